Background: an optimization exercise with open tools, aiming at small area. Do not read the settings as production practice. Where RTL was checked, it was by simulation tests only, not by an equivalence proof against the original. Runs are listed by start time; runs that overlapped did not see each other's results, and the first one shown may already differ from the original design. The series may have gaps, and a smaller design here may also do less where the tests do not look. Only the layout flow was run in run 1; the RTL was not checked for function there.

`design/flow/constraint.sdc`:
```
create_clock -name core_clock -period 16.0 [get_ports {clk}]
set_input_delay 3.2000 -clock core_clock [delete_from_list [all_inputs] [get_ports {clk}]]
set_output_delay 3.2000 -clock core_clock [all_outputs]
set_load 0.01 [all_outputs]
```
`design/flow/run.sh`:
```
#!/bin/bash
# synth_recipe.tcl (not shown) runs the flow's synth.tcl, then flattens the netlist and writes it again
# the make line also repeats each setting of config.mk as NAME=value (left out here)
make -C /OpenROAD-flow-scripts/flow DESIGN_CONFIG=/design/flow/config.mk WORK_HOME=/design/flow/orfs CLKGATE_MAP_FILE= SYNTH_SCRIPT=/design/flow/synth_recipe.tcl finish
```
`design/flow/design.v`:
```
module hold_detect #(
    parameter [15:0]  SAMPLE_DELAY = 16'd100
) (
    input  wire  rstn,
    input  wire  clk,
    input  wire  in,
    output reg   out
);
reg        latch1, latch2;
reg [15:0] cnt;
always @ (posedge clk or negedge rstn)
    if(~rstn)
        {latch1, latch2} <= '1;
    else
        {latch1, latch2} <= {in, latch1};
always @ (posedge clk or negedge rstn)
    if(~rstn) begin
        out <= 1'b0;
        cnt <= 16'd0;
    end else begin
        out <= 1'b0;
        if(latch1) begin
            if(latch2) begin
                if( cnt != 16'd0 )
                    cnt <= cnt - 16'd1;
                out <= cnt == 16'd1;
            end else begin
                cnt <= SAMPLE_DELAY;
            end
        end else begin
            cnt <= 16'd0;
        end
    end
endmodule
module sincos(
    input  wire               rstn,
    input  wire               clk,
    input  wire               i_en,
    input  wire        [11:0] i_theta,       
    output reg                o_en,
    output reg  signed [15:0] o_sin, o_cos   
);
enum logic [2:0] {IDLE, S1, S2, S3, S4, S5} stat;
reg [11:0] theta_a, theta_b;
reg        cos_z, cos_s, sin_z, sin_s;
reg [ 9:0] rom_x;
reg [14:0] rom_y;
reg signed [15:0] cos_tmp;
always @ (posedge clk or negedge rstn)
    if(~rstn) begin
        stat <= IDLE;
        {theta_a, theta_b} <= '0;
        {cos_z, cos_s, sin_z, sin_s} <= '0;
        rom_x <= '0;
        cos_tmp <= '0;
        {o_en, o_sin, o_cos} <= '0;
    end else begin
        o_en <= 1'b0;
        case(stat)
            IDLE: if(i_en) begin
                stat <= S1;
                theta_a <= i_theta - 12'd1024;
                if(i_theta>12'd2048)
                    theta_b <= 12'd0 - i_theta;
                else
                    theta_b <= i_theta;
            end
            S1: begin
                stat <= S2;
                if(theta_a>12'd2048)
                    theta_b <= 12'd0 - theta_a;
                else
                    theta_b <= theta_a;
                if(theta_b>12'd1024) begin
                    rom_x <= 10'd0 - theta_b[9:0];
                    cos_z <= 1'b0;
                    cos_s <= 1'b1;
                end else begin
                    rom_x <= theta_b[9:0];
                    cos_z <= theta_b==12'd1024;
                    cos_s <= 1'b0;
                end
            end
            S2: begin
                stat <= S3;
                if(theta_b>12'd1024) begin
                    rom_x <= 10'd0 - theta_b[9:0];
                    sin_z <= 1'b0;
                    sin_s <= 1'b1;
                end else begin
                    rom_x <= theta_b[9:0];
                    sin_z <= theta_b==12'd1024;
                    sin_s <= 1'b0;
                end
            end
            S3: begin
                stat <= S4;
                if(cos_z)
                    cos_tmp <= '0;
                else if(cos_s)
                    cos_tmp <= -$signed({1'b0,rom_y});
                else
                    cos_tmp <=  $signed({1'b0,rom_y});
            end
            S4: begin
                stat <= S5;
                o_en <= 1'b1;
                o_cos <= cos_tmp;
                if(sin_z)
                    o_sin <= '0;
                else if(sin_s)
                    o_sin <= -$signed({1'b0,rom_y});
                else
                    o_sin <= $signed({1'b0,rom_y});
            end
            S5: stat <= IDLE;
        endcase
    end
always @ (posedge clk)
case(rom_x)
10'd0:rom_y<=15'd16384;
10'd1:rom_y<=15'd16384;
10'd2:rom_y<=15'd16384;
10'd3:rom_y<=15'd16384;
10'd4:rom_y<=15'd16384;
10'd5:rom_y<=15'd16384;
10'd6:rom_y<=15'd16383;
10'd7:rom_y<=15'd16383;
10'd8:rom_y<=15'd16383;
10'd9:rom_y<=15'd16382;
10'd10:rom_y<=15'd16382;
10'd11:rom_y<=15'd16382;
10'd12:rom_y<=15'd16381;
10'd13:rom_y<=15'd16381;
10'd14:rom_y<=15'd16380;
10'd15:rom_y<=15'd16380;
10'd16:rom_y<=15'd16379;
10'd17:rom_y<=15'd16378;
10'd18:rom_y<=15'd16378;
10'd19:rom_y<=15'd16377;
10'd20:rom_y<=15'd16376;
10'd21:rom_y<=15'd16375;
10'd22:rom_y<=15'd16375;
10'd23:rom_y<=15'd16374;
10'd24:rom_y<=15'd16373;
10'd25:rom_y<=15'd16372;
10'd26:rom_y<=15'd16371;
10'd27:rom_y<=15'd16370;
10'd28:rom_y<=15'd16369;
10'd29:rom_y<=15'd16368;
10'd30:rom_y<=15'd16367;
10'd31:rom_y<=15'd16365;
10'd32:rom_y<=15'd16364;
10'd33:rom_y<=15'd16363;
10'd34:rom_y<=15'd16362;
10'd35:rom_y<=15'd16360;
10'd36:rom_y<=15'd16359;
10'd37:rom_y<=15'd16358;
10'd38:rom_y<=15'd16356;
10'd39:rom_y<=15'd16355;
10'd40:rom_y<=15'd16353;
10'd41:rom_y<=15'd16352;
10'd42:rom_y<=15'd16350;
10'd43:rom_y<=15'd16348;
10'd44:rom_y<=15'd16347;
10'd45:rom_y<=15'd16345;
10'd46:rom_y<=15'd16343;
10'd47:rom_y<=15'd16341;
10'd48:rom_y<=15'd16340;
10'd49:rom_y<=15'd16338;
10'd50:rom_y<=15'd16336;
10'd51:rom_y<=15'd16334;
10'd52:rom_y<=15'd16332;
10'd53:rom_y<=15'd16330;
10'd54:rom_y<=15'd16328;
10'd55:rom_y<=15'd16326;
10'd56:rom_y<=15'd16324;
10'd57:rom_y<=15'd16321;
10'd58:rom_y<=15'd16319;
10'd59:rom_y<=15'd16317;
10'd60:rom_y<=15'd16315;
10'd61:rom_y<=15'd16312;
10'd62:rom_y<=15'd16310;
10'd63:rom_y<=15'd16308;
10'd64:rom_y<=15'd16305;
10'd65:rom_y<=15'd16303;
10'd66:rom_y<=15'd16300;
10'd67:rom_y<=15'd16298;
10'd68:rom_y<=15'd16295;
10'd69:rom_y<=15'd16292;
10'd70:rom_y<=15'd16290;
10'd71:rom_y<=15'd16287;
10'd72:rom_y<=15'd16284;
10'd73:rom_y<=15'd16281;
10'd74:rom_y<=15'd16279;
10'd75:rom_y<=15'd16276;
10'd76:rom_y<=15'd16273;
10'd77:rom_y<=15'd16270;
10'd78:rom_y<=15'd16267;
10'd79:rom_y<=15'd16264;
10'd80:rom_y<=15'd16261;
10'd81:rom_y<=15'd16258;
10'd82:rom_y<=15'd16255;
10'd83:rom_y<=15'd16251;
10'd84:rom_y<=15'd16248;
10'd85:rom_y<=15'd16245;
10'd86:rom_y<=15'd16242;
10'd87:rom_y<=15'd16238;
10'd88:rom_y<=15'd16235;
10'd89:rom_y<=15'd16232;
10'd90:rom_y<=15'd16228;
10'd91:rom_y<=15'd16225;
10'd92:rom_y<=15'd16221;
10'd93:rom_y<=15'd16218;
10'd94:rom_y<=15'd16214;
10'd95:rom_y<=15'd16210;
10'd96:rom_y<=15'd16207;
10'd97:rom_y<=15'd16203;
10'd98:rom_y<=15'd16199;
10'd99:rom_y<=15'd16195;
10'd100:rom_y<=15'd16192;
10'd101:rom_y<=15'd16188;
10'd102:rom_y<=15'd16184;
10'd103:rom_y<=15'd16180;
10'd104:rom_y<=15'd16176;
10'd105:rom_y<=15'd16172;
10'd106:rom_y<=15'd16168;
10'd107:rom_y<=15'd16164;
10'd108:rom_y<=15'd16160;
10'd109:rom_y<=15'd16156;
10'd110:rom_y<=15'd16151;
10'd111:rom_y<=15'd16147;
10'd112:rom_y<=15'd16143;
10'd113:rom_y<=15'd16138;
10'd114:rom_y<=15'd16134;
10'd115:rom_y<=15'd16130;
10'd116:rom_y<=15'd16125;
10'd117:rom_y<=15'd16121;
10'd118:rom_y<=15'd16116;
10'd119:rom_y<=15'd16112;
10'd120:rom_y<=15'd16107;
10'd121:rom_y<=15'd16103;
10'd122:rom_y<=15'd16098;
10'd123:rom_y<=15'd16093;
10'd124:rom_y<=15'd16088;
10'd125:rom_y<=15'd16084;
10'd126:rom_y<=15'd16079;
10'd127:rom_y<=15'd16074;
10'd128:rom_y<=15'd16069;
10'd129:rom_y<=15'd16064;
10'd130:rom_y<=15'd16059;
10'd131:rom_y<=15'd16054;
10'd132:rom_y<=15'd16049;
10'd133:rom_y<=15'd16044;
10'd134:rom_y<=15'd16039;
10'd135:rom_y<=15'd16034;
10'd136:rom_y<=15'd16029;
10'd137:rom_y<=15'd16024;
10'd138:rom_y<=15'd16018;
10'd139:rom_y<=15'd16013;
10'd140:rom_y<=15'd16008;
10'd141:rom_y<=15'd16002;
10'd142:rom_y<=15'd15997;
10'd143:rom_y<=15'd15991;
10'd144:rom_y<=15'd15986;
10'd145:rom_y<=15'd15980;
10'd146:rom_y<=15'd15975;
10'd147:rom_y<=15'd15969;
10'd148:rom_y<=15'd15964;
10'd149:rom_y<=15'd15958;
10'd150:rom_y<=15'd15952;
10'd151:rom_y<=15'd15946;
10'd152:rom_y<=15'd15941;
10'd153:rom_y<=15'd15935;
10'd154:rom_y<=15'd15929;
10'd155:rom_y<=15'd15923;
10'd156:rom_y<=15'd15917;
10'd157:rom_y<=15'd15911;
10'd158:rom_y<=15'd15905;
10'd159:rom_y<=15'd15899;
10'd160:rom_y<=15'd15893;
10'd161:rom_y<=15'd15887;
10'd162:rom_y<=15'd15881;
10'd163:rom_y<=15'd15875;
10'd164:rom_y<=15'd15868;
10'd165:rom_y<=15'd15862;
10'd166:rom_y<=15'd15856;
10'd167:rom_y<=15'd15849;
10'd168:rom_y<=15'd15843;
10'd169:rom_y<=15'd15837;
10'd170:rom_y<=15'd15830;
10'd171:rom_y<=15'd15824;
10'd172:rom_y<=15'd15817;
10'd173:rom_y<=15'd15810;
10'd174:rom_y<=15'd15804;
10'd175:rom_y<=15'd15797;
10'd176:rom_y<=15'd15791;
10'd177:rom_y<=15'd15784;
10'd178:rom_y<=15'd15777;
10'd179:rom_y<=15'd15770;
10'd180:rom_y<=15'd15763;
10'd181:rom_y<=15'd15757;
10'd182:rom_y<=15'd15750;
10'd183:rom_y<=15'd15743;
10'd184:rom_y<=15'd15736;
10'd185:rom_y<=15'd15729;
10'd186:rom_y<=15'd15722;
10'd187:rom_y<=15'd15715;
10'd188:rom_y<=15'd15707;
10'd189:rom_y<=15'd15700;
10'd190:rom_y<=15'd15693;
10'd191:rom_y<=15'd15686;
10'd192:rom_y<=15'd15679;
10'd193:rom_y<=15'd15671;
10'd194:rom_y<=15'd15664;
10'd195:rom_y<=15'd15656;
10'd196:rom_y<=15'd15649;
10'd197:rom_y<=15'd15642;
10'd198:rom_y<=15'd15634;
10'd199:rom_y<=15'd15627;
10'd200:rom_y<=15'd15619;
10'd201:rom_y<=15'd15611;
10'd202:rom_y<=15'd15604;
10'd203:rom_y<=15'd15596;
10'd204:rom_y<=15'd15588;
10'd205:rom_y<=15'd15581;
10'd206:rom_y<=15'd15573;
10'd207:rom_y<=15'd15565;
10'd208:rom_y<=15'd15557;
10'd209:rom_y<=15'd15549;
10'd210:rom_y<=15'd15541;
10'd211:rom_y<=15'd15533;
10'd212:rom_y<=15'd15525;
10'd213:rom_y<=15'd15517;
10'd214:rom_y<=15'd15509;
10'd215:rom_y<=15'd15501;
10'd216:rom_y<=15'd15493;
10'd217:rom_y<=15'd15485;
10'd218:rom_y<=15'd15476;
10'd219:rom_y<=15'd15468;
10'd220:rom_y<=15'd15460;
10'd221:rom_y<=15'd15451;
10'd222:rom_y<=15'd15443;
10'd223:rom_y<=15'd15435;
10'd224:rom_y<=15'd15426;
10'd225:rom_y<=15'd15418;
10'd226:rom_y<=15'd15409;
10'd227:rom_y<=15'd15401;
10'd228:rom_y<=15'd15392;
10'd229:rom_y<=15'd15383;
10'd230:rom_y<=15'd15375;
10'd231:rom_y<=15'd15366;
10'd232:rom_y<=15'd15357;
10'd233:rom_y<=15'd15349;
10'd234:rom_y<=15'd15340;
10'd235:rom_y<=15'd15331;
10'd236:rom_y<=15'd15322;
10'd237:rom_y<=15'd15313;
10'd238:rom_y<=15'd15304;
10'd239:rom_y<=15'd15295;
10'd240:rom_y<=15'd15286;
10'd241:rom_y<=15'd15277;
10'd242:rom_y<=15'd15268;
10'd243:rom_y<=15'd15259;
10'd244:rom_y<=15'd15250;
10'd245:rom_y<=15'd15240;
10'd246:rom_y<=15'd15231;
10'd247:rom_y<=15'd15222;
10'd248:rom_y<=15'd15213;
10'd249:rom_y<=15'd15203;
10'd250:rom_y<=15'd15194;
10'd251:rom_y<=15'd15184;
10'd252:rom_y<=15'd15175;
10'd253:rom_y<=15'd15166;
10'd254:rom_y<=15'd15156;
10'd255:rom_y<=15'd15146;
10'd256:rom_y<=15'd15137;
10'd257:rom_y<=15'd15127;
10'd258:rom_y<=15'd15118;
10'd259:rom_y<=15'd15108;
10'd260:rom_y<=15'd15098;
10'd261:rom_y<=15'd15088;
10'd262:rom_y<=15'd15078;
10'd263:rom_y<=15'd15069;
10'd264:rom_y<=15'd15059;
10'd265:rom_y<=15'd15049;
10'd266:rom_y<=15'd15039;
10'd267:rom_y<=15'd15029;
10'd268:rom_y<=15'd15019;
10'd269:rom_y<=15'd15009;
10'd270:rom_y<=15'd14999;
10'd271:rom_y<=15'd14989;
10'd272:rom_y<=15'd14978;
10'd273:rom_y<=15'd14968;
10'd274:rom_y<=15'd14958;
10'd275:rom_y<=15'd14948;
10'd276:rom_y<=15'd14937;
10'd277:rom_y<=15'd14927;
10'd278:rom_y<=15'd14917;
10'd279:rom_y<=15'd14906;
10'd280:rom_y<=15'd14896;
10'd281:rom_y<=15'd14885;
10'd282:rom_y<=15'd14875;
10'd283:rom_y<=15'd14864;
10'd284:rom_y<=15'd14854;
10'd285:rom_y<=15'd14843;
10'd286:rom_y<=15'd14832;
10'd287:rom_y<=15'd14822;
10'd288:rom_y<=15'd14811;
10'd289:rom_y<=15'd14800;
10'd290:rom_y<=15'd14789;
10'd291:rom_y<=15'd14779;
10'd292:rom_y<=15'd14768;
10'd293:rom_y<=15'd14757;
10'd294:rom_y<=15'd14746;
10'd295:rom_y<=15'd14735;
10'd296:rom_y<=15'd14724;
10'd297:rom_y<=15'd14713;
10'd298:rom_y<=15'd14702;
10'd299:rom_y<=15'd14691;
10'd300:rom_y<=15'd14680;
10'd301:rom_y<=15'd14668;
10'd302:rom_y<=15'd14657;
10'd303:rom_y<=15'd14646;
10'd304:rom_y<=15'd14635;
10'd305:rom_y<=15'd14623;
10'd306:rom_y<=15'd14612;
10'd307:rom_y<=15'd14601;
10'd308:rom_y<=15'd14589;
10'd309:rom_y<=15'd14578;
10'd310:rom_y<=15'd14566;
10'd311:rom_y<=15'd14555;
10'd312:rom_y<=15'd14543;
10'd313:rom_y<=15'd14531;
10'd314:rom_y<=15'd14520;
10'd315:rom_y<=15'd14508;
10'd316:rom_y<=15'd14497;
10'd317:rom_y<=15'd14485;
10'd318:rom_y<=15'd14473;
10'd319:rom_y<=15'd14461;
10'd320:rom_y<=15'd14449;
10'd321:rom_y<=15'd14438;
10'd322:rom_y<=15'd14426;
10'd323:rom_y<=15'd14414;
10'd324:rom_y<=15'd14402;
10'd325:rom_y<=15'd14390;
10'd326:rom_y<=15'd14378;
10'd327:rom_y<=15'd14366;
10'd328:rom_y<=15'd14354;
10'd329:rom_y<=15'd14341;
10'd330:rom_y<=15'd14329;
10'd331:rom_y<=15'd14317;
10'd332:rom_y<=15'd14305;
10'd333:rom_y<=15'd14293;
10'd334:rom_y<=15'd14280;
10'd335:rom_y<=15'd14268;
10'd336:rom_y<=15'd14256;
10'd337:rom_y<=15'd14243;
10'd338:rom_y<=15'd14231;
10'd339:rom_y<=15'd14218;
10'd340:rom_y<=15'd14206;
10'd341:rom_y<=15'd14193;
10'd342:rom_y<=15'd14181;
10'd343:rom_y<=15'd14168;
10'd344:rom_y<=15'd14155;
10'd345:rom_y<=15'd14143;
10'd346:rom_y<=15'd14130;
10'd347:rom_y<=15'd14117;
10'd348:rom_y<=15'd14104;
10'd349:rom_y<=15'd14092;
10'd350:rom_y<=15'd14079;
10'd351:rom_y<=15'd14066;
10'd352:rom_y<=15'd14053;
10'd353:rom_y<=15'd14040;
10'd354:rom_y<=15'd14027;
10'd355:rom_y<=15'd14014;
10'd356:rom_y<=15'd14001;
10'd357:rom_y<=15'd13988;
10'd358:rom_y<=15'd13975;
10'd359:rom_y<=15'd13962;
10'd360:rom_y<=15'd13949;
10'd361:rom_y<=15'd13935;
10'd362:rom_y<=15'd13922;
10'd363:rom_y<=15'd13909;
10'd364:rom_y<=15'd13896;
10'd365:rom_y<=15'd13882;
10'd366:rom_y<=15'd13869;
10'd367:rom_y<=15'd13856;
10'd368:rom_y<=15'd13842;
10'd369:rom_y<=15'd13829;
10'd370:rom_y<=15'd13815;
10'd371:rom_y<=15'd13802;
10'd372:rom_y<=15'd13788;
10'd373:rom_y<=15'd13774;
10'd374:rom_y<=15'd13761;
10'd375:rom_y<=15'd13747;
10'd376:rom_y<=15'd13733;
10'd377:rom_y<=15'd13720;
10'd378:rom_y<=15'd13706;
10'd379:rom_y<=15'd13692;
10'd380:rom_y<=15'd13678;
10'd381:rom_y<=15'd13665;
10'd382:rom_y<=15'd13651;
10'd383:rom_y<=15'd13637;
10'd384:rom_y<=15'd13623;
10'd385:rom_y<=15'd13609;
10'd386:rom_y<=15'd13595;
10'd387:rom_y<=15'd13581;
10'd388:rom_y<=15'd13567;
10'd389:rom_y<=15'd13553;
10'd390:rom_y<=15'd13538;
10'd391:rom_y<=15'd13524;
10'd392:rom_y<=15'd13510;
10'd393:rom_y<=15'd13496;
10'd394:rom_y<=15'd13482;
10'd395:rom_y<=15'd13467;
10'd396:rom_y<=15'd13453;
10'd397:rom_y<=15'd13439;
10'd398:rom_y<=15'd13424;
10'd399:rom_y<=15'd13410;
10'd400:rom_y<=15'd13395;
10'd401:rom_y<=15'd13381;
10'd402:rom_y<=15'd13366;
10'd403:rom_y<=15'd13352;
10'd404:rom_y<=15'd13337;
10'd405:rom_y<=15'd13323;
10'd406:rom_y<=15'd13308;
10'd407:rom_y<=15'd13293;
10'd408:rom_y<=15'd13279;
10'd409:rom_y<=15'd13264;
10'd410:rom_y<=15'd13249;
10'd411:rom_y<=15'd13234;
10'd412:rom_y<=15'd13219;
10'd413:rom_y<=15'd13205;
10'd414:rom_y<=15'd13190;
10'd415:rom_y<=15'd13175;
10'd416:rom_y<=15'd13160;
10'd417:rom_y<=15'd13145;
10'd418:rom_y<=15'd13130;
10'd419:rom_y<=15'd13115;
10'd420:rom_y<=15'd13100;
10'd421:rom_y<=15'd13085;
10'd422:rom_y<=15'd13069;
10'd423:rom_y<=15'd13054;
10'd424:rom_y<=15'd13039;
10'd425:rom_y<=15'd13024;
10'd426:rom_y<=15'd13008;
10'd427:rom_y<=15'd12993;
10'd428:rom_y<=15'd12978;
10'd429:rom_y<=15'd12963;
10'd430:rom_y<=15'd12947;
10'd431:rom_y<=15'd12932;
10'd432:rom_y<=15'd12916;
10'd433:rom_y<=15'd12901;
10'd434:rom_y<=15'd12885;
10'd435:rom_y<=15'd12870;
10'd436:rom_y<=15'd12854;
10'd437:rom_y<=15'd12839;
10'd438:rom_y<=15'd12823;
10'd439:rom_y<=15'd12807;
10'd440:rom_y<=15'd12792;
10'd441:rom_y<=15'd12776;
10'd442:rom_y<=15'd12760;
10'd443:rom_y<=15'd12744;
10'd444:rom_y<=15'd12729;
10'd445:rom_y<=15'd12713;
10'd446:rom_y<=15'd12697;
10'd447:rom_y<=15'd12681;
10'd448:rom_y<=15'd12665;
10'd449:rom_y<=15'd12649;
10'd450:rom_y<=15'd12633;
10'd451:rom_y<=15'd12617;
10'd452:rom_y<=15'd12601;
10'd453:rom_y<=15'd12585;
10'd454:rom_y<=15'd12569;
10'd455:rom_y<=15'd12553;
10'd456:rom_y<=15'd12537;
10'd457:rom_y<=15'd12520;
10'd458:rom_y<=15'd12504;
10'd459:rom_y<=15'd12488;
10'd460:rom_y<=15'd12472;
10'd461:rom_y<=15'd12455;
10'd462:rom_y<=15'd12439;
10'd463:rom_y<=15'd12423;
10'd464:rom_y<=15'd12406;
10'd465:rom_y<=15'd12390;
10'd466:rom_y<=15'd12373;
10'd467:rom_y<=15'd12357;
10'd468:rom_y<=15'd12340;
10'd469:rom_y<=15'd12324;
10'd470:rom_y<=15'd12307;
10'd471:rom_y<=15'd12290;
10'd472:rom_y<=15'd12274;
10'd473:rom_y<=15'd12257;
10'd474:rom_y<=15'd12240;
10'd475:rom_y<=15'd12224;
10'd476:rom_y<=15'd12207;
10'd477:rom_y<=15'd12190;
10'd478:rom_y<=15'd12173;
10'd479:rom_y<=15'd12157;
10'd480:rom_y<=15'd12140;
10'd481:rom_y<=15'd12123;
10'd482:rom_y<=15'd12106;
10'd483:rom_y<=15'd12089;
10'd484:rom_y<=15'd12072;
10'd485:rom_y<=15'd12055;
10'd486:rom_y<=15'd12038;
10'd487:rom_y<=15'd12021;
10'd488:rom_y<=15'd12004;
10'd489:rom_y<=15'd11987;
10'd490:rom_y<=15'd11970;
10'd491:rom_y<=15'd11952;
10'd492:rom_y<=15'd11935;
10'd493:rom_y<=15'd11918;
10'd494:rom_y<=15'd11901;
10'd495:rom_y<=15'd11883;
10'd496:rom_y<=15'd11866;
10'd497:rom_y<=15'd11849;
10'd498:rom_y<=15'd11831;
10'd499:rom_y<=15'd11814;
10'd500:rom_y<=15'd11797;
10'd501:rom_y<=15'd11779;
10'd502:rom_y<=15'd11762;
10'd503:rom_y<=15'd11744;
10'd504:rom_y<=15'd11727;
10'd505:rom_y<=15'd11709;
10'd506:rom_y<=15'd11691;
10'd507:rom_y<=15'd11674;
10'd508:rom_y<=15'd11656;
10'd509:rom_y<=15'd11638;
10'd510:rom_y<=15'd11621;
10'd511:rom_y<=15'd11603;
10'd512:rom_y<=15'd11585;
10'd513:rom_y<=15'd11567;
10'd514:rom_y<=15'd11550;
10'd515:rom_y<=15'd11532;
10'd516:rom_y<=15'd11514;
10'd517:rom_y<=15'd11496;
10'd518:rom_y<=15'd11478;
10'd519:rom_y<=15'd11460;
10'd520:rom_y<=15'd11442;
10'd521:rom_y<=15'd11424;
10'd522:rom_y<=15'd11406;
10'd523:rom_y<=15'd11388;
10'd524:rom_y<=15'd11370;
10'd525:rom_y<=15'd11352;
10'd526:rom_y<=15'd11334;
10'd527:rom_y<=15'd11316;
10'd528:rom_y<=15'd11297;
10'd529:rom_y<=15'd11279;
10'd530:rom_y<=15'd11261;
10'd531:rom_y<=15'd11243;
10'd532:rom_y<=15'd11224;
10'd533:rom_y<=15'd11206;
10'd534:rom_y<=15'd11188;
10'd535:rom_y<=15'd11169;
10'd536:rom_y<=15'd11151;
10'd537:rom_y<=15'd11133;
10'd538:rom_y<=15'd11114;
10'd539:rom_y<=15'd11096;
10'd540:rom_y<=15'd11077;
10'd541:rom_y<=15'd11059;
10'd542:rom_y<=15'd11040;
10'd543:rom_y<=15'd11021;
10'd544:rom_y<=15'd11003;
10'd545:rom_y<=15'd10984;
10'd546:rom_y<=15'd10966;
10'd547:rom_y<=15'd10947;
10'd548:rom_y<=15'd10928;
10'd549:rom_y<=15'd10909;
10'd550:rom_y<=15'd10891;
10'd551:rom_y<=15'd10872;
10'd552:rom_y<=15'd10853;
10'd553:rom_y<=15'd10834;
10'd554:rom_y<=15'd10815;
10'd555:rom_y<=15'd10796;
10'd556:rom_y<=15'd10778;
10'd557:rom_y<=15'd10759;
10'd558:rom_y<=15'd10740;
10'd559:rom_y<=15'd10721;
10'd560:rom_y<=15'd10702;
10'd561:rom_y<=15'd10683;
10'd562:rom_y<=15'd10663;
10'd563:rom_y<=15'd10644;
10'd564:rom_y<=15'd10625;
10'd565:rom_y<=15'd10606;
10'd566:rom_y<=15'd10587;
10'd567:rom_y<=15'd10568;
10'd568:rom_y<=15'd10549;
10'd569:rom_y<=15'd10529;
10'd570:rom_y<=15'd10510;
10'd571:rom_y<=15'd10491;
10'd572:rom_y<=15'd10471;
10'd573:rom_y<=15'd10452;
10'd574:rom_y<=15'd10433;
10'd575:rom_y<=15'd10413;
10'd576:rom_y<=15'd10394;
10'd577:rom_y<=15'd10374;
10'd578:rom_y<=15'd10355;
10'd579:rom_y<=15'd10336;
10'd580:rom_y<=15'd10316;
10'd581:rom_y<=15'd10296;
10'd582:rom_y<=15'd10277;
10'd583:rom_y<=15'd10257;
10'd584:rom_y<=15'd10238;
10'd585:rom_y<=15'd10218;
10'd586:rom_y<=15'd10198;
10'd587:rom_y<=15'd10179;
10'd588:rom_y<=15'd10159;
10'd589:rom_y<=15'd10139;
10'd590:rom_y<=15'd10120;
10'd591:rom_y<=15'd10100;
10'd592:rom_y<=15'd10080;
10'd593:rom_y<=15'd10060;
10'd594:rom_y<=15'd10040;
10'd595:rom_y<=15'd10020;
10'd596:rom_y<=15'd10001;
10'd597:rom_y<=15'd9981;
10'd598:rom_y<=15'd9961;
10'd599:rom_y<=15'd9941;
10'd600:rom_y<=15'd9921;
10'd601:rom_y<=15'd9901;
10'd602:rom_y<=15'd9881;
10'd603:rom_y<=15'd9861;
10'd604:rom_y<=15'd9841;
10'd605:rom_y<=15'd9820;
10'd606:rom_y<=15'd9800;
10'd607:rom_y<=15'd9780;
10'd608:rom_y<=15'd9760;
10'd609:rom_y<=15'd9740;
10'd610:rom_y<=15'd9720;
10'd611:rom_y<=15'd9699;
10'd612:rom_y<=15'd9679;
10'd613:rom_y<=15'd9659;
10'd614:rom_y<=15'd9638;
10'd615:rom_y<=15'd9618;
10'd616:rom_y<=15'd9598;
10'd617:rom_y<=15'd9577;
10'd618:rom_y<=15'd9557;
10'd619:rom_y<=15'd9537;
10'd620:rom_y<=15'd9516;
10'd621:rom_y<=15'd9496;
10'd622:rom_y<=15'd9475;
10'd623:rom_y<=15'd9455;
10'd624:rom_y<=15'd9434;
10'd625:rom_y<=15'd9413;
10'd626:rom_y<=15'd9393;
10'd627:rom_y<=15'd9372;
10'd628:rom_y<=15'd9352;
10'd629:rom_y<=15'd9331;
10'd630:rom_y<=15'd9310;
10'd631:rom_y<=15'd9290;
10'd632:rom_y<=15'd9269;
10'd633:rom_y<=15'd9248;
10'd634:rom_y<=15'd9227;
10'd635:rom_y<=15'd9207;
10'd636:rom_y<=15'd9186;
10'd637:rom_y<=15'd9165;
10'd638:rom_y<=15'd9144;
10'd639:rom_y<=15'd9123;
10'd640:rom_y<=15'd9102;
10'd641:rom_y<=15'd9082;
10'd642:rom_y<=15'd9061;
10'd643:rom_y<=15'd9040;
10'd644:rom_y<=15'd9019;
10'd645:rom_y<=15'd8998;
10'd646:rom_y<=15'd8977;
10'd647:rom_y<=15'd8956;
10'd648:rom_y<=15'd8935;
10'd649:rom_y<=15'd8914;
10'd650:rom_y<=15'd8892;
10'd651:rom_y<=15'd8871;
10'd652:rom_y<=15'd8850;
10'd653:rom_y<=15'd8829;
10'd654:rom_y<=15'd8808;
10'd655:rom_y<=15'd8787;
10'd656:rom_y<=15'd8765;
10'd657:rom_y<=15'd8744;
10'd658:rom_y<=15'd8723;
10'd659:rom_y<=15'd8702;
10'd660:rom_y<=15'd8680;
10'd661:rom_y<=15'd8659;
10'd662:rom_y<=15'd8638;
10'd663:rom_y<=15'd8616;
10'd664:rom_y<=15'd8595;
10'd665:rom_y<=15'd8573;
10'd666:rom_y<=15'd8552;
10'd667:rom_y<=15'd8531;
10'd668:rom_y<=15'd8509;
10'd669:rom_y<=15'd8488;
10'd670:rom_y<=15'd8466;
10'd671:rom_y<=15'd8445;
10'd672:rom_y<=15'd8423;
10'd673:rom_y<=15'd8401;
10'd674:rom_y<=15'd8380;
10'd675:rom_y<=15'd8358;
10'd676:rom_y<=15'd8337;
10'd677:rom_y<=15'd8315;
10'd678:rom_y<=15'd8293;
10'd679:rom_y<=15'd8272;
10'd680:rom_y<=15'd8250;
10'd681:rom_y<=15'd8228;
10'd682:rom_y<=15'd8207;
10'd683:rom_y<=15'd8185;
10'd684:rom_y<=15'd8163;
10'd685:rom_y<=15'd8141;
10'd686:rom_y<=15'd8119;
10'd687:rom_y<=15'd8098;
10'd688:rom_y<=15'd8076;
10'd689:rom_y<=15'd8054;
10'd690:rom_y<=15'd8032;
10'd691:rom_y<=15'd8010;
10'd692:rom_y<=15'd7988;
10'd693:rom_y<=15'd7966;
10'd694:rom_y<=15'd7944;
10'd695:rom_y<=15'd7922;
10'd696:rom_y<=15'd7900;
10'd697:rom_y<=15'd7878;
10'd698:rom_y<=15'd7856;
10'd699:rom_y<=15'd7834;
10'd700:rom_y<=15'd7812;
10'd701:rom_y<=15'd7790;
10'd702:rom_y<=15'd7768;
10'd703:rom_y<=15'd7746;
10'd704:rom_y<=15'd7723;
10'd705:rom_y<=15'd7701;
10'd706:rom_y<=15'd7679;
10'd707:rom_y<=15'd7657;
10'd708:rom_y<=15'd7635;
10'd709:rom_y<=15'd7612;
10'd710:rom_y<=15'd7590;
10'd711:rom_y<=15'd7568;
10'd712:rom_y<=15'd7545;
10'd713:rom_y<=15'd7523;
10'd714:rom_y<=15'd7501;
10'd715:rom_y<=15'd7478;
10'd716:rom_y<=15'd7456;
10'd717:rom_y<=15'd7434;
10'd718:rom_y<=15'd7411;
10'd719:rom_y<=15'd7389;
10'd720:rom_y<=15'd7366;
10'd721:rom_y<=15'd7344;
10'd722:rom_y<=15'd7321;
10'd723:rom_y<=15'd7299;
10'd724:rom_y<=15'd7276;
10'd725:rom_y<=15'd7254;
10'd726:rom_y<=15'd7231;
10'd727:rom_y<=15'd7209;
10'd728:rom_y<=15'd7186;
10'd729:rom_y<=15'd7164;
10'd730:rom_y<=15'd7141;
10'd731:rom_y<=15'd7118;
10'd732:rom_y<=15'd7096;
10'd733:rom_y<=15'd7073;
10'd734:rom_y<=15'd7050;
10'd735:rom_y<=15'd7028;
10'd736:rom_y<=15'd7005;
10'd737:rom_y<=15'd6982;
10'd738:rom_y<=15'd6960;
10'd739:rom_y<=15'd6937;
10'd740:rom_y<=15'd6914;
10'd741:rom_y<=15'd6891;
10'd742:rom_y<=15'd6868;
10'd743:rom_y<=15'd6846;
10'd744:rom_y<=15'd6823;
10'd745:rom_y<=15'd6800;
10'd746:rom_y<=15'd6777;
10'd747:rom_y<=15'd6754;
10'd748:rom_y<=15'd6731;
10'd749:rom_y<=15'd6708;
10'd750:rom_y<=15'd6685;
10'd751:rom_y<=15'd6662;
10'd752:rom_y<=15'd6639;
10'd753:rom_y<=15'd6616;
10'd754:rom_y<=15'd6593;
10'd755:rom_y<=15'd6570;
10'd756:rom_y<=15'd6547;
10'd757:rom_y<=15'd6524;
10'd758:rom_y<=15'd6501;
10'd759:rom_y<=15'd6478;
10'd760:rom_y<=15'd6455;
10'd761:rom_y<=15'd6432;
10'd762:rom_y<=15'd6409;
10'd763:rom_y<=15'd6386;
10'd764:rom_y<=15'd6363;
10'd765:rom_y<=15'd6339;
10'd766:rom_y<=15'd6316;
10'd767:rom_y<=15'd6293;
10'd768:rom_y<=15'd6270;
10'd769:rom_y<=15'd6247;
10'd770:rom_y<=15'd6223;
10'd771:rom_y<=15'd6200;
10'd772:rom_y<=15'd6177;
10'd773:rom_y<=15'd6154;
10'd774:rom_y<=15'd6130;
10'd775:rom_y<=15'd6107;
10'd776:rom_y<=15'd6084;
10'd777:rom_y<=15'd6060;
10'd778:rom_y<=15'd6037;
10'd779:rom_y<=15'd6014;
10'd780:rom_y<=15'd5990;
10'd781:rom_y<=15'd5967;
10'd782:rom_y<=15'd5943;
10'd783:rom_y<=15'd5920;
10'd784:rom_y<=15'd5897;
10'd785:rom_y<=15'd5873;
10'd786:rom_y<=15'd5850;
10'd787:rom_y<=15'd5826;
10'd788:rom_y<=15'd5803;
10'd789:rom_y<=15'd5779;
10'd790:rom_y<=15'd5756;
10'd791:rom_y<=15'd5732;
10'd792:rom_y<=15'd5708;
10'd793:rom_y<=15'd5685;
10'd794:rom_y<=15'd5661;
10'd795:rom_y<=15'd5638;
10'd796:rom_y<=15'd5614;
10'd797:rom_y<=15'd5591;
10'd798:rom_y<=15'd5567;
10'd799:rom_y<=15'd5543;
10'd800:rom_y<=15'd5520;
10'd801:rom_y<=15'd5496;
10'd802:rom_y<=15'd5472;
10'd803:rom_y<=15'd5449;
10'd804:rom_y<=15'd5425;
10'd805:rom_y<=15'd5401;
10'd806:rom_y<=15'd5377;
10'd807:rom_y<=15'd5354;
10'd808:rom_y<=15'd5330;
10'd809:rom_y<=15'd5306;
10'd810:rom_y<=15'd5282;
10'd811:rom_y<=15'd5259;
10'd812:rom_y<=15'd5235;
10'd813:rom_y<=15'd5211;
10'd814:rom_y<=15'd5187;
10'd815:rom_y<=15'd5163;
10'd816:rom_y<=15'd5139;
10'd817:rom_y<=15'd5115;
10'd818:rom_y<=15'd5092;
10'd819:rom_y<=15'd5068;
10'd820:rom_y<=15'd5044;
10'd821:rom_y<=15'd5020;
10'd822:rom_y<=15'd4996;
10'd823:rom_y<=15'd4972;
10'd824:rom_y<=15'd4948;
10'd825:rom_y<=15'd4924;
10'd826:rom_y<=15'd4900;
10'd827:rom_y<=15'd4876;
10'd828:rom_y<=15'd4852;
10'd829:rom_y<=15'd4828;
10'd830:rom_y<=15'd4804;
10'd831:rom_y<=15'd4780;
10'd832:rom_y<=15'd4756;
10'd833:rom_y<=15'd4732;
10'd834:rom_y<=15'd4708;
10'd835:rom_y<=15'd4684;
10'd836:rom_y<=15'd4660;
10'd837:rom_y<=15'd4636;
10'd838:rom_y<=15'd4612;
10'd839:rom_y<=15'd4587;
10'd840:rom_y<=15'd4563;
10'd841:rom_y<=15'd4539;
10'd842:rom_y<=15'd4515;
10'd843:rom_y<=15'd4491;
10'd844:rom_y<=15'd4467;
10'd845:rom_y<=15'd4442;
10'd846:rom_y<=15'd4418;
10'd847:rom_y<=15'd4394;
10'd848:rom_y<=15'd4370;
10'd849:rom_y<=15'd4346;
10'd850:rom_y<=15'd4321;
10'd851:rom_y<=15'd4297;
10'd852:rom_y<=15'd4273;
10'd853:rom_y<=15'd4249;
10'd854:rom_y<=15'd4224;
10'd855:rom_y<=15'd4200;
10'd856:rom_y<=15'd4176;
10'd857:rom_y<=15'd4151;
10'd858:rom_y<=15'd4127;
10'd859:rom_y<=15'd4103;
10'd860:rom_y<=15'd4078;
10'd861:rom_y<=15'd4054;
10'd862:rom_y<=15'd4030;
10'd863:rom_y<=15'd4005;
10'd864:rom_y<=15'd3981;
10'd865:rom_y<=15'd3957;
10'd866:rom_y<=15'd3932;
10'd867:rom_y<=15'd3908;
10'd868:rom_y<=15'd3883;
10'd869:rom_y<=15'd3859;
10'd870:rom_y<=15'd3835;
10'd871:rom_y<=15'd3810;
10'd872:rom_y<=15'd3786;
10'd873:rom_y<=15'd3761;
10'd874:rom_y<=15'd3737;
10'd875:rom_y<=15'd3712;
10'd876:rom_y<=15'd3688;
10'd877:rom_y<=15'd3663;
10'd878:rom_y<=15'd3639;
10'd879:rom_y<=15'd3614;
10'd880:rom_y<=15'd3590;
10'd881:rom_y<=15'd3565;
10'd882:rom_y<=15'd3541;
10'd883:rom_y<=15'd3516;
10'd884:rom_y<=15'd3492;
10'd885:rom_y<=15'd3467;
10'd886:rom_y<=15'd3442;
10'd887:rom_y<=15'd3418;
10'd888:rom_y<=15'd3393;
10'd889:rom_y<=15'd3369;
10'd890:rom_y<=15'd3344;
10'd891:rom_y<=15'd3320;
10'd892:rom_y<=15'd3295;
10'd893:rom_y<=15'd3270;
10'd894:rom_y<=15'd3246;
10'd895:rom_y<=15'd3221;
10'd896:rom_y<=15'd3196;
10'd897:rom_y<=15'd3172;
10'd898:rom_y<=15'd3147;
10'd899:rom_y<=15'd3122;
10'd900:rom_y<=15'd3098;
10'd901:rom_y<=15'd3073;
10'd902:rom_y<=15'd3048;
10'd903:rom_y<=15'd3024;
10'd904:rom_y<=15'd2999;
10'd905:rom_y<=15'd2974;
10'd906:rom_y<=15'd2949;
10'd907:rom_y<=15'd2925;
10'd908:rom_y<=15'd2900;
10'd909:rom_y<=15'd2875;
10'd910:rom_y<=15'd2851;
10'd911:rom_y<=15'd2826;
10'd912:rom_y<=15'd2801;
10'd913:rom_y<=15'd2776;
10'd914:rom_y<=15'd2752;
10'd915:rom_y<=15'd2727;
10'd916:rom_y<=15'd2702;
10'd917:rom_y<=15'd2677;
10'd918:rom_y<=15'd2652;
10'd919:rom_y<=15'd2628;
10'd920:rom_y<=15'd2603;
10'd921:rom_y<=15'd2578;
10'd922:rom_y<=15'd2553;
10'd923:rom_y<=15'd2528;
10'd924:rom_y<=15'd2503;
10'd925:rom_y<=15'd2479;
10'd926:rom_y<=15'd2454;
10'd927:rom_y<=15'd2429;
10'd928:rom_y<=15'd2404;
10'd929:rom_y<=15'd2379;
10'd930:rom_y<=15'd2354;
10'd931:rom_y<=15'd2329;
10'd932:rom_y<=15'd2305;
10'd933:rom_y<=15'd2280;
10'd934:rom_y<=15'd2255;
10'd935:rom_y<=15'd2230;
10'd936:rom_y<=15'd2205;
10'd937:rom_y<=15'd2180;
10'd938:rom_y<=15'd2155;
10'd939:rom_y<=15'd2130;
10'd940:rom_y<=15'd2105;
10'd941:rom_y<=15'd2080;
10'd942:rom_y<=15'd2055;
10'd943:rom_y<=15'd2031;
10'd944:rom_y<=15'd2006;
10'd945:rom_y<=15'd1981;
10'd946:rom_y<=15'd1956;
10'd947:rom_y<=15'd1931;
10'd948:rom_y<=15'd1906;
10'd949:rom_y<=15'd1881;
10'd950:rom_y<=15'd1856;
10'd951:rom_y<=15'd1831;
10'd952:rom_y<=15'd1806;
10'd953:rom_y<=15'd1781;
10'd954:rom_y<=15'd1756;
10'd955:rom_y<=15'd1731;
10'd956:rom_y<=15'd1706;
10'd957:rom_y<=15'd1681;
10'd958:rom_y<=15'd1656;
10'd959:rom_y<=15'd1631;
10'd960:rom_y<=15'd1606;
10'd961:rom_y<=15'd1581;
10'd962:rom_y<=15'd1556;
10'd963:rom_y<=15'd1531;
10'd964:rom_y<=15'd1506;
10'd965:rom_y<=15'd1481;
10'd966:rom_y<=15'd1456;
10'd967:rom_y<=15'd1431;
10'd968:rom_y<=15'd1406;
10'd969:rom_y<=15'd1381;
10'd970:rom_y<=15'd1356;
10'd971:rom_y<=15'd1331;
10'd972:rom_y<=15'd1306;
10'd973:rom_y<=15'd1280;
10'd974:rom_y<=15'd1255;
10'd975:rom_y<=15'd1230;
10'd976:rom_y<=15'd1205;
10'd977:rom_y<=15'd1180;
10'd978:rom_y<=15'd1155;
10'd979:rom_y<=15'd1130;
10'd980:rom_y<=15'd1105;
10'd981:rom_y<=15'd1080;
10'd982:rom_y<=15'd1055;
10'd983:rom_y<=15'd1030;
10'd984:rom_y<=15'd1005;
10'd985:rom_y<=15'd980;
10'd986:rom_y<=15'd955;
10'd987:rom_y<=15'd929;
10'd988:rom_y<=15'd904;
10'd989:rom_y<=15'd879;
10'd990:rom_y<=15'd854;
10'd991:rom_y<=15'd829;
10'd992:rom_y<=15'd804;
10'd993:rom_y<=15'd779;
10'd994:rom_y<=15'd754;
10'd995:rom_y<=15'd729;
10'd996:rom_y<=15'd704;
10'd997:rom_y<=15'd678;
10'd998:rom_y<=15'd653;
10'd999:rom_y<=15'd628;
10'd1000:rom_y<=15'd603;
10'd1001:rom_y<=15'd578;
10'd1002:rom_y<=15'd553;
10'd1003:rom_y<=15'd528;
10'd1004:rom_y<=15'd503;
10'd1005:rom_y<=15'd477;
10'd1006:rom_y<=15'd452;
10'd1007:rom_y<=15'd427;
10'd1008:rom_y<=15'd402;
10'd1009:rom_y<=15'd377;
10'd1010:rom_y<=15'd352;
10'd1011:rom_y<=15'd327;
10'd1012:rom_y<=15'd302;
10'd1013:rom_y<=15'd276;
10'd1014:rom_y<=15'd251;
10'd1015:rom_y<=15'd226;
10'd1016:rom_y<=15'd201;
10'd1017:rom_y<=15'd176;
10'd1018:rom_y<=15'd151;
10'd1019:rom_y<=15'd126;
10'd1020:rom_y<=15'd101;
10'd1021:rom_y<=15'd75;
10'd1022:rom_y<=15'd50;
10'd1023:rom_y<=15'd25;
endcase
endmodule
module clark_tr(
    input  wire               rstn,
    input  wire               clk,
    input  wire               i_en,
    input  wire signed [15:0] i_ia, i_ib, i_ic,    
    output reg                o_en,
    output reg  signed [15:0] o_ialpha, o_ibeta
);
reg               en_s1;
reg signed [15:0] ax2_s1, bmc_s1, bpc_s1;
reg               en_s2;
reg signed [15:0] ialpha_s2, i_beta1_s2, i_beta2_s2, i_beta3_s2;
always @ (posedge clk or negedge rstn)
    if(~rstn) begin
        {en_s1, ax2_s1, bmc_s1, bpc_s1} <= '0;
    end else begin
        en_s1 <= i_en;
        ax2_s1 <= i_ia << 1;
        bmc_s1 <= i_ib - i_ic;
        bpc_s1 <= i_ib + i_ic;
    end
always @ (posedge clk or negedge rstn)
    if(~rstn) begin
        {en_s2, ialpha_s2, i_beta1_s2, i_beta2_s2, i_beta3_s2} <= '0;
    end else begin
        en_s2 <= en_s1;
        ialpha_s2 <= ax2_s1 - bpc_s1;
        i_beta1_s2 <= bmc_s1                                     +
                      $signed({{ 1{bmc_s1[15]}}, bmc_s1[15: 1]}) +
                      $signed({{ 3{bmc_s1[15]}}, bmc_s1[15: 3]});
        i_beta2_s2 <= $signed({{ 4{bmc_s1[15]}}, bmc_s1[15: 4]}) +
                      $signed({{ 5{bmc_s1[15]}}, bmc_s1[15: 5]}) +
                      $signed({{ 7{bmc_s1[15]}}, bmc_s1[15: 7]});
        i_beta3_s2 <= $signed({{ 8{bmc_s1[15]}}, bmc_s1[15: 8]}) +
                      $signed({{10{bmc_s1[15]}}, bmc_s1[15:10]}) +
                      $signed({{11{bmc_s1[15]}}, bmc_s1[15:11]});
    end
always @ (posedge clk or negedge rstn)
    if(~rstn) begin
        {o_en, o_ialpha, o_ibeta} <= 1'b0;
    end else begin
        o_en <= en_s2;
        if(en_s2) begin
            o_ialpha <= ialpha_s2;
            o_ibeta <= i_beta1_s2 + i_beta2_s2 + i_beta3_s2;
        end
    end
endmodule
module park_tr(
    input  wire               rstn,
    input  wire               clk,
    input  wire        [11:0] psi,
    input  wire               i_en,
    input  wire signed [15:0] i_ialpha, i_ibeta,
    output reg                o_en,
    output signed [15:0] o_id, o_iq
);
reg  signed [15:0] o_id_now, o_iq_now;
reg  signed [15:0] o_id_last, o_iq_last;
wire  signed [27:0] o_id_low, o_iq_low;
reg signed [15:0] sin_psi, cos_psi;   
reg               en_s1;
reg signed [31:0] alpha_cos, alpha_sin, beta_cos, beta_sin;
wire signed[31:0] ide = alpha_cos + beta_sin;
wire signed[31:0] iqe = beta_cos  - alpha_sin;
sincos sincos_i(
    .rstn        ( rstn       ),
    .clk         ( clk        ),
    .i_en        ( 1'b1       ),
    .i_theta     ( psi        ),
    .o_en        (            ),
    .o_sin       ( sin_psi    ),
    .o_cos       ( cos_psi    )
);
always @ (posedge clk or negedge rstn)
    if(~rstn) begin
        {en_s1, alpha_cos, alpha_sin, beta_cos, beta_sin} <= '0;
    end else begin
        en_s1 <= i_en;
        alpha_cos <= i_ialpha * cos_psi;
        alpha_sin <= i_ialpha * sin_psi;
        beta_cos  <= i_ibeta  * cos_psi;
        beta_sin  <= i_ibeta  * sin_psi;
    end
always @ (posedge clk or negedge rstn)
    if(~rstn) begin
        {o_en, o_id_now, o_iq_now, o_id_last, o_iq_last} <= '0;
    end else begin
        o_en <= en_s1;
        if(en_s1) begin
            o_id_now <= ide[31:16];
            o_iq_now <= iqe[31:16];
			o_id_last <= o_id;
			o_iq_last <= o_iq;	
        end
    end
assign o_id_low = (26 * o_id_now)+ (4070 * o_id_last);
assign o_iq_low = (26 * o_iq_now)+ (4070 * o_iq_last);
assign o_id = o_id_low[27:12];
assign o_iq = o_iq_low[27:12];
endmodule
module pi_controller #(
    parameter logic [23:0] Kp = 24'd25169,
    parameter logic [23:0] Ki = 24'd2
) (
    input  wire               rstn,
    input  wire               clk,
    input  wire               i_en,
    input  wire signed [15:0] i_aim,
    input  wire signed [15:0] i_real,
    output reg                o_en,
    output wire signed [15:0] o_value
);
parameter [23:0] Kp1 = 24'd243250;
parameter [23:0] Ki1 = 24'd1;
reg               en1, en2, en3, en4;
reg signed [31:0] pdelta, idelta, kpdelta1, kpdelta, kidelta, kpidelta, value;
assign o_value = value[31:16];
always @(posedge clk or negedge rstn)	begin
	if (!rstn) begin
		pdelta <= 'd0;
		idelta <= 'd0;
		value <= 'd0;
	end
	else begin
		pdelta <= i_aim - i_real;
		idelta <= idelta +  pdelta; 
		value <= $signed((Kp1 * pdelta) + (Ki1 * idelta));
	end
end
endmodule
module cartesian2polar #(
    parameter ATTENUAION = 0
) (
    input  wire               rstn,
    input  wire               clk,
    input  wire               i_en,
    input  wire signed [15:0] i_x, i_y,
    output reg                o_en,
    output reg         [11:0] o_rho,
    output reg         [11:0] o_theta
);
reg [ 4:0] cnt;
reg        signx, signy, signxy;
reg [15:0] absx, absy;   
reg [27:0] smtb, smta;
reg [27:0] accb;
reg [15:0] acca;
reg [8:0] rom_a, rom_theta;
reg [8:0] a;
reg [11:0] theta;
reg [15:0] amp;
wire [23:0] mul = {15'd0,a} * {8'd0,absx};
wire [15:0] amp_w = {2'b0,mul[23:10]} + absx;
wire [15:0] ampatt_w = amp_w >> ATTENUAION;
always @ (posedge clk or negedge rstn)
    if(~rstn) begin
        cnt <= '0;
        {signx, signy, signxy, absx, absy, smtb, smta, accb, acca} <= '0;
        {a, theta, amp} <= '0;
        {o_en, o_rho, o_theta} <= '0;
    end else begin
        o_en <= 1'b0;
        if(cnt==5'd0) begin
            accb <= '0;
            acca <= '0;
            signx <= i_x<$signed(16'd0);
            signy <= i_y<$signed(16'd0);
            absx  <= i_x<$signed(16'd0) ? -i_x : i_x;
            absy  <= i_y<$signed(16'd0) ? -i_y : i_y;
            if(i_en)
                cnt <= 5'd30;
        end else begin
            cnt <= cnt - 5'd1;
            if(cnt>=5'd30) begin
                signxy <= absx < absy;
                if(absx < absy) begin
                    absx <= absy;
                    smtb <= {absy, 12'h0};
                    smta <= {absx, 12'h0};
                end else begin
                    smtb <= {absx, 12'h0};
                    smta <= {absy, 12'h0};
                end
            end else if(cnt>5'd4) begin
                if( accb + smtb <= 28'h8000 ) begin
                    accb <= accb + smtb;
                    acca <= acca + smta[15:0];
                end
                smtb <= smtb >> 1;
                smta <= smta >> 1;
            end else if(cnt==5'd4) begin
                a <= acca[15] ? 9'd424 : rom_a;
                theta <= (acca[15:3]>=13'd4090) ? 12'd512 : {3'b0,rom_theta};
            end else if(cnt==5'd3) begin
                if(signxy) begin
                    theta <= 12'd1024 - theta;
                end
            end else if(cnt==5'd2) begin
                amp <= ampatt_w;
                if(signx)
                    theta <= 12'd2048 - theta;
            end else if(cnt==5'd1) begin
                o_en <= 1'b1;
                o_rho <= amp>16'd4095 ? 12'd4095 : amp[11:0];
                o_theta <= signy ? 12'd0-theta : theta;
            end
        end
    end
always @ (posedge clk)
case(acca[14:3])
12'd0:{rom_a,rom_theta}<={9'd0,9'd0};
12'd1:{rom_a,rom_theta}<={9'd0,9'd0};
12'd2:{rom_a,rom_theta}<={9'd0,9'd0};
12'd3:{rom_a,rom_theta}<={9'd0,9'd0};
12'd4:{rom_a,rom_theta}<={9'd0,9'd1};
12'd5:{rom_a,rom_theta}<={9'd0,9'd1};
12'd6:{rom_a,rom_theta}<={9'd0,9'd1};
12'd7:{rom_a,rom_theta}<={9'd0,9'd1};
12'd8:{rom_a,rom_theta}<={9'd0,9'd1};
12'd9:{rom_a,rom_theta}<={9'd0,9'd1};
12'd10:{rom_a,rom_theta}<={9'd0,9'd2};
12'd11:{rom_a,rom_theta}<={9'd0,9'd2};
12'd12:{rom_a,rom_theta}<={9'd0,9'd2};
12'd13:{rom_a,rom_theta}<={9'd0,9'd2};
12'd14:{rom_a,rom_theta}<={9'd0,9'd2};
12'd15:{rom_a,rom_theta}<={9'd0,9'd2};
12'd16:{rom_a,rom_theta}<={9'd0,9'd3};
12'd17:{rom_a,rom_theta}<={9'd0,9'd3};
12'd18:{rom_a,rom_theta}<={9'd0,9'd3};
12'd19:{rom_a,rom_theta}<={9'd0,9'd3};
12'd20:{rom_a,rom_theta}<={9'd0,9'd3};
12'd21:{rom_a,rom_theta}<={9'd0,9'd3};
12'd22:{rom_a,rom_theta}<={9'd0,9'd4};
12'd23:{rom_a,rom_theta}<={9'd0,9'd4};
12'd24:{rom_a,rom_theta}<={9'd0,9'd4};
12'd25:{rom_a,rom_theta}<={9'd0,9'd4};
12'd26:{rom_a,rom_theta}<={9'd0,9'd4};
12'd27:{rom_a,rom_theta}<={9'd0,9'd4};
12'd28:{rom_a,rom_theta}<={9'd0,9'd4};
12'd29:{rom_a,rom_theta}<={9'd0,9'd5};
12'd30:{rom_a,rom_theta}<={9'd0,9'd5};
12'd31:{rom_a,rom_theta}<={9'd0,9'd5};
12'd32:{rom_a,rom_theta}<={9'd0,9'd5};
12'd33:{rom_a,rom_theta}<={9'd0,9'd5};
12'd34:{rom_a,rom_theta}<={9'd0,9'd5};
12'd35:{rom_a,rom_theta}<={9'd0,9'd6};
12'd36:{rom_a,rom_theta}<={9'd0,9'd6};
12'd37:{rom_a,rom_theta}<={9'd0,9'd6};
12'd38:{rom_a,rom_theta}<={9'd0,9'd6};
12'd39:{rom_a,rom_theta}<={9'd0,9'd6};
12'd40:{rom_a,rom_theta}<={9'd0,9'd6};
12'd41:{rom_a,rom_theta}<={9'd0,9'd7};
12'd42:{rom_a,rom_theta}<={9'd0,9'd7};
12'd43:{rom_a,rom_theta}<={9'd0,9'd7};
12'd44:{rom_a,rom_theta}<={9'd0,9'd7};
12'd45:{rom_a,rom_theta}<={9'd0,9'd7};
12'd46:{rom_a,rom_theta}<={9'd0,9'd7};
12'd47:{rom_a,rom_theta}<={9'd0,9'd7};
12'd48:{rom_a,rom_theta}<={9'd0,9'd8};
12'd49:{rom_a,rom_theta}<={9'd0,9'd8};
12'd50:{rom_a,rom_theta}<={9'd0,9'd8};
12'd51:{rom_a,rom_theta}<={9'd0,9'd8};
12'd52:{rom_a,rom_theta}<={9'd0,9'd8};
12'd53:{rom_a,rom_theta}<={9'd0,9'd8};
12'd54:{rom_a,rom_theta}<={9'd0,9'd9};
12'd55:{rom_a,rom_theta}<={9'd0,9'd9};
12'd56:{rom_a,rom_theta}<={9'd0,9'd9};
12'd57:{rom_a,rom_theta}<={9'd0,9'd9};
12'd58:{rom_a,rom_theta}<={9'd0,9'd9};
12'd59:{rom_a,rom_theta}<={9'd0,9'd9};
12'd60:{rom_a,rom_theta}<={9'd0,9'd10};
12'd61:{rom_a,rom_theta}<={9'd0,9'd10};
12'd62:{rom_a,rom_theta}<={9'd0,9'd10};
12'd63:{rom_a,rom_theta}<={9'd0,9'd10};
12'd64:{rom_a,rom_theta}<={9'd0,9'd10};
12'd65:{rom_a,rom_theta}<={9'd0,9'd10};
12'd66:{rom_a,rom_theta}<={9'd0,9'd11};
12'd67:{rom_a,rom_theta}<={9'd0,9'd11};
12'd68:{rom_a,rom_theta}<={9'd0,9'd11};
12'd69:{rom_a,rom_theta}<={9'd0,9'd11};
12'd70:{rom_a,rom_theta}<={9'd0,9'd11};
12'd71:{rom_a,rom_theta}<={9'd0,9'd11};
12'd72:{rom_a,rom_theta}<={9'd0,9'd11};
12'd73:{rom_a,rom_theta}<={9'd0,9'd12};
12'd74:{rom_a,rom_theta}<={9'd0,9'd12};
12'd75:{rom_a,rom_theta}<={9'd0,9'd12};
12'd76:{rom_a,rom_theta}<={9'd0,9'd12};
12'd77:{rom_a,rom_theta}<={9'd0,9'd12};
12'd78:{rom_a,rom_theta}<={9'd0,9'd12};
12'd79:{rom_a,rom_theta}<={9'd0,9'd13};
12'd80:{rom_a,rom_theta}<={9'd0,9'd13};
12'd81:{rom_a,rom_theta}<={9'd0,9'd13};
12'd82:{rom_a,rom_theta}<={9'd0,9'd13};
12'd83:{rom_a,rom_theta}<={9'd0,9'd13};
12'd84:{rom_a,rom_theta}<={9'd0,9'd13};
12'd85:{rom_a,rom_theta}<={9'd0,9'd14};
12'd86:{rom_a,rom_theta}<={9'd0,9'd14};
12'd87:{rom_a,rom_theta}<={9'd0,9'd14};
12'd88:{rom_a,rom_theta}<={9'd0,9'd14};
12'd89:{rom_a,rom_theta}<={9'd0,9'd14};
12'd90:{rom_a,rom_theta}<={9'd0,9'd14};
12'd91:{rom_a,rom_theta}<={9'd0,9'd14};
12'd92:{rom_a,rom_theta}<={9'd0,9'd15};
12'd93:{rom_a,rom_theta}<={9'd0,9'd15};
12'd94:{rom_a,rom_theta}<={9'd0,9'd15};
12'd95:{rom_a,rom_theta}<={9'd0,9'd15};
12'd96:{rom_a,rom_theta}<={9'd0,9'd15};
12'd97:{rom_a,rom_theta}<={9'd0,9'd15};
12'd98:{rom_a,rom_theta}<={9'd0,9'd16};
12'd99:{rom_a,rom_theta}<={9'd0,9'd16};
12'd100:{rom_a,rom_theta}<={9'd0,9'd16};
12'd101:{rom_a,rom_theta}<={9'd0,9'd16};
12'd102:{rom_a,rom_theta}<={9'd0,9'd16};
12'd103:{rom_a,rom_theta}<={9'd0,9'd16};
12'd104:{rom_a,rom_theta}<={9'd0,9'd17};
12'd105:{rom_a,rom_theta}<={9'd0,9'd17};
12'd106:{rom_a,rom_theta}<={9'd0,9'd17};
12'd107:{rom_a,rom_theta}<={9'd0,9'd17};
12'd108:{rom_a,rom_theta}<={9'd0,9'd17};
12'd109:{rom_a,rom_theta}<={9'd0,9'd17};
12'd110:{rom_a,rom_theta}<={9'd0,9'd18};
12'd111:{rom_a,rom_theta}<={9'd0,9'd18};
12'd112:{rom_a,rom_theta}<={9'd0,9'd18};
12'd113:{rom_a,rom_theta}<={9'd0,9'd18};
12'd114:{rom_a,rom_theta}<={9'd0,9'd18};
12'd115:{rom_a,rom_theta}<={9'd0,9'd18};
12'd116:{rom_a,rom_theta}<={9'd0,9'd18};
12'd117:{rom_a,rom_theta}<={9'd0,9'd19};
12'd118:{rom_a,rom_theta}<={9'd0,9'd19};
12'd119:{rom_a,rom_theta}<={9'd0,9'd19};
12'd120:{rom_a,rom_theta}<={9'd0,9'd19};
12'd121:{rom_a,rom_theta}<={9'd0,9'd19};
12'd122:{rom_a,rom_theta}<={9'd0,9'd19};
12'd123:{rom_a,rom_theta}<={9'd0,9'd20};
12'd124:{rom_a,rom_theta}<={9'd0,9'd20};
12'd125:{rom_a,rom_theta}<={9'd0,9'd20};
12'd126:{rom_a,rom_theta}<={9'd0,9'd20};
12'd127:{rom_a,rom_theta}<={9'd0,9'd20};
12'd128:{rom_a,rom_theta}<={9'd0,9'd20};
12'd129:{rom_a,rom_theta}<={9'd1,9'd21};
12'd130:{rom_a,rom_theta}<={9'd1,9'd21};
12'd131:{rom_a,rom_theta}<={9'd1,9'd21};
12'd132:{rom_a,rom_theta}<={9'd1,9'd21};
12'd133:{rom_a,rom_theta}<={9'd1,9'd21};
12'd134:{rom_a,rom_theta}<={9'd1,9'd21};
12'd135:{rom_a,rom_theta}<={9'd1,9'd21};
12'd136:{rom_a,rom_theta}<={9'd1,9'd22};
12'd137:{rom_a,rom_theta}<={9'd1,9'd22};
12'd138:{rom_a,rom_theta}<={9'd1,9'd22};
12'd139:{rom_a,rom_theta}<={9'd1,9'd22};
12'd140:{rom_a,rom_theta}<={9'd1,9'd22};
12'd141:{rom_a,rom_theta}<={9'd1,9'd22};
12'd142:{rom_a,rom_theta}<={9'd1,9'd23};
12'd143:{rom_a,rom_theta}<={9'd1,9'd23};
12'd144:{rom_a,rom_theta}<={9'd1,9'd23};
12'd145:{rom_a,rom_theta}<={9'd1,9'd23};
12'd146:{rom_a,rom_theta}<={9'd1,9'd23};
12'd147:{rom_a,rom_theta}<={9'd1,9'd23};
12'd148:{rom_a,rom_theta}<={9'd1,9'd24};
12'd149:{rom_a,rom_theta}<={9'd1,9'd24};
12'd150:{rom_a,rom_theta}<={9'd1,9'd24};
12'd151:{rom_a,rom_theta}<={9'd1,9'd24};
12'd152:{rom_a,rom_theta}<={9'd1,9'd24};
12'd153:{rom_a,rom_theta}<={9'd1,9'd24};
12'd154:{rom_a,rom_theta}<={9'd1,9'd24};
12'd155:{rom_a,rom_theta}<={9'd1,9'd25};
12'd156:{rom_a,rom_theta}<={9'd1,9'd25};
12'd157:{rom_a,rom_theta}<={9'd1,9'd25};
12'd158:{rom_a,rom_theta}<={9'd1,9'd25};
12'd159:{rom_a,rom_theta}<={9'd1,9'd25};
12'd160:{rom_a,rom_theta}<={9'd1,9'd25};
12'd161:{rom_a,rom_theta}<={9'd1,9'd26};
12'd162:{rom_a,rom_theta}<={9'd1,9'd26};
12'd163:{rom_a,rom_theta}<={9'd1,9'd26};
12'd164:{rom_a,rom_theta}<={9'd1,9'd26};
12'd165:{rom_a,rom_theta}<={9'd1,9'd26};
12'd166:{rom_a,rom_theta}<={9'd1,9'd26};
12'd167:{rom_a,rom_theta}<={9'd1,9'd27};
12'd168:{rom_a,rom_theta}<={9'd1,9'd27};
12'd169:{rom_a,rom_theta}<={9'd1,9'd27};
12'd170:{rom_a,rom_theta}<={9'd1,9'd27};
12'd171:{rom_a,rom_theta}<={9'd1,9'd27};
12'd172:{rom_a,rom_theta}<={9'd1,9'd27};
12'd173:{rom_a,rom_theta}<={9'd1,9'd28};
12'd174:{rom_a,rom_theta}<={9'd1,9'd28};
12'd175:{rom_a,rom_theta}<={9'd1,9'd28};
12'd176:{rom_a,rom_theta}<={9'd1,9'd28};
12'd177:{rom_a,rom_theta}<={9'd1,9'd28};
12'd178:{rom_a,rom_theta}<={9'd1,9'd28};
12'd179:{rom_a,rom_theta}<={9'd1,9'd28};
12'd180:{rom_a,rom_theta}<={9'd1,9'd29};
12'd181:{rom_a,rom_theta}<={9'd1,9'd29};
12'd182:{rom_a,rom_theta}<={9'd1,9'd29};
12'd183:{rom_a,rom_theta}<={9'd1,9'd29};
12'd184:{rom_a,rom_theta}<={9'd1,9'd29};
12'd185:{rom_a,rom_theta}<={9'd1,9'd29};
12'd186:{rom_a,rom_theta}<={9'd1,9'd30};
12'd187:{rom_a,rom_theta}<={9'd1,9'd30};
12'd188:{rom_a,rom_theta}<={9'd1,9'd30};
12'd189:{rom_a,rom_theta}<={9'd1,9'd30};
12'd190:{rom_a,rom_theta}<={9'd1,9'd30};
12'd191:{rom_a,rom_theta}<={9'd1,9'd30};
12'd192:{rom_a,rom_theta}<={9'd1,9'd31};
12'd193:{rom_a,rom_theta}<={9'd1,9'd31};
12'd194:{rom_a,rom_theta}<={9'd1,9'd31};
12'd195:{rom_a,rom_theta}<={9'd1,9'd31};
12'd196:{rom_a,rom_theta}<={9'd1,9'd31};
12'd197:{rom_a,rom_theta}<={9'd1,9'd31};
12'd198:{rom_a,rom_theta}<={9'd1,9'd31};
12'd199:{rom_a,rom_theta}<={9'd1,9'd32};
12'd200:{rom_a,rom_theta}<={9'd1,9'd32};
12'd201:{rom_a,rom_theta}<={9'd1,9'd32};
12'd202:{rom_a,rom_theta}<={9'd1,9'd32};
12'd203:{rom_a,rom_theta}<={9'd1,9'd32};
12'd204:{rom_a,rom_theta}<={9'd1,9'd32};
12'd205:{rom_a,rom_theta}<={9'd1,9'd33};
12'd206:{rom_a,rom_theta}<={9'd1,9'd33};
12'd207:{rom_a,rom_theta}<={9'd1,9'd33};
12'd208:{rom_a,rom_theta}<={9'd1,9'd33};
12'd209:{rom_a,rom_theta}<={9'd1,9'd33};
12'd210:{rom_a,rom_theta}<={9'd1,9'd33};
12'd211:{rom_a,rom_theta}<={9'd1,9'd34};
12'd212:{rom_a,rom_theta}<={9'd1,9'd34};
12'd213:{rom_a,rom_theta}<={9'd1,9'd34};
12'd214:{rom_a,rom_theta}<={9'd1,9'd34};
12'd215:{rom_a,rom_theta}<={9'd1,9'd34};
12'd216:{rom_a,rom_theta}<={9'd1,9'd34};
12'd217:{rom_a,rom_theta}<={9'd1,9'd35};
12'd218:{rom_a,rom_theta}<={9'd1,9'd35};
12'd219:{rom_a,rom_theta}<={9'd1,9'd35};
12'd220:{rom_a,rom_theta}<={9'd1,9'd35};
12'd221:{rom_a,rom_theta}<={9'd1,9'd35};
12'd222:{rom_a,rom_theta}<={9'd2,9'd35};
12'd223:{rom_a,rom_theta}<={9'd2,9'd35};
12'd224:{rom_a,rom_theta}<={9'd2,9'd36};
12'd225:{rom_a,rom_theta}<={9'd2,9'd36};
12'd226:{rom_a,rom_theta}<={9'd2,9'd36};
12'd227:{rom_a,rom_theta}<={9'd2,9'd36};
12'd228:{rom_a,rom_theta}<={9'd2,9'd36};
12'd229:{rom_a,rom_theta}<={9'd2,9'd36};
12'd230:{rom_a,rom_theta}<={9'd2,9'd37};
12'd231:{rom_a,rom_theta}<={9'd2,9'd37};
12'd232:{rom_a,rom_theta}<={9'd2,9'd37};
12'd233:{rom_a,rom_theta}<={9'd2,9'd37};
12'd234:{rom_a,rom_theta}<={9'd2,9'd37};
12'd235:{rom_a,rom_theta}<={9'd2,9'd37};
12'd236:{rom_a,rom_theta}<={9'd2,9'd38};
12'd237:{rom_a,rom_theta}<={9'd2,9'd38};
12'd238:{rom_a,rom_theta}<={9'd2,9'd38};
12'd239:{rom_a,rom_theta}<={9'd2,9'd38};
12'd240:{rom_a,rom_theta}<={9'd2,9'd38};
12'd241:{rom_a,rom_theta}<={9'd2,9'd38};
12'd242:{rom_a,rom_theta}<={9'd2,9'd38};
12'd243:{rom_a,rom_theta}<={9'd2,9'd39};
12'd244:{rom_a,rom_theta}<={9'd2,9'd39};
12'd245:{rom_a,rom_theta}<={9'd2,9'd39};
12'd246:{rom_a,rom_theta}<={9'd2,9'd39};
12'd247:{rom_a,rom_theta}<={9'd2,9'd39};
12'd248:{rom_a,rom_theta}<={9'd2,9'd39};
12'd249:{rom_a,rom_theta}<={9'd2,9'd40};
12'd250:{rom_a,rom_theta}<={9'd2,9'd40};
12'd251:{rom_a,rom_theta}<={9'd2,9'd40};
12'd252:{rom_a,rom_theta}<={9'd2,9'd40};
12'd253:{rom_a,rom_theta}<={9'd2,9'd40};
12'd254:{rom_a,rom_theta}<={9'd2,9'd40};
12'd255:{rom_a,rom_theta}<={9'd2,9'd41};
12'd256:{rom_a,rom_theta}<={9'd2,9'd41};
12'd257:{rom_a,rom_theta}<={9'd2,9'd41};
12'd258:{rom_a,rom_theta}<={9'd2,9'd41};
12'd259:{rom_a,rom_theta}<={9'd2,9'd41};
12'd260:{rom_a,rom_theta}<={9'd2,9'd41};
12'd261:{rom_a,rom_theta}<={9'd2,9'd41};
12'd262:{rom_a,rom_theta}<={9'd2,9'd42};
12'd263:{rom_a,rom_theta}<={9'd2,9'd42};
12'd264:{rom_a,rom_theta}<={9'd2,9'd42};
12'd265:{rom_a,rom_theta}<={9'd2,9'd42};
12'd266:{rom_a,rom_theta}<={9'd2,9'd42};
12'd267:{rom_a,rom_theta}<={9'd2,9'd42};
12'd268:{rom_a,rom_theta}<={9'd2,9'd43};
12'd269:{rom_a,rom_theta}<={9'd2,9'd43};
12'd270:{rom_a,rom_theta}<={9'd2,9'd43};
12'd271:{rom_a,rom_theta}<={9'd2,9'd43};
12'd272:{rom_a,rom_theta}<={9'd2,9'd43};
12'd273:{rom_a,rom_theta}<={9'd2,9'd43};
12'd274:{rom_a,rom_theta}<={9'd2,9'd44};
12'd275:{rom_a,rom_theta}<={9'd2,9'd44};
12'd276:{rom_a,rom_theta}<={9'd2,9'd44};
12'd277:{rom_a,rom_theta}<={9'd2,9'd44};
12'd278:{rom_a,rom_theta}<={9'd2,9'd44};
12'd279:{rom_a,rom_theta}<={9'd2,9'd44};
12'd280:{rom_a,rom_theta}<={9'd2,9'd44};
12'd281:{rom_a,rom_theta}<={9'd2,9'd45};
12'd282:{rom_a,rom_theta}<={9'd2,9'd45};
12'd283:{rom_a,rom_theta}<={9'd2,9'd45};
12'd284:{rom_a,rom_theta}<={9'd2,9'd45};
12'd285:{rom_a,rom_theta}<={9'd2,9'd45};
12'd286:{rom_a,rom_theta}<={9'd2,9'd45};
12'd287:{rom_a,rom_theta}<={9'd3,9'd46};
12'd288:{rom_a,rom_theta}<={9'd3,9'd46};
12'd289:{rom_a,rom_theta}<={9'd3,9'd46};
12'd290:{rom_a,rom_theta}<={9'd3,9'd46};
12'd291:{rom_a,rom_theta}<={9'd3,9'd46};
12'd292:{rom_a,rom_theta}<={9'd3,9'd46};
12'd293:{rom_a,rom_theta}<={9'd3,9'd47};
12'd294:{rom_a,rom_theta}<={9'd3,9'd47};
12'd295:{rom_a,rom_theta}<={9'd3,9'd47};
12'd296:{rom_a,rom_theta}<={9'd3,9'd47};
12'd297:{rom_a,rom_theta}<={9'd3,9'd47};
12'd298:{rom_a,rom_theta}<={9'd3,9'd47};
12'd299:{rom_a,rom_theta}<={9'd3,9'd48};
12'd300:{rom_a,rom_theta}<={9'd3,9'd48};
12'd301:{rom_a,rom_theta}<={9'd3,9'd48};
12'd302:{rom_a,rom_theta}<={9'd3,9'd48};
12'd303:{rom_a,rom_theta}<={9'd3,9'd48};
12'd304:{rom_a,rom_theta}<={9'd3,9'd48};
12'd305:{rom_a,rom_theta}<={9'd3,9'd48};
12'd306:{rom_a,rom_theta}<={9'd3,9'd49};
12'd307:{rom_a,rom_theta}<={9'd3,9'd49};
12'd308:{rom_a,rom_theta}<={9'd3,9'd49};
12'd309:{rom_a,rom_theta}<={9'd3,9'd49};
12'd310:{rom_a,rom_theta}<={9'd3,9'd49};
12'd311:{rom_a,rom_theta}<={9'd3,9'd49};
12'd312:{rom_a,rom_theta}<={9'd3,9'd50};
12'd313:{rom_a,rom_theta}<={9'd3,9'd50};
12'd314:{rom_a,rom_theta}<={9'd3,9'd50};
12'd315:{rom_a,rom_theta}<={9'd3,9'd50};
12'd316:{rom_a,rom_theta}<={9'd3,9'd50};
12'd317:{rom_a,rom_theta}<={9'd3,9'd50};
12'd318:{rom_a,rom_theta}<={9'd3,9'd51};
12'd319:{rom_a,rom_theta}<={9'd3,9'd51};
12'd320:{rom_a,rom_theta}<={9'd3,9'd51};
12'd321:{rom_a,rom_theta}<={9'd3,9'd51};
12'd322:{rom_a,rom_theta}<={9'd3,9'd51};
12'd323:{rom_a,rom_theta}<={9'd3,9'd51};
12'd324:{rom_a,rom_theta}<={9'd3,9'd51};
12'd325:{rom_a,rom_theta}<={9'd3,9'd52};
12'd326:{rom_a,rom_theta}<={9'd3,9'd52};
12'd327:{rom_a,rom_theta}<={9'd3,9'd52};
12'd328:{rom_a,rom_theta}<={9'd3,9'd52};
12'd329:{rom_a,rom_theta}<={9'd3,9'd52};
12'd330:{rom_a,rom_theta}<={9'd3,9'd52};
12'd331:{rom_a,rom_theta}<={9'd3,9'd53};
12'd332:{rom_a,rom_theta}<={9'd3,9'd53};
12'd333:{rom_a,rom_theta}<={9'd3,9'd53};
12'd334:{rom_a,rom_theta}<={9'd3,9'd53};
12'd335:{rom_a,rom_theta}<={9'd3,9'd53};
12'd336:{rom_a,rom_theta}<={9'd3,9'd53};
12'd337:{rom_a,rom_theta}<={9'd3,9'd54};
12'd338:{rom_a,rom_theta}<={9'd3,9'd54};
12'd339:{rom_a,rom_theta}<={9'd4,9'd54};
12'd340:{rom_a,rom_theta}<={9'd4,9'd54};
12'd341:{rom_a,rom_theta}<={9'd4,9'd54};
12'd342:{rom_a,rom_theta}<={9'd4,9'd54};
12'd343:{rom_a,rom_theta}<={9'd4,9'd54};
12'd344:{rom_a,rom_theta}<={9'd4,9'd55};
12'd345:{rom_a,rom_theta}<={9'd4,9'd55};
12'd346:{rom_a,rom_theta}<={9'd4,9'd55};
12'd347:{rom_a,rom_theta}<={9'd4,9'd55};
12'd348:{rom_a,rom_theta}<={9'd4,9'd55};
12'd349:{rom_a,rom_theta}<={9'd4,9'd55};
12'd350:{rom_a,rom_theta}<={9'd4,9'd56};
12'd351:{rom_a,rom_theta}<={9'd4,9'd56};
12'd352:{rom_a,rom_theta}<={9'd4,9'd56};
12'd353:{rom_a,rom_theta}<={9'd4,9'd56};
12'd354:{rom_a,rom_theta}<={9'd4,9'd56};
12'd355:{rom_a,rom_theta}<={9'd4,9'd56};
12'd356:{rom_a,rom_theta}<={9'd4,9'd57};
12'd357:{rom_a,rom_theta}<={9'd4,9'd57};
12'd358:{rom_a,rom_theta}<={9'd4,9'd57};
12'd359:{rom_a,rom_theta}<={9'd4,9'd57};
12'd360:{rom_a,rom_theta}<={9'd4,9'd57};
12'd361:{rom_a,rom_theta}<={9'd4,9'd57};
12'd362:{rom_a,rom_theta}<={9'd4,9'd57};
12'd363:{rom_a,rom_theta}<={9'd4,9'd58};
12'd364:{rom_a,rom_theta}<={9'd4,9'd58};
12'd365:{rom_a,rom_theta}<={9'd4,9'd58};
12'd366:{rom_a,rom_theta}<={9'd4,9'd58};
12'd367:{rom_a,rom_theta}<={9'd4,9'd58};
12'd368:{rom_a,rom_theta}<={9'd4,9'd58};
12'd369:{rom_a,rom_theta}<={9'd4,9'd59};
12'd370:{rom_a,rom_theta}<={9'd4,9'd59};
12'd371:{rom_a,rom_theta}<={9'd4,9'd59};
12'd372:{rom_a,rom_theta}<={9'd4,9'd59};
12'd373:{rom_a,rom_theta}<={9'd4,9'd59};
12'd374:{rom_a,rom_theta}<={9'd4,9'd59};
12'd375:{rom_a,rom_theta}<={9'd4,9'd60};
12'd376:{rom_a,rom_theta}<={9'd4,9'd60};
12'd377:{rom_a,rom_theta}<={9'd4,9'd60};
12'd378:{rom_a,rom_theta}<={9'd4,9'd60};
12'd379:{rom_a,rom_theta}<={9'd4,9'd60};
12'd380:{rom_a,rom_theta}<={9'd4,9'd60};
12'd381:{rom_a,rom_theta}<={9'd4,9'd60};
12'd382:{rom_a,rom_theta}<={9'd4,9'd61};
12'd383:{rom_a,rom_theta}<={9'd4,9'd61};
12'd384:{rom_a,rom_theta}<={9'd4,9'd61};
12'd385:{rom_a,rom_theta}<={9'd5,9'd61};
12'd386:{rom_a,rom_theta}<={9'd5,9'd61};
12'd387:{rom_a,rom_theta}<={9'd5,9'd61};
12'd388:{rom_a,rom_theta}<={9'd5,9'd62};
12'd389:{rom_a,rom_theta}<={9'd5,9'd62};
12'd390:{rom_a,rom_theta}<={9'd5,9'd62};
12'd391:{rom_a,rom_theta}<={9'd5,9'd62};
12'd392:{rom_a,rom_theta}<={9'd5,9'd62};
12'd393:{rom_a,rom_theta}<={9'd5,9'd62};
12'd394:{rom_a,rom_theta}<={9'd5,9'd63};
12'd395:{rom_a,rom_theta}<={9'd5,9'd63};
12'd396:{rom_a,rom_theta}<={9'd5,9'd63};
12'd397:{rom_a,rom_theta}<={9'd5,9'd63};
12'd398:{rom_a,rom_theta}<={9'd5,9'd63};
12'd399:{rom_a,rom_theta}<={9'd5,9'd63};
12'd400:{rom_a,rom_theta}<={9'd5,9'd63};
12'd401:{rom_a,rom_theta}<={9'd5,9'd64};
12'd402:{rom_a,rom_theta}<={9'd5,9'd64};
12'd403:{rom_a,rom_theta}<={9'd5,9'd64};
12'd404:{rom_a,rom_theta}<={9'd5,9'd64};
12'd405:{rom_a,rom_theta}<={9'd5,9'd64};
12'd406:{rom_a,rom_theta}<={9'd5,9'd64};
12'd407:{rom_a,rom_theta}<={9'd5,9'd65};
12'd408:{rom_a,rom_theta}<={9'd5,9'd65};
12'd409:{rom_a,rom_theta}<={9'd5,9'd65};
12'd410:{rom_a,rom_theta}<={9'd5,9'd65};
12'd411:{rom_a,rom_theta}<={9'd5,9'd65};
12'd412:{rom_a,rom_theta}<={9'd5,9'd65};
12'd413:{rom_a,rom_theta}<={9'd5,9'd66};
12'd414:{rom_a,rom_theta}<={9'd5,9'd66};
12'd415:{rom_a,rom_theta}<={9'd5,9'd66};
12'd416:{rom_a,rom_theta}<={9'd5,9'd66};
12'd417:{rom_a,rom_theta}<={9'd5,9'd66};
12'd418:{rom_a,rom_theta}<={9'd5,9'd66};
12'd419:{rom_a,rom_theta}<={9'd5,9'd66};
12'd420:{rom_a,rom_theta}<={9'd5,9'd67};
12'd421:{rom_a,rom_theta}<={9'd5,9'd67};
12'd422:{rom_a,rom_theta}<={9'd5,9'd67};
12'd423:{rom_a,rom_theta}<={9'd5,9'd67};
12'd424:{rom_a,rom_theta}<={9'd5,9'd67};
12'd425:{rom_a,rom_theta}<={9'd5,9'd67};
12'd426:{rom_a,rom_theta}<={9'd6,9'd68};
12'd427:{rom_a,rom_theta}<={9'd6,9'd68};
12'd428:{rom_a,rom_theta}<={9'd6,9'd68};
12'd429:{rom_a,rom_theta}<={9'd6,9'd68};
12'd430:{rom_a,rom_theta}<={9'd6,9'd68};
12'd431:{rom_a,rom_theta}<={9'd6,9'd68};
12'd432:{rom_a,rom_theta}<={9'd6,9'd69};
12'd433:{rom_a,rom_theta}<={9'd6,9'd69};
12'd434:{rom_a,rom_theta}<={9'd6,9'd69};
12'd435:{rom_a,rom_theta}<={9'd6,9'd69};
12'd436:{rom_a,rom_theta}<={9'd6,9'd69};
12'd437:{rom_a,rom_theta}<={9'd6,9'd69};
12'd438:{rom_a,rom_theta}<={9'd6,9'd69};
12'd439:{rom_a,rom_theta}<={9'd6,9'd70};
12'd440:{rom_a,rom_theta}<={9'd6,9'd70};
12'd441:{rom_a,rom_theta}<={9'd6,9'd70};
12'd442:{rom_a,rom_theta}<={9'd6,9'd70};
12'd443:{rom_a,rom_theta}<={9'd6,9'd70};
12'd444:{rom_a,rom_theta}<={9'd6,9'd70};
12'd445:{rom_a,rom_theta}<={9'd6,9'd71};
12'd446:{rom_a,rom_theta}<={9'd6,9'd71};
12'd447:{rom_a,rom_theta}<={9'd6,9'd71};
12'd448:{rom_a,rom_theta}<={9'd6,9'd71};
12'd449:{rom_a,rom_theta}<={9'd6,9'd71};
12'd450:{rom_a,rom_theta}<={9'd6,9'd71};
12'd451:{rom_a,rom_theta}<={9'd6,9'd71};
12'd452:{rom_a,rom_theta}<={9'd6,9'd72};
12'd453:{rom_a,rom_theta}<={9'd6,9'd72};
12'd454:{rom_a,rom_theta}<={9'd6,9'd72};
12'd455:{rom_a,rom_theta}<={9'd6,9'd72};
12'd456:{rom_a,rom_theta}<={9'd6,9'd72};
12'd457:{rom_a,rom_theta}<={9'd6,9'd72};
12'd458:{rom_a,rom_theta}<={9'd6,9'd73};
12'd459:{rom_a,rom_theta}<={9'd6,9'd73};
12'd460:{rom_a,rom_theta}<={9'd6,9'd73};
12'd461:{rom_a,rom_theta}<={9'd6,9'd73};
12'd462:{rom_a,rom_theta}<={9'd6,9'd73};
12'd463:{rom_a,rom_theta}<={9'd7,9'd73};
12'd464:{rom_a,rom_theta}<={9'd7,9'd74};
12'd465:{rom_a,rom_theta}<={9'd7,9'd74};
12'd466:{rom_a,rom_theta}<={9'd7,9'd74};
12'd467:{rom_a,rom_theta}<={9'd7,9'd74};
12'd468:{rom_a,rom_theta}<={9'd7,9'd74};
12'd469:{rom_a,rom_theta}<={9'd7,9'd74};
12'd470:{rom_a,rom_theta}<={9'd7,9'd74};
12'd471:{rom_a,rom_theta}<={9'd7,9'd75};
12'd472:{rom_a,rom_theta}<={9'd7,9'd75};
12'd473:{rom_a,rom_theta}<={9'd7,9'd75};
12'd474:{rom_a,rom_theta}<={9'd7,9'd75};
12'd475:{rom_a,rom_theta}<={9'd7,9'd75};
12'd476:{rom_a,rom_theta}<={9'd7,9'd75};
12'd477:{rom_a,rom_theta}<={9'd7,9'd76};
12'd478:{rom_a,rom_theta}<={9'd7,9'd76};
12'd479:{rom_a,rom_theta}<={9'd7,9'd76};
12'd480:{rom_a,rom_theta}<={9'd7,9'd76};
12'd481:{rom_a,rom_theta}<={9'd7,9'd76};
12'd482:{rom_a,rom_theta}<={9'd7,9'd76};
12'd483:{rom_a,rom_theta}<={9'd7,9'd77};
12'd484:{rom_a,rom_theta}<={9'd7,9'd77};
12'd485:{rom_a,rom_theta}<={9'd7,9'd77};
12'd486:{rom_a,rom_theta}<={9'd7,9'd77};
12'd487:{rom_a,rom_theta}<={9'd7,9'd77};
12'd488:{rom_a,rom_theta}<={9'd7,9'd77};
12'd489:{rom_a,rom_theta}<={9'd7,9'd77};
12'd490:{rom_a,rom_theta}<={9'd7,9'd78};
12'd491:{rom_a,rom_theta}<={9'd7,9'd78};
12'd492:{rom_a,rom_theta}<={9'd7,9'd78};
12'd493:{rom_a,rom_theta}<={9'd7,9'd78};
12'd494:{rom_a,rom_theta}<={9'd7,9'd78};
12'd495:{rom_a,rom_theta}<={9'd7,9'd78};
12'd496:{rom_a,rom_theta}<={9'd7,9'd79};
12'd497:{rom_a,rom_theta}<={9'd8,9'd79};
12'd498:{rom_a,rom_theta}<={9'd8,9'd79};
12'd499:{rom_a,rom_theta}<={9'd8,9'd79};
12'd500:{rom_a,rom_theta}<={9'd8,9'd79};
12'd501:{rom_a,rom_theta}<={9'd8,9'd79};
12'd502:{rom_a,rom_theta}<={9'd8,9'd79};
12'd503:{rom_a,rom_theta}<={9'd8,9'd80};
12'd504:{rom_a,rom_theta}<={9'd8,9'd80};
12'd505:{rom_a,rom_theta}<={9'd8,9'd80};
12'd506:{rom_a,rom_theta}<={9'd8,9'd80};
12'd507:{rom_a,rom_theta}<={9'd8,9'd80};
12'd508:{rom_a,rom_theta}<={9'd8,9'd80};
12'd509:{rom_a,rom_theta}<={9'd8,9'd81};
12'd510:{rom_a,rom_theta}<={9'd8,9'd81};
12'd511:{rom_a,rom_theta}<={9'd8,9'd81};
12'd512:{rom_a,rom_theta}<={9'd8,9'd81};
12'd513:{rom_a,rom_theta}<={9'd8,9'd81};
12'd514:{rom_a,rom_theta}<={9'd8,9'd81};
12'd515:{rom_a,rom_theta}<={9'd8,9'd82};
12'd516:{rom_a,rom_theta}<={9'd8,9'd82};
12'd517:{rom_a,rom_theta}<={9'd8,9'd82};
12'd518:{rom_a,rom_theta}<={9'd8,9'd82};
12'd519:{rom_a,rom_theta}<={9'd8,9'd82};
12'd520:{rom_a,rom_theta}<={9'd8,9'd82};
12'd521:{rom_a,rom_theta}<={9'd8,9'd82};
12'd522:{rom_a,rom_theta}<={9'd8,9'd83};
12'd523:{rom_a,rom_theta}<={9'd8,9'd83};
12'd524:{rom_a,rom_theta}<={9'd8,9'd83};
12'd525:{rom_a,rom_theta}<={9'd8,9'd83};
12'd526:{rom_a,rom_theta}<={9'd8,9'd83};
12'd527:{rom_a,rom_theta}<={9'd8,9'd83};
12'd528:{rom_a,rom_theta}<={9'd8,9'd84};
12'd529:{rom_a,rom_theta}<={9'd9,9'd84};
12'd530:{rom_a,rom_theta}<={9'd9,9'd84};
12'd531:{rom_a,rom_theta}<={9'd9,9'd84};
12'd532:{rom_a,rom_theta}<={9'd9,9'd84};
12'd533:{rom_a,rom_theta}<={9'd9,9'd84};
12'd534:{rom_a,rom_theta}<={9'd9,9'd85};
12'd535:{rom_a,rom_theta}<={9'd9,9'd85};
12'd536:{rom_a,rom_theta}<={9'd9,9'd85};
12'd537:{rom_a,rom_theta}<={9'd9,9'd85};
12'd538:{rom_a,rom_theta}<={9'd9,9'd85};
12'd539:{rom_a,rom_theta}<={9'd9,9'd85};
12'd540:{rom_a,rom_theta}<={9'd9,9'd85};
12'd541:{rom_a,rom_theta}<={9'd9,9'd86};
12'd542:{rom_a,rom_theta}<={9'd9,9'd86};
12'd543:{rom_a,rom_theta}<={9'd9,9'd86};
12'd544:{rom_a,rom_theta}<={9'd9,9'd86};
12'd545:{rom_a,rom_theta}<={9'd9,9'd86};
12'd546:{rom_a,rom_theta}<={9'd9,9'd86};
12'd547:{rom_a,rom_theta}<={9'd9,9'd87};
12'd548:{rom_a,rom_theta}<={9'd9,9'd87};
12'd549:{rom_a,rom_theta}<={9'd9,9'd87};
12'd550:{rom_a,rom_theta}<={9'd9,9'd87};
12'd551:{rom_a,rom_theta}<={9'd9,9'd87};
12'd552:{rom_a,rom_theta}<={9'd9,9'd87};
12'd553:{rom_a,rom_theta}<={9'd9,9'd87};
12'd554:{rom_a,rom_theta}<={9'd9,9'd88};
12'd555:{rom_a,rom_theta}<={9'd9,9'd88};
12'd556:{rom_a,rom_theta}<={9'd9,9'd88};
12'd557:{rom_a,rom_theta}<={9'd9,9'd88};
12'd558:{rom_a,rom_theta}<={9'd9,9'd88};
12'd559:{rom_a,rom_theta}<={9'd9,9'd88};
12'd560:{rom_a,rom_theta}<={9'd10,9'd89};
12'd561:{rom_a,rom_theta}<={9'd10,9'd89};
12'd562:{rom_a,rom_theta}<={9'd10,9'd89};
12'd563:{rom_a,rom_theta}<={9'd10,9'd89};
12'd564:{rom_a,rom_theta}<={9'd10,9'd89};
12'd565:{rom_a,rom_theta}<={9'd10,9'd89};
12'd566:{rom_a,rom_theta}<={9'd10,9'd90};
12'd567:{rom_a,rom_theta}<={9'd10,9'd90};
12'd568:{rom_a,rom_theta}<={9'd10,9'd90};
12'd569:{rom_a,rom_theta}<={9'd10,9'd90};
12'd570:{rom_a,rom_theta}<={9'd10,9'd90};
12'd571:{rom_a,rom_theta}<={9'd10,9'd90};
12'd572:{rom_a,rom_theta}<={9'd10,9'd90};
12'd573:{rom_a,rom_theta}<={9'd10,9'd91};
12'd574:{rom_a,rom_theta}<={9'd10,9'd91};
12'd575:{rom_a,rom_theta}<={9'd10,9'd91};
12'd576:{rom_a,rom_theta}<={9'd10,9'd91};
12'd577:{rom_a,rom_theta}<={9'd10,9'd91};
12'd578:{rom_a,rom_theta}<={9'd10,9'd91};
12'd579:{rom_a,rom_theta}<={9'd10,9'd92};
12'd580:{rom_a,rom_theta}<={9'd10,9'd92};
12'd581:{rom_a,rom_theta}<={9'd10,9'd92};
12'd582:{rom_a,rom_theta}<={9'd10,9'd92};
12'd583:{rom_a,rom_theta}<={9'd10,9'd92};
12'd584:{rom_a,rom_theta}<={9'd10,9'd92};
12'd585:{rom_a,rom_theta}<={9'd10,9'd92};
12'd586:{rom_a,rom_theta}<={9'd10,9'd93};
12'd587:{rom_a,rom_theta}<={9'd10,9'd93};
12'd588:{rom_a,rom_theta}<={9'd10,9'd93};
12'd589:{rom_a,rom_theta}<={9'd11,9'd93};
12'd590:{rom_a,rom_theta}<={9'd11,9'd93};
12'd591:{rom_a,rom_theta}<={9'd11,9'd93};
12'd592:{rom_a,rom_theta}<={9'd11,9'd94};
12'd593:{rom_a,rom_theta}<={9'd11,9'd94};
12'd594:{rom_a,rom_theta}<={9'd11,9'd94};
12'd595:{rom_a,rom_theta}<={9'd11,9'd94};
12'd596:{rom_a,rom_theta}<={9'd11,9'd94};
12'd597:{rom_a,rom_theta}<={9'd11,9'd94};
12'd598:{rom_a,rom_theta}<={9'd11,9'd95};
12'd599:{rom_a,rom_theta}<={9'd11,9'd95};
12'd600:{rom_a,rom_theta}<={9'd11,9'd95};
12'd601:{rom_a,rom_theta}<={9'd11,9'd95};
12'd602:{rom_a,rom_theta}<={9'd11,9'd95};
12'd603:{rom_a,rom_theta}<={9'd11,9'd95};
12'd604:{rom_a,rom_theta}<={9'd11,9'd95};
12'd605:{rom_a,rom_theta}<={9'd11,9'd96};
12'd606:{rom_a,rom_theta}<={9'd11,9'd96};
12'd607:{rom_a,rom_theta}<={9'd11,9'd96};
12'd608:{rom_a,rom_theta}<={9'd11,9'd96};
12'd609:{rom_a,rom_theta}<={9'd11,9'd96};
12'd610:{rom_a,rom_theta}<={9'd11,9'd96};
12'd611:{rom_a,rom_theta}<={9'd11,9'd97};
12'd612:{rom_a,rom_theta}<={9'd11,9'd97};
12'd613:{rom_a,rom_theta}<={9'd11,9'd97};
12'd614:{rom_a,rom_theta}<={9'd11,9'd97};
12'd615:{rom_a,rom_theta}<={9'd11,9'd97};
12'd616:{rom_a,rom_theta}<={9'd12,9'd97};
12'd617:{rom_a,rom_theta}<={9'd12,9'd97};
12'd618:{rom_a,rom_theta}<={9'd12,9'd98};
12'd619:{rom_a,rom_theta}<={9'd12,9'd98};
12'd620:{rom_a,rom_theta}<={9'd12,9'd98};
12'd621:{rom_a,rom_theta}<={9'd12,9'd98};
12'd622:{rom_a,rom_theta}<={9'd12,9'd98};
12'd623:{rom_a,rom_theta}<={9'd12,9'd98};
12'd624:{rom_a,rom_theta}<={9'd12,9'd99};
12'd625:{rom_a,rom_theta}<={9'd12,9'd99};
12'd626:{rom_a,rom_theta}<={9'd12,9'd99};
12'd627:{rom_a,rom_theta}<={9'd12,9'd99};
12'd628:{rom_a,rom_theta}<={9'd12,9'd99};
12'd629:{rom_a,rom_theta}<={9'd12,9'd99};
12'd630:{rom_a,rom_theta}<={9'd12,9'd99};
12'd631:{rom_a,rom_theta}<={9'd12,9'd100};
12'd632:{rom_a,rom_theta}<={9'd12,9'd100};
12'd633:{rom_a,rom_theta}<={9'd12,9'd100};
12'd634:{rom_a,rom_theta}<={9'd12,9'd100};
12'd635:{rom_a,rom_theta}<={9'd12,9'd100};
12'd636:{rom_a,rom_theta}<={9'd12,9'd100};
12'd637:{rom_a,rom_theta}<={9'd12,9'd101};
12'd638:{rom_a,rom_theta}<={9'd12,9'd101};
12'd639:{rom_a,rom_theta}<={9'd12,9'd101};
12'd640:{rom_a,rom_theta}<={9'd12,9'd101};
12'd641:{rom_a,rom_theta}<={9'd12,9'd101};
12'd642:{rom_a,rom_theta}<={9'd13,9'd101};
12'd643:{rom_a,rom_theta}<={9'd13,9'd102};
12'd644:{rom_a,rom_theta}<={9'd13,9'd102};
12'd645:{rom_a,rom_theta}<={9'd13,9'd102};
12'd646:{rom_a,rom_theta}<={9'd13,9'd102};
12'd647:{rom_a,rom_theta}<={9'd13,9'd102};
12'd648:{rom_a,rom_theta}<={9'd13,9'd102};
12'd649:{rom_a,rom_theta}<={9'd13,9'd102};
12'd650:{rom_a,rom_theta}<={9'd13,9'd103};
12'd651:{rom_a,rom_theta}<={9'd13,9'd103};
12'd652:{rom_a,rom_theta}<={9'd13,9'd103};
12'd653:{rom_a,rom_theta}<={9'd13,9'd103};
12'd654:{rom_a,rom_theta}<={9'd13,9'd103};
12'd655:{rom_a,rom_theta}<={9'd13,9'd103};
12'd656:{rom_a,rom_theta}<={9'd13,9'd104};
12'd657:{rom_a,rom_theta}<={9'd13,9'd104};
12'd658:{rom_a,rom_theta}<={9'd13,9'd104};
12'd659:{rom_a,rom_theta}<={9'd13,9'd104};
12'd660:{rom_a,rom_theta}<={9'd13,9'd104};
12'd661:{rom_a,rom_theta}<={9'd13,9'd104};
12'd662:{rom_a,rom_theta}<={9'd13,9'd104};
12'd663:{rom_a,rom_theta}<={9'd13,9'd105};
12'd664:{rom_a,rom_theta}<={9'd13,9'd105};
12'd665:{rom_a,rom_theta}<={9'd13,9'd105};
12'd666:{rom_a,rom_theta}<={9'd13,9'd105};
12'd667:{rom_a,rom_theta}<={9'd13,9'd105};
12'd668:{rom_a,rom_theta}<={9'd14,9'd105};
12'd669:{rom_a,rom_theta}<={9'd14,9'd106};
12'd670:{rom_a,rom_theta}<={9'd14,9'd106};
12'd671:{rom_a,rom_theta}<={9'd14,9'd106};
12'd672:{rom_a,rom_theta}<={9'd14,9'd106};
12'd673:{rom_a,rom_theta}<={9'd14,9'd106};
12'd674:{rom_a,rom_theta}<={9'd14,9'd106};
12'd675:{rom_a,rom_theta}<={9'd14,9'd106};
12'd676:{rom_a,rom_theta}<={9'd14,9'd107};
12'd677:{rom_a,rom_theta}<={9'd14,9'd107};
12'd678:{rom_a,rom_theta}<={9'd14,9'd107};
12'd679:{rom_a,rom_theta}<={9'd14,9'd107};
12'd680:{rom_a,rom_theta}<={9'd14,9'd107};
12'd681:{rom_a,rom_theta}<={9'd14,9'd107};
12'd682:{rom_a,rom_theta}<={9'd14,9'd108};
12'd683:{rom_a,rom_theta}<={9'd14,9'd108};
12'd684:{rom_a,rom_theta}<={9'd14,9'd108};
12'd685:{rom_a,rom_theta}<={9'd14,9'd108};
12'd686:{rom_a,rom_theta}<={9'd14,9'd108};
12'd687:{rom_a,rom_theta}<={9'd14,9'd108};
12'd688:{rom_a,rom_theta}<={9'd14,9'd108};
12'd689:{rom_a,rom_theta}<={9'd14,9'd109};
12'd690:{rom_a,rom_theta}<={9'd14,9'd109};
12'd691:{rom_a,rom_theta}<={9'd14,9'd109};
12'd692:{rom_a,rom_theta}<={9'd15,9'd109};
12'd693:{rom_a,rom_theta}<={9'd15,9'd109};
12'd694:{rom_a,rom_theta}<={9'd15,9'd109};
12'd695:{rom_a,rom_theta}<={9'd15,9'd110};
12'd696:{rom_a,rom_theta}<={9'd15,9'd110};
12'd697:{rom_a,rom_theta}<={9'd15,9'd110};
12'd698:{rom_a,rom_theta}<={9'd15,9'd110};
12'd699:{rom_a,rom_theta}<={9'd15,9'd110};
12'd700:{rom_a,rom_theta}<={9'd15,9'd110};
12'd701:{rom_a,rom_theta}<={9'd15,9'd110};
12'd702:{rom_a,rom_theta}<={9'd15,9'd111};
12'd703:{rom_a,rom_theta}<={9'd15,9'd111};
12'd704:{rom_a,rom_theta}<={9'd15,9'd111};
12'd705:{rom_a,rom_theta}<={9'd15,9'd111};
12'd706:{rom_a,rom_theta}<={9'd15,9'd111};
12'd707:{rom_a,rom_theta}<={9'd15,9'd111};
12'd708:{rom_a,rom_theta}<={9'd15,9'd112};
12'd709:{rom_a,rom_theta}<={9'd15,9'd112};
12'd710:{rom_a,rom_theta}<={9'd15,9'd112};
12'd711:{rom_a,rom_theta}<={9'd15,9'd112};
12'd712:{rom_a,rom_theta}<={9'd15,9'd112};
12'd713:{rom_a,rom_theta}<={9'd15,9'd112};
12'd714:{rom_a,rom_theta}<={9'd15,9'd113};
12'd715:{rom_a,rom_theta}<={9'd15,9'd113};
12'd716:{rom_a,rom_theta}<={9'd16,9'd113};
12'd717:{rom_a,rom_theta}<={9'd16,9'd113};
12'd718:{rom_a,rom_theta}<={9'd16,9'd113};
12'd719:{rom_a,rom_theta}<={9'd16,9'd113};
12'd720:{rom_a,rom_theta}<={9'd16,9'd113};
12'd721:{rom_a,rom_theta}<={9'd16,9'd114};
12'd722:{rom_a,rom_theta}<={9'd16,9'd114};
12'd723:{rom_a,rom_theta}<={9'd16,9'd114};
12'd724:{rom_a,rom_theta}<={9'd16,9'd114};
12'd725:{rom_a,rom_theta}<={9'd16,9'd114};
12'd726:{rom_a,rom_theta}<={9'd16,9'd114};
12'd727:{rom_a,rom_theta}<={9'd16,9'd115};
12'd728:{rom_a,rom_theta}<={9'd16,9'd115};
12'd729:{rom_a,rom_theta}<={9'd16,9'd115};
12'd730:{rom_a,rom_theta}<={9'd16,9'd115};
12'd731:{rom_a,rom_theta}<={9'd16,9'd115};
12'd732:{rom_a,rom_theta}<={9'd16,9'd115};
12'd733:{rom_a,rom_theta}<={9'd16,9'd115};
12'd734:{rom_a,rom_theta}<={9'd16,9'd116};
12'd735:{rom_a,rom_theta}<={9'd16,9'd116};
12'd736:{rom_a,rom_theta}<={9'd16,9'd116};
12'd737:{rom_a,rom_theta}<={9'd16,9'd116};
12'd738:{rom_a,rom_theta}<={9'd16,9'd116};
12'd739:{rom_a,rom_theta}<={9'd17,9'd116};
12'd740:{rom_a,rom_theta}<={9'd17,9'd117};
12'd741:{rom_a,rom_theta}<={9'd17,9'd117};
12'd742:{rom_a,rom_theta}<={9'd17,9'd117};
12'd743:{rom_a,rom_theta}<={9'd17,9'd117};
12'd744:{rom_a,rom_theta}<={9'd17,9'd117};
12'd745:{rom_a,rom_theta}<={9'd17,9'd117};
12'd746:{rom_a,rom_theta}<={9'd17,9'd117};
12'd747:{rom_a,rom_theta}<={9'd17,9'd118};
12'd748:{rom_a,rom_theta}<={9'd17,9'd118};
12'd749:{rom_a,rom_theta}<={9'd17,9'd118};
12'd750:{rom_a,rom_theta}<={9'd17,9'd118};
12'd751:{rom_a,rom_theta}<={9'd17,9'd118};
12'd752:{rom_a,rom_theta}<={9'd17,9'd118};
12'd753:{rom_a,rom_theta}<={9'd17,9'd119};
12'd754:{rom_a,rom_theta}<={9'd17,9'd119};
12'd755:{rom_a,rom_theta}<={9'd17,9'd119};
12'd756:{rom_a,rom_theta}<={9'd17,9'd119};
12'd757:{rom_a,rom_theta}<={9'd17,9'd119};
12'd758:{rom_a,rom_theta}<={9'd17,9'd119};
12'd759:{rom_a,rom_theta}<={9'd17,9'd119};
12'd760:{rom_a,rom_theta}<={9'd17,9'd120};
12'd761:{rom_a,rom_theta}<={9'd18,9'd120};
12'd762:{rom_a,rom_theta}<={9'd18,9'd120};
12'd763:{rom_a,rom_theta}<={9'd18,9'd120};
12'd764:{rom_a,rom_theta}<={9'd18,9'd120};
12'd765:{rom_a,rom_theta}<={9'd18,9'd120};
12'd766:{rom_a,rom_theta}<={9'd18,9'd121};
12'd767:{rom_a,rom_theta}<={9'd18,9'd121};
12'd768:{rom_a,rom_theta}<={9'd18,9'd121};
12'd769:{rom_a,rom_theta}<={9'd18,9'd121};
12'd770:{rom_a,rom_theta}<={9'd18,9'd121};
12'd771:{rom_a,rom_theta}<={9'd18,9'd121};
12'd772:{rom_a,rom_theta}<={9'd18,9'd121};
12'd773:{rom_a,rom_theta}<={9'd18,9'd122};
12'd774:{rom_a,rom_theta}<={9'd18,9'd122};
12'd775:{rom_a,rom_theta}<={9'd18,9'd122};
12'd776:{rom_a,rom_theta}<={9'd18,9'd122};
12'd777:{rom_a,rom_theta}<={9'd18,9'd122};
12'd778:{rom_a,rom_theta}<={9'd18,9'd122};
12'd779:{rom_a,rom_theta}<={9'd18,9'd123};
12'd780:{rom_a,rom_theta}<={9'd18,9'd123};
12'd781:{rom_a,rom_theta}<={9'd18,9'd123};
12'd782:{rom_a,rom_theta}<={9'd18,9'd123};
12'd783:{rom_a,rom_theta}<={9'd19,9'd123};
12'd784:{rom_a,rom_theta}<={9'd19,9'd123};
12'd785:{rom_a,rom_theta}<={9'd19,9'd123};
12'd786:{rom_a,rom_theta}<={9'd19,9'd124};
12'd787:{rom_a,rom_theta}<={9'd19,9'd124};
12'd788:{rom_a,rom_theta}<={9'd19,9'd124};
12'd789:{rom_a,rom_theta}<={9'd19,9'd124};
12'd790:{rom_a,rom_theta}<={9'd19,9'd124};
12'd791:{rom_a,rom_theta}<={9'd19,9'd124};
12'd792:{rom_a,rom_theta}<={9'd19,9'd125};
12'd793:{rom_a,rom_theta}<={9'd19,9'd125};
12'd794:{rom_a,rom_theta}<={9'd19,9'd125};
12'd795:{rom_a,rom_theta}<={9'd19,9'd125};
12'd796:{rom_a,rom_theta}<={9'd19,9'd125};
12'd797:{rom_a,rom_theta}<={9'd19,9'd125};
12'd798:{rom_a,rom_theta}<={9'd19,9'd125};
12'd799:{rom_a,rom_theta}<={9'd19,9'd126};
12'd800:{rom_a,rom_theta}<={9'd19,9'd126};
12'd801:{rom_a,rom_theta}<={9'd19,9'd126};
12'd802:{rom_a,rom_theta}<={9'd19,9'd126};
12'd803:{rom_a,rom_theta}<={9'd19,9'd126};
12'd804:{rom_a,rom_theta}<={9'd20,9'd126};
12'd805:{rom_a,rom_theta}<={9'd20,9'd127};
12'd806:{rom_a,rom_theta}<={9'd20,9'd127};
12'd807:{rom_a,rom_theta}<={9'd20,9'd127};
12'd808:{rom_a,rom_theta}<={9'd20,9'd127};
12'd809:{rom_a,rom_theta}<={9'd20,9'd127};
12'd810:{rom_a,rom_theta}<={9'd20,9'd127};
12'd811:{rom_a,rom_theta}<={9'd20,9'd127};
12'd812:{rom_a,rom_theta}<={9'd20,9'd128};
12'd813:{rom_a,rom_theta}<={9'd20,9'd128};
12'd814:{rom_a,rom_theta}<={9'd20,9'd128};
12'd815:{rom_a,rom_theta}<={9'd20,9'd128};
12'd816:{rom_a,rom_theta}<={9'd20,9'd128};
12'd817:{rom_a,rom_theta}<={9'd20,9'd128};
12'd818:{rom_a,rom_theta}<={9'd20,9'd128};
12'd819:{rom_a,rom_theta}<={9'd20,9'd129};
12'd820:{rom_a,rom_theta}<={9'd20,9'd129};
12'd821:{rom_a,rom_theta}<={9'd20,9'd129};
12'd822:{rom_a,rom_theta}<={9'd20,9'd129};
12'd823:{rom_a,rom_theta}<={9'd20,9'd129};
12'd824:{rom_a,rom_theta}<={9'd21,9'd129};
12'd825:{rom_a,rom_theta}<={9'd21,9'd130};
12'd826:{rom_a,rom_theta}<={9'd21,9'd130};
12'd827:{rom_a,rom_theta}<={9'd21,9'd130};
12'd828:{rom_a,rom_theta}<={9'd21,9'd130};
12'd829:{rom_a,rom_theta}<={9'd21,9'd130};
12'd830:{rom_a,rom_theta}<={9'd21,9'd130};
12'd831:{rom_a,rom_theta}<={9'd21,9'd130};
12'd832:{rom_a,rom_theta}<={9'd21,9'd131};
12'd833:{rom_a,rom_theta}<={9'd21,9'd131};
12'd834:{rom_a,rom_theta}<={9'd21,9'd131};
12'd835:{rom_a,rom_theta}<={9'd21,9'd131};
12'd836:{rom_a,rom_theta}<={9'd21,9'd131};
12'd837:{rom_a,rom_theta}<={9'd21,9'd131};
12'd838:{rom_a,rom_theta}<={9'd21,9'd132};
12'd839:{rom_a,rom_theta}<={9'd21,9'd132};
12'd840:{rom_a,rom_theta}<={9'd21,9'd132};
12'd841:{rom_a,rom_theta}<={9'd21,9'd132};
12'd842:{rom_a,rom_theta}<={9'd21,9'd132};
12'd843:{rom_a,rom_theta}<={9'd21,9'd132};
12'd844:{rom_a,rom_theta}<={9'd22,9'd132};
12'd845:{rom_a,rom_theta}<={9'd22,9'd133};
12'd846:{rom_a,rom_theta}<={9'd22,9'd133};
12'd847:{rom_a,rom_theta}<={9'd22,9'd133};
12'd848:{rom_a,rom_theta}<={9'd22,9'd133};
12'd849:{rom_a,rom_theta}<={9'd22,9'd133};
12'd850:{rom_a,rom_theta}<={9'd22,9'd133};
12'd851:{rom_a,rom_theta}<={9'd22,9'd134};
12'd852:{rom_a,rom_theta}<={9'd22,9'd134};
12'd853:{rom_a,rom_theta}<={9'd22,9'd134};
12'd854:{rom_a,rom_theta}<={9'd22,9'd134};
12'd855:{rom_a,rom_theta}<={9'd22,9'd134};
12'd856:{rom_a,rom_theta}<={9'd22,9'd134};
12'd857:{rom_a,rom_theta}<={9'd22,9'd134};
12'd858:{rom_a,rom_theta}<={9'd22,9'd135};
12'd859:{rom_a,rom_theta}<={9'd22,9'd135};
12'd860:{rom_a,rom_theta}<={9'd22,9'd135};
12'd861:{rom_a,rom_theta}<={9'd22,9'd135};
12'd862:{rom_a,rom_theta}<={9'd22,9'd135};
12'd863:{rom_a,rom_theta}<={9'd22,9'd135};
12'd864:{rom_a,rom_theta}<={9'd23,9'd136};
12'd865:{rom_a,rom_theta}<={9'd23,9'd136};
12'd866:{rom_a,rom_theta}<={9'd23,9'd136};
12'd867:{rom_a,rom_theta}<={9'd23,9'd136};
12'd868:{rom_a,rom_theta}<={9'd23,9'd136};
12'd869:{rom_a,rom_theta}<={9'd23,9'd136};
12'd870:{rom_a,rom_theta}<={9'd23,9'd136};
12'd871:{rom_a,rom_theta}<={9'd23,9'd137};
12'd872:{rom_a,rom_theta}<={9'd23,9'd137};
12'd873:{rom_a,rom_theta}<={9'd23,9'd137};
12'd874:{rom_a,rom_theta}<={9'd23,9'd137};
12'd875:{rom_a,rom_theta}<={9'd23,9'd137};
12'd876:{rom_a,rom_theta}<={9'd23,9'd137};
12'd877:{rom_a,rom_theta}<={9'd23,9'd138};
12'd878:{rom_a,rom_theta}<={9'd23,9'd138};
12'd879:{rom_a,rom_theta}<={9'd23,9'd138};
12'd880:{rom_a,rom_theta}<={9'd23,9'd138};
12'd881:{rom_a,rom_theta}<={9'd23,9'd138};
12'd882:{rom_a,rom_theta}<={9'd23,9'd138};
12'd883:{rom_a,rom_theta}<={9'd24,9'd138};
12'd884:{rom_a,rom_theta}<={9'd24,9'd139};
12'd885:{rom_a,rom_theta}<={9'd24,9'd139};
12'd886:{rom_a,rom_theta}<={9'd24,9'd139};
12'd887:{rom_a,rom_theta}<={9'd24,9'd139};
12'd888:{rom_a,rom_theta}<={9'd24,9'd139};
12'd889:{rom_a,rom_theta}<={9'd24,9'd139};
12'd890:{rom_a,rom_theta}<={9'd24,9'd139};
12'd891:{rom_a,rom_theta}<={9'd24,9'd140};
12'd892:{rom_a,rom_theta}<={9'd24,9'd140};
12'd893:{rom_a,rom_theta}<={9'd24,9'd140};
12'd894:{rom_a,rom_theta}<={9'd24,9'd140};
12'd895:{rom_a,rom_theta}<={9'd24,9'd140};
12'd896:{rom_a,rom_theta}<={9'd24,9'd140};
12'd897:{rom_a,rom_theta}<={9'd24,9'd141};
12'd898:{rom_a,rom_theta}<={9'd24,9'd141};
12'd899:{rom_a,rom_theta}<={9'd24,9'd141};
12'd900:{rom_a,rom_theta}<={9'd24,9'd141};
12'd901:{rom_a,rom_theta}<={9'd24,9'd141};
12'd902:{rom_a,rom_theta}<={9'd25,9'd141};
12'd903:{rom_a,rom_theta}<={9'd25,9'd141};
12'd904:{rom_a,rom_theta}<={9'd25,9'd142};
12'd905:{rom_a,rom_theta}<={9'd25,9'd142};
12'd906:{rom_a,rom_theta}<={9'd25,9'd142};
12'd907:{rom_a,rom_theta}<={9'd25,9'd142};
12'd908:{rom_a,rom_theta}<={9'd25,9'd142};
12'd909:{rom_a,rom_theta}<={9'd25,9'd142};
12'd910:{rom_a,rom_theta}<={9'd25,9'd143};
12'd911:{rom_a,rom_theta}<={9'd25,9'd143};
12'd912:{rom_a,rom_theta}<={9'd25,9'd143};
12'd913:{rom_a,rom_theta}<={9'd25,9'd143};
12'd914:{rom_a,rom_theta}<={9'd25,9'd143};
12'd915:{rom_a,rom_theta}<={9'd25,9'd143};
12'd916:{rom_a,rom_theta}<={9'd25,9'd143};
12'd917:{rom_a,rom_theta}<={9'd25,9'd144};
12'd918:{rom_a,rom_theta}<={9'd25,9'd144};
12'd919:{rom_a,rom_theta}<={9'd25,9'd144};
12'd920:{rom_a,rom_theta}<={9'd26,9'd144};
12'd921:{rom_a,rom_theta}<={9'd26,9'd144};
12'd922:{rom_a,rom_theta}<={9'd26,9'd144};
12'd923:{rom_a,rom_theta}<={9'd26,9'd144};
12'd924:{rom_a,rom_theta}<={9'd26,9'd145};
12'd925:{rom_a,rom_theta}<={9'd26,9'd145};
12'd926:{rom_a,rom_theta}<={9'd26,9'd145};
12'd927:{rom_a,rom_theta}<={9'd26,9'd145};
12'd928:{rom_a,rom_theta}<={9'd26,9'd145};
12'd929:{rom_a,rom_theta}<={9'd26,9'd145};
12'd930:{rom_a,rom_theta}<={9'd26,9'd146};
12'd931:{rom_a,rom_theta}<={9'd26,9'd146};
12'd932:{rom_a,rom_theta}<={9'd26,9'd146};
12'd933:{rom_a,rom_theta}<={9'd26,9'd146};
12'd934:{rom_a,rom_theta}<={9'd26,9'd146};
12'd935:{rom_a,rom_theta}<={9'd26,9'd146};
12'd936:{rom_a,rom_theta}<={9'd26,9'd146};
12'd937:{rom_a,rom_theta}<={9'd26,9'd147};
12'd938:{rom_a,rom_theta}<={9'd27,9'd147};
12'd939:{rom_a,rom_theta}<={9'd27,9'd147};
12'd940:{rom_a,rom_theta}<={9'd27,9'd147};
12'd941:{rom_a,rom_theta}<={9'd27,9'd147};
12'd942:{rom_a,rom_theta}<={9'd27,9'd147};
12'd943:{rom_a,rom_theta}<={9'd27,9'd148};
12'd944:{rom_a,rom_theta}<={9'd27,9'd148};
12'd945:{rom_a,rom_theta}<={9'd27,9'd148};
12'd946:{rom_a,rom_theta}<={9'd27,9'd148};
12'd947:{rom_a,rom_theta}<={9'd27,9'd148};
12'd948:{rom_a,rom_theta}<={9'd27,9'd148};
12'd949:{rom_a,rom_theta}<={9'd27,9'd148};
12'd950:{rom_a,rom_theta}<={9'd27,9'd149};
12'd951:{rom_a,rom_theta}<={9'd27,9'd149};
12'd952:{rom_a,rom_theta}<={9'd27,9'd149};
12'd953:{rom_a,rom_theta}<={9'd27,9'd149};
12'd954:{rom_a,rom_theta}<={9'd27,9'd149};
12'd955:{rom_a,rom_theta}<={9'd27,9'd149};
12'd956:{rom_a,rom_theta}<={9'd28,9'd149};
12'd957:{rom_a,rom_theta}<={9'd28,9'd150};
12'd958:{rom_a,rom_theta}<={9'd28,9'd150};
12'd959:{rom_a,rom_theta}<={9'd28,9'd150};
12'd960:{rom_a,rom_theta}<={9'd28,9'd150};
12'd961:{rom_a,rom_theta}<={9'd28,9'd150};
12'd962:{rom_a,rom_theta}<={9'd28,9'd150};
12'd963:{rom_a,rom_theta}<={9'd28,9'd151};
12'd964:{rom_a,rom_theta}<={9'd28,9'd151};
12'd965:{rom_a,rom_theta}<={9'd28,9'd151};
12'd966:{rom_a,rom_theta}<={9'd28,9'd151};
12'd967:{rom_a,rom_theta}<={9'd28,9'd151};
12'd968:{rom_a,rom_theta}<={9'd28,9'd151};
12'd969:{rom_a,rom_theta}<={9'd28,9'd151};
12'd970:{rom_a,rom_theta}<={9'd28,9'd152};
12'd971:{rom_a,rom_theta}<={9'd28,9'd152};
12'd972:{rom_a,rom_theta}<={9'd28,9'd152};
12'd973:{rom_a,rom_theta}<={9'd28,9'd152};
12'd974:{rom_a,rom_theta}<={9'd29,9'd152};
12'd975:{rom_a,rom_theta}<={9'd29,9'd152};
12'd976:{rom_a,rom_theta}<={9'd29,9'd152};
12'd977:{rom_a,rom_theta}<={9'd29,9'd153};
12'd978:{rom_a,rom_theta}<={9'd29,9'd153};
12'd979:{rom_a,rom_theta}<={9'd29,9'd153};
12'd980:{rom_a,rom_theta}<={9'd29,9'd153};
12'd981:{rom_a,rom_theta}<={9'd29,9'd153};
12'd982:{rom_a,rom_theta}<={9'd29,9'd153};
12'd983:{rom_a,rom_theta}<={9'd29,9'd154};
12'd984:{rom_a,rom_theta}<={9'd29,9'd154};
12'd985:{rom_a,rom_theta}<={9'd29,9'd154};
12'd986:{rom_a,rom_theta}<={9'd29,9'd154};
12'd987:{rom_a,rom_theta}<={9'd29,9'd154};
12'd988:{rom_a,rom_theta}<={9'd29,9'd154};
12'd989:{rom_a,rom_theta}<={9'd29,9'd154};
12'd990:{rom_a,rom_theta}<={9'd29,9'd155};
12'd991:{rom_a,rom_theta}<={9'd30,9'd155};
12'd992:{rom_a,rom_theta}<={9'd30,9'd155};
12'd993:{rom_a,rom_theta}<={9'd30,9'd155};
12'd994:{rom_a,rom_theta}<={9'd30,9'd155};
12'd995:{rom_a,rom_theta}<={9'd30,9'd155};
12'd996:{rom_a,rom_theta}<={9'd30,9'd156};
12'd997:{rom_a,rom_theta}<={9'd30,9'd156};
12'd998:{rom_a,rom_theta}<={9'd30,9'd156};
12'd999:{rom_a,rom_theta}<={9'd30,9'd156};
12'd1000:{rom_a,rom_theta}<={9'd30,9'd156};
12'd1001:{rom_a,rom_theta}<={9'd30,9'd156};
12'd1002:{rom_a,rom_theta}<={9'd30,9'd156};
12'd1003:{rom_a,rom_theta}<={9'd30,9'd157};
12'd1004:{rom_a,rom_theta}<={9'd30,9'd157};
12'd1005:{rom_a,rom_theta}<={9'd30,9'd157};
12'd1006:{rom_a,rom_theta}<={9'd30,9'd157};
12'd1007:{rom_a,rom_theta}<={9'd30,9'd157};
12'd1008:{rom_a,rom_theta}<={9'd31,9'd157};
12'd1009:{rom_a,rom_theta}<={9'd31,9'd157};
12'd1010:{rom_a,rom_theta}<={9'd31,9'd158};
12'd1011:{rom_a,rom_theta}<={9'd31,9'd158};
12'd1012:{rom_a,rom_theta}<={9'd31,9'd158};
12'd1013:{rom_a,rom_theta}<={9'd31,9'd158};
12'd1014:{rom_a,rom_theta}<={9'd31,9'd158};
12'd1015:{rom_a,rom_theta}<={9'd31,9'd158};
12'd1016:{rom_a,rom_theta}<={9'd31,9'd159};
12'd1017:{rom_a,rom_theta}<={9'd31,9'd159};
12'd1018:{rom_a,rom_theta}<={9'd31,9'd159};
12'd1019:{rom_a,rom_theta}<={9'd31,9'd159};
12'd1020:{rom_a,rom_theta}<={9'd31,9'd159};
12'd1021:{rom_a,rom_theta}<={9'd31,9'd159};
12'd1022:{rom_a,rom_theta}<={9'd31,9'd159};
12'd1023:{rom_a,rom_theta}<={9'd31,9'd160};
12'd1024:{rom_a,rom_theta}<={9'd32,9'd160};
12'd1025:{rom_a,rom_theta}<={9'd32,9'd160};
12'd1026:{rom_a,rom_theta}<={9'd32,9'd160};
12'd1027:{rom_a,rom_theta}<={9'd32,9'd160};
12'd1028:{rom_a,rom_theta}<={9'd32,9'd160};
12'd1029:{rom_a,rom_theta}<={9'd32,9'd160};
12'd1030:{rom_a,rom_theta}<={9'd32,9'd161};
12'd1031:{rom_a,rom_theta}<={9'd32,9'd161};
12'd1032:{rom_a,rom_theta}<={9'd32,9'd161};
12'd1033:{rom_a,rom_theta}<={9'd32,9'd161};
12'd1034:{rom_a,rom_theta}<={9'd32,9'd161};
12'd1035:{rom_a,rom_theta}<={9'd32,9'd161};
12'd1036:{rom_a,rom_theta}<={9'd32,9'd161};
12'd1037:{rom_a,rom_theta}<={9'd32,9'd162};
12'd1038:{rom_a,rom_theta}<={9'd32,9'd162};
12'd1039:{rom_a,rom_theta}<={9'd32,9'd162};
12'd1040:{rom_a,rom_theta}<={9'd32,9'd162};
12'd1041:{rom_a,rom_theta}<={9'd33,9'd162};
12'd1042:{rom_a,rom_theta}<={9'd33,9'd162};
12'd1043:{rom_a,rom_theta}<={9'd33,9'd163};
12'd1044:{rom_a,rom_theta}<={9'd33,9'd163};
12'd1045:{rom_a,rom_theta}<={9'd33,9'd163};
12'd1046:{rom_a,rom_theta}<={9'd33,9'd163};
12'd1047:{rom_a,rom_theta}<={9'd33,9'd163};
12'd1048:{rom_a,rom_theta}<={9'd33,9'd163};
12'd1049:{rom_a,rom_theta}<={9'd33,9'd163};
12'd1050:{rom_a,rom_theta}<={9'd33,9'd164};
12'd1051:{rom_a,rom_theta}<={9'd33,9'd164};
12'd1052:{rom_a,rom_theta}<={9'd33,9'd164};
12'd1053:{rom_a,rom_theta}<={9'd33,9'd164};
12'd1054:{rom_a,rom_theta}<={9'd33,9'd164};
12'd1055:{rom_a,rom_theta}<={9'd33,9'd164};
12'd1056:{rom_a,rom_theta}<={9'd33,9'd164};
12'd1057:{rom_a,rom_theta}<={9'd34,9'd165};
12'd1058:{rom_a,rom_theta}<={9'd34,9'd165};
12'd1059:{rom_a,rom_theta}<={9'd34,9'd165};
12'd1060:{rom_a,rom_theta}<={9'd34,9'd165};
12'd1061:{rom_a,rom_theta}<={9'd34,9'd165};
12'd1062:{rom_a,rom_theta}<={9'd34,9'd165};
12'd1063:{rom_a,rom_theta}<={9'd34,9'd166};
12'd1064:{rom_a,rom_theta}<={9'd34,9'd166};
12'd1065:{rom_a,rom_theta}<={9'd34,9'd166};
12'd1066:{rom_a,rom_theta}<={9'd34,9'd166};
12'd1067:{rom_a,rom_theta}<={9'd34,9'd166};
12'd1068:{rom_a,rom_theta}<={9'd34,9'd166};
12'd1069:{rom_a,rom_theta}<={9'd34,9'd166};
12'd1070:{rom_a,rom_theta}<={9'd34,9'd167};
12'd1071:{rom_a,rom_theta}<={9'd34,9'd167};
12'd1072:{rom_a,rom_theta}<={9'd34,9'd167};
12'd1073:{rom_a,rom_theta}<={9'd35,9'd167};
12'd1074:{rom_a,rom_theta}<={9'd35,9'd167};
12'd1075:{rom_a,rom_theta}<={9'd35,9'd167};
12'd1076:{rom_a,rom_theta}<={9'd35,9'd167};
12'd1077:{rom_a,rom_theta}<={9'd35,9'd168};
12'd1078:{rom_a,rom_theta}<={9'd35,9'd168};
12'd1079:{rom_a,rom_theta}<={9'd35,9'd168};
12'd1080:{rom_a,rom_theta}<={9'd35,9'd168};
12'd1081:{rom_a,rom_theta}<={9'd35,9'd168};
12'd1082:{rom_a,rom_theta}<={9'd35,9'd168};
12'd1083:{rom_a,rom_theta}<={9'd35,9'd169};
12'd1084:{rom_a,rom_theta}<={9'd35,9'd169};
12'd1085:{rom_a,rom_theta}<={9'd35,9'd169};
12'd1086:{rom_a,rom_theta}<={9'd35,9'd169};
12'd1087:{rom_a,rom_theta}<={9'd35,9'd169};
12'd1088:{rom_a,rom_theta}<={9'd36,9'd169};
12'd1089:{rom_a,rom_theta}<={9'd36,9'd169};
12'd1090:{rom_a,rom_theta}<={9'd36,9'd170};
12'd1091:{rom_a,rom_theta}<={9'd36,9'd170};
12'd1092:{rom_a,rom_theta}<={9'd36,9'd170};
12'd1093:{rom_a,rom_theta}<={9'd36,9'd170};
12'd1094:{rom_a,rom_theta}<={9'd36,9'd170};
12'd1095:{rom_a,rom_theta}<={9'd36,9'd170};
12'd1096:{rom_a,rom_theta}<={9'd36,9'd170};
12'd1097:{rom_a,rom_theta}<={9'd36,9'd171};
12'd1098:{rom_a,rom_theta}<={9'd36,9'd171};
12'd1099:{rom_a,rom_theta}<={9'd36,9'd171};
12'd1100:{rom_a,rom_theta}<={9'd36,9'd171};
12'd1101:{rom_a,rom_theta}<={9'd36,9'd171};
12'd1102:{rom_a,rom_theta}<={9'd36,9'd171};
12'd1103:{rom_a,rom_theta}<={9'd36,9'd171};
12'd1104:{rom_a,rom_theta}<={9'd37,9'd172};
12'd1105:{rom_a,rom_theta}<={9'd37,9'd172};
12'd1106:{rom_a,rom_theta}<={9'd37,9'd172};
12'd1107:{rom_a,rom_theta}<={9'd37,9'd172};
12'd1108:{rom_a,rom_theta}<={9'd37,9'd172};
12'd1109:{rom_a,rom_theta}<={9'd37,9'd172};
12'd1110:{rom_a,rom_theta}<={9'd37,9'd173};
12'd1111:{rom_a,rom_theta}<={9'd37,9'd173};
12'd1112:{rom_a,rom_theta}<={9'd37,9'd173};
12'd1113:{rom_a,rom_theta}<={9'd37,9'd173};
12'd1114:{rom_a,rom_theta}<={9'd37,9'd173};
12'd1115:{rom_a,rom_theta}<={9'd37,9'd173};
12'd1116:{rom_a,rom_theta}<={9'd37,9'd173};
12'd1117:{rom_a,rom_theta}<={9'd37,9'd174};
12'd1118:{rom_a,rom_theta}<={9'd37,9'd174};
12'd1119:{rom_a,rom_theta}<={9'd38,9'd174};
12'd1120:{rom_a,rom_theta}<={9'd38,9'd174};
12'd1121:{rom_a,rom_theta}<={9'd38,9'd174};
12'd1122:{rom_a,rom_theta}<={9'd38,9'd174};
12'd1123:{rom_a,rom_theta}<={9'd38,9'd174};
12'd1124:{rom_a,rom_theta}<={9'd38,9'd175};
12'd1125:{rom_a,rom_theta}<={9'd38,9'd175};
12'd1126:{rom_a,rom_theta}<={9'd38,9'd175};
12'd1127:{rom_a,rom_theta}<={9'd38,9'd175};
12'd1128:{rom_a,rom_theta}<={9'd38,9'd175};
12'd1129:{rom_a,rom_theta}<={9'd38,9'd175};
12'd1130:{rom_a,rom_theta}<={9'd38,9'd175};
12'd1131:{rom_a,rom_theta}<={9'd38,9'd176};
12'd1132:{rom_a,rom_theta}<={9'd38,9'd176};
12'd1133:{rom_a,rom_theta}<={9'd38,9'd176};
12'd1134:{rom_a,rom_theta}<={9'd39,9'd176};
12'd1135:{rom_a,rom_theta}<={9'd39,9'd176};
12'd1136:{rom_a,rom_theta}<={9'd39,9'd176};
12'd1137:{rom_a,rom_theta}<={9'd39,9'd177};
12'd1138:{rom_a,rom_theta}<={9'd39,9'd177};
12'd1139:{rom_a,rom_theta}<={9'd39,9'd177};
12'd1140:{rom_a,rom_theta}<={9'd39,9'd177};
12'd1141:{rom_a,rom_theta}<={9'd39,9'd177};
12'd1142:{rom_a,rom_theta}<={9'd39,9'd177};
12'd1143:{rom_a,rom_theta}<={9'd39,9'd177};
12'd1144:{rom_a,rom_theta}<={9'd39,9'd178};
12'd1145:{rom_a,rom_theta}<={9'd39,9'd178};
12'd1146:{rom_a,rom_theta}<={9'd39,9'd178};
12'd1147:{rom_a,rom_theta}<={9'd39,9'd178};
12'd1148:{rom_a,rom_theta}<={9'd39,9'd178};
12'd1149:{rom_a,rom_theta}<={9'd40,9'd178};
12'd1150:{rom_a,rom_theta}<={9'd40,9'd178};
12'd1151:{rom_a,rom_theta}<={9'd40,9'd179};
12'd1152:{rom_a,rom_theta}<={9'd40,9'd179};
12'd1153:{rom_a,rom_theta}<={9'd40,9'd179};
12'd1154:{rom_a,rom_theta}<={9'd40,9'd179};
12'd1155:{rom_a,rom_theta}<={9'd40,9'd179};
12'd1156:{rom_a,rom_theta}<={9'd40,9'd179};
12'd1157:{rom_a,rom_theta}<={9'd40,9'd179};
12'd1158:{rom_a,rom_theta}<={9'd40,9'd180};
12'd1159:{rom_a,rom_theta}<={9'd40,9'd180};
12'd1160:{rom_a,rom_theta}<={9'd40,9'd180};
12'd1161:{rom_a,rom_theta}<={9'd40,9'd180};
12'd1162:{rom_a,rom_theta}<={9'd40,9'd180};
12'd1163:{rom_a,rom_theta}<={9'd40,9'd180};
12'd1164:{rom_a,rom_theta}<={9'd41,9'd180};
12'd1165:{rom_a,rom_theta}<={9'd41,9'd181};
12'd1166:{rom_a,rom_theta}<={9'd41,9'd181};
12'd1167:{rom_a,rom_theta}<={9'd41,9'd181};
12'd1168:{rom_a,rom_theta}<={9'd41,9'd181};
12'd1169:{rom_a,rom_theta}<={9'd41,9'd181};
12'd1170:{rom_a,rom_theta}<={9'd41,9'd181};
12'd1171:{rom_a,rom_theta}<={9'd41,9'd182};
12'd1172:{rom_a,rom_theta}<={9'd41,9'd182};
12'd1173:{rom_a,rom_theta}<={9'd41,9'd182};
12'd1174:{rom_a,rom_theta}<={9'd41,9'd182};
12'd1175:{rom_a,rom_theta}<={9'd41,9'd182};
12'd1176:{rom_a,rom_theta}<={9'd41,9'd182};
12'd1177:{rom_a,rom_theta}<={9'd41,9'd182};
12'd1178:{rom_a,rom_theta}<={9'd42,9'd183};
12'd1179:{rom_a,rom_theta}<={9'd42,9'd183};
12'd1180:{rom_a,rom_theta}<={9'd42,9'd183};
12'd1181:{rom_a,rom_theta}<={9'd42,9'd183};
12'd1182:{rom_a,rom_theta}<={9'd42,9'd183};
12'd1183:{rom_a,rom_theta}<={9'd42,9'd183};
12'd1184:{rom_a,rom_theta}<={9'd42,9'd183};
12'd1185:{rom_a,rom_theta}<={9'd42,9'd184};
12'd1186:{rom_a,rom_theta}<={9'd42,9'd184};
12'd1187:{rom_a,rom_theta}<={9'd42,9'd184};
12'd1188:{rom_a,rom_theta}<={9'd42,9'd184};
12'd1189:{rom_a,rom_theta}<={9'd42,9'd184};
12'd1190:{rom_a,rom_theta}<={9'd42,9'd184};
12'd1191:{rom_a,rom_theta}<={9'd42,9'd184};
12'd1192:{rom_a,rom_theta}<={9'd42,9'd185};
12'd1193:{rom_a,rom_theta}<={9'd43,9'd185};
12'd1194:{rom_a,rom_theta}<={9'd43,9'd185};
12'd1195:{rom_a,rom_theta}<={9'd43,9'd185};
12'd1196:{rom_a,rom_theta}<={9'd43,9'd185};
12'd1197:{rom_a,rom_theta}<={9'd43,9'd185};
12'd1198:{rom_a,rom_theta}<={9'd43,9'd185};
12'd1199:{rom_a,rom_theta}<={9'd43,9'd186};
12'd1200:{rom_a,rom_theta}<={9'd43,9'd186};
12'd1201:{rom_a,rom_theta}<={9'd43,9'd186};
12'd1202:{rom_a,rom_theta}<={9'd43,9'd186};
12'd1203:{rom_a,rom_theta}<={9'd43,9'd186};
12'd1204:{rom_a,rom_theta}<={9'd43,9'd186};
12'd1205:{rom_a,rom_theta}<={9'd43,9'd187};
12'd1206:{rom_a,rom_theta}<={9'd43,9'd187};
12'd1207:{rom_a,rom_theta}<={9'd44,9'd187};
12'd1208:{rom_a,rom_theta}<={9'd44,9'd187};
12'd1209:{rom_a,rom_theta}<={9'd44,9'd187};
12'd1210:{rom_a,rom_theta}<={9'd44,9'd187};
12'd1211:{rom_a,rom_theta}<={9'd44,9'd187};
12'd1212:{rom_a,rom_theta}<={9'd44,9'd188};
12'd1213:{rom_a,rom_theta}<={9'd44,9'd188};
12'd1214:{rom_a,rom_theta}<={9'd44,9'd188};
12'd1215:{rom_a,rom_theta}<={9'd44,9'd188};
12'd1216:{rom_a,rom_theta}<={9'd44,9'd188};
12'd1217:{rom_a,rom_theta}<={9'd44,9'd188};
12'd1218:{rom_a,rom_theta}<={9'd44,9'd188};
12'd1219:{rom_a,rom_theta}<={9'd44,9'd189};
12'd1220:{rom_a,rom_theta}<={9'd44,9'd189};
12'd1221:{rom_a,rom_theta}<={9'd45,9'd189};
12'd1222:{rom_a,rom_theta}<={9'd45,9'd189};
12'd1223:{rom_a,rom_theta}<={9'd45,9'd189};
12'd1224:{rom_a,rom_theta}<={9'd45,9'd189};
12'd1225:{rom_a,rom_theta}<={9'd45,9'd189};
12'd1226:{rom_a,rom_theta}<={9'd45,9'd190};
12'd1227:{rom_a,rom_theta}<={9'd45,9'd190};
12'd1228:{rom_a,rom_theta}<={9'd45,9'd190};
12'd1229:{rom_a,rom_theta}<={9'd45,9'd190};
12'd1230:{rom_a,rom_theta}<={9'd45,9'd190};
12'd1231:{rom_a,rom_theta}<={9'd45,9'd190};
12'd1232:{rom_a,rom_theta}<={9'd45,9'd190};
12'd1233:{rom_a,rom_theta}<={9'd45,9'd191};
12'd1234:{rom_a,rom_theta}<={9'd45,9'd191};
12'd1235:{rom_a,rom_theta}<={9'd46,9'd191};
12'd1236:{rom_a,rom_theta}<={9'd46,9'd191};
12'd1237:{rom_a,rom_theta}<={9'd46,9'd191};
12'd1238:{rom_a,rom_theta}<={9'd46,9'd191};
12'd1239:{rom_a,rom_theta}<={9'd46,9'd191};
12'd1240:{rom_a,rom_theta}<={9'd46,9'd192};
12'd1241:{rom_a,rom_theta}<={9'd46,9'd192};
12'd1242:{rom_a,rom_theta}<={9'd46,9'd192};
12'd1243:{rom_a,rom_theta}<={9'd46,9'd192};
12'd1244:{rom_a,rom_theta}<={9'd46,9'd192};
12'd1245:{rom_a,rom_theta}<={9'd46,9'd192};
12'd1246:{rom_a,rom_theta}<={9'd46,9'd193};
12'd1247:{rom_a,rom_theta}<={9'd46,9'd193};
12'd1248:{rom_a,rom_theta}<={9'd46,9'd193};
12'd1249:{rom_a,rom_theta}<={9'd47,9'd193};
12'd1250:{rom_a,rom_theta}<={9'd47,9'd193};
12'd1251:{rom_a,rom_theta}<={9'd47,9'd193};
12'd1252:{rom_a,rom_theta}<={9'd47,9'd193};
12'd1253:{rom_a,rom_theta}<={9'd47,9'd194};
12'd1254:{rom_a,rom_theta}<={9'd47,9'd194};
12'd1255:{rom_a,rom_theta}<={9'd47,9'd194};
12'd1256:{rom_a,rom_theta}<={9'd47,9'd194};
12'd1257:{rom_a,rom_theta}<={9'd47,9'd194};
12'd1258:{rom_a,rom_theta}<={9'd47,9'd194};
12'd1259:{rom_a,rom_theta}<={9'd47,9'd194};
12'd1260:{rom_a,rom_theta}<={9'd47,9'd195};
12'd1261:{rom_a,rom_theta}<={9'd47,9'd195};
12'd1262:{rom_a,rom_theta}<={9'd48,9'd195};
12'd1263:{rom_a,rom_theta}<={9'd48,9'd195};
12'd1264:{rom_a,rom_theta}<={9'd48,9'd195};
12'd1265:{rom_a,rom_theta}<={9'd48,9'd195};
12'd1266:{rom_a,rom_theta}<={9'd48,9'd195};
12'd1267:{rom_a,rom_theta}<={9'd48,9'd196};
12'd1268:{rom_a,rom_theta}<={9'd48,9'd196};
12'd1269:{rom_a,rom_theta}<={9'd48,9'd196};
12'd1270:{rom_a,rom_theta}<={9'd48,9'd196};
12'd1271:{rom_a,rom_theta}<={9'd48,9'd196};
12'd1272:{rom_a,rom_theta}<={9'd48,9'd196};
12'd1273:{rom_a,rom_theta}<={9'd48,9'd196};
12'd1274:{rom_a,rom_theta}<={9'd48,9'd197};
12'd1275:{rom_a,rom_theta}<={9'd48,9'd197};
12'd1276:{rom_a,rom_theta}<={9'd49,9'd197};
12'd1277:{rom_a,rom_theta}<={9'd49,9'd197};
12'd1278:{rom_a,rom_theta}<={9'd49,9'd197};
12'd1279:{rom_a,rom_theta}<={9'd49,9'd197};
12'd1280:{rom_a,rom_theta}<={9'd49,9'd197};
12'd1281:{rom_a,rom_theta}<={9'd49,9'd198};
12'd1282:{rom_a,rom_theta}<={9'd49,9'd198};
12'd1283:{rom_a,rom_theta}<={9'd49,9'd198};
12'd1284:{rom_a,rom_theta}<={9'd49,9'd198};
12'd1285:{rom_a,rom_theta}<={9'd49,9'd198};
12'd1286:{rom_a,rom_theta}<={9'd49,9'd198};
12'd1287:{rom_a,rom_theta}<={9'd49,9'd198};
12'd1288:{rom_a,rom_theta}<={9'd49,9'd199};
12'd1289:{rom_a,rom_theta}<={9'd50,9'd199};
12'd1290:{rom_a,rom_theta}<={9'd50,9'd199};
12'd1291:{rom_a,rom_theta}<={9'd50,9'd199};
12'd1292:{rom_a,rom_theta}<={9'd50,9'd199};
12'd1293:{rom_a,rom_theta}<={9'd50,9'd199};
12'd1294:{rom_a,rom_theta}<={9'd50,9'd199};
12'd1295:{rom_a,rom_theta}<={9'd50,9'd200};
12'd1296:{rom_a,rom_theta}<={9'd50,9'd200};
12'd1297:{rom_a,rom_theta}<={9'd50,9'd200};
12'd1298:{rom_a,rom_theta}<={9'd50,9'd200};
12'd1299:{rom_a,rom_theta}<={9'd50,9'd200};
12'd1300:{rom_a,rom_theta}<={9'd50,9'd200};
12'd1301:{rom_a,rom_theta}<={9'd50,9'd200};
12'd1302:{rom_a,rom_theta}<={9'd50,9'd201};
12'd1303:{rom_a,rom_theta}<={9'd51,9'd201};
12'd1304:{rom_a,rom_theta}<={9'd51,9'd201};
12'd1305:{rom_a,rom_theta}<={9'd51,9'd201};
12'd1306:{rom_a,rom_theta}<={9'd51,9'd201};
12'd1307:{rom_a,rom_theta}<={9'd51,9'd201};
12'd1308:{rom_a,rom_theta}<={9'd51,9'd202};
12'd1309:{rom_a,rom_theta}<={9'd51,9'd202};
12'd1310:{rom_a,rom_theta}<={9'd51,9'd202};
12'd1311:{rom_a,rom_theta}<={9'd51,9'd202};
12'd1312:{rom_a,rom_theta}<={9'd51,9'd202};
12'd1313:{rom_a,rom_theta}<={9'd51,9'd202};
12'd1314:{rom_a,rom_theta}<={9'd51,9'd202};
12'd1315:{rom_a,rom_theta}<={9'd51,9'd203};
12'd1316:{rom_a,rom_theta}<={9'd52,9'd203};
12'd1317:{rom_a,rom_theta}<={9'd52,9'd203};
12'd1318:{rom_a,rom_theta}<={9'd52,9'd203};
12'd1319:{rom_a,rom_theta}<={9'd52,9'd203};
12'd1320:{rom_a,rom_theta}<={9'd52,9'd203};
12'd1321:{rom_a,rom_theta}<={9'd52,9'd203};
12'd1322:{rom_a,rom_theta}<={9'd52,9'd204};
12'd1323:{rom_a,rom_theta}<={9'd52,9'd204};
12'd1324:{rom_a,rom_theta}<={9'd52,9'd204};
12'd1325:{rom_a,rom_theta}<={9'd52,9'd204};
12'd1326:{rom_a,rom_theta}<={9'd52,9'd204};
12'd1327:{rom_a,rom_theta}<={9'd52,9'd204};
12'd1328:{rom_a,rom_theta}<={9'd52,9'd204};
12'd1329:{rom_a,rom_theta}<={9'd53,9'd205};
12'd1330:{rom_a,rom_theta}<={9'd53,9'd205};
12'd1331:{rom_a,rom_theta}<={9'd53,9'd205};
12'd1332:{rom_a,rom_theta}<={9'd53,9'd205};
12'd1333:{rom_a,rom_theta}<={9'd53,9'd205};
12'd1334:{rom_a,rom_theta}<={9'd53,9'd205};
12'd1335:{rom_a,rom_theta}<={9'd53,9'd205};
12'd1336:{rom_a,rom_theta}<={9'd53,9'd206};
12'd1337:{rom_a,rom_theta}<={9'd53,9'd206};
12'd1338:{rom_a,rom_theta}<={9'd53,9'd206};
12'd1339:{rom_a,rom_theta}<={9'd53,9'd206};
12'd1340:{rom_a,rom_theta}<={9'd53,9'd206};
12'd1341:{rom_a,rom_theta}<={9'd53,9'd206};
12'd1342:{rom_a,rom_theta}<={9'd54,9'd206};
12'd1343:{rom_a,rom_theta}<={9'd54,9'd207};
12'd1344:{rom_a,rom_theta}<={9'd54,9'd207};
12'd1345:{rom_a,rom_theta}<={9'd54,9'd207};
12'd1346:{rom_a,rom_theta}<={9'd54,9'd207};
12'd1347:{rom_a,rom_theta}<={9'd54,9'd207};
12'd1348:{rom_a,rom_theta}<={9'd54,9'd207};
12'd1349:{rom_a,rom_theta}<={9'd54,9'd207};
12'd1350:{rom_a,rom_theta}<={9'd54,9'd208};
12'd1351:{rom_a,rom_theta}<={9'd54,9'd208};
12'd1352:{rom_a,rom_theta}<={9'd54,9'd208};
12'd1353:{rom_a,rom_theta}<={9'd54,9'd208};
12'd1354:{rom_a,rom_theta}<={9'd54,9'd208};
12'd1355:{rom_a,rom_theta}<={9'd55,9'd208};
12'd1356:{rom_a,rom_theta}<={9'd55,9'd208};
12'd1357:{rom_a,rom_theta}<={9'd55,9'd209};
12'd1358:{rom_a,rom_theta}<={9'd55,9'd209};
12'd1359:{rom_a,rom_theta}<={9'd55,9'd209};
12'd1360:{rom_a,rom_theta}<={9'd55,9'd209};
12'd1361:{rom_a,rom_theta}<={9'd55,9'd209};
12'd1362:{rom_a,rom_theta}<={9'd55,9'd209};
12'd1363:{rom_a,rom_theta}<={9'd55,9'd209};
12'd1364:{rom_a,rom_theta}<={9'd55,9'd210};
12'd1365:{rom_a,rom_theta}<={9'd55,9'd210};
12'd1366:{rom_a,rom_theta}<={9'd55,9'd210};
12'd1367:{rom_a,rom_theta}<={9'd56,9'd210};
12'd1368:{rom_a,rom_theta}<={9'd56,9'd210};
12'd1369:{rom_a,rom_theta}<={9'd56,9'd210};
12'd1370:{rom_a,rom_theta}<={9'd56,9'd210};
12'd1371:{rom_a,rom_theta}<={9'd56,9'd211};
12'd1372:{rom_a,rom_theta}<={9'd56,9'd211};
12'd1373:{rom_a,rom_theta}<={9'd56,9'd211};
12'd1374:{rom_a,rom_theta}<={9'd56,9'd211};
12'd1375:{rom_a,rom_theta}<={9'd56,9'd211};
12'd1376:{rom_a,rom_theta}<={9'd56,9'd211};
12'd1377:{rom_a,rom_theta}<={9'd56,9'd211};
12'd1378:{rom_a,rom_theta}<={9'd56,9'd212};
12'd1379:{rom_a,rom_theta}<={9'd56,9'd212};
12'd1380:{rom_a,rom_theta}<={9'd57,9'd212};
12'd1381:{rom_a,rom_theta}<={9'd57,9'd212};
12'd1382:{rom_a,rom_theta}<={9'd57,9'd212};
12'd1383:{rom_a,rom_theta}<={9'd57,9'd212};
12'd1384:{rom_a,rom_theta}<={9'd57,9'd212};
12'd1385:{rom_a,rom_theta}<={9'd57,9'd213};
12'd1386:{rom_a,rom_theta}<={9'd57,9'd213};
12'd1387:{rom_a,rom_theta}<={9'd57,9'd213};
12'd1388:{rom_a,rom_theta}<={9'd57,9'd213};
12'd1389:{rom_a,rom_theta}<={9'd57,9'd213};
12'd1390:{rom_a,rom_theta}<={9'd57,9'd213};
12'd1391:{rom_a,rom_theta}<={9'd57,9'd213};
12'd1392:{rom_a,rom_theta}<={9'd58,9'd214};
12'd1393:{rom_a,rom_theta}<={9'd58,9'd214};
12'd1394:{rom_a,rom_theta}<={9'd58,9'd214};
12'd1395:{rom_a,rom_theta}<={9'd58,9'd214};
12'd1396:{rom_a,rom_theta}<={9'd58,9'd214};
12'd1397:{rom_a,rom_theta}<={9'd58,9'd214};
12'd1398:{rom_a,rom_theta}<={9'd58,9'd214};
12'd1399:{rom_a,rom_theta}<={9'd58,9'd215};
12'd1400:{rom_a,rom_theta}<={9'd58,9'd215};
12'd1401:{rom_a,rom_theta}<={9'd58,9'd215};
12'd1402:{rom_a,rom_theta}<={9'd58,9'd215};
12'd1403:{rom_a,rom_theta}<={9'd58,9'd215};
12'd1404:{rom_a,rom_theta}<={9'd58,9'd215};
12'd1405:{rom_a,rom_theta}<={9'd59,9'd215};
12'd1406:{rom_a,rom_theta}<={9'd59,9'd216};
12'd1407:{rom_a,rom_theta}<={9'd59,9'd216};
12'd1408:{rom_a,rom_theta}<={9'd59,9'd216};
12'd1409:{rom_a,rom_theta}<={9'd59,9'd216};
12'd1410:{rom_a,rom_theta}<={9'd59,9'd216};
12'd1411:{rom_a,rom_theta}<={9'd59,9'd216};
12'd1412:{rom_a,rom_theta}<={9'd59,9'd216};
12'd1413:{rom_a,rom_theta}<={9'd59,9'd217};
12'd1414:{rom_a,rom_theta}<={9'd59,9'd217};
12'd1415:{rom_a,rom_theta}<={9'd59,9'd217};
12'd1416:{rom_a,rom_theta}<={9'd59,9'd217};
12'd1417:{rom_a,rom_theta}<={9'd60,9'd217};
12'd1418:{rom_a,rom_theta}<={9'd60,9'd217};
12'd1419:{rom_a,rom_theta}<={9'd60,9'd217};
12'd1420:{rom_a,rom_theta}<={9'd60,9'd218};
12'd1421:{rom_a,rom_theta}<={9'd60,9'd218};
12'd1422:{rom_a,rom_theta}<={9'd60,9'd218};
12'd1423:{rom_a,rom_theta}<={9'd60,9'd218};
12'd1424:{rom_a,rom_theta}<={9'd60,9'd218};
12'd1425:{rom_a,rom_theta}<={9'd60,9'd218};
12'd1426:{rom_a,rom_theta}<={9'd60,9'd218};
12'd1427:{rom_a,rom_theta}<={9'd60,9'd219};
12'd1428:{rom_a,rom_theta}<={9'd60,9'd219};
12'd1429:{rom_a,rom_theta}<={9'd61,9'd219};
12'd1430:{rom_a,rom_theta}<={9'd61,9'd219};
12'd1431:{rom_a,rom_theta}<={9'd61,9'd219};
12'd1432:{rom_a,rom_theta}<={9'd61,9'd219};
12'd1433:{rom_a,rom_theta}<={9'd61,9'd219};
12'd1434:{rom_a,rom_theta}<={9'd61,9'd220};
12'd1435:{rom_a,rom_theta}<={9'd61,9'd220};
12'd1436:{rom_a,rom_theta}<={9'd61,9'd220};
12'd1437:{rom_a,rom_theta}<={9'd61,9'd220};
12'd1438:{rom_a,rom_theta}<={9'd61,9'd220};
12'd1439:{rom_a,rom_theta}<={9'd61,9'd220};
12'd1440:{rom_a,rom_theta}<={9'd61,9'd220};
12'd1441:{rom_a,rom_theta}<={9'd62,9'd221};
12'd1442:{rom_a,rom_theta}<={9'd62,9'd221};
12'd1443:{rom_a,rom_theta}<={9'd62,9'd221};
12'd1444:{rom_a,rom_theta}<={9'd62,9'd221};
12'd1445:{rom_a,rom_theta}<={9'd62,9'd221};
12'd1446:{rom_a,rom_theta}<={9'd62,9'd221};
12'd1447:{rom_a,rom_theta}<={9'd62,9'd221};
12'd1448:{rom_a,rom_theta}<={9'd62,9'd222};
12'd1449:{rom_a,rom_theta}<={9'd62,9'd222};
12'd1450:{rom_a,rom_theta}<={9'd62,9'd222};
12'd1451:{rom_a,rom_theta}<={9'd62,9'd222};
12'd1452:{rom_a,rom_theta}<={9'd62,9'd222};
12'd1453:{rom_a,rom_theta}<={9'd63,9'd222};
12'd1454:{rom_a,rom_theta}<={9'd63,9'd222};
12'd1455:{rom_a,rom_theta}<={9'd63,9'd223};
12'd1456:{rom_a,rom_theta}<={9'd63,9'd223};
12'd1457:{rom_a,rom_theta}<={9'd63,9'd223};
12'd1458:{rom_a,rom_theta}<={9'd63,9'd223};
12'd1459:{rom_a,rom_theta}<={9'd63,9'd223};
12'd1460:{rom_a,rom_theta}<={9'd63,9'd223};
12'd1461:{rom_a,rom_theta}<={9'd63,9'd223};
12'd1462:{rom_a,rom_theta}<={9'd63,9'd223};
12'd1463:{rom_a,rom_theta}<={9'd63,9'd224};
12'd1464:{rom_a,rom_theta}<={9'd63,9'd224};
12'd1465:{rom_a,rom_theta}<={9'd64,9'd224};
12'd1466:{rom_a,rom_theta}<={9'd64,9'd224};
12'd1467:{rom_a,rom_theta}<={9'd64,9'd224};
12'd1468:{rom_a,rom_theta}<={9'd64,9'd224};
12'd1469:{rom_a,rom_theta}<={9'd64,9'd224};
12'd1470:{rom_a,rom_theta}<={9'd64,9'd225};
12'd1471:{rom_a,rom_theta}<={9'd64,9'd225};
12'd1472:{rom_a,rom_theta}<={9'd64,9'd225};
12'd1473:{rom_a,rom_theta}<={9'd64,9'd225};
12'd1474:{rom_a,rom_theta}<={9'd64,9'd225};
12'd1475:{rom_a,rom_theta}<={9'd64,9'd225};
12'd1476:{rom_a,rom_theta}<={9'd64,9'd225};
12'd1477:{rom_a,rom_theta}<={9'd65,9'd226};
12'd1478:{rom_a,rom_theta}<={9'd65,9'd226};
12'd1479:{rom_a,rom_theta}<={9'd65,9'd226};
12'd1480:{rom_a,rom_theta}<={9'd65,9'd226};
12'd1481:{rom_a,rom_theta}<={9'd65,9'd226};
12'd1482:{rom_a,rom_theta}<={9'd65,9'd226};
12'd1483:{rom_a,rom_theta}<={9'd65,9'd226};
12'd1484:{rom_a,rom_theta}<={9'd65,9'd227};
12'd1485:{rom_a,rom_theta}<={9'd65,9'd227};
12'd1486:{rom_a,rom_theta}<={9'd65,9'd227};
12'd1487:{rom_a,rom_theta}<={9'd65,9'd227};
12'd1488:{rom_a,rom_theta}<={9'd65,9'd227};
12'd1489:{rom_a,rom_theta}<={9'd66,9'd227};
12'd1490:{rom_a,rom_theta}<={9'd66,9'd227};
12'd1491:{rom_a,rom_theta}<={9'd66,9'd228};
12'd1492:{rom_a,rom_theta}<={9'd66,9'd228};
12'd1493:{rom_a,rom_theta}<={9'd66,9'd228};
12'd1494:{rom_a,rom_theta}<={9'd66,9'd228};
12'd1495:{rom_a,rom_theta}<={9'd66,9'd228};
12'd1496:{rom_a,rom_theta}<={9'd66,9'd228};
12'd1497:{rom_a,rom_theta}<={9'd66,9'd228};
12'd1498:{rom_a,rom_theta}<={9'd66,9'd229};
12'd1499:{rom_a,rom_theta}<={9'd66,9'd229};
12'd1500:{rom_a,rom_theta}<={9'd67,9'd229};
12'd1501:{rom_a,rom_theta}<={9'd67,9'd229};
12'd1502:{rom_a,rom_theta}<={9'd67,9'd229};
12'd1503:{rom_a,rom_theta}<={9'd67,9'd229};
12'd1504:{rom_a,rom_theta}<={9'd67,9'd229};
12'd1505:{rom_a,rom_theta}<={9'd67,9'd230};
12'd1506:{rom_a,rom_theta}<={9'd67,9'd230};
12'd1507:{rom_a,rom_theta}<={9'd67,9'd230};
12'd1508:{rom_a,rom_theta}<={9'd67,9'd230};
12'd1509:{rom_a,rom_theta}<={9'd67,9'd230};
12'd1510:{rom_a,rom_theta}<={9'd67,9'd230};
12'd1511:{rom_a,rom_theta}<={9'd67,9'd230};
12'd1512:{rom_a,rom_theta}<={9'd68,9'd231};
12'd1513:{rom_a,rom_theta}<={9'd68,9'd231};
12'd1514:{rom_a,rom_theta}<={9'd68,9'd231};
12'd1515:{rom_a,rom_theta}<={9'd68,9'd231};
12'd1516:{rom_a,rom_theta}<={9'd68,9'd231};
12'd1517:{rom_a,rom_theta}<={9'd68,9'd231};
12'd1518:{rom_a,rom_theta}<={9'd68,9'd231};
12'd1519:{rom_a,rom_theta}<={9'd68,9'd232};
12'd1520:{rom_a,rom_theta}<={9'd68,9'd232};
12'd1521:{rom_a,rom_theta}<={9'd68,9'd232};
12'd1522:{rom_a,rom_theta}<={9'd68,9'd232};
12'd1523:{rom_a,rom_theta}<={9'd68,9'd232};
12'd1524:{rom_a,rom_theta}<={9'd69,9'd232};
12'd1525:{rom_a,rom_theta}<={9'd69,9'd232};
12'd1526:{rom_a,rom_theta}<={9'd69,9'd232};
12'd1527:{rom_a,rom_theta}<={9'd69,9'd233};
12'd1528:{rom_a,rom_theta}<={9'd69,9'd233};
12'd1529:{rom_a,rom_theta}<={9'd69,9'd233};
12'd1530:{rom_a,rom_theta}<={9'd69,9'd233};
12'd1531:{rom_a,rom_theta}<={9'd69,9'd233};
12'd1532:{rom_a,rom_theta}<={9'd69,9'd233};
12'd1533:{rom_a,rom_theta}<={9'd69,9'd233};
12'd1534:{rom_a,rom_theta}<={9'd69,9'd234};
12'd1535:{rom_a,rom_theta}<={9'd70,9'd234};
12'd1536:{rom_a,rom_theta}<={9'd70,9'd234};
12'd1537:{rom_a,rom_theta}<={9'd70,9'd234};
12'd1538:{rom_a,rom_theta}<={9'd70,9'd234};
12'd1539:{rom_a,rom_theta}<={9'd70,9'd234};
12'd1540:{rom_a,rom_theta}<={9'd70,9'd234};
12'd1541:{rom_a,rom_theta}<={9'd70,9'd235};
12'd1542:{rom_a,rom_theta}<={9'd70,9'd235};
12'd1543:{rom_a,rom_theta}<={9'd70,9'd235};
12'd1544:{rom_a,rom_theta}<={9'd70,9'd235};
12'd1545:{rom_a,rom_theta}<={9'd70,9'd235};
12'd1546:{rom_a,rom_theta}<={9'd71,9'd235};
12'd1547:{rom_a,rom_theta}<={9'd71,9'd235};
12'd1548:{rom_a,rom_theta}<={9'd71,9'd236};
12'd1549:{rom_a,rom_theta}<={9'd71,9'd236};
12'd1550:{rom_a,rom_theta}<={9'd71,9'd236};
12'd1551:{rom_a,rom_theta}<={9'd71,9'd236};
12'd1552:{rom_a,rom_theta}<={9'd71,9'd236};
12'd1553:{rom_a,rom_theta}<={9'd71,9'd236};
12'd1554:{rom_a,rom_theta}<={9'd71,9'd236};
12'd1555:{rom_a,rom_theta}<={9'd71,9'd237};
12'd1556:{rom_a,rom_theta}<={9'd71,9'd237};
12'd1557:{rom_a,rom_theta}<={9'd71,9'd237};
12'd1558:{rom_a,rom_theta}<={9'd72,9'd237};
12'd1559:{rom_a,rom_theta}<={9'd72,9'd237};
12'd1560:{rom_a,rom_theta}<={9'd72,9'd237};
12'd1561:{rom_a,rom_theta}<={9'd72,9'd237};
12'd1562:{rom_a,rom_theta}<={9'd72,9'd238};
12'd1563:{rom_a,rom_theta}<={9'd72,9'd238};
12'd1564:{rom_a,rom_theta}<={9'd72,9'd238};
12'd1565:{rom_a,rom_theta}<={9'd72,9'd238};
12'd1566:{rom_a,rom_theta}<={9'd72,9'd238};
12'd1567:{rom_a,rom_theta}<={9'd72,9'd238};
12'd1568:{rom_a,rom_theta}<={9'd72,9'd238};
12'd1569:{rom_a,rom_theta}<={9'd73,9'd238};
12'd1570:{rom_a,rom_theta}<={9'd73,9'd239};
12'd1571:{rom_a,rom_theta}<={9'd73,9'd239};
12'd1572:{rom_a,rom_theta}<={9'd73,9'd239};
12'd1573:{rom_a,rom_theta}<={9'd73,9'd239};
12'd1574:{rom_a,rom_theta}<={9'd73,9'd239};
12'd1575:{rom_a,rom_theta}<={9'd73,9'd239};
12'd1576:{rom_a,rom_theta}<={9'd73,9'd239};
12'd1577:{rom_a,rom_theta}<={9'd73,9'd240};
12'd1578:{rom_a,rom_theta}<={9'd73,9'd240};
12'd1579:{rom_a,rom_theta}<={9'd73,9'd240};
12'd1580:{rom_a,rom_theta}<={9'd74,9'd240};
12'd1581:{rom_a,rom_theta}<={9'd74,9'd240};
12'd1582:{rom_a,rom_theta}<={9'd74,9'd240};
12'd1583:{rom_a,rom_theta}<={9'd74,9'd240};
12'd1584:{rom_a,rom_theta}<={9'd74,9'd241};
12'd1585:{rom_a,rom_theta}<={9'd74,9'd241};
12'd1586:{rom_a,rom_theta}<={9'd74,9'd241};
12'd1587:{rom_a,rom_theta}<={9'd74,9'd241};
12'd1588:{rom_a,rom_theta}<={9'd74,9'd241};
12'd1589:{rom_a,rom_theta}<={9'd74,9'd241};
12'd1590:{rom_a,rom_theta}<={9'd74,9'd241};
12'd1591:{rom_a,rom_theta}<={9'd75,9'd242};
12'd1592:{rom_a,rom_theta}<={9'd75,9'd242};
12'd1593:{rom_a,rom_theta}<={9'd75,9'd242};
12'd1594:{rom_a,rom_theta}<={9'd75,9'd242};
12'd1595:{rom_a,rom_theta}<={9'd75,9'd242};
12'd1596:{rom_a,rom_theta}<={9'd75,9'd242};
12'd1597:{rom_a,rom_theta}<={9'd75,9'd242};
12'd1598:{rom_a,rom_theta}<={9'd75,9'd242};
12'd1599:{rom_a,rom_theta}<={9'd75,9'd243};
12'd1600:{rom_a,rom_theta}<={9'd75,9'd243};
12'd1601:{rom_a,rom_theta}<={9'd75,9'd243};
12'd1602:{rom_a,rom_theta}<={9'd76,9'd243};
12'd1603:{rom_a,rom_theta}<={9'd76,9'd243};
12'd1604:{rom_a,rom_theta}<={9'd76,9'd243};
12'd1605:{rom_a,rom_theta}<={9'd76,9'd243};
12'd1606:{rom_a,rom_theta}<={9'd76,9'd244};
12'd1607:{rom_a,rom_theta}<={9'd76,9'd244};
12'd1608:{rom_a,rom_theta}<={9'd76,9'd244};
12'd1609:{rom_a,rom_theta}<={9'd76,9'd244};
12'd1610:{rom_a,rom_theta}<={9'd76,9'd244};
12'd1611:{rom_a,rom_theta}<={9'd76,9'd244};
12'd1612:{rom_a,rom_theta}<={9'd76,9'd244};
12'd1613:{rom_a,rom_theta}<={9'd77,9'd245};
12'd1614:{rom_a,rom_theta}<={9'd77,9'd245};
12'd1615:{rom_a,rom_theta}<={9'd77,9'd245};
12'd1616:{rom_a,rom_theta}<={9'd77,9'd245};
12'd1617:{rom_a,rom_theta}<={9'd77,9'd245};
12'd1618:{rom_a,rom_theta}<={9'd77,9'd245};
12'd1619:{rom_a,rom_theta}<={9'd77,9'd245};
12'd1620:{rom_a,rom_theta}<={9'd77,9'd246};
12'd1621:{rom_a,rom_theta}<={9'd77,9'd246};
12'd1622:{rom_a,rom_theta}<={9'd77,9'd246};
12'd1623:{rom_a,rom_theta}<={9'd77,9'd246};
12'd1624:{rom_a,rom_theta}<={9'd78,9'd246};
12'd1625:{rom_a,rom_theta}<={9'd78,9'd246};
12'd1626:{rom_a,rom_theta}<={9'd78,9'd246};
12'd1627:{rom_a,rom_theta}<={9'd78,9'd246};
12'd1628:{rom_a,rom_theta}<={9'd78,9'd247};
12'd1629:{rom_a,rom_theta}<={9'd78,9'd247};
12'd1630:{rom_a,rom_theta}<={9'd78,9'd247};
12'd1631:{rom_a,rom_theta}<={9'd78,9'd247};
12'd1632:{rom_a,rom_theta}<={9'd78,9'd247};
12'd1633:{rom_a,rom_theta}<={9'd78,9'd247};
12'd1634:{rom_a,rom_theta}<={9'd78,9'd247};
12'd1635:{rom_a,rom_theta}<={9'd79,9'd248};
12'd1636:{rom_a,rom_theta}<={9'd79,9'd248};
12'd1637:{rom_a,rom_theta}<={9'd79,9'd248};
12'd1638:{rom_a,rom_theta}<={9'd79,9'd248};
12'd1639:{rom_a,rom_theta}<={9'd79,9'd248};
12'd1640:{rom_a,rom_theta}<={9'd79,9'd248};
12'd1641:{rom_a,rom_theta}<={9'd79,9'd248};
12'd1642:{rom_a,rom_theta}<={9'd79,9'd249};
12'd1643:{rom_a,rom_theta}<={9'd79,9'd249};
12'd1644:{rom_a,rom_theta}<={9'd79,9'd249};
12'd1645:{rom_a,rom_theta}<={9'd79,9'd249};
12'd1646:{rom_a,rom_theta}<={9'd80,9'd249};
12'd1647:{rom_a,rom_theta}<={9'd80,9'd249};
12'd1648:{rom_a,rom_theta}<={9'd80,9'd249};
12'd1649:{rom_a,rom_theta}<={9'd80,9'd250};
12'd1650:{rom_a,rom_theta}<={9'd80,9'd250};
12'd1651:{rom_a,rom_theta}<={9'd80,9'd250};
12'd1652:{rom_a,rom_theta}<={9'd80,9'd250};
12'd1653:{rom_a,rom_theta}<={9'd80,9'd250};
12'd1654:{rom_a,rom_theta}<={9'd80,9'd250};
12'd1655:{rom_a,rom_theta}<={9'd80,9'd250};
12'd1656:{rom_a,rom_theta}<={9'd81,9'd250};
12'd1657:{rom_a,rom_theta}<={9'd81,9'd251};
12'd1658:{rom_a,rom_theta}<={9'd81,9'd251};
12'd1659:{rom_a,rom_theta}<={9'd81,9'd251};
12'd1660:{rom_a,rom_theta}<={9'd81,9'd251};
12'd1661:{rom_a,rom_theta}<={9'd81,9'd251};
12'd1662:{rom_a,rom_theta}<={9'd81,9'd251};
12'd1663:{rom_a,rom_theta}<={9'd81,9'd251};
12'd1664:{rom_a,rom_theta}<={9'd81,9'd252};
12'd1665:{rom_a,rom_theta}<={9'd81,9'd252};
12'd1666:{rom_a,rom_theta}<={9'd81,9'd252};
12'd1667:{rom_a,rom_theta}<={9'd82,9'd252};
12'd1668:{rom_a,rom_theta}<={9'd82,9'd252};
12'd1669:{rom_a,rom_theta}<={9'd82,9'd252};
12'd1670:{rom_a,rom_theta}<={9'd82,9'd252};
12'd1671:{rom_a,rom_theta}<={9'd82,9'd253};
12'd1672:{rom_a,rom_theta}<={9'd82,9'd253};
12'd1673:{rom_a,rom_theta}<={9'd82,9'd253};
12'd1674:{rom_a,rom_theta}<={9'd82,9'd253};
12'd1675:{rom_a,rom_theta}<={9'd82,9'd253};
12'd1676:{rom_a,rom_theta}<={9'd82,9'd253};
12'd1677:{rom_a,rom_theta}<={9'd83,9'd253};
12'd1678:{rom_a,rom_theta}<={9'd83,9'd253};
12'd1679:{rom_a,rom_theta}<={9'd83,9'd254};
12'd1680:{rom_a,rom_theta}<={9'd83,9'd254};
12'd1681:{rom_a,rom_theta}<={9'd83,9'd254};
12'd1682:{rom_a,rom_theta}<={9'd83,9'd254};
12'd1683:{rom_a,rom_theta}<={9'd83,9'd254};
12'd1684:{rom_a,rom_theta}<={9'd83,9'd254};
12'd1685:{rom_a,rom_theta}<={9'd83,9'd254};
12'd1686:{rom_a,rom_theta}<={9'd83,9'd255};
12'd1687:{rom_a,rom_theta}<={9'd83,9'd255};
12'd1688:{rom_a,rom_theta}<={9'd84,9'd255};
12'd1689:{rom_a,rom_theta}<={9'd84,9'd255};
12'd1690:{rom_a,rom_theta}<={9'd84,9'd255};
12'd1691:{rom_a,rom_theta}<={9'd84,9'd255};
12'd1692:{rom_a,rom_theta}<={9'd84,9'd255};
12'd1693:{rom_a,rom_theta}<={9'd84,9'd256};
12'd1694:{rom_a,rom_theta}<={9'd84,9'd256};
12'd1695:{rom_a,rom_theta}<={9'd84,9'd256};
12'd1696:{rom_a,rom_theta}<={9'd84,9'd256};
12'd1697:{rom_a,rom_theta}<={9'd84,9'd256};
12'd1698:{rom_a,rom_theta}<={9'd85,9'd256};
12'd1699:{rom_a,rom_theta}<={9'd85,9'd256};
12'd1700:{rom_a,rom_theta}<={9'd85,9'd256};
12'd1701:{rom_a,rom_theta}<={9'd85,9'd257};
12'd1702:{rom_a,rom_theta}<={9'd85,9'd257};
12'd1703:{rom_a,rom_theta}<={9'd85,9'd257};
12'd1704:{rom_a,rom_theta}<={9'd85,9'd257};
12'd1705:{rom_a,rom_theta}<={9'd85,9'd257};
12'd1706:{rom_a,rom_theta}<={9'd85,9'd257};
12'd1707:{rom_a,rom_theta}<={9'd85,9'd257};
12'd1708:{rom_a,rom_theta}<={9'd85,9'd258};
12'd1709:{rom_a,rom_theta}<={9'd86,9'd258};
12'd1710:{rom_a,rom_theta}<={9'd86,9'd258};
12'd1711:{rom_a,rom_theta}<={9'd86,9'd258};
12'd1712:{rom_a,rom_theta}<={9'd86,9'd258};
12'd1713:{rom_a,rom_theta}<={9'd86,9'd258};
12'd1714:{rom_a,rom_theta}<={9'd86,9'd258};
12'd1715:{rom_a,rom_theta}<={9'd86,9'd258};
12'd1716:{rom_a,rom_theta}<={9'd86,9'd259};
12'd1717:{rom_a,rom_theta}<={9'd86,9'd259};
12'd1718:{rom_a,rom_theta}<={9'd86,9'd259};
12'd1719:{rom_a,rom_theta}<={9'd87,9'd259};
12'd1720:{rom_a,rom_theta}<={9'd87,9'd259};
12'd1721:{rom_a,rom_theta}<={9'd87,9'd259};
12'd1722:{rom_a,rom_theta}<={9'd87,9'd259};
12'd1723:{rom_a,rom_theta}<={9'd87,9'd260};
12'd1724:{rom_a,rom_theta}<={9'd87,9'd260};
12'd1725:{rom_a,rom_theta}<={9'd87,9'd260};
12'd1726:{rom_a,rom_theta}<={9'd87,9'd260};
12'd1727:{rom_a,rom_theta}<={9'd87,9'd260};
12'd1728:{rom_a,rom_theta}<={9'd87,9'd260};
12'd1729:{rom_a,rom_theta}<={9'd87,9'd260};
12'd1730:{rom_a,rom_theta}<={9'd88,9'd261};
12'd1731:{rom_a,rom_theta}<={9'd88,9'd261};
12'd1732:{rom_a,rom_theta}<={9'd88,9'd261};
12'd1733:{rom_a,rom_theta}<={9'd88,9'd261};
12'd1734:{rom_a,rom_theta}<={9'd88,9'd261};
12'd1735:{rom_a,rom_theta}<={9'd88,9'd261};
12'd1736:{rom_a,rom_theta}<={9'd88,9'd261};
12'd1737:{rom_a,rom_theta}<={9'd88,9'd261};
12'd1738:{rom_a,rom_theta}<={9'd88,9'd262};
12'd1739:{rom_a,rom_theta}<={9'd88,9'd262};
12'd1740:{rom_a,rom_theta}<={9'd89,9'd262};
12'd1741:{rom_a,rom_theta}<={9'd89,9'd262};
12'd1742:{rom_a,rom_theta}<={9'd89,9'd262};
12'd1743:{rom_a,rom_theta}<={9'd89,9'd262};
12'd1744:{rom_a,rom_theta}<={9'd89,9'd262};
12'd1745:{rom_a,rom_theta}<={9'd89,9'd263};
12'd1746:{rom_a,rom_theta}<={9'd89,9'd263};
12'd1747:{rom_a,rom_theta}<={9'd89,9'd263};
12'd1748:{rom_a,rom_theta}<={9'd89,9'd263};
12'd1749:{rom_a,rom_theta}<={9'd89,9'd263};
12'd1750:{rom_a,rom_theta}<={9'd90,9'd263};
12'd1751:{rom_a,rom_theta}<={9'd90,9'd263};
12'd1752:{rom_a,rom_theta}<={9'd90,9'd263};
12'd1753:{rom_a,rom_theta}<={9'd90,9'd264};
12'd1754:{rom_a,rom_theta}<={9'd90,9'd264};
12'd1755:{rom_a,rom_theta}<={9'd90,9'd264};
12'd1756:{rom_a,rom_theta}<={9'd90,9'd264};
12'd1757:{rom_a,rom_theta}<={9'd90,9'd264};
12'd1758:{rom_a,rom_theta}<={9'd90,9'd264};
12'd1759:{rom_a,rom_theta}<={9'd90,9'd264};
12'd1760:{rom_a,rom_theta}<={9'd91,9'd265};
12'd1761:{rom_a,rom_theta}<={9'd91,9'd265};
12'd1762:{rom_a,rom_theta}<={9'd91,9'd265};
12'd1763:{rom_a,rom_theta}<={9'd91,9'd265};
12'd1764:{rom_a,rom_theta}<={9'd91,9'd265};
12'd1765:{rom_a,rom_theta}<={9'd91,9'd265};
12'd1766:{rom_a,rom_theta}<={9'd91,9'd265};
12'd1767:{rom_a,rom_theta}<={9'd91,9'd266};
12'd1768:{rom_a,rom_theta}<={9'd91,9'd266};
12'd1769:{rom_a,rom_theta}<={9'd91,9'd266};
12'd1770:{rom_a,rom_theta}<={9'd92,9'd266};
12'd1771:{rom_a,rom_theta}<={9'd92,9'd266};
12'd1772:{rom_a,rom_theta}<={9'd92,9'd266};
12'd1773:{rom_a,rom_theta}<={9'd92,9'd266};
12'd1774:{rom_a,rom_theta}<={9'd92,9'd266};
12'd1775:{rom_a,rom_theta}<={9'd92,9'd267};
12'd1776:{rom_a,rom_theta}<={9'd92,9'd267};
12'd1777:{rom_a,rom_theta}<={9'd92,9'd267};
12'd1778:{rom_a,rom_theta}<={9'd92,9'd267};
12'd1779:{rom_a,rom_theta}<={9'd92,9'd267};
12'd1780:{rom_a,rom_theta}<={9'd93,9'd267};
12'd1781:{rom_a,rom_theta}<={9'd93,9'd267};
12'd1782:{rom_a,rom_theta}<={9'd93,9'd268};
12'd1783:{rom_a,rom_theta}<={9'd93,9'd268};
12'd1784:{rom_a,rom_theta}<={9'd93,9'd268};
12'd1785:{rom_a,rom_theta}<={9'd93,9'd268};
12'd1786:{rom_a,rom_theta}<={9'd93,9'd268};
12'd1787:{rom_a,rom_theta}<={9'd93,9'd268};
12'd1788:{rom_a,rom_theta}<={9'd93,9'd268};
12'd1789:{rom_a,rom_theta}<={9'd93,9'd268};
12'd1790:{rom_a,rom_theta}<={9'd94,9'd269};
12'd1791:{rom_a,rom_theta}<={9'd94,9'd269};
12'd1792:{rom_a,rom_theta}<={9'd94,9'd269};
12'd1793:{rom_a,rom_theta}<={9'd94,9'd269};
12'd1794:{rom_a,rom_theta}<={9'd94,9'd269};
12'd1795:{rom_a,rom_theta}<={9'd94,9'd269};
12'd1796:{rom_a,rom_theta}<={9'd94,9'd269};
12'd1797:{rom_a,rom_theta}<={9'd94,9'd270};
12'd1798:{rom_a,rom_theta}<={9'd94,9'd270};
12'd1799:{rom_a,rom_theta}<={9'd94,9'd270};
12'd1800:{rom_a,rom_theta}<={9'd95,9'd270};
12'd1801:{rom_a,rom_theta}<={9'd95,9'd270};
12'd1802:{rom_a,rom_theta}<={9'd95,9'd270};
12'd1803:{rom_a,rom_theta}<={9'd95,9'd270};
12'd1804:{rom_a,rom_theta}<={9'd95,9'd270};
12'd1805:{rom_a,rom_theta}<={9'd95,9'd271};
12'd1806:{rom_a,rom_theta}<={9'd95,9'd271};
12'd1807:{rom_a,rom_theta}<={9'd95,9'd271};
12'd1808:{rom_a,rom_theta}<={9'd95,9'd271};
12'd1809:{rom_a,rom_theta}<={9'd95,9'd271};
12'd1810:{rom_a,rom_theta}<={9'd96,9'd271};
12'd1811:{rom_a,rom_theta}<={9'd96,9'd271};
12'd1812:{rom_a,rom_theta}<={9'd96,9'd272};
12'd1813:{rom_a,rom_theta}<={9'd96,9'd272};
12'd1814:{rom_a,rom_theta}<={9'd96,9'd272};
12'd1815:{rom_a,rom_theta}<={9'd96,9'd272};
12'd1816:{rom_a,rom_theta}<={9'd96,9'd272};
12'd1817:{rom_a,rom_theta}<={9'd96,9'd272};
12'd1818:{rom_a,rom_theta}<={9'd96,9'd272};
12'd1819:{rom_a,rom_theta}<={9'd96,9'd272};
12'd1820:{rom_a,rom_theta}<={9'd97,9'd273};
12'd1821:{rom_a,rom_theta}<={9'd97,9'd273};
12'd1822:{rom_a,rom_theta}<={9'd97,9'd273};
12'd1823:{rom_a,rom_theta}<={9'd97,9'd273};
12'd1824:{rom_a,rom_theta}<={9'd97,9'd273};
12'd1825:{rom_a,rom_theta}<={9'd97,9'd273};
12'd1826:{rom_a,rom_theta}<={9'd97,9'd273};
12'd1827:{rom_a,rom_theta}<={9'd97,9'd274};
12'd1828:{rom_a,rom_theta}<={9'd97,9'd274};
12'd1829:{rom_a,rom_theta}<={9'd97,9'd274};
12'd1830:{rom_a,rom_theta}<={9'd98,9'd274};
12'd1831:{rom_a,rom_theta}<={9'd98,9'd274};
12'd1832:{rom_a,rom_theta}<={9'd98,9'd274};
12'd1833:{rom_a,rom_theta}<={9'd98,9'd274};
12'd1834:{rom_a,rom_theta}<={9'd98,9'd274};
12'd1835:{rom_a,rom_theta}<={9'd98,9'd275};
12'd1836:{rom_a,rom_theta}<={9'd98,9'd275};
12'd1837:{rom_a,rom_theta}<={9'd98,9'd275};
12'd1838:{rom_a,rom_theta}<={9'd98,9'd275};
12'd1839:{rom_a,rom_theta}<={9'd98,9'd275};
12'd1840:{rom_a,rom_theta}<={9'd99,9'd275};
12'd1841:{rom_a,rom_theta}<={9'd99,9'd275};
12'd1842:{rom_a,rom_theta}<={9'd99,9'd275};
12'd1843:{rom_a,rom_theta}<={9'd99,9'd276};
12'd1844:{rom_a,rom_theta}<={9'd99,9'd276};
12'd1845:{rom_a,rom_theta}<={9'd99,9'd276};
12'd1846:{rom_a,rom_theta}<={9'd99,9'd276};
12'd1847:{rom_a,rom_theta}<={9'd99,9'd276};
12'd1848:{rom_a,rom_theta}<={9'd99,9'd276};
12'd1849:{rom_a,rom_theta}<={9'd99,9'd276};
12'd1850:{rom_a,rom_theta}<={9'd100,9'd277};
12'd1851:{rom_a,rom_theta}<={9'd100,9'd277};
12'd1852:{rom_a,rom_theta}<={9'd100,9'd277};
12'd1853:{rom_a,rom_theta}<={9'd100,9'd277};
12'd1854:{rom_a,rom_theta}<={9'd100,9'd277};
12'd1855:{rom_a,rom_theta}<={9'd100,9'd277};
12'd1856:{rom_a,rom_theta}<={9'd100,9'd277};
12'd1857:{rom_a,rom_theta}<={9'd100,9'd277};
12'd1858:{rom_a,rom_theta}<={9'd100,9'd278};
12'd1859:{rom_a,rom_theta}<={9'd101,9'd278};
12'd1860:{rom_a,rom_theta}<={9'd101,9'd278};
12'd1861:{rom_a,rom_theta}<={9'd101,9'd278};
12'd1862:{rom_a,rom_theta}<={9'd101,9'd278};
12'd1863:{rom_a,rom_theta}<={9'd101,9'd278};
12'd1864:{rom_a,rom_theta}<={9'd101,9'd278};
12'd1865:{rom_a,rom_theta}<={9'd101,9'd279};
12'd1866:{rom_a,rom_theta}<={9'd101,9'd279};
12'd1867:{rom_a,rom_theta}<={9'd101,9'd279};
12'd1868:{rom_a,rom_theta}<={9'd101,9'd279};
12'd1869:{rom_a,rom_theta}<={9'd102,9'd279};
12'd1870:{rom_a,rom_theta}<={9'd102,9'd279};
12'd1871:{rom_a,rom_theta}<={9'd102,9'd279};
12'd1872:{rom_a,rom_theta}<={9'd102,9'd279};
12'd1873:{rom_a,rom_theta}<={9'd102,9'd280};
12'd1874:{rom_a,rom_theta}<={9'd102,9'd280};
12'd1875:{rom_a,rom_theta}<={9'd102,9'd280};
12'd1876:{rom_a,rom_theta}<={9'd102,9'd280};
12'd1877:{rom_a,rom_theta}<={9'd102,9'd280};
12'd1878:{rom_a,rom_theta}<={9'd103,9'd280};
12'd1879:{rom_a,rom_theta}<={9'd103,9'd280};
12'd1880:{rom_a,rom_theta}<={9'd103,9'd281};
12'd1881:{rom_a,rom_theta}<={9'd103,9'd281};
12'd1882:{rom_a,rom_theta}<={9'd103,9'd281};
12'd1883:{rom_a,rom_theta}<={9'd103,9'd281};
12'd1884:{rom_a,rom_theta}<={9'd103,9'd281};
12'd1885:{rom_a,rom_theta}<={9'd103,9'd281};
12'd1886:{rom_a,rom_theta}<={9'd103,9'd281};
12'd1887:{rom_a,rom_theta}<={9'd103,9'd281};
12'd1888:{rom_a,rom_theta}<={9'd104,9'd282};
12'd1889:{rom_a,rom_theta}<={9'd104,9'd282};
12'd1890:{rom_a,rom_theta}<={9'd104,9'd282};
12'd1891:{rom_a,rom_theta}<={9'd104,9'd282};
12'd1892:{rom_a,rom_theta}<={9'd104,9'd282};
12'd1893:{rom_a,rom_theta}<={9'd104,9'd282};
12'd1894:{rom_a,rom_theta}<={9'd104,9'd282};
12'd1895:{rom_a,rom_theta}<={9'd104,9'd282};
12'd1896:{rom_a,rom_theta}<={9'd104,9'd283};
12'd1897:{rom_a,rom_theta}<={9'd104,9'd283};
12'd1898:{rom_a,rom_theta}<={9'd105,9'd283};
12'd1899:{rom_a,rom_theta}<={9'd105,9'd283};
12'd1900:{rom_a,rom_theta}<={9'd105,9'd283};
12'd1901:{rom_a,rom_theta}<={9'd105,9'd283};
12'd1902:{rom_a,rom_theta}<={9'd105,9'd283};
12'd1903:{rom_a,rom_theta}<={9'd105,9'd284};
12'd1904:{rom_a,rom_theta}<={9'd105,9'd284};
12'd1905:{rom_a,rom_theta}<={9'd105,9'd284};
12'd1906:{rom_a,rom_theta}<={9'd105,9'd284};
12'd1907:{rom_a,rom_theta}<={9'd106,9'd284};
12'd1908:{rom_a,rom_theta}<={9'd106,9'd284};
12'd1909:{rom_a,rom_theta}<={9'd106,9'd284};
12'd1910:{rom_a,rom_theta}<={9'd106,9'd284};
12'd1911:{rom_a,rom_theta}<={9'd106,9'd285};
12'd1912:{rom_a,rom_theta}<={9'd106,9'd285};
12'd1913:{rom_a,rom_theta}<={9'd106,9'd285};
12'd1914:{rom_a,rom_theta}<={9'd106,9'd285};
12'd1915:{rom_a,rom_theta}<={9'd106,9'd285};
12'd1916:{rom_a,rom_theta}<={9'd106,9'd285};
12'd1917:{rom_a,rom_theta}<={9'd107,9'd285};
12'd1918:{rom_a,rom_theta}<={9'd107,9'd285};
12'd1919:{rom_a,rom_theta}<={9'd107,9'd286};
12'd1920:{rom_a,rom_theta}<={9'd107,9'd286};
12'd1921:{rom_a,rom_theta}<={9'd107,9'd286};
12'd1922:{rom_a,rom_theta}<={9'd107,9'd286};
12'd1923:{rom_a,rom_theta}<={9'd107,9'd286};
12'd1924:{rom_a,rom_theta}<={9'd107,9'd286};
12'd1925:{rom_a,rom_theta}<={9'd107,9'd286};
12'd1926:{rom_a,rom_theta}<={9'd108,9'd287};
12'd1927:{rom_a,rom_theta}<={9'd108,9'd287};
12'd1928:{rom_a,rom_theta}<={9'd108,9'd287};
12'd1929:{rom_a,rom_theta}<={9'd108,9'd287};
12'd1930:{rom_a,rom_theta}<={9'd108,9'd287};
12'd1931:{rom_a,rom_theta}<={9'd108,9'd287};
12'd1932:{rom_a,rom_theta}<={9'd108,9'd287};
12'd1933:{rom_a,rom_theta}<={9'd108,9'd287};
12'd1934:{rom_a,rom_theta}<={9'd108,9'd288};
12'd1935:{rom_a,rom_theta}<={9'd109,9'd288};
12'd1936:{rom_a,rom_theta}<={9'd109,9'd288};
12'd1937:{rom_a,rom_theta}<={9'd109,9'd288};
12'd1938:{rom_a,rom_theta}<={9'd109,9'd288};
12'd1939:{rom_a,rom_theta}<={9'd109,9'd288};
12'd1940:{rom_a,rom_theta}<={9'd109,9'd288};
12'd1941:{rom_a,rom_theta}<={9'd109,9'd288};
12'd1942:{rom_a,rom_theta}<={9'd109,9'd289};
12'd1943:{rom_a,rom_theta}<={9'd109,9'd289};
12'd1944:{rom_a,rom_theta}<={9'd109,9'd289};
12'd1945:{rom_a,rom_theta}<={9'd110,9'd289};
12'd1946:{rom_a,rom_theta}<={9'd110,9'd289};
12'd1947:{rom_a,rom_theta}<={9'd110,9'd289};
12'd1948:{rom_a,rom_theta}<={9'd110,9'd289};
12'd1949:{rom_a,rom_theta}<={9'd110,9'd290};
12'd1950:{rom_a,rom_theta}<={9'd110,9'd290};
12'd1951:{rom_a,rom_theta}<={9'd110,9'd290};
12'd1952:{rom_a,rom_theta}<={9'd110,9'd290};
12'd1953:{rom_a,rom_theta}<={9'd110,9'd290};
12'd1954:{rom_a,rom_theta}<={9'd111,9'd290};
12'd1955:{rom_a,rom_theta}<={9'd111,9'd290};
12'd1956:{rom_a,rom_theta}<={9'd111,9'd290};
12'd1957:{rom_a,rom_theta}<={9'd111,9'd291};
12'd1958:{rom_a,rom_theta}<={9'd111,9'd291};
12'd1959:{rom_a,rom_theta}<={9'd111,9'd291};
12'd1960:{rom_a,rom_theta}<={9'd111,9'd291};
12'd1961:{rom_a,rom_theta}<={9'd111,9'd291};
12'd1962:{rom_a,rom_theta}<={9'd111,9'd291};
12'd1963:{rom_a,rom_theta}<={9'd112,9'd291};
12'd1964:{rom_a,rom_theta}<={9'd112,9'd291};
12'd1965:{rom_a,rom_theta}<={9'd112,9'd292};
12'd1966:{rom_a,rom_theta}<={9'd112,9'd292};
12'd1967:{rom_a,rom_theta}<={9'd112,9'd292};
12'd1968:{rom_a,rom_theta}<={9'd112,9'd292};
12'd1969:{rom_a,rom_theta}<={9'd112,9'd292};
12'd1970:{rom_a,rom_theta}<={9'd112,9'd292};
12'd1971:{rom_a,rom_theta}<={9'd112,9'd292};
12'd1972:{rom_a,rom_theta}<={9'd112,9'd293};
12'd1973:{rom_a,rom_theta}<={9'd113,9'd293};
12'd1974:{rom_a,rom_theta}<={9'd113,9'd293};
12'd1975:{rom_a,rom_theta}<={9'd113,9'd293};
12'd1976:{rom_a,rom_theta}<={9'd113,9'd293};
12'd1977:{rom_a,rom_theta}<={9'd113,9'd293};
12'd1978:{rom_a,rom_theta}<={9'd113,9'd293};
12'd1979:{rom_a,rom_theta}<={9'd113,9'd293};
12'd1980:{rom_a,rom_theta}<={9'd113,9'd294};
12'd1981:{rom_a,rom_theta}<={9'd113,9'd294};
12'd1982:{rom_a,rom_theta}<={9'd114,9'd294};
12'd1983:{rom_a,rom_theta}<={9'd114,9'd294};
12'd1984:{rom_a,rom_theta}<={9'd114,9'd294};
12'd1985:{rom_a,rom_theta}<={9'd114,9'd294};
12'd1986:{rom_a,rom_theta}<={9'd114,9'd294};
12'd1987:{rom_a,rom_theta}<={9'd114,9'd294};
12'd1988:{rom_a,rom_theta}<={9'd114,9'd295};
12'd1989:{rom_a,rom_theta}<={9'd114,9'd295};
12'd1990:{rom_a,rom_theta}<={9'd114,9'd295};
12'd1991:{rom_a,rom_theta}<={9'd115,9'd295};
12'd1992:{rom_a,rom_theta}<={9'd115,9'd295};
12'd1993:{rom_a,rom_theta}<={9'd115,9'd295};
12'd1994:{rom_a,rom_theta}<={9'd115,9'd295};
12'd1995:{rom_a,rom_theta}<={9'd115,9'd295};
12'd1996:{rom_a,rom_theta}<={9'd115,9'd296};
12'd1997:{rom_a,rom_theta}<={9'd115,9'd296};
12'd1998:{rom_a,rom_theta}<={9'd115,9'd296};
12'd1999:{rom_a,rom_theta}<={9'd115,9'd296};
12'd2000:{rom_a,rom_theta}<={9'd116,9'd296};
12'd2001:{rom_a,rom_theta}<={9'd116,9'd296};
12'd2002:{rom_a,rom_theta}<={9'd116,9'd296};
12'd2003:{rom_a,rom_theta}<={9'd116,9'd296};
12'd2004:{rom_a,rom_theta}<={9'd116,9'd297};
12'd2005:{rom_a,rom_theta}<={9'd116,9'd297};
12'd2006:{rom_a,rom_theta}<={9'd116,9'd297};
12'd2007:{rom_a,rom_theta}<={9'd116,9'd297};
12'd2008:{rom_a,rom_theta}<={9'd116,9'd297};
12'd2009:{rom_a,rom_theta}<={9'd117,9'd297};
12'd2010:{rom_a,rom_theta}<={9'd117,9'd297};
12'd2011:{rom_a,rom_theta}<={9'd117,9'd298};
12'd2012:{rom_a,rom_theta}<={9'd117,9'd298};
12'd2013:{rom_a,rom_theta}<={9'd117,9'd298};
12'd2014:{rom_a,rom_theta}<={9'd117,9'd298};
12'd2015:{rom_a,rom_theta}<={9'd117,9'd298};
12'd2016:{rom_a,rom_theta}<={9'd117,9'd298};
12'd2017:{rom_a,rom_theta}<={9'd117,9'd298};
12'd2018:{rom_a,rom_theta}<={9'd118,9'd298};
12'd2019:{rom_a,rom_theta}<={9'd118,9'd299};
12'd2020:{rom_a,rom_theta}<={9'd118,9'd299};
12'd2021:{rom_a,rom_theta}<={9'd118,9'd299};
12'd2022:{rom_a,rom_theta}<={9'd118,9'd299};
12'd2023:{rom_a,rom_theta}<={9'd118,9'd299};
12'd2024:{rom_a,rom_theta}<={9'd118,9'd299};
12'd2025:{rom_a,rom_theta}<={9'd118,9'd299};
12'd2026:{rom_a,rom_theta}<={9'd118,9'd299};
12'd2027:{rom_a,rom_theta}<={9'd119,9'd300};
12'd2028:{rom_a,rom_theta}<={9'd119,9'd300};
12'd2029:{rom_a,rom_theta}<={9'd119,9'd300};
12'd2030:{rom_a,rom_theta}<={9'd119,9'd300};
12'd2031:{rom_a,rom_theta}<={9'd119,9'd300};
12'd2032:{rom_a,rom_theta}<={9'd119,9'd300};
12'd2033:{rom_a,rom_theta}<={9'd119,9'd300};
12'd2034:{rom_a,rom_theta}<={9'd119,9'd300};
12'd2035:{rom_a,rom_theta}<={9'd119,9'd301};
12'd2036:{rom_a,rom_theta}<={9'd120,9'd301};
12'd2037:{rom_a,rom_theta}<={9'd120,9'd301};
12'd2038:{rom_a,rom_theta}<={9'd120,9'd301};
12'd2039:{rom_a,rom_theta}<={9'd120,9'd301};
12'd2040:{rom_a,rom_theta}<={9'd120,9'd301};
12'd2041:{rom_a,rom_theta}<={9'd120,9'd301};
12'd2042:{rom_a,rom_theta}<={9'd120,9'd301};
12'd2043:{rom_a,rom_theta}<={9'd120,9'd302};
12'd2044:{rom_a,rom_theta}<={9'd120,9'd302};
12'd2045:{rom_a,rom_theta}<={9'd121,9'd302};
12'd2046:{rom_a,rom_theta}<={9'd121,9'd302};
12'd2047:{rom_a,rom_theta}<={9'd121,9'd302};
12'd2048:{rom_a,rom_theta}<={9'd121,9'd302};
12'd2049:{rom_a,rom_theta}<={9'd121,9'd302};
12'd2050:{rom_a,rom_theta}<={9'd121,9'd303};
12'd2051:{rom_a,rom_theta}<={9'd121,9'd303};
12'd2052:{rom_a,rom_theta}<={9'd121,9'd303};
12'd2053:{rom_a,rom_theta}<={9'd121,9'd303};
12'd2054:{rom_a,rom_theta}<={9'd122,9'd303};
12'd2055:{rom_a,rom_theta}<={9'd122,9'd303};
12'd2056:{rom_a,rom_theta}<={9'd122,9'd303};
12'd2057:{rom_a,rom_theta}<={9'd122,9'd303};
12'd2058:{rom_a,rom_theta}<={9'd122,9'd304};
12'd2059:{rom_a,rom_theta}<={9'd122,9'd304};
12'd2060:{rom_a,rom_theta}<={9'd122,9'd304};
12'd2061:{rom_a,rom_theta}<={9'd122,9'd304};
12'd2062:{rom_a,rom_theta}<={9'd122,9'd304};
12'd2063:{rom_a,rom_theta}<={9'd123,9'd304};
12'd2064:{rom_a,rom_theta}<={9'd123,9'd304};
12'd2065:{rom_a,rom_theta}<={9'd123,9'd304};
12'd2066:{rom_a,rom_theta}<={9'd123,9'd305};
12'd2067:{rom_a,rom_theta}<={9'd123,9'd305};
12'd2068:{rom_a,rom_theta}<={9'd123,9'd305};
12'd2069:{rom_a,rom_theta}<={9'd123,9'd305};
12'd2070:{rom_a,rom_theta}<={9'd123,9'd305};
12'd2071:{rom_a,rom_theta}<={9'd123,9'd305};
12'd2072:{rom_a,rom_theta}<={9'd124,9'd305};
12'd2073:{rom_a,rom_theta}<={9'd124,9'd305};
12'd2074:{rom_a,rom_theta}<={9'd124,9'd306};
12'd2075:{rom_a,rom_theta}<={9'd124,9'd306};
12'd2076:{rom_a,rom_theta}<={9'd124,9'd306};
12'd2077:{rom_a,rom_theta}<={9'd124,9'd306};
12'd2078:{rom_a,rom_theta}<={9'd124,9'd306};
12'd2079:{rom_a,rom_theta}<={9'd124,9'd306};
12'd2080:{rom_a,rom_theta}<={9'd124,9'd306};
12'd2081:{rom_a,rom_theta}<={9'd125,9'd306};
12'd2082:{rom_a,rom_theta}<={9'd125,9'd307};
12'd2083:{rom_a,rom_theta}<={9'd125,9'd307};
12'd2084:{rom_a,rom_theta}<={9'd125,9'd307};
12'd2085:{rom_a,rom_theta}<={9'd125,9'd307};
12'd2086:{rom_a,rom_theta}<={9'd125,9'd307};
12'd2087:{rom_a,rom_theta}<={9'd125,9'd307};
12'd2088:{rom_a,rom_theta}<={9'd125,9'd307};
12'd2089:{rom_a,rom_theta}<={9'd125,9'd307};
12'd2090:{rom_a,rom_theta}<={9'd126,9'd308};
12'd2091:{rom_a,rom_theta}<={9'd126,9'd308};
12'd2092:{rom_a,rom_theta}<={9'd126,9'd308};
12'd2093:{rom_a,rom_theta}<={9'd126,9'd308};
12'd2094:{rom_a,rom_theta}<={9'd126,9'd308};
12'd2095:{rom_a,rom_theta}<={9'd126,9'd308};
12'd2096:{rom_a,rom_theta}<={9'd126,9'd308};
12'd2097:{rom_a,rom_theta}<={9'd126,9'd308};
12'd2098:{rom_a,rom_theta}<={9'd127,9'd309};
12'd2099:{rom_a,rom_theta}<={9'd127,9'd309};
12'd2100:{rom_a,rom_theta}<={9'd127,9'd309};
12'd2101:{rom_a,rom_theta}<={9'd127,9'd309};
12'd2102:{rom_a,rom_theta}<={9'd127,9'd309};
12'd2103:{rom_a,rom_theta}<={9'd127,9'd309};
12'd2104:{rom_a,rom_theta}<={9'd127,9'd309};
12'd2105:{rom_a,rom_theta}<={9'd127,9'd309};
12'd2106:{rom_a,rom_theta}<={9'd127,9'd310};
12'd2107:{rom_a,rom_theta}<={9'd128,9'd310};
12'd2108:{rom_a,rom_theta}<={9'd128,9'd310};
12'd2109:{rom_a,rom_theta}<={9'd128,9'd310};
12'd2110:{rom_a,rom_theta}<={9'd128,9'd310};
12'd2111:{rom_a,rom_theta}<={9'd128,9'd310};
12'd2112:{rom_a,rom_theta}<={9'd128,9'd310};
12'd2113:{rom_a,rom_theta}<={9'd128,9'd310};
12'd2114:{rom_a,rom_theta}<={9'd128,9'd311};
12'd2115:{rom_a,rom_theta}<={9'd128,9'd311};
12'd2116:{rom_a,rom_theta}<={9'd129,9'd311};
12'd2117:{rom_a,rom_theta}<={9'd129,9'd311};
12'd2118:{rom_a,rom_theta}<={9'd129,9'd311};
12'd2119:{rom_a,rom_theta}<={9'd129,9'd311};
12'd2120:{rom_a,rom_theta}<={9'd129,9'd311};
12'd2121:{rom_a,rom_theta}<={9'd129,9'd311};
12'd2122:{rom_a,rom_theta}<={9'd129,9'd312};
12'd2123:{rom_a,rom_theta}<={9'd129,9'd312};
12'd2124:{rom_a,rom_theta}<={9'd129,9'd312};
12'd2125:{rom_a,rom_theta}<={9'd130,9'd312};
12'd2126:{rom_a,rom_theta}<={9'd130,9'd312};
12'd2127:{rom_a,rom_theta}<={9'd130,9'd312};
12'd2128:{rom_a,rom_theta}<={9'd130,9'd312};
12'd2129:{rom_a,rom_theta}<={9'd130,9'd312};
12'd2130:{rom_a,rom_theta}<={9'd130,9'd313};
12'd2131:{rom_a,rom_theta}<={9'd130,9'd313};
12'd2132:{rom_a,rom_theta}<={9'd130,9'd313};
12'd2133:{rom_a,rom_theta}<={9'd131,9'd313};
12'd2134:{rom_a,rom_theta}<={9'd131,9'd313};
12'd2135:{rom_a,rom_theta}<={9'd131,9'd313};
12'd2136:{rom_a,rom_theta}<={9'd131,9'd313};
12'd2137:{rom_a,rom_theta}<={9'd131,9'd313};
12'd2138:{rom_a,rom_theta}<={9'd131,9'd314};
12'd2139:{rom_a,rom_theta}<={9'd131,9'd314};
12'd2140:{rom_a,rom_theta}<={9'd131,9'd314};
12'd2141:{rom_a,rom_theta}<={9'd131,9'd314};
12'd2142:{rom_a,rom_theta}<={9'd132,9'd314};
12'd2143:{rom_a,rom_theta}<={9'd132,9'd314};
12'd2144:{rom_a,rom_theta}<={9'd132,9'd314};
12'd2145:{rom_a,rom_theta}<={9'd132,9'd314};
12'd2146:{rom_a,rom_theta}<={9'd132,9'd315};
12'd2147:{rom_a,rom_theta}<={9'd132,9'd315};
12'd2148:{rom_a,rom_theta}<={9'd132,9'd315};
12'd2149:{rom_a,rom_theta}<={9'd132,9'd315};
12'd2150:{rom_a,rom_theta}<={9'd132,9'd315};
12'd2151:{rom_a,rom_theta}<={9'd133,9'd315};
12'd2152:{rom_a,rom_theta}<={9'd133,9'd315};
12'd2153:{rom_a,rom_theta}<={9'd133,9'd315};
12'd2154:{rom_a,rom_theta}<={9'd133,9'd316};
12'd2155:{rom_a,rom_theta}<={9'd133,9'd316};
12'd2156:{rom_a,rom_theta}<={9'd133,9'd316};
12'd2157:{rom_a,rom_theta}<={9'd133,9'd316};
12'd2158:{rom_a,rom_theta}<={9'd133,9'd316};
12'd2159:{rom_a,rom_theta}<={9'd134,9'd316};
12'd2160:{rom_a,rom_theta}<={9'd134,9'd316};
12'd2161:{rom_a,rom_theta}<={9'd134,9'd316};
12'd2162:{rom_a,rom_theta}<={9'd134,9'd317};
12'd2163:{rom_a,rom_theta}<={9'd134,9'd317};
12'd2164:{rom_a,rom_theta}<={9'd134,9'd317};
12'd2165:{rom_a,rom_theta}<={9'd134,9'd317};
12'd2166:{rom_a,rom_theta}<={9'd134,9'd317};
12'd2167:{rom_a,rom_theta}<={9'd134,9'd317};
12'd2168:{rom_a,rom_theta}<={9'd135,9'd317};
12'd2169:{rom_a,rom_theta}<={9'd135,9'd317};
12'd2170:{rom_a,rom_theta}<={9'd135,9'd318};
12'd2171:{rom_a,rom_theta}<={9'd135,9'd318};
12'd2172:{rom_a,rom_theta}<={9'd135,9'd318};
12'd2173:{rom_a,rom_theta}<={9'd135,9'd318};
12'd2174:{rom_a,rom_theta}<={9'd135,9'd318};
12'd2175:{rom_a,rom_theta}<={9'd135,9'd318};
12'd2176:{rom_a,rom_theta}<={9'd136,9'd318};
12'd2177:{rom_a,rom_theta}<={9'd136,9'd318};
12'd2178:{rom_a,rom_theta}<={9'd136,9'd319};
12'd2179:{rom_a,rom_theta}<={9'd136,9'd319};
12'd2180:{rom_a,rom_theta}<={9'd136,9'd319};
12'd2181:{rom_a,rom_theta}<={9'd136,9'd319};
12'd2182:{rom_a,rom_theta}<={9'd136,9'd319};
12'd2183:{rom_a,rom_theta}<={9'd136,9'd319};
12'd2184:{rom_a,rom_theta}<={9'd136,9'd319};
12'd2185:{rom_a,rom_theta}<={9'd137,9'd319};
12'd2186:{rom_a,rom_theta}<={9'd137,9'd320};
12'd2187:{rom_a,rom_theta}<={9'd137,9'd320};
12'd2188:{rom_a,rom_theta}<={9'd137,9'd320};
12'd2189:{rom_a,rom_theta}<={9'd137,9'd320};
12'd2190:{rom_a,rom_theta}<={9'd137,9'd320};
12'd2191:{rom_a,rom_theta}<={9'd137,9'd320};
12'd2192:{rom_a,rom_theta}<={9'd137,9'd320};
12'd2193:{rom_a,rom_theta}<={9'd138,9'd320};
12'd2194:{rom_a,rom_theta}<={9'd138,9'd321};
12'd2195:{rom_a,rom_theta}<={9'd138,9'd321};
12'd2196:{rom_a,rom_theta}<={9'd138,9'd321};
12'd2197:{rom_a,rom_theta}<={9'd138,9'd321};
12'd2198:{rom_a,rom_theta}<={9'd138,9'd321};
12'd2199:{rom_a,rom_theta}<={9'd138,9'd321};
12'd2200:{rom_a,rom_theta}<={9'd138,9'd321};
12'd2201:{rom_a,rom_theta}<={9'd138,9'd321};
12'd2202:{rom_a,rom_theta}<={9'd139,9'd322};
12'd2203:{rom_a,rom_theta}<={9'd139,9'd322};
12'd2204:{rom_a,rom_theta}<={9'd139,9'd322};
12'd2205:{rom_a,rom_theta}<={9'd139,9'd322};
12'd2206:{rom_a,rom_theta}<={9'd139,9'd322};
12'd2207:{rom_a,rom_theta}<={9'd139,9'd322};
12'd2208:{rom_a,rom_theta}<={9'd139,9'd322};
12'd2209:{rom_a,rom_theta}<={9'd139,9'd322};
12'd2210:{rom_a,rom_theta}<={9'd140,9'd323};
12'd2211:{rom_a,rom_theta}<={9'd140,9'd323};
12'd2212:{rom_a,rom_theta}<={9'd140,9'd323};
12'd2213:{rom_a,rom_theta}<={9'd140,9'd323};
12'd2214:{rom_a,rom_theta}<={9'd140,9'd323};
12'd2215:{rom_a,rom_theta}<={9'd140,9'd323};
12'd2216:{rom_a,rom_theta}<={9'd140,9'd323};
12'd2217:{rom_a,rom_theta}<={9'd140,9'd323};
12'd2218:{rom_a,rom_theta}<={9'd140,9'd324};
12'd2219:{rom_a,rom_theta}<={9'd141,9'd324};
12'd2220:{rom_a,rom_theta}<={9'd141,9'd324};
12'd2221:{rom_a,rom_theta}<={9'd141,9'd324};
12'd2222:{rom_a,rom_theta}<={9'd141,9'd324};
12'd2223:{rom_a,rom_theta}<={9'd141,9'd324};
12'd2224:{rom_a,rom_theta}<={9'd141,9'd324};
12'd2225:{rom_a,rom_theta}<={9'd141,9'd324};
12'd2226:{rom_a,rom_theta}<={9'd141,9'd325};
12'd2227:{rom_a,rom_theta}<={9'd142,9'd325};
12'd2228:{rom_a,rom_theta}<={9'd142,9'd325};
12'd2229:{rom_a,rom_theta}<={9'd142,9'd325};
12'd2230:{rom_a,rom_theta}<={9'd142,9'd325};
12'd2231:{rom_a,rom_theta}<={9'd142,9'd325};
12'd2232:{rom_a,rom_theta}<={9'd142,9'd325};
12'd2233:{rom_a,rom_theta}<={9'd142,9'd325};
12'd2234:{rom_a,rom_theta}<={9'd142,9'd326};
12'd2235:{rom_a,rom_theta}<={9'd143,9'd326};
12'd2236:{rom_a,rom_theta}<={9'd143,9'd326};
12'd2237:{rom_a,rom_theta}<={9'd143,9'd326};
12'd2238:{rom_a,rom_theta}<={9'd143,9'd326};
12'd2239:{rom_a,rom_theta}<={9'd143,9'd326};
12'd2240:{rom_a,rom_theta}<={9'd143,9'd326};
12'd2241:{rom_a,rom_theta}<={9'd143,9'd326};
12'd2242:{rom_a,rom_theta}<={9'd143,9'd326};
12'd2243:{rom_a,rom_theta}<={9'd143,9'd327};
12'd2244:{rom_a,rom_theta}<={9'd144,9'd327};
12'd2245:{rom_a,rom_theta}<={9'd144,9'd327};
12'd2246:{rom_a,rom_theta}<={9'd144,9'd327};
12'd2247:{rom_a,rom_theta}<={9'd144,9'd327};
12'd2248:{rom_a,rom_theta}<={9'd144,9'd327};
12'd2249:{rom_a,rom_theta}<={9'd144,9'd327};
12'd2250:{rom_a,rom_theta}<={9'd144,9'd327};
12'd2251:{rom_a,rom_theta}<={9'd144,9'd328};
12'd2252:{rom_a,rom_theta}<={9'd145,9'd328};
12'd2253:{rom_a,rom_theta}<={9'd145,9'd328};
12'd2254:{rom_a,rom_theta}<={9'd145,9'd328};
12'd2255:{rom_a,rom_theta}<={9'd145,9'd328};
12'd2256:{rom_a,rom_theta}<={9'd145,9'd328};
12'd2257:{rom_a,rom_theta}<={9'd145,9'd328};
12'd2258:{rom_a,rom_theta}<={9'd145,9'd328};
12'd2259:{rom_a,rom_theta}<={9'd145,9'd329};
12'd2260:{rom_a,rom_theta}<={9'd146,9'd329};
12'd2261:{rom_a,rom_theta}<={9'd146,9'd329};
12'd2262:{rom_a,rom_theta}<={9'd146,9'd329};
12'd2263:{rom_a,rom_theta}<={9'd146,9'd329};
12'd2264:{rom_a,rom_theta}<={9'd146,9'd329};
12'd2265:{rom_a,rom_theta}<={9'd146,9'd329};
12'd2266:{rom_a,rom_theta}<={9'd146,9'd329};
12'd2267:{rom_a,rom_theta}<={9'd146,9'd330};
12'd2268:{rom_a,rom_theta}<={9'd146,9'd330};
12'd2269:{rom_a,rom_theta}<={9'd147,9'd330};
12'd2270:{rom_a,rom_theta}<={9'd147,9'd330};
12'd2271:{rom_a,rom_theta}<={9'd147,9'd330};
12'd2272:{rom_a,rom_theta}<={9'd147,9'd330};
12'd2273:{rom_a,rom_theta}<={9'd147,9'd330};
12'd2274:{rom_a,rom_theta}<={9'd147,9'd330};
12'd2275:{rom_a,rom_theta}<={9'd147,9'd331};
12'd2276:{rom_a,rom_theta}<={9'd147,9'd331};
12'd2277:{rom_a,rom_theta}<={9'd148,9'd331};
12'd2278:{rom_a,rom_theta}<={9'd148,9'd331};
12'd2279:{rom_a,rom_theta}<={9'd148,9'd331};
12'd2280:{rom_a,rom_theta}<={9'd148,9'd331};
12'd2281:{rom_a,rom_theta}<={9'd148,9'd331};
12'd2282:{rom_a,rom_theta}<={9'd148,9'd331};
12'd2283:{rom_a,rom_theta}<={9'd148,9'd331};
12'd2284:{rom_a,rom_theta}<={9'd148,9'd332};
12'd2285:{rom_a,rom_theta}<={9'd149,9'd332};
12'd2286:{rom_a,rom_theta}<={9'd149,9'd332};
12'd2287:{rom_a,rom_theta}<={9'd149,9'd332};
12'd2288:{rom_a,rom_theta}<={9'd149,9'd332};
12'd2289:{rom_a,rom_theta}<={9'd149,9'd332};
12'd2290:{rom_a,rom_theta}<={9'd149,9'd332};
12'd2291:{rom_a,rom_theta}<={9'd149,9'd332};
12'd2292:{rom_a,rom_theta}<={9'd149,9'd333};
12'd2293:{rom_a,rom_theta}<={9'd150,9'd333};
12'd2294:{rom_a,rom_theta}<={9'd150,9'd333};
12'd2295:{rom_a,rom_theta}<={9'd150,9'd333};
12'd2296:{rom_a,rom_theta}<={9'd150,9'd333};
12'd2297:{rom_a,rom_theta}<={9'd150,9'd333};
12'd2298:{rom_a,rom_theta}<={9'd150,9'd333};
12'd2299:{rom_a,rom_theta}<={9'd150,9'd333};
12'd2300:{rom_a,rom_theta}<={9'd150,9'd334};
12'd2301:{rom_a,rom_theta}<={9'd151,9'd334};
12'd2302:{rom_a,rom_theta}<={9'd151,9'd334};
12'd2303:{rom_a,rom_theta}<={9'd151,9'd334};
12'd2304:{rom_a,rom_theta}<={9'd151,9'd334};
12'd2305:{rom_a,rom_theta}<={9'd151,9'd334};
12'd2306:{rom_a,rom_theta}<={9'd151,9'd334};
12'd2307:{rom_a,rom_theta}<={9'd151,9'd334};
12'd2308:{rom_a,rom_theta}<={9'd151,9'd335};
12'd2309:{rom_a,rom_theta}<={9'd151,9'd335};
12'd2310:{rom_a,rom_theta}<={9'd152,9'd335};
12'd2311:{rom_a,rom_theta}<={9'd152,9'd335};
12'd2312:{rom_a,rom_theta}<={9'd152,9'd335};
12'd2313:{rom_a,rom_theta}<={9'd152,9'd335};
12'd2314:{rom_a,rom_theta}<={9'd152,9'd335};
12'd2315:{rom_a,rom_theta}<={9'd152,9'd335};
12'd2316:{rom_a,rom_theta}<={9'd152,9'd335};
12'd2317:{rom_a,rom_theta}<={9'd152,9'd336};
12'd2318:{rom_a,rom_theta}<={9'd153,9'd336};
12'd2319:{rom_a,rom_theta}<={9'd153,9'd336};
12'd2320:{rom_a,rom_theta}<={9'd153,9'd336};
12'd2321:{rom_a,rom_theta}<={9'd153,9'd336};
12'd2322:{rom_a,rom_theta}<={9'd153,9'd336};
12'd2323:{rom_a,rom_theta}<={9'd153,9'd336};
12'd2324:{rom_a,rom_theta}<={9'd153,9'd336};
12'd2325:{rom_a,rom_theta}<={9'd153,9'd337};
12'd2326:{rom_a,rom_theta}<={9'd154,9'd337};
12'd2327:{rom_a,rom_theta}<={9'd154,9'd337};
12'd2328:{rom_a,rom_theta}<={9'd154,9'd337};
12'd2329:{rom_a,rom_theta}<={9'd154,9'd337};
12'd2330:{rom_a,rom_theta}<={9'd154,9'd337};
12'd2331:{rom_a,rom_theta}<={9'd154,9'd337};
12'd2332:{rom_a,rom_theta}<={9'd154,9'd337};
12'd2333:{rom_a,rom_theta}<={9'd154,9'd338};
12'd2334:{rom_a,rom_theta}<={9'd155,9'd338};
12'd2335:{rom_a,rom_theta}<={9'd155,9'd338};
12'd2336:{rom_a,rom_theta}<={9'd155,9'd338};
12'd2337:{rom_a,rom_theta}<={9'd155,9'd338};
12'd2338:{rom_a,rom_theta}<={9'd155,9'd338};
12'd2339:{rom_a,rom_theta}<={9'd155,9'd338};
12'd2340:{rom_a,rom_theta}<={9'd155,9'd338};
12'd2341:{rom_a,rom_theta}<={9'd155,9'd338};
12'd2342:{rom_a,rom_theta}<={9'd156,9'd339};
12'd2343:{rom_a,rom_theta}<={9'd156,9'd339};
12'd2344:{rom_a,rom_theta}<={9'd156,9'd339};
12'd2345:{rom_a,rom_theta}<={9'd156,9'd339};
12'd2346:{rom_a,rom_theta}<={9'd156,9'd339};
12'd2347:{rom_a,rom_theta}<={9'd156,9'd339};
12'd2348:{rom_a,rom_theta}<={9'd156,9'd339};
12'd2349:{rom_a,rom_theta}<={9'd156,9'd339};
12'd2350:{rom_a,rom_theta}<={9'd157,9'd340};
12'd2351:{rom_a,rom_theta}<={9'd157,9'd340};
12'd2352:{rom_a,rom_theta}<={9'd157,9'd340};
12'd2353:{rom_a,rom_theta}<={9'd157,9'd340};
12'd2354:{rom_a,rom_theta}<={9'd157,9'd340};
12'd2355:{rom_a,rom_theta}<={9'd157,9'd340};
12'd2356:{rom_a,rom_theta}<={9'd157,9'd340};
12'd2357:{rom_a,rom_theta}<={9'd157,9'd340};
12'd2358:{rom_a,rom_theta}<={9'd158,9'd341};
12'd2359:{rom_a,rom_theta}<={9'd158,9'd341};
12'd2360:{rom_a,rom_theta}<={9'd158,9'd341};
12'd2361:{rom_a,rom_theta}<={9'd158,9'd341};
12'd2362:{rom_a,rom_theta}<={9'd158,9'd341};
12'd2363:{rom_a,rom_theta}<={9'd158,9'd341};
12'd2364:{rom_a,rom_theta}<={9'd158,9'd341};
12'd2365:{rom_a,rom_theta}<={9'd158,9'd341};
12'd2366:{rom_a,rom_theta}<={9'd159,9'd341};
12'd2367:{rom_a,rom_theta}<={9'd159,9'd342};
12'd2368:{rom_a,rom_theta}<={9'd159,9'd342};
12'd2369:{rom_a,rom_theta}<={9'd159,9'd342};
12'd2370:{rom_a,rom_theta}<={9'd159,9'd342};
12'd2371:{rom_a,rom_theta}<={9'd159,9'd342};
12'd2372:{rom_a,rom_theta}<={9'd159,9'd342};
12'd2373:{rom_a,rom_theta}<={9'd159,9'd342};
12'd2374:{rom_a,rom_theta}<={9'd160,9'd342};
12'd2375:{rom_a,rom_theta}<={9'd160,9'd343};
12'd2376:{rom_a,rom_theta}<={9'd160,9'd343};
12'd2377:{rom_a,rom_theta}<={9'd160,9'd343};
12'd2378:{rom_a,rom_theta}<={9'd160,9'd343};
12'd2379:{rom_a,rom_theta}<={9'd160,9'd343};
12'd2380:{rom_a,rom_theta}<={9'd160,9'd343};
12'd2381:{rom_a,rom_theta}<={9'd160,9'd343};
12'd2382:{rom_a,rom_theta}<={9'd161,9'd343};
12'd2383:{rom_a,rom_theta}<={9'd161,9'd343};
12'd2384:{rom_a,rom_theta}<={9'd161,9'd344};
12'd2385:{rom_a,rom_theta}<={9'd161,9'd344};
12'd2386:{rom_a,rom_theta}<={9'd161,9'd344};
12'd2387:{rom_a,rom_theta}<={9'd161,9'd344};
12'd2388:{rom_a,rom_theta}<={9'd161,9'd344};
12'd2389:{rom_a,rom_theta}<={9'd161,9'd344};
12'd2390:{rom_a,rom_theta}<={9'd162,9'd344};
12'd2391:{rom_a,rom_theta}<={9'd162,9'd344};
12'd2392:{rom_a,rom_theta}<={9'd162,9'd345};
12'd2393:{rom_a,rom_theta}<={9'd162,9'd345};
12'd2394:{rom_a,rom_theta}<={9'd162,9'd345};
12'd2395:{rom_a,rom_theta}<={9'd162,9'd345};
12'd2396:{rom_a,rom_theta}<={9'd162,9'd345};
12'd2397:{rom_a,rom_theta}<={9'd162,9'd345};
12'd2398:{rom_a,rom_theta}<={9'd163,9'd345};
12'd2399:{rom_a,rom_theta}<={9'd163,9'd345};
12'd2400:{rom_a,rom_theta}<={9'd163,9'd346};
12'd2401:{rom_a,rom_theta}<={9'd163,9'd346};
12'd2402:{rom_a,rom_theta}<={9'd163,9'd346};
12'd2403:{rom_a,rom_theta}<={9'd163,9'd346};
12'd2404:{rom_a,rom_theta}<={9'd163,9'd346};
12'd2405:{rom_a,rom_theta}<={9'd163,9'd346};
12'd2406:{rom_a,rom_theta}<={9'd164,9'd346};
12'd2407:{rom_a,rom_theta}<={9'd164,9'd346};
12'd2408:{rom_a,rom_theta}<={9'd164,9'd346};
12'd2409:{rom_a,rom_theta}<={9'd164,9'd347};
12'd2410:{rom_a,rom_theta}<={9'd164,9'd347};
12'd2411:{rom_a,rom_theta}<={9'd164,9'd347};
12'd2412:{rom_a,rom_theta}<={9'd164,9'd347};
12'd2413:{rom_a,rom_theta}<={9'd164,9'd347};
12'd2414:{rom_a,rom_theta}<={9'd165,9'd347};
12'd2415:{rom_a,rom_theta}<={9'd165,9'd347};
12'd2416:{rom_a,rom_theta}<={9'd165,9'd347};
12'd2417:{rom_a,rom_theta}<={9'd165,9'd348};
12'd2418:{rom_a,rom_theta}<={9'd165,9'd348};
12'd2419:{rom_a,rom_theta}<={9'd165,9'd348};
12'd2420:{rom_a,rom_theta}<={9'd165,9'd348};
12'd2421:{rom_a,rom_theta}<={9'd165,9'd348};
12'd2422:{rom_a,rom_theta}<={9'd166,9'd348};
12'd2423:{rom_a,rom_theta}<={9'd166,9'd348};
12'd2424:{rom_a,rom_theta}<={9'd166,9'd348};
12'd2425:{rom_a,rom_theta}<={9'd166,9'd348};
12'd2426:{rom_a,rom_theta}<={9'd166,9'd349};
12'd2427:{rom_a,rom_theta}<={9'd166,9'd349};
12'd2428:{rom_a,rom_theta}<={9'd166,9'd349};
12'd2429:{rom_a,rom_theta}<={9'd167,9'd349};
12'd2430:{rom_a,rom_theta}<={9'd167,9'd349};
12'd2431:{rom_a,rom_theta}<={9'd167,9'd349};
12'd2432:{rom_a,rom_theta}<={9'd167,9'd349};
12'd2433:{rom_a,rom_theta}<={9'd167,9'd349};
12'd2434:{rom_a,rom_theta}<={9'd167,9'd350};
12'd2435:{rom_a,rom_theta}<={9'd167,9'd350};
12'd2436:{rom_a,rom_theta}<={9'd167,9'd350};
12'd2437:{rom_a,rom_theta}<={9'd168,9'd350};
12'd2438:{rom_a,rom_theta}<={9'd168,9'd350};
12'd2439:{rom_a,rom_theta}<={9'd168,9'd350};
12'd2440:{rom_a,rom_theta}<={9'd168,9'd350};
12'd2441:{rom_a,rom_theta}<={9'd168,9'd350};
12'd2442:{rom_a,rom_theta}<={9'd168,9'd350};
12'd2443:{rom_a,rom_theta}<={9'd168,9'd351};
12'd2444:{rom_a,rom_theta}<={9'd168,9'd351};
12'd2445:{rom_a,rom_theta}<={9'd169,9'd351};
12'd2446:{rom_a,rom_theta}<={9'd169,9'd351};
12'd2447:{rom_a,rom_theta}<={9'd169,9'd351};
12'd2448:{rom_a,rom_theta}<={9'd169,9'd351};
12'd2449:{rom_a,rom_theta}<={9'd169,9'd351};
12'd2450:{rom_a,rom_theta}<={9'd169,9'd351};
12'd2451:{rom_a,rom_theta}<={9'd169,9'd352};
12'd2452:{rom_a,rom_theta}<={9'd169,9'd352};
12'd2453:{rom_a,rom_theta}<={9'd170,9'd352};
12'd2454:{rom_a,rom_theta}<={9'd170,9'd352};
12'd2455:{rom_a,rom_theta}<={9'd170,9'd352};
12'd2456:{rom_a,rom_theta}<={9'd170,9'd352};
12'd2457:{rom_a,rom_theta}<={9'd170,9'd352};
12'd2458:{rom_a,rom_theta}<={9'd170,9'd352};
12'd2459:{rom_a,rom_theta}<={9'd170,9'd352};
12'd2460:{rom_a,rom_theta}<={9'd170,9'd353};
12'd2461:{rom_a,rom_theta}<={9'd171,9'd353};
12'd2462:{rom_a,rom_theta}<={9'd171,9'd353};
12'd2463:{rom_a,rom_theta}<={9'd171,9'd353};
12'd2464:{rom_a,rom_theta}<={9'd171,9'd353};
12'd2465:{rom_a,rom_theta}<={9'd171,9'd353};
12'd2466:{rom_a,rom_theta}<={9'd171,9'd353};
12'd2467:{rom_a,rom_theta}<={9'd171,9'd353};
12'd2468:{rom_a,rom_theta}<={9'd172,9'd354};
12'd2469:{rom_a,rom_theta}<={9'd172,9'd354};
12'd2470:{rom_a,rom_theta}<={9'd172,9'd354};
12'd2471:{rom_a,rom_theta}<={9'd172,9'd354};
12'd2472:{rom_a,rom_theta}<={9'd172,9'd354};
12'd2473:{rom_a,rom_theta}<={9'd172,9'd354};
12'd2474:{rom_a,rom_theta}<={9'd172,9'd354};
12'd2475:{rom_a,rom_theta}<={9'd172,9'd354};
12'd2476:{rom_a,rom_theta}<={9'd173,9'd354};
12'd2477:{rom_a,rom_theta}<={9'd173,9'd355};
12'd2478:{rom_a,rom_theta}<={9'd173,9'd355};
12'd2479:{rom_a,rom_theta}<={9'd173,9'd355};
12'd2480:{rom_a,rom_theta}<={9'd173,9'd355};
12'd2481:{rom_a,rom_theta}<={9'd173,9'd355};
12'd2482:{rom_a,rom_theta}<={9'd173,9'd355};
12'd2483:{rom_a,rom_theta}<={9'd173,9'd355};
12'd2484:{rom_a,rom_theta}<={9'd174,9'd355};
12'd2485:{rom_a,rom_theta}<={9'd174,9'd355};
12'd2486:{rom_a,rom_theta}<={9'd174,9'd356};
12'd2487:{rom_a,rom_theta}<={9'd174,9'd356};
12'd2488:{rom_a,rom_theta}<={9'd174,9'd356};
12'd2489:{rom_a,rom_theta}<={9'd174,9'd356};
12'd2490:{rom_a,rom_theta}<={9'd174,9'd356};
12'd2491:{rom_a,rom_theta}<={9'd174,9'd356};
12'd2492:{rom_a,rom_theta}<={9'd175,9'd356};
12'd2493:{rom_a,rom_theta}<={9'd175,9'd356};
12'd2494:{rom_a,rom_theta}<={9'd175,9'd357};
12'd2495:{rom_a,rom_theta}<={9'd175,9'd357};
12'd2496:{rom_a,rom_theta}<={9'd175,9'd357};
12'd2497:{rom_a,rom_theta}<={9'd175,9'd357};
12'd2498:{rom_a,rom_theta}<={9'd175,9'd357};
12'd2499:{rom_a,rom_theta}<={9'd176,9'd357};
12'd2500:{rom_a,rom_theta}<={9'd176,9'd357};
12'd2501:{rom_a,rom_theta}<={9'd176,9'd357};
12'd2502:{rom_a,rom_theta}<={9'd176,9'd357};
12'd2503:{rom_a,rom_theta}<={9'd176,9'd358};
12'd2504:{rom_a,rom_theta}<={9'd176,9'd358};
12'd2505:{rom_a,rom_theta}<={9'd176,9'd358};
12'd2506:{rom_a,rom_theta}<={9'd176,9'd358};
12'd2507:{rom_a,rom_theta}<={9'd177,9'd358};
12'd2508:{rom_a,rom_theta}<={9'd177,9'd358};
12'd2509:{rom_a,rom_theta}<={9'd177,9'd358};
12'd2510:{rom_a,rom_theta}<={9'd177,9'd358};
12'd2511:{rom_a,rom_theta}<={9'd177,9'd359};
12'd2512:{rom_a,rom_theta}<={9'd177,9'd359};
12'd2513:{rom_a,rom_theta}<={9'd177,9'd359};
12'd2514:{rom_a,rom_theta}<={9'd177,9'd359};
12'd2515:{rom_a,rom_theta}<={9'd178,9'd359};
12'd2516:{rom_a,rom_theta}<={9'd178,9'd359};
12'd2517:{rom_a,rom_theta}<={9'd178,9'd359};
12'd2518:{rom_a,rom_theta}<={9'd178,9'd359};
12'd2519:{rom_a,rom_theta}<={9'd178,9'd359};
12'd2520:{rom_a,rom_theta}<={9'd178,9'd360};
12'd2521:{rom_a,rom_theta}<={9'd178,9'd360};
12'd2522:{rom_a,rom_theta}<={9'd179,9'd360};
12'd2523:{rom_a,rom_theta}<={9'd179,9'd360};
12'd2524:{rom_a,rom_theta}<={9'd179,9'd360};
12'd2525:{rom_a,rom_theta}<={9'd179,9'd360};
12'd2526:{rom_a,rom_theta}<={9'd179,9'd360};
12'd2527:{rom_a,rom_theta}<={9'd179,9'd360};
12'd2528:{rom_a,rom_theta}<={9'd179,9'd360};
12'd2529:{rom_a,rom_theta}<={9'd179,9'd361};
12'd2530:{rom_a,rom_theta}<={9'd180,9'd361};
12'd2531:{rom_a,rom_theta}<={9'd180,9'd361};
12'd2532:{rom_a,rom_theta}<={9'd180,9'd361};
12'd2533:{rom_a,rom_theta}<={9'd180,9'd361};
12'd2534:{rom_a,rom_theta}<={9'd180,9'd361};
12'd2535:{rom_a,rom_theta}<={9'd180,9'd361};
12'd2536:{rom_a,rom_theta}<={9'd180,9'd361};
12'd2537:{rom_a,rom_theta}<={9'd181,9'd362};
12'd2538:{rom_a,rom_theta}<={9'd181,9'd362};
12'd2539:{rom_a,rom_theta}<={9'd181,9'd362};
12'd2540:{rom_a,rom_theta}<={9'd181,9'd362};
12'd2541:{rom_a,rom_theta}<={9'd181,9'd362};
12'd2542:{rom_a,rom_theta}<={9'd181,9'd362};
12'd2543:{rom_a,rom_theta}<={9'd181,9'd362};
12'd2544:{rom_a,rom_theta}<={9'd181,9'd362};
12'd2545:{rom_a,rom_theta}<={9'd182,9'd362};
12'd2546:{rom_a,rom_theta}<={9'd182,9'd363};
12'd2547:{rom_a,rom_theta}<={9'd182,9'd363};
12'd2548:{rom_a,rom_theta}<={9'd182,9'd363};
12'd2549:{rom_a,rom_theta}<={9'd182,9'd363};
12'd2550:{rom_a,rom_theta}<={9'd182,9'd363};
12'd2551:{rom_a,rom_theta}<={9'd182,9'd363};
12'd2552:{rom_a,rom_theta}<={9'd182,9'd363};
12'd2553:{rom_a,rom_theta}<={9'd183,9'd363};
12'd2554:{rom_a,rom_theta}<={9'd183,9'd363};
12'd2555:{rom_a,rom_theta}<={9'd183,9'd364};
12'd2556:{rom_a,rom_theta}<={9'd183,9'd364};
12'd2557:{rom_a,rom_theta}<={9'd183,9'd364};
12'd2558:{rom_a,rom_theta}<={9'd183,9'd364};
12'd2559:{rom_a,rom_theta}<={9'd183,9'd364};
12'd2560:{rom_a,rom_theta}<={9'd184,9'd364};
12'd2561:{rom_a,rom_theta}<={9'd184,9'd364};
12'd2562:{rom_a,rom_theta}<={9'd184,9'd364};
12'd2563:{rom_a,rom_theta}<={9'd184,9'd364};
12'd2564:{rom_a,rom_theta}<={9'd184,9'd365};
12'd2565:{rom_a,rom_theta}<={9'd184,9'd365};
12'd2566:{rom_a,rom_theta}<={9'd184,9'd365};
12'd2567:{rom_a,rom_theta}<={9'd184,9'd365};
12'd2568:{rom_a,rom_theta}<={9'd185,9'd365};
12'd2569:{rom_a,rom_theta}<={9'd185,9'd365};
12'd2570:{rom_a,rom_theta}<={9'd185,9'd365};
12'd2571:{rom_a,rom_theta}<={9'd185,9'd365};
12'd2572:{rom_a,rom_theta}<={9'd185,9'd366};
12'd2573:{rom_a,rom_theta}<={9'd185,9'd366};
12'd2574:{rom_a,rom_theta}<={9'd185,9'd366};
12'd2575:{rom_a,rom_theta}<={9'd186,9'd366};
12'd2576:{rom_a,rom_theta}<={9'd186,9'd366};
12'd2577:{rom_a,rom_theta}<={9'd186,9'd366};
12'd2578:{rom_a,rom_theta}<={9'd186,9'd366};
12'd2579:{rom_a,rom_theta}<={9'd186,9'd366};
12'd2580:{rom_a,rom_theta}<={9'd186,9'd366};
12'd2581:{rom_a,rom_theta}<={9'd186,9'd367};
12'd2582:{rom_a,rom_theta}<={9'd186,9'd367};
12'd2583:{rom_a,rom_theta}<={9'd187,9'd367};
12'd2584:{rom_a,rom_theta}<={9'd187,9'd367};
12'd2585:{rom_a,rom_theta}<={9'd187,9'd367};
12'd2586:{rom_a,rom_theta}<={9'd187,9'd367};
12'd2587:{rom_a,rom_theta}<={9'd187,9'd367};
12'd2588:{rom_a,rom_theta}<={9'd187,9'd367};
12'd2589:{rom_a,rom_theta}<={9'd187,9'd367};
12'd2590:{rom_a,rom_theta}<={9'd188,9'd368};
12'd2591:{rom_a,rom_theta}<={9'd188,9'd368};
12'd2592:{rom_a,rom_theta}<={9'd188,9'd368};
12'd2593:{rom_a,rom_theta}<={9'd188,9'd368};
12'd2594:{rom_a,rom_theta}<={9'd188,9'd368};
12'd2595:{rom_a,rom_theta}<={9'd188,9'd368};
12'd2596:{rom_a,rom_theta}<={9'd188,9'd368};
12'd2597:{rom_a,rom_theta}<={9'd188,9'd368};
12'd2598:{rom_a,rom_theta}<={9'd189,9'd368};
12'd2599:{rom_a,rom_theta}<={9'd189,9'd369};
12'd2600:{rom_a,rom_theta}<={9'd189,9'd369};
12'd2601:{rom_a,rom_theta}<={9'd189,9'd369};
12'd2602:{rom_a,rom_theta}<={9'd189,9'd369};
12'd2603:{rom_a,rom_theta}<={9'd189,9'd369};
12'd2604:{rom_a,rom_theta}<={9'd189,9'd369};
12'd2605:{rom_a,rom_theta}<={9'd190,9'd369};
12'd2606:{rom_a,rom_theta}<={9'd190,9'd369};
12'd2607:{rom_a,rom_theta}<={9'd190,9'd370};
12'd2608:{rom_a,rom_theta}<={9'd190,9'd370};
12'd2609:{rom_a,rom_theta}<={9'd190,9'd370};
12'd2610:{rom_a,rom_theta}<={9'd190,9'd370};
12'd2611:{rom_a,rom_theta}<={9'd190,9'd370};
12'd2612:{rom_a,rom_theta}<={9'd190,9'd370};
12'd2613:{rom_a,rom_theta}<={9'd191,9'd370};
12'd2614:{rom_a,rom_theta}<={9'd191,9'd370};
12'd2615:{rom_a,rom_theta}<={9'd191,9'd370};
12'd2616:{rom_a,rom_theta}<={9'd191,9'd371};
12'd2617:{rom_a,rom_theta}<={9'd191,9'd371};
12'd2618:{rom_a,rom_theta}<={9'd191,9'd371};
12'd2619:{rom_a,rom_theta}<={9'd191,9'd371};
12'd2620:{rom_a,rom_theta}<={9'd192,9'd371};
12'd2621:{rom_a,rom_theta}<={9'd192,9'd371};
12'd2622:{rom_a,rom_theta}<={9'd192,9'd371};
12'd2623:{rom_a,rom_theta}<={9'd192,9'd371};
12'd2624:{rom_a,rom_theta}<={9'd192,9'd371};
12'd2625:{rom_a,rom_theta}<={9'd192,9'd372};
12'd2626:{rom_a,rom_theta}<={9'd192,9'd372};
12'd2627:{rom_a,rom_theta}<={9'd193,9'd372};
12'd2628:{rom_a,rom_theta}<={9'd193,9'd372};
12'd2629:{rom_a,rom_theta}<={9'd193,9'd372};
12'd2630:{rom_a,rom_theta}<={9'd193,9'd372};
12'd2631:{rom_a,rom_theta}<={9'd193,9'd372};
12'd2632:{rom_a,rom_theta}<={9'd193,9'd372};
12'd2633:{rom_a,rom_theta}<={9'd193,9'd372};
12'd2634:{rom_a,rom_theta}<={9'd193,9'd373};
12'd2635:{rom_a,rom_theta}<={9'd194,9'd373};
12'd2636:{rom_a,rom_theta}<={9'd194,9'd373};
12'd2637:{rom_a,rom_theta}<={9'd194,9'd373};
12'd2638:{rom_a,rom_theta}<={9'd194,9'd373};
12'd2639:{rom_a,rom_theta}<={9'd194,9'd373};
12'd2640:{rom_a,rom_theta}<={9'd194,9'd373};
12'd2641:{rom_a,rom_theta}<={9'd194,9'd373};
12'd2642:{rom_a,rom_theta}<={9'd195,9'd373};
12'd2643:{rom_a,rom_theta}<={9'd195,9'd374};
12'd2644:{rom_a,rom_theta}<={9'd195,9'd374};
12'd2645:{rom_a,rom_theta}<={9'd195,9'd374};
12'd2646:{rom_a,rom_theta}<={9'd195,9'd374};
12'd2647:{rom_a,rom_theta}<={9'd195,9'd374};
12'd2648:{rom_a,rom_theta}<={9'd195,9'd374};
12'd2649:{rom_a,rom_theta}<={9'd195,9'd374};
12'd2650:{rom_a,rom_theta}<={9'd196,9'd374};
12'd2651:{rom_a,rom_theta}<={9'd196,9'd374};
12'd2652:{rom_a,rom_theta}<={9'd196,9'd375};
12'd2653:{rom_a,rom_theta}<={9'd196,9'd375};
12'd2654:{rom_a,rom_theta}<={9'd196,9'd375};
12'd2655:{rom_a,rom_theta}<={9'd196,9'd375};
12'd2656:{rom_a,rom_theta}<={9'd196,9'd375};
12'd2657:{rom_a,rom_theta}<={9'd197,9'd375};
12'd2658:{rom_a,rom_theta}<={9'd197,9'd375};
12'd2659:{rom_a,rom_theta}<={9'd197,9'd375};
12'd2660:{rom_a,rom_theta}<={9'd197,9'd375};
12'd2661:{rom_a,rom_theta}<={9'd197,9'd376};
12'd2662:{rom_a,rom_theta}<={9'd197,9'd376};
12'd2663:{rom_a,rom_theta}<={9'd197,9'd376};
12'd2664:{rom_a,rom_theta}<={9'd198,9'd376};
12'd2665:{rom_a,rom_theta}<={9'd198,9'd376};
12'd2666:{rom_a,rom_theta}<={9'd198,9'd376};
12'd2667:{rom_a,rom_theta}<={9'd198,9'd376};
12'd2668:{rom_a,rom_theta}<={9'd198,9'd376};
12'd2669:{rom_a,rom_theta}<={9'd198,9'd376};
12'd2670:{rom_a,rom_theta}<={9'd198,9'd377};
12'd2671:{rom_a,rom_theta}<={9'd198,9'd377};
12'd2672:{rom_a,rom_theta}<={9'd199,9'd377};
12'd2673:{rom_a,rom_theta}<={9'd199,9'd377};
12'd2674:{rom_a,rom_theta}<={9'd199,9'd377};
12'd2675:{rom_a,rom_theta}<={9'd199,9'd377};
12'd2676:{rom_a,rom_theta}<={9'd199,9'd377};
12'd2677:{rom_a,rom_theta}<={9'd199,9'd377};
12'd2678:{rom_a,rom_theta}<={9'd199,9'd377};
12'd2679:{rom_a,rom_theta}<={9'd200,9'd378};
12'd2680:{rom_a,rom_theta}<={9'd200,9'd378};
12'd2681:{rom_a,rom_theta}<={9'd200,9'd378};
12'd2682:{rom_a,rom_theta}<={9'd200,9'd378};
12'd2683:{rom_a,rom_theta}<={9'd200,9'd378};
12'd2684:{rom_a,rom_theta}<={9'd200,9'd378};
12'd2685:{rom_a,rom_theta}<={9'd200,9'd378};
12'd2686:{rom_a,rom_theta}<={9'd201,9'd378};
12'd2687:{rom_a,rom_theta}<={9'd201,9'd378};
12'd2688:{rom_a,rom_theta}<={9'd201,9'd379};
12'd2689:{rom_a,rom_theta}<={9'd201,9'd379};
12'd2690:{rom_a,rom_theta}<={9'd201,9'd379};
12'd2691:{rom_a,rom_theta}<={9'd201,9'd379};
12'd2692:{rom_a,rom_theta}<={9'd201,9'd379};
12'd2693:{rom_a,rom_theta}<={9'd201,9'd379};
12'd2694:{rom_a,rom_theta}<={9'd202,9'd379};
12'd2695:{rom_a,rom_theta}<={9'd202,9'd379};
12'd2696:{rom_a,rom_theta}<={9'd202,9'd379};
12'd2697:{rom_a,rom_theta}<={9'd202,9'd380};
12'd2698:{rom_a,rom_theta}<={9'd202,9'd380};
12'd2699:{rom_a,rom_theta}<={9'd202,9'd380};
12'd2700:{rom_a,rom_theta}<={9'd202,9'd380};
12'd2701:{rom_a,rom_theta}<={9'd203,9'd380};
12'd2702:{rom_a,rom_theta}<={9'd203,9'd380};
12'd2703:{rom_a,rom_theta}<={9'd203,9'd380};
12'd2704:{rom_a,rom_theta}<={9'd203,9'd380};
12'd2705:{rom_a,rom_theta}<={9'd203,9'd380};
12'd2706:{rom_a,rom_theta}<={9'd203,9'd381};
12'd2707:{rom_a,rom_theta}<={9'd203,9'd381};
12'd2708:{rom_a,rom_theta}<={9'd204,9'd381};
12'd2709:{rom_a,rom_theta}<={9'd204,9'd381};
12'd2710:{rom_a,rom_theta}<={9'd204,9'd381};
12'd2711:{rom_a,rom_theta}<={9'd204,9'd381};
12'd2712:{rom_a,rom_theta}<={9'd204,9'd381};
12'd2713:{rom_a,rom_theta}<={9'd204,9'd381};
12'd2714:{rom_a,rom_theta}<={9'd204,9'd381};
12'd2715:{rom_a,rom_theta}<={9'd205,9'd382};
12'd2716:{rom_a,rom_theta}<={9'd205,9'd382};
12'd2717:{rom_a,rom_theta}<={9'd205,9'd382};
12'd2718:{rom_a,rom_theta}<={9'd205,9'd382};
12'd2719:{rom_a,rom_theta}<={9'd205,9'd382};
12'd2720:{rom_a,rom_theta}<={9'd205,9'd382};
12'd2721:{rom_a,rom_theta}<={9'd205,9'd382};
12'd2722:{rom_a,rom_theta}<={9'd205,9'd382};
12'd2723:{rom_a,rom_theta}<={9'd206,9'd382};
12'd2724:{rom_a,rom_theta}<={9'd206,9'd383};
12'd2725:{rom_a,rom_theta}<={9'd206,9'd383};
12'd2726:{rom_a,rom_theta}<={9'd206,9'd383};
12'd2727:{rom_a,rom_theta}<={9'd206,9'd383};
12'd2728:{rom_a,rom_theta}<={9'd206,9'd383};
12'd2729:{rom_a,rom_theta}<={9'd206,9'd383};
12'd2730:{rom_a,rom_theta}<={9'd207,9'd383};
12'd2731:{rom_a,rom_theta}<={9'd207,9'd383};
12'd2732:{rom_a,rom_theta}<={9'd207,9'd383};
12'd2733:{rom_a,rom_theta}<={9'd207,9'd384};
12'd2734:{rom_a,rom_theta}<={9'd207,9'd384};
12'd2735:{rom_a,rom_theta}<={9'd207,9'd384};
12'd2736:{rom_a,rom_theta}<={9'd207,9'd384};
12'd2737:{rom_a,rom_theta}<={9'd208,9'd384};
12'd2738:{rom_a,rom_theta}<={9'd208,9'd384};
12'd2739:{rom_a,rom_theta}<={9'd208,9'd384};
12'd2740:{rom_a,rom_theta}<={9'd208,9'd384};
12'd2741:{rom_a,rom_theta}<={9'd208,9'd384};
12'd2742:{rom_a,rom_theta}<={9'd208,9'd385};
12'd2743:{rom_a,rom_theta}<={9'd208,9'd385};
12'd2744:{rom_a,rom_theta}<={9'd209,9'd385};
12'd2745:{rom_a,rom_theta}<={9'd209,9'd385};
12'd2746:{rom_a,rom_theta}<={9'd209,9'd385};
12'd2747:{rom_a,rom_theta}<={9'd209,9'd385};
12'd2748:{rom_a,rom_theta}<={9'd209,9'd385};
12'd2749:{rom_a,rom_theta}<={9'd209,9'd385};
12'd2750:{rom_a,rom_theta}<={9'd209,9'd385};
12'd2751:{rom_a,rom_theta}<={9'd210,9'd386};
12'd2752:{rom_a,rom_theta}<={9'd210,9'd386};
12'd2753:{rom_a,rom_theta}<={9'd210,9'd386};
12'd2754:{rom_a,rom_theta}<={9'd210,9'd386};
12'd2755:{rom_a,rom_theta}<={9'd210,9'd386};
12'd2756:{rom_a,rom_theta}<={9'd210,9'd386};
12'd2757:{rom_a,rom_theta}<={9'd210,9'd386};
12'd2758:{rom_a,rom_theta}<={9'd210,9'd386};
12'd2759:{rom_a,rom_theta}<={9'd211,9'd386};
12'd2760:{rom_a,rom_theta}<={9'd211,9'd387};
12'd2761:{rom_a,rom_theta}<={9'd211,9'd387};
12'd2762:{rom_a,rom_theta}<={9'd211,9'd387};
12'd2763:{rom_a,rom_theta}<={9'd211,9'd387};
12'd2764:{rom_a,rom_theta}<={9'd211,9'd387};
12'd2765:{rom_a,rom_theta}<={9'd211,9'd387};
12'd2766:{rom_a,rom_theta}<={9'd212,9'd387};
12'd2767:{rom_a,rom_theta}<={9'd212,9'd387};
12'd2768:{rom_a,rom_theta}<={9'd212,9'd387};
12'd2769:{rom_a,rom_theta}<={9'd212,9'd388};
12'd2770:{rom_a,rom_theta}<={9'd212,9'd388};
12'd2771:{rom_a,rom_theta}<={9'd212,9'd388};
12'd2772:{rom_a,rom_theta}<={9'd212,9'd388};
12'd2773:{rom_a,rom_theta}<={9'd213,9'd388};
12'd2774:{rom_a,rom_theta}<={9'd213,9'd388};
12'd2775:{rom_a,rom_theta}<={9'd213,9'd388};
12'd2776:{rom_a,rom_theta}<={9'd213,9'd388};
12'd2777:{rom_a,rom_theta}<={9'd213,9'd388};
12'd2778:{rom_a,rom_theta}<={9'd213,9'd389};
12'd2779:{rom_a,rom_theta}<={9'd213,9'd389};
12'd2780:{rom_a,rom_theta}<={9'd214,9'd389};
12'd2781:{rom_a,rom_theta}<={9'd214,9'd389};
12'd2782:{rom_a,rom_theta}<={9'd214,9'd389};
12'd2783:{rom_a,rom_theta}<={9'd214,9'd389};
12'd2784:{rom_a,rom_theta}<={9'd214,9'd389};
12'd2785:{rom_a,rom_theta}<={9'd214,9'd389};
12'd2786:{rom_a,rom_theta}<={9'd214,9'd389};
12'd2787:{rom_a,rom_theta}<={9'd215,9'd389};
12'd2788:{rom_a,rom_theta}<={9'd215,9'd390};
12'd2789:{rom_a,rom_theta}<={9'd215,9'd390};
12'd2790:{rom_a,rom_theta}<={9'd215,9'd390};
12'd2791:{rom_a,rom_theta}<={9'd215,9'd390};
12'd2792:{rom_a,rom_theta}<={9'd215,9'd390};
12'd2793:{rom_a,rom_theta}<={9'd215,9'd390};
12'd2794:{rom_a,rom_theta}<={9'd216,9'd390};
12'd2795:{rom_a,rom_theta}<={9'd216,9'd390};
12'd2796:{rom_a,rom_theta}<={9'd216,9'd390};
12'd2797:{rom_a,rom_theta}<={9'd216,9'd391};
12'd2798:{rom_a,rom_theta}<={9'd216,9'd391};
12'd2799:{rom_a,rom_theta}<={9'd216,9'd391};
12'd2800:{rom_a,rom_theta}<={9'd216,9'd391};
12'd2801:{rom_a,rom_theta}<={9'd217,9'd391};
12'd2802:{rom_a,rom_theta}<={9'd217,9'd391};
12'd2803:{rom_a,rom_theta}<={9'd217,9'd391};
12'd2804:{rom_a,rom_theta}<={9'd217,9'd391};
12'd2805:{rom_a,rom_theta}<={9'd217,9'd391};
12'd2806:{rom_a,rom_theta}<={9'd217,9'd392};
12'd2807:{rom_a,rom_theta}<={9'd217,9'd392};
12'd2808:{rom_a,rom_theta}<={9'd218,9'd392};
12'd2809:{rom_a,rom_theta}<={9'd218,9'd392};
12'd2810:{rom_a,rom_theta}<={9'd218,9'd392};
12'd2811:{rom_a,rom_theta}<={9'd218,9'd392};
12'd2812:{rom_a,rom_theta}<={9'd218,9'd392};
12'd2813:{rom_a,rom_theta}<={9'd218,9'd392};
12'd2814:{rom_a,rom_theta}<={9'd218,9'd392};
12'd2815:{rom_a,rom_theta}<={9'd219,9'd393};
12'd2816:{rom_a,rom_theta}<={9'd219,9'd393};
12'd2817:{rom_a,rom_theta}<={9'd219,9'd393};
12'd2818:{rom_a,rom_theta}<={9'd219,9'd393};
12'd2819:{rom_a,rom_theta}<={9'd219,9'd393};
12'd2820:{rom_a,rom_theta}<={9'd219,9'd393};
12'd2821:{rom_a,rom_theta}<={9'd219,9'd393};
12'd2822:{rom_a,rom_theta}<={9'd220,9'd393};
12'd2823:{rom_a,rom_theta}<={9'd220,9'd393};
12'd2824:{rom_a,rom_theta}<={9'd220,9'd393};
12'd2825:{rom_a,rom_theta}<={9'd220,9'd394};
12'd2826:{rom_a,rom_theta}<={9'd220,9'd394};
12'd2827:{rom_a,rom_theta}<={9'd220,9'd394};
12'd2828:{rom_a,rom_theta}<={9'd220,9'd394};
12'd2829:{rom_a,rom_theta}<={9'd220,9'd394};
12'd2830:{rom_a,rom_theta}<={9'd221,9'd394};
12'd2831:{rom_a,rom_theta}<={9'd221,9'd394};
12'd2832:{rom_a,rom_theta}<={9'd221,9'd394};
12'd2833:{rom_a,rom_theta}<={9'd221,9'd394};
12'd2834:{rom_a,rom_theta}<={9'd221,9'd395};
12'd2835:{rom_a,rom_theta}<={9'd221,9'd395};
12'd2836:{rom_a,rom_theta}<={9'd221,9'd395};
12'd2837:{rom_a,rom_theta}<={9'd222,9'd395};
12'd2838:{rom_a,rom_theta}<={9'd222,9'd395};
12'd2839:{rom_a,rom_theta}<={9'd222,9'd395};
12'd2840:{rom_a,rom_theta}<={9'd222,9'd395};
12'd2841:{rom_a,rom_theta}<={9'd222,9'd395};
12'd2842:{rom_a,rom_theta}<={9'd222,9'd395};
12'd2843:{rom_a,rom_theta}<={9'd222,9'd396};
12'd2844:{rom_a,rom_theta}<={9'd223,9'd396};
12'd2845:{rom_a,rom_theta}<={9'd223,9'd396};
12'd2846:{rom_a,rom_theta}<={9'd223,9'd396};
12'd2847:{rom_a,rom_theta}<={9'd223,9'd396};
12'd2848:{rom_a,rom_theta}<={9'd223,9'd396};
12'd2849:{rom_a,rom_theta}<={9'd223,9'd396};
12'd2850:{rom_a,rom_theta}<={9'd223,9'd396};
12'd2851:{rom_a,rom_theta}<={9'd224,9'd396};
12'd2852:{rom_a,rom_theta}<={9'd224,9'd397};
12'd2853:{rom_a,rom_theta}<={9'd224,9'd397};
12'd2854:{rom_a,rom_theta}<={9'd224,9'd397};
12'd2855:{rom_a,rom_theta}<={9'd224,9'd397};
12'd2856:{rom_a,rom_theta}<={9'd224,9'd397};
12'd2857:{rom_a,rom_theta}<={9'd224,9'd397};
12'd2858:{rom_a,rom_theta}<={9'd225,9'd397};
12'd2859:{rom_a,rom_theta}<={9'd225,9'd397};
12'd2860:{rom_a,rom_theta}<={9'd225,9'd397};
12'd2861:{rom_a,rom_theta}<={9'd225,9'd397};
12'd2862:{rom_a,rom_theta}<={9'd225,9'd398};
12'd2863:{rom_a,rom_theta}<={9'd225,9'd398};
12'd2864:{rom_a,rom_theta}<={9'd225,9'd398};
12'd2865:{rom_a,rom_theta}<={9'd226,9'd398};
12'd2866:{rom_a,rom_theta}<={9'd226,9'd398};
12'd2867:{rom_a,rom_theta}<={9'd226,9'd398};
12'd2868:{rom_a,rom_theta}<={9'd226,9'd398};
12'd2869:{rom_a,rom_theta}<={9'd226,9'd398};
12'd2870:{rom_a,rom_theta}<={9'd226,9'd398};
12'd2871:{rom_a,rom_theta}<={9'd226,9'd399};
12'd2872:{rom_a,rom_theta}<={9'd227,9'd399};
12'd2873:{rom_a,rom_theta}<={9'd227,9'd399};
12'd2874:{rom_a,rom_theta}<={9'd227,9'd399};
12'd2875:{rom_a,rom_theta}<={9'd227,9'd399};
12'd2876:{rom_a,rom_theta}<={9'd227,9'd399};
12'd2877:{rom_a,rom_theta}<={9'd227,9'd399};
12'd2878:{rom_a,rom_theta}<={9'd228,9'd399};
12'd2879:{rom_a,rom_theta}<={9'd228,9'd399};
12'd2880:{rom_a,rom_theta}<={9'd228,9'd399};
12'd2881:{rom_a,rom_theta}<={9'd228,9'd400};
12'd2882:{rom_a,rom_theta}<={9'd228,9'd400};
12'd2883:{rom_a,rom_theta}<={9'd228,9'd400};
12'd2884:{rom_a,rom_theta}<={9'd228,9'd400};
12'd2885:{rom_a,rom_theta}<={9'd229,9'd400};
12'd2886:{rom_a,rom_theta}<={9'd229,9'd400};
12'd2887:{rom_a,rom_theta}<={9'd229,9'd400};
12'd2888:{rom_a,rom_theta}<={9'd229,9'd400};
12'd2889:{rom_a,rom_theta}<={9'd229,9'd400};
12'd2890:{rom_a,rom_theta}<={9'd229,9'd401};
12'd2891:{rom_a,rom_theta}<={9'd229,9'd401};
12'd2892:{rom_a,rom_theta}<={9'd230,9'd401};
12'd2893:{rom_a,rom_theta}<={9'd230,9'd401};
12'd2894:{rom_a,rom_theta}<={9'd230,9'd401};
12'd2895:{rom_a,rom_theta}<={9'd230,9'd401};
12'd2896:{rom_a,rom_theta}<={9'd230,9'd401};
12'd2897:{rom_a,rom_theta}<={9'd230,9'd401};
12'd2898:{rom_a,rom_theta}<={9'd230,9'd401};
12'd2899:{rom_a,rom_theta}<={9'd231,9'd402};
12'd2900:{rom_a,rom_theta}<={9'd231,9'd402};
12'd2901:{rom_a,rom_theta}<={9'd231,9'd402};
12'd2902:{rom_a,rom_theta}<={9'd231,9'd402};
12'd2903:{rom_a,rom_theta}<={9'd231,9'd402};
12'd2904:{rom_a,rom_theta}<={9'd231,9'd402};
12'd2905:{rom_a,rom_theta}<={9'd231,9'd402};
12'd2906:{rom_a,rom_theta}<={9'd232,9'd402};
12'd2907:{rom_a,rom_theta}<={9'd232,9'd402};
12'd2908:{rom_a,rom_theta}<={9'd232,9'd402};
12'd2909:{rom_a,rom_theta}<={9'd232,9'd403};
12'd2910:{rom_a,rom_theta}<={9'd232,9'd403};
12'd2911:{rom_a,rom_theta}<={9'd232,9'd403};
12'd2912:{rom_a,rom_theta}<={9'd232,9'd403};
12'd2913:{rom_a,rom_theta}<={9'd233,9'd403};
12'd2914:{rom_a,rom_theta}<={9'd233,9'd403};
12'd2915:{rom_a,rom_theta}<={9'd233,9'd403};
12'd2916:{rom_a,rom_theta}<={9'd233,9'd403};
12'd2917:{rom_a,rom_theta}<={9'd233,9'd403};
12'd2918:{rom_a,rom_theta}<={9'd233,9'd404};
12'd2919:{rom_a,rom_theta}<={9'd233,9'd404};
12'd2920:{rom_a,rom_theta}<={9'd234,9'd404};
12'd2921:{rom_a,rom_theta}<={9'd234,9'd404};
12'd2922:{rom_a,rom_theta}<={9'd234,9'd404};
12'd2923:{rom_a,rom_theta}<={9'd234,9'd404};
12'd2924:{rom_a,rom_theta}<={9'd234,9'd404};
12'd2925:{rom_a,rom_theta}<={9'd234,9'd404};
12'd2926:{rom_a,rom_theta}<={9'd234,9'd404};
12'd2927:{rom_a,rom_theta}<={9'd235,9'd404};
12'd2928:{rom_a,rom_theta}<={9'd235,9'd405};
12'd2929:{rom_a,rom_theta}<={9'd235,9'd405};
12'd2930:{rom_a,rom_theta}<={9'd235,9'd405};
12'd2931:{rom_a,rom_theta}<={9'd235,9'd405};
12'd2932:{rom_a,rom_theta}<={9'd235,9'd405};
12'd2933:{rom_a,rom_theta}<={9'd235,9'd405};
12'd2934:{rom_a,rom_theta}<={9'd236,9'd405};
12'd2935:{rom_a,rom_theta}<={9'd236,9'd405};
12'd2936:{rom_a,rom_theta}<={9'd236,9'd405};
12'd2937:{rom_a,rom_theta}<={9'd236,9'd406};
12'd2938:{rom_a,rom_theta}<={9'd236,9'd406};
12'd2939:{rom_a,rom_theta}<={9'd236,9'd406};
12'd2940:{rom_a,rom_theta}<={9'd236,9'd406};
12'd2941:{rom_a,rom_theta}<={9'd237,9'd406};
12'd2942:{rom_a,rom_theta}<={9'd237,9'd406};
12'd2943:{rom_a,rom_theta}<={9'd237,9'd406};
12'd2944:{rom_a,rom_theta}<={9'd237,9'd406};
12'd2945:{rom_a,rom_theta}<={9'd237,9'd406};
12'd2946:{rom_a,rom_theta}<={9'd237,9'd406};
12'd2947:{rom_a,rom_theta}<={9'd237,9'd407};
12'd2948:{rom_a,rom_theta}<={9'd238,9'd407};
12'd2949:{rom_a,rom_theta}<={9'd238,9'd407};
12'd2950:{rom_a,rom_theta}<={9'd238,9'd407};
12'd2951:{rom_a,rom_theta}<={9'd238,9'd407};
12'd2952:{rom_a,rom_theta}<={9'd238,9'd407};
12'd2953:{rom_a,rom_theta}<={9'd238,9'd407};
12'd2954:{rom_a,rom_theta}<={9'd239,9'd407};
12'd2955:{rom_a,rom_theta}<={9'd239,9'd407};
12'd2956:{rom_a,rom_theta}<={9'd239,9'd408};
12'd2957:{rom_a,rom_theta}<={9'd239,9'd408};
12'd2958:{rom_a,rom_theta}<={9'd239,9'd408};
12'd2959:{rom_a,rom_theta}<={9'd239,9'd408};
12'd2960:{rom_a,rom_theta}<={9'd239,9'd408};
12'd2961:{rom_a,rom_theta}<={9'd240,9'd408};
12'd2962:{rom_a,rom_theta}<={9'd240,9'd408};
12'd2963:{rom_a,rom_theta}<={9'd240,9'd408};
12'd2964:{rom_a,rom_theta}<={9'd240,9'd408};
12'd2965:{rom_a,rom_theta}<={9'd240,9'd408};
12'd2966:{rom_a,rom_theta}<={9'd240,9'd409};
12'd2967:{rom_a,rom_theta}<={9'd240,9'd409};
12'd2968:{rom_a,rom_theta}<={9'd241,9'd409};
12'd2969:{rom_a,rom_theta}<={9'd241,9'd409};
12'd2970:{rom_a,rom_theta}<={9'd241,9'd409};
12'd2971:{rom_a,rom_theta}<={9'd241,9'd409};
12'd2972:{rom_a,rom_theta}<={9'd241,9'd409};
12'd2973:{rom_a,rom_theta}<={9'd241,9'd409};
12'd2974:{rom_a,rom_theta}<={9'd241,9'd409};
12'd2975:{rom_a,rom_theta}<={9'd242,9'd410};
12'd2976:{rom_a,rom_theta}<={9'd242,9'd410};
12'd2977:{rom_a,rom_theta}<={9'd242,9'd410};
12'd2978:{rom_a,rom_theta}<={9'd242,9'd410};
12'd2979:{rom_a,rom_theta}<={9'd242,9'd410};
12'd2980:{rom_a,rom_theta}<={9'd242,9'd410};
12'd2981:{rom_a,rom_theta}<={9'd242,9'd410};
12'd2982:{rom_a,rom_theta}<={9'd243,9'd410};
12'd2983:{rom_a,rom_theta}<={9'd243,9'd410};
12'd2984:{rom_a,rom_theta}<={9'd243,9'd410};
12'd2985:{rom_a,rom_theta}<={9'd243,9'd411};
12'd2986:{rom_a,rom_theta}<={9'd243,9'd411};
12'd2987:{rom_a,rom_theta}<={9'd243,9'd411};
12'd2988:{rom_a,rom_theta}<={9'd244,9'd411};
12'd2989:{rom_a,rom_theta}<={9'd244,9'd411};
12'd2990:{rom_a,rom_theta}<={9'd244,9'd411};
12'd2991:{rom_a,rom_theta}<={9'd244,9'd411};
12'd2992:{rom_a,rom_theta}<={9'd244,9'd411};
12'd2993:{rom_a,rom_theta}<={9'd244,9'd411};
12'd2994:{rom_a,rom_theta}<={9'd244,9'd411};
12'd2995:{rom_a,rom_theta}<={9'd245,9'd412};
12'd2996:{rom_a,rom_theta}<={9'd245,9'd412};
12'd2997:{rom_a,rom_theta}<={9'd245,9'd412};
12'd2998:{rom_a,rom_theta}<={9'd245,9'd412};
12'd2999:{rom_a,rom_theta}<={9'd245,9'd412};
12'd3000:{rom_a,rom_theta}<={9'd245,9'd412};
12'd3001:{rom_a,rom_theta}<={9'd245,9'd412};
12'd3002:{rom_a,rom_theta}<={9'd246,9'd412};
12'd3003:{rom_a,rom_theta}<={9'd246,9'd412};
12'd3004:{rom_a,rom_theta}<={9'd246,9'd413};
12'd3005:{rom_a,rom_theta}<={9'd246,9'd413};
12'd3006:{rom_a,rom_theta}<={9'd246,9'd413};
12'd3007:{rom_a,rom_theta}<={9'd246,9'd413};
12'd3008:{rom_a,rom_theta}<={9'd246,9'd413};
12'd3009:{rom_a,rom_theta}<={9'd247,9'd413};
12'd3010:{rom_a,rom_theta}<={9'd247,9'd413};
12'd3011:{rom_a,rom_theta}<={9'd247,9'd413};
12'd3012:{rom_a,rom_theta}<={9'd247,9'd413};
12'd3013:{rom_a,rom_theta}<={9'd247,9'd413};
12'd3014:{rom_a,rom_theta}<={9'd247,9'd414};
12'd3015:{rom_a,rom_theta}<={9'd248,9'd414};
12'd3016:{rom_a,rom_theta}<={9'd248,9'd414};
12'd3017:{rom_a,rom_theta}<={9'd248,9'd414};
12'd3018:{rom_a,rom_theta}<={9'd248,9'd414};
12'd3019:{rom_a,rom_theta}<={9'd248,9'd414};
12'd3020:{rom_a,rom_theta}<={9'd248,9'd414};
12'd3021:{rom_a,rom_theta}<={9'd248,9'd414};
12'd3022:{rom_a,rom_theta}<={9'd249,9'd414};
12'd3023:{rom_a,rom_theta}<={9'd249,9'd414};
12'd3024:{rom_a,rom_theta}<={9'd249,9'd415};
12'd3025:{rom_a,rom_theta}<={9'd249,9'd415};
12'd3026:{rom_a,rom_theta}<={9'd249,9'd415};
12'd3027:{rom_a,rom_theta}<={9'd249,9'd415};
12'd3028:{rom_a,rom_theta}<={9'd249,9'd415};
12'd3029:{rom_a,rom_theta}<={9'd250,9'd415};
12'd3030:{rom_a,rom_theta}<={9'd250,9'd415};
12'd3031:{rom_a,rom_theta}<={9'd250,9'd415};
12'd3032:{rom_a,rom_theta}<={9'd250,9'd415};
12'd3033:{rom_a,rom_theta}<={9'd250,9'd416};
12'd3034:{rom_a,rom_theta}<={9'd250,9'd416};
12'd3035:{rom_a,rom_theta}<={9'd250,9'd416};
12'd3036:{rom_a,rom_theta}<={9'd251,9'd416};
12'd3037:{rom_a,rom_theta}<={9'd251,9'd416};
12'd3038:{rom_a,rom_theta}<={9'd251,9'd416};
12'd3039:{rom_a,rom_theta}<={9'd251,9'd416};
12'd3040:{rom_a,rom_theta}<={9'd251,9'd416};
12'd3041:{rom_a,rom_theta}<={9'd251,9'd416};
12'd3042:{rom_a,rom_theta}<={9'd252,9'd416};
12'd3043:{rom_a,rom_theta}<={9'd252,9'd417};
12'd3044:{rom_a,rom_theta}<={9'd252,9'd417};
12'd3045:{rom_a,rom_theta}<={9'd252,9'd417};
12'd3046:{rom_a,rom_theta}<={9'd252,9'd417};
12'd3047:{rom_a,rom_theta}<={9'd252,9'd417};
12'd3048:{rom_a,rom_theta}<={9'd252,9'd417};
12'd3049:{rom_a,rom_theta}<={9'd253,9'd417};
12'd3050:{rom_a,rom_theta}<={9'd253,9'd417};
12'd3051:{rom_a,rom_theta}<={9'd253,9'd417};
12'd3052:{rom_a,rom_theta}<={9'd253,9'd417};
12'd3053:{rom_a,rom_theta}<={9'd253,9'd418};
12'd3054:{rom_a,rom_theta}<={9'd253,9'd418};
12'd3055:{rom_a,rom_theta}<={9'd253,9'd418};
12'd3056:{rom_a,rom_theta}<={9'd254,9'd418};
12'd3057:{rom_a,rom_theta}<={9'd254,9'd418};
12'd3058:{rom_a,rom_theta}<={9'd254,9'd418};
12'd3059:{rom_a,rom_theta}<={9'd254,9'd418};
12'd3060:{rom_a,rom_theta}<={9'd254,9'd418};
12'd3061:{rom_a,rom_theta}<={9'd254,9'd418};
12'd3062:{rom_a,rom_theta}<={9'd255,9'd418};
12'd3063:{rom_a,rom_theta}<={9'd255,9'd419};
12'd3064:{rom_a,rom_theta}<={9'd255,9'd419};
12'd3065:{rom_a,rom_theta}<={9'd255,9'd419};
12'd3066:{rom_a,rom_theta}<={9'd255,9'd419};
12'd3067:{rom_a,rom_theta}<={9'd255,9'd419};
12'd3068:{rom_a,rom_theta}<={9'd255,9'd419};
12'd3069:{rom_a,rom_theta}<={9'd256,9'd419};
12'd3070:{rom_a,rom_theta}<={9'd256,9'd419};
12'd3071:{rom_a,rom_theta}<={9'd256,9'd419};
12'd3072:{rom_a,rom_theta}<={9'd256,9'd419};
12'd3073:{rom_a,rom_theta}<={9'd256,9'd420};
12'd3074:{rom_a,rom_theta}<={9'd256,9'd420};
12'd3075:{rom_a,rom_theta}<={9'd256,9'd420};
12'd3076:{rom_a,rom_theta}<={9'd257,9'd420};
12'd3077:{rom_a,rom_theta}<={9'd257,9'd420};
12'd3078:{rom_a,rom_theta}<={9'd257,9'd420};
12'd3079:{rom_a,rom_theta}<={9'd257,9'd420};
12'd3080:{rom_a,rom_theta}<={9'd257,9'd420};
12'd3081:{rom_a,rom_theta}<={9'd257,9'd420};
12'd3082:{rom_a,rom_theta}<={9'd258,9'd421};
12'd3083:{rom_a,rom_theta}<={9'd258,9'd421};
12'd3084:{rom_a,rom_theta}<={9'd258,9'd421};
12'd3085:{rom_a,rom_theta}<={9'd258,9'd421};
12'd3086:{rom_a,rom_theta}<={9'd258,9'd421};
12'd3087:{rom_a,rom_theta}<={9'd258,9'd421};
12'd3088:{rom_a,rom_theta}<={9'd258,9'd421};
12'd3089:{rom_a,rom_theta}<={9'd259,9'd421};
12'd3090:{rom_a,rom_theta}<={9'd259,9'd421};
12'd3091:{rom_a,rom_theta}<={9'd259,9'd421};
12'd3092:{rom_a,rom_theta}<={9'd259,9'd422};
12'd3093:{rom_a,rom_theta}<={9'd259,9'd422};
12'd3094:{rom_a,rom_theta}<={9'd259,9'd422};
12'd3095:{rom_a,rom_theta}<={9'd259,9'd422};
12'd3096:{rom_a,rom_theta}<={9'd260,9'd422};
12'd3097:{rom_a,rom_theta}<={9'd260,9'd422};
12'd3098:{rom_a,rom_theta}<={9'd260,9'd422};
12'd3099:{rom_a,rom_theta}<={9'd260,9'd422};
12'd3100:{rom_a,rom_theta}<={9'd260,9'd422};
12'd3101:{rom_a,rom_theta}<={9'd260,9'd422};
12'd3102:{rom_a,rom_theta}<={9'd261,9'd423};
12'd3103:{rom_a,rom_theta}<={9'd261,9'd423};
12'd3104:{rom_a,rom_theta}<={9'd261,9'd423};
12'd3105:{rom_a,rom_theta}<={9'd261,9'd423};
12'd3106:{rom_a,rom_theta}<={9'd261,9'd423};
12'd3107:{rom_a,rom_theta}<={9'd261,9'd423};
12'd3108:{rom_a,rom_theta}<={9'd261,9'd423};
12'd3109:{rom_a,rom_theta}<={9'd262,9'd423};
12'd3110:{rom_a,rom_theta}<={9'd262,9'd423};
12'd3111:{rom_a,rom_theta}<={9'd262,9'd423};
12'd3112:{rom_a,rom_theta}<={9'd262,9'd424};
12'd3113:{rom_a,rom_theta}<={9'd262,9'd424};
12'd3114:{rom_a,rom_theta}<={9'd262,9'd424};
12'd3115:{rom_a,rom_theta}<={9'd262,9'd424};
12'd3116:{rom_a,rom_theta}<={9'd263,9'd424};
12'd3117:{rom_a,rom_theta}<={9'd263,9'd424};
12'd3118:{rom_a,rom_theta}<={9'd263,9'd424};
12'd3119:{rom_a,rom_theta}<={9'd263,9'd424};
12'd3120:{rom_a,rom_theta}<={9'd263,9'd424};
12'd3121:{rom_a,rom_theta}<={9'd263,9'd424};
12'd3122:{rom_a,rom_theta}<={9'd264,9'd425};
12'd3123:{rom_a,rom_theta}<={9'd264,9'd425};
12'd3124:{rom_a,rom_theta}<={9'd264,9'd425};
12'd3125:{rom_a,rom_theta}<={9'd264,9'd425};
12'd3126:{rom_a,rom_theta}<={9'd264,9'd425};
12'd3127:{rom_a,rom_theta}<={9'd264,9'd425};
12'd3128:{rom_a,rom_theta}<={9'd264,9'd425};
12'd3129:{rom_a,rom_theta}<={9'd265,9'd425};
12'd3130:{rom_a,rom_theta}<={9'd265,9'd425};
12'd3131:{rom_a,rom_theta}<={9'd265,9'd425};
12'd3132:{rom_a,rom_theta}<={9'd265,9'd426};
12'd3133:{rom_a,rom_theta}<={9'd265,9'd426};
12'd3134:{rom_a,rom_theta}<={9'd265,9'd426};
12'd3135:{rom_a,rom_theta}<={9'd266,9'd426};
12'd3136:{rom_a,rom_theta}<={9'd266,9'd426};
12'd3137:{rom_a,rom_theta}<={9'd266,9'd426};
12'd3138:{rom_a,rom_theta}<={9'd266,9'd426};
12'd3139:{rom_a,rom_theta}<={9'd266,9'd426};
12'd3140:{rom_a,rom_theta}<={9'd266,9'd426};
12'd3141:{rom_a,rom_theta}<={9'd266,9'd426};
12'd3142:{rom_a,rom_theta}<={9'd267,9'd427};
12'd3143:{rom_a,rom_theta}<={9'd267,9'd427};
12'd3144:{rom_a,rom_theta}<={9'd267,9'd427};
12'd3145:{rom_a,rom_theta}<={9'd267,9'd427};
12'd3146:{rom_a,rom_theta}<={9'd267,9'd427};
12'd3147:{rom_a,rom_theta}<={9'd267,9'd427};
12'd3148:{rom_a,rom_theta}<={9'd267,9'd427};
12'd3149:{rom_a,rom_theta}<={9'd268,9'd427};
12'd3150:{rom_a,rom_theta}<={9'd268,9'd427};
12'd3151:{rom_a,rom_theta}<={9'd268,9'd427};
12'd3152:{rom_a,rom_theta}<={9'd268,9'd428};
12'd3153:{rom_a,rom_theta}<={9'd268,9'd428};
12'd3154:{rom_a,rom_theta}<={9'd268,9'd428};
12'd3155:{rom_a,rom_theta}<={9'd269,9'd428};
12'd3156:{rom_a,rom_theta}<={9'd269,9'd428};
12'd3157:{rom_a,rom_theta}<={9'd269,9'd428};
12'd3158:{rom_a,rom_theta}<={9'd269,9'd428};
12'd3159:{rom_a,rom_theta}<={9'd269,9'd428};
12'd3160:{rom_a,rom_theta}<={9'd269,9'd428};
12'd3161:{rom_a,rom_theta}<={9'd269,9'd428};
12'd3162:{rom_a,rom_theta}<={9'd270,9'd429};
12'd3163:{rom_a,rom_theta}<={9'd270,9'd429};
12'd3164:{rom_a,rom_theta}<={9'd270,9'd429};
12'd3165:{rom_a,rom_theta}<={9'd270,9'd429};
12'd3166:{rom_a,rom_theta}<={9'd270,9'd429};
12'd3167:{rom_a,rom_theta}<={9'd270,9'd429};
12'd3168:{rom_a,rom_theta}<={9'd271,9'd429};
12'd3169:{rom_a,rom_theta}<={9'd271,9'd429};
12'd3170:{rom_a,rom_theta}<={9'd271,9'd429};
12'd3171:{rom_a,rom_theta}<={9'd271,9'd429};
12'd3172:{rom_a,rom_theta}<={9'd271,9'd430};
12'd3173:{rom_a,rom_theta}<={9'd271,9'd430};
12'd3174:{rom_a,rom_theta}<={9'd271,9'd430};
12'd3175:{rom_a,rom_theta}<={9'd272,9'd430};
12'd3176:{rom_a,rom_theta}<={9'd272,9'd430};
12'd3177:{rom_a,rom_theta}<={9'd272,9'd430};
12'd3178:{rom_a,rom_theta}<={9'd272,9'd430};
12'd3179:{rom_a,rom_theta}<={9'd272,9'd430};
12'd3180:{rom_a,rom_theta}<={9'd272,9'd430};
12'd3181:{rom_a,rom_theta}<={9'd273,9'd430};
12'd3182:{rom_a,rom_theta}<={9'd273,9'd431};
12'd3183:{rom_a,rom_theta}<={9'd273,9'd431};
12'd3184:{rom_a,rom_theta}<={9'd273,9'd431};
12'd3185:{rom_a,rom_theta}<={9'd273,9'd431};
12'd3186:{rom_a,rom_theta}<={9'd273,9'd431};
12'd3187:{rom_a,rom_theta}<={9'd273,9'd431};
12'd3188:{rom_a,rom_theta}<={9'd274,9'd431};
12'd3189:{rom_a,rom_theta}<={9'd274,9'd431};
12'd3190:{rom_a,rom_theta}<={9'd274,9'd431};
12'd3191:{rom_a,rom_theta}<={9'd274,9'd431};
12'd3192:{rom_a,rom_theta}<={9'd274,9'd432};
12'd3193:{rom_a,rom_theta}<={9'd274,9'd432};
12'd3194:{rom_a,rom_theta}<={9'd275,9'd432};
12'd3195:{rom_a,rom_theta}<={9'd275,9'd432};
12'd3196:{rom_a,rom_theta}<={9'd275,9'd432};
12'd3197:{rom_a,rom_theta}<={9'd275,9'd432};
12'd3198:{rom_a,rom_theta}<={9'd275,9'd432};
12'd3199:{rom_a,rom_theta}<={9'd275,9'd432};
12'd3200:{rom_a,rom_theta}<={9'd275,9'd432};
12'd3201:{rom_a,rom_theta}<={9'd276,9'd432};
12'd3202:{rom_a,rom_theta}<={9'd276,9'd433};
12'd3203:{rom_a,rom_theta}<={9'd276,9'd433};
12'd3204:{rom_a,rom_theta}<={9'd276,9'd433};
12'd3205:{rom_a,rom_theta}<={9'd276,9'd433};
12'd3206:{rom_a,rom_theta}<={9'd276,9'd433};
12'd3207:{rom_a,rom_theta}<={9'd277,9'd433};
12'd3208:{rom_a,rom_theta}<={9'd277,9'd433};
12'd3209:{rom_a,rom_theta}<={9'd277,9'd433};
12'd3210:{rom_a,rom_theta}<={9'd277,9'd433};
12'd3211:{rom_a,rom_theta}<={9'd277,9'd433};
12'd3212:{rom_a,rom_theta}<={9'd277,9'd434};
12'd3213:{rom_a,rom_theta}<={9'd277,9'd434};
12'd3214:{rom_a,rom_theta}<={9'd278,9'd434};
12'd3215:{rom_a,rom_theta}<={9'd278,9'd434};
12'd3216:{rom_a,rom_theta}<={9'd278,9'd434};
12'd3217:{rom_a,rom_theta}<={9'd278,9'd434};
12'd3218:{rom_a,rom_theta}<={9'd278,9'd434};
12'd3219:{rom_a,rom_theta}<={9'd278,9'd434};
12'd3220:{rom_a,rom_theta}<={9'd279,9'd434};
12'd3221:{rom_a,rom_theta}<={9'd279,9'd434};
12'd3222:{rom_a,rom_theta}<={9'd279,9'd435};
12'd3223:{rom_a,rom_theta}<={9'd279,9'd435};
12'd3224:{rom_a,rom_theta}<={9'd279,9'd435};
12'd3225:{rom_a,rom_theta}<={9'd279,9'd435};
12'd3226:{rom_a,rom_theta}<={9'd279,9'd435};
12'd3227:{rom_a,rom_theta}<={9'd280,9'd435};
12'd3228:{rom_a,rom_theta}<={9'd280,9'd435};
12'd3229:{rom_a,rom_theta}<={9'd280,9'd435};
12'd3230:{rom_a,rom_theta}<={9'd280,9'd435};
12'd3231:{rom_a,rom_theta}<={9'd280,9'd435};
12'd3232:{rom_a,rom_theta}<={9'd280,9'd435};
12'd3233:{rom_a,rom_theta}<={9'd281,9'd436};
12'd3234:{rom_a,rom_theta}<={9'd281,9'd436};
12'd3235:{rom_a,rom_theta}<={9'd281,9'd436};
12'd3236:{rom_a,rom_theta}<={9'd281,9'd436};
12'd3237:{rom_a,rom_theta}<={9'd281,9'd436};
12'd3238:{rom_a,rom_theta}<={9'd281,9'd436};
12'd3239:{rom_a,rom_theta}<={9'd281,9'd436};
12'd3240:{rom_a,rom_theta}<={9'd282,9'd436};
12'd3241:{rom_a,rom_theta}<={9'd282,9'd436};
12'd3242:{rom_a,rom_theta}<={9'd282,9'd436};
12'd3243:{rom_a,rom_theta}<={9'd282,9'd437};
12'd3244:{rom_a,rom_theta}<={9'd282,9'd437};
12'd3245:{rom_a,rom_theta}<={9'd282,9'd437};
12'd3246:{rom_a,rom_theta}<={9'd283,9'd437};
12'd3247:{rom_a,rom_theta}<={9'd283,9'd437};
12'd3248:{rom_a,rom_theta}<={9'd283,9'd437};
12'd3249:{rom_a,rom_theta}<={9'd283,9'd437};
12'd3250:{rom_a,rom_theta}<={9'd283,9'd437};
12'd3251:{rom_a,rom_theta}<={9'd283,9'd437};
12'd3252:{rom_a,rom_theta}<={9'd283,9'd437};
12'd3253:{rom_a,rom_theta}<={9'd284,9'd438};
12'd3254:{rom_a,rom_theta}<={9'd284,9'd438};
12'd3255:{rom_a,rom_theta}<={9'd284,9'd438};
12'd3256:{rom_a,rom_theta}<={9'd284,9'd438};
12'd3257:{rom_a,rom_theta}<={9'd284,9'd438};
12'd3258:{rom_a,rom_theta}<={9'd284,9'd438};
12'd3259:{rom_a,rom_theta}<={9'd285,9'd438};
12'd3260:{rom_a,rom_theta}<={9'd285,9'd438};
12'd3261:{rom_a,rom_theta}<={9'd285,9'd438};
12'd3262:{rom_a,rom_theta}<={9'd285,9'd438};
12'd3263:{rom_a,rom_theta}<={9'd285,9'd439};
12'd3264:{rom_a,rom_theta}<={9'd285,9'd439};
12'd3265:{rom_a,rom_theta}<={9'd286,9'd439};
12'd3266:{rom_a,rom_theta}<={9'd286,9'd439};
12'd3267:{rom_a,rom_theta}<={9'd286,9'd439};
12'd3268:{rom_a,rom_theta}<={9'd286,9'd439};
12'd3269:{rom_a,rom_theta}<={9'd286,9'd439};
12'd3270:{rom_a,rom_theta}<={9'd286,9'd439};
12'd3271:{rom_a,rom_theta}<={9'd286,9'd439};
12'd3272:{rom_a,rom_theta}<={9'd287,9'd439};
12'd3273:{rom_a,rom_theta}<={9'd287,9'd439};
12'd3274:{rom_a,rom_theta}<={9'd287,9'd440};
12'd3275:{rom_a,rom_theta}<={9'd287,9'd440};
12'd3276:{rom_a,rom_theta}<={9'd287,9'd440};
12'd3277:{rom_a,rom_theta}<={9'd287,9'd440};
12'd3278:{rom_a,rom_theta}<={9'd288,9'd440};
12'd3279:{rom_a,rom_theta}<={9'd288,9'd440};
12'd3280:{rom_a,rom_theta}<={9'd288,9'd440};
12'd3281:{rom_a,rom_theta}<={9'd288,9'd440};
12'd3282:{rom_a,rom_theta}<={9'd288,9'd440};
12'd3283:{rom_a,rom_theta}<={9'd288,9'd440};
12'd3284:{rom_a,rom_theta}<={9'd288,9'd441};
12'd3285:{rom_a,rom_theta}<={9'd289,9'd441};
12'd3286:{rom_a,rom_theta}<={9'd289,9'd441};
12'd3287:{rom_a,rom_theta}<={9'd289,9'd441};
12'd3288:{rom_a,rom_theta}<={9'd289,9'd441};
12'd3289:{rom_a,rom_theta}<={9'd289,9'd441};
12'd3290:{rom_a,rom_theta}<={9'd289,9'd441};
12'd3291:{rom_a,rom_theta}<={9'd290,9'd441};
12'd3292:{rom_a,rom_theta}<={9'd290,9'd441};
12'd3293:{rom_a,rom_theta}<={9'd290,9'd441};
12'd3294:{rom_a,rom_theta}<={9'd290,9'd442};
12'd3295:{rom_a,rom_theta}<={9'd290,9'd442};
12'd3296:{rom_a,rom_theta}<={9'd290,9'd442};
12'd3297:{rom_a,rom_theta}<={9'd291,9'd442};
12'd3298:{rom_a,rom_theta}<={9'd291,9'd442};
12'd3299:{rom_a,rom_theta}<={9'd291,9'd442};
12'd3300:{rom_a,rom_theta}<={9'd291,9'd442};
12'd3301:{rom_a,rom_theta}<={9'd291,9'd442};
12'd3302:{rom_a,rom_theta}<={9'd291,9'd442};
12'd3303:{rom_a,rom_theta}<={9'd291,9'd442};
12'd3304:{rom_a,rom_theta}<={9'd292,9'd442};
12'd3305:{rom_a,rom_theta}<={9'd292,9'd443};
12'd3306:{rom_a,rom_theta}<={9'd292,9'd443};
12'd3307:{rom_a,rom_theta}<={9'd292,9'd443};
12'd3308:{rom_a,rom_theta}<={9'd292,9'd443};
12'd3309:{rom_a,rom_theta}<={9'd292,9'd443};
12'd3310:{rom_a,rom_theta}<={9'd293,9'd443};
12'd3311:{rom_a,rom_theta}<={9'd293,9'd443};
12'd3312:{rom_a,rom_theta}<={9'd293,9'd443};
12'd3313:{rom_a,rom_theta}<={9'd293,9'd443};
12'd3314:{rom_a,rom_theta}<={9'd293,9'd443};
12'd3315:{rom_a,rom_theta}<={9'd293,9'd444};
12'd3316:{rom_a,rom_theta}<={9'd294,9'd444};
12'd3317:{rom_a,rom_theta}<={9'd294,9'd444};
12'd3318:{rom_a,rom_theta}<={9'd294,9'd444};
12'd3319:{rom_a,rom_theta}<={9'd294,9'd444};
12'd3320:{rom_a,rom_theta}<={9'd294,9'd444};
12'd3321:{rom_a,rom_theta}<={9'd294,9'd444};
12'd3322:{rom_a,rom_theta}<={9'd294,9'd444};
12'd3323:{rom_a,rom_theta}<={9'd295,9'd444};
12'd3324:{rom_a,rom_theta}<={9'd295,9'd444};
12'd3325:{rom_a,rom_theta}<={9'd295,9'd445};
12'd3326:{rom_a,rom_theta}<={9'd295,9'd445};
12'd3327:{rom_a,rom_theta}<={9'd295,9'd445};
12'd3328:{rom_a,rom_theta}<={9'd295,9'd445};
12'd3329:{rom_a,rom_theta}<={9'd296,9'd445};
12'd3330:{rom_a,rom_theta}<={9'd296,9'd445};
12'd3331:{rom_a,rom_theta}<={9'd296,9'd445};
12'd3332:{rom_a,rom_theta}<={9'd296,9'd445};
12'd3333:{rom_a,rom_theta}<={9'd296,9'd445};
12'd3334:{rom_a,rom_theta}<={9'd296,9'd445};
12'd3335:{rom_a,rom_theta}<={9'd296,9'd445};
12'd3336:{rom_a,rom_theta}<={9'd297,9'd446};
12'd3337:{rom_a,rom_theta}<={9'd297,9'd446};
12'd3338:{rom_a,rom_theta}<={9'd297,9'd446};
12'd3339:{rom_a,rom_theta}<={9'd297,9'd446};
12'd3340:{rom_a,rom_theta}<={9'd297,9'd446};
12'd3341:{rom_a,rom_theta}<={9'd297,9'd446};
12'd3342:{rom_a,rom_theta}<={9'd298,9'd446};
12'd3343:{rom_a,rom_theta}<={9'd298,9'd446};
12'd3344:{rom_a,rom_theta}<={9'd298,9'd446};
12'd3345:{rom_a,rom_theta}<={9'd298,9'd446};
12'd3346:{rom_a,rom_theta}<={9'd298,9'd447};
12'd3347:{rom_a,rom_theta}<={9'd298,9'd447};
12'd3348:{rom_a,rom_theta}<={9'd299,9'd447};
12'd3349:{rom_a,rom_theta}<={9'd299,9'd447};
12'd3350:{rom_a,rom_theta}<={9'd299,9'd447};
12'd3351:{rom_a,rom_theta}<={9'd299,9'd447};
12'd3352:{rom_a,rom_theta}<={9'd299,9'd447};
12'd3353:{rom_a,rom_theta}<={9'd299,9'd447};
12'd3354:{rom_a,rom_theta}<={9'd300,9'd447};
12'd3355:{rom_a,rom_theta}<={9'd300,9'd447};
12'd3356:{rom_a,rom_theta}<={9'd300,9'd447};
12'd3357:{rom_a,rom_theta}<={9'd300,9'd448};
12'd3358:{rom_a,rom_theta}<={9'd300,9'd448};
12'd3359:{rom_a,rom_theta}<={9'd300,9'd448};
12'd3360:{rom_a,rom_theta}<={9'd300,9'd448};
12'd3361:{rom_a,rom_theta}<={9'd301,9'd448};
12'd3362:{rom_a,rom_theta}<={9'd301,9'd448};
12'd3363:{rom_a,rom_theta}<={9'd301,9'd448};
12'd3364:{rom_a,rom_theta}<={9'd301,9'd448};
12'd3365:{rom_a,rom_theta}<={9'd301,9'd448};
12'd3366:{rom_a,rom_theta}<={9'd301,9'd448};
12'd3367:{rom_a,rom_theta}<={9'd302,9'd449};
12'd3368:{rom_a,rom_theta}<={9'd302,9'd449};
12'd3369:{rom_a,rom_theta}<={9'd302,9'd449};
12'd3370:{rom_a,rom_theta}<={9'd302,9'd449};
12'd3371:{rom_a,rom_theta}<={9'd302,9'd449};
12'd3372:{rom_a,rom_theta}<={9'd302,9'd449};
12'd3373:{rom_a,rom_theta}<={9'd303,9'd449};
12'd3374:{rom_a,rom_theta}<={9'd303,9'd449};
12'd3375:{rom_a,rom_theta}<={9'd303,9'd449};
12'd3376:{rom_a,rom_theta}<={9'd303,9'd449};
12'd3377:{rom_a,rom_theta}<={9'd303,9'd449};
12'd3378:{rom_a,rom_theta}<={9'd303,9'd450};
12'd3379:{rom_a,rom_theta}<={9'd303,9'd450};
12'd3380:{rom_a,rom_theta}<={9'd304,9'd450};
12'd3381:{rom_a,rom_theta}<={9'd304,9'd450};
12'd3382:{rom_a,rom_theta}<={9'd304,9'd450};
12'd3383:{rom_a,rom_theta}<={9'd304,9'd450};
12'd3384:{rom_a,rom_theta}<={9'd304,9'd450};
12'd3385:{rom_a,rom_theta}<={9'd304,9'd450};
12'd3386:{rom_a,rom_theta}<={9'd305,9'd450};
12'd3387:{rom_a,rom_theta}<={9'd305,9'd450};
12'd3388:{rom_a,rom_theta}<={9'd305,9'd451};
12'd3389:{rom_a,rom_theta}<={9'd305,9'd451};
12'd3390:{rom_a,rom_theta}<={9'd305,9'd451};
12'd3391:{rom_a,rom_theta}<={9'd305,9'd451};
12'd3392:{rom_a,rom_theta}<={9'd306,9'd451};
12'd3393:{rom_a,rom_theta}<={9'd306,9'd451};
12'd3394:{rom_a,rom_theta}<={9'd306,9'd451};
12'd3395:{rom_a,rom_theta}<={9'd306,9'd451};
12'd3396:{rom_a,rom_theta}<={9'd306,9'd451};
12'd3397:{rom_a,rom_theta}<={9'd306,9'd451};
12'd3398:{rom_a,rom_theta}<={9'd306,9'd451};
12'd3399:{rom_a,rom_theta}<={9'd307,9'd452};
12'd3400:{rom_a,rom_theta}<={9'd307,9'd452};
12'd3401:{rom_a,rom_theta}<={9'd307,9'd452};
12'd3402:{rom_a,rom_theta}<={9'd307,9'd452};
12'd3403:{rom_a,rom_theta}<={9'd307,9'd452};
12'd3404:{rom_a,rom_theta}<={9'd307,9'd452};
12'd3405:{rom_a,rom_theta}<={9'd308,9'd452};
12'd3406:{rom_a,rom_theta}<={9'd308,9'd452};
12'd3407:{rom_a,rom_theta}<={9'd308,9'd452};
12'd3408:{rom_a,rom_theta}<={9'd308,9'd452};
12'd3409:{rom_a,rom_theta}<={9'd308,9'd452};
12'd3410:{rom_a,rom_theta}<={9'd308,9'd453};
12'd3411:{rom_a,rom_theta}<={9'd309,9'd453};
12'd3412:{rom_a,rom_theta}<={9'd309,9'd453};
12'd3413:{rom_a,rom_theta}<={9'd309,9'd453};
12'd3414:{rom_a,rom_theta}<={9'd309,9'd453};
12'd3415:{rom_a,rom_theta}<={9'd309,9'd453};
12'd3416:{rom_a,rom_theta}<={9'd309,9'd453};
12'd3417:{rom_a,rom_theta}<={9'd310,9'd453};
12'd3418:{rom_a,rom_theta}<={9'd310,9'd453};
12'd3419:{rom_a,rom_theta}<={9'd310,9'd453};
12'd3420:{rom_a,rom_theta}<={9'd310,9'd454};
12'd3421:{rom_a,rom_theta}<={9'd310,9'd454};
12'd3422:{rom_a,rom_theta}<={9'd310,9'd454};
12'd3423:{rom_a,rom_theta}<={9'd310,9'd454};
12'd3424:{rom_a,rom_theta}<={9'd311,9'd454};
12'd3425:{rom_a,rom_theta}<={9'd311,9'd454};
12'd3426:{rom_a,rom_theta}<={9'd311,9'd454};
12'd3427:{rom_a,rom_theta}<={9'd311,9'd454};
12'd3428:{rom_a,rom_theta}<={9'd311,9'd454};
12'd3429:{rom_a,rom_theta}<={9'd311,9'd454};
12'd3430:{rom_a,rom_theta}<={9'd312,9'd454};
12'd3431:{rom_a,rom_theta}<={9'd312,9'd455};
12'd3432:{rom_a,rom_theta}<={9'd312,9'd455};
12'd3433:{rom_a,rom_theta}<={9'd312,9'd455};
12'd3434:{rom_a,rom_theta}<={9'd312,9'd455};
12'd3435:{rom_a,rom_theta}<={9'd312,9'd455};
12'd3436:{rom_a,rom_theta}<={9'd313,9'd455};
12'd3437:{rom_a,rom_theta}<={9'd313,9'd455};
12'd3438:{rom_a,rom_theta}<={9'd313,9'd455};
12'd3439:{rom_a,rom_theta}<={9'd313,9'd455};
12'd3440:{rom_a,rom_theta}<={9'd313,9'd455};
12'd3441:{rom_a,rom_theta}<={9'd313,9'd455};
12'd3442:{rom_a,rom_theta}<={9'd314,9'd456};
12'd3443:{rom_a,rom_theta}<={9'd314,9'd456};
12'd3444:{rom_a,rom_theta}<={9'd314,9'd456};
12'd3445:{rom_a,rom_theta}<={9'd314,9'd456};
12'd3446:{rom_a,rom_theta}<={9'd314,9'd456};
12'd3447:{rom_a,rom_theta}<={9'd314,9'd456};
12'd3448:{rom_a,rom_theta}<={9'd315,9'd456};
12'd3449:{rom_a,rom_theta}<={9'd315,9'd456};
12'd3450:{rom_a,rom_theta}<={9'd315,9'd456};
12'd3451:{rom_a,rom_theta}<={9'd315,9'd456};
12'd3452:{rom_a,rom_theta}<={9'd315,9'd457};
12'd3453:{rom_a,rom_theta}<={9'd315,9'd457};
12'd3454:{rom_a,rom_theta}<={9'd315,9'd457};
12'd3455:{rom_a,rom_theta}<={9'd316,9'd457};
12'd3456:{rom_a,rom_theta}<={9'd316,9'd457};
12'd3457:{rom_a,rom_theta}<={9'd316,9'd457};
12'd3458:{rom_a,rom_theta}<={9'd316,9'd457};
12'd3459:{rom_a,rom_theta}<={9'd316,9'd457};
12'd3460:{rom_a,rom_theta}<={9'd316,9'd457};
12'd3461:{rom_a,rom_theta}<={9'd317,9'd457};
12'd3462:{rom_a,rom_theta}<={9'd317,9'd457};
12'd3463:{rom_a,rom_theta}<={9'd317,9'd458};
12'd3464:{rom_a,rom_theta}<={9'd317,9'd458};
12'd3465:{rom_a,rom_theta}<={9'd317,9'd458};
12'd3466:{rom_a,rom_theta}<={9'd317,9'd458};
12'd3467:{rom_a,rom_theta}<={9'd318,9'd458};
12'd3468:{rom_a,rom_theta}<={9'd318,9'd458};
12'd3469:{rom_a,rom_theta}<={9'd318,9'd458};
12'd3470:{rom_a,rom_theta}<={9'd318,9'd458};
12'd3471:{rom_a,rom_theta}<={9'd318,9'd458};
12'd3472:{rom_a,rom_theta}<={9'd318,9'd458};
12'd3473:{rom_a,rom_theta}<={9'd319,9'd458};
12'd3474:{rom_a,rom_theta}<={9'd319,9'd459};
12'd3475:{rom_a,rom_theta}<={9'd319,9'd459};
12'd3476:{rom_a,rom_theta}<={9'd319,9'd459};
12'd3477:{rom_a,rom_theta}<={9'd319,9'd459};
12'd3478:{rom_a,rom_theta}<={9'd319,9'd459};
12'd3479:{rom_a,rom_theta}<={9'd320,9'd459};
12'd3480:{rom_a,rom_theta}<={9'd320,9'd459};
12'd3481:{rom_a,rom_theta}<={9'd320,9'd459};
12'd3482:{rom_a,rom_theta}<={9'd320,9'd459};
12'd3483:{rom_a,rom_theta}<={9'd320,9'd459};
12'd3484:{rom_a,rom_theta}<={9'd320,9'd459};
12'd3485:{rom_a,rom_theta}<={9'd320,9'd460};
12'd3486:{rom_a,rom_theta}<={9'd321,9'd460};
12'd3487:{rom_a,rom_theta}<={9'd321,9'd460};
12'd3488:{rom_a,rom_theta}<={9'd321,9'd460};
12'd3489:{rom_a,rom_theta}<={9'd321,9'd460};
12'd3490:{rom_a,rom_theta}<={9'd321,9'd460};
12'd3491:{rom_a,rom_theta}<={9'd321,9'd460};
12'd3492:{rom_a,rom_theta}<={9'd322,9'd460};
12'd3493:{rom_a,rom_theta}<={9'd322,9'd460};
12'd3494:{rom_a,rom_theta}<={9'd322,9'd460};
12'd3495:{rom_a,rom_theta}<={9'd322,9'd460};
12'd3496:{rom_a,rom_theta}<={9'd322,9'd461};
12'd3497:{rom_a,rom_theta}<={9'd322,9'd461};
12'd3498:{rom_a,rom_theta}<={9'd323,9'd461};
12'd3499:{rom_a,rom_theta}<={9'd323,9'd461};
12'd3500:{rom_a,rom_theta}<={9'd323,9'd461};
12'd3501:{rom_a,rom_theta}<={9'd323,9'd461};
12'd3502:{rom_a,rom_theta}<={9'd323,9'd461};
12'd3503:{rom_a,rom_theta}<={9'd323,9'd461};
12'd3504:{rom_a,rom_theta}<={9'd324,9'd461};
12'd3505:{rom_a,rom_theta}<={9'd324,9'd461};
12'd3506:{rom_a,rom_theta}<={9'd324,9'd462};
12'd3507:{rom_a,rom_theta}<={9'd324,9'd462};
12'd3508:{rom_a,rom_theta}<={9'd324,9'd462};
12'd3509:{rom_a,rom_theta}<={9'd324,9'd462};
12'd3510:{rom_a,rom_theta}<={9'd325,9'd462};
12'd3511:{rom_a,rom_theta}<={9'd325,9'd462};
12'd3512:{rom_a,rom_theta}<={9'd325,9'd462};
12'd3513:{rom_a,rom_theta}<={9'd325,9'd462};
12'd3514:{rom_a,rom_theta}<={9'd325,9'd462};
12'd3515:{rom_a,rom_theta}<={9'd325,9'd462};
12'd3516:{rom_a,rom_theta}<={9'd326,9'd462};
12'd3517:{rom_a,rom_theta}<={9'd326,9'd463};
12'd3518:{rom_a,rom_theta}<={9'd326,9'd463};
12'd3519:{rom_a,rom_theta}<={9'd326,9'd463};
12'd3520:{rom_a,rom_theta}<={9'd326,9'd463};
12'd3521:{rom_a,rom_theta}<={9'd326,9'd463};
12'd3522:{rom_a,rom_theta}<={9'd327,9'd463};
12'd3523:{rom_a,rom_theta}<={9'd327,9'd463};
12'd3524:{rom_a,rom_theta}<={9'd327,9'd463};
12'd3525:{rom_a,rom_theta}<={9'd327,9'd463};
12'd3526:{rom_a,rom_theta}<={9'd327,9'd463};
12'd3527:{rom_a,rom_theta}<={9'd327,9'd463};
12'd3528:{rom_a,rom_theta}<={9'd327,9'd464};
12'd3529:{rom_a,rom_theta}<={9'd328,9'd464};
12'd3530:{rom_a,rom_theta}<={9'd328,9'd464};
12'd3531:{rom_a,rom_theta}<={9'd328,9'd464};
12'd3532:{rom_a,rom_theta}<={9'd328,9'd464};
12'd3533:{rom_a,rom_theta}<={9'd328,9'd464};
12'd3534:{rom_a,rom_theta}<={9'd328,9'd464};
12'd3535:{rom_a,rom_theta}<={9'd329,9'd464};
12'd3536:{rom_a,rom_theta}<={9'd329,9'd464};
12'd3537:{rom_a,rom_theta}<={9'd329,9'd464};
12'd3538:{rom_a,rom_theta}<={9'd329,9'd464};
12'd3539:{rom_a,rom_theta}<={9'd329,9'd465};
12'd3540:{rom_a,rom_theta}<={9'd329,9'd465};
12'd3541:{rom_a,rom_theta}<={9'd330,9'd465};
12'd3542:{rom_a,rom_theta}<={9'd330,9'd465};
12'd3543:{rom_a,rom_theta}<={9'd330,9'd465};
12'd3544:{rom_a,rom_theta}<={9'd330,9'd465};
12'd3545:{rom_a,rom_theta}<={9'd330,9'd465};
12'd3546:{rom_a,rom_theta}<={9'd330,9'd465};
12'd3547:{rom_a,rom_theta}<={9'd331,9'd465};
12'd3548:{rom_a,rom_theta}<={9'd331,9'd465};
12'd3549:{rom_a,rom_theta}<={9'd331,9'd465};
12'd3550:{rom_a,rom_theta}<={9'd331,9'd466};
12'd3551:{rom_a,rom_theta}<={9'd331,9'd466};
12'd3552:{rom_a,rom_theta}<={9'd331,9'd466};
12'd3553:{rom_a,rom_theta}<={9'd332,9'd466};
12'd3554:{rom_a,rom_theta}<={9'd332,9'd466};
12'd3555:{rom_a,rom_theta}<={9'd332,9'd466};
12'd3556:{rom_a,rom_theta}<={9'd332,9'd466};
12'd3557:{rom_a,rom_theta}<={9'd332,9'd466};
12'd3558:{rom_a,rom_theta}<={9'd332,9'd466};
12'd3559:{rom_a,rom_theta}<={9'd333,9'd466};
12'd3560:{rom_a,rom_theta}<={9'd333,9'd466};
12'd3561:{rom_a,rom_theta}<={9'd333,9'd467};
12'd3562:{rom_a,rom_theta}<={9'd333,9'd467};
12'd3563:{rom_a,rom_theta}<={9'd333,9'd467};
12'd3564:{rom_a,rom_theta}<={9'd333,9'd467};
12'd3565:{rom_a,rom_theta}<={9'd334,9'd467};
12'd3566:{rom_a,rom_theta}<={9'd334,9'd467};
12'd3567:{rom_a,rom_theta}<={9'd334,9'd467};
12'd3568:{rom_a,rom_theta}<={9'd334,9'd467};
12'd3569:{rom_a,rom_theta}<={9'd334,9'd467};
12'd3570:{rom_a,rom_theta}<={9'd334,9'd467};
12'd3571:{rom_a,rom_theta}<={9'd335,9'd467};
12'd3572:{rom_a,rom_theta}<={9'd335,9'd468};
12'd3573:{rom_a,rom_theta}<={9'd335,9'd468};
12'd3574:{rom_a,rom_theta}<={9'd335,9'd468};
12'd3575:{rom_a,rom_theta}<={9'd335,9'd468};
12'd3576:{rom_a,rom_theta}<={9'd335,9'd468};
12'd3577:{rom_a,rom_theta}<={9'd336,9'd468};
12'd3578:{rom_a,rom_theta}<={9'd336,9'd468};
12'd3579:{rom_a,rom_theta}<={9'd336,9'd468};
12'd3580:{rom_a,rom_theta}<={9'd336,9'd468};
12'd3581:{rom_a,rom_theta}<={9'd336,9'd468};
12'd3582:{rom_a,rom_theta}<={9'd336,9'd468};
12'd3583:{rom_a,rom_theta}<={9'd336,9'd469};
12'd3584:{rom_a,rom_theta}<={9'd337,9'd469};
12'd3585:{rom_a,rom_theta}<={9'd337,9'd469};
12'd3586:{rom_a,rom_theta}<={9'd337,9'd469};
12'd3587:{rom_a,rom_theta}<={9'd337,9'd469};
12'd3588:{rom_a,rom_theta}<={9'd337,9'd469};
12'd3589:{rom_a,rom_theta}<={9'd337,9'd469};
12'd3590:{rom_a,rom_theta}<={9'd338,9'd469};
12'd3591:{rom_a,rom_theta}<={9'd338,9'd469};
12'd3592:{rom_a,rom_theta}<={9'd338,9'd469};
12'd3593:{rom_a,rom_theta}<={9'd338,9'd469};
12'd3594:{rom_a,rom_theta}<={9'd338,9'd470};
12'd3595:{rom_a,rom_theta}<={9'd338,9'd470};
12'd3596:{rom_a,rom_theta}<={9'd339,9'd470};
12'd3597:{rom_a,rom_theta}<={9'd339,9'd470};
12'd3598:{rom_a,rom_theta}<={9'd339,9'd470};
12'd3599:{rom_a,rom_theta}<={9'd339,9'd470};
12'd3600:{rom_a,rom_theta}<={9'd339,9'd470};
12'd3601:{rom_a,rom_theta}<={9'd339,9'd470};
12'd3602:{rom_a,rom_theta}<={9'd340,9'd470};
12'd3603:{rom_a,rom_theta}<={9'd340,9'd470};
12'd3604:{rom_a,rom_theta}<={9'd340,9'd470};
12'd3605:{rom_a,rom_theta}<={9'd340,9'd470};
12'd3606:{rom_a,rom_theta}<={9'd340,9'd471};
12'd3607:{rom_a,rom_theta}<={9'd340,9'd471};
12'd3608:{rom_a,rom_theta}<={9'd341,9'd471};
12'd3609:{rom_a,rom_theta}<={9'd341,9'd471};
12'd3610:{rom_a,rom_theta}<={9'd341,9'd471};
12'd3611:{rom_a,rom_theta}<={9'd341,9'd471};
12'd3612:{rom_a,rom_theta}<={9'd341,9'd471};
12'd3613:{rom_a,rom_theta}<={9'd341,9'd471};
12'd3614:{rom_a,rom_theta}<={9'd342,9'd471};
12'd3615:{rom_a,rom_theta}<={9'd342,9'd471};
12'd3616:{rom_a,rom_theta}<={9'd342,9'd471};
12'd3617:{rom_a,rom_theta}<={9'd342,9'd472};
12'd3618:{rom_a,rom_theta}<={9'd342,9'd472};
12'd3619:{rom_a,rom_theta}<={9'd342,9'd472};
12'd3620:{rom_a,rom_theta}<={9'd343,9'd472};
12'd3621:{rom_a,rom_theta}<={9'd343,9'd472};
12'd3622:{rom_a,rom_theta}<={9'd343,9'd472};
12'd3623:{rom_a,rom_theta}<={9'd343,9'd472};
12'd3624:{rom_a,rom_theta}<={9'd343,9'd472};
12'd3625:{rom_a,rom_theta}<={9'd343,9'd472};
12'd3626:{rom_a,rom_theta}<={9'd344,9'd472};
12'd3627:{rom_a,rom_theta}<={9'd344,9'd472};
12'd3628:{rom_a,rom_theta}<={9'd344,9'd473};
12'd3629:{rom_a,rom_theta}<={9'd344,9'd473};
12'd3630:{rom_a,rom_theta}<={9'd344,9'd473};
12'd3631:{rom_a,rom_theta}<={9'd344,9'd473};
12'd3632:{rom_a,rom_theta}<={9'd345,9'd473};
12'd3633:{rom_a,rom_theta}<={9'd345,9'd473};
12'd3634:{rom_a,rom_theta}<={9'd345,9'd473};
12'd3635:{rom_a,rom_theta}<={9'd345,9'd473};
12'd3636:{rom_a,rom_theta}<={9'd345,9'd473};
12'd3637:{rom_a,rom_theta}<={9'd345,9'd473};
12'd3638:{rom_a,rom_theta}<={9'd346,9'd473};
12'd3639:{rom_a,rom_theta}<={9'd346,9'd474};
12'd3640:{rom_a,rom_theta}<={9'd346,9'd474};
12'd3641:{rom_a,rom_theta}<={9'd346,9'd474};
12'd3642:{rom_a,rom_theta}<={9'd346,9'd474};
12'd3643:{rom_a,rom_theta}<={9'd346,9'd474};
12'd3644:{rom_a,rom_theta}<={9'd347,9'd474};
12'd3645:{rom_a,rom_theta}<={9'd347,9'd474};
12'd3646:{rom_a,rom_theta}<={9'd347,9'd474};
12'd3647:{rom_a,rom_theta}<={9'd347,9'd474};
12'd3648:{rom_a,rom_theta}<={9'd347,9'd474};
12'd3649:{rom_a,rom_theta}<={9'd347,9'd474};
12'd3650:{rom_a,rom_theta}<={9'd348,9'd475};
12'd3651:{rom_a,rom_theta}<={9'd348,9'd475};
12'd3652:{rom_a,rom_theta}<={9'd348,9'd475};
12'd3653:{rom_a,rom_theta}<={9'd348,9'd475};
12'd3654:{rom_a,rom_theta}<={9'd348,9'd475};
12'd3655:{rom_a,rom_theta}<={9'd348,9'd475};
12'd3656:{rom_a,rom_theta}<={9'd349,9'd475};
12'd3657:{rom_a,rom_theta}<={9'd349,9'd475};
12'd3658:{rom_a,rom_theta}<={9'd349,9'd475};
12'd3659:{rom_a,rom_theta}<={9'd349,9'd475};
12'd3660:{rom_a,rom_theta}<={9'd349,9'd475};
12'd3661:{rom_a,rom_theta}<={9'd349,9'd475};
12'd3662:{rom_a,rom_theta}<={9'd350,9'd476};
12'd3663:{rom_a,rom_theta}<={9'd350,9'd476};
12'd3664:{rom_a,rom_theta}<={9'd350,9'd476};
12'd3665:{rom_a,rom_theta}<={9'd350,9'd476};
12'd3666:{rom_a,rom_theta}<={9'd350,9'd476};
12'd3667:{rom_a,rom_theta}<={9'd350,9'd476};
12'd3668:{rom_a,rom_theta}<={9'd351,9'd476};
12'd3669:{rom_a,rom_theta}<={9'd351,9'd476};
12'd3670:{rom_a,rom_theta}<={9'd351,9'd476};
12'd3671:{rom_a,rom_theta}<={9'd351,9'd476};
12'd3672:{rom_a,rom_theta}<={9'd351,9'd476};
12'd3673:{rom_a,rom_theta}<={9'd351,9'd477};
12'd3674:{rom_a,rom_theta}<={9'd352,9'd477};
12'd3675:{rom_a,rom_theta}<={9'd352,9'd477};
12'd3676:{rom_a,rom_theta}<={9'd352,9'd477};
12'd3677:{rom_a,rom_theta}<={9'd352,9'd477};
12'd3678:{rom_a,rom_theta}<={9'd352,9'd477};
12'd3679:{rom_a,rom_theta}<={9'd352,9'd477};
12'd3680:{rom_a,rom_theta}<={9'd353,9'd477};
12'd3681:{rom_a,rom_theta}<={9'd353,9'd477};
12'd3682:{rom_a,rom_theta}<={9'd353,9'd477};
12'd3683:{rom_a,rom_theta}<={9'd353,9'd477};
12'd3684:{rom_a,rom_theta}<={9'd353,9'd478};
12'd3685:{rom_a,rom_theta}<={9'd353,9'd478};
12'd3686:{rom_a,rom_theta}<={9'd354,9'd478};
12'd3687:{rom_a,rom_theta}<={9'd354,9'd478};
12'd3688:{rom_a,rom_theta}<={9'd354,9'd478};
12'd3689:{rom_a,rom_theta}<={9'd354,9'd478};
12'd3690:{rom_a,rom_theta}<={9'd354,9'd478};
12'd3691:{rom_a,rom_theta}<={9'd354,9'd478};
12'd3692:{rom_a,rom_theta}<={9'd355,9'd478};
12'd3693:{rom_a,rom_theta}<={9'd355,9'd478};
12'd3694:{rom_a,rom_theta}<={9'd355,9'd478};
12'd3695:{rom_a,rom_theta}<={9'd355,9'd478};
12'd3696:{rom_a,rom_theta}<={9'd355,9'd479};
12'd3697:{rom_a,rom_theta}<={9'd355,9'd479};
12'd3698:{rom_a,rom_theta}<={9'd356,9'd479};
12'd3699:{rom_a,rom_theta}<={9'd356,9'd479};
12'd3700:{rom_a,rom_theta}<={9'd356,9'd479};
12'd3701:{rom_a,rom_theta}<={9'd356,9'd479};
12'd3702:{rom_a,rom_theta}<={9'd356,9'd479};
12'd3703:{rom_a,rom_theta}<={9'd356,9'd479};
12'd3704:{rom_a,rom_theta}<={9'd357,9'd479};
12'd3705:{rom_a,rom_theta}<={9'd357,9'd479};
12'd3706:{rom_a,rom_theta}<={9'd357,9'd479};
12'd3707:{rom_a,rom_theta}<={9'd357,9'd480};
12'd3708:{rom_a,rom_theta}<={9'd357,9'd480};
12'd3709:{rom_a,rom_theta}<={9'd357,9'd480};
12'd3710:{rom_a,rom_theta}<={9'd358,9'd480};
12'd3711:{rom_a,rom_theta}<={9'd358,9'd480};
12'd3712:{rom_a,rom_theta}<={9'd358,9'd480};
12'd3713:{rom_a,rom_theta}<={9'd358,9'd480};
12'd3714:{rom_a,rom_theta}<={9'd358,9'd480};
12'd3715:{rom_a,rom_theta}<={9'd358,9'd480};
12'd3716:{rom_a,rom_theta}<={9'd359,9'd480};
12'd3717:{rom_a,rom_theta}<={9'd359,9'd480};
12'd3718:{rom_a,rom_theta}<={9'd359,9'd480};
12'd3719:{rom_a,rom_theta}<={9'd359,9'd481};
12'd3720:{rom_a,rom_theta}<={9'd359,9'd481};
12'd3721:{rom_a,rom_theta}<={9'd359,9'd481};
12'd3722:{rom_a,rom_theta}<={9'd360,9'd481};
12'd3723:{rom_a,rom_theta}<={9'd360,9'd481};
12'd3724:{rom_a,rom_theta}<={9'd360,9'd481};
12'd3725:{rom_a,rom_theta}<={9'd360,9'd481};
12'd3726:{rom_a,rom_theta}<={9'd360,9'd481};
12'd3727:{rom_a,rom_theta}<={9'd360,9'd481};
12'd3728:{rom_a,rom_theta}<={9'd361,9'd481};
12'd3729:{rom_a,rom_theta}<={9'd361,9'd481};
12'd3730:{rom_a,rom_theta}<={9'd361,9'd482};
12'd3731:{rom_a,rom_theta}<={9'd361,9'd482};
12'd3732:{rom_a,rom_theta}<={9'd361,9'd482};
12'd3733:{rom_a,rom_theta}<={9'd361,9'd482};
12'd3734:{rom_a,rom_theta}<={9'd362,9'd482};
12'd3735:{rom_a,rom_theta}<={9'd362,9'd482};
12'd3736:{rom_a,rom_theta}<={9'd362,9'd482};
12'd3737:{rom_a,rom_theta}<={9'd362,9'd482};
12'd3738:{rom_a,rom_theta}<={9'd362,9'd482};
12'd3739:{rom_a,rom_theta}<={9'd362,9'd482};
12'd3740:{rom_a,rom_theta}<={9'd363,9'd482};
12'd3741:{rom_a,rom_theta}<={9'd363,9'd482};
12'd3742:{rom_a,rom_theta}<={9'd363,9'd483};
12'd3743:{rom_a,rom_theta}<={9'd363,9'd483};
12'd3744:{rom_a,rom_theta}<={9'd363,9'd483};
12'd3745:{rom_a,rom_theta}<={9'd363,9'd483};
12'd3746:{rom_a,rom_theta}<={9'd364,9'd483};
12'd3747:{rom_a,rom_theta}<={9'd364,9'd483};
12'd3748:{rom_a,rom_theta}<={9'd364,9'd483};
12'd3749:{rom_a,rom_theta}<={9'd364,9'd483};
12'd3750:{rom_a,rom_theta}<={9'd364,9'd483};
12'd3751:{rom_a,rom_theta}<={9'd365,9'd483};
12'd3752:{rom_a,rom_theta}<={9'd365,9'd483};
12'd3753:{rom_a,rom_theta}<={9'd365,9'd484};
12'd3754:{rom_a,rom_theta}<={9'd365,9'd484};
12'd3755:{rom_a,rom_theta}<={9'd365,9'd484};
12'd3756:{rom_a,rom_theta}<={9'd365,9'd484};
12'd3757:{rom_a,rom_theta}<={9'd366,9'd484};
12'd3758:{rom_a,rom_theta}<={9'd366,9'd484};
12'd3759:{rom_a,rom_theta}<={9'd366,9'd484};
12'd3760:{rom_a,rom_theta}<={9'd366,9'd484};
12'd3761:{rom_a,rom_theta}<={9'd366,9'd484};
12'd3762:{rom_a,rom_theta}<={9'd366,9'd484};
12'd3763:{rom_a,rom_theta}<={9'd367,9'd484};
12'd3764:{rom_a,rom_theta}<={9'd367,9'd484};
12'd3765:{rom_a,rom_theta}<={9'd367,9'd485};
12'd3766:{rom_a,rom_theta}<={9'd367,9'd485};
12'd3767:{rom_a,rom_theta}<={9'd367,9'd485};
12'd3768:{rom_a,rom_theta}<={9'd367,9'd485};
12'd3769:{rom_a,rom_theta}<={9'd368,9'd485};
12'd3770:{rom_a,rom_theta}<={9'd368,9'd485};
12'd3771:{rom_a,rom_theta}<={9'd368,9'd485};
12'd3772:{rom_a,rom_theta}<={9'd368,9'd485};
12'd3773:{rom_a,rom_theta}<={9'd368,9'd485};
12'd3774:{rom_a,rom_theta}<={9'd368,9'd485};
12'd3775:{rom_a,rom_theta}<={9'd369,9'd485};
12'd3776:{rom_a,rom_theta}<={9'd369,9'd486};
12'd3777:{rom_a,rom_theta}<={9'd369,9'd486};
12'd3778:{rom_a,rom_theta}<={9'd369,9'd486};
12'd3779:{rom_a,rom_theta}<={9'd369,9'd486};
12'd3780:{rom_a,rom_theta}<={9'd369,9'd486};
12'd3781:{rom_a,rom_theta}<={9'd370,9'd486};
12'd3782:{rom_a,rom_theta}<={9'd370,9'd486};
12'd3783:{rom_a,rom_theta}<={9'd370,9'd486};
12'd3784:{rom_a,rom_theta}<={9'd370,9'd486};
12'd3785:{rom_a,rom_theta}<={9'd370,9'd486};
12'd3786:{rom_a,rom_theta}<={9'd370,9'd486};
12'd3787:{rom_a,rom_theta}<={9'd371,9'd486};
12'd3788:{rom_a,rom_theta}<={9'd371,9'd487};
12'd3789:{rom_a,rom_theta}<={9'd371,9'd487};
12'd3790:{rom_a,rom_theta}<={9'd371,9'd487};
12'd3791:{rom_a,rom_theta}<={9'd371,9'd487};
12'd3792:{rom_a,rom_theta}<={9'd371,9'd487};
12'd3793:{rom_a,rom_theta}<={9'd372,9'd487};
12'd3794:{rom_a,rom_theta}<={9'd372,9'd487};
12'd3795:{rom_a,rom_theta}<={9'd372,9'd487};
12'd3796:{rom_a,rom_theta}<={9'd372,9'd487};
12'd3797:{rom_a,rom_theta}<={9'd372,9'd487};
12'd3798:{rom_a,rom_theta}<={9'd372,9'd487};
12'd3799:{rom_a,rom_theta}<={9'd373,9'd487};
12'd3800:{rom_a,rom_theta}<={9'd373,9'd488};
12'd3801:{rom_a,rom_theta}<={9'd373,9'd488};
12'd3802:{rom_a,rom_theta}<={9'd373,9'd488};
12'd3803:{rom_a,rom_theta}<={9'd373,9'd488};
12'd3804:{rom_a,rom_theta}<={9'd373,9'd488};
12'd3805:{rom_a,rom_theta}<={9'd374,9'd488};
12'd3806:{rom_a,rom_theta}<={9'd374,9'd488};
12'd3807:{rom_a,rom_theta}<={9'd374,9'd488};
12'd3808:{rom_a,rom_theta}<={9'd374,9'd488};
12'd3809:{rom_a,rom_theta}<={9'd374,9'd488};
12'd3810:{rom_a,rom_theta}<={9'd375,9'd488};
12'd3811:{rom_a,rom_theta}<={9'd375,9'd489};
12'd3812:{rom_a,rom_theta}<={9'd375,9'd489};
12'd3813:{rom_a,rom_theta}<={9'd375,9'd489};
12'd3814:{rom_a,rom_theta}<={9'd375,9'd489};
12'd3815:{rom_a,rom_theta}<={9'd375,9'd489};
12'd3816:{rom_a,rom_theta}<={9'd376,9'd489};
12'd3817:{rom_a,rom_theta}<={9'd376,9'd489};
12'd3818:{rom_a,rom_theta}<={9'd376,9'd489};
12'd3819:{rom_a,rom_theta}<={9'd376,9'd489};
12'd3820:{rom_a,rom_theta}<={9'd376,9'd489};
12'd3821:{rom_a,rom_theta}<={9'd376,9'd489};
12'd3822:{rom_a,rom_theta}<={9'd377,9'd489};
12'd3823:{rom_a,rom_theta}<={9'd377,9'd490};
12'd3824:{rom_a,rom_theta}<={9'd377,9'd490};
12'd3825:{rom_a,rom_theta}<={9'd377,9'd490};
12'd3826:{rom_a,rom_theta}<={9'd377,9'd490};
12'd3827:{rom_a,rom_theta}<={9'd377,9'd490};
12'd3828:{rom_a,rom_theta}<={9'd378,9'd490};
12'd3829:{rom_a,rom_theta}<={9'd378,9'd490};
12'd3830:{rom_a,rom_theta}<={9'd378,9'd490};
12'd3831:{rom_a,rom_theta}<={9'd378,9'd490};
12'd3832:{rom_a,rom_theta}<={9'd378,9'd490};
12'd3833:{rom_a,rom_theta}<={9'd378,9'd490};
12'd3834:{rom_a,rom_theta}<={9'd379,9'd490};
12'd3835:{rom_a,rom_theta}<={9'd379,9'd491};
12'd3836:{rom_a,rom_theta}<={9'd379,9'd491};
12'd3837:{rom_a,rom_theta}<={9'd379,9'd491};
12'd3838:{rom_a,rom_theta}<={9'd379,9'd491};
12'd3839:{rom_a,rom_theta}<={9'd379,9'd491};
12'd3840:{rom_a,rom_theta}<={9'd380,9'd491};
12'd3841:{rom_a,rom_theta}<={9'd380,9'd491};
12'd3842:{rom_a,rom_theta}<={9'd380,9'd491};
12'd3843:{rom_a,rom_theta}<={9'd380,9'd491};
12'd3844:{rom_a,rom_theta}<={9'd380,9'd491};
12'd3845:{rom_a,rom_theta}<={9'd380,9'd491};
12'd3846:{rom_a,rom_theta}<={9'd381,9'd491};
12'd3847:{rom_a,rom_theta}<={9'd381,9'd492};
12'd3848:{rom_a,rom_theta}<={9'd381,9'd492};
12'd3849:{rom_a,rom_theta}<={9'd381,9'd492};
12'd3850:{rom_a,rom_theta}<={9'd381,9'd492};
12'd3851:{rom_a,rom_theta}<={9'd382,9'd492};
12'd3852:{rom_a,rom_theta}<={9'd382,9'd492};
12'd3853:{rom_a,rom_theta}<={9'd382,9'd492};
12'd3854:{rom_a,rom_theta}<={9'd382,9'd492};
12'd3855:{rom_a,rom_theta}<={9'd382,9'd492};
12'd3856:{rom_a,rom_theta}<={9'd382,9'd492};
12'd3857:{rom_a,rom_theta}<={9'd383,9'd492};
12'd3858:{rom_a,rom_theta}<={9'd383,9'd492};
12'd3859:{rom_a,rom_theta}<={9'd383,9'd493};
12'd3860:{rom_a,rom_theta}<={9'd383,9'd493};
12'd3861:{rom_a,rom_theta}<={9'd383,9'd493};
12'd3862:{rom_a,rom_theta}<={9'd383,9'd493};
12'd3863:{rom_a,rom_theta}<={9'd384,9'd493};
12'd3864:{rom_a,rom_theta}<={9'd384,9'd493};
12'd3865:{rom_a,rom_theta}<={9'd384,9'd493};
12'd3866:{rom_a,rom_theta}<={9'd384,9'd493};
12'd3867:{rom_a,rom_theta}<={9'd384,9'd493};
12'd3868:{rom_a,rom_theta}<={9'd384,9'd493};
12'd3869:{rom_a,rom_theta}<={9'd385,9'd493};
12'd3870:{rom_a,rom_theta}<={9'd385,9'd494};
12'd3871:{rom_a,rom_theta}<={9'd385,9'd494};
12'd3872:{rom_a,rom_theta}<={9'd385,9'd494};
12'd3873:{rom_a,rom_theta}<={9'd385,9'd494};
12'd3874:{rom_a,rom_theta}<={9'd385,9'd494};
12'd3875:{rom_a,rom_theta}<={9'd386,9'd494};
12'd3876:{rom_a,rom_theta}<={9'd386,9'd494};
12'd3877:{rom_a,rom_theta}<={9'd386,9'd494};
12'd3878:{rom_a,rom_theta}<={9'd386,9'd494};
12'd3879:{rom_a,rom_theta}<={9'd386,9'd494};
12'd3880:{rom_a,rom_theta}<={9'd386,9'd494};
12'd3881:{rom_a,rom_theta}<={9'd387,9'd494};
12'd3882:{rom_a,rom_theta}<={9'd387,9'd495};
12'd3883:{rom_a,rom_theta}<={9'd387,9'd495};
12'd3884:{rom_a,rom_theta}<={9'd387,9'd495};
12'd3885:{rom_a,rom_theta}<={9'd387,9'd495};
12'd3886:{rom_a,rom_theta}<={9'd388,9'd495};
12'd3887:{rom_a,rom_theta}<={9'd388,9'd495};
12'd3888:{rom_a,rom_theta}<={9'd388,9'd495};
12'd3889:{rom_a,rom_theta}<={9'd388,9'd495};
12'd3890:{rom_a,rom_theta}<={9'd388,9'd495};
12'd3891:{rom_a,rom_theta}<={9'd388,9'd495};
12'd3892:{rom_a,rom_theta}<={9'd389,9'd495};
12'd3893:{rom_a,rom_theta}<={9'd389,9'd495};
12'd3894:{rom_a,rom_theta}<={9'd389,9'd496};
12'd3895:{rom_a,rom_theta}<={9'd389,9'd496};
12'd3896:{rom_a,rom_theta}<={9'd389,9'd496};
12'd3897:{rom_a,rom_theta}<={9'd389,9'd496};
12'd3898:{rom_a,rom_theta}<={9'd390,9'd496};
12'd3899:{rom_a,rom_theta}<={9'd390,9'd496};
12'd3900:{rom_a,rom_theta}<={9'd390,9'd496};
12'd3901:{rom_a,rom_theta}<={9'd390,9'd496};
12'd3902:{rom_a,rom_theta}<={9'd390,9'd496};
12'd3903:{rom_a,rom_theta}<={9'd390,9'd496};
12'd3904:{rom_a,rom_theta}<={9'd391,9'd496};
12'd3905:{rom_a,rom_theta}<={9'd391,9'd496};
12'd3906:{rom_a,rom_theta}<={9'd391,9'd497};
12'd3907:{rom_a,rom_theta}<={9'd391,9'd497};
12'd3908:{rom_a,rom_theta}<={9'd391,9'd497};
12'd3909:{rom_a,rom_theta}<={9'd391,9'd497};
12'd3910:{rom_a,rom_theta}<={9'd392,9'd497};
12'd3911:{rom_a,rom_theta}<={9'd392,9'd497};
12'd3912:{rom_a,rom_theta}<={9'd392,9'd497};
12'd3913:{rom_a,rom_theta}<={9'd392,9'd497};
12'd3914:{rom_a,rom_theta}<={9'd392,9'd497};
12'd3915:{rom_a,rom_theta}<={9'd393,9'd497};
12'd3916:{rom_a,rom_theta}<={9'd393,9'd497};
12'd3917:{rom_a,rom_theta}<={9'd393,9'd497};
12'd3918:{rom_a,rom_theta}<={9'd393,9'd498};
12'd3919:{rom_a,rom_theta}<={9'd393,9'd498};
12'd3920:{rom_a,rom_theta}<={9'd393,9'd498};
12'd3921:{rom_a,rom_theta}<={9'd394,9'd498};
12'd3922:{rom_a,rom_theta}<={9'd394,9'd498};
12'd3923:{rom_a,rom_theta}<={9'd394,9'd498};
12'd3924:{rom_a,rom_theta}<={9'd394,9'd498};
12'd3925:{rom_a,rom_theta}<={9'd394,9'd498};
12'd3926:{rom_a,rom_theta}<={9'd394,9'd498};
12'd3927:{rom_a,rom_theta}<={9'd395,9'd498};
12'd3928:{rom_a,rom_theta}<={9'd395,9'd498};
12'd3929:{rom_a,rom_theta}<={9'd395,9'd498};
12'd3930:{rom_a,rom_theta}<={9'd395,9'd499};
12'd3931:{rom_a,rom_theta}<={9'd395,9'd499};
12'd3932:{rom_a,rom_theta}<={9'd395,9'd499};
12'd3933:{rom_a,rom_theta}<={9'd396,9'd499};
12'd3934:{rom_a,rom_theta}<={9'd396,9'd499};
12'd3935:{rom_a,rom_theta}<={9'd396,9'd499};
12'd3936:{rom_a,rom_theta}<={9'd396,9'd499};
12'd3937:{rom_a,rom_theta}<={9'd396,9'd499};
12'd3938:{rom_a,rom_theta}<={9'd396,9'd499};
12'd3939:{rom_a,rom_theta}<={9'd397,9'd499};
12'd3940:{rom_a,rom_theta}<={9'd397,9'd499};
12'd3941:{rom_a,rom_theta}<={9'd397,9'd499};
12'd3942:{rom_a,rom_theta}<={9'd397,9'd500};
12'd3943:{rom_a,rom_theta}<={9'd397,9'd500};
12'd3944:{rom_a,rom_theta}<={9'd398,9'd500};
12'd3945:{rom_a,rom_theta}<={9'd398,9'd500};
12'd3946:{rom_a,rom_theta}<={9'd398,9'd500};
12'd3947:{rom_a,rom_theta}<={9'd398,9'd500};
12'd3948:{rom_a,rom_theta}<={9'd398,9'd500};
12'd3949:{rom_a,rom_theta}<={9'd398,9'd500};
12'd3950:{rom_a,rom_theta}<={9'd399,9'd500};
12'd3951:{rom_a,rom_theta}<={9'd399,9'd500};
12'd3952:{rom_a,rom_theta}<={9'd399,9'd500};
12'd3953:{rom_a,rom_theta}<={9'd399,9'd500};
12'd3954:{rom_a,rom_theta}<={9'd399,9'd501};
12'd3955:{rom_a,rom_theta}<={9'd399,9'd501};
12'd3956:{rom_a,rom_theta}<={9'd400,9'd501};
12'd3957:{rom_a,rom_theta}<={9'd400,9'd501};
12'd3958:{rom_a,rom_theta}<={9'd400,9'd501};
12'd3959:{rom_a,rom_theta}<={9'd400,9'd501};
12'd3960:{rom_a,rom_theta}<={9'd400,9'd501};
12'd3961:{rom_a,rom_theta}<={9'd400,9'd501};
12'd3962:{rom_a,rom_theta}<={9'd401,9'd501};
12'd3963:{rom_a,rom_theta}<={9'd401,9'd501};
12'd3964:{rom_a,rom_theta}<={9'd401,9'd501};
12'd3965:{rom_a,rom_theta}<={9'd401,9'd501};
12'd3966:{rom_a,rom_theta}<={9'd401,9'd501};
12'd3967:{rom_a,rom_theta}<={9'd402,9'd502};
12'd3968:{rom_a,rom_theta}<={9'd402,9'd502};
12'd3969:{rom_a,rom_theta}<={9'd402,9'd502};
12'd3970:{rom_a,rom_theta}<={9'd402,9'd502};
12'd3971:{rom_a,rom_theta}<={9'd402,9'd502};
12'd3972:{rom_a,rom_theta}<={9'd402,9'd502};
12'd3973:{rom_a,rom_theta}<={9'd403,9'd502};
12'd3974:{rom_a,rom_theta}<={9'd403,9'd502};
12'd3975:{rom_a,rom_theta}<={9'd403,9'd502};
12'd3976:{rom_a,rom_theta}<={9'd403,9'd502};
12'd3977:{rom_a,rom_theta}<={9'd403,9'd502};
12'd3978:{rom_a,rom_theta}<={9'd403,9'd502};
12'd3979:{rom_a,rom_theta}<={9'd404,9'd503};
12'd3980:{rom_a,rom_theta}<={9'd404,9'd503};
12'd3981:{rom_a,rom_theta}<={9'd404,9'd503};
12'd3982:{rom_a,rom_theta}<={9'd404,9'd503};
12'd3983:{rom_a,rom_theta}<={9'd404,9'd503};
12'd3984:{rom_a,rom_theta}<={9'd404,9'd503};
12'd3985:{rom_a,rom_theta}<={9'd405,9'd503};
12'd3986:{rom_a,rom_theta}<={9'd405,9'd503};
12'd3987:{rom_a,rom_theta}<={9'd405,9'd503};
12'd3988:{rom_a,rom_theta}<={9'd405,9'd503};
12'd3989:{rom_a,rom_theta}<={9'd405,9'd503};
12'd3990:{rom_a,rom_theta}<={9'd406,9'd503};
12'd3991:{rom_a,rom_theta}<={9'd406,9'd504};
12'd3992:{rom_a,rom_theta}<={9'd406,9'd504};
12'd3993:{rom_a,rom_theta}<={9'd406,9'd504};
12'd3994:{rom_a,rom_theta}<={9'd406,9'd504};
12'd3995:{rom_a,rom_theta}<={9'd406,9'd504};
12'd3996:{rom_a,rom_theta}<={9'd407,9'd504};
12'd3997:{rom_a,rom_theta}<={9'd407,9'd504};
12'd3998:{rom_a,rom_theta}<={9'd407,9'd504};
12'd3999:{rom_a,rom_theta}<={9'd407,9'd504};
12'd4000:{rom_a,rom_theta}<={9'd407,9'd504};
12'd4001:{rom_a,rom_theta}<={9'd407,9'd504};
12'd4002:{rom_a,rom_theta}<={9'd408,9'd504};
12'd4003:{rom_a,rom_theta}<={9'd408,9'd505};
12'd4004:{rom_a,rom_theta}<={9'd408,9'd505};
12'd4005:{rom_a,rom_theta}<={9'd408,9'd505};
12'd4006:{rom_a,rom_theta}<={9'd408,9'd505};
12'd4007:{rom_a,rom_theta}<={9'd409,9'd505};
12'd4008:{rom_a,rom_theta}<={9'd409,9'd505};
12'd4009:{rom_a,rom_theta}<={9'd409,9'd505};
12'd4010:{rom_a,rom_theta}<={9'd409,9'd505};
12'd4011:{rom_a,rom_theta}<={9'd409,9'd505};
12'd4012:{rom_a,rom_theta}<={9'd409,9'd505};
12'd4013:{rom_a,rom_theta}<={9'd410,9'd505};
12'd4014:{rom_a,rom_theta}<={9'd410,9'd505};
12'd4015:{rom_a,rom_theta}<={9'd410,9'd505};
12'd4016:{rom_a,rom_theta}<={9'd410,9'd506};
12'd4017:{rom_a,rom_theta}<={9'd410,9'd506};
12'd4018:{rom_a,rom_theta}<={9'd410,9'd506};
12'd4019:{rom_a,rom_theta}<={9'd411,9'd506};
12'd4020:{rom_a,rom_theta}<={9'd411,9'd506};
12'd4021:{rom_a,rom_theta}<={9'd411,9'd506};
12'd4022:{rom_a,rom_theta}<={9'd411,9'd506};
12'd4023:{rom_a,rom_theta}<={9'd411,9'd506};
12'd4024:{rom_a,rom_theta}<={9'd411,9'd506};
12'd4025:{rom_a,rom_theta}<={9'd412,9'd506};
12'd4026:{rom_a,rom_theta}<={9'd412,9'd506};
12'd4027:{rom_a,rom_theta}<={9'd412,9'd506};
12'd4028:{rom_a,rom_theta}<={9'd412,9'd507};
12'd4029:{rom_a,rom_theta}<={9'd412,9'd507};
12'd4030:{rom_a,rom_theta}<={9'd413,9'd507};
12'd4031:{rom_a,rom_theta}<={9'd413,9'd507};
12'd4032:{rom_a,rom_theta}<={9'd413,9'd507};
12'd4033:{rom_a,rom_theta}<={9'd413,9'd507};
12'd4034:{rom_a,rom_theta}<={9'd413,9'd507};
12'd4035:{rom_a,rom_theta}<={9'd413,9'd507};
12'd4036:{rom_a,rom_theta}<={9'd414,9'd507};
12'd4037:{rom_a,rom_theta}<={9'd414,9'd507};
12'd4038:{rom_a,rom_theta}<={9'd414,9'd507};
12'd4039:{rom_a,rom_theta}<={9'd414,9'd507};
12'd4040:{rom_a,rom_theta}<={9'd414,9'd508};
12'd4041:{rom_a,rom_theta}<={9'd414,9'd508};
12'd4042:{rom_a,rom_theta}<={9'd415,9'd508};
12'd4043:{rom_a,rom_theta}<={9'd415,9'd508};
12'd4044:{rom_a,rom_theta}<={9'd415,9'd508};
12'd4045:{rom_a,rom_theta}<={9'd415,9'd508};
12'd4046:{rom_a,rom_theta}<={9'd415,9'd508};
12'd4047:{rom_a,rom_theta}<={9'd416,9'd508};
12'd4048:{rom_a,rom_theta}<={9'd416,9'd508};
12'd4049:{rom_a,rom_theta}<={9'd416,9'd508};
12'd4050:{rom_a,rom_theta}<={9'd416,9'd508};
12'd4051:{rom_a,rom_theta}<={9'd416,9'd508};
12'd4052:{rom_a,rom_theta}<={9'd416,9'd508};
12'd4053:{rom_a,rom_theta}<={9'd417,9'd509};
12'd4054:{rom_a,rom_theta}<={9'd417,9'd509};
12'd4055:{rom_a,rom_theta}<={9'd417,9'd509};
12'd4056:{rom_a,rom_theta}<={9'd417,9'd509};
12'd4057:{rom_a,rom_theta}<={9'd417,9'd509};
12'd4058:{rom_a,rom_theta}<={9'd417,9'd509};
12'd4059:{rom_a,rom_theta}<={9'd418,9'd509};
12'd4060:{rom_a,rom_theta}<={9'd418,9'd509};
12'd4061:{rom_a,rom_theta}<={9'd418,9'd509};
12'd4062:{rom_a,rom_theta}<={9'd418,9'd509};
12'd4063:{rom_a,rom_theta}<={9'd418,9'd509};
12'd4064:{rom_a,rom_theta}<={9'd419,9'd509};
12'd4065:{rom_a,rom_theta}<={9'd419,9'd510};
12'd4066:{rom_a,rom_theta}<={9'd419,9'd510};
12'd4067:{rom_a,rom_theta}<={9'd419,9'd510};
12'd4068:{rom_a,rom_theta}<={9'd419,9'd510};
12'd4069:{rom_a,rom_theta}<={9'd419,9'd510};
12'd4070:{rom_a,rom_theta}<={9'd420,9'd510};
12'd4071:{rom_a,rom_theta}<={9'd420,9'd510};
12'd4072:{rom_a,rom_theta}<={9'd420,9'd510};
12'd4073:{rom_a,rom_theta}<={9'd420,9'd510};
12'd4074:{rom_a,rom_theta}<={9'd420,9'd510};
12'd4075:{rom_a,rom_theta}<={9'd420,9'd510};
12'd4076:{rom_a,rom_theta}<={9'd421,9'd510};
12'd4077:{rom_a,rom_theta}<={9'd421,9'd510};
12'd4078:{rom_a,rom_theta}<={9'd421,9'd511};
12'd4079:{rom_a,rom_theta}<={9'd421,9'd511};
12'd4080:{rom_a,rom_theta}<={9'd421,9'd511};
12'd4081:{rom_a,rom_theta}<={9'd422,9'd511};
12'd4082:{rom_a,rom_theta}<={9'd422,9'd511};
12'd4083:{rom_a,rom_theta}<={9'd422,9'd511};
12'd4084:{rom_a,rom_theta}<={9'd422,9'd511};
12'd4085:{rom_a,rom_theta}<={9'd422,9'd511};
12'd4086:{rom_a,rom_theta}<={9'd422,9'd511};
12'd4087:{rom_a,rom_theta}<={9'd423,9'd511};
12'd4088:{rom_a,rom_theta}<={9'd423,9'd511};
12'd4089:{rom_a,rom_theta}<={9'd423,9'd511};
12'd4090:{rom_a,rom_theta}<={9'd423,9'd511};
12'd4091:{rom_a,rom_theta}<={9'd423,9'd511};
12'd4092:{rom_a,rom_theta}<={9'd423,9'd511};
12'd4093:{rom_a,rom_theta}<={9'd424,9'd511};
12'd4094:{rom_a,rom_theta}<={9'd424,9'd511};
12'd4095:{rom_a,rom_theta}<={9'd424,9'd511};
endcase
endmodule
module svpwm (
    input  wire        rstn,
    input  wire        clk,
    input  wire [ 8:0] v_amp,                        
    input  wire [11:0] v_rho,                        
    input  wire [11:0] v_theta,                      
    output reg         pwm_en, pwm_a, pwm_b, pwm_c   
);
localparam ROM_LATENCY = 11'd4;
reg  [10:0] cnt;
reg  [11:0] rom_x;
reg         rom_sy;
reg  [ 8:0] rom_y;
reg  [ 8:0] mul_i1;
reg  [11:0] mul_i2;
wire [20:0] mul_y = mul_i1 * mul_i2;
reg  [11:0] mul_o;
reg         sya, syb, syc;
reg  [ 8:0] ya, yb;
reg  [ 9:0] pwma_duty, pwmb_duty, pwmc_duty;
reg  [10:0] pwma_lb, pwma_ub, pwmb_lb, pwmb_ub, pwmc_lb, pwmc_ub;
reg         pwm_act;
always @ (posedge clk or negedge rstn)
    if(~rstn)
        mul_o <= '0;
    else
        mul_o <= mul_y[20:9];
always @ (posedge clk or negedge rstn)
    if(~rstn)
        cnt <= '0;
    else
        cnt <= cnt + 11'd1;
always @ (posedge clk or negedge rstn)
    if(~rstn) begin
        rom_x <= '0;
        mul_i1 <= '0;
        mul_i2 <= '0;
        {sya, syb, syc} <= '0;
        {ya, yb} <= '0;
        {pwma_duty, pwmb_duty, pwmc_duty} <= '0;
        {pwma_lb, pwma_ub, pwmb_lb, pwmb_ub, pwmc_lb, pwmc_ub} <= '0;
        pwm_act <= 1'b0;
    end else begin
        if(cnt==11'd2041-ROM_LATENCY) begin
            rom_x <= v_theta;
            mul_i1 <= v_amp;
            mul_i2 <= v_rho;
        end else if(cnt==11'd2042-ROM_LATENCY) begin
            rom_x <= rom_x - 12'd1365;
        end else if(cnt==11'd2043-ROM_LATENCY) begin
            rom_x <= rom_x - 12'd1365;
            mul_i2 <= mul_o + 12'd8;
        end else if(cnt==11'd2042) begin
            mul_i1 <= rom_y;
            sya <= rom_sy;
        end else if(cnt==11'd2043) begin
            mul_i1 <= rom_y;
            syb <= rom_sy;
        end else if(cnt==11'd2044) begin
            mul_i1 <= rom_y;
            syc <= rom_sy;
            ya <= mul_o[11:3];
        end else if(cnt==11'd2045) begin
            yb <= mul_o[11:3];
        end else if(cnt==11'd2046) begin
            pwma_duty <= sya ? 10'd512-{1'b0, ya        } : 10'd512+{1'b0, ya        };
            pwmb_duty <= syb ? 10'd512-{1'b0, yb        } : 10'd512+{1'b0, yb        };
            pwmc_duty <= syc ? 10'd512-{1'b0,mul_o[11:3]} : 10'd512+{1'b0,mul_o[11:3]};
        end else if(cnt==11'd2047) begin
            pwma_lb <= 11'd0 + {1'b0, pwma_duty};
            pwma_ub <= 11'd0 - {1'b0, pwma_duty};
            pwmb_lb <= 11'd0 + {1'b0, pwmb_duty};
            pwmb_ub <= 11'd0 - {1'b0, pwmb_duty};
            pwmc_lb <= 11'd0 + {1'b0, pwmc_duty};
            pwmc_ub <= 11'd0 - {1'b0, pwmc_duty};
            pwm_act <= 1'b1;
        end
    end
always @ (posedge clk or negedge rstn)
    if(~rstn) begin
        pwm_en <= 1'b0;
        pwm_a <= 1'b1;
        pwm_b <= 1'b1;
        pwm_c <= 1'b1;
    end else begin
        pwm_en <= pwm_act;
        pwm_a <= ~pwm_act || cnt<=pwma_lb || cnt>pwma_ub;
        pwm_b <= ~pwm_act || cnt<=pwmb_lb || cnt>pwmb_ub;
        pwm_c <= ~pwm_act || cnt<=pwmc_lb || cnt>pwmc_ub;
    end
reg [11:0] x1;
reg [ 9:0] x2;
reg        s2;
reg        z2;
reg [ 8:0] y3;
reg        s3;
reg        z3;
always @ (posedge clk)
    if(rom_x >= 12'd2048)
        x1 <= 12'd0 - rom_x;
    else
        x1 <= rom_x;
always @ (posedge clk) begin
    z2 <= x1 == 12'd1024;
    if( x1 <= 12'd1024 ) begin
        x2 <= x1[9:0];
        s2 <= 1'b0;
    end else begin
        x2 <= 10'd0 - x1[9:0];
        s2 <= 1'b1;
    end
end
always @ (posedge clk) begin
    z3 <= z2;
    s3 <= s2;
end
always @ (posedge clk) begin
    rom_sy <= s3;
    if(z3)
        rom_y <= 9'd0;
    else
        rom_y <= y3;
end
always @ (posedge clk)
case(x2)
10'd0:y3<=9'd442;
10'd1:y3<=9'd443;
10'd2:y3<=9'd443;
10'd3:y3<=9'd444;
10'd4:y3<=9'd444;
10'd5:y3<=9'd444;
10'd6:y3<=9'd445;
10'd7:y3<=9'd445;
10'd8:y3<=9'd446;
10'd9:y3<=9'd446;
10'd10:y3<=9'd446;
10'd11:y3<=9'd447;
10'd12:y3<=9'd447;
10'd13:y3<=9'd447;
10'd14:y3<=9'd448;
10'd15:y3<=9'd448;
10'd16:y3<=9'd449;
10'd17:y3<=9'd449;
10'd18:y3<=9'd449;
10'd19:y3<=9'd450;
10'd20:y3<=9'd450;
10'd21:y3<=9'd450;
10'd22:y3<=9'd451;
10'd23:y3<=9'd451;
10'd24:y3<=9'd452;
10'd25:y3<=9'd452;
10'd26:y3<=9'd452;
10'd27:y3<=9'd453;
10'd28:y3<=9'd453;
10'd29:y3<=9'd453;
10'd30:y3<=9'd454;
10'd31:y3<=9'd454;
10'd32:y3<=9'd454;
10'd33:y3<=9'd455;
10'd34:y3<=9'd455;
10'd35:y3<=9'd456;
10'd36:y3<=9'd456;
10'd37:y3<=9'd456;
10'd38:y3<=9'd457;
10'd39:y3<=9'd457;
10'd40:y3<=9'd457;
10'd41:y3<=9'd458;
10'd42:y3<=9'd458;
10'd43:y3<=9'd458;
10'd44:y3<=9'd459;
10'd45:y3<=9'd459;
10'd46:y3<=9'd459;
10'd47:y3<=9'd460;
10'd48:y3<=9'd460;
10'd49:y3<=9'd460;
10'd50:y3<=9'd461;
10'd51:y3<=9'd461;
10'd52:y3<=9'd461;
10'd53:y3<=9'd462;
10'd54:y3<=9'd462;
10'd55:y3<=9'd462;
10'd56:y3<=9'd463;
10'd57:y3<=9'd463;
10'd58:y3<=9'd463;
10'd59:y3<=9'd464;
10'd60:y3<=9'd464;
10'd61:y3<=9'd464;
10'd62:y3<=9'd465;
10'd63:y3<=9'd465;
10'd64:y3<=9'd465;
10'd65:y3<=9'd466;
10'd66:y3<=9'd466;
10'd67:y3<=9'd466;
10'd68:y3<=9'd467;
10'd69:y3<=9'd467;
10'd70:y3<=9'd467;
10'd71:y3<=9'd468;
10'd72:y3<=9'd468;
10'd73:y3<=9'd468;
10'd74:y3<=9'd469;
10'd75:y3<=9'd469;
10'd76:y3<=9'd469;
10'd77:y3<=9'd470;
10'd78:y3<=9'd470;
10'd79:y3<=9'd470;
10'd80:y3<=9'd470;
10'd81:y3<=9'd471;
10'd82:y3<=9'd471;
10'd83:y3<=9'd471;
10'd84:y3<=9'd472;
10'd85:y3<=9'd472;
10'd86:y3<=9'd472;
10'd87:y3<=9'd473;
10'd88:y3<=9'd473;
10'd89:y3<=9'd473;
10'd90:y3<=9'd473;
10'd91:y3<=9'd474;
10'd92:y3<=9'd474;
10'd93:y3<=9'd474;
10'd94:y3<=9'd475;
10'd95:y3<=9'd475;
10'd96:y3<=9'd475;
10'd97:y3<=9'd475;
10'd98:y3<=9'd476;
10'd99:y3<=9'd476;
10'd100:y3<=9'd476;
10'd101:y3<=9'd477;
10'd102:y3<=9'd477;
10'd103:y3<=9'd477;
10'd104:y3<=9'd477;
10'd105:y3<=9'd478;
10'd106:y3<=9'd478;
10'd107:y3<=9'd478;
10'd108:y3<=9'd479;
10'd109:y3<=9'd479;
10'd110:y3<=9'd479;
10'd111:y3<=9'd479;
10'd112:y3<=9'd480;
10'd113:y3<=9'd480;
10'd114:y3<=9'd480;
10'd115:y3<=9'd480;
10'd116:y3<=9'd481;
10'd117:y3<=9'd481;
10'd118:y3<=9'd481;
10'd119:y3<=9'd482;
10'd120:y3<=9'd482;
10'd121:y3<=9'd482;
10'd122:y3<=9'd482;
10'd123:y3<=9'd483;
10'd124:y3<=9'd483;
10'd125:y3<=9'd483;
10'd126:y3<=9'd483;
10'd127:y3<=9'd484;
10'd128:y3<=9'd484;
10'd129:y3<=9'd484;
10'd130:y3<=9'd484;
10'd131:y3<=9'd485;
10'd132:y3<=9'd485;
10'd133:y3<=9'd485;
10'd134:y3<=9'd485;
10'd135:y3<=9'd486;
10'd136:y3<=9'd486;
10'd137:y3<=9'd486;
10'd138:y3<=9'd486;
10'd139:y3<=9'd487;
10'd140:y3<=9'd487;
10'd141:y3<=9'd487;
10'd142:y3<=9'd487;
10'd143:y3<=9'd488;
10'd144:y3<=9'd488;
10'd145:y3<=9'd488;
10'd146:y3<=9'd488;
10'd147:y3<=9'd488;
10'd148:y3<=9'd489;
10'd149:y3<=9'd489;
10'd150:y3<=9'd489;
10'd151:y3<=9'd489;
10'd152:y3<=9'd490;
10'd153:y3<=9'd490;
10'd154:y3<=9'd490;
10'd155:y3<=9'd490;
10'd156:y3<=9'd490;
10'd157:y3<=9'd491;
10'd158:y3<=9'd491;
10'd159:y3<=9'd491;
10'd160:y3<=9'd491;
10'd161:y3<=9'd492;
10'd162:y3<=9'd492;
10'd163:y3<=9'd492;
10'd164:y3<=9'd492;
10'd165:y3<=9'd492;
10'd166:y3<=9'd493;
10'd167:y3<=9'd493;
10'd168:y3<=9'd493;
10'd169:y3<=9'd493;
10'd170:y3<=9'd493;
10'd171:y3<=9'd494;
10'd172:y3<=9'd494;
10'd173:y3<=9'd494;
10'd174:y3<=9'd494;
10'd175:y3<=9'd494;
10'd176:y3<=9'd495;
10'd177:y3<=9'd495;
10'd178:y3<=9'd495;
10'd179:y3<=9'd495;
10'd180:y3<=9'd495;
10'd181:y3<=9'd496;
10'd182:y3<=9'd496;
10'd183:y3<=9'd496;
10'd184:y3<=9'd496;
10'd185:y3<=9'd496;
10'd186:y3<=9'd497;
10'd187:y3<=9'd497;
10'd188:y3<=9'd497;
10'd189:y3<=9'd497;
10'd190:y3<=9'd497;
10'd191:y3<=9'd497;
10'd192:y3<=9'd498;
10'd193:y3<=9'd498;
10'd194:y3<=9'd498;
10'd195:y3<=9'd498;
10'd196:y3<=9'd498;
10'd197:y3<=9'd499;
10'd198:y3<=9'd499;
10'd199:y3<=9'd499;
10'd200:y3<=9'd499;
10'd201:y3<=9'd499;
10'd202:y3<=9'd499;
10'd203:y3<=9'd500;
10'd204:y3<=9'd500;
10'd205:y3<=9'd500;
10'd206:y3<=9'd500;
10'd207:y3<=9'd500;
10'd208:y3<=9'd500;
10'd209:y3<=9'd500;
10'd210:y3<=9'd501;
10'd211:y3<=9'd501;
10'd212:y3<=9'd501;
10'd213:y3<=9'd501;
10'd214:y3<=9'd501;
10'd215:y3<=9'd501;
10'd216:y3<=9'd502;
10'd217:y3<=9'd502;
10'd218:y3<=9'd502;
10'd219:y3<=9'd502;
10'd220:y3<=9'd502;
10'd221:y3<=9'd502;
10'd222:y3<=9'd502;
10'd223:y3<=9'd503;
10'd224:y3<=9'd503;
10'd225:y3<=9'd503;
10'd226:y3<=9'd503;
10'd227:y3<=9'd503;
10'd228:y3<=9'd503;
10'd229:y3<=9'd503;
10'd230:y3<=9'd504;
10'd231:y3<=9'd504;
10'd232:y3<=9'd504;
10'd233:y3<=9'd504;
10'd234:y3<=9'd504;
10'd235:y3<=9'd504;
10'd236:y3<=9'd504;
10'd237:y3<=9'd504;
10'd238:y3<=9'd505;
10'd239:y3<=9'd505;
10'd240:y3<=9'd505;
10'd241:y3<=9'd505;
10'd242:y3<=9'd505;
10'd243:y3<=9'd505;
10'd244:y3<=9'd505;
10'd245:y3<=9'd505;
10'd246:y3<=9'd506;
10'd247:y3<=9'd506;
10'd248:y3<=9'd506;
10'd249:y3<=9'd506;
10'd250:y3<=9'd506;
10'd251:y3<=9'd506;
10'd252:y3<=9'd506;
10'd253:y3<=9'd506;
10'd254:y3<=9'd506;
10'd255:y3<=9'd507;
10'd256:y3<=9'd507;
10'd257:y3<=9'd507;
10'd258:y3<=9'd507;
10'd259:y3<=9'd507;
10'd260:y3<=9'd507;
10'd261:y3<=9'd507;
10'd262:y3<=9'd507;
10'd263:y3<=9'd507;
10'd264:y3<=9'd507;
10'd265:y3<=9'd507;
10'd266:y3<=9'd508;
10'd267:y3<=9'd508;
10'd268:y3<=9'd508;
10'd269:y3<=9'd508;
10'd270:y3<=9'd508;
10'd271:y3<=9'd508;
10'd272:y3<=9'd508;
10'd273:y3<=9'd508;
10'd274:y3<=9'd508;
10'd275:y3<=9'd508;
10'd276:y3<=9'd508;
10'd277:y3<=9'd509;
10'd278:y3<=9'd509;
10'd279:y3<=9'd509;
10'd280:y3<=9'd509;
10'd281:y3<=9'd509;
10'd282:y3<=9'd509;
10'd283:y3<=9'd509;
10'd284:y3<=9'd509;
10'd285:y3<=9'd509;
10'd286:y3<=9'd509;
10'd287:y3<=9'd509;
10'd288:y3<=9'd509;
10'd289:y3<=9'd509;
10'd290:y3<=9'd509;
10'd291:y3<=9'd509;
10'd292:y3<=9'd510;
10'd293:y3<=9'd510;
10'd294:y3<=9'd510;
10'd295:y3<=9'd510;
10'd296:y3<=9'd510;
10'd297:y3<=9'd510;
10'd298:y3<=9'd510;
10'd299:y3<=9'd510;
10'd300:y3<=9'd510;
10'd301:y3<=9'd510;
10'd302:y3<=9'd510;
10'd303:y3<=9'd510;
10'd304:y3<=9'd510;
10'd305:y3<=9'd510;
10'd306:y3<=9'd510;
10'd307:y3<=9'd510;
10'd308:y3<=9'd510;
10'd309:y3<=9'd510;
10'd310:y3<=9'd510;
10'd311:y3<=9'd510;
10'd312:y3<=9'd510;
10'd313:y3<=9'd511;
10'd314:y3<=9'd511;
10'd315:y3<=9'd511;
10'd316:y3<=9'd511;
10'd317:y3<=9'd511;
10'd318:y3<=9'd511;
10'd319:y3<=9'd511;
10'd320:y3<=9'd511;
10'd321:y3<=9'd511;
10'd322:y3<=9'd511;
10'd323:y3<=9'd511;
10'd324:y3<=9'd511;
10'd325:y3<=9'd511;
10'd326:y3<=9'd511;
10'd327:y3<=9'd511;
10'd328:y3<=9'd511;
10'd329:y3<=9'd511;
10'd330:y3<=9'd511;
10'd331:y3<=9'd511;
10'd332:y3<=9'd511;
10'd333:y3<=9'd511;
10'd334:y3<=9'd511;
10'd335:y3<=9'd511;
10'd336:y3<=9'd511;
10'd337:y3<=9'd511;
10'd338:y3<=9'd511;
10'd339:y3<=9'd511;
10'd340:y3<=9'd511;
10'd341:y3<=9'd511;
10'd342:y3<=9'd511;
10'd343:y3<=9'd511;
10'd344:y3<=9'd511;
10'd345:y3<=9'd511;
10'd346:y3<=9'd511;
10'd347:y3<=9'd511;
10'd348:y3<=9'd511;
10'd349:y3<=9'd511;
10'd350:y3<=9'd511;
10'd351:y3<=9'd511;
10'd352:y3<=9'd511;
10'd353:y3<=9'd511;
10'd354:y3<=9'd511;
10'd355:y3<=9'd511;
10'd356:y3<=9'd511;
10'd357:y3<=9'd511;
10'd358:y3<=9'd511;
10'd359:y3<=9'd511;
10'd360:y3<=9'd511;
10'd361:y3<=9'd511;
10'd362:y3<=9'd511;
10'd363:y3<=9'd511;
10'd364:y3<=9'd511;
10'd365:y3<=9'd511;
10'd366:y3<=9'd511;
10'd367:y3<=9'd511;
10'd368:y3<=9'd511;
10'd369:y3<=9'd511;
10'd370:y3<=9'd511;
10'd371:y3<=9'd510;
10'd372:y3<=9'd510;
10'd373:y3<=9'd510;
10'd374:y3<=9'd510;
10'd375:y3<=9'd510;
10'd376:y3<=9'd510;
10'd377:y3<=9'd510;
10'd378:y3<=9'd510;
10'd379:y3<=9'd510;
10'd380:y3<=9'd510;
10'd381:y3<=9'd510;
10'd382:y3<=9'd510;
10'd383:y3<=9'd510;
10'd384:y3<=9'd510;
10'd385:y3<=9'd510;
10'd386:y3<=9'd510;
10'd387:y3<=9'd510;
10'd388:y3<=9'd510;
10'd389:y3<=9'd510;
10'd390:y3<=9'd510;
10'd391:y3<=9'd510;
10'd392:y3<=9'd509;
10'd393:y3<=9'd509;
10'd394:y3<=9'd509;
10'd395:y3<=9'd509;
10'd396:y3<=9'd509;
10'd397:y3<=9'd509;
10'd398:y3<=9'd509;
10'd399:y3<=9'd509;
10'd400:y3<=9'd509;
10'd401:y3<=9'd509;
10'd402:y3<=9'd509;
10'd403:y3<=9'd509;
10'd404:y3<=9'd509;
10'd405:y3<=9'd509;
10'd406:y3<=9'd508;
10'd407:y3<=9'd508;
10'd408:y3<=9'd508;
10'd409:y3<=9'd508;
10'd410:y3<=9'd508;
10'd411:y3<=9'd508;
10'd412:y3<=9'd508;
10'd413:y3<=9'd508;
10'd414:y3<=9'd508;
10'd415:y3<=9'd508;
10'd416:y3<=9'd508;
10'd417:y3<=9'd508;
10'd418:y3<=9'd507;
10'd419:y3<=9'd507;
10'd420:y3<=9'd507;
10'd421:y3<=9'd507;
10'd422:y3<=9'd507;
10'd423:y3<=9'd507;
10'd424:y3<=9'd507;
10'd425:y3<=9'd507;
10'd426:y3<=9'd507;
10'd427:y3<=9'd507;
10'd428:y3<=9'd506;
10'd429:y3<=9'd506;
10'd430:y3<=9'd506;
10'd431:y3<=9'd506;
10'd432:y3<=9'd506;
10'd433:y3<=9'd506;
10'd434:y3<=9'd506;
10'd435:y3<=9'd506;
10'd436:y3<=9'd506;
10'd437:y3<=9'd506;
10'd438:y3<=9'd505;
10'd439:y3<=9'd505;
10'd440:y3<=9'd505;
10'd441:y3<=9'd505;
10'd442:y3<=9'd505;
10'd443:y3<=9'd505;
10'd444:y3<=9'd505;
10'd445:y3<=9'd505;
10'd446:y3<=9'd504;
10'd447:y3<=9'd504;
10'd448:y3<=9'd504;
10'd449:y3<=9'd504;
10'd450:y3<=9'd504;
10'd451:y3<=9'd504;
10'd452:y3<=9'd504;
10'd453:y3<=9'd504;
10'd454:y3<=9'd503;
10'd455:y3<=9'd503;
10'd456:y3<=9'd503;
10'd457:y3<=9'd503;
10'd458:y3<=9'd503;
10'd459:y3<=9'd503;
10'd460:y3<=9'd503;
10'd461:y3<=9'd502;
10'd462:y3<=9'd502;
10'd463:y3<=9'd502;
10'd464:y3<=9'd502;
10'd465:y3<=9'd502;
10'd466:y3<=9'd502;
10'd467:y3<=9'd502;
10'd468:y3<=9'd501;
10'd469:y3<=9'd501;
10'd470:y3<=9'd501;
10'd471:y3<=9'd501;
10'd472:y3<=9'd501;
10'd473:y3<=9'd501;
10'd474:y3<=9'd500;
10'd475:y3<=9'd500;
10'd476:y3<=9'd500;
10'd477:y3<=9'd500;
10'd478:y3<=9'd500;
10'd479:y3<=9'd500;
10'd480:y3<=9'd499;
10'd481:y3<=9'd499;
10'd482:y3<=9'd499;
10'd483:y3<=9'd499;
10'd484:y3<=9'd499;
10'd485:y3<=9'd499;
10'd486:y3<=9'd498;
10'd487:y3<=9'd498;
10'd488:y3<=9'd498;
10'd489:y3<=9'd498;
10'd490:y3<=9'd498;
10'd491:y3<=9'd498;
10'd492:y3<=9'd497;
10'd493:y3<=9'd497;
10'd494:y3<=9'd497;
10'd495:y3<=9'd497;
10'd496:y3<=9'd497;
10'd497:y3<=9'd496;
10'd498:y3<=9'd496;
10'd499:y3<=9'd496;
10'd500:y3<=9'd496;
10'd501:y3<=9'd496;
10'd502:y3<=9'd496;
10'd503:y3<=9'd495;
10'd504:y3<=9'd495;
10'd505:y3<=9'd495;
10'd506:y3<=9'd495;
10'd507:y3<=9'd495;
10'd508:y3<=9'd494;
10'd509:y3<=9'd494;
10'd510:y3<=9'd494;
10'd511:y3<=9'd494;
10'd512:y3<=9'd494;
10'd513:y3<=9'd493;
10'd514:y3<=9'd493;
10'd515:y3<=9'd493;
10'd516:y3<=9'd493;
10'd517:y3<=9'd493;
10'd518:y3<=9'd492;
10'd519:y3<=9'd492;
10'd520:y3<=9'd492;
10'd521:y3<=9'd492;
10'd522:y3<=9'd491;
10'd523:y3<=9'd491;
10'd524:y3<=9'd491;
10'd525:y3<=9'd491;
10'd526:y3<=9'd491;
10'd527:y3<=9'd490;
10'd528:y3<=9'd490;
10'd529:y3<=9'd490;
10'd530:y3<=9'd490;
10'd531:y3<=9'd490;
10'd532:y3<=9'd489;
10'd533:y3<=9'd489;
10'd534:y3<=9'd489;
10'd535:y3<=9'd489;
10'd536:y3<=9'd488;
10'd537:y3<=9'd488;
10'd538:y3<=9'd488;
10'd539:y3<=9'd488;
10'd540:y3<=9'd487;
10'd541:y3<=9'd487;
10'd542:y3<=9'd487;
10'd543:y3<=9'd487;
10'd544:y3<=9'd486;
10'd545:y3<=9'd486;
10'd546:y3<=9'd486;
10'd547:y3<=9'd486;
10'd548:y3<=9'd486;
10'd549:y3<=9'd485;
10'd550:y3<=9'd485;
10'd551:y3<=9'd485;
10'd552:y3<=9'd485;
10'd553:y3<=9'd484;
10'd554:y3<=9'd484;
10'd555:y3<=9'd484;
10'd556:y3<=9'd484;
10'd557:y3<=9'd483;
10'd558:y3<=9'd483;
10'd559:y3<=9'd483;
10'd560:y3<=9'd482;
10'd561:y3<=9'd482;
10'd562:y3<=9'd482;
10'd563:y3<=9'd482;
10'd564:y3<=9'd481;
10'd565:y3<=9'd481;
10'd566:y3<=9'd481;
10'd567:y3<=9'd481;
10'd568:y3<=9'd480;
10'd569:y3<=9'd480;
10'd570:y3<=9'd480;
10'd571:y3<=9'd480;
10'd572:y3<=9'd479;
10'd573:y3<=9'd479;
10'd574:y3<=9'd479;
10'd575:y3<=9'd478;
10'd576:y3<=9'd478;
10'd577:y3<=9'd478;
10'd578:y3<=9'd478;
10'd579:y3<=9'd477;
10'd580:y3<=9'd477;
10'd581:y3<=9'd477;
10'd582:y3<=9'd477;
10'd583:y3<=9'd476;
10'd584:y3<=9'd476;
10'd585:y3<=9'd476;
10'd586:y3<=9'd475;
10'd587:y3<=9'd475;
10'd588:y3<=9'd475;
10'd589:y3<=9'd475;
10'd590:y3<=9'd474;
10'd591:y3<=9'd474;
10'd592:y3<=9'd474;
10'd593:y3<=9'd473;
10'd594:y3<=9'd473;
10'd595:y3<=9'd473;
10'd596:y3<=9'd472;
10'd597:y3<=9'd472;
10'd598:y3<=9'd472;
10'd599:y3<=9'd472;
10'd600:y3<=9'd471;
10'd601:y3<=9'd471;
10'd602:y3<=9'd471;
10'd603:y3<=9'd470;
10'd604:y3<=9'd470;
10'd605:y3<=9'd470;
10'd606:y3<=9'd469;
10'd607:y3<=9'd469;
10'd608:y3<=9'd469;
10'd609:y3<=9'd468;
10'd610:y3<=9'd468;
10'd611:y3<=9'd468;
10'd612:y3<=9'd468;
10'd613:y3<=9'd467;
10'd614:y3<=9'd467;
10'd615:y3<=9'd467;
10'd616:y3<=9'd466;
10'd617:y3<=9'd466;
10'd618:y3<=9'd466;
10'd619:y3<=9'd465;
10'd620:y3<=9'd465;
10'd621:y3<=9'd465;
10'd622:y3<=9'd464;
10'd623:y3<=9'd464;
10'd624:y3<=9'd464;
10'd625:y3<=9'd463;
10'd626:y3<=9'd463;
10'd627:y3<=9'd463;
10'd628:y3<=9'd462;
10'd629:y3<=9'd462;
10'd630:y3<=9'd462;
10'd631:y3<=9'd461;
10'd632:y3<=9'd461;
10'd633:y3<=9'd461;
10'd634:y3<=9'd460;
10'd635:y3<=9'd460;
10'd636:y3<=9'd460;
10'd637:y3<=9'd459;
10'd638:y3<=9'd459;
10'd639:y3<=9'd459;
10'd640:y3<=9'd458;
10'd641:y3<=9'd458;
10'd642:y3<=9'd458;
10'd643:y3<=9'd457;
10'd644:y3<=9'd457;
10'd645:y3<=9'd457;
10'd646:y3<=9'd456;
10'd647:y3<=9'd456;
10'd648:y3<=9'd455;
10'd649:y3<=9'd455;
10'd650:y3<=9'd455;
10'd651:y3<=9'd454;
10'd652:y3<=9'd454;
10'd653:y3<=9'd454;
10'd654:y3<=9'd453;
10'd655:y3<=9'd453;
10'd656:y3<=9'd453;
10'd657:y3<=9'd452;
10'd658:y3<=9'd452;
10'd659:y3<=9'd451;
10'd660:y3<=9'd451;
10'd661:y3<=9'd451;
10'd662:y3<=9'd450;
10'd663:y3<=9'd450;
10'd664:y3<=9'd450;
10'd665:y3<=9'd449;
10'd666:y3<=9'd449;
10'd667:y3<=9'd448;
10'd668:y3<=9'd448;
10'd669:y3<=9'd448;
10'd670:y3<=9'd447;
10'd671:y3<=9'd447;
10'd672:y3<=9'd447;
10'd673:y3<=9'd446;
10'd674:y3<=9'd446;
10'd675:y3<=9'd445;
10'd676:y3<=9'd445;
10'd677:y3<=9'd445;
10'd678:y3<=9'd444;
10'd679:y3<=9'd444;
10'd680:y3<=9'd444;
10'd681:y3<=9'd443;
10'd682:y3<=9'd443;
10'd683:y3<=9'd442;
10'd684:y3<=9'd441;
10'd685:y3<=9'd440;
10'd686:y3<=9'd439;
10'd687:y3<=9'd437;
10'd688:y3<=9'd436;
10'd689:y3<=9'd435;
10'd690:y3<=9'd434;
10'd691:y3<=9'd433;
10'd692:y3<=9'd431;
10'd693:y3<=9'd430;
10'd694:y3<=9'd429;
10'd695:y3<=9'd428;
10'd696:y3<=9'd427;
10'd697:y3<=9'd425;
10'd698:y3<=9'd424;
10'd699:y3<=9'd423;
10'd700:y3<=9'd422;
10'd701:y3<=9'd421;
10'd702:y3<=9'd420;
10'd703:y3<=9'd418;
10'd704:y3<=9'd417;
10'd705:y3<=9'd416;
10'd706:y3<=9'd415;
10'd707:y3<=9'd414;
10'd708:y3<=9'd412;
10'd709:y3<=9'd411;
10'd710:y3<=9'd410;
10'd711:y3<=9'd409;
10'd712:y3<=9'd408;
10'd713:y3<=9'd406;
10'd714:y3<=9'd405;
10'd715:y3<=9'd404;
10'd716:y3<=9'd403;
10'd717:y3<=9'd401;
10'd718:y3<=9'd400;
10'd719:y3<=9'd399;
10'd720:y3<=9'd398;
10'd721:y3<=9'd397;
10'd722:y3<=9'd395;
10'd723:y3<=9'd394;
10'd724:y3<=9'd393;
10'd725:y3<=9'd392;
10'd726:y3<=9'd391;
10'd727:y3<=9'd389;
10'd728:y3<=9'd388;
10'd729:y3<=9'd387;
10'd730:y3<=9'd386;
10'd731:y3<=9'd384;
10'd732:y3<=9'd383;
10'd733:y3<=9'd382;
10'd734:y3<=9'd381;
10'd735:y3<=9'd380;
10'd736:y3<=9'd378;
10'd737:y3<=9'd377;
10'd738:y3<=9'd376;
10'd739:y3<=9'd375;
10'd740:y3<=9'd373;
10'd741:y3<=9'd372;
10'd742:y3<=9'd371;
10'd743:y3<=9'd370;
10'd744:y3<=9'd368;
10'd745:y3<=9'd367;
10'd746:y3<=9'd366;
10'd747:y3<=9'd365;
10'd748:y3<=9'd363;
10'd749:y3<=9'd362;
10'd750:y3<=9'd361;
10'd751:y3<=9'd360;
10'd752:y3<=9'd359;
10'd753:y3<=9'd357;
10'd754:y3<=9'd356;
10'd755:y3<=9'd355;
10'd756:y3<=9'd354;
10'd757:y3<=9'd352;
10'd758:y3<=9'd351;
10'd759:y3<=9'd350;
10'd760:y3<=9'd349;
10'd761:y3<=9'd347;
10'd762:y3<=9'd346;
10'd763:y3<=9'd345;
10'd764:y3<=9'd344;
10'd765:y3<=9'd342;
10'd766:y3<=9'd341;
10'd767:y3<=9'd340;
10'd768:y3<=9'd339;
10'd769:y3<=9'd337;
10'd770:y3<=9'd336;
10'd771:y3<=9'd335;
10'd772:y3<=9'd334;
10'd773:y3<=9'd332;
10'd774:y3<=9'd331;
10'd775:y3<=9'd330;
10'd776:y3<=9'd328;
10'd777:y3<=9'd327;
10'd778:y3<=9'd326;
10'd779:y3<=9'd325;
10'd780:y3<=9'd323;
10'd781:y3<=9'd322;
10'd782:y3<=9'd321;
10'd783:y3<=9'd320;
10'd784:y3<=9'd318;
10'd785:y3<=9'd317;
10'd786:y3<=9'd316;
10'd787:y3<=9'd315;
10'd788:y3<=9'd313;
10'd789:y3<=9'd312;
10'd790:y3<=9'd311;
10'd791:y3<=9'd309;
10'd792:y3<=9'd308;
10'd793:y3<=9'd307;
10'd794:y3<=9'd306;
10'd795:y3<=9'd304;
10'd796:y3<=9'd303;
10'd797:y3<=9'd302;
10'd798:y3<=9'd301;
10'd799:y3<=9'd299;
10'd800:y3<=9'd298;
10'd801:y3<=9'd297;
10'd802:y3<=9'd295;
10'd803:y3<=9'd294;
10'd804:y3<=9'd293;
10'd805:y3<=9'd292;
10'd806:y3<=9'd290;
10'd807:y3<=9'd289;
10'd808:y3<=9'd288;
10'd809:y3<=9'd286;
10'd810:y3<=9'd285;
10'd811:y3<=9'd284;
10'd812:y3<=9'd283;
10'd813:y3<=9'd281;
10'd814:y3<=9'd280;
10'd815:y3<=9'd279;
10'd816:y3<=9'd277;
10'd817:y3<=9'd276;
10'd818:y3<=9'd275;
10'd819:y3<=9'd274;
10'd820:y3<=9'd272;
10'd821:y3<=9'd271;
10'd822:y3<=9'd270;
10'd823:y3<=9'd268;
10'd824:y3<=9'd267;
10'd825:y3<=9'd266;
10'd826:y3<=9'd264;
10'd827:y3<=9'd263;
10'd828:y3<=9'd262;
10'd829:y3<=9'd261;
10'd830:y3<=9'd259;
10'd831:y3<=9'd258;
10'd832:y3<=9'd257;
10'd833:y3<=9'd255;
10'd834:y3<=9'd254;
10'd835:y3<=9'd253;
10'd836:y3<=9'd251;
10'd837:y3<=9'd250;
10'd838:y3<=9'd249;
10'd839:y3<=9'd248;
10'd840:y3<=9'd246;
10'd841:y3<=9'd245;
10'd842:y3<=9'd244;
10'd843:y3<=9'd242;
10'd844:y3<=9'd241;
10'd845:y3<=9'd240;
10'd846:y3<=9'd238;
10'd847:y3<=9'd237;
10'd848:y3<=9'd236;
10'd849:y3<=9'd234;
10'd850:y3<=9'd233;
10'd851:y3<=9'd232;
10'd852:y3<=9'd231;
10'd853:y3<=9'd229;
10'd854:y3<=9'd228;
10'd855:y3<=9'd227;
10'd856:y3<=9'd225;
10'd857:y3<=9'd224;
10'd858:y3<=9'd223;
10'd859:y3<=9'd221;
10'd860:y3<=9'd220;
10'd861:y3<=9'd219;
10'd862:y3<=9'd217;
10'd863:y3<=9'd216;
10'd864:y3<=9'd215;
10'd865:y3<=9'd213;
10'd866:y3<=9'd212;
10'd867:y3<=9'd211;
10'd868:y3<=9'd209;
10'd869:y3<=9'd208;
10'd870:y3<=9'd207;
10'd871:y3<=9'd206;
10'd872:y3<=9'd204;
10'd873:y3<=9'd203;
10'd874:y3<=9'd202;
10'd875:y3<=9'd200;
10'd876:y3<=9'd199;
10'd877:y3<=9'd198;
10'd878:y3<=9'd196;
10'd879:y3<=9'd195;
10'd880:y3<=9'd194;
10'd881:y3<=9'd192;
10'd882:y3<=9'd191;
10'd883:y3<=9'd190;
10'd884:y3<=9'd188;
10'd885:y3<=9'd187;
10'd886:y3<=9'd186;
10'd887:y3<=9'd184;
10'd888:y3<=9'd183;
10'd889:y3<=9'd182;
10'd890:y3<=9'd180;
10'd891:y3<=9'd179;
10'd892:y3<=9'd178;
10'd893:y3<=9'd176;
10'd894:y3<=9'd175;
10'd895:y3<=9'd174;
10'd896:y3<=9'd172;
10'd897:y3<=9'd171;
10'd898:y3<=9'd170;
10'd899:y3<=9'd168;
10'd900:y3<=9'd167;
10'd901:y3<=9'd166;
10'd902:y3<=9'd164;
10'd903:y3<=9'd163;
10'd904:y3<=9'd162;
10'd905:y3<=9'd160;
10'd906:y3<=9'd159;
10'd907:y3<=9'd158;
10'd908:y3<=9'd156;
10'd909:y3<=9'd155;
10'd910:y3<=9'd154;
10'd911:y3<=9'd152;
10'd912:y3<=9'd151;
10'd913:y3<=9'd150;
10'd914:y3<=9'd148;
10'd915:y3<=9'd147;
10'd916:y3<=9'd146;
10'd917:y3<=9'd144;
10'd918:y3<=9'd143;
10'd919:y3<=9'd142;
10'd920:y3<=9'd140;
10'd921:y3<=9'd139;
10'd922:y3<=9'd138;
10'd923:y3<=9'd136;
10'd924:y3<=9'd135;
10'd925:y3<=9'd134;
10'd926:y3<=9'd132;
10'd927:y3<=9'd131;
10'd928:y3<=9'd129;
10'd929:y3<=9'd128;
10'd930:y3<=9'd127;
10'd931:y3<=9'd125;
10'd932:y3<=9'd124;
10'd933:y3<=9'd123;
10'd934:y3<=9'd121;
10'd935:y3<=9'd120;
10'd936:y3<=9'd119;
10'd937:y3<=9'd117;
10'd938:y3<=9'd116;
10'd939:y3<=9'd115;
10'd940:y3<=9'd113;
10'd941:y3<=9'd112;
10'd942:y3<=9'd111;
10'd943:y3<=9'd109;
10'd944:y3<=9'd108;
10'd945:y3<=9'd107;
10'd946:y3<=9'd105;
10'd947:y3<=9'd104;
10'd948:y3<=9'd103;
10'd949:y3<=9'd101;
10'd950:y3<=9'd100;
10'd951:y3<=9'd99;
10'd952:y3<=9'd97;
10'd953:y3<=9'd96;
10'd954:y3<=9'd94;
10'd955:y3<=9'd93;
10'd956:y3<=9'd92;
10'd957:y3<=9'd90;
10'd958:y3<=9'd89;
10'd959:y3<=9'd88;
10'd960:y3<=9'd86;
10'd961:y3<=9'd85;
10'd962:y3<=9'd84;
10'd963:y3<=9'd82;
10'd964:y3<=9'd81;
10'd965:y3<=9'd80;
10'd966:y3<=9'd78;
10'd967:y3<=9'd77;
10'd968:y3<=9'd76;
10'd969:y3<=9'd74;
10'd970:y3<=9'd73;
10'd971:y3<=9'd71;
10'd972:y3<=9'd70;
10'd973:y3<=9'd69;
10'd974:y3<=9'd67;
10'd975:y3<=9'd66;
10'd976:y3<=9'd65;
10'd977:y3<=9'd63;
10'd978:y3<=9'd62;
10'd979:y3<=9'd61;
10'd980:y3<=9'd59;
10'd981:y3<=9'd58;
10'd982:y3<=9'd57;
10'd983:y3<=9'd55;
10'd984:y3<=9'd54;
10'd985:y3<=9'd52;
10'd986:y3<=9'd51;
10'd987:y3<=9'd50;
10'd988:y3<=9'd48;
10'd989:y3<=9'd47;
10'd990:y3<=9'd46;
10'd991:y3<=9'd44;
10'd992:y3<=9'd43;
10'd993:y3<=9'd42;
10'd994:y3<=9'd40;
10'd995:y3<=9'd39;
10'd996:y3<=9'd38;
10'd997:y3<=9'd36;
10'd998:y3<=9'd35;
10'd999:y3<=9'd33;
10'd1000:y3<=9'd32;
10'd1001:y3<=9'd31;
10'd1002:y3<=9'd29;
10'd1003:y3<=9'd28;
10'd1004:y3<=9'd27;
10'd1005:y3<=9'd25;
10'd1006:y3<=9'd24;
10'd1007:y3<=9'd23;
10'd1008:y3<=9'd21;
10'd1009:y3<=9'd20;
10'd1010:y3<=9'd19;
10'd1011:y3<=9'd17;
10'd1012:y3<=9'd16;
10'd1013:y3<=9'd14;
10'd1014:y3<=9'd13;
10'd1015:y3<=9'd12;
10'd1016:y3<=9'd10;
10'd1017:y3<=9'd9;
10'd1018:y3<=9'd8;
10'd1019:y3<=9'd6;
10'd1020:y3<=9'd5;
10'd1021:y3<=9'd4;
10'd1022:y3<=9'd2;
10'd1023:y3<=9'd1;
endcase
endmodule
module foc_top #(
    parameter              INIT_CYCLES  = 4000,      
    parameter logic        ANGLE_INV    = 1'b0,      
    parameter logic [ 7:0] POLE_PAIR    = 8'd14,      
    parameter logic [ 8:0] MAX_AMP      = 9'd384,    
    parameter logic [ 8:0] SAMPLE_DELAY = 9'd120,    
    parameter logic [23:0] Kp           = 24'd5169, 
    parameter logic [23:0] Ki           = 24'd3      
) (
    input  wire               rstn,                  
    input  wire               clk,                   
    input  wire        [11:0] phi,                   
    output wire               sn_adc,                
    input  wire               en_adc,                
    input  wire        [11:0] adc_a, adc_b, adc_c,   
    output wire               pwm_en,                
    output wire               pwm_a,                 
    output wire               pwm_b,                 
    output wire               pwm_c,                 
    output wire               en_idq,                
    output wire signed [15:0] id,                    
    output wire signed [15:0] iq,                    
    input  wire signed [15:0] id_aim,                
    input  wire signed [15:0] iq_aim,                
    output reg                init_done              
);
reg         [31:0] init_cnt;
reg         [11:0] init_phi;       
reg         [11:0] psi;            
reg                en_iabc;        
reg  signed [15:0] ia, ib, ic;     
wire               en_ialphabeta;  
wire signed [15:0] ialpha, ibeta;  
wire signed [15:0] vd, vq;         
wire        [11:0] vr_rho;         
wire        [11:0] vr_theta;       
reg         [11:0] vs_rho;         
reg         [11:0] vs_theta;       
generate if(ANGLE_INV) begin                               
    always @ (posedge clk or negedge init_done) 
        if(~init_done)
            psi <= '0;
        else
            psi <= {4'h0, POLE_PAIR} * (init_phi - phi);   
end else begin                                             
    always @ (posedge clk or negedge init_done) 
        if(~init_done)
            psi <= '0;
        else
            psi <= {4'h0, POLE_PAIR} * (phi - init_phi);   
end endgenerate
always @ (posedge clk or negedge init_done)
    if(~init_done) begin
        {en_iabc, ia, ib, ic} <= '0;
    end else begin
        en_iabc <= en_adc;
        if(en_adc) begin
            ia <= $signed( ({4'b0, adc_b} + {4'b0, adc_c} - {3'b0, adc_a, 1'b0})*24 );    
            ib <= $signed( ({4'b0, adc_a} + {4'b0, adc_c} - {3'b0, adc_b, 1'b0})*24 );    
            ic <= $signed( ({4'b0, adc_a} + {4'b0, adc_b} - {3'b0, adc_c, 1'b0})*24 );    
        end
    end
clark_tr clark_tr_i(
    .rstn         ( init_done                ),
    .clk          ( clk                      ),
    .i_en         ( en_iabc                  ),
    .i_ia         ( ia                       ),   
    .i_ib         ( ib                       ),   
    .i_ic         ( ic                       ),   
    .o_en         ( en_ialphabeta            ),
    .o_ialpha     ( ialpha                   ),   
    .o_ibeta      ( ibeta                    )    
);
park_tr park_tr_i (
    .rstn         ( init_done                ),
    .clk          ( clk                      ),
    .psi          ( psi                      ),   
    .i_en         ( en_ialphabeta            ),
    .i_ialpha     ( ialpha                   ),   
    .i_ibeta      ( ibeta                    ),   
    .o_en         ( en_idq                   ),
    .o_id         ( id                       ),   
    .o_iq         ( iq                       )    
);
pi_controller #(
    .Kp           ( Kp                       ),
    .Ki           ( Ki                       )
) pi_id_i (
    .rstn         ( init_done                ),
    .clk          ( clk                      ),
    .i_en         ( en_idq                   ),
    .i_aim        ( id_aim                   ),   
    .i_real       ( id                       ),   
    .o_en         (                          ),
    .o_value      ( vd                       )    
);
pi_controller #(
    .Kp           ( Kp                       ),
    .Ki           ( Ki                       )
) pi_iq_i (
    .rstn         ( init_done                ),
    .clk          ( clk                      ),
    .i_en         ( en_idq                   ),
    .i_aim        ( iq_aim                   ),   
    .i_real       ( iq                       ),   
    .o_en         (                          ),
    .o_value      ( vq                       )    
);
cartesian2polar cartesian2polar_i (
    .rstn         ( init_done                ),
    .clk          ( clk                      ),
    .i_en         ( 1'b1                     ),
    .i_x          ( vd                       ),   
    .i_y          ( vq                       ),   
    .o_en         (                          ),
    .o_rho        ( vr_rho                   ),   
    .o_theta      ( vr_theta                 )    
);
always @ (posedge clk or negedge rstn)
    if(~rstn) begin
        {vs_rho, vs_theta} <= '0;
        init_cnt <= '0;
        init_phi <= '0;
        init_done <= 1'b0;
    end else begin
        if(init_cnt<=INIT_CYCLES) begin       
            vs_rho <= 12'd4095;               
            vs_theta <= 12'd0;                
            init_cnt <= init_cnt + 1;
            if(init_cnt==INIT_CYCLES) begin   
                init_phi <= phi;              
                init_done <= 1'b1;            
            end
        end else begin                        
            vs_rho <= vr_rho;                 
            vs_theta <= vr_theta + psi;       
        end
    end
svpwm svpwm_i (
    .rstn         ( rstn                     ),
    .clk          ( clk                      ),
    .v_amp        ( MAX_AMP                  ),
    .v_rho        ( vs_rho                   ),   
    .v_theta      ( vs_theta                 ),   
    .pwm_en       ( pwm_en                   ),   
    .pwm_a        ( pwm_a                    ),   
    .pwm_b        ( pwm_b                    ),   
    .pwm_c        ( pwm_c                    )    
);
hold_detect #(
    .SAMPLE_DELAY ( SAMPLE_DELAY             )
) adc_sn_ctrl_i (
    .rstn         ( init_done                ),
    .clk          ( clk                      ),
    .in           ( ~pwm_a & ~pwm_b & ~pwm_c ),   
    .out          ( sn_adc                   )    
);
endmodule
```
`design/flow/config.mk`:
```
export PLATFORM = sky130hd
export DESIGN_NAME = foc_top
export DESIGN_NICKNAME = foc_top
export VERILOG_FILES = /design/flow/design.v
export SDC_FILE = /design/flow/constraint.sdc
export NUM_CORES = 4
export LEC_CHECK = 0
export CAP_MARGIN = 20
export CORE_MARGIN = 2
export CORE_UTILIZATION = 40
export SLEW_MARGIN = 20
export SYNTH_MEMORY_MAX_BITS = 131072
```
==> flow_summary.yaml, run 1 <==
status:
  outcome: "complete, no violations"
global_route:
  grt_pass1_wl_mm: 710
  antenna_found_initial: 20
  grt_usage_pct: 24.0
  grt_pass1_vias: 122578
  overflow: 0
  grt_max_degree: 158
critical_path:
  worstSetupPathDepth: 31
  critPathSlowestCell: "a2111oi_1"
  critical_path_buf_inv_count: 6
  critPathKind: "register to output pin"
  cp-start-kind: "register"
  crit_top_cell: "inv_1"
  end_kind: "output pin"
  crit_required_ns: 12.80
  cp.arrival_ns: 10.09
  path_max_fanout: 7
  cpPeakStageDelay_ns: 1.08
  critPathTopFamily: "compound AO/OA/AOI/OAI gates"
  reg2reg_depth: 37
synthesis:
  ys_ff_latch: 1106
  synth_edf_count: 0
  synth_nets: 20495
  synthCells: 17275
  synth_area_um2: 148000
  synth_cell_types: 94
  ys_async_sr_fraction_pct: 92.9
  ys_warn_count: 8
  synth-seq-area-share_pct: 18.5
  syn_area_per_cell_um2: 8.55
  ys.flop_type: "dfrtp_1"
floorplan:
  coreArea_um2: 368000
  ios: 122
  start_util_pct: 40.1
  die_h_um: 612
  rows: 223
  dieWidth_um: 612
  die-area_um2: 374000
job:
  timing.max_cap.violations: 0
routing:
  drt-initial-drc-count: 10080
  antenna_left: 0
  finalWirelength_mm: 449
  vias: 121104
  drcViolationCount: 0
  wire_per_inst_um: 20.5
  viasPerCell: 5.54
  first_pass_iters: 7
clock_tree:
  cts_sinks: 1106
  post-cts-setup-buffer-count: 0
  path_clk_slew_ns: 0.06
  clock_latency_ns: 0.95
  cts-htree-levels: 4
  cts_root_buf: "clkbuf_16"
  tritoncts: "built"
  numCtsBuffers: 146
  cts_resized: 0
  cts.path.max_buffers: 4
  holdBufCountCts: 0
layout:
  final_layout_size_suffix_gt1_share_pct: 4.55
  fin_util_pct: 43.1
  finalNonFillerCells: 21867
  syn2layout_area_growth_pct: 7.42
  fin_nets: 20123
placement:
  pre_cts_ws_ns: 3.78
  dp.cells: 21592
  hpwl_mm: 335
  numPortBuffers: 120
  gp_congestion: 1.01
min_path:
  min_path_type: "register to async pin"
sta:
  max_freq_mhz: 75.3
  min_period_ns: 13.29
  tightest_slew_ns: 1.23
  maxSlewViolCount: 0
  finalHoldViolations: 0
  tns_ns: 0
  rsz0062_at_grt: "false"
  fin_crit_sh_pct: 83.0
  fin_ws_ns: 2.71
  final.setup_skew_ns: 0.118
  timing.max_slew.rel_slack_pct: 17.6
  setup_viol_count_final: 0
==> Yosys cell counts, types with 104 or more instances <==
| cell | n | area share (%) |
|---|---|---|
| mux2_2 | 109 | 0.83 |
| clkbuf_1 | 752 | 1.9 |
| xnor2_1 | 605 | 3.6 |
| nand3_1 | 189 | 0.64 |
| a31oi_1 | 128 | 0.54 |
| and2_1 | 535 | 2.3 |
| xor2_1 | 241 | 1.4 |
| o211ai_1 | 134 | 0.68 |
| dfrtp_1 | 1023 | 17 |
| nand2b_1 | 154 | 0.65 |
| a21o_1 | 226 | 1.1 |
| nand2_1 | 1875 | 4.8 |
| ha_1 | 1460 | 12 |
| nor3_1 | 260 | 0.88 |
| buf_1 | 130 | 0.33 |
| nor2_1 | 986 | 2.5 |
| fa_1 | 1677 | 23 |
| inv_1 | 2597 | 6.6 |
| or3_1 | 104 | 0.44 |
| o21a_1 | 115 | 0.58 |
| nor2b_1 | 146 | 0.62 |
| o21ai_0 | 1133 | 3.8 |
| a211oi_1 | 140 | 0.71 |
| a21oi_1 | 1102 | 3.7 |
==> cell type report <==
class / count / area (um2)
Clock inverter: 72 / 897
Clock buffer: 189 / 4060
Inverter: 2610 / 9800
Multi-Input combinational cell: 12668 / 107000
Sequential cell: 1106 / 27400
Tap cell: 4837 / 6050
Timing Repair Buffer: 371 / 3140
Antenna cell: 14 / 35.0
Fill cell: 36708 / 210000
==> cells by family after synthesis <==
group,share of synthesized area (%)
adder cells (fa/ha/maj),35.2
buffers and inverters,8.92
XOR/XNOR,5.05
AND/OR/NAND/NOR,14.4
multiplexers,1.92
AO/OA/AOI/OAI,16.1
flip-flops,18.5
==> layer usage <==
layer / wire, um / track usage [%] / vias to the layer above
li1: - / - / 56278
met1: 192000 / 31.9 / 59608
met2: 207000 / 39.1 / 4054
met3: 30500 / 3.73 / 1146
met4: 19900 / 9.09 / 18
met5: 124 / 0 / -
==> stage by stage <==
stage	hold slack, ns	instance area, um2
detailed placement	0.247	154000
floorplan	0.310	148000
global route	0.270	159000
CTS	0.258	159000
finish	0.248	159000
global placement	0.244	154000
==> worst register-to-register path: cells and delay by family, from the launching register on <==
| kind | cells | cell delay [ns] |
|---|---|---|
| DFF | 1 | 0.54 |
| adders and majority gates | 9 | 3.31 |
| xor gates and xnor gates | 2 | 0.69 |
| and+or+nand+nor | 8 | 1.18 |
| AOI/OAI and AO/OA | 13 | 3.07 |
| buffers and inverters | 5 | 0.41 |
==> flip-flops by register name, indices dropped and copies added, names as in the netlist, 17 cells and up <==
name                    cells
pi_id_i.idelta             32
pi_iq_i.idelta             32
park_tr_i.alpha_cos        29
park_tr_i.alpha_sin        29
pi_id_i.pdelta             17
cartesian2polar_i.smtb     28
pi_iq_i.pdelta             17
cartesian2polar_i.smta     28
cartesian2polar_i.accb     28
park_tr_i.beta_cos         29
init_cnt                   32
park_tr_i.beta_sin         29
==> path summary, 6_finish.rpt <==
| kind | start | end | slack, ns |
|---|---|---|---|
| setup / recovery | park_tr_i.o_iq_last[2]$_DFFE_PN0P_ | iq[12] | 2.71 |
| hold / removal | init_done$_DFFE_PN0P_ | psi[4]$_DFF_PN0_ | 0.25 |
| setup reg to reg | park_tr_i.o_iq_last[2]$_DFFE_PN0P_ | pi_iq_i.pdelta[30]$_DFF_PN0_ | 6.70 |
| hold reg to reg | init_done$_DFFE_PN0P_ | psi[4]$_DFF_PN0_ | 0.25 |
| max in group asynchronous | rstn | init_cnt[5]$_DFFE_PN0P_ | 12.08 |
| min in group core_clock | svpwm_i.z2$_DFF_P_ | svpwm_i.z3$_DFF_P_ | 0.33 |
==> layout by cell type, fill, tap and decap left out, drive strengths merged, types with 99 or more instances in the layout <==
cell | Yosys | routed
inv | 2600 | 2614
nand2 | 1875 | 1875
fa | 1677 | 1677
ha | 1460 | 1460
o21ai | 1137 | 1137
a21oi | 1102 | 1102
dfrtp | 1023 | 1023
nor2 | 986 | 986
xnor2 | 605 | 605
and2 | 537 | 537
nor3 | 260 | 260
buf | 138 | 252
xor2 | 241 | 241
a21o | 226 | 226
nand3 | 189 | 189
clkbuf | 753 | 189
nand2b | 154 | 154
nor2b | 146 | 146
a211oi | 140 | 140
o211ai | 134 | 134
a31oi | 128 | 128
clkdlybuf4s50 | 0 | 119
o21a | 115 | 115
mux2 | 109 | 109
or3 | 104 | 104
and3 | 99 | 99
o22ai | 99 | 99
Power of run 1 is not shown: default switching activity piles up to over one toggle a cycle in this logic, so the estimate is an artifact.
--- run 2: outline of the changes from run 1 ---
design/flow/design.v: 6764 -> 6583 lines; modules unchanged: 1
  hold_detect: edited, 34 -> 43 lines
  sincos: edited, 1112 -> 1061 lines, shown in part
  clark_tr: edited, 48 -> 10 lines
  park_tr: edited, 53 -> 48 lines
  pi_controller: edited, 30 -> 25 lines
  svpwm: edited, 1151 -> 1086 lines, not shown
  foc_top: edited, 158 -> 132 lines
==> module hold_detect as of run 2 <==
module hold_detect #(
    parameter [15:0]  SAMPLE_DELAY = 16'd100
) (
    input  wire  rstn,
    input  wire  clk,
    input  wire  in,
    output reg   out
);
function integer bits_for(input integer v);
    integer n;
    begin
        n = 1;
        while ((1 << n) <= v) n = n + 1;
        bits_for = n;
    end
endfunction
localparam W = bits_for(SAMPLE_DELAY);
reg         latch1, latch2;
reg [W-1:0] cnt;
always @ (posedge clk or negedge rstn)
    if(~rstn)
        {latch1, latch2} <= '1;
    else
        {latch1, latch2} <= {in, latch1};
always @ (posedge clk or negedge rstn)
    if(~rstn) begin
        out <= 1'b0;
        cnt <= '0;
    end else begin
        out <= 1'b0;
        if(latch1) begin
            if(latch2) begin
                if( cnt != '0 )
                    cnt <= cnt - 1'b1;
                out <= cnt == 1;
            end else begin
                cnt <= SAMPLE_DELAY[W-1:0];
            end
        end else begin
            cnt <= '0;
        end
    end
endmodule
==> module sincos, changes in run 2, first 53 of 2157 lines <==
@@ -3,1109 +3,1058 @@
     input  wire               clk,
-    input  wire               i_en,
     input  wire        [11:0] i_theta,       
-    output reg                o_en,
     output reg  signed [15:0] o_sin, o_cos   
 );
-enum logic [2:0] {IDLE, S1, S2, S3, S4, S5} stat;
-reg [11:0] theta_a, theta_b;
-reg        cos_z, cos_s, sin_z, sin_s;
-reg [ 9:0] rom_x;
-reg [14:0] rom_y;
+reg        [ 2:0] ph;
+reg        [11:0] th;
 reg signed [15:0] cos_tmp;
+wire [11:0] ang = (ph == 3'd4) ? th - 12'd1024 : th;
+wire [11:0] fb  = (ang > 12'd2048) ? 12'd0 - ang : ang;
+wire        neg = fb > 12'd1024;
+wire        zro = fb == 12'd1024;
+wire [ 9:0] rx  = neg ? 10'd0 - fb[9:0] : fb[9:0];
+reg  [14:0] ry;
+wire signed [15:0] val = zro ? 16'sd0 : neg ? -$signed({1'b0, ry}) : $signed({1'b0, ry});
 always @ (posedge clk or negedge rstn)
     if(~rstn) begin
-        stat <= IDLE;
-        {theta_a, theta_b} <= '0;
-        {cos_z, cos_s, sin_z, sin_s} <= '0;
-        rom_x <= '0;
+        ph <= '0;
+        th <= '0;
         cos_tmp <= '0;
-        {o_en, o_sin, o_cos} <= '0;
+        {o_sin, o_cos} <= '0;
     end else begin
-        o_en <= 1'b0;
-        case(stat)
-            IDLE: if(i_en) begin
-                stat <= S1;
-                theta_a <= i_theta - 12'd1024;
-                if(i_theta>12'd2048)
-                    theta_b <= 12'd0 - i_theta;
-                else
-                    theta_b <= i_theta;
-            end
-            S1: begin
-                stat <= S2;
-                if(theta_a>12'd2048)
-                    theta_b <= 12'd0 - theta_a;
-                else
-                    theta_b <= theta_a;
-                if(theta_b>12'd1024) begin
-                    rom_x <= 10'd0 - theta_b[9:0];
-                    cos_z <= 1'b0;
==> module clark_tr as of run 2 <==
module clark_tr(
    input  wire        [11:0] adc_a, adc_b, adc_c,
    output wire        [12:0] o_a,     
    output wire        [12:0] o_m      
);
wire [12:0] u = {1'b0, adc_b} + {1'b0, adc_c} - {adc_a, 1'b0};
wire [12:0] v = {1'b0, adc_c} - {1'b0, adc_b};
assign o_a = {u[9:0], 3'b0} + u;
assign o_m = {v[9:0], 3'b0} + v;
endmodule
==> module park_tr as of run 2 <==
module park_tr(
    input  wire               rstn,
    input  wire               clk,
    input  wire               i_en,        
    input  wire        [12:0] i_a,         
    input  wire        [12:0] i_m,         
    input  wire signed [15:0] sin_psi, cos_psi,
    output reg                o_en,
    output reg  signed [15:0] o_id, o_iq
);
reg  [4:0] en_d;
reg [25:0] s0, s1, s2, s3;
reg signed [15:0] pd, pq;
wire signed [15:0] alpha = {s3[25:13], 3'b0};
wire        [15:0] bmc   = {s3[12:0], 3'b0};
wire signed [15:0] b1 = bmc + $signed({{ 1{bmc[15]}}, bmc[15: 1]}) + $signed({{ 3{bmc[15]}}, bmc[15: 3]});
wire signed [15:0] b2 = $signed({{ 4{bmc[15]}}, bmc[15: 4]}) + $signed({{ 5{bmc[15]}}, bmc[15: 5]}) + $signed({{ 7{bmc[15]}}, bmc[15: 7]});
wire signed [15:0] b3 = $signed({{ 8{bmc[15]}}, bmc[15: 8]}) + $signed({{10{bmc[15]}}, bmc[15:10]}) + $signed({{11{bmc[15]}}, bmc[15:11]});
wire signed [15:0] beta = b1 + b2 + b3;
wire signed [31:0] ide = alpha * cos_psi + beta * sin_psi;
wire signed [31:0] iqe = beta * cos_psi - alpha * sin_psi;
wire signed [16:0] dd = pd - o_id;
wire signed [16:0] dq = pq - o_iq;
wire signed [21:0] md = dd * 5'sd13;
wire signed [21:0] mq = dq * 5'sd13;
always @ (posedge clk) begin
    s0 <= {i_a, i_m};
    s1 <= s0;
    s2 <= s1;
    s3 <= s2;
    pd <= ide[31:16];
    pq <= iqe[31:16];
end
always @ (posedge clk or negedge rstn)
    if(~rstn) begin
        en_d <= '0;
        o_en <= 1'b0;
        o_id <= '0;
        o_iq <= '0;
    end else begin
        en_d <= {en_d[3:0], i_en};
        o_en <= en_d[4];
        if(en_d[4]) begin
            o_id <= o_id + $signed(md[21:11]);
            o_iq <= o_iq + $signed(mq[21:11]);
        end
    end
endmodule
==> module pi_controller as of run 2 <==
module pi_controller #(
    parameter logic [23:0] Kp = 24'd25169,
    parameter logic [23:0] Ki = 24'd2
) (
    input  wire               rstn,
    input  wire               clk,
    input  wire signed [15:0] i_aim,
    input  wire signed [15:0] i_real,
    output reg  signed [15:0] o_value
);
reg  signed [16:0] pdelta;
reg         [31:0] idelta;
wire [31:0] pd = {{15{pdelta[16]}}, pdelta};
wire [31:0] value = (pd << 18) - (pd << 14) - (pd << 11) - (pd << 9) + (pd << 6) - (pd << 4) + (pd << 1) + idelta;
always @(posedge clk or negedge rstn)
    if (!rstn) begin
        pdelta  <= '0;
        idelta  <= '0;
        o_value <= '0;
    end else begin
        pdelta  <= i_aim - i_real;
        idelta  <= idelta + pd;
        o_value <= value[31:16];
    end
endmodule
==> module foc_top as of run 2 <==
module foc_top #(
    parameter              INIT_CYCLES  = 4000,      
    parameter logic        ANGLE_INV    = 1'b0,
    parameter logic [ 7:0] POLE_PAIR    = 8'd14,
    parameter logic [ 8:0] MAX_AMP      = 9'd384,
    parameter logic [ 8:0] SAMPLE_DELAY = 9'd120,
    parameter logic [23:0] Kp           = 24'd5169,
    parameter logic [23:0] Ki           = 24'd3
) (
    input  wire               rstn,
    input  wire               clk,
    input  wire        [11:0] phi,
    output wire               sn_adc,
    input  wire               en_adc,
    input  wire        [11:0] adc_a, adc_b, adc_c,
    output wire               pwm_en,
    output wire               pwm_a,
    output wire               pwm_b,
    output wire               pwm_c,
    output wire               en_idq,
    output wire signed [15:0] id,
    output wire signed [15:0] iq,
    input  wire signed [15:0] id_aim,
    input  wire signed [15:0] iq_aim,
    output reg                init_done
);
function integer bits_for(input integer v);
    integer n;
    begin
        n = 1;
        while ((1 << n) <= v) n = n + 1;
        bits_for = n;
    end
endfunction
localparam CW = bits_for(INIT_CYCLES);
reg  [CW-1:0] init_cnt;
reg  [  11:0] init_phi;
wire [  11:0] dphi    = ANGLE_INV ? init_phi - phi : phi - init_phi;
wire [  11:0] psi_nxt = {4'h0, POLE_PAIR} * dphi;      
wire [  12:0] ialpha3, ibmc3;
wire signed [15:0] sin_psi, cos_psi;
wire signed [15:0] vd, vq;
wire        [11:0] vr_rho, vr_theta;
always @ (posedge clk or negedge rstn)
    if(~rstn) begin
        init_cnt  <= '0;
        init_phi  <= '0;
        init_done <= 1'b0;
    end else if(~init_done) begin
        init_cnt <= init_cnt + 1'b1;
        if(init_cnt == INIT_CYCLES) begin
            init_phi  <= phi;
            init_done <= 1'b1;
        end
    end
sincos sincos_i (
    .rstn         ( init_done                ),
    .clk          ( clk                      ),
    .i_theta      ( psi_nxt                  ),
    .o_sin        ( sin_psi                  ),
    .o_cos        ( cos_psi                  )
);
clark_tr clark_tr_i (
    .adc_a        ( adc_a                    ),
    .adc_b        ( adc_b                    ),
    .adc_c        ( adc_c                    ),
    .o_a          ( ialpha3                  ),
    .o_m          ( ibmc3                    )
);
park_tr park_tr_i (
    .rstn         ( init_done                ),
    .clk          ( clk                      ),
    .i_en         ( en_adc                   ),
    .i_a          ( ialpha3                  ),
    .i_m          ( ibmc3                    ),
    .sin_psi      ( sin_psi                  ),
    .cos_psi      ( cos_psi                  ),
    .o_en         ( en_idq                   ),
    .o_id         ( id                       ),
    .o_iq         ( iq                       )
);
pi_controller #(
    .Kp           ( Kp                       ),
    .Ki           ( Ki                       )
) pi_id_i (
    .rstn         ( init_done                ),
    .clk          ( clk                      ),
    .i_aim        ( id_aim                   ),
    .i_real       ( id                       ),
    .o_value      ( vd                       )
);
pi_controller #(
    .Kp           ( Kp                       ),
    .Ki           ( Ki                       )
) pi_iq_i (
    .rstn         ( init_done                ),
    .clk          ( clk                      ),
    .i_aim        ( iq_aim                   ),
    .i_real       ( iq                       ),
    .o_value      ( vq                       )
);
cartesian2polar cartesian2polar_i (
    .rstn         ( init_done                ),
    .clk          ( clk                      ),
    .i_en         ( 1'b1                     ),
    .i_x          ( vd                       ),
    .i_y          ( vq                       ),
    .o_en         (                          ),
    .o_rho        ( vr_rho                   ),
    .o_theta      ( vr_theta                 )
);
svpwm svpwm_i (
    .rstn         ( rstn                     ),
    .clk          ( clk                      ),
    .en           ( init_done                ),
    .psi_nxt      ( psi_nxt                  ),
    .v_rho        ( vr_rho                   ),
    .v_theta      ( vr_theta                 ),
    .pwm_en       ( pwm_en                   ),
    .pwm_a        ( pwm_a                    ),
    .pwm_b        ( pwm_b                    ),
    .pwm_c        ( pwm_c                    )
);
hold_detect #(
    .SAMPLE_DELAY ( SAMPLE_DELAY             )
) adc_sn_ctrl_i (
    .rstn         ( init_done                ),
    .clk          ( clk                      ),
    .in           ( ~pwm_a & ~pwm_b & ~pwm_c ),
    .out          ( sn_adc                   )
);
endmodule
==> flow_summary.yaml, run 2 <==
status:
  outcome: "complete, no violations"
placement:
  gp_congestion: 1.07
  hpwl_mm: 291
  placed_area_um2: 122000
  numPortBuffers: 120
layout:
  fin_nets: 16239
  final_layout_size_suffix_gt1_share_pct: 4.81
  final_area_um2: 125000
  reg_top3: "pi_id_i.idelta x32, pi_iq_i.idelta x32"
  final_common_cell: "inv_1"
  syn2layout_area_growth_pct: 7.21
  final_cell_mix: "inv_1 (1,960), nand2_1 (1,534), fa_1 (1,454)"
global_route:
  grt_usage_pct: 26.7
  grt_pass1_vias: 100427
  overflow: 0
  grt_pass1_wl_mm: 614
  antenna_found_initial: 18
  grt_max_degree: 103
clock_tree:
  holdBufCountCts: 0
  path_clk_slew_ns: 0.07
  cts-htree-levels: 3
  numCtsBuffers: 84
  clock_latency_ns: 0.75
  post-cts-setup-buffer-count: 0
  cts.path.max_buffers: 3
  tritoncts: "built"
  cts_resized: 0
  cts_root_buf: "clkbuf_16"
  cts_sinks: 685
sta:
  finalHoldViolations: 0
  min_period_ns: 13.83
  fin_crit_sh_pct: 86.5
  max_freq_mhz: 72.3
  final.setup_skew_ns: 0.0501
  rsz0062_at_grt: "false"
  setup_viol_count_final: 0
  maxSlewViolCount: 0
  tightest_slew_ns: 1.29
  tns_ns: 0
  timing.max_slew.rel_slack_pct: 13.8
routing:
  vias: 102171
  drcViolationCount: 0
  viasPerCell: 5.80
  drt-initial-drc-count: 11277
  wire_per_inst_um: 22.5
  finalWirelength_mm: 396
  first_pass_iters: 12
  antenna_left: 0
synthesis:
  synth_top_area_share_pct: 25.0
  yosysMostFrequentCell: "inv_1"
  ys.flop_type: "dfrtp_1"
  synth_cell_types: 128
  synth_nets: 16587
  synthCells: 13970
  yosys-top-cells-count: "inv_1 (1,960), nand2_1 (1,535), fa_1 (1,454)"
  synth-seq-area-share_pct: 14.3
  synth_area_um2: 116000
  synth_area_leaders: "fa_1 (25%), ha_1 (12%), dfrtp_1 (10%)"
  syn_area_per_cell_um2: 8.34
  synth_edf_count: 54
  yosysTopAreaCell: "fa_1"
  ys_async_sr_fraction_pct: 70.2
  ys_ff_latch: 685
  ys_warn_count: 7
critical_path:
  crit_required_ns: 16.67
  critPathSlowestCell: "dfxtp_1"
  cp.arrival_ns: 14.50
  critical_path_buf_inv_count: 8
  crit_top_cell: "fa_1"
  critPathKind: "register to register"
  cpPeakStageDelay_ns: 0.68
  end_kind: "register"
  critPathTopFamily: "adder cells"
  cp-start-kind: "register"
  path_max_fanout: 32
floorplan:
  die-area_um2: 296000
  coreArea_um2: 290000
  dieWidth_um: 544
  ios: 122
  die_h_um: 544
  start_util_pct: 40.1
  rows: 198
min_path:
  min_path_type: "register to register"
job:
  timing.max_cap.violations: 0
## run 2: cell types whose count changed after synthesis, sizes merged, moves of 142 or more
| cell | change |
|---|---|
| nor2 | -154 |
| nand2 | -338 |
| dfrtp | -547 |
| inv | -635 |
| a21oi | -171 |
| o21ai | -256 |
| ha | -380 |
| xnor2 | -142 |
| fa | -223 |
## run 2: path summary, 6_finish.rpt
check	endpoint	slack, ns	cells past startpoint	startpoint
setup / recovery	park_tr_i.pq[15]$_DFF_P_	2.17	46	park_tr_i.s3[8]$_DFF_P_
hold / removal	park_tr_i.s3[12]$_DFF_P_	0.32	0	park_tr_i.s2[12]$_DFF_P_
setup reg to reg	park_tr_i.pq[15]$_DFF_P_	2.17	46	park_tr_i.s3[8]$_DFF_P_
hold reg to reg	park_tr_i.s3[12]$_DFF_P_	0.32	0	park_tr_i.s2[12]$_DFF_P_
max in group asynchronous	park_tr_i.en_d[4]$_DFF_PN0_	12.05	5	init_done$_DFF_PN0_
min in group asynchronous	adc_sn_ctrl_i.cnt[0]$_DFFE_PN0P_	0.62	1	init_done$_DFF_PN0_
## run 2: cell families (layout without fill, tap and decap cells)
logic type	Yosys count	after routing	share of synthesized area (%)
simple gates	3722	3722	14.7
compound gates	3441	3441	19.0
buf+inv	2817	2541	9.26
fa+ha+maj	2541	2541	36.7
flops	685	685	14.3
xor+xnor	643	643	4.85
mux	121	121	1.18
other cells	0	11	0
## run 2: metrics by stage
stage	cells	worst slack [ns]	utilization (%)	hold slack, ns
global placement	17435	2.20	41.9	0.310
detailed placement	17436	2.13	41.9	0.312
finish	17605	2.17	43.0	0.322
CTS	17594	2.07	43.0	0.320
global route	17597	1.13	43.0	0.329
floorplan	13970	2.55	-	0.310
## run 2: final cells by class
cell class                      instances  area, um2
Inverter                             1975       7420
Clock buffer                          114       2440
Sequential cell                       685      16700
Multi-Input combinational cell      10468      89400
Antenna cell                           11       27.5
Fill cell                           29307     165000
Timing Repair Buffer                  408       3390
Clock inverter                         44        663
Tap cell                             3900       4880
## run 2: layer usage
layer  GRT usage (%)  vias up  wire [um]
li1                -    45969          -
met1            36.4    49646     167000
met2            40.3     5172     170000
met3            6.22     1378      39100
met4            11.2        6      20900
met5               0        -         34
Power of run 2 is left out for the same reason.
==> run 3: too many edits to list; what changed since run 2 <==
design/flow/design.v: 6583 -> 9804 lines; modules unchanged: 0
  hold_detect: edited, 43 -> 56 lines
  sincos: edited, 1061 -> 1077 lines
  clark_tr: edited, 10 -> 7 lines
  clark_sum: new, 170 lines, not shown
  park_tr: edited, 48 -> 44 lines
  park_beta: new, 181 lines, not shown
  park_mul: new, 2012 lines, not shown
  park_filt: new, 259 lines, not shown
  pi_controller: edited, 25 -> 25 lines
  pi_adders: new, 170 lines, not shown
  pi_value: new, 314 lines, not shown
  cartesian2polar: edited, 4178 -> 4199 lines, shown in part
  svpwm: edited, 1086 -> 1129 lines, not shown
  foc_top: edited, 132 -> 161 lines
==> module hold_detect, changes in run 3 <==
@@ -19,2 +19,15 @@
 reg [W-1:0] cnt;
+function automatic [32:0] rca (input [31:0] a, input [31:0] b, input ci);
+    integer i;
+    reg c;
+    begin
+        c = ci;
+        for (i = 0; i < 32; i = i + 1) begin
+            rca[i] = a[i] ^ b[i] ^ c;
+            c = (a[i] & b[i]) | (a[i] & c) | (b[i] & c);
+        end
+        rca[32] = c;
+    end
+endfunction
+wire [32:0] dec_w = rca({{(32-W){1'b0}}, cnt}, 32'hffffffff, 1'b0);
 always @ (posedge clk or negedge rstn)
@@ -33,3 +46,3 @@
                 if( cnt != '0 )
-                    cnt <= cnt - 1'b1;
+                    cnt <= dec_w[W-1:0];
                 out <= cnt == 1;
==> module sincos, changes in run 3 <==
@@ -9,9 +9,25 @@
 reg signed [15:0] cos_tmp;
-wire [11:0] ang = (ph == 3'd4) ? th - 12'd1024 : th;
-wire [11:0] fb  = (ang > 12'd2048) ? 12'd0 - ang : ang;
-wire        neg = fb > 12'd1024;
+function automatic [32:0] rca (input [31:0] a, input [31:0] b, input ci);
+    integer i;
+    reg c;
+    begin
+        c = ci;
+        for (i = 0; i < 32; i = i + 1) begin
+            rca[i] = a[i] ^ b[i] ^ c;
+            c = (a[i] & b[i]) | (a[i] & c) | (b[i] & c);
+        end
+        rca[32] = c;
+    end
+endfunction
+wire [ 1:0] thq = th[11:10] - 2'd1;
+wire [11:0] ang = (ph == 3'd4) ? {thq, th[9:0]} : th;
+wire [32:0] fb_w = rca({20'd0, ang ^ {12{ang[11]}}}, 32'd0, ang[11]);
+wire [11:0] fb  = fb_w[11:0];
+wire        neg = fb[11] || (fb[10] && fb[9:0] != 10'd0);
 wire        zro = fb == 12'd1024;
-wire [ 9:0] rx  = neg ? 10'd0 - fb[9:0] : fb[9:0];
+wire [32:0] rx_w = rca({22'd0, fb[9:0] ^ {10{neg}}}, 32'd0, neg);
+wire [ 9:0] rx  = rx_w[9:0];
 reg  [14:0] ry;
-wire signed [15:0] val = zro ? 16'sd0 : neg ? -$signed({1'b0, ry}) : $signed({1'b0, ry});
+wire [32:0] v_w = rca({16'd0, {1'b0, ry} ^ {16{neg}}}, 32'd0, neg);
+wire signed [15:0] val = zro ? 16'sd0 : v_w[15:0];
 always @ (posedge clk or negedge rstn)
@@ -20,3 +36,2 @@
         th <= '0;
-        cos_tmp <= '0;
         {o_sin, o_cos} <= '0;
@@ -26,4 +41,2 @@
             th <= i_theta;
-        if(ph == 3'd0)
-            cos_tmp <= val;
         if(ph == 3'd4) begin
@@ -33,2 +46,5 @@
     end
+always @ (posedge clk)
+    if(ph == 3'd0)
+        cos_tmp <= val;
 always @*
==> module clark_tr as of run 3 <==
module clark_tr(
    input  wire [11:0] adc_a, adc_b, adc_c,
    output wire [12:0] o_a,     
    output wire [12:0] o_m      
);
clark_sum clark_sum_i ( .adc_a(adc_a), .adc_b(adc_b), .adc_c(adc_c), .o_a(o_a), .o_m(o_m) );
endmodule
==> module park_tr as of run 3 <==
module park_tr(
    input  wire               rstn,
    input  wire               clk,
    input  wire               i_en,        
    input  wire        [12:0] i_a,         
    input  wire        [12:0] i_m,         
    input  wire signed [15:0] sin_psi, cos_psi,
    output reg                o_en,
    output reg  signed [15:0] o_id, o_iq
);
reg  [ 4:0] en_d;
reg  [25:0] s0, s1, s2;
reg  [12:0] s3a;
reg  [15:0] s3b;
reg  [15:0] pd, pq;
wire [15:0] beta, pd_w, pq_w, id_w, iq_w;
park_beta park_beta_i ( .m(s2[12:0]), .beta(beta) );
park_mul  park_mul_i  ( .a3(s3a), .beta(s3b), .c(cos_psi), .s(sin_psi), .pd(pd_w), .pq(pq_w) );
park_filt park_filt_d ( .x(o_id), .p(pd), .y(id_w) );
park_filt park_filt_q ( .x(o_iq), .p(pq), .y(iq_w) );
always @ (posedge clk) begin
    s0  <= {i_a, i_m};
    s1  <= s0;
    s2  <= s1;
    s3a <= s2[25:13];
    s3b <= beta;
    pd  <= pd_w;
    pq  <= pq_w;
end
always @ (posedge clk or negedge rstn)
    if(~rstn) begin
        en_d <= '0;
        o_en <= 1'b0;
        o_id <= '0;
        o_iq <= '0;
    end else begin
        en_d <= {en_d[3:0], i_en};
        o_en <= en_d[4];
        if(en_d[4]) begin
            o_id <= id_w;
            o_iq <= iq_w;
        end
    end
endmodule
==> module pi_controller as of run 3 <==
module pi_controller #(
    parameter logic [23:0] Kp = 24'd25169,
    parameter logic [23:0] Ki = 24'd2
) (
    input  wire               rstn,
    input  wire               clk,
    input  wire signed [15:0] i_aim,
    input  wire signed [15:0] i_real,
    output wire signed [15:0] o_value
);
reg  [16:0] pdelta;
reg  [31:0] idelta;
wire [16:0] pd_w;
wire [31:0] id_w;
pi_adders pi_adders_i ( .aim(i_aim), .rl(i_real), .pd(pdelta), .idelta(idelta), .d(pd_w), .inext(id_w) );
pi_value  pi_value_i  ( .pd(pdelta), .idelta(idelta), .v(o_value) );
always @(posedge clk or negedge rstn)
    if (!rstn) begin
        pdelta  <= '0;
        idelta  <= '0;
    end else begin
        pdelta  <= pd_w;
        idelta  <= id_w;
    end
endmodule
==> module cartesian2polar, changes in run 3, first 56 of 8364 lines <==
@@ -1,4177 +1,4198 @@
-module cartesian2polar #(
-    parameter ATTENUAION = 0
-) (
+module cartesian2polar (
     input  wire               rstn,
     input  wire               clk,
-    input  wire               i_en,
+    input  wire               i_go,
     input  wire signed [15:0] i_x, i_y,
-    output reg                o_en,
-    output reg         [11:0] o_rho,
+    output wire        [11:0] o_rho,
     output reg         [11:0] o_theta
 );
-reg [ 4:0] cnt;
-reg        signx, signy, signxy;
-reg [15:0] absx, absy;   
-reg [27:0] smtb, smta;
-reg [27:0] accb;
-reg [15:0] acca;
-reg [8:0] rom_a, rom_theta;
-reg [8:0] a;
-reg [11:0] theta;
-reg [15:0] amp;
-wire [23:0] mul = {15'd0,a} * {8'd0,absx};
-wire [15:0] amp_w = {2'b0,mul[23:10]} + absx;
-wire [15:0] ampatt_w = amp_w >> ATTENUAION;
+reg  [ 5:0] k;
+reg  [15:0] xr, yr;          
+reg         signx, signy, signxy;
+reg  [27:0] smtb;
+reg  [11:0] smta_lo;         
+reg  [15:0] accb, acca;
+reg  [ 8:0] a;
+reg  [16:0] ph;
+function automatic [32:0] rca (input [31:0] a, input [31:0] b, input ci);
+    integer i;
+    reg c;
+    begin
+        c = ci;
+        for (i = 0; i < 32; i = i + 1) begin
+            rca[i] = a[i] ^ b[i] ^ c;
+            c = (a[i] & b[i]) | (a[i] & c) | (b[i] & c);
+        end
+        rca[32] = c;
+    end
+endfunction
+wire [32:0] absx_w = rca({16'd0, xr ^ {16{xr[15]}}}, 32'd0, xr[15]);
+wire [32:0] absy_w = rca({16'd0, yr ^ {16{yr[15]}}}, 32'd0, yr[15]);
+wire [15:0] absx = absx_w[15:0];
+wire [15:0] absy = absy_w[15:0];
+wire [32:0] cmp_w = rca({16'd0, absx}, {16'd0, ~absy}, 1'b1);
+wire        xlty = ~cmp_w[16];
+wire [32:0] bsum_w = rca({16'd0, accb}, {16'd0, smtb[15:0]}, 1'b0);
+wire [16:0] bsum = bsum_w[16:0];
==> module foc_top, changes in run 3 <==
@@ -37,4 +37,24 @@
 reg  [  11:0] init_phi;
-wire [  11:0] dphi    = ANGLE_INV ? init_phi - phi : phi - init_phi;
-wire [  11:0] psi_nxt = {4'h0, POLE_PAIR} * dphi;      
+function automatic [32:0] rca (input [31:0] a, input [31:0] b, input ci);
+    integer i;
+    reg c;
+    begin
+        c = ci;
+        for (i = 0; i < 32; i = i + 1) begin
+            rca[i] = a[i] ^ b[i] ^ c;
+            c = (a[i] & b[i]) | (a[i] & c) | (b[i] & c);
+        end
+        rca[32] = c;
+    end
+endfunction
+wire [  32:0] dphi_w  = ANGLE_INV ? rca({20'd0, init_phi}, {20'd0, ~phi}, 1'b1) : rca({20'd0, phi}, {20'd0, ~init_phi}, 1'b1);
+wire [  11:0] dphi    = dphi_w[11:0];
+wire [  11:0] psi_nxt;                                  
+generate if (POLE_PAIR == 8'd14) begin : g_pp14
+    wire [32:0] p14_w = rca({20'd0, dphi[7:0], 4'd0}, {20'd0, ~{dphi[10:0], 1'b0}}, 1'b1);    
+    assign psi_nxt = p14_w[11:0];
+end else begin : g_pp
+    assign psi_nxt = {4'h0, POLE_PAIR} * dphi;
+end endgenerate
+wire [  32:0] icnt_w  = rca({{(32-CW){1'b0}}, init_cnt}, 32'd1, 1'b0);
 wire [  12:0] ialpha3, ibmc3;
@@ -49,3 +69,3 @@
     end else if(~init_done) begin
-        init_cnt <= init_cnt + 1'b1;
+        init_cnt <= icnt_w[CW-1:0];
         if(init_cnt == INIT_CYCLES) begin
@@ -101,2 +121,11 @@
 );
+reg  [4:0] c2p_cnt;
+wire [32:0] c2p_dec = rca({27'd0, c2p_cnt}, 32'hffffffff, 1'b0);
+wire [10:0] pwm_cnt;
+always @ (posedge clk or negedge init_done)
+    if(~init_done)
+        c2p_cnt <= '0;
+    else
+        c2p_cnt <= (c2p_cnt == 5'd0) ? 5'd30 : c2p_dec[4:0];
+wire c2p_go = init_done && c2p_cnt == 5'd1 && pwm_cnt >= 11'd1974 && pwm_cnt <= 11'd2004;
 cartesian2polar cartesian2polar_i (
@@ -104,6 +133,5 @@
     .clk          ( clk                      ),
-    .i_en         ( 1'b1                     ),
+    .i_go         ( c2p_go                   ),
     .i_x          ( vd                       ),
     .i_y          ( vq                       ),
-    .o_en         (                          ),
     .o_rho        ( vr_rho                   ),
@@ -118,2 +146,3 @@
     .v_theta      ( vr_theta                 ),
+    .cnt          ( pwm_cnt                  ),
     .pwm_en       ( pwm_en                   ),
removed: design/flow/run.sh
==> design/flow/flow/run.sh (new file) <==
#!/bin/bash
# Layout: the standard ORFS flow (standard.sh), plus one netlist pass between synthesis
# and floorplan: flow/polarity.py lets full adders work on complemented values where that
# saves inverters (a full adder is self-dual), and drops the synthesis buffers (the
# placement repair adds the buffers the layout needs). Registers are not touched.
set -euo pipefail
R=orfs/results/${FLOW_PLATFORM}/foc_top/base
bash standard.sh synth > synth.log 2>&1
cp "$R/1_2_yosys.v" 1_2_yosys.standard.v
python3 flow/polarity.py 1_2_yosys.standard.v "$R/1_2_yosys.v" --buffers > polarity.log 2>&1
touch "$R/1_2_yosys.v"
bash standard.sh > layout.log 2>&1
==> design/flow/flow/polarity.py (new file) <==
#!/usr/bin/env python3
"""Remove inverters around full adders in a Yosys-mapped sky130 netlist.

A full adder is self-dual: FA(~a, ~b, ~c) = (~sum, ~cout). Synthesis leaves many
inverters between full adders; this chooses, for each full adder, whether it works on
the true or the complemented values so that as few inverters as possible are needed,
then rewrites the netlist. Registers and all other cells are left as they are.
Usage: polarity.py IN.v OUT.v [--buffers]   (--buffers: also drop synthesis buffers;
the placer's repair adds the buffers the layout needs)"""
import re, sys
from collections import defaultdict

src = open(sys.argv[1]).read()
m = re.search(r'^module\s+(\S+)\s*\((.*?)\);', src, re.S | re.M)
body_start = m.end()
end = src.rindex('endmodule')
head, body, tail = src[:body_start], src[body_start:end], src[end:]

# split body into statements ending with ';'
stmts = []
cur = ''
for line in body.splitlines(keepends=True):
    cur += line
    if line.rstrip().endswith(';'):
        stmts.append(cur); cur = ''
if cur.strip():
    stmts.append(cur)

cell_re = re.compile(r'^\s*(\S+)\s+(\S+)\s*\((.*)\)\s*;\s*$', re.S)
pin_re = re.compile(r'\.(\w+)\s*\(\s*(.*?)\s*\)\s*(?:,|$)', re.S)
OUTPINS = {'X', 'Y', 'Q', 'Q_N', 'SUM', 'COUT', 'HI', 'LO'}

cells = []      # (idx, type, name, [(pin, net)])
protected = set()
for i, s in enumerate(stmts):
    t = s.strip()
    if t.startswith(('wire', 'input', 'output', 'inout', 'reg')):
        continue
    if t.startswith('assign'):
        for tok in re.findall(r'(\\\S+\s|[A-Za-z_][\w$]*(?:\s*\[\d+(?::\d+)?\])?)', t[6:]):
            protected.add(tok.strip())
        continue
    mm = cell_re.match(s)
    if not mm:
        continue
    typ, name, pins = mm.group(1), mm.group(2), mm.group(3)
    if not typ.startswith('sky130_'):
        continue
    pl = [(p, n.strip()) for p, n in pin_re.findall(pins)]
    cells.append((i, typ, name, pl))

# ports are protected
for kind in ('input', 'output', 'inout'):
    for s in stmts:
        t = s.strip()
        if t.startswith(kind):
            nm = t.rstrip(';').split()[-1]
            protected.add(nm)
# also bit-selects of port vectors
portnames = set(p.split('[')[0].strip() for p in protected)

def is_prot(n):
    return n in protected or n.split('[')[0].strip() in portnames or "'" in n

isinv = lambda t: re.match(r'sky130_fd_sc_hd__inv_\d+$', t) is not None
isfa = lambda t: re.match(r'sky130_fd_sc_hd__fa_\d+$', t) is not None

isbuf = lambda t: re.match(r'sky130_fd_sc_hd__(buf|clkbuf)_\d+$', t) is not None
BUFS = '--buffers' in sys.argv

comp = {}       # collapsed inverter/buffer output net -> (input net, inversion)
dead = set()    # statement indexes of collapsed cells
nbuf = 0
for (i, typ, name, pl) in cells:
    d = dict(pl)
    if isinv(typ) and 'A' in d and 'Y' in d and not is_prot(d['Y']):
        comp[d['Y']] = (d['A'], 1)
        dead.add(i)
    elif BUFS and isbuf(typ) and 'A' in d and 'X' in d and not is_prot(d['X']):
        comp[d['X']] = (d['A'], 0)
        dead.add(i); nbuf += 1

def base(n):
    p = 0
    seen = 0
    while n in comp:
        n, q = comp[n]; p ^= q; seen += 1
        if seen > 1000:
            raise SystemExit('inverter loop')
    return n, p

driver = {}     # base net -> (cell idx, pin)
for (i, typ, name, pl) in cells:
    if i in dead:
        continue
    for p, n in pl:
        if p in OUTPINS:
            driver[n] = (i, typ)

fa_ids = [i for (i, typ, name, pl) in cells if isfa(typ) and i not in dead]
flip = {i: 0 for i in fa_ids}
# an FA is flippable only if its outputs are not protected nets
for (i, typ, name, pl) in cells:
    if i in flip:
        for p, n in pl:
            if p in OUTPINS and is_prot(n):
                del flip[i]; break

loads = defaultdict(list)        # base -> list of (cell idx, pin, pol)
cnt = defaultdict(lambda: [0, 0])
fa_in = defaultdict(list)        # fa idx -> list of (base, pol)
fa_out = defaultdict(list)       # fa idx -> bases driven
for (i, typ, name, pl) in cells:
    if i in dead:
        continue
    for p, n in pl:
        if p in OUTPINS:
            if i in flip:
                fa_out[i].append(n)
            continue
        b, q = base(n)
        loads[b].append((i, p, q))
        cnt[b][q] += 1
        if i in flip:
            fa_in[i].append((b, q))
# loads of protected nets that are complements (e.g. a port driven through a kept inverter) are normal cells

def prov(b):
    d = driver.get(b)
    return flip.get(d[0], 0) if d else 0

def cost(b):
    return 1 if cnt[b][1 - prov(b)] > 0 else 0

before = sum(cost(b) for b in list(cnt.keys()))
changed = True
passes = 0
while changed and passes < 50:
    changed = False
    passes += 1
    for f in list(flip.keys()):
        aff = set(b for b, q in fa_in[f]) | set(fa_out[f])
        c0 = sum(cost(b) for b in aff)
        old = flip[f]
        for b, q in fa_in[f]:
            cnt[b][q ^ old] -= 1; cnt[b][q ^ old ^ 1] += 1
        flip[f] ^= 1
        c1 = sum(cost(b) for b in aff)
        if c1 < c0:
            changed = True
        else:
            for b, q in fa_in[f]:
                cnt[b][q ^ old ^ 1] -= 1; cnt[b][q ^ old] += 1
            flip[f] = old
after = sum(cost(b) for b in list(cnt.keys()))

# rewrite
def esc(n):
    return n + " " if n.startswith("\\") else n
newwires = []
newcells = []
compnet = {}
k = [0]
def phys(b, r):
    p = prov(b)
    if r == p:
        return b
    if "'" in b:   # constant
        return {"1'h0": "1'h1", "1'h1": "1'h0", "1'b0": "1'b1", "1'b1": "1'b0"}[b]
    if b not in compnet:
        nm = f"_pol{k[0]}_"; k[0] += 1
        compnet[b] = nm
        newwires.append(f"  wire {nm};\n")
        newcells.append(f"  sky130_fd_sc_hd__inv_1 _polinv{k[0]}_ (\n    .A({esc(b)}),\n    .Y({nm})\n  );\n")
    return compnet[b]

out = []
for i, s in enumerate(stmts):
    if i in dead:
        continue
    out.append(s)
idx_of = {}
for (i, typ, name, pl) in cells:
    if i in dead:
        continue
    f = flip.get(i, 0)
    newpl = []
    for p, n in pl:
        if p in OUTPINS:
            newpl.append((p, n))
        else:
            b, q = base(n)
            newpl.append((p, phys(b, q ^ f)))
    if newpl != pl:
        s = stmts[i]
        lead = s[:len(s) - len(s.lstrip())]
        txt = lead + f"{typ} {name} (\n" + ",\n".join(f"    .{p}({esc(n)})" for p, n in newpl) + "\n  );\n"
        idx_of[i] = txt
out = []
for i, s in enumerate(stmts):
    if i in dead:
        continue
    out.append(idx_of.get(i, s))
res = head + "".join(newwires) + "".join(out) + "".join(newcells) + tail
open(sys.argv[2], 'w').write(res)
ninv_before = sum(1 for (i, t, n, pl) in cells if isinv(t))
print(f"full adders {len(fa_ids)}, flippable {len(flip)}, flipped {sum(flip.values())}, passes {passes}")
print(f"inverters before {ninv_before}, buffers removed {nbuf}, collapsed {len(dead)}, added {len(newcells)}, after {ninv_before - len(dead) + nbuf + len(newcells)}")
==> design/flow/standard.sh (new file) <==
#!/bin/bash
# synth_recipe.tcl (not shown) runs the flow's synth.tcl, then flattens the netlist and writes it again
# the make line also repeats each setting of config.mk as NAME=value (left out here)
make -C /OpenROAD-flow-scripts/flow DESIGN_CONFIG=/design/flow/config.mk WORK_HOME=/design/flow/orfs CLKGATE_MAP_FILE= SYNTH_SCRIPT=/design/flow/synth_recipe.tcl "${@:-finish}"
--- a/design/flow/config.mk
+++ b/design/flow/config.mk
@@ -8,4 +8,6 @@
 export CAP_MARGIN = 20
+export CELL_PAD_IN_SITES_DETAIL_PLACEMENT = 1
 export CORE_MARGIN = 2
-export CORE_UTILIZATION = 40
+export CORE_UTILIZATION = 30
+export PLACE_DENSITY = 0.5
 export SLEW_MARGIN = 20
==> flow_summary.yaml, run 3 <==
floorplan:
  dieWidth_um: 534
  coreArea_um2: 280000
  start_util_pct: 30.2
  die_h_um: 534
  die-area_um2: 286000
  rows: 194
  ios: 122
critical_path:
  critPathSlowestCell: "fa_1"
  critPathTopFamily: "adder cells"
  path_max_fanout: 8
  worstSetupPathDepth: 45
  cp-start-kind: "register"
  cp.arrival_ns: 16.05
  end_kind: "register"
  crit_top_cell: "fa_1"
  critical_path_buf_inv_count: 4
  crit_required_ns: 16.63
  critPathKind: "register to register"
  reg2reg_depth: 45
  cpPeakStageDelay_ns: 0.57
layout:
  final_common_cell: "fa_1"
  fillers: 32251
  final_cell_mix: "fa_1 (1,153), inv_1 (877), nor2_1 (832)"
  syn2layout_area_growth_pct: 14.3
  final_layout_size_suffix_gt1_share_pct: 8.60
  reg_top3: "pi_id_i.idelta x32, pi_iq_i.idelta x32, cartesian2polar_i.smtb x28"
  fin_nets: 11451
  finalNonFillerCells: 13429
global_route:
  grt_usage_pct: 29.7
  antenna_found_initial: 28
  overflow: 0
  grt_pass1_vias: 86812
  grt_max_degree: 146
  grt_pass1_wl_mm: 625
clock_tree:
  cts_sinks: 630
  path_clk_slew_ns: 0.07
  clock_latency_ns: 0.72
  cts.path.max_buffers: 3
  cts_resized: 0
  holdBufCountCts: 0
  post-cts-setup-buffer-count: 0
  cts_root_buf: "clkbuf_16"
  tritoncts: "built"
  cts-htree-levels: 3
  numCtsBuffers: 79
sta:
  finalHoldViolations: 0
  hold_ws_ns: 0.281
  rsz0062_at_grt: "false"
  maxSlewViolCount: 0
  max_freq_mhz: 64.9
  tns_ns: 0
  tightest_slew_ns: 1.34
  fin_crit_sh_pct: 96.4
  timing.max_slew.rel_slack_pct: 10.8
  final.setup_skew_ns: 0.0709
  min_period_ns: 15.42
  setup_viol_count_final: 0
placement:
  hpwl_mm: 318
  gp_congestion: 1.08
  dp.cells: 13263
  numPortBuffers: 120
synthesis:
  synthCells: 9054
  syn_area_per_cell_um2: 9.32
  synth_area_um2: 84400
  synth_nets: 10884
  ys_warn_count: 7
min_path:
  min_path_type: "register to async pin"
routing:
  drcViolationCount: 0
  vias: 82116
  wire_per_inst_um: 32.1
  finalWirelength_mm: 432
  first_pass_iters: 8
  drt-initial-drc-count: 9032
  viasPerCell: 6.11
  antenna_left: 0
job:
  timing.max_cap.violations: 0
status:
  outcome: "complete, no violations"
run 3: layout make-up:
class / instances / area, um2 / share of cell area (%)
sequential: 630 / 16000 / 16.6
antenna: 18 / 45.0 / 0.0467
clock buffer: 98 / 2130 / 2.21
timing repair buffer: 498 / 4150 / 4.30
inverter: 885 / 3320 / 3.44
multi-input combinational: 7527 / 65500 / 67.9
tap: 3724 / 4660 / 4.83
clock inverter: 49 / 658 / 0.682
run 3: routing by layer:
layer / track usage [%] / vias to the layer above / part of all wire (%)
met5: 0 / - / 0.020
met4: 17.6 / 14 / 7.1
met3: 6.29 / 1370 / 8.6
met2: 47.1 / 4628 / 45
met1: 37.2 / 42162 / 39
li1: - / 33942 / -
run 3: worst register-to-register path: cells and delay by family, from the launching register on:
| kind | cells | cell delay [ns] |
|---|---|---|
| AO/OA/AOI/OAI | 2 | 0.24 |
| XOR/XNOR | 3 | 0.45 |
| adder cells (fa/ha/maj) | 35 | 13.70 |
| buffers and inverters | 4 | 0.33 |
| flip-flops | 1 | 0.49 |
| multiplexers | 1 | 0.14 |
run 3: worst paths after layout:
kind	startpoint	end	slack, ns
hold / removal	init_done$_DFF_PN0_	c2p_cnt[1]$_DFF_PN0_	0.28
max in group asynchronous	rstn	init_done$_DFF_PN0_	12.81
setup reg to reg	park_tr_i.s3b[1]$_DFF_P_	park_tr_i.pd[15]$_DFF_P_	0.58
setup / recovery	park_tr_i.s3b[1]$_DFF_P_	park_tr_i.pd[15]$_DFF_P_	0.58
hold reg to reg	init_done$_DFF_PN0_	c2p_cnt[1]$_DFF_PN0_	0.28
min in group core_clock	park_tr_i.s0[3]$_DFF_P_	park_tr_i.s1[3]$_DFF_P_	0.32
run 3: per-stage QoR:
stage	area [um2]	setup slack [ns]	util [%]
after floorplan	84400	0.605	-
after global placement	93600	0.678	33.5
after detailed placement	93600	0.656	33.5
after CTS	96400	0.602	34.5
after global routing	96400	0.00384	34.5
final	96500	0.582	34.5
Power of run 3 is left out for the same reason.
## Run 4: large edit since run 3, in outline
design/flow/design.v: 9804 -> 6250 lines; modules unchanged: 12
  cartesian2polar: edited, 4199 -> 645 lines, shown in part
  svpwm: edited, 1129 -> 1129 lines
==> module cartesian2polar, changes in run 4, first 46 of 4705 lines <==
@@ -8,3 +8,5 @@
 );
-reg  [ 5:0] k;
+reg  [ 6:0] k;
+reg         f15;             
+reg         ovr;             
 reg  [15:0] xr, yr;          
@@ -44,5 +46,10 @@
 wire [ 1:0] c_u  = signy ? 2'd0 - in_u : in_u;
-wire [32:0] t3_w = rca({20'd0, o_theta ^ {12{sgm}}}, {20'd0, c_u, 10'd0}, sgm);
+wire [32:0] t3_w = rca({20'd0, th0 ^ {12{sgm}}}, {20'd0, c_u, 10'd0}, sgm);
 wire [11:0] t3 = t3_w[11:0];
-wire [ 3:0] mt = k[3:0] + 4'd4;          
+wire [32:0] hsum_w = rca({7'd0, smtb[23:0], 1'b0}, {20'd0, accb[11] ? acca[11:0] : 12'd0}, 1'b0);
+wire [15:0] rem2 = {yr[13:0], smtb[25:24]};
+wire [32:0] sdif_w = rca({16'd0, rem2}, {16'd0, ~{1'b0, acca[12:0], 2'b01}}, 1'b1);
+wire        sge = sdif_w[16];
+wire [32:0] ainc_w = rca({19'd0, acca[12:0]}, 32'd2, 1'b0);
+wire [ 3:0] mt = k[3:0] + 4'd10;         
 wire        mb = (mt == 4'd10) ? 1'b1 : (mt == 4'd9) ? 1'b0 : a[mt];
@@ -50,4 +57,8 @@
 wire [16:0] psum = psum_w[16:0];
-wire [32:0] kinc = rca({26'd0, k}, 32'd1, 1'b0);
-reg  [ 8:0] rom_a, rom_theta;
+wire [32:0] kinc = rca({25'd0, k}, 32'd1, 1'b0);
+reg  [11:0] thr;             
+wire [ 3:0] sb = 4'd8 - (k[3:0] - 4'd11);
+wire [ 8:0] cand = o_theta[8:0] | (9'd1 << sb);
+wire [32:0] tcmp_w = rca({20'd0, acca[11:0]}, {20'd0, ~thr}, 1'b1);    
+wire [11:0] th0 = ovr ? 12'd512 : o_theta;
 assign o_rho = (ph[16:12] != 5'd0) ? 12'd4095 : ph[11:0];
@@ -60,14 +71,16 @@
         if(i_go)
-            k <= 6'd1;
-        else if(k == 6'd39)
-            k <= 6'd0;
-        else if(k != 6'd0)
-            k <= kinc[5:0];
-        if(k == 6'd26)
-            o_theta <= (acca_n[15:3] >= 13'd4090) ? 12'd512 : {3'b0, rom_theta};
-        if(k == 6'd27)
+            k <= 7'd1;
+        else if(k == 7'd64)
+            k <= 7'd0;
+        else if(k != 7'd0)
+            k <= kinc[6:0];
==> module svpwm, changes in run 4 <==
@@ -56,3 +56,3 @@
         cnt <= cnt_w[10:0];
-        if(cnt == 11'd2043)
+        if(cnt == 11'd22)
             u <= 5'd1;
--- a/design/flow/flow/polarity.py
+++ b/design/flow/flow/polarity.py
@@ -13,2 +13,3 @@
 src = open(sys.argv[1]).read()
+src = re.sub(r'\(\*.*?\*\)', '', src, flags=re.S)     # drop attributes
 m = re.search(r'^module\s+(\S+)\s*\((.*?)\);', src, re.S | re.M)
--- a/design/flow/config.mk
+++ b/design/flow/config.mk
@@ -7,7 +7,9 @@
 export LEC_CHECK = 0
+export ABC_AREA = 1
 export CAP_MARGIN = 20
 export CELL_PAD_IN_SITES_DETAIL_PLACEMENT = 1
+export CELL_PAD_IN_SITES_GLOBAL_PLACEMENT = 1
 export CORE_MARGIN = 2
-export CORE_UTILIZATION = 30
-export PLACE_DENSITY = 0.5
+export CORE_UTILIZATION = 25
+export PLACE_DENSITY = 0.4
 export SLEW_MARGIN = 20
==> flow_summary.yaml, run 4 <==
sta:
  maxSlewViolCount: 0
  final.setup_skew_ns: 0.0960
  timing.max_slew.rel_slack_pct: 22.1
  max_freq_mhz: 65.2
  rsz0062_at_grt: "false"
  finalHoldViolations: 0
  tightest_slew_ns: 1.16
  tns_ns: 0
  min_period_ns: 15.33
  setup_viol_count_final: 0
  fin_crit_sh_pct: 95.8
layout:
  fin_nets: 10956
  final_layout_size_suffix_gt1_share_pct: 5.27
  fin_util_pct: 28.8
  final_cell_mix: "nand2_1 (1,636), inv_1 (1,443), fa_1 (1,169)"
  final_common_cell: "nand2_1"
  reg_top3: "pi_id_i.idelta x32, pi_iq_i.idelta x32, cartesian2polar_i.smtb x28"
  syn2layout_area_growth_pct: 14.4
  final_area_um2: 88000
clock_tree:
  tritoncts: "built"
  cts_sinks: 615
  clock_latency_ns: 0.84
  holdBufCountCts: 0
  path_clk_slew_ns: 0.07
  cts-htree-levels: 3
  cts.path.max_buffers: 4
  cts_root_buf: "clkbuf_16"
  numCtsBuffers: 92
floorplan:
  start_util_pct: 25.1
  die-area_um2: 312000
  dieWidth_um: 559
  ios: 122
  coreArea_um2: 306000
  rows: 203
  die_h_um: 559
critical_path:
  critPathKind: "register to register"
  cp.arrival_ns: 16.05
  crit_top_cell: "fa_1"
  crit_required_ns: 16.72
  r2r_setup_slack_ns: 0.67
  critPathSlowestCell: "fa_1"
  path_max_fanout: 3
  rr_startpoint: "park_tr_i.s3b[0]$_DFF_P_"
  cp-start-kind: "register"
  cpPeakStageDelay_ns: 0.57
  end_kind: "register"
  regToRegEndpoint: "park_tr_i.pd[15]$_DFF_P_"
  reg2reg_depth: 46
routing:
  antenna_left: 0
  finalWirelength_mm: 350
  wire_per_inst_um: 26.4
  first_pass_iters: 5
  drcViolationCount: 0
  viasPerCell: 5.09
  drt-initial-drc-count: 4574
  vias: 67358
global_route:
  overflow: 0
  grt_max_degree: 116
  grt_pass1_wl_mm: 523
  antenna_found_initial: 8
  grt_pass1_vias: 74919
  grt_usage_pct: 22.5
min_path:
  min_path_type: "register to async pin"
job:
  timing.max_cap.violations: 0
status:
  outcome: "complete, no violations"
placement:
  numPortBuffers: 120
  gp_congestion: 0.890
  placed_area_um2: 85000
  hpwl_mm: 269
synthesis:
  synthCells: 8641
  synth_area_um2: 77000
  ys_warn_count: 7
  synth_nets: 10526
  syn_area_per_cell_um2: 8.91
run 4: worst max path at each step:
stage	from	slack, ns	endpoint	cells after the start
2_1_floorplan	park_tr_i.s3b[0]$_DFF_P_	0.70	park_tr_i.pd[15]$_DFF_P_	46
3_3_place_gp	park_tr_i.s3b[1]$_DFF_P_	0.27	park_tr_i.pd[15]$_DFF_P_	46
3_5_place_dp	park_tr_i.s3b[1]$_DFF_P_	0.28	park_tr_i.pd[15]$_DFF_P_	46
4_1_cts	park_tr_i.s3b[1]$_DFF_P_	0.15	park_tr_i.pd[15]$_DFF_P_	46
5_1_grt	park_tr_i.s3b[0]$_DFF_P_	0.01	park_tr_i.pd[15]$_DFF_P_	46
6_report	park_tr_i.s3b[0]$_DFF_P_	0.67	park_tr_i.pd[15]$_DFF_P_	46
run 4: final cells by class:
| class | count | area, um2 |
|---|---|---|
| Clock buffer | 119 | 2510 |
| Clock inverter | 47 | 472 |
| Fill cell | 35661 | 218000 |
| Sequential cell | 615 | 15700 |
| Multi-Input combinational cell | 6528 | 55700 |
| Tap cell | 4100 | 5130 |
| Timing Repair Buffer | 348 | 2930 |
| Inverter | 1486 | 5580 |
| Antenna cell | 1 | 2.50 |
run 4: critical path, delay by kind of cell, from the launching register on:
kind	cells	cell delay, ns
adder cells (fa/ha/maj)	35	13.59
XOR/XNOR	3	0.50
AO/OA/AOI/OAI	2	0.30
buffers and inverters	6	0.46
flip-flops	1	0.36
run 4: per-layer routing:
layer,vias up,GRT usage (%),share of wire (%)
met2,1906,37.2,47
met4,0,7.40,3.6
met1,34894,30.8,46
met5,-,0,0
li1,29954,-,-
met3,604,2.17,4.3
run 4: what timing repair did:
action,in CTS,in global routing
buffers inserted,0,0
resized for setup,0,9
endpoints found under the hold margin,0,0
setup endpoints to repair,0,2
run 4: per-stage QoR:
stage          setup WS, ns  hold WS, ns  std cells
2_1_floorplan         0.705        0.310       8641
3_3_place_gp          0.265        0.291      13077
3_5_place_dp          0.282        0.297      13077
4_1_cts               0.153        0.287      13243
5_1_grt              0.0131        0.298      13244
6_report              0.673        0.273      13244
Power of run 4 is left out for the same reason.
==> run 5, diff against run 4 <==
==> design/flow/run.sh (new file) <==
#!/bin/bash
# synth_recipe.tcl (not shown) runs the flow's synth.tcl, then flattens the netlist and writes it again
# the make line also repeats each setting of config.mk as NAME=value (left out here)
make -C /OpenROAD-flow-scripts/flow DESIGN_CONFIG=/design/flow/config.mk WORK_HOME=/design/flow/orfs CLKGATE_MAP_FILE= SYNTH_SCRIPT=/design/flow/synth_recipe.tcl finish
removed: design/flow/flow/run.sh
removed: design/flow/flow/polarity.py
removed: design/flow/standard.sh
==> flow_summary.yaml, run 5 <==
status:
  outcome: "complete, no violations"
global_route:
  antenna_found_initial: 4
  grt_max_degree: 96
  grt_usage_pct: 21.7
  grt_pass1_wl_mm: 538
  grt_pass1_vias: 77386
  overflow: 0
critical_path:
  r2r_setup_slack_ns: 0.59
  rr_startpoint: "park_tr_i.s3b[1]$_DFF_P_"
  reg2reg_depth: 51
  path_max_fanout: 5
  critPathKind: "register to register"
  end_kind: "register"
  cp-start-kind: "register"
  critPathSlowestCell: "fa_1"
  cpPeakStageDelay_ns: 0.56
  regToRegEndpoint: "park_tr_i.pq[15]$_DFF_P_"
  crit_required_ns: 16.72
  cp.arrival_ns: 16.13
  crit_top_cell: "fa_1"
routing:
  antenna_left: 0
  viasPerCell: 4.91
  highest-signal-layer: "met5"
  first_pass_iters: 6
  wire_per_inst_um: 25.2
  finalWirelength_mm: 359
  wl_met3_mm: 14.8
  met2_length_mm: 166
  vias: 69965
  wirelength_met1_mm: 166
  drcViolationCount: 0
  drt-initial-drc-count: 4459
clock_tree:
  numCtsBuffers: 95
  clock_latency_ns: 0.84
  cts_root_buf: "clkbuf_16"
  cts_sinks: 615
  path_clk_slew_ns: 0.06
  tritoncts: "built"
  holdBufCountCts: 0
  cts-htree-levels: 3
  cts.path.max_buffers: 4
min_path:
  min_path_type: "register to register"
  worstHoldPathCells: 0
  whs_endpoint: "park_tr_i.s2[7]$_DFF_P_"
  hp-start: "park_tr_i.s1[7]$_DFF_P_"
job:
  timing.max_cap.violations: 0
floorplan:
  coreArea_um2: 325000
  rows: 209
  ios: 122
  die_h_um: 575
  dieWidth_um: 575
  start_util_pct: 25.2
  die-area_um2: 331000
sta:
  final.setup_skew_ns: 0.0716
  maxSlewViolCount: 0
  rsz0062_at_grt: "false"
  fin_crit_sh_pct: 96.3
  max_freq_mhz: 64.9
  finalHoldViolations: 0
  min_period_ns: 15.41
  fin_ws_ns: 0.590
  timing.max_slew.rel_slack_pct: 27.2
  hold_ws_ns: 0.274
  setup_viol_count_final: 0
  tightest_slew_ns: 1.09
  tns_ns: 0
synthesis:
  ys_ff_latch: 615
  synth_nets: 11740
  synth_edf_count: 201
  syn_area_per_cell_um2: 8.28
  yosysTopAreaCell: "fa_1"
  yosysMostFrequentCell: "inv_1"
  ys_warn_count: 7
  yosys-top-cells-count: "inv_1 (2,202), nand2_1 (1,636), fa_1 (1,176)"
  synthCells: 9855
  synth-seq-area-share_pct: 19.3
  synth_area_um2: 81600
  synth_top_area_share_pct: 28.8
  ys.flop_type: "dfrtp_1"
  ys_async_sr_fraction_pct: 45.2
  synth_area_leaders: "fa_1 (29%), inv_1 (10%), ha_1 (9.6%)"
  synth_cell_types: 78
layout:
  regArea_um2: 15700
  final_layout_size_suffix_gt1_share_pct: 5.03
  multi_input_area_um2: 55700
  final_cell_mix: "inv_1 (2,199), nand2_1 (1,635), fa_1 (1,168)"
  fillers: 38159
  reg_top3: "pi_id_i.idelta x32, pi_iq_i.idelta x32, cartesian2polar_i.smtb x28"
  final_common_cell: "inv_1"
  fin_nets: 11726
  syn2layout_area_growth_pct: 11.8
placement:
  numPortBuffers: 120
  gp_congestion: 0.896
  hpwl_mm: 278
  pre_cts_ws_ns: 0.0179
## run 5: changes by cell type in the layout (fill, tap and decap cells not counted), sizes merged
cell / before / now
clkinvlp: 3 / 2
clkinv: 71 / 68
buf: 229 / 232
diode: 1 / 3
bufinv: 7 / 3
clkbuf: 119 / 130
inv: 1452 / 2219
## run 5: worst max-delay path by stage
stage	from	end	slack, ns	cells after the start
2_1_floorplan	park_tr_i.s3b[2]$_DFF_P_	park_tr_i.pq[15]$_DFF_P_	0.79	48
3_3_place_gp	park_tr_i.s3b[1]$_DFF_P_	park_tr_i.pq[15]$_DFF_P_	-0.08	51
3_5_place_dp	park_tr_i.s3b[1]$_DFF_P_	park_tr_i.pq[15]$_DFF_P_	0.02	51
4_1_cts	park_tr_i.s3b[0]$_DFF_P_	park_tr_i.pq[15]$_DFF_P_	0.009	51
5_1_grt	park_tr_i.s3b[1]$_DFF_P_	park_tr_i.pq[15]$_DFF_P_	0.04	51
6_report	park_tr_i.s3b[1]$_DFF_P_	park_tr_i.pq[15]$_DFF_P_	0.59	51
## run 5: cells by family after synthesis
kind of cell    synth area share [%]
mux                            0.245
flops                           19.3
xor+xnor                        1.79
fa+ha+maj                       38.4
buf+inv                         12.7
compound gates                  14.4
simple gates                    13.2
## run 5: cell type report
type	count	area share, %
Clock buffer	130	2.92
Antenna cell	3	0.00822
Tap cell	4325	5.93
Timing Repair Buffer	351	3.22
Clock inverter	42	0.418
Multi-Input combinational cell	6528	61.0
Inverter	2250	9.26
Sequential cell	615	17.2
## run 5: routing by layer
layer  global-route usage [%]  vias to the layer above
li1                         -                    31512
met1                     29.7                    36087
met2                     35.6                     1757
met3                     2.31                      607
met4                     6.86                        2
met5                        0                        -
## run 5: what timing repair did
item                                    4_1_cts  5_1_grt
pin swaps                                     0        2
resized for setup                             2        9
endpoints found under the setup margin        1        3
buffers inserted                              0        1
## run 5: stage by stage
stage	cell area (um2)	instances	utilization, %
floorplan	81600	9855	-
global placement	88200	14067	27.2
finish	91300	14244	28.1
global route	91300	14243	28.1
detailed placement	88200	14067	27.2
CTS	91200	14239	28.1
## run 5: critical path: cells and delay by family (launching register included)
family	cells	cell delay (ns)
adder cells (fa/ha/maj)	36	13.49
buffers and inverters	9	0.62
XOR/XNOR	3	0.42
AO/OA/AOI/OAI	3	0.39
flip-flops	1	0.37
Power of run 5 is left out for the same reason.
==> run 6, diff against run 5 <==
==> design/flow/flow/run.sh (new file) <==
#!/bin/bash
# Layout: the standard ORFS flow (standard.sh), plus one netlist pass between synthesis
# and floorplan: flow/polarity.py lets full adders work on complemented values where that
# saves inverters (a full adder is self-dual), and drops the synthesis buffers (the
# placement repair adds the buffers the layout needs). Registers are not touched.
set -euo pipefail
R=orfs/results/${FLOW_PLATFORM}/foc_top/base
bash standard.sh synth > synth.log 2>&1
cp "$R/1_2_yosys.v" 1_2_yosys.standard.v
python3 flow/polarity.py 1_2_yosys.standard.v "$R/1_2_yosys.v" --buffers > polarity.log 2>&1
touch "$R/1_2_yosys.v"
bash standard.sh > layout.log 2>&1
==> design/flow/flow/polarity.py: back to that of run 4 <==
==> design/flow/standard.sh (new file) <==
#!/bin/bash
# synth_recipe.tcl (not shown) runs the flow's synth.tcl, then flattens the netlist and writes it again
# the make line also repeats each setting of config.mk as NAME=value (left out here)
make -C /OpenROAD-flow-scripts/flow DESIGN_CONFIG=/design/flow/config.mk WORK_HOME=/design/flow/orfs CLKGATE_MAP_FILE= SYNTH_SCRIPT=/design/flow/synth_recipe.tcl "${@:-finish}"
--- a/design/flow/config.mk
+++ b/design/flow/config.mk
@@ -13,2 +13,3 @@
 export CORE_UTILIZATION = 25
+export CTS_BUF_LIST = sky130_fd_sc_hd__clkbuf_8
 export PLACE_DENSITY = 0.4
removed: design/flow/run.sh
==> flow_summary.yaml, run 6 <==
status:
  outcome: "complete, no violations"
global_route:
  grt_max_degree: 116
  grt_pass1_wl_mm: 525
  grt_pass1_vias: 75518
  grt_usage_pct: 22.6
  antenna_found_initial: 10
  overflow: 0
placement:
  numPortBuffers: 120
  placed_area_um2: 85000
  hpwl_mm: 269
  gp_congestion: 0.890
floorplan:
  dieWidth_um: 559
  die-area_um2: 312000
  rows: 203
  die_h_um: 559
  coreArea_um2: 306000
  start_util_pct: 25.1
  ios: 122
layout:
  syn2layout_area_growth_pct: 14.2
  final_cell_mix: "nand2_1 (1,636), inv_1 (1,485), fa_1 (1,168)"
  regArea_um2: 15700
  fillers: 35721
  fin_nets: 11005
  final_layout_size_suffix_gt1_share_pct: 5.93
  reg_top3: "pi_id_i.idelta x32, pi_iq_i.idelta x32, cartesian2polar_i.smtb x28"
  final_area_um2: 87900
  multi_input_area_um2: 55700
  final_common_cell: "nand2_1"
  fin_util_pct: 28.7
sta:
  setup_viol_count_final: 0
  min_period_ns: 15.28
  max_freq_mhz: 65.5
  finalHoldViolations: 0
  maxSlewViolCount: 0
  timing.max_slew.rel_slack_pct: 20.1
  fin_crit_sh_pct: 95.5
  tns_ns: 0
  rsz0062_at_grt: "false"
  tightest_slew_ns: 1.19
  final.setup_skew_ns: 0.0936
critical_path:
  cp-start-kind: "register"
  critPathSlowestCell: "fa_1"
  cp.arrival_ns: 16.16
  r2r_setup_slack_ns: 0.72
  crit_top_cell: "fa_1"
  cpPeakStageDelay_ns: 0.57
  crit_required_ns: 16.88
  end_kind: "register"
  critPathKind: "register to register"
  path_max_fanout: 3
routing:
  finalWirelength_mm: 351
  drcViolationCount: 0
  drt-initial-drc-count: 4431
  first_pass_iters: 5
  viasPerCell: 5.08
  antenna_left: 0
  wire_per_inst_um: 26.3
  vias: 67713
clock_tree:
  holdBufCountCts: 0
  cts_root_buf: "clkbuf_8"
  cts-htree-levels: 4
  cts_sinks: 615
  numCtsBuffers: 141
  clock_latency_ns: 0.96
  cts_resized: 0
  tritoncts: "built"
  path_clk_slew_ns: 0.06
  cts.path.max_buffers: 4
  post-cts-setup-buffer-count: 0
synthesis:
  synth_area_um2: 77000
  ys_warn_count: 7
  synthCells: 8641
  syn_area_per_cell_um2: 8.91
  synth_nets: 10526
job:
  timing.max_cap.violations: 0
min_path:
  min_path_type: "register to async pin"
-- run 6: critical path, delay by kind of cell, from the launching register on --
family,cells,cell delay [ns]
flip-flops,1,0.37
AO/OA/AOI/OAI,2,0.30
adder cells (fa/ha/maj),35,13.58
buffers and inverters,6,0.45
XOR/XNOR,3,0.50
-- run 6: metal layers --
layer / track usage, % / vias up / part of all wire (%)
li1: - / 30072 / -
met3: 2.54 / 672 / 4.6
met2: 37.1 / 1988 / 46
met4: 7.82 / 0 / 3.8
met5: 0 / - / 0
met1: 30.7 / 34981 / 45
-- run 6: final cells by class --
cell class | count | share of cell area, %
Clock inverter | 87 | 0.612
Inverter | 1486 | 6.34
Timing Repair Buffer | 348 | 3.34
Clock buffer | 167 | 2.61
Multi-Input combinational cell | 6528 | 63.4
Sequential cell | 615 | 17.9
Tap cell | 4100 | 5.84
Antenna cell | 3 | 0.00854
-- run 6: per-stage QoR --
stage,hold slack [ns],setup slack (ns),cells
final,0.289,0.723,13334
after global routing,0.307,0.0408,13333
after CTS,0.301,0.195,13331
after detailed placement,0.297,0.282,13077
after global placement,0.291,0.265,13077
after floorplan,0.310,0.705,8641
-- run 6: final timing paths --
kind                                                            end  cells past startpoint                startpoint
max                                        park_tr_i.pd[15]$_DFF_P_                     46  park_tr_i.s3b[0]$_DFF_P_
min                        cartesian2polar_i.o_theta[5]$_DFFE_PN0P_                      0       init_done$_DFF_PN0_
max reg2reg                                park_tr_i.pd[15]$_DFF_P_                     46  park_tr_i.s3b[0]$_DFF_P_
min reg2reg                cartesian2polar_i.o_theta[5]$_DFFE_PN0P_                      0       init_done$_DFF_PN0_
max in group asynchronous                       init_done$_DFF_PN0_                      2                      rstn
min in group core_clock                    park_tr_i.s2[16]$_DFF_P_                      0  park_tr_i.s1[16]$_DFF_P_
Power of run 6 is left out for the same reason.
==> run 7, diff against run 6 <==
--- a/design/flow/config.mk
+++ b/design/flow/config.mk
@@ -14,2 +14,3 @@
 export CTS_BUF_LIST = sky130_fd_sc_hd__clkbuf_8
+export GPL_TIMING_DRIVEN = 0
 export PLACE_DENSITY = 0.4
==> flow_summary.yaml, run 7 <==
floorplan:
  die-area_um2: 312000
  coreArea_um2: 306000
  ios: 122
  die_h_um: 559
  rows: 203
  dieWidth_um: 559
  start_util_pct: 25.1
critical_path:
  end_kind: "register"
  critPathSlowestCell: "dfxtp_2"
  crit_top_cell: "fa_1"
  critPathKind: "register to register"
  crit_required_ns: 16.87
  cpPeakStageDelay_ns: 0.88
  reg2reg_depth: 40
  path_max_fanout: 18
  cp-start-kind: "register"
  cp.arrival_ns: 16.34
routing:
  viasPerCell: 5.07
  antenna_left: 0
  drcViolationCount: 0
  drt-initial-drc-count: 4201
  first_pass_iters: 5
  vias: 66985
  finalWirelength_mm: 349
  wire_per_inst_um: 26.4
clock_tree:
  cts_root_buf: "clkbuf_8"
  tritoncts: "built"
  numCtsBuffers: 142
  cts_sinks: 615
  cts.path.max_buffers: 4
  cts-htree-levels: 4
  clock_latency_ns: 0.97
  path_clk_slew_ns: 0.06
synthesis:
  synthCells: 8641
  synth_area_um2: 77000
  syn_area_per_cell_um2: 8.91
  ys_warn_count: 7
  synth_nets: 10526
sta:
  tightest_slew_ns: 1.25
  timing.max_slew.rel_slack_pct: 16.8
  min_period_ns: 15.48
  final.setup_skew_ns: 0.0863
  tns_ns: 0
  maxSlewViolCount: 0
  rsz0062_at_grt: "false"
  setup_viol_count_final: 0
  finalHoldViolations: 0
  fin_crit_sh_pct: 96.7
  fin_ws_ns: 0.524
  max_freq_mhz: 64.6
global_route:
  grt_pass1_vias: 74807
  overflow: 0
  grt_util_met2_pct: 37.5
  globalRouteMet1Util_pct: 30.2
  antenna_found_initial: 8
  grt_usage_pct: 22.5
  grt-busiest-layer: "met2"
  use_met3_pct: 2.63
  grt_pass1_wl_mm: 521
  grt_max_degree: 73
layout:
  fin_util_pct: 28.9
  final_layout_size_suffix_gt1_share_pct: 5.73
  final_cell_mix: "nand2_1 (1,620), inv_1 (1,473), fa_1 (1,161)"
  fin_nets: 10889
  reg_top3: "pi_id_i.idelta x32, pi_iq_i.idelta x32, cartesian2polar_i.smtb x28"
  syn2layout_area_growth_pct: 14.9
  final_area_um2: 88400
  final_common_cell: "nand2_1"
placement:
  hpwl_mm: 265
  gp_congestion: 0.878
  numPortBuffers: 120
  placed_area_um2: 85000
  pre_cts_ws_ns: -1.58
status:
  outcome: "complete, no violations"
min_path:
  min_path_type: "register to async pin"
job:
  timing.max_cap.violations: 0
==> run 7: worst max-delay path: cells and delay by family (launching register included) <==
family,cells,cell delay [ns]
flops,1,0.88
compound gates,2,0.33
fa+ha+maj,30,12.62
buf+inv,5,1.02
xor+xnor,3,0.47
==> run 7: routing by layer <==
layer	wire length [um]	share of wire, %
met1	158000	45
met2	165000	47
met3	13500	3.9
met4	12400	3.6
met5	75	0.021
==> run 7: area by class of cell <==
type                            count  area [um2]
Antenna cell                        8        20.0
Buffer                             12        90.1
Clock buffer                      167        2300
Clock inverter                     88         659
Fill cell                       35487      218000
Inverter                         1486        5630
Multi-Input combinational cell   6528       55900
Sequential cell                   615       15800
Tap cell                         4100        5130
Timing Repair Buffer              219        2860
==> run 7: metrics by stage <==
step | std cells | hold slack, ns
final | 13223 | 0.171
after global routing | 13220 | 0.179
after CTS | 13202 | 0.172
after detailed placement | 12926 | 0.171
after global placement | 12861 | 0.310
after floorplan | 8641 | 0.310
==> run 7: worst paths after layout <==
kind	startpoint	endpoint	slack (ns)
worst max-delay path	park_tr_i.s3a[5]$_DFF_P_	park_tr_i.pd[15]$_DFF_P_	0.52
worst min-delay path	init_done$_DFF_PN0_	sincos_i.th[1]$_DFFE_PN0P_	0.17
worst max register to register	park_tr_i.s3a[5]$_DFF_P_	park_tr_i.pd[15]$_DFF_P_	0.52
worst min register to register	init_done$_DFF_PN0_	sincos_i.th[1]$_DFFE_PN0P_	0.17
max in group asynchronous	rstn	init_done$_DFF_PN0_	13.44
min in group core_clock	park_tr_i.s1[15]$_DFF_P_	park_tr_i.s2[15]$_DFF_P_	0.32
==> run 7: timing repair <==
| action | 4_1_cts | 5_1_grt |
|---|---|---|
| hold buffers | 0 | 0 |
| endpoints found under the setup margin | 9 | 4 |
| resized for setup | 22 | 19 |
| pin swaps | 3 | 6 |
| buffers inserted | 21 | 11 |
Power of run 7 is left out for the same reason.
==> run 8, diff against run 7 <==
==> design/flow/flow/run.sh (replaced) <==
#!/bin/bash
# Layout: the standard ORFS flow (standard.sh), plus two netlist passes between synthesis
# and floorplan. flow/polarity.py lets full adders work on complemented values where that
# saves inverters (a full adder is self-dual) and drops the synthesis buffers (placement
# repair adds the buffers the layout needs); flow/resyn.sh then re-maps the remaining
# combinational cells with ABC for area. Registers, full and half adders are not touched.
set -euo pipefail
R=orfs/results/${FLOW_PLATFORM}/foc_top/base
LIB=${FLOW_HOME}/platforms/sky130hd/lib/sky130_fd_sc_hd__tt_025C_1v80.lib
bash standard.sh synth > synth.log 2>&1
cp "$R/1_2_yosys.v" 1_2_yosys.standard.v
python3 flow/polarity.py 1_2_yosys.standard.v 1_2_yosys.polarity.v --buffers > polarity.log 2>&1
bash flow/resyn.sh 1_2_yosys.polarity.v "$R/1_2_yosys.v" "$LIB" > resyn.log 2>&1
touch "$R/1_2_yosys.v"
bash standard.sh > layout.log 2>&1
==> design/flow/flow/resyn.sh (new file) <==
#!/bin/bash
# resyn.sh IN.v OUT.v LIB: re-map the combinational cells of a mapped netlist with ABC
# (area mapping), keeping every register, full adder, half adder and tie cell as it is.
set -euo pipefail
IN=$1; OUT=$2; LIB=$3
KEEP=$(grep -o 'sky130_fd_sc_hd__[a-z0-9_]*' "$IN" | sort -u | grep -E '__(fa|ha)_|__(e|s)?df|__dl|__conb' | tr '\n' ' ')
DONT=""
for c in probe_p_8 probec_p_8 lpflow_bleeder_1 lpflow_clkbufkapwr_1 lpflow_clkbufkapwr_16 lpflow_clkbufkapwr_2 \
         lpflow_clkbufkapwr_4 lpflow_clkbufkapwr_8 lpflow_clkinvkapwr_1 lpflow_clkinvkapwr_16 lpflow_clkinvkapwr_2 \
         lpflow_clkinvkapwr_4 lpflow_clkinvkapwr_8 lpflow_decapkapwr_12 lpflow_decapkapwr_3 lpflow_decapkapwr_4 \
         lpflow_decapkapwr_6 lpflow_decapkapwr_8 lpflow_inputiso0n_1 lpflow_inputiso0p_1 lpflow_inputiso1n_1 \
         lpflow_inputiso1p_1 lpflow_inputisolatch_1 lpflow_isobufsrc_1 lpflow_isobufsrc_16 lpflow_isobufsrc_2 \
         lpflow_isobufsrc_4 lpflow_isobufsrc_8 lpflow_isobufsrckapwr_16 lpflow_lsbuf_lh_hl_isowell_tap_1 \
         lpflow_lsbuf_lh_hl_isowell_tap_2 lpflow_lsbuf_lh_hl_isowell_tap_4 lpflow_lsbuf_lh_isowell_4 \
         lpflow_lsbuf_lh_isowell_tap_1 lpflow_lsbuf_lh_isowell_tap_2 lpflow_lsbuf_lh_isowell_tap_4; do
    DONT="$DONT -dont_use sky130_fd_sc_hd__$c"
done
cat > resyn.ys <<EOT
read_liberty -ignore_miss_func $LIB
read_verilog $IN
hierarchy -top foc_top
blackbox $KEEP
flatten
opt_clean
abc -liberty $LIB $DONT -script +strash;dch;map,-a;topo
opt_clean
hierarchy -top foc_top
stat -liberty $LIB
write_verilog -noattr -nohex -nodec $OUT
EOT
yosys -s resyn.ys
--- a/design/flow/config.mk
+++ b/design/flow/config.mk
@@ -13,4 +13,2 @@
 export CORE_UTILIZATION = 25
-export CTS_BUF_LIST = sky130_fd_sc_hd__clkbuf_8
-export GPL_TIMING_DRIVEN = 0
 export PLACE_DENSITY = 0.4
==> flow_summary.yaml, run 8 <==
clock_tree:
  clock_latency_ns: 0.87
  cts.path.max_buffers: 4
  holdBufCountCts: 0
  post-cts-setup-buffer-count: 0
  tritoncts: "built"
  numCtsBuffers: 91
  cts-htree-levels: 3
  path_clk_slew_ns: 0.07
  cts_root_buf: "clkbuf_16"
  cts_sinks: 615
global_route:
  grt_pass1_wl_mm: 532
  grt_max_degree: 63
  antenna_found_initial: 8
  overflow: 0
  grt_pass1_vias: 73832
  grt_usage_pct: 23.5
critical_path:
  cp.arrival_ns: 16.14
  rr_startpoint: "park_tr_i.s3b[1]$_DFF_P_"
  path_max_fanout: 5
  cpPeakStageDelay_ns: 0.57
  r2r_setup_slack_ns: 0.61
  crit_required_ns: 16.74
  critPathKind: "register to register"
  crit_top_cell: "fa_1"
  critPathSlowestCell: "fa_1"
  reg2reg_depth: 47
  end_kind: "register"
  regToRegEndpoint: "park_tr_i.pd[15]$_DFF_P_"
  cp-start-kind: "register"
sta:
  fin_crit_sh_pct: 96.2
  setup_viol_count_final: 0
  timing.max_slew.rel_slack_pct: 12.7
  tightest_slew_ns: 1.30
  min_period_ns: 15.39
  max_freq_mhz: 65.0
  finalHoldViolations: 0
  maxSlewViolCount: 0
  fin_ws_ns: 0.606
  final.setup_skew_ns: 0.110
layout:
  fin_util_pct: 29.0
  final_cell_mix: "clkinv_1 (1,449), fa_1 (1,167), nor2_1 (965)"
  syn2layout_area_growth_pct: 15.2
  final_common_cell: "clkinv_1"
  fin_nets: 10643
  fillers: 34720
  final_area_um2: 87100
  final_layout_size_suffix_gt1_share_pct: 6.15
  reg_top3: "pi_id_i.idelta x32, pi_iq_i.idelta x32, cartesian2polar_i.smtb x28"
synthesis:
  syn_area_per_cell_um2: 9.16
  synthCells: 8252
  synth_nets: 10137
  ys_warn_count: 7
  synth_area_um2: 75600
placement:
  pre_cts_ws_ns: 0.0627
  placed_area_um2: 84100
  hpwl_mm: 279
  numPortBuffers: 120
  gp_congestion: 0.942
routing:
  finalWirelength_mm: 363
  wire_per_inst_um: 28.4
  viasPerCell: 5.24
  drcViolationCount: 0
  vias: 67075
  drt-initial-drc-count: 4846
  first_pass_iters: 5
  antenna_left: 0
floorplan:
  start_util_pct: 25.2
  coreArea_um2: 300000
  rows: 201
  dieWidth_um: 554
  die_h_um: 554
  ios: 122
  die-area_um2: 307000
job:
  timing.max_cap.violations: 0
min_path:
  min_path_type: "register to async pin"
status:
  outcome: "complete, no violations"
## run 8: worst max path at each step
stage                                         from                        to  slack, ns  cells past startpoint
after global placement    park_tr_i.s3b[1]$_DFF_P_  park_tr_i.pd[15]$_DFF_P_    -0.0006                     47
after global routing      park_tr_i.s3b[1]$_DFF_P_  park_tr_i.pd[15]$_DFF_P_     -0.008                     47
after detailed placement  park_tr_i.s3b[1]$_DFF_P_  park_tr_i.pd[15]$_DFF_P_       0.06                     47
after CTS                 park_tr_i.s3b[1]$_DFF_P_  park_tr_i.pd[15]$_DFF_P_       0.02                     47
final                     park_tr_i.s3b[1]$_DFF_P_  park_tr_i.pd[15]$_DFF_P_       0.61                     47
after floorplan           park_tr_i.s3b[2]$_DFF_P_  park_tr_i.pd[15]$_DFF_P_       0.42                     46
## run 8: routing by layer
layer / part of all wire [%] / vias up / wire (um) / global-route usage [%]
li1: - / 29318 / - / -
met1: 45 / 34742 / 163000 / 31.9
met2: 46 / 2291 / 166000 / 38.0
met3: 5.3 / 722 / 19100 / 3.19
met4: 4.2 / 2 / 15100 / 8.47
met5: 0.0028 / - / 10 / 0
## run 8: metrics by stage
step	cells	setup TNS, ns	hold WS, ns
6_report	12796	0	0.193
5_1_grt	12791	-0.00842	0.209
4_1_cts	12786	0	0.211
3_5_place_dp	12623	0	0.313
3_3_place_gp	12622	-0.000599	0.310
2_1_floorplan	8252	0	0.310
## run 8: cell type report
type / instances / area [um2] / area share [%]
multi-input combinational: 6194 / 54600 / 62.7
sequential: 615 / 15700 / 18.1
inverter: 1443 / 5420 / 6.22
tap: 3958 / 4950 / 5.68
timing repair buffer: 413 / 3400 / 3.90
clock buffer: 111 / 2450 / 2.82
clock inverter: 52 / 529 / 0.607
antenna: 10 / 25.0 / 0.0287
## run 8: worst max-delay path: cells and delay by family, from the launching register on
kind	cells	cell delay, ns
AO/OA/AOI/OAI	3	0.39
XOR/XNOR	3	0.48
adder cells (fa/ha/maj)	35	13.55
buffers and inverters	6	0.52
flip-flops	1	0.38
## run 8: timing repair
item,in CTS,in global routing
gates resized for setup,1,10
setup endpoints to repair,1,3
hold endpoints to repair,0,0
Power of run 8 is left out for the same reason.
==> run 9, diff against run 8 <==
--- a/design/flow/flow/resyn.sh
+++ b/design/flow/flow/resyn.sh
@@ -24,3 +24,3 @@
 opt_clean
-abc -liberty $LIB $DONT -script +strash;dch;map,-a;topo
+abc -liberty $LIB $DONT -script +strash;dch,-f;map,-a;strash;dch,-f;map,-a;topo
 opt_clean
--- a/design/flow/config.mk
+++ b/design/flow/config.mk
@@ -13,2 +13,3 @@
 export CORE_UTILIZATION = 25
+export CTS_BUF_LIST = sky130_fd_sc_hd__clkbuf_8
 export PLACE_DENSITY = 0.4
==> flow_summary.yaml, run 9 <==
sta:
  max_freq_mhz: 65.5
  setup_viol_count_final: 0
  min_period_ns: 15.26
  fin_crit_sh_pct: 95.4
  rsz0062_at_grt: "false"
  tightest_slew_ns: 1.19
  maxSlewViolCount: 0
  fin_ws_ns: 0.739
  tns_ns: 0
  final.setup_skew_ns: 0.0794
  hold_ws_ns: 0.304
  finalHoldViolations: 0
  timing.max_slew.rel_slack_pct: 20.7
synthesis:
  synthCells: 8170
  synth_area_um2: 75200
  synth_nets: 10055
  syn_area_per_cell_um2: 9.21
  ys_warn_count: 7
layout:
  final_area_um2: 86400
  final_layout_size_suffix_gt1_share_pct: 6.33
  fin_nets: 10594
  final_cell_mix: "clkinv_1 (1,383), fa_1 (1,168), nor2_1 (928)"
  reg_top3: "pi_id_i.idelta x32, pi_iq_i.idelta x32, cartesian2polar_i.smtb x28"
  syn2layout_area_growth_pct: 14.8
  final_common_cell: "clkinv_1"
floorplan:
  die-area_um2: 305000
  coreArea_um2: 300000
  dieWidth_um: 553
  die_h_um: 553
  ios: 122
  rows: 201
  start_util_pct: 25.1
global_route:
  antenna_found_initial: 7
  grt_max_degree: 65
  grt_usage_pct: 23.1
  grt_pass1_vias: 74162
  grt_pass1_wl_mm: 525
  overflow: 0
clock_tree:
  cts_root_buf: "clkbuf_8"
  clock_latency_ns: 0.97
  post-cts-setup-buffer-count: 0
  tritoncts: "built"
  cts_sinks: 615
  path_clk_slew_ns: 0.05
  numCtsBuffers: 143
  holdBufCountCts: 0
  cts.path.max_buffers: 4
  cts-htree-levels: 4
routing:
  vias: 66789
  drcViolationCount: 0
  wire_per_inst_um: 27.8
  finalWirelength_mm: 355
  drt-initial-drc-count: 4437
  first_pass_iters: 6
  antenna_left: 0
  viasPerCell: 5.23
critical_path:
  cp-start-kind: "register"
  cpPeakStageDelay_ns: 0.60
  critPathSlowestCell: "fa_1"
  critPathKind: "register to register"
  crit_required_ns: 16.78
  path_max_fanout: 5
  end_kind: "register"
  cp.arrival_ns: 16.04
  critical_path_buf_inv_count: 6
  critPathTopFamily: "adder cells"
  crit_top_cell: "fa_1"
status:
  outcome: "complete, no violations"
placement:
  placed_area_um2: 83500
  pre_cts_ws_ns: 0.0957
  numPortBuffers: 120
  gp_congestion: 0.932
  hpwl_mm: 273
min_path:
  min_path_type: "register to register"
job:
  timing.max_cap.violations: 0
## run 9: cell type report
class | instances | area (um2)
clock inverter | 93 | 608
timing repair buffer | 394 | 3270
multi-input combinational | 6183 | 54500
clock buffer | 160 | 2200
fill | 34653 | 213000
inverter | 1372 | 5150
tap | 3958 | 4950
sequential | 615 | 15700
antenna | 6 | 15.0
## run 9: worst register-to-register path: cells and delay by family, from the launching register on
kind	cells	cell delay [ns]
AO/OA/AOI/OAI	3	0.38
flip-flops	1	0.38
XOR/XNOR	3	0.42
buffers and inverters	6	0.52
adder cells (fa/ha/maj)	35	13.43
## run 9: through the flow
step,util (%),std cells
floorplan,-,8170
global placement,27.9,12522
detailed placement,27.9,12522
CTS,28.8,12775
global route,28.8,12776
finish,28.8,12781
## run 9: worst paths after layout
path | start | end | slack [ns] | cells past startpoint
max | park_tr_i.s3b[1]$_DFF_P_ | park_tr_i.pd[15]$_DFF_P_ | 0.74 | 47
min | park_tr_i.s0[10]$_DFF_P_ | park_tr_i.s1[10]$_DFF_P_ | 0.30 | 0
max reg2reg | park_tr_i.s3b[1]$_DFF_P_ | park_tr_i.pd[15]$_DFF_P_ | 0.74 | 47
min reg2reg | park_tr_i.s0[10]$_DFF_P_ | park_tr_i.s1[10]$_DFF_P_ | 0.30 | 0
max in group asynchronous | rstn | init_done$_DFF_PN0_ | 13.01 | 2
min in group asynchronous | init_done$_DFF_PN0_ | cartesian2polar_i.o_theta[5]$_DFFE_PN0P_ | 0.34 | 0
## run 9: layer usage
metal	GRT usage (%)	up-vias	wire length (um)
met3	2.77	818	16600
met4	9.26	0	15600
met1	30.9	34616	158000
met5	0	-	0
met2	37.8	2164	165000
li1	-	29191	-
## run 9: what timing repair did
action / 4_1_cts / 5_1_grt
endpoints found under the setup margin: 1 / 4
pin swaps: 0 / 3
resized for setup: 1 / 12
Power of run 9 is left out for the same reason.
==> run 10, diff against run 9 <==
--- a/design/flow/config.mk
+++ b/design/flow/config.mk
@@ -13,3 +13,2 @@
 export CORE_UTILIZATION = 25
-export CTS_BUF_LIST = sky130_fd_sc_hd__clkbuf_8
 export PLACE_DENSITY = 0.4
==> flow_summary.yaml, run 10 <==
status:
  outcome: "complete, no violations"
placement:
  hpwl_mm: 273
  placed_area_um2: 83500
  numPortBuffers: 120
  gp_congestion: 0.932
critical_path:
  path_max_fanout: 5
  critPathKind: "register to register"
  cp.arrival_ns: 16.01
  cp-start-kind: "register"
  end_kind: "register"
  crit_top_cell: "fa_1"
  crit_required_ns: 16.73
  critPathSlowestCell: "fa_1"
  cpPeakStageDelay_ns: 0.60
routing:
  drcViolationCount: 0
  drt-initial-drc-count: 4667
  wire_per_inst_um: 27.9
  finalWirelength_mm: 354
  first_pass_iters: 6
  vias: 66419
  viasPerCell: 5.23
  antenna_left: 0
synthesis:
  synthCells: 8170
  ys_warn_count: 7
  synth_nets: 10055
  synth_area_um2: 75200
  syn_area_per_cell_um2: 9.21
floorplan:
  die-area_um2: 305000
  die_h_um: 553
  rows: 201
  start_util_pct: 25.1
  dieWidth_um: 553
  coreArea_um2: 300000
  ios: 122
global_route:
  grt_pass1_vias: 73602
  grt_pass1_wl_mm: 523
  antenna_found_initial: 10
  overflow: 0
  grt_usage_pct: 23.0
  grt_max_degree: 65
sta:
  fin_crit_sh_pct: 95.5
  finalHoldViolations: 0
  setup_viol_count_final: 0
  tightest_slew_ns: 1.18
  min_period_ns: 15.28
  final.setup_skew_ns: 0.0705
  hold_ws_ns: 0.312
  timing.max_slew.rel_slack_pct: 21.0
  max_freq_mhz: 65.5
  maxSlewViolCount: 0
clock_tree:
  cts_sinks: 615
  tritoncts: "built"
  numCtsBuffers: 92
  cts_root_buf: "clkbuf_16"
  cts.path.max_buffers: 4
  path_clk_slew_ns: 0.06
  cts-htree-levels: 3
  clock_latency_ns: 0.87
min_path:
  min_path_type: "register to register"
layout:
  syn2layout_area_growth_pct: 15.2
  reg_top3: "pi_id_i.idelta x32, pi_iq_i.idelta x32, cartesian2polar_i.smtb x28"
  final_cell_mix: "clkinv_1 (1,374), fa_1 (1,169), nor2_1 (928)"
  fin_nets: 10544
  final_area_um2: 86700
  final_layout_size_suffix_gt1_share_pct: 5.81
  final_common_cell: "clkinv_1"
job:
  timing.max_cap.violations: 0
==> run 10: per-layer routing <==
| metal | track usage [%] | wire [um] |
|---|---|---|
| met5 | 0 | 0 |
| met4 | 9.17 | 15700 |
| met3 | 2.52 | 15800 |
| met2 | 37.8 | 164000 |
| met1 | 30.9 | 158000 |
==> run 10: layout make-up <==
| cell class | instances | area, um2 |
|---|---|---|
| fillers | 34516 | 213000 |
| multi-input cells | 6183 | 54500 |
| flip-flops and latches | 615 | 15700 |
| inverters | 1372 | 5150 |
| well taps | 3958 | 4950 |
| repair buffers | 395 | 3290 |
| clock buffers | 122 | 2590 |
| clock inverters | 42 | 497 |
| diodes | 5 | 12.5 |
==> run 10: per-stage QoR <==
stage / setup TNS (ns) / worst slack (ns) / utilization, % / cells
after floorplan: 0 / 0.413 / - / 8170
after global placement: 0 / 0.0173 / 27.9 / 12522
after detailed placement: 0 / 0.0957 / 27.9 / 12522
after CTS: 0 / 0.0387 / 28.9 / 12686
after global routing: -0.00967 / -0.00967 / 28.9 / 12689
final: 0 / 0.723 / 28.9 / 12692
==> run 10: final timing paths <==
kind / from / end / slack [ns] / depth (start not counted)
worst max-delay path: park_tr_i.s3b[1]$_DFF_P_ / park_tr_i.pd[15]$_DFF_P_ / 0.72 / 47
worst min-delay path: park_tr_i.s2[20]$_DFF_P_ / park_tr_i.s3a[7]$_DFF_P_ / 0.31 / 0
worst max register to register: park_tr_i.s3b[1]$_DFF_P_ / park_tr_i.pd[15]$_DFF_P_ / 0.72 / 47
worst min register to register: park_tr_i.s2[20]$_DFF_P_ / park_tr_i.s3a[7]$_DFF_P_ / 0.31 / 0
max in group asynchronous: rstn / init_done$_DFF_PN0_ / 12.89 / 2
min in group asynchronous: init_done$_DFF_PN0_ / cartesian2polar_i.o_theta[2]$_DFFE_PN0P_ / 0.35 / 0
==> run 10: repair_timing <==
item                                    4_1_cts  5_1_grt
gates resized for setup                       1        9
cloned                                        0        0
hold buffers                                  0        0
endpoints found under the setup margin        1        3
pin swaps                                     0        2
setup buffers                                 0        0
==> run 10: critical path, delay by kind of cell (launching register included) <==
family / cells / cell delay [ns]
XOR/XNOR: 3 / 0.47
adder cells (fa/ha/maj): 35 / 13.41
buffers and inverters: 6 / 0.53
flip-flops: 1 / 0.38
AO/OA/AOI/OAI: 3 / 0.39
Power of run 10 is left out for the same reason.

==> port drivers added, routing unchanged <==
How much do the figures lean on ideal ports? The routed layouts below were timed once more, with nothing changed but the port constraints. Step 1 sets driving cells, clkbuf_16 on the clock port and buf_2 on the other inputs (assumed; they add their load-dependent delay and slew). Step 2 adds t to the input delays and takes it off the output delays; t is the mean of the earliest and latest rising clock arrival at the registers after step 1. Input paths then give back, and output paths get back, about the clock's delay inside the block. Three values: ideal, step 1, step 2; two values: the first two.
run | shift t [ns] | setup WS [ns] | worst hold slack (ns) | cell pins on the clock port's net
run 1 | 1.000 | 2.713 / 2.596 / 3.596 | 0.248 / 0.248 / 0.248 | 1
run 2 | 0.830 | 2.166 / 2.166 / 2.166 | 0.322 / 0.322 / 0.322 | 1
run 3 | 0.792 | 0.582 / 0.582 / 0.582 | 0.281 / 0.281 / 0.281 | 1
run 4 | 0.893 | 0.673 / 0.673 / 0.673 | 0.273 / 0.273 / 0.273 | 1
run 5 | 0.911 | 0.590 / 0.590 / 0.590 | 0.274 / 0.274 / 0.274 | 1
run 6 | 1.012 | 0.723 / 0.723 / 0.723 | 0.289 / 0.289 / 0.289 | 1
run 7 | 1.020 | 0.524 / 0.524 / 0.524 | 0.171 / 0.171 / 0.171 | 1
run 8 | 0.918 | 0.606 / 0.606 / 0.606 | 0.193 / 0.193 / 0.193 | 1
run 9 | 1.035 | 0.739 / 0.739 / 0.739 | 0.304 / 0.304 / 0.304 | 1
run 10 | 0.939 | 0.723 / 0.723 / 0.723 | 0.312 / 0.312 / 0.312 | 1
After both steps setup and hold are still met in every run listed.
